Context: an optimization exercise on an open-source flow, tuned for small area. The choices shown serve that exercise and are no tape-out recipe.
Function was checked by simulation only, so behaviour that the tests miss may differ from the original.
Runs are listed by start time; runs that overlapped did not see each other's results, and the first one shown may already differ from the original design.
Some runs may be left out. An edit can pass the tests and still lose a function that they never use.
Power figures rest on the tool's default switching activity, not on a simulated workload.

===== config.mk =====
export PLATFORM = sky130hd
export DESIGN_NAME = projeto_vinho_top
export DESIGN_NICKNAME = projeto_vinho_top
export VERILOG_FILES = /design/flow/design.v
export SDC_FILE = /design/flow/constraint.sdc
export NUM_CORES = 4
export LEC_CHECK = 0
export CAP_MARGIN = 20
export CORE_MARGIN = 2
export CORE_UTILIZATION = 40
export PLACE_DENSITY = 0.6
export SLEW_MARGIN = 20

===== constraint.sdc =====
create_clock -name core_clock -period 10.0 [get_ports {CLOCK_50}]
set_input_delay 2.0000 -clock core_clock [delete_from_list [all_inputs] [get_ports {CLOCK_50}]]
set_output_delay 2.0000 -clock core_clock [all_outputs]
set_load 0.01 [all_outputs]

===== design.v =====
module fsm_main (
    input wire clk,                       
    input wire reset,                     
    input wire cmd_iniciar,               
    input wire sensor_nivel,              
    input wire alarme_rolha,              
	 input wire aprovado,                 
    input wire reprovado,               
	 output wire esteira,						 
    output wire valvula_ativa,            
    output wire vedacao_ativa,            
    output wire decrementar_rolha,        
    output wire descarte_ativo,           
    output wire garrafa_aprovada,         
	 output wire posicao_cq
);
    localparam IDLE = 4'b0000 ;
	 localparam ESTEIRA = 4'b0001 ;
    localparam ENCHENDO = 4'b0010 ;
    localparam CONCLUIDO = 4'b0011 ;
	 localparam VEDANDO =  4'b0100 ;
	 localparam POSICAO_CQ = 4'b0101 ;
	 localparam DESCARTANDO = 4'b0110 ;
	 localparam APROVADO = 4'b0111 ;
	 reg [25:0] tempo_motor;
	 reg [25:0] tempo_ved;
	 reg [25:0] tempo_descarte;
	 reg [25:0] tempo_aprovado;
	 parameter UM_SEGUNDO = 26'd1000;    
	 reg motor;
    reg [3:0] estado_atual;
    always @(posedge clk or posedge reset) begin
        if (reset) begin
            estado_atual <= IDLE;
				tempo_motor <= 0;
				tempo_ved <= 0;
				motor <= 1'b0;
				tempo_descarte <= 0;
				tempo_aprovado <= 0;
        end else begin
            case (estado_atual)
                IDLE: begin
							tempo_motor <= 0;
							motor <= 1'b0;
                    if (cmd_iniciar) begin
                        estado_atual <= ESTEIRA;
                    end
                end
					 ESTEIRA: begin
							motor <= 1'b1;
							tempo_motor <= tempo_motor + 1;
							tempo_descarte <= 0;
							tempo_ved <= 0;
							tempo_aprovado <= 0;
							if (tempo_motor >= UM_SEGUNDO) begin
								motor <= 1'b0;
								tempo_motor <= 0;
								estado_atual <= ENCHENDO;
							end
                end
                ENCHENDO: begin
                    if (sensor_nivel && !alarme_rolha) begin
                        estado_atual <= VEDANDO;
                    end
						  else if (alarme_rolha) begin
								estado_atual <= IDLE;
							end
                end
					 VEDANDO: begin
						tempo_ved <= tempo_ved+1;
						if (tempo_ved >= UM_SEGUNDO) begin
							tempo_ved <= 0;
							estado_atual <= POSICAO_CQ;
						end
					 end
					 POSICAO_CQ: begin
                    if (reprovado && !aprovado) begin
                        estado_atual <= DESCARTANDO;
                    end
						  if (aprovado && !reprovado) begin
                        estado_atual <= APROVADO;
                    end
					 end
					 DESCARTANDO: begin
							tempo_descarte <= tempo_descarte+1;
							if (tempo_descarte >= UM_SEGUNDO) begin
								tempo_descarte <= 0;
								 estado_atual <= ESTEIRA;
							end
                end
                APROVADO: begin
                    tempo_aprovado <= tempo_aprovado+1;
                    if (tempo_aprovado >= UM_SEGUNDO) begin
								tempo_aprovado <= 0;
                        estado_atual <= ESTEIRA;
                    end
                end
                default: begin
                    estado_atual <= IDLE;
                end
            endcase
        end
    end
    wire state_bit0, state_bit1, state_bit2, state_bit3;
    buf (state_bit0, estado_atual[0]);
    buf (state_bit1, estado_atual[1]);
	 buf (state_bit2, estado_atual[2]);
	 buf (state_bit3, estado_atual[3]);
    wire not_state_bit0, not_state_bit1, not_state_bit2, not_state_bit3;
    not (not_state_bit0, state_bit0);
    not (not_state_bit1, state_bit1);
	 not (not_state_bit2, state_bit2);
	 not (not_state_bit3, state_bit3);
	 buf (esteira, motor);
    and (valvula_ativa, not_state_bit3, not_state_bit2, state_bit1, not_state_bit0);
	 wire estado_ved;
	 and (estado_ved, not_state_bit3, state_bit2, not_state_bit1, not_state_bit0);
	 buf (vedacao_ativa , estado_ved);
	 buf (decrementar_rolha, estado_ved);
	 and (posicao_cq, not_state_bit3, state_bit2, not_state_bit1, state_bit0);
	 and (descarte_ativo, not_state_bit3, state_bit2, state_bit1, not_state_bit0);
	 and (garrafa_aprovada, not_state_bit3, state_bit2, state_bit1, state_bit0);
endmodule
module contador_rolhas (
    input wire clk,                       
    input wire reset,                     
    input wire decrementar,               
    input wire sw_adicionar_manual,       
    output reg dispensador_ativo,         
    output reg alarme_rolha_vazia,        
    output reg [6:0] contador_valor       
);
    parameter MAX_ROLHAS = 7'd99;
    parameter LIMITE_REPOSICAO = 7'd5;    
    parameter QTD_REPOSICAO = 7'd15;      
    localparam IDLE = 2'd0;
    localparam DISPENSANDO = 2'd1;
    localparam AGUARDANDO = 2'd2;
	 reg estoque;
    reg [1:0] estado_dispensador;
    reg [25:0] timer_dispensador;         
    reg adicionar_rolhas_dispensador;     
    parameter TEMPO_DISPENSADOR = 26'd1000;  
    reg decrementar_prev;
    reg sw_adicionar_prev;
    wire pulso_decrementar;
    wire pulso_adicionar;
    assign pulso_decrementar = decrementar && !decrementar_prev;
    assign pulso_adicionar = sw_adicionar_manual && !sw_adicionar_prev;
    always @(posedge clk or posedge reset) begin
        if (reset) begin
            decrementar_prev <= 1'b0;
            sw_adicionar_prev <= 1'b0;
        end else begin
            decrementar_prev <= decrementar;
            sw_adicionar_prev <= sw_adicionar_manual;
        end
    end
    always @(posedge clk or posedge reset) begin
        if (reset) begin
            contador_valor <= 7'd20;   
            alarme_rolha_vazia <= 1'b0;
            estado_dispensador <= IDLE;
            dispensador_ativo <= 1'b0;
            timer_dispensador <= 0;
            adicionar_rolhas_dispensador <= 1'b0;
				estoque <= 1'b1;
        end else begin
            case (estado_dispensador)
                IDLE: begin
                    dispensador_ativo <= 1'b0;
                    timer_dispensador <= 0;
                    adicionar_rolhas_dispensador <= 1'b0;
                    if (contador_valor == LIMITE_REPOSICAO && estoque) begin
                        estado_dispensador <= DISPENSANDO;
                        dispensador_ativo <= 1'b1;
                    end
                end
                DISPENSANDO: begin
                    dispensador_ativo <= 1'b1;
                    timer_dispensador <= timer_dispensador + 1;
                    adicionar_rolhas_dispensador <= 1'b0;
                    if (timer_dispensador >= TEMPO_DISPENSADOR && estoque) begin
                        adicionar_rolhas_dispensador <= 1'b1;   
                        estado_dispensador <= AGUARDANDO;
                        dispensador_ativo <= 1'b0;
                        timer_dispensador <= 0;
								estoque <= 1'b0;
                    end
                end
                AGUARDANDO: begin
                    dispensador_ativo <= 1'b0;
                    adicionar_rolhas_dispensador <= 1'b0;
                    if (contador_valor != LIMITE_REPOSICAO && 
                        contador_valor != (LIMITE_REPOSICAO + QTD_REPOSICAO)) begin
                        estado_dispensador <= IDLE;
                    end
                end
                default: begin
                    estado_dispensador <= IDLE;
                    dispensador_ativo <= 1'b0;
                    adicionar_rolhas_dispensador <= 1'b0;
						  estoque <= 1'b1;
                end
            endcase
            if (adicionar_rolhas_dispensador) begin
                if (contador_valor + QTD_REPOSICAO <= MAX_ROLHAS) begin
                    contador_valor <= contador_valor + QTD_REPOSICAO;
                end else begin
                    contador_valor <= MAX_ROLHAS;
                end
            end else if (pulso_adicionar && contador_valor < MAX_ROLHAS) begin
                contador_valor <= contador_valor + 1;
            end else if (pulso_decrementar && contador_valor > 0) begin
                contador_valor <= contador_valor - 1;
            end
            if (contador_valor == 0) begin
                alarme_rolha_vazia <= 1'b1;
            end else if (contador_valor == 1 && pulso_decrementar) begin
                alarme_rolha_vazia <= 1'b1;
            end else begin
                alarme_rolha_vazia <= 1'b0;
            end
        end
    end
endmodule
module contador_duzias_v2 (
    input wire clk,
    input wire reset,
    input wire incrementar,
    output reg [6:0] contador_valor
);
    parameter MAX_DUZIAS = 7'd10;
    parameter DUZIA = 7'd12;
    reg [3:0] doze;
    reg incrementar_prev;        
    wire pulso_subida;           
    assign pulso_subida = incrementar && !incrementar_prev;
    always @(posedge clk or posedge reset) begin
        if (reset) begin
            contador_valor <= 7'd0;
            doze <= 4'd0;
            incrementar_prev <= 1'b0;
        end else begin
            incrementar_prev <= incrementar;
            if (pulso_subida) begin
                if (doze >= DUZIA - 1) begin  
                    doze <= 0;
                    if (contador_valor >= MAX_DUZIAS)
                        contador_valor <= 0;  
                    else
                        contador_valor <= contador_valor + 1;
                end else begin
                    doze <= doze + 1;
                end
            end
        end
    end
endmodule
module debounce (
    input wire clk,               
    input wire reset,             
    input wire button_in,         
    output reg pulse_out          
);
    parameter COUNTER_WIDTH = 20;
    parameter COUNTER_MAX = 20'd20;  
    reg [COUNTER_WIDTH-1:0] counter;
    reg button_sync_0;           
    reg button_sync_1;           
    reg button_stable;           
    reg button_stable_prev;      
    always @(posedge clk or posedge reset) begin
        if (reset) begin
            button_sync_0 <= 1'b1;   
            button_sync_1 <= 1'b1;
        end else begin
            button_sync_0 <= button_in;
            button_sync_1 <= button_sync_0;
        end
    end
    always @(posedge clk or posedge reset) begin
        if (reset) begin
            counter <= 0;
            button_stable <= 1'b1;   
        end else begin
            if (button_sync_1 != button_stable) begin
                counter <= counter + 1;
                if (counter >= COUNTER_MAX) begin
                    button_stable <= button_sync_1;
                    counter <= 0;
                end
            end else begin
                counter <= 0;
            end
        end
    end
    always @(posedge clk or posedge reset) begin
        if (reset) begin
            button_stable_prev <= 1'b1;
        end else begin
            button_stable_prev <= button_stable;
        end
    end
    always @(posedge clk or posedge reset) begin
        if (reset) begin
            pulse_out <= 1'b0;
        end else begin
            pulse_out <= (button_stable_prev == 1'b1) && (button_stable == 1'b0);
        end
    end
endmodule
module decodificador_display (
    input wire [6:0] valor,         
    output reg [6:0] hex1,          
    output reg [6:0] hex0           
);
    wire [3:0] dezena;
    wire [3:0] unidade;
    assign dezena = valor / 10;
    assign unidade = valor % 10;
    always @(*) begin
        case (unidade)
            4'd0: hex0 = 7'b1000000;  
            4'd1: hex0 = 7'b1111001;  
            4'd2: hex0 = 7'b0100100;  
            4'd3: hex0 = 7'b0110000;  
            4'd4: hex0 = 7'b0011001;  
            4'd5: hex0 = 7'b0010010;  
            4'd6: hex0 = 7'b0000010;  
            4'd7: hex0 = 7'b1111000;  
            4'd8: hex0 = 7'b0000000;  
            4'd9: hex0 = 7'b0010000;  
            default: hex0 = 7'b1111111;  
        endcase
    end
    always @(*) begin
        case (dezena)
            4'd0: hex1 = 7'b1000000;  
            4'd1: hex1 = 7'b1111001;  
            4'd2: hex1 = 7'b0100100;  
            4'd3: hex1 = 7'b0110000;  
            4'd4: hex1 = 7'b0011001;  
            4'd5: hex1 = 7'b0010010;  
            4'd6: hex1 = 7'b0000010;  
            4'd7: hex1 = 7'b1111000;  
            4'd8: hex1 = 7'b0000000;  
            4'd9: hex1 = 7'b0010000;  
            default: hex1 = 7'b1111111;  
        endcase
    end
endmodule
module projeto_vinho_top (
    input wire CLOCK_50,                      
    input wire KEY0,                          
    input wire KEY1,                          
    input wire [7:0] SW,                      
    output wire [9:0] LEDR,                   
    output wire [6:0] HEX0,                   
    output wire [6:0] HEX1,                   
    output wire [6:0] HEX2,                   
    output wire [6:0] HEX3                    
);
    wire sensor_nivel;                        
    wire aprovado_cq;                         
    wire reprovado_cq;                        
    wire sensor_posicao_cq;                    
    wire sw_adicionar_rolha;                  
	 wire iniciar;
    wire clk;
    wire reset;
    wire not_key1;
    wire posicao_cq;
    wire esteira_enchimento;
	 debounce debounce_sensor (
        .clk(clk),
        .reset(reset),
        .button_in(SW[1]),
        .pulse_out(sensor_nivel)
    );
	debounce debounce_apro_cq (
        .clk(clk),
        .reset(reset),
        .button_in(SW[2]),
        .pulse_out(aprovado_cq)
    );
	 debounce debounce_repro_cq (
        .clk(clk),
        .reset(reset),
        .button_in(SW[3]),
        .pulse_out(reprovado_cq)
    );
	 debounce debounce_add_rolha (
        .clk(clk),
        .reset(reset),
        .button_in(SW[7]),
        .pulse_out(sw_adicionar_rolha)
    );
	 not (iniciar, KEY0);
    wire alarme_rolha_vazia;                  
    wire dispensador_ativo;                   
    wire descarte_ativo;                      
    wire vedacao_ativa;                       
    wire valvula_ativa;                       
    wire motor_ativo;                         
    supply0 gnd;   
    wire zero_const;
    buf (zero_const, gnd);
    buf (LEDR[0], alarme_rolha_vazia);
    buf (LEDR[1], zero_const);                
    buf (LEDR[2], zero_const);                
    buf (LEDR[3], zero_const);                
    buf (LEDR[4], posicao_cq);                
    buf (LEDR[5], dispensador_ativo);
    buf (LEDR[6], descarte_ativo);		 
    buf (LEDR[7], vedacao_ativa);
    buf (LEDR[8], valvula_ativa);
    buf (LEDR[9], motor_ativo);
    buf (clk, CLOCK_50);
    not (not_key1, KEY1);                   
    buf (reset, not_key1);
    wire pulso_start;
    wire pulso_reset;
    wire cmd_mover_para_enchimento;
    wire cmd_mover_para_cq;
    wire cmd_mover_para_final;
    wire cmd_encher;
    wire cmd_vedar;
    wire incrementar_garrafa;
    wire enchimento_concluido;
    wire vedacao_concluida;
    wire cq_concluida;
    wire garrafa_aprovada;
    wire decrementar_rolha;
    wire [6:0] contador_rolhas;
    wire [6:0] contador_duzias;
    or (motor_ativo, esteira_enchimento);
    debounce debounce_start (
        .clk(clk),
        .reset(reset),
        .button_in(KEY0),
        .pulse_out(pulso_start)
    );
    fsm_main fsm_main_inst (
		.clk(clk),                       
		.reset(reset),                     
		.cmd_iniciar(iniciar),               
		.sensor_nivel(sensor_nivel),              
		.alarme_rolha(alarme_rolha_vazia),              
		.aprovado(aprovado_cq),                 
		.reprovado(reprovado_cq),               
		.esteira(esteira_enchimento),						 
		.valvula_ativa(valvula_ativa),            
		.vedacao_ativa(vedacao_ativa),            
		.decrementar_rolha(decrementar_rolha),        
		.descarte_ativo(descarte_ativo),           
		.garrafa_aprovada(garrafa_aprovada),         
		.posicao_cq(posicao_cq)
	);
    contador_rolhas contador_rolhas_inst (
        .clk(clk),
        .reset(reset),
        .decrementar(decrementar_rolha),
        .sw_adicionar_manual(sw_adicionar_rolha),
        .dispensador_ativo(dispensador_ativo),
        .alarme_rolha_vazia(alarme_rolha_vazia),
        .contador_valor(contador_rolhas)
    );
	 buf (incrementar_garrafa, garrafa_aprovada);
	 wire reset_duzias;
	 or (reset_duzias, reset, pulso_start);
    contador_duzias_v2 contador_duzias_inst (
        .clk(clk),
        .reset(reset_duzias),
        .incrementar(incrementar_garrafa),
        .contador_valor(contador_duzias)
    );
    decodificador_display dec_rolhas (
        .valor(contador_rolhas),
        .hex1(HEX1),
        .hex0(HEX0)
    );
    decodificador_display dec_duzias (
        .valor(contador_duzias),
        .hex1(HEX3),
        .hex0(HEX2)
    );
endmodule

===== run.sh =====
#!/bin/bash
# synth_recipe.tcl (not shown) runs the flow's synth.tcl, then flattens the netlist and writes it again
# the make line also repeats each setting of config.mk as NAME=value (left out here)
make -C /OpenROAD-flow-scripts/flow DESIGN_CONFIG=/design/flow/config.mk WORK_HOME=/design/flow/orfs CLKGATE_MAP_FILE= SYNTH_SCRIPT=/design/flow/synth_recipe.tcl finish

==> run notes, run 1 <==
setup TNS 0 ns; Worst-Margin Slew 1.08 ns; worst path cell trace or2_1 -> ha_1 -> nand2b_2 -> o2111ai_2 -> a22oi_1 -> or3_4 -> clkinv_2 -> a211oi_2 -> o31ai_4 -> inv_4 -> xnor2_1 -> inv_1 -> ha_1 -> a21oi_1 -> o21ai_0 -> a21boi_0 -> a211oi_2 -> a21o_1 -> clkdlybuf4s50_1; initial antenna violation count 0; CP startpoint kind flip-flop; HPWL after DPL 16.8 mm; Hold Crit Class reg2reg; Leakage 0.00710 µW; R2R Setup Slk 6.98 ns; num rows 68; I/O Pins 49; most common cell after layout, fill and taps aside dfrtp_1; CTS Buf Count 30; CTS Buffer Depth 3; Crit path largest cell delay 0.58 ns; IO Port Bufs 41; final core area utilization 46.2%; total congestion overflow 0; clk latency of the worst-skew pair 0.54 ns; Final nets 1547; chip height 190 µm; cts hold-fix bufs 0; CP Capture Type primary output; Critical path origin contador_duzias_inst.contador_valor[5]$_DFFE_PP0P_; WL per Instance 13.1 µm; Yosys cell types 89; arrival time at the worst endpoint 5.96 ns; Final ANT Viol Nets 0; clock period minus worst slack 7.96 ns; relative slew slack 28.0%; # diodes 0; Layout Cells excl Fill 1962; Pwr Density 217 mW/mm²; Fin. Hold Viols 0; layout cells sized above 1 7.50%; largest cells by area after synthesis dfrtp_1, ha_1, o21ai_0, dfstp_2, nor2_1; final WL 25.8 mm; main flop type after synthesis dfrtp_1; CTS tree done; share of the synthesized area in the top cell type 47.5%; Synthesis Warnings 5; DR pass1 iterations 5; vias in the first global route 9757; via count 10.0k; Reg2Reg Launch Point contador_rolhas_inst.timer_dispensador[12]$_DFFE_PN0P_; Critical R2R Capture contador_rolhas_inst.timer_dispensador[19]$_DFFE_PN0P_; status complete, no violations; combinational power share 29.7%; Worst-path clk slew 0.06 ns; Synth Area per Inst 9.91 µm²; critical path depth 19; Post-synth EDFFs 0; clock power share 33.3%; Critical Path Sink HEX2[3]; chip width 190 µm; WP buf/inv 4; post-CTS sizing 0; Root Buffer clkbuf_16; r2r worst-path depth 7; Tcrit/Tclk final 79.6%; critical path's slowest cell dfrtp_1; most frequent cells in the layout dfrtp_1, nor2_1, o21ai_0; Area growth, synth to finish 14.6%; Inst Count DP 1908; GPL Wtd Cong 0.871; Peak Freq 0.126 GHz; DR vias/cell 5.11; synthesized area 0.0139 mm²; largest net degree at the start of global routing 178; CP max FO 21; Switch Pwr 1060 µW; core box area 0.0344 mm²; Seq/Total Area, Yosys 51.8%; sequential share of power 37.0%; total track usage 14.5%; maxcap violations 0; Mapped Cells 1400; Residual DRC 0; area leader, netlist dfrtp_1; first-pass GRT wire length 45.4 mm; final slew viol count 0; Post-CTS Setup Bufs 0; htree depth 1; clock sinks 286; Initial Util 40.4%; Async SR Flop Fraction 100%; Crit Path Class reg2out; internal power 2390 µW; worst clock skew 0.00998 ns; Top delay family on crit path compound AO/OA/AOI/OAI gates; fill count 3232; #FFs+latches synth 286; final setup violation count 0; peak supply drop 304 µV; RSZ-0062 raised after global routing false; die area 0.0362 mm²; Switching Share 30.7%; Initial DRC Count 646; CP required 8.00 ns
-- metrics by stage --
stage               instance area [µm²]  setup WS [ns]  power, µW  hold WS, ns
floorplan                         14200           4.08       1950        0.345
global placement                  14800           2.74       2310        0.346
detailed placement                14800           2.69       2320        0.347
CTS                               15900           2.08       3490        0.355
global route                      15900           1.59       3650        0.360
finish                            15900           2.04       3450        0.354
-- logic make-up after synthesis --
group	count (synthesis)	share of synthesized area, %
AND/OR/NAND/NOR	558	20.9
buffers and inverters	122	3.88
flip-flops	286	51.8
multiplexers	19	1.53
AO/OA/AOI/OAI	316	14.1
other	1	0.0270
adder cells (fa/ha/maj)	54	4.83
XOR/XNOR	44	2.91
-- flip-flops by register name, indices dropped and copies added (netlist names), 2 cells and up --
| signal | cells |
|---|---|
| debounce_start.counter | 20 |
| contador_rolhas_inst.estado_dispensador | 2 |
| debounce_repro_cq.counter | 20 |
| debounce_add_rolha.counter | 20 |
| contador_duzias_inst.contador_valor | 7 |
| contador_duzias_inst.doze | 4 |
| contador_rolhas_inst.timer_dispensador | 26 |
| fsm_main_inst.tempo_aprovado | 26 |
| fsm_main_inst.tempo_ved | 26 |
| contador_rolhas_inst.contador_valor | 7 |
| fsm_main_inst.tempo_descarte | 26 |
| fsm_main_inst.estado_atual | 3 |
| fsm_main_inst.tempo_motor | 26 |
| debounce_sensor.counter | 20 |
| debounce_apro_cq.counter | 20 |
-- worst min-delay path by stage --
stage,from,endpoint,slack [ns],cells after the start
floorplan,debounce_add_rolha.button_sync_0$_DFF_PN1_,debounce_add_rolha.button_sync_1$_DFF_PN1_,0.35,0
global placement,debounce_add_rolha.button_sync_0$_DFF_PN1_,debounce_add_rolha.button_sync_1$_DFF_PN1_,0.35,0
detailed placement,debounce_repro_cq.button_sync_0$_DFF_PN1_,debounce_repro_cq.button_sync_1$_DFF_PN1_,0.35,0
CTS,debounce_repro_cq.button_sync_0$_DFF_PN1_,debounce_repro_cq.button_sync_1$_DFF_PN1_,0.36,0
global route,debounce_repro_cq.button_sync_0$_DFF_PN1_,debounce_repro_cq.button_sync_1$_DFF_PN1_,0.36,0
finish,debounce_repro_cq.button_sync_0$_DFF_PN1_,debounce_repro_cq.button_sync_1$_DFF_PN1_,0.35,0
-- power groups by stage --
| stage | registers (µW) | logic [µW] | clock network, µW |
|---|---|---|---|
| after floorplan | 1230 | 713 | 0 |
| after global placement | 1290 | 1020 | 0 |
| after detailed placement | 1290 | 1030 | 0 |
| after CTS | 1270 | 1030 | 1180 |
| after global routing | 1280 | 1140 | 1230 |
| final | 1270 | 1020 | 1150 |
-- synthesized netlist by cell type (all sizes together), types with 25 or more instances --
library cell,count
a21oi,65
and2,63
buf,25
clkbuf,43
dfrtp,263
ha,51
inv,51
nand2,114
nand3,52
nor2,124
nor3,27
nor4,39
o21ai,125
xor2,28
-- metal layers --
layer	share of wire, %	GRT usage, %
met4	1.5	3.76
met2	47	24.6
met1	48	19.9
met5	0	0
met3	3.7	1.71
-- layout make-up --
type	instances	area [µm²]	area share [%]
clock buffers	45	908	5.72
repair buffers	44	450	2.83
multi-input cells	1069	6440	40.5
well taps	455	569	3.58
inverters	54	206	1.30
clock inverters	9	135	0.850
flip-flops and latches	286	7190	45.2
==> run 2, diff against run 1 <==
==> design.v (replaced) <==
module fsm_main (
    input  wire clk,
    input  wire reset,
    input  wire cmd_iniciar,
    input  wire sensor_nivel,
    input  wire alarme_rolha,
    input  wire aprovado,
    input  wire reprovado,
    output wire esteira,
    output wire valvula_ativa,
    output wire vedacao_ativa,
    output wire decrementar_rolha,
    output wire descarte_ativo,
    output wire garrafa_aprovada,
    output wire posicao_cq
);
    localparam IDLE        = 3'd0;
    localparam ESTEIRA0    = 3'd1;
    localparam ESTEIRA     = 3'd2;
    localparam ENCHENDO    = 3'd3;
    localparam VEDANDO     = 3'd4;
    localparam POSICAO_CQ  = 3'd5;
    localparam DESCARTANDO = 3'd6;
    localparam APROVADO    = 3'd7;
    reg [2:0] estado;
    reg [9:0] tempo;
    wire fim = (tempo == 10'b0101100100);
    wire temporizado = (estado == ESTEIRA0) | (estado == ESTEIRA) |
                       (estado == VEDANDO) | (estado == DESCARTANDO) |
                       (estado == APROVADO);
    always @(posedge clk or posedge reset) begin
        if (reset) begin
            estado <= IDLE;
            tempo  <= 10'd0;
        end else begin
            if (fim | ~temporizado)
                tempo <= 10'd0;
            else
                tempo <= {tempo[8:0], ~(tempo[9] ^ tempo[6])};
            case (estado)
                IDLE:        if (cmd_iniciar) estado <= ESTEIRA0;
                ESTEIRA0:    estado <= ESTEIRA;
                ESTEIRA:     if (fim) estado <= ENCHENDO;
                ENCHENDO:    if (alarme_rolha) estado <= IDLE;
                             else if (sensor_nivel) estado <= VEDANDO;
                VEDANDO:     if (fim) estado <= POSICAO_CQ;
                POSICAO_CQ:  if (reprovado & ~aprovado) estado <= DESCARTANDO;
                             else if (aprovado & ~reprovado) estado <= APROVADO;
                DESCARTANDO: if (fim) estado <= ESTEIRA0;
                APROVADO:    if (fim) estado <= ESTEIRA0;
            endcase
        end
    end
    assign esteira           = (estado == ESTEIRA);
    assign valvula_ativa     = (estado == ENCHENDO);
    assign vedacao_ativa     = (estado == VEDANDO);
    assign decrementar_rolha = (estado == VEDANDO);
    assign posicao_cq        = (estado == POSICAO_CQ);
    assign descarte_ativo    = (estado == DESCARTANDO);
    assign garrafa_aprovada  = (estado == APROVADO);
endmodule
module contador_rolhas (
    input  wire clk,
    input  wire reset,
    input  wire decrementar,
    input  wire sw_adicionar_manual,    
    output wire dispensador_ativo,
    output reg  alarme_rolha_vazia,
    output reg  [4:0] dezena,
    output reg  [4:0] unidade
);
    reg       decrementar_prev;
    reg [9:0] disp;
    wire pulso_decrementar = decrementar & ~decrementar_prev;
    wire u0  = ~unidade[4] & ~unidade[0];
    wire u1  = ~unidade[1] &  unidade[0];
    wire u5  =  unidade[4] &  unidade[0];
    wire u9  =  unidade[4] & ~unidade[3];
    wire d0  = ~dezena[4]  & ~dezena[0];
    wire d9  =  dezena[4]  & ~dezena[3];
    wire c0  = d0 & u0;
    wire c1  = d0 & u1;
    wire c5  = d0 & u5;
    wire c99 = d9 & u9;
    wire h     = disp[9] & disp[8] & disp[7] & disp[6] & disp[5] & disp[3];
    wire repor = h & disp[0] & ~disp[1];                        
    assign dispensador_ativo = ~(h & (disp[0] | disp[1]));      
    wire disp_en = ~h | ~disp[1] | (disp[0] & c5);
    wire [4:0] dez_inc  = {dezena[3:0], ~dezena[4]};
    wire [4:0] dez_inc2 = {dezena[2:0], ~dezena[4], ~dezena[3]};
    always @(posedge clk or posedge reset) begin
        if (reset) begin
            decrementar_prev   <= 1'b0;
            disp               <= 10'd1023;
            alarme_rolha_vazia <= 1'b0;
            dezena             <= 5'b00011;      
            unidade            <= 5'b00000;
        end else begin
            decrementar_prev <= decrementar;
            if (disp_en)
                disp <= disp + 10'd1;
            if (repor) begin
                unidade <= ~unidade;
                dezena  <= unidade[4] ? dez_inc2 : dez_inc;
            end else if (sw_adicionar_manual & ~c99) begin
                unidade <= {unidade[3:0], ~unidade[4]};
                if (u9) dezena <= dez_inc;
            end else if (pulso_decrementar & ~c0) begin
                unidade <= {~unidade[0], unidade[4:1]};
                if (u0) dezena <= {~dezena[0], dezena[4:1]};
            end
            alarme_rolha_vazia <= c0 | (c1 & pulso_decrementar);
        end
    end
endmodule
module contador_duzias_v2 (
    input  wire clk,
    input  wire reset,
    input  wire incrementar,
    output reg  [4:0] unidade,
    output reg        dezena
);
    reg [3:0] doze;                      
    reg       incrementar_prev;
    wire pulso_subida = incrementar & ~incrementar_prev;
    wire doze_fim     = doze[3] & doze[1] & doze[0];         
    wire unid9        = unidade[4] & ~unidade[3];
    always @(posedge clk or posedge reset) begin
        if (reset) begin
            unidade          <= 5'd0;
            dezena           <= 1'b0;
            doze             <= 4'd0;
            incrementar_prev <= 1'b0;
        end else begin
            incrementar_prev <= incrementar;
            if (pulso_subida) begin
                if (doze_fim) begin
                    doze <= 4'd0;
                    if (dezena) begin
                        dezena <= 1'b0;
                    end else if (unid9) begin
                        dezena  <= 1'b1;
                        unidade <= 5'd0;
                    end else begin
                        unidade <= {unidade[3:0], ~unidade[4]};
                    end
                end else begin
                    doze <= doze + 4'd1;
                end
            end
        end
    end
endmodule
module debounce (
    input  wire clk,
    input  wire reset,
    input  wire button_in,
    output reg  pulse_out
);
    reg       button_sync_0;
    reg       button_sync_1;
    reg       button_stable;
    reg       button_stable_prev;
    reg [4:0] counter;
    wire differ = button_sync_1 ^ button_stable;
    wire fim    = counter[4] & ~counter[3] & ~counter[1] & ~counter[0];
    always @(posedge clk or posedge reset) begin
        if (reset) begin
            button_sync_0      <= 1'b1;
            button_sync_1      <= 1'b1;
            button_stable      <= 1'b1;
            button_stable_prev <= 1'b1;
            counter            <= 5'd0;
            pulse_out          <= 1'b0;
        end else begin
            button_sync_0      <= button_in;
            button_sync_1      <= button_sync_0;
            button_stable_prev <= button_stable;
            pulse_out          <= button_stable_prev & ~button_stable;
            if (differ & fim)
                button_stable <= button_sync_1;
            if (differ & ~fim)
                counter <= {counter[3:0], ~(counter[4] ^ counter[0])};
            else
                counter <= 5'd0;
        end
    end
endmodule
module decodificador_display (
    input  wire [4:0] j,
    output wire [6:0] hex
);
    wire d0 = ~j[4] & ~j[0];
    wire d1 = ~j[1] &  j[0];
    wire d2 = ~j[2] &  j[1];
    wire d3 = ~j[3] &  j[2];
    wire d4 = ~j[4] &  j[3];
    wire d5 =  j[4] &  j[0];
    wire d6 =  j[4] & ~j[0] & j[1];
    wire d7 = ~j[1] &  j[2];
    wire d8 = ~j[2] &  j[3];
    wire d9 = ~j[3] &  j[4];
    assign hex[0] = d1 | d4;
    assign hex[1] = j[4] & j[1];                        
    assign hex[2] = d2;
    assign hex[3] = d1 | d4 | d7;
    assign hex[4] = d1 | d3 | d4 | d5 | d7 | d9;
    assign hex[5] = (j[0] & ~j[3]) | d7;                
    assign hex[6] = ~j[1] & (~j[4] | j[2]);             
endmodule
module projeto_vinho_top (
    input  wire       CLOCK_50,
    input  wire       KEY0,        
    input  wire       KEY1,        
    input  wire [7:0] SW,
    output wire [9:0] LEDR,
    output wire [6:0] HEX0,
    output wire [6:0] HEX1,
    output wire [6:0] HEX2,
    output wire [6:0] HEX3
);
    wire clk   = CLOCK_50;
    wire reset = ~KEY1;
    wire sensor_nivel, aprovado_cq, reprovado_cq, sw_adicionar_rolha, pulso_start;
    debounce debounce_sensor   (.clk(clk), .reset(reset), .button_in(SW[1]), .pulse_out(sensor_nivel));
    debounce debounce_apro_cq  (.clk(clk), .reset(reset), .button_in(SW[2]), .pulse_out(aprovado_cq));
    debounce debounce_repro_cq (.clk(clk), .reset(reset), .button_in(SW[3]), .pulse_out(reprovado_cq));
    debounce debounce_add_rolha(.clk(clk), .reset(reset), .button_in(SW[7]), .pulse_out(sw_adicionar_rolha));
    debounce debounce_start    (.clk(clk), .reset(reset), .button_in(KEY0),  .pulse_out(pulso_start));
    wire alarme_rolha_vazia, dispensador_ativo;
    wire motor_ativo, valvula_ativa, vedacao_ativa, decrementar_rolha;
    wire descarte_ativo, garrafa_aprovada, posicao_cq;
    fsm_main fsm_main_inst (
        .clk(clk),
        .reset(reset),
        .cmd_iniciar(~KEY0),
        .sensor_nivel(sensor_nivel),
        .alarme_rolha(alarme_rolha_vazia),
        .aprovado(aprovado_cq),
        .reprovado(reprovado_cq),
        .esteira(motor_ativo),
        .valvula_ativa(valvula_ativa),
        .vedacao_ativa(vedacao_ativa),
        .decrementar_rolha(decrementar_rolha),
        .descarte_ativo(descarte_ativo),
        .garrafa_aprovada(garrafa_aprovada),
        .posicao_cq(posicao_cq)
    );
    wire [4:0] rolhas_dezena, rolhas_unidade;
    contador_rolhas contador_rolhas_inst (
        .clk(clk),
        .reset(reset),
        .decrementar(decrementar_rolha),
        .sw_adicionar_manual(sw_adicionar_rolha),
        .dispensador_ativo(dispensador_ativo),
        .alarme_rolha_vazia(alarme_rolha_vazia),
        .dezena(rolhas_dezena),
        .unidade(rolhas_unidade)
    );
    wire reset_duzias = reset | pulso_start;
    wire [4:0] duzias_unidade;
    wire       duzias_dezena;
    contador_duzias_v2 contador_duzias_inst (
        .clk(clk),
        .reset(reset_duzias),
        .incrementar(garrafa_aprovada),
        .unidade(duzias_unidade),
        .dezena(duzias_dezena)
    );
    assign LEDR = {motor_ativo, valvula_ativa, vedacao_ativa, descarte_ativo,
                   dispensador_ativo, posicao_cq, 3'b000, alarme_rolha_vazia};
    decodificador_display dec_rolhas_u (.j(rolhas_unidade), .hex(HEX0));
    decodificador_display dec_rolhas_d (.j(rolhas_dezena),  .hex(HEX1));
    decodificador_display dec_duzias_u (.j(duzias_unidade), .hex(HEX2));
    assign HEX3 = duzias_dezena ? 7'b1111001 : 7'b1000000;
endmodule
==> run 2 against run 1 <==
Still clean on timing, DRC and antenna. Clock power decreased by 73%. Sequential share of layout area increased by 2.5 points. Sequential cell count decreased by 190. Largest cell class unchanged. Largest power group unchanged. Highest routed layer unchanged.
==> run notes, run 2 <==
status complete, no violations; main flop type after synthesis dfrtp_1; most common cell after layout, fill and taps aside dfrtp_1; Reg2Reg Launch Point contador_rolhas_inst.disp[3]$_DFFE_PN1P_; die area 0.0121 mm² (-66%); chip height 110 µm (-42%); core box area 0.0109 mm² (-68%); Critical R2R Capture contador_rolhas_inst.dezena[3]$_DFFE_PN0P_; layout cells sized above 1 16.0% (+8.5 points); clock power share 22.1% (-11 points); Post-synth EDFFs 0 (unchanged); Mapped Cells 410 (-71%); largest net degree at the start of global routing 49 (-72%); clock period minus worst slack 4.14 ns (-3.81 ns); CP max FO 23 (+9.5%); DR vias/cell 5.11 (about the same); clk latency of the worst-skew pair 0.33 ns (-0.21 ns); area leader, netlist dfrtp_1; first-pass GRT wire length 13.2 mm (-71%); Peak Freq 0.241 GHz (+92%); worst hold start debounce_sensor.button_sync_0$_DFF_PN1_; final slew viol count 0 (unchanged); WL per Instance 13.3 µm (+1.2%); total track usage 13.7% (-0.85 points); Post-CTS Setup Bufs 0 (unchanged); final setup violation count 0 (unchanged); r2r worst-path depth 5 (-2); CP startpoint kind flip-flop; WHS 0.356 ns (+0.00159 ns); Initial DRC Count 222 (-66%); CP Capture Type primary output; Switch Pwr 477 µW (-55%); # diodes 0 (unchanged); Tcrit/Tclk final 41.4% (-38 points); sequential share of power 45.1% (+8.1 points); Area growth, synth to finish 13.7%; Crit Path Class reg2out; relative slew slack 35.5% (+7.5 points); Worst Hold Endpoint debounce_sensor.button_sync_1$_DFF_PN1_; pre-CTS setup slack 6.20 ns (+3.51 ns); IO Port Bufs 38 (-7.3%); synthesized area 0.00450 mm² (-68%); largest cells by area after synthesis dfrtp_1, dfstp_2, and2_1, buf_4, xnor2_1; num rows 38 (-44%); DR pass1 iterations 4 (-1); maxcap violations 0 (unchanged); DP Area 0.00486 mm² (-67%); Leakage 0.00222 µW (-69%); internal power 911 µW (-62%); cts hold-fix bufs 0 (unchanged); #FFs+latches synth 96 (-66%); share of the synthesized area in the top cell type 35.6% (-12 points); worst clock skew 0.00392 ns (-0.00607 ns); peak supply drop 138 µV (-54%); Async SR Flop Fraction 100% (unchanged); Final ANT Viol Nets 0 (unchanged); Worst-path clk slew 0.07 ns (about the same); top post-synthesis cells by count dfrtp_1, and2_1, dfstp_2, buf_4, nor2_1; Worst-Margin Slew 0.965 ns (-0.114 ns); initial antenna violation count 0 (unchanged); GPL Wtd Cong 0.811 (-6.9%); final core area utilization 46.9% (+0.62 points); most numerous cell in the Yosys netlist dfrtp_1; CTS tree done; combinational power share 32.8% (+3.1 points); setup TNS 0 ns (unchanged); Seq/Total Area, Yosys 54.2% (+2.4 points); biggest regs contador_rolhas_inst.disp (10), fsm_main_inst.tempo (10); final WL 7.61 mm (-70%); Fin. Hold Viols 0 (unchanged); Hold Crit Class reg2reg; Final nets 445 (-71%); Final Instance Area 0.00512 mm² (-68%); hold path cells 0 (unchanged); total congestion overflow 0 (unchanged); Switching Share 34.4% (+3.7 points); Root Buffer clkbuf_16; Residual DRC 0 (unchanged); R2R Setup Slk 7.76 ns (+0.78 ns); Yosys cell types 62 (-30%); RSZ-0062 raised after global routing false; Pwr Density 271 mW/mm² (+25%); post-CTS sizing 0 (unchanged); htree depth 3 (+2); via count 2924 (-71%); vias in the first global route 2854 (-71%); most frequent cells in the layout dfrtp_1, clkdlybuf4s50_1, and2_1; setup ws final 5.86 ns (+3.81 ns); I/O Pins 49 (unchanged); chip width 110 µm (-42%); CP required 8.00 ns (about the same); arrival time at the worst endpoint 2.14 ns (-3.82 ns); clock sinks 96 (-66%); CTS Buffer Depth 2 (-1); Synthesis Warnings 4 (-1); Synth Area per Inst 11.0 µm² (+11%); CTS Buf Count 9 (-70%); HPWL after DPL 5.18 mm (-69%); Initial Util 41.2% (+0.84 points)
==> run 2: cell types whose count changed in the layout (fill, tap and decap cells not counted), sizes merged, moves of 34 or more <==
cell    before  now
conb        78    6
dfrtp      263   64
o21ai      125   17
nand3       52    6
inv         52   18
nor4        39    1
ha          51    7
nand2      114   18
nor2       124   19
clkbuf      45   11
a21oi       65   12
==> run 2: cell families (layout without fill, tap and decap cells) <==
| kind of cell | Yosys count | count (layout) | share of synthesized area, % |
|---|---|---|---|
| compound gates | 71 | 71 | 11.1 |
| simple gates | 146 | 146 | 19.2 |
| fa+ha+maj | 7 | 7 | 1.94 |
| other cells | 2 | 6 | 0.167 |
| mux | 10 | 10 | 2.44 |
| xor+xnor | 23 | 23 | 4.47 |
| buf+inv | 55 | 73 | 6.50 |
| flops | 96 | 96 | 54.2 |
==> run 2: metrics by stage <==
stage / power, µW / instances
2_1_floorplan: 939 / 414
6_report: 1390 / 572
3_3_place_gp: 1070 / 556
5_1_grt: 1490 / 572
3_5_place_dp: 1090 / 556
4_1_cts: 1410 / 572
==> run 2: cell type report <==
cell class | instances | area, µm²
clock buffers | 11 | 233
clock inverters | 5 | 32.5
fillers | 997 | 5810
inverters | 17 | 63.8
multi-input cells | 263 | 1780
flip-flops and latches | 96 | 2440
well taps | 140 | 175
repair buffers | 40 | 393
==> run 2: power by group through the flow <==
stage / combinational (µW) / sequential, µW / clock (µW)
global route: 513 / 644 / 338
finish: 455 / 626 / 306
CTS: 460 / 625 / 321
detailed placement: 458 / 631 / 0
floorplan: 378 / 561 / 0
global placement: 447 / 627 / 0
==> run 2: per-layer routing <==
| metal | GRT usage (%) | routed length (µm) | up-vias |
|---|---|---|---|
| met2 | 21.6 | 3550 | 46 |
| met4 | 3.66 | 59 | 0 |
| li1 | - | - | 1434 |
| met5 | 0 | 0 | - |
| met1 | 18.6 | 3710 | 1439 |
| met3 | 3.82 | 292 | 5 |
==> run 2: worst max path at each step <==
stage / from / endpoint / slack, ns / cells past startpoint
6_report: contador_rolhas_inst.unidade[4]$_DFFE_PN0P_ / HEX0[4] / 5.86 / 4
5_1_grt: contador_rolhas_inst.unidade[4]$_DFFE_PN0P_ / HEX0[4] / 5.70 / 4
4_1_cts: fsm_main_inst.estado[1]$_DFFE_PN0P_ / LEDR[8] / 5.84 / 3
3_5_place_dp: fsm_main_inst.estado[1]$_DFFE_PN0P_ / LEDR[8] / 6.20 / 3
3_3_place_gp: fsm_main_inst.estado[1]$_DFFE_PN0P_ / LEDR[8] / 6.24 / 3
2_1_floorplan: contador_rolhas_inst.unidade[4]$_DFFE_PN0P_ / HEX0[4] / 6.68 / 4
==> run 2: worst max-delay path, stage by stage, from the launching register on <==
cell and delay [ns]:
dfrtp_1 0.82, nor3_1 0.10, a31oi_1 0.18, o32a_1 0.18
clkdlybuf4s50_1 0.53
==> run 3, diff against run 2 <==
--- a/config.mk
+++ b/config.mk
@@ -9,4 +9,7 @@
 export CORE_MARGIN = 2
 export CORE_UTILIZATION = 40
+export CTS_BUF_LIST = sky130_fd_sc_hd__clkbuf_16
+export CTS_CLUSTER_DIAMETER = 200
+export CTS_CLUSTER_SIZE = 40
 export PLACE_DENSITY = 0.6
 export SLEW_MARGIN = 20
==> run 3 against run 2 <==
Critical path type unchanged. Worst hold slack barely moved. Clock skew is essentially flat. Total power barely moved. Via count down 0.14%. Fmax barely moved. Largest power group unchanged. Critical path depth did not move. First-iteration DRC count grew 0.45%. Setup slack about the same. Sequential share of layout area unchanged.
==> run notes, run 3 <==
most frequent cells in the layout dfrtp_1, clkdlybuf4s50_1, and2_1; CP Capture Type primary output; core box area 0.0109 mm² (unchanged); Synth Area in XOR/XNOR 4.47% (unchanged); first-pass GRT wire length 13.2 mm (unchanged); mux cell area share after synthesis 2.44% (unchanged); layout cells sized above 1 16.0% (unchanged); final WL 7.62 mm (+0.20%); die area 0.0121 mm² (unchanged); Final Instance Area 0.00512 mm² (unchanged); DP Area 0.00486 mm² (unchanged); share of the synthesized area in the top cell type 35.6% (unchanged); HPWL after DPL 5.18 mm (unchanged); DR pass1 iterations 4 (unchanged); Pwr Density 271 mW/mm² (about the same); largest family of logic cells by synthesized area simple AND/OR/NAND/NOR gates; Tcrit/Tclk final 41.4% (about the same); num rows 38 (unchanged); largest net degree at the start of global routing 49 (unchanged); Synthesis Warnings 4 (unchanged); chip width 110 µm (unchanged); compound-cell area share of the yosys netlist 11.1% (unchanged); CTS Buffer Depth 2 (unchanged); simple-gate share of the synthesized area 19.2% (unchanged); synthesized area 0.00450 mm² (unchanged); biggest regs contador_rolhas_inst.disp (10), fsm_main_inst.tempo (10); final setup violation count 0 (unchanged); Fin. Hold Viols 0 (unchanged); relative slew slack 35.5% (unchanged); clock sinks 96 (unchanged); R2R Setup Slk 7.76 ns (about the same); Leakage 0.00222 µW (+0.37%); Peak Freq 0.241 GHz (about the same); Post-CTS Setup Bufs 0 (unchanged); top post-synthesis cells by count dfrtp_1, and2_1, dfstp_2, buf_4, nor2_1; Seq/Total Area, Yosys 54.2% (unchanged); status complete, no violations; cts hold-fix bufs 0 (unchanged); Async SR Flop Fraction 100% (unchanged); #FFs+latches synth 96 (unchanged); largest cells by area after synthesis dfrtp_1, dfstp_2, and2_1, buf_4, xnor2_1; Residual DRC 0 (unchanged); Initial Util 41.2% (unchanged); CP max FO 23 (unchanged); Layout Cells excl Fill 572 (unchanged); via count 2920 (-0.14%); most common cell after layout, fill and taps aside dfrtp_1; CTS Buf Count 9 (unchanged); maxcap violations 0 (unchanged); most numerous cell in the Yosys netlist dfrtp_1; IO Port Bufs 38 (unchanged); peak supply drop 139 µV (about the same); arrival time at the worst endpoint 2.14 ns (about the same); Mapped Cells 410 (unchanged); initial antenna violation count 0 (unchanged); Post-Synth Adder-Cell Area 1.94% (unchanged); I/O Pins 49 (unchanged); total track usage 13.7% (unchanged); Post-synth EDFFs 0 (unchanged); htree depth 3 (unchanged); clk latency of the worst-skew pair 0.33 ns (about the same); clock period minus worst slack 4.14 ns (-0.0000500 ns); # diodes 0 (unchanged); RSZ-0062 raised after global routing false; DR vias/cell 5.10 (-0.14%); CP startpoint kind flip-flop; Final nets 445 (unchanged); CP required 8.00 ns (about the same); Yosys cell types 62 (unchanged); final slew viol count 0 (unchanged); post-CTS sizing 0 (unchanged); Final ANT Viol Nets 0 (unchanged); area leader, netlist dfrtp_1; Initial DRC Count 223 (+0.45%); Tot Pwr 1390 µW (about the same); Hold Crit Class reg2reg; Area growth, synth to finish 13.7% (unchanged); main flop type after synthesis dfrtp_1; Root Buffer clkbuf_16; chip height 110 µm (unchanged); CTS tree done; Synth Area per Inst 11.0 µm² (unchanged); Crit Path Class reg2out; setup TNS 0 ns (unchanged); fill count 997 (unchanged); Inst Count DP 556 (unchanged); Worst-path clk slew 0.07 ns (about the same); Worst-Margin Slew 0.965 ns (unchanged); WL per Instance 13.3 µm (+0.20%); vias in the first global route 2854 (unchanged); GPL Wtd Cong 0.811 (unchanged); worst clock skew 0.00383 ns (-0.0000849 ns); total congestion overflow 0 (unchanged)
## run 3: power breakdown
| part | internal, µW | total (µW) | switching [µW] |
|---|---|---|---|
| Combinational | 237 | 455 | 218 |
| Clock | 167 | 305 | 138 |
| Sequential | 505 | 626 | 121 |
## run 3: worst max-delay path, cell delays in order (launching register included)
cell	delay, ns
dfrtp_1	0.82
nor3_1	0.10
a31oi_1	0.18
o32a_1	0.18
clkdlybuf4s50_1	0.53
## run 3: layout make-up
class                   instances  area, µm²  share of cell area (%)
clock buffers                   9        225                    4.40
well taps                     140        175                    3.42
flip-flops and latches         96       2440                    47.7
multi-input cells             263       1780                    34.8
inverters                      17       63.8                    1.25
clock inverters                 7       40.0                   0.781
repair buffers                 40        393                    7.67
## run 3: metal layers
layer	up-vias	GRT usage, %	routed length (µm)
met4	0	3.66	65
met1	1428	18.6	3710
met5	-	0	0
met3	9	3.82	299
li1	1432	-	-
met2	51	21.6	3540
## run 3: path summary, 6_finish.rpt
| check | startpoint | end | cells after the start |
|---|---|---|---|
| setup reg to reg | contador_rolhas_inst.disp[3]$_DFFE_PN1P_ | contador_rolhas_inst.dezena[3]$_DFFE_PN0P_ | 5 |
| hold reg to reg | debounce_sensor.button_sync_0$_DFF_PN1_ | debounce_sensor.button_sync_1$_DFF_PN1_ | 0 |
| setup / recovery | contador_rolhas_inst.unidade[4]$_DFFE_PN0P_ | HEX0[4] | 4 |
| min in group asynchronous | debounce_start.pulse_out$_DFF_PN0_ | contador_duzias_inst.unidade[0]$_DFFE_PP0P_ | 1 |
| hold / removal | debounce_sensor.button_sync_0$_DFF_PN1_ | debounce_sensor.button_sync_1$_DFF_PN1_ | 0 |
| max in group asynchronous | KEY1 | contador_duzias_inst.doze[0]$_DFFE_PP0P_ | 2 |
## run 3: cell families (layout without fill, tap and decap cells)
| kind of cell | Yosys count | in the layout |
|---|---|---|
| other cells | 2 | 6 |
| compound gates | 71 | 71 |
| mux | 10 | 10 |
| fa+ha+maj | 7 | 7 |
| xor+xnor | 23 | 23 |
| flops | 96 | 96 |
| simple gates | 146 | 146 |
| buf+inv | 55 | 73 |
## run 3: metrics by stage
stage	setup WS, ns	util, %	hold slack, ns
final	5.86	46.9	0.356
after global routing	5.70	46.9	0.358
after CTS	5.84	46.9	0.358
after detailed placement	6.20	44.4	0.348
after global placement	6.24	44.4	0.346
after floorplan	6.68	-	0.345
==> run 4, diff against run 3 <==
--- a/config.mk
+++ b/config.mk
@@ -9,7 +9,5 @@
 export CORE_MARGIN = 2
 export CORE_UTILIZATION = 40
-export CTS_BUF_LIST = sky130_fd_sc_hd__clkbuf_16
-export CTS_CLUSTER_DIAMETER = 200
-export CTS_CLUSTER_SIZE = 40
+export CTS_BUF_LIST = sky130_fd_sc_hd__clkbuf_8
 export PLACE_DENSITY = 0.6
 export SLEW_MARGIN = 20
==> run 4 against run 3 <==
Cell count did not move. Worst hold slack improved by 0.0033 ns. Sequential share of layout area rose by 0.96 points. Clock skew rose by 0.0020 ns.
==> run notes, run 4 <==
status complete, no violations; final slew viol count 0 (unchanged); most common cell after layout, fill and taps aside dfrtp_1; initial antenna violation count 0 (unchanged); area of the multi-input gates 0.00178 mm² (unchanged); chip width 110 µm (unchanged); Final ANT Viol Nets 0 (unchanged); Mapped Cells 410 (unchanged); Crit path largest cell delay 0.83 ns (about the same); htree depth 3 (unchanged); Reg area 0.00244 mm² (unchanged); Final Instance Area 0.00502 mm² (-2.0%); relative slew slack 35.6% (+0.074 points); HPWL after DPL 5.18 mm (unchanged); total congestion overflow 0 (unchanged); setup TNS 0 ns (unchanged); first-pass GRT wire length 13.2 mm (+0.11%); peak supply drop 122 µV (-12%); Seq/Total Area, Yosys 54.2% (unchanged); Initial Util 41.2% (unchanged); die area 0.0121 mm² (unchanged); worst hold start debounce_sensor.button_sync_0$_DFF_PN1_; Root Buffer clkbuf_8; worst clock skew 0.00586 ns (+0.00203 ns); post-CTS sizing 0 (unchanged); synthesized area 0.00450 mm² (unchanged); largest net degree at the start of global routing 49 (unchanged); clock sinks 96 (unchanged); chip height 110 µm (unchanged); largest cells by area after synthesis dfrtp_1, dfstp_2, and2_1, buf_4, xnor2_1; Leakage 0.00218 µW (-2.1%); Fin. Hold Viols 0 (unchanged); critical path's slowest cell dfrtp_1; Pwr Density 259 mW/mm² (-4.5%); main flop type after synthesis dfrtp_1; Worst-Margin Slew 0.964 ns (-0.00111 ns); Final nets 445 (unchanged); Tcrit/Tclk final 41.8% (+0.35 points); M3 GR Usage 3.82% (unchanged); biggest regs contador_rolhas_inst.disp (10), fsm_main_inst.tempo (10); total track usage 13.7% (+0.038 points); Residual DRC 0 (unchanged); core box area 0.0109 mm² (unchanged); Critical R2R Capture contador_rolhas_inst.dezena[3]$_DFFE_PN0P_; vias in the first global route 2873 (+0.67%); clock period minus worst slack 4.18 ns (+0.0354 ns); Hold Crit Class reg2reg; DR pass1 iterations 4 (unchanged); met1 GRT Util 18.2% (-0.45 points); CP max FO 23 (unchanged); Most Used Layer, Global Route met2; most frequent cells in the layout dfrtp_1, clkdlybuf4s50_1, and2_1; met2 usage 22.0% (+0.39 points); CTS tree done; cts hold-fix bufs 0 (unchanged); CP startpoint kind flip-flop; most numerous cell in the Yosys netlist dfrtp_1; num rows 38 (unchanged); arrival time at the worst endpoint 2.18 ns (+0.04 ns); RSZ-0062 raised after global routing false; DP Area 0.00486 mm² (unchanged); final setup violation count 0 (unchanged); CP required 8.00 ns (about the same); DR vias/cell 5.11 (about the same); IO Port Bufs 38 (unchanged); CTS Buffer Depth 2 (unchanged); Initial DRC Count 241 (+8.1%); share of the synthesized area in the top cell type 35.6% (unchanged); final WL 7.62 mm (unchanged); clk latency of the worst-skew pair 0.35 ns (+0.02 ns); layout cells sized above 1 16.0% (unchanged); Worst-path clk slew 0.09 ns (+0.02 ns); Async SR Flop Fraction 100% (unchanged); area leader, netlist dfrtp_1; via count 2922 (+0.068%); Crit Path Class reg2out; Post-CTS Setup Bufs 0 (unchanged); CTS Buf Count 9 (unchanged); top post-synthesis cells by count dfrtp_1, and2_1, dfstp_2, buf_4, nor2_1; I/O Pins 49 (unchanged); WL per Instance 13.3 µm (unchanged); Peak Freq 0.239 GHz (-0.85%); worst path cell trace nor3_1 -> a31oi_1 -> o32a_1 -> clkdlybuf4s50_1; hold path cells 0 (unchanged); fill count 1011 (+1.4%); Yosys cell types 62 (unchanged); Reg2Reg Launch Point contador_rolhas_inst.disp[3]$_DFFE_PN1P_; #FFs+latches synth 96 (unchanged); # diodes 0 (unchanged); Worst Hold Endpoint debounce_sensor.button_sync_1$_DFF_PN1_; Post-synth EDFFs 0 (unchanged); Synthesis Warnings 4 (unchanged); CP Capture Type primary output; Synth Area per Inst 11.0 µm² (unchanged); GPL Wtd Cong 0.811 (unchanged); Area growth, synth to finish 11.5%; R2R Setup Slk 7.76 ns (about the same); maxcap violations 0 (unchanged); r2r worst-path depth 5 (unchanged)
==> run 4: cell counts after synthesis <==
No cell type changed its count.
==> run 4: metal layers <==
layer	vias up	wire, µm
met5	-	0
met4	0	71
met3	7	328
met2	56	3610
met1	1432	3610
li1	1427	-
==> run 4: logic make-up after synthesis <==
logic type	after synthesis	share of synthesized area, %
simple gates	146	19.2
flops	96	54.2
compound gates	71	11.1
buf+inv	55	6.50
xor+xnor	23	4.47
mux	10	2.44
fa+ha+maj	7	1.94
other cells	2	0.167
==> run 4: critical path, delay by kind of cell (launching register included) <==
kind / cells / cell delay (ns)
flops: 1 / 0.83
buf+inv: 1 / 0.53
compound gates: 2 / 0.36
simple gates: 1 / 0.10
==> run 4: through the flow <==
step           hold WS (ns)  cells  worst slack, ns  power (µW)  utilization, %
2_1_floorplan         0.345    414             6.68         939               -
3_3_place_gp          0.346    556             6.24        1070            44.4
3_5_place_dp          0.348    556             6.20        1090            44.4
4_1_cts               0.361    572             5.80        1320            45.9
5_1_grt               0.362    572             5.66        1400            45.9
6_report              0.359    572             5.82        1300            45.9
==> run 4: worst max-delay path by stage <==
stage | from | to
after floorplan | contador_rolhas_inst.unidade[4]$_DFFE_PN0P_ | HEX0[4]
after global placement | fsm_main_inst.estado[1]$_DFFE_PN0P_ | LEDR[8]
after detailed placement | fsm_main_inst.estado[1]$_DFFE_PN0P_ | LEDR[8]
after CTS | fsm_main_inst.estado[1]$_DFFE_PN0P_ | LEDR[8]
after global routing | contador_rolhas_inst.unidade[4]$_DFFE_PN0P_ | HEX0[4]
final | contador_rolhas_inst.unidade[4]$_DFFE_PN0P_ | HEX0[4]
==> run 4: final cells by class <==
class / instances / area share [%]
clock inverters: 7 / 0.797
repair buffers: 40 / 7.82
multi-input cells: 263 / 35.5
flip-flops and latches: 96 / 48.6
clock buffers: 9 / 2.47
well taps: 140 / 3.49
inverters: 17 / 1.27
==> run 4: where the power goes <==
| group | switching (µW) | total, µW | internal, µW |
|---|---|---|---|
| logic | 218 | 455 | 237 |
| clock network | 130 | 219 | 88.7 |
| registers | 121 | 625 | 504 |
==> run 5, diff against run 4 <==
--- a/config.mk
+++ b/config.mk
@@ -9,5 +9,5 @@
 export CORE_MARGIN = 2
 export CORE_UTILIZATION = 40
-export CTS_BUF_LIST = sky130_fd_sc_hd__clkbuf_8
+export CTS_BUF_LIST = sky130_fd_sc_hd__clkbuf_4 sky130_fd_sc_hd__clkbuf_8
 export PLACE_DENSITY = 0.6
 export SLEW_MARGIN = 20
==> run 5 against run 4 <==
Largest cell class unchanged. Core utilization grew 0.069 points. Setup slack is essentially flat. Synthesized cell count is the same. Worst hold slack is the same. Area after synthesis is the same. Die area is the same. Global-route usage is the same. Sequential power is essentially flat. Clock power grew 3%. Critical endpoint unchanged. First-iteration DRC count is the same. Final area grew 0.15%.
==> run notes, run 5 <==
WL per Instance 13.3 µm (unchanged); HPWL after DPL 5.18 mm (unchanged); area leader, netlist dfrtp_1; largest cells by area after synthesis dfrtp_1, dfstp_2, and2_1, buf_4, xnor2_1; pre-CTS setup slack 6.20 ns (unchanged); top post-synthesis cells by count dfrtp_1, and2_1, dfstp_2, buf_4, nor2_1; chip height 110 µm (unchanged); RSZ-0062 raised after global routing false; relative slew slack 35.6% (unchanged); met2 WL post-DR 3.61 mm (unchanged); CTS Buffer Depth 2 (unchanged); htree depth 3 (unchanged); Post-synth EDFFs 0 (unchanged); DR pass1 iterations 4 (unchanged); CTS Buf Count 9 (unchanged); peak supply drop 122 µV (about the same); #FFs+latches synth 96 (unchanged); final WL 7.62 mm (unchanged); GPL Wtd Cong 0.811 (unchanged); most common cell after layout, fill and taps aside dfrtp_1; arrival time at the worst endpoint 2.18 ns (about the same); Yosys cell types 62 (unchanged); initial antenna violation count 0 (unchanged); I/O Pins 49 (unchanged); total congestion overflow 0 (unchanged); CP required 8.00 ns (about the same); worst clock skew 0.00587 ns (+0.00000597 ns); Synth Area per Inst 11.0 µm² (unchanged); DP Area 0.00486 mm² (unchanged); share of the synthesized area in the top cell type 35.6% (unchanged); most numerous cell in the Yosys netlist dfrtp_1; DR vias/cell 5.11 (unchanged); Leakage 0.00218 µW (about the same); Fin. Hold Viols 0 (unchanged); uppermost layer routed met4; final setup violation count 0 (unchanged); # diodes 0 (unchanged); met1 WL 3.61 mm (about the same); Async SR Flop Fraction 100% (unchanged); clock period minus worst slack 4.18 ns (-0.000220 ns); Synthesis Warnings 4 (unchanged); CP max FO 23 (unchanged); Routed met3 length 328 µm (unchanged); most frequent cells in the layout dfrtp_1, clkdlybuf4s50_1, and2_1; cts hold-fix bufs 0 (unchanged); internal power 838 µW (+0.90%); setup TNS 0 ns (unchanged); via count 2922 (unchanged); maxcap violations 0 (unchanged); Initial DRC Count 241 (unchanged); Mapped Cells 410 (unchanged); clock power share 17.3% (+0.5 points); CP Capture Type primary output; Final Instance Area 0.00503 mm² (+0.15%); synthesized area 0.00450 mm² (unchanged); main flop type after synthesis dfrtp_1; Final nets 445 (unchanged); first-pass GRT wire length 13.2 mm (unchanged); Peak Freq 0.239 GHz (about the same); chip width 110 µm (unchanged); total track usage 13.7% (unchanged); num rows 38 (unchanged); Post-CTS Setup Bufs 0 (unchanged); biggest regs contador_rolhas_inst.disp (10), fsm_main_inst.tempo (10); layout cells sized above 1 16.4% (+0.46 points); IO Port Bufs 38 (unchanged); largest net degree at the start of global routing 49 (unchanged); Worst-path clk slew 0.09 ns (about the same); setup ws final 5.82 ns (+0.000220 ns); post-CTS sizing 0 (unchanged); vias in the first global route 2873 (unchanged); combinational power share 34.8% (-0.2 points); Tcrit/Tclk final 41.8% (about the same); final core area utilization 46.0% (+0.069 points); clock sinks 96 (unchanged); Crit Path Class reg2out; final slew viol count 0 (unchanged); Worst-Margin Slew 0.964 ns (unchanged); Seq/Total Area, Yosys 54.2% (unchanged); Root Buffer clkbuf_8; CP startpoint kind flip-flop; CTS tree done; sequential share of power 47.9% (-0.3 points); Final ANT Viol Nets 0 (unchanged); Switching Share 35.9% (-0.21 points); Area growth, synth to finish 11.7%; core box area 0.0109 mm² (unchanged); Initial Util 41.2% (unchanged); die area 0.0121 mm² (unchanged); Residual DRC 0 (unchanged); Hold Crit Class reg2reg; status complete, no violations; clk latency of the worst-skew pair 0.35 ns (about the same); Pwr Density 260 mW/mm² (+0.41%); Switch Pwr 468 µW (about the same)
run 5: kinds of logic after synthesis:
family / synth area share [%]
AO/OA/AOI/OAI: 11.1
XOR/XNOR: 4.47
adder cells (fa/ha/maj): 1.94
buffers and inverters: 6.50
flip-flops: 54.2
multiplexers: 2.44
other: 0.167
AND/OR/NAND/NOR: 19.2
run 5: area by class of cell:
type	count	area, µm²
Clock buffer	11	139
Fill cell	1011	5910
Inverter	17	63.8
Sequential cell	96	2440
Timing Repair Buffer	40	393
Clock inverter	5	32.5
Multi-Input combinational cell	263	1780
Tap cell	140	175
run 5: worst paths after layout:
check	start	to	slack [ns]	cells past startpoint
worst max-delay path	contador_rolhas_inst.unidade[4]$_DFFE_PN0P_	HEX0[4]	5.82	4
worst min-delay path	debounce_sensor.button_sync_0$_DFF_PN1_	debounce_sensor.button_sync_1$_DFF_PN1_	0.36	0
max in group asynchronous	KEY1	contador_duzias_inst.dezena$_DFFE_PP0P_	7.08	2
worst min register to register	debounce_sensor.button_sync_0$_DFF_PN1_	debounce_sensor.button_sync_1$_DFF_PN1_	0.36	0
min in group asynchronous	debounce_start.pulse_out$_DFF_PN0_	contador_duzias_inst.unidade[0]$_DFFE_PP0P_	0.52	1
worst max register to register	contador_rolhas_inst.disp[3]$_DFFE_PN1P_	contador_rolhas_inst.dezena[3]$_DFFE_PN0P_	7.76	5
run 5: routing by layer:
metal  GRT usage [%]  vias to the layer above
met5               0                        -
met4            4.20                        0
met3            3.82                        7
met2            22.0                       56
met1            18.2                     1432
li1                -                     1427
run 5: power groups by stage:
stage	clock network, µW	logic (µW)	registers (µW)
after global routing	255	513	643
final	226	455	625
after floorplan	0	378	561
after detailed placement	0	458	631
after CTS	239	460	625
after global placement	0	447	627
run 5: critical path, stage by stage (launching register included):
cell,delay [ns]
dfrtp_1,0.83
nor3_1,0.10
a31oi_1,0.18
o32a_1,0.18
clkdlybuf4s50_1,0.53
run 5: stage by stage:
stage	power [µW]	std cells	hold WS (ns)
6_report	1310	572	0.359
3_5_place_dp	1090	556	0.348
2_1_floorplan	939	414	0.345
3_3_place_gp	1070	556	0.346
5_1_grt	1410	572	0.362
4_1_cts	1320	572	0.361
==> run 6, diff against run 5 <==
--- a/design.v
+++ b/design.v
@@ -24,6 +24,6 @@
     localparam APROVADO    = 3'd7;
     reg [2:0] estado;
-    reg [9:0] tempo;
-    wire fim = (tempo == 10'b0101100100);
+    reg [9:0] r;
+    wire fim = (r == 10'b1001000111);
     wire temporizado = (estado == ESTEIRA0) | (estado == ESTEIRA) |
                        (estado == VEDANDO) | (estado == DESCARTANDO) |
@@ -32,10 +32,10 @@
         if (reset) begin
             estado <= IDLE;
-            tempo  <= 10'd0;
-        end else begin
-            if (fim | ~temporizado)
-                tempo <= 10'd0;
+            r      <= 10'd0;
+        end else begin
+            if (temporizado & ~fim)
+                r <= {~r[8:0], r[9] ^ r[6]};
             else
-                tempo <= {tempo[8:0], ~(tempo[9] ^ tempo[6])};
+                r <= 10'd0;
             case (estado)
                 IDLE:        if (cmd_iniciar) estado <= ESTEIRA0;
@@ -65,5 +65,5 @@
     input  wire decrementar,
     input  wire sw_adicionar_manual,    
-    output wire dispensador_ativo,
+    output reg  dispensador_ativo,
     output reg  alarme_rolha_vazia,
     output reg  [4:0] dezena,
@@ -71,5 +71,6 @@
 );
     reg       decrementar_prev;
-    reg [9:0] disp;
+    reg [9:0] r;
+    reg       gasto;
     wire pulso_decrementar = decrementar & ~decrementar_prev;
     wire u0  = ~unidade[4] & ~unidade[0];
@@ -83,8 +84,6 @@
     wire c5  = d0 & u5;
     wire c99 = d9 & u9;
-    wire h     = disp[9] & disp[8] & disp[7] & disp[6] & disp[5] & disp[3];
-    wire repor = h & disp[0] & ~disp[1];                        
-    assign dispensador_ativo = ~(h & (disp[0] | disp[1]));      
-    wire disp_en = ~h | ~disp[1] | (disp[0] & c5);
+    wire fim   = (r == 10'b1001000111);
+    wire repor = gasto & r[4];
     wire [4:0] dez_inc  = {dezena[3:0], ~dezena[4]};
     wire [4:0] dez_inc2 = {dezena[2:0], ~dezena[4], ~dezena[3]};
@@ -92,5 +91,7 @@
         if (reset) begin
             decrementar_prev   <= 1'b0;
-            disp               <= 10'd1023;
+            r                  <= 10'd0;
+            dispensador_ativo  <= 1'b0;
+            gasto              <= 1'b0;
             alarme_rolha_vazia <= 1'b0;
             dezena             <= 5'b00011;      
@@ -98,6 +99,14 @@
         end else begin
             decrementar_prev <= decrementar;
-            if (disp_en)
-                disp <= disp + 10'd1;
+            if (dispensador_ativo)
+                r <= {~r[8:0], r[9] ^ r[6]};
+            else
+                r <= 10'd0;
+            if (dispensador_ativo & fim) begin
+                dispensador_ativo <= 1'b0;
+                gasto             <= 1'b1;
+            end else if (c5 & ~gasto) begin
+                dispensador_ativo <= 1'b1;
+            end
             if (repor) begin
                 unidade <= ~unidade;
@@ -162,7 +171,7 @@
     reg       button_stable;
     reg       button_stable_prev;
-    reg [4:0] counter;
+    reg [4:0] r;
     wire differ = button_sync_1 ^ button_stable;
-    wire fim    = counter[4] & ~counter[3] & ~counter[1] & ~counter[0];
+    wire fim    = r[2] & r[1] & r[0];
     always @(posedge clk or posedge reset) begin
         if (reset) begin
@@ -171,5 +180,5 @@
             button_stable      <= 1'b1;
             button_stable_prev <= 1'b1;
-            counter            <= 5'd0;
+            r                  <= 5'b00000;
             pulse_out          <= 1'b0;
         end else begin
@@ -181,7 +190,7 @@
                 button_stable <= button_sync_1;
             if (differ & ~fim)
-                counter <= {counter[3:0], ~(counter[4] ^ counter[0])};
+                r <= {~r[3:0], r[4] ^ r[1]};
             else
-                counter <= 5'd0;
+                r <= 5'b00000;
         end
     end
--- a/config.mk
+++ b/config.mk
@@ -9,5 +9,5 @@
 export CORE_MARGIN = 2
 export CORE_UTILIZATION = 40
-export CTS_BUF_LIST = sky130_fd_sc_hd__clkbuf_4 sky130_fd_sc_hd__clkbuf_8
+export CTS_BUF_LIST = sky130_fd_sc_hd__clkbuf_8
 export PLACE_DENSITY = 0.6
 export SLEW_MARGIN = 20
==> run 6 against run 5 <==
Still clean. Count of clock-buffer cells in the layout down 1. Clock skew up 0.0041 ns. Worst hold slack about the same. Total power down 1.9%. Area after synthesis down 3.0%. Final area down 1.2%. Global-route usage down 0.50 points. Synthesized cell count down 3.2%. Clock power up 22%. Combinational power down about 20%. Die area down 2.9%. Largest power group unchanged. Highest routed layer unchanged.
==> run notes, run 6 <==
status complete, no violations; Final nets 436 (-2.0%); total track usage 13.2% (-0.50 points); Final ANT Viol Nets 0 (unchanged); most numerous cell in the Yosys netlist dfrtp_1; HPWL after DPL 4.88 mm (-5.9%); Worst-Margin Slew 0.725 ns (-0.239 ns); Seq/Total Area, Yosys 56.8% (+2.5 points); worst path cell trace clkinv_1 -> nor3_1 -> clkdlybuf4s50_1; main flop type after synthesis dfrtp_1; CTS Buf Count 9 (unchanged); initial antenna violation count 0 (unchanged); post-CTS sizing 0 (unchanged); CP max FO 16 (-30%); largest cells by area after synthesis dfrtp_1, dfstp_2, nor2_1, buf_4, nor2b_1; Initial Util 40.7% (-0.53 points); top post-synthesis cells by count dfrtp_1, nor2_1, dfstp_2, inv_1, nand2_1; chip height 109 µm (-1.5%); share of the synthesized area in the top cell type 43.5% (+8.0 points); Post-synth EDFFs 0 (unchanged); clk latency of the worst-skew pair 0.36 ns (about the same); Synth Area per Inst 11.0 µm² (+0.18%); Hold Crit Class reg2async; DR pass1 iterations 4 (unchanged); Root Buffer clkbuf_8; final WL 7.26 mm (-4.8%); Tcrit/Tclk final 44.1% (+2.3 points); clock sinks 98 (+2.1%); #FFs+latches synth 98 (+2.1%); cts hold-fix bufs 0 (unchanged); biggest regs contador_rolhas_inst.r (10), fsm_main_inst.r (10); Area growth, synth to finish 13.7%; largest net degree at the start of global routing 83 (+69%); vias in the first global route 2653 (-7.7%); Fin. Hold Viols 0 (unchanged); WL per Instance 12.8 µm (-3.6%); chip width 109 µm (-1.5%); I/O Pins 49 (unchanged); layout cells sized above 1 15.1% (-1.4 points); area leader, netlist dfrtp_1; final slew viol count 0 (unchanged); DR vias/cell 5.10 (-0.11%); CP startpoint kind flip-flop; # diodes 0 (unchanged); Leakage 0.00211 µW (-2.8%); WHS 0.360 ns (+0.000374 ns); total congestion overflow 0 (unchanged); relative slew slack 51.7% (+16 points); setup TNS 0 ns (unchanged); Mapped Cells 397 (-3.2%); most frequent cells in the layout dfrtp_1, nor2_1, clkdlybuf4s50_1; Switch Pwr 415 µW (-11%); Post-CTS Setup Bufs 0 (unchanged); Peak Freq 0.227 GHz (-5.3%); arrival time at the worst endpoint 2.41 ns (+0.23 ns); CP Capture Type primary output; core box area 0.0107 mm² (-1.7%); peak supply drop 112 µV (-8.3%); htree depth 3 (unchanged); Yosys cell types 65 (+4.8%); most common cell after layout, fill and taps aside dfrtp_1; Tot Pwr 1280 µW (-1.9%); worst clock skew 0.00998 ns (+0.00411 ns); sequential share of power 49.9% (+2.0 points); Crit path largest cell delay 0.68 ns (-0.15 ns); CP required 8.00 ns (about the same); Pwr Density 258 mW/mm² (-0.68%); Residual DRC 0 (unchanged); clock period minus worst slack 4.41 ns (+0.232 ns); via count 2883 (-1.3%); RSZ-0062 raised after global routing false; final setup violation count 0 (unchanged); first-pass GRT wire length 12.3 mm (-6.7%); Synthesis Warnings 4 (unchanged); combinational power share 28.5% (-6.3 points); Worst-path clk slew 0.09 ns (about the same); Crit Path Class reg2out; CTS Buffer Depth 2 (unchanged); Initial DRC Count 152 (-37%); maxcap violations 0 (unchanged); die area 0.0118 mm² (-2.9%); Top delay family on crit path buffers and inverters; num rows 38 (unchanged); fill count 1016 (+0.49%); internal power 866 µW (+3.3%); clock power share 21.6% (+4.3 points); WP buf/inv 2 (+1); IO Port Bufs 38 (unchanged); CTS tree done; Switching Share 32.4% (-3.4 points); GPL Wtd Cong 0.789 (-2.7%); synthesized area 0.00437 mm² (-3.0%); critical path's slowest cell dfrtp_1; Async SR Flop Fraction 100% (unchanged)
run 6: cells by family (layout without fill, tap and decap cells):
group                    Yosys count  count (layout)  synth area share [%]
AND/OR/NAND/NOR                  137             137                  16.9
flip-flops                        98              98                  56.8
AO/OA/AOI/OAI                     77              77                  12.6
buffers and inverters             54              78                  6.64
multiplexers                      14              14                  3.52
XOR/XNOR                          10              10                  2.00
adder cells (fa/ha/maj)            5               5                  1.43
other                              2               6                 0.172
run 6: per-stage QoR:
stage	setup slack [ns]	instance area, µm²	util (%)	std cells
6_report	5.59	4970	46.2	565
5_1_grt	5.42	4970	46.2	565
4_1_cts	5.53	4960	46.2	565
3_5_place_dp	5.95	4740	44.1	549
3_3_place_gp	5.95	4740	44.1	549
2_1_floorplan	6.66	4380	-	401
run 6: power groups by stage:
stage	sequential, µW	clock (µW)	combinational (µW)
after global placement	642	0	358
final	639	276	365
after detailed placement	644	0	368
after floorplan	597	0	281
after CTS	638	287	370
after global routing	659	302	413
run 6: path summary, 6_finish.rpt:
kind / endpoint / slack (ns) / from / cells past startpoint
worst max-delay path: LEDR[9] / 5.59 / fsm_main_inst.estado[1]$_DFFE_PN0P_ / 3
worst min-delay path: contador_duzias_inst.unidade[3]$_DFFE_PP0P_ / 0.36 / debounce_start.pulse_out$_DFF_PN0_ / 1
worst max register to register: fsm_main_inst.estado[2]$_DFFE_PN0P_ / 7.74 / fsm_main_inst.estado[1]$_DFFE_PN0P_ / 7
worst min register to register: contador_duzias_inst.unidade[3]$_DFFE_PP0P_ / 0.36 / debounce_start.pulse_out$_DFF_PN0_ / 1
max in group asynchronous: contador_rolhas_inst.unidade[1]$_DFFE_PN0P_ / 7.66 / KEY1 / 2
min in group core_clock: debounce_add_rolha.button_sync_1$_DFF_PN1_ / 0.36 / debounce_add_rolha.button_sync_0$_DFF_PN1_ / 0
run 6: routing by layer:
metal	share of wire, %	vias up	GRT usage [%]	routed length, µm
met5	0	-	0	0
met2	46	65	20.1	3350
met4	1.6	0	5.31	117
met3	4.5	12	3.07	323
met1	48	1400	18.4	3470
li1	-	1406	-	-
run 6: final cells by class:
class | instances | area (µm²) | share of cell area [%]
Clock buffer | 10 | 138 | 2.77
Multi-Input combinational cell | 249 | 1620 | 32.5
Inverter | 23 | 86.3 | 1.74
Tap cell | 140 | 175 | 3.53
Clock inverter | 6 | 82.6 | 1.66
Timing Repair Buffer | 39 | 389 | 7.83
Sequential cell | 98 | 2480 | 49.9
run 6: worst register-to-register path, cell delays in order, from the launching register on:
cell and delay, ns:
dfrtp_1 0.68, clkinv_1 0.35, ha_1 0.45, nor3b_1 0.21
a21oi_1 0.07, o32ai_1 0.24, nor2_1 0.06, a21oi_1 0.12
==> run 7, diff against run 6 <==
==> flow/run.sh (new file) <==
#!/bin/bash
# The standard layout, with two changes made right after global placement
# (flow/downsize.tcl): port buffers are sky130_fd_sc_hd__buf_1, and logic
# cells start at their smallest drive strength.
export BUFFER_PORTS_ARGS="-buffer_cell sky130_fd_sc_hd__buf_1"
export POST_GLOBAL_PLACE_TCL="$PWD/flow/downsize.tcl"
bash standard.sh > standard.log 2>&1
==> flow/downsize.tcl (new file) <==
set dmap [dict create \
  sky130_fd_sc_hd__a2111o_2 sky130_fd_sc_hd__a2111o_1 \
  sky130_fd_sc_hd__a2111o_4 sky130_fd_sc_hd__a2111o_1 \
  sky130_fd_sc_hd__a2111oi_1 sky130_fd_sc_hd__a2111oi_0 \
  sky130_fd_sc_hd__a2111oi_2 sky130_fd_sc_hd__a2111oi_0 \
  sky130_fd_sc_hd__a2111oi_4 sky130_fd_sc_hd__a2111oi_0 \
  sky130_fd_sc_hd__a211o_2 sky130_fd_sc_hd__a211o_1 \
  sky130_fd_sc_hd__a211o_4 sky130_fd_sc_hd__a211o_1 \
  sky130_fd_sc_hd__a211oi_2 sky130_fd_sc_hd__a211oi_1 \
  sky130_fd_sc_hd__a211oi_4 sky130_fd_sc_hd__a211oi_1 \
  sky130_fd_sc_hd__a21bo_4 sky130_fd_sc_hd__a21bo_1 \
  sky130_fd_sc_hd__a21boi_2 sky130_fd_sc_hd__a21boi_0 \
  sky130_fd_sc_hd__a21boi_4 sky130_fd_sc_hd__a21boi_0 \
  sky130_fd_sc_hd__a21o_2 sky130_fd_sc_hd__a21o_1 \
  sky130_fd_sc_hd__a21o_4 sky130_fd_sc_hd__a21o_1 \
  sky130_fd_sc_hd__a21oi_2 sky130_fd_sc_hd__a21oi_1 \
  sky130_fd_sc_hd__a21oi_4 sky130_fd_sc_hd__a21oi_1 \
  sky130_fd_sc_hd__a221o_2 sky130_fd_sc_hd__a221o_1 \
  sky130_fd_sc_hd__a221o_4 sky130_fd_sc_hd__a221o_1 \
  sky130_fd_sc_hd__a221oi_2 sky130_fd_sc_hd__a221oi_1 \
  sky130_fd_sc_hd__a221oi_4 sky130_fd_sc_hd__a221oi_1 \
  sky130_fd_sc_hd__a22o_2 sky130_fd_sc_hd__a22o_1 \
  sky130_fd_sc_hd__a22o_4 sky130_fd_sc_hd__a22o_1 \
  sky130_fd_sc_hd__a22oi_2 sky130_fd_sc_hd__a22oi_1 \
  sky130_fd_sc_hd__a22oi_4 sky130_fd_sc_hd__a22oi_1 \
  sky130_fd_sc_hd__a2bb2o_2 sky130_fd_sc_hd__a2bb2o_1 \
  sky130_fd_sc_hd__a2bb2o_4 sky130_fd_sc_hd__a2bb2o_1 \
  sky130_fd_sc_hd__a2bb2oi_2 sky130_fd_sc_hd__a2bb2oi_1 \
  sky130_fd_sc_hd__a2bb2oi_4 sky130_fd_sc_hd__a2bb2oi_1 \
  sky130_fd_sc_hd__a311o_2 sky130_fd_sc_hd__a311o_1 \
  sky130_fd_sc_hd__a311o_4 sky130_fd_sc_hd__a311o_1 \
  sky130_fd_sc_hd__a311oi_2 sky130_fd_sc_hd__a311oi_1 \
  sky130_fd_sc_hd__a311oi_4 sky130_fd_sc_hd__a311oi_1 \
  sky130_fd_sc_hd__a31o_4 sky130_fd_sc_hd__a31o_1 \
  sky130_fd_sc_hd__a31oi_2 sky130_fd_sc_hd__a31oi_1 \
  sky130_fd_sc_hd__a31oi_4 sky130_fd_sc_hd__a31oi_1 \
  sky130_fd_sc_hd__a32o_2 sky130_fd_sc_hd__a32o_1 \
  sky130_fd_sc_hd__a32o_4 sky130_fd_sc_hd__a32o_1 \
  sky130_fd_sc_hd__a32oi_2 sky130_fd_sc_hd__a32oi_1 \
  sky130_fd_sc_hd__a32oi_4 sky130_fd_sc_hd__a32oi_1 \
  sky130_fd_sc_hd__a41o_2 sky130_fd_sc_hd__a41o_1 \
  sky130_fd_sc_hd__a41o_4 sky130_fd_sc_hd__a41o_1 \
  sky130_fd_sc_hd__a41oi_2 sky130_fd_sc_hd__a41oi_1 \
  sky130_fd_sc_hd__a41oi_4 sky130_fd_sc_hd__a41oi_1 \
  sky130_fd_sc_hd__and2_2 sky130_fd_sc_hd__and2_0 \
  sky130_fd_sc_hd__and2_4 sky130_fd_sc_hd__and2_0 \
  sky130_fd_sc_hd__and2b_2 sky130_fd_sc_hd__and2b_1 \
  sky130_fd_sc_hd__and2b_4 sky130_fd_sc_hd__and2b_1 \
  sky130_fd_sc_hd__and3_2 sky130_fd_sc_hd__and3_1 \
  sky130_fd_sc_hd__and3_4 sky130_fd_sc_hd__and3_1 \
  sky130_fd_sc_hd__and3b_2 sky130_fd_sc_hd__and3b_1 \
  sky130_fd_sc_hd__and3b_4 sky130_fd_sc_hd__and3b_1 \
  sky130_fd_sc_hd__and4_2 sky130_fd_sc_hd__and4_1 \
  sky130_fd_sc_hd__and4_4 sky130_fd_sc_hd__and4_1 \
  sky130_fd_sc_hd__and4b_2 sky130_fd_sc_hd__and4b_1 \
  sky130_fd_sc_hd__and4b_4 sky130_fd_sc_hd__and4b_1 \
  sky130_fd_sc_hd__and4bb_4 sky130_fd_sc_hd__and4bb_1 \
  sky130_fd_sc_hd__buf_2 sky130_fd_sc_hd__buf_1 \
  sky130_fd_sc_hd__buf_4 sky130_fd_sc_hd__buf_1 \
  sky130_fd_sc_hd__buf_6 sky130_fd_sc_hd__buf_1 \
  sky130_fd_sc_hd__buf_8 sky130_fd_sc_hd__buf_1 \
  sky130_fd_sc_hd__buf_12 sky130_fd_sc_hd__buf_1 \
  sky130_fd_sc_hd__buf_16 sky130_fd_sc_hd__buf_1 \
  sky130_fd_sc_hd__bufbuf_16 sky130_fd_sc_hd__bufbuf_8 \
  sky130_fd_sc_hd__bufinv_16 sky130_fd_sc_hd__bufinv_8 \
  sky130_fd_sc_hd__fa_2 sky130_fd_sc_hd__fa_1 \
  sky130_fd_sc_hd__fa_4 sky130_fd_sc_hd__fa_1 \
  sky130_fd_sc_hd__ha_2 sky130_fd_sc_hd__ha_1 \
  sky130_fd_sc_hd__ha_4 sky130_fd_sc_hd__ha_1 \
  sky130_fd_sc_hd__inv_4 sky130_fd_sc_hd__inv_1 \
  sky130_fd_sc_hd__inv_6 sky130_fd_sc_hd__inv_1 \
  sky130_fd_sc_hd__inv_8 sky130_fd_sc_hd__inv_1 \
  sky130_fd_sc_hd__inv_12 sky130_fd_sc_hd__inv_1 \
  sky130_fd_sc_hd__inv_16 sky130_fd_sc_hd__inv_1 \
  sky130_fd_sc_hd__maj3_2 sky130_fd_sc_hd__maj3_1 \
  sky130_fd_sc_hd__maj3_4 sky130_fd_sc_hd__maj3_1 \
  sky130_fd_sc_hd__mux2_4 sky130_fd_sc_hd__mux2_1 \
  sky130_fd_sc_hd__mux2_8 sky130_fd_sc_hd__mux2_1 \
  sky130_fd_sc_hd__mux2i_2 sky130_fd_sc_hd__mux2i_1 \
  sky130_fd_sc_hd__mux2i_4 sky130_fd_sc_hd__mux2i_1 \
  sky130_fd_sc_hd__mux4_4 sky130_fd_sc_hd__mux4_2 \
  sky130_fd_sc_hd__mux4_1 sky130_fd_sc_hd__mux4_2 \
  sky130_fd_sc_hd__nand2_2 sky130_fd_sc_hd__nand2_1 \
  sky130_fd_sc_hd__nand2_4 sky130_fd_sc_hd__nand2_1 \
  sky130_fd_sc_hd__nand2_8 sky130_fd_sc_hd__nand2_1 \
  sky130_fd_sc_hd__nand2b_2 sky130_fd_sc_hd__nand2b_1 \
  sky130_fd_sc_hd__nand2b_4 sky130_fd_sc_hd__nand2b_1 \
  sky130_fd_sc_hd__nand3_2 sky130_fd_sc_hd__nand3_1 \
  sky130_fd_sc_hd__nand3_4 sky130_fd_sc_hd__nand3_1 \
  sky130_fd_sc_hd__nand3b_2 sky130_fd_sc_hd__nand3b_1 \
  sky130_fd_sc_hd__nand3b_4 sky130_fd_sc_hd__nand3b_1 \
  sky130_fd_sc_hd__nand4_2 sky130_fd_sc_hd__nand4_1 \
  sky130_fd_sc_hd__nand4_4 sky130_fd_sc_hd__nand4_1 \
  sky130_fd_sc_hd__nand4b_2 sky130_fd_sc_hd__nand4b_1 \
  sky130_fd_sc_hd__nand4b_4 sky130_fd_sc_hd__nand4b_1 \
  sky130_fd_sc_hd__nand4bb_2 sky130_fd_sc_hd__nand4bb_1 \
  sky130_fd_sc_hd__nand4bb_4 sky130_fd_sc_hd__nand4bb_1 \
  sky130_fd_sc_hd__nor2_2 sky130_fd_sc_hd__nor2_1 \
  sky130_fd_sc_hd__nor2_4 sky130_fd_sc_hd__nor2_1 \
  sky130_fd_sc_hd__nor2_8 sky130_fd_sc_hd__nor2_1 \
  sky130_fd_sc_hd__nor2b_2 sky130_fd_sc_hd__nor2b_1 \
  sky130_fd_sc_hd__nor2b_4 sky130_fd_sc_hd__nor2b_1 \
  sky130_fd_sc_hd__nor3_2 sky130_fd_sc_hd__nor3_1 \
  sky130_fd_sc_hd__nor3_4 sky130_fd_sc_hd__nor3_1 \
  sky130_fd_sc_hd__nor3b_2 sky130_fd_sc_hd__nor3b_1 \
  sky130_fd_sc_hd__nor3b_4 sky130_fd_sc_hd__nor3b_1 \
  sky130_fd_sc_hd__nor4_2 sky130_fd_sc_hd__nor4_1 \
  sky130_fd_sc_hd__nor4_4 sky130_fd_sc_hd__nor4_1 \
  sky130_fd_sc_hd__nor4b_2 sky130_fd_sc_hd__nor4b_1 \
  sky130_fd_sc_hd__nor4b_4 sky130_fd_sc_hd__nor4b_1 \
  sky130_fd_sc_hd__nor4bb_2 sky130_fd_sc_hd__nor4bb_1 \
  sky130_fd_sc_hd__nor4bb_4 sky130_fd_sc_hd__nor4bb_1 \
  sky130_fd_sc_hd__o2111a_2 sky130_fd_sc_hd__o2111a_1 \
  sky130_fd_sc_hd__o2111a_4 sky130_fd_sc_hd__o2111a_1 \
  sky130_fd_sc_hd__o2111ai_2 sky130_fd_sc_hd__o2111ai_1 \
  sky130_fd_sc_hd__o2111ai_4 sky130_fd_sc_hd__o2111ai_1 \
  sky130_fd_sc_hd__o211a_4 sky130_fd_sc_hd__o211a_1 \
  sky130_fd_sc_hd__o211ai_2 sky130_fd_sc_hd__o211ai_1 \
  sky130_fd_sc_hd__o211ai_4 sky130_fd_sc_hd__o211ai_1 \
  sky130_fd_sc_hd__o21a_2 sky130_fd_sc_hd__o21a_1 \
  sky130_fd_sc_hd__o21a_4 sky130_fd_sc_hd__o21a_1 \
  sky130_fd_sc_hd__o21ai_2 sky130_fd_sc_hd__o21ai_0 \
  sky130_fd_sc_hd__o21ai_4 sky130_fd_sc_hd__o21ai_0 \
  sky130_fd_sc_hd__o21ba_4 sky130_fd_sc_hd__o21ba_1 \
  sky130_fd_sc_hd__o21bai_2 sky130_fd_sc_hd__o21bai_1 \
  sky130_fd_sc_hd__o21bai_4 sky130_fd_sc_hd__o21bai_1 \
  sky130_fd_sc_hd__o221a_4 sky130_fd_sc_hd__o221a_1 \
  sky130_fd_sc_hd__o221ai_2 sky130_fd_sc_hd__o221ai_1 \
  sky130_fd_sc_hd__o221ai_4 sky130_fd_sc_hd__o221ai_1 \
  sky130_fd_sc_hd__o22a_2 sky130_fd_sc_hd__o22a_1 \
  sky130_fd_sc_hd__o22a_4 sky130_fd_sc_hd__o22a_1 \
  sky130_fd_sc_hd__o22ai_2 sky130_fd_sc_hd__o22ai_1 \
  sky130_fd_sc_hd__o22ai_4 sky130_fd_sc_hd__o22ai_1 \
  sky130_fd_sc_hd__o2bb2a_2 sky130_fd_sc_hd__o2bb2a_1 \
  sky130_fd_sc_hd__o2bb2a_4 sky130_fd_sc_hd__o2bb2a_1 \
  sky130_fd_sc_hd__o2bb2ai_2 sky130_fd_sc_hd__o2bb2ai_1 \
  sky130_fd_sc_hd__o2bb2ai_4 sky130_fd_sc_hd__o2bb2ai_1 \
  sky130_fd_sc_hd__o311a_2 sky130_fd_sc_hd__o311a_1 \
  sky130_fd_sc_hd__o311a_4 sky130_fd_sc_hd__o311a_1 \
  sky130_fd_sc_hd__o311ai_2 sky130_fd_sc_hd__o311ai_0 \
  sky130_fd_sc_hd__o311ai_4 sky130_fd_sc_hd__o311ai_0 \
  sky130_fd_sc_hd__o31a_2 sky130_fd_sc_hd__o31a_1 \
  sky130_fd_sc_hd__o31a_4 sky130_fd_sc_hd__o31a_1 \
  sky130_fd_sc_hd__o31ai_2 sky130_fd_sc_hd__o31ai_1 \
  sky130_fd_sc_hd__o31ai_4 sky130_fd_sc_hd__o31ai_1 \
  sky130_fd_sc_hd__o32a_2 sky130_fd_sc_hd__o32a_1 \
  sky130_fd_sc_hd__o32a_4 sky130_fd_sc_hd__o32a_1 \
  sky130_fd_sc_hd__o32ai_2 sky130_fd_sc_hd__o32ai_1 \
  sky130_fd_sc_hd__o32ai_4 sky130_fd_sc_hd__o32ai_1 \
  sky130_fd_sc_hd__o41a_2 sky130_fd_sc_hd__o41a_1 \
  sky130_fd_sc_hd__o41a_4 sky130_fd_sc_hd__o41a_1 \
  sky130_fd_sc_hd__o41ai_2 sky130_fd_sc_hd__o41ai_1 \
  sky130_fd_sc_hd__o41ai_4 sky130_fd_sc_hd__o41ai_1 \
  sky130_fd_sc_hd__or2_4 sky130_fd_sc_hd__or2_0 \
  sky130_fd_sc_hd__or2b_2 sky130_fd_sc_hd__or2b_1 \
  sky130_fd_sc_hd__or2b_4 sky130_fd_sc_hd__or2b_1 \
  sky130_fd_sc_hd__or3_2 sky130_fd_sc_hd__or3_1 \
  sky130_fd_sc_hd__or3_4 sky130_fd_sc_hd__or3_1 \
  sky130_fd_sc_hd__or3b_4 sky130_fd_sc_hd__or3b_1 \
  sky130_fd_sc_hd__or4_2 sky130_fd_sc_hd__or4_1 \
  sky130_fd_sc_hd__or4_4 sky130_fd_sc_hd__or4_1 \
  sky130_fd_sc_hd__or4b_4 sky130_fd_sc_hd__or4b_1 \
  sky130_fd_sc_hd__or4bb_2 sky130_fd_sc_hd__or4bb_1 \
  sky130_fd_sc_hd__or4bb_4 sky130_fd_sc_hd__or4bb_1 \
  sky130_fd_sc_hd__sdlclkp_2 sky130_fd_sc_hd__sdlclkp_1 \
  sky130_fd_sc_hd__sdlclkp_4 sky130_fd_sc_hd__sdlclkp_1 \
  sky130_fd_sc_hd__xnor2_2 sky130_fd_sc_hd__xnor2_1 \
  sky130_fd_sc_hd__xnor2_4 sky130_fd_sc_hd__xnor2_1 \
  sky130_fd_sc_hd__xnor3_2 sky130_fd_sc_hd__xnor3_1 \
  sky130_fd_sc_hd__xnor3_4 sky130_fd_sc_hd__xnor3_1 \
  sky130_fd_sc_hd__xor2_2 sky130_fd_sc_hd__xor2_1 \
  sky130_fd_sc_hd__xor2_4 sky130_fd_sc_hd__xor2_1 \
  sky130_fd_sc_hd__xor3_2 sky130_fd_sc_hd__xor3_1 \
  sky130_fd_sc_hd__xor3_4 sky130_fd_sc_hd__xor3_1 \
]
# Downsize every logic cell to the smallest cell of the same function, and
# make the port buffers the smallest buffer; repair_design and repair_timing
# later in the flow upsize whatever timing, slew or load then calls for.
set n 0
foreach inst [get_cells *] {
  set ref [get_property $inst ref_name]
  set name [get_full_name $inst]
  if {[dict exists $dmap $ref]} {
    replace_cell $name [dict get $dmap $ref]
    incr n
  } elseif {$ref eq "sky130_fd_sc_hd__clkdlybuf4s50_1" && [regexp {^(input|output)[0-9]+$} $name]} {
    replace_cell $name sky130_fd_sc_hd__buf_1
    incr n
  }
}
puts "downsize: replaced $n cells"
==> standard.sh (new file) <==
#!/bin/bash
# synth_recipe.tcl (not shown) runs the flow's synth.tcl, then flattens the netlist and writes it again
# the make line also repeats each setting of config.mk as NAME=value (left out here)
make -C /OpenROAD-flow-scripts/flow DESIGN_CONFIG=/design/flow/config.mk WORK_HOME=/design/flow/orfs CLKGATE_MAP_FILE= SYNTH_SCRIPT=/design/flow/synth_recipe.tcl "${@:-finish}"
removed: run.sh
==> run 7 against run 6 <==
Still clean on timing, DRC and antenna. Clock skew rose by 0.0037 ns. Wire length decreased by 1.7%. Non-clock buffer count up 1. Global-route usage down 0.073 points. Total power decreased by 7.0%. Sequential power down 0.8%. Worst hold slack worse by 0.0021 ns. Clock power is 11% lower. Sequential share of layout area up 3.4 points. Critical path type unchanged. Critical endpoint unchanged. Largest power group unchanged.
==> run notes, run 7 <==
# diodes 0 (unchanged); Root Buffer clkbuf_8; Post-Synth Adder-Cell Area 1.43% (unchanged); largest net degree at the start of global routing 34 (-59%); CP max FO 16 (unchanged); biggest regs contador_rolhas_inst.r (10), fsm_main_inst.r (10); Final nets 437 (+0.23%); Seq/Total Area, Yosys 56.8% (unchanged); layout cells sized above 1 11.7% (-3.3 points); Initial DRC Count 119 (-22%); Crit Path Class reg2out; Crit path largest cell delay 0.65 ns (-0.03 ns); Tot Pwr 1190 µW (-7.0%); clock sinks 98 (unchanged); maxcap violations 0 (unchanged); Worst-path clk slew 0.09 ns (about the same); Synth Area per Inst 11.0 µm² (unchanged); Post-synth EDFFs 0 (unchanged); HPWL after DPL 4.87 mm (-0.15%); Fin. Hold Viols 0 (unchanged); mux cell area share after synthesis 3.52% (unchanged); met2 usage 20.5% (+0.45 points); htree depth 3 (unchanged); compound-cell area share of the yosys netlist 12.6% (unchanged); clock period minus worst slack 3.94 ns (-0.465 ns); #FFs+latches synth 98 (unchanged); largest cells by area after synthesis dfrtp_1, dfstp_2, nor2_1, buf_4, nor2b_1; relative slew slack 29.9% (-22 points); chip height 109 µm (unchanged); Hold Crit Class reg2reg; final core area utilization 43.3% (-3.0 points); worst path cell trace clkinv_1 -> nor3_1 -> buf_1; worst clock skew 0.0137 ns (+0.00373 ns); Synth Area in XOR/XNOR 2.00% (unchanged); Pwr Density 256 mW/mm² (-0.57%); I/O Pins 49 (unchanged); CTS Buffer Depth 2 (unchanged); final slew viol count 0 (unchanged); initial antenna violation count 0 (unchanged); main flop type after synthesis dfrtp_1; Area growth, synth to finish 6.39%; Peak Freq 0.253 GHz (+12%); Worst-Margin Slew 1.04 ns (+0.316 ns); share of the synthesized area in the top cell type 43.5% (unchanged); first-pass GRT wire length 12.2 mm (-0.73%); total track usage 13.2% (-0.073 points); WHS 0.358 ns (-0.00213 ns); Final ANT Viol Nets 0 (unchanged); CP Capture Type primary output; met1 GRT Util 17.9% (-0.46 points); vias in the first global route 2609 (-1.7%); DR vias/cell 4.99 (-2.1%); Mapped Cells 397 (unchanged); total congestion overflow 0 (unchanged); top post-synthesis cells by count dfrtp_1, nor2_1, dfstp_2, inv_1, nand2_1; cts hold-fix bufs 0 (unchanged); core box area 0.0107 mm² (unchanged); Most Used Layer, Global Route met2; final WL 7.14 mm (-1.7%); most common cell after layout, fill and taps aside dfrtp_1; largest family of logic cells by synthesized area simple AND/OR/NAND/NOR gates; arrival time at the worst endpoint 1.94 ns (-0.47 ns); num rows 38 (unchanged); CTS tree done; post-CTS sizing 0 (unchanged); Leakage 0.00199 µW (-6.0%); area leader, netlist dfrtp_1; RSZ-0062 raised after global routing false; CTS Buf Count 9 (unchanged); Async SR Flop Fraction 100% (unchanged); DR pass1 iterations 4 (unchanged); final setup violation count 0 (unchanged); M3 GR Usage 2.89% (-0.18 points); CP required 8.00 ns (about the same); most numerous cell in the Yosys netlist dfrtp_1; critical path's slowest cell dfrtp_1; synthesized area 0.00437 mm² (unchanged); IO Port Bufs 38 (unchanged); setup TNS 0 ns (unchanged); CP startpoint kind flip-flop; Tcrit/Tclk final 39.4% (-4.7 points); status complete, no violations; WL per Instance 12.6 µm (-1.9%); Initial Util 40.7% (unchanged); Post-CTS Setup Bufs 0 (unchanged); Synthesis Warnings 4 (unchanged); Residual DRC 0 (unchanged); via count 2827 (-1.9%); die area 0.0118 mm² (unchanged); peak supply drop 80.1 µV (-29%); clk latency of the worst-skew pair 0.36 ns (about the same); most frequent cells in the layout dfrtp_1, nor2_1, buf_1; chip width 109 µm (unchanged); simple-gate share of the synthesized area 16.9% (unchanged); Yosys cell types 65 (unchanged)
run 7: routing by layer:
layer	routed length [µm]	part of all wire, %
met2	3250	46
met4	127	1.8
met5	0	0
met3	276	3.9
met1	3480	49
run 7: kinds of logic after synthesis:
logic type,count (synthesis)
AND/OR/NAND/NOR,137
flip-flops,98
AO/OA/AOI/OAI,77
buffers and inverters,54
multiplexers,14
XOR/XNOR,10
adder cells (fa/ha/maj),5
other,2
run 7: final timing paths:
check,startpoint,to,slack (ns),cells after the start
worst max-delay path,fsm_main_inst.estado[1]$_DFFE_PN0P_,LEDR[9],6.06,3
worst min-delay path,debounce_start.button_sync_0$_DFF_PN1_,debounce_start.button_sync_1$_DFF_PN1_,0.36,0
worst max register to register,contador_rolhas_inst.unidade[4]$_DFFE_PN0P_,contador_rolhas_inst.dezena[0]$_DFFE_PN1P_,7.28,5
worst min register to register,debounce_start.button_sync_0$_DFF_PN1_,debounce_start.button_sync_1$_DFF_PN1_,0.36,0
max in group asynchronous,KEY1,debounce_add_rolha.button_stable_prev$_DFF_PN1_,7.20,3
min in group asynchronous,debounce_start.pulse_out$_DFF_PN0_,contador_duzias_inst.doze[3]$_DFFE_PP0P_,0.50,1
run 7: report_power, final:
part           total [µW]  leakage [µW]  switching [µW]  internal (µW)
Sequential            634       0.00117             103            531
Clock                 245      0.000110             126            119
Combinational         313      0.000710             173            139
Total                1190       0.00199             402            790
run 7: layout make-up:
cell class              instances  area, µm²
flip-flops and latches         98       2480
clock buffers                  10        138
repair buffers                 40        171
fillers                      1018       6100
well taps                     140        175
clock inverters                 6       51.3
inverters                      23       86.3
multi-input cells             249       1550
run 7: worst max-delay path: cells and delay by family (launching register included):
family | cells | cell delay, ns
flip-flops | 1 | 0.65
buffers and inverters | 2 | 0.54
AND/OR/NAND/NOR | 1 | 0.40
run 7: through the flow:
stage                     cells  setup WS [ns]  area (µm²)
final                       566           6.06        4650
after global routing        566           5.91        4650
after CTS                   566           6.01        4650
after detailed placement    550           6.42        4460
after global placement      549           6.37        4510
after floorplan             401           6.66        4380
==> run 8, diff against run 7 <==
--- a/flow/run.sh
+++ b/flow/run.sh
@@ -5,3 +5,4 @@
 export BUFFER_PORTS_ARGS="-buffer_cell sky130_fd_sc_hd__buf_1"
 export POST_GLOBAL_PLACE_TCL="$PWD/flow/downsize.tcl"
+export CTS_ARGS="-sink_clustering_enable -repair_clock_nets -buf_list sky130_fd_sc_hd__clkbuf_8 -dont_use_dummy_load -sink_clustering_size 30 -sink_clustering_max_diameter 100"
 bash standard.sh > standard.log 2>&1
==> run 8 against run 7 <==
Register-to-register slack barely moved. Sequential share of layout area grew 0.76 points. Count of clock-buffer cells in the layout down 1. Highest routed layer unchanged. Die area did not move. Clock skew is 0.0031 ns higher. Critical endpoint unchanged. First-iteration DRC count fell by 15%. Still clean on timing, DRC and antenna. Largest power group unchanged.
==> run notes, run 8 <==
status complete, no violations; Initial DRC Count 101 (-15%); peak supply drop 79.3 µV (-1.0%); cts hold-fix bufs 0 (unchanged); largest net degree at the start of global routing 34 (unchanged); Inst Count DP 550 (unchanged); Root Buffer clkbuf_8; first-pass GRT wire length 12.2 mm (-0.34%); clock power share 17.1% (-3.4 points); clock sinks 98 (unchanged); # diodes 0 (unchanged); DP Area 0.00446 mm² (unchanged); Crit path largest cell delay 0.64 ns (about the same); area leader, netlist dfrtp_1; CP max FO 16 (unchanged); synthesized area 0.00437 mm² (unchanged); HPWL after DPL 4.87 mm (unchanged); clk latency of the worst-skew pair 0.35 ns (about the same); Yosys cell types 65 (unchanged); worst hold start debounce_start.button_sync_0$_DFF_PN1_; vias in the first global route 2610 (+0.038%); top post-synthesis cells by count dfrtp_1, nor2_1, dfstp_2, inv_1, nand2_1; arrival time at the worst endpoint 1.93 ns (about the same); WHS 0.356 ns (-0.00151 ns); largest cells by area after synthesis dfrtp_1, dfstp_2, nor2_1, buf_4, nor2b_1; post-CTS sizing 0 (unchanged); Post-CTS Setup Bufs 0 (unchanged); worst path cell trace clkinv_1 -> nor3_1 -> buf_1; CTS Buffer Depth 2 (unchanged); Crit Path Class reg2out; RSZ-0062 raised after global routing false; setup TNS 0 ns (unchanged); combinational power share 27.3% (+1.1 points); Layout Cells excl Fill 559 (-1.2%); main flop type after synthesis dfrtp_1; final setup violation count 0 (unchanged); Seq/Total Area, Yosys 56.8% (unchanged); final core area utilization 42.7% (-0.61 points); Worst-path clk slew 0.08 ns (about the same); htree depth 3 (unchanged); sequential share of power 55.6% (+2.4 points); Switch Pwr 392 µW (-2.4%); clock period minus worst slack 3.93 ns (-0.0140 ns); most numerous cell in the Yosys netlist dfrtp_1; maxcap violations 0 (unchanged); Synthesis Warnings 4 (unchanged); num rows 38 (unchanged); #FFs+latches synth 98 (unchanged); Tcrit/Tclk final 39.3% (-0.14 points); CP Capture Type primary output; I/O Pins 49 (unchanged); final WL 7.11 mm (-0.29%); Residual DRC 0 (unchanged); Leakage 0.00194 µW (-2.3%); Final Instance Area 0.00458 mm² (-1.4%); share of the synthesized area in the top cell type 43.5% (unchanged); Top delay family on crit path flip-flops; Post-synth EDFFs 0 (unchanged); Hold Crit Class reg2reg; die area 0.0118 mm² (unchanged); core box area 0.0107 mm² (unchanged); Final nets 437 (unchanged); Mapped Cells 397 (unchanged); layout cells sized above 1 11.0% (-0.76 points); R2R Setup Slk 7.28 ns (about the same); DR vias/cell 5.06 (+1.2%); WL per Instance 12.7 µm (+0.95%); critical path's slowest cell dfrtp_1; Worst-Margin Slew 1.05 ns (+0.00796 ns); most frequent cells in the layout dfrtp_1, nor2_1, buf_1; Switching Share 34.3% (+0.57 points); total track usage 13.1% (-0.037 points); Critical path origin fsm_main_inst.estado[1]$_DFFE_PN0P_; worst clock skew 0.0168 ns (+0.00307 ns); Async SR Flop Fraction 100% (unchanged); Fin. Hold Viols 0 (unchanged); most common cell after layout, fill and taps aside dfrtp_1; via count 2826 (-0.035%); chip height 109 µm (unchanged); initial antenna violation count 0 (unchanged); Reg2Reg Launch Point contador_rolhas_inst.unidade[4]$_DFFE_PN0P_; Final ANT Viol Nets 0 (unchanged); Synth Area per Inst 11.0 µm² (unchanged); internal power 752 µW (-4.8%); Pwr Density 250 mW/mm² (-2.6%); CTS tree done; WP buf/inv 2 (unchanged); Area growth, synth to finish 4.90%; relative slew slack 29.3% (-0.54 points); IO Port Bufs 38 (unchanged); Peak Freq 0.254 GHz (+0.36%); CTS Buf Count 9 (unchanged); biggest regs contador_rolhas_inst.r (10), fsm_main_inst.r (10); total congestion overflow 0 (unchanged); final slew viol count 0 (unchanged); chip width 109 µm (unchanged); CP required 8.00 ns (about the same); DR pass1 iterations 4 (unchanged); CP startpoint kind flip-flop; Initial Util 40.7% (unchanged)
-- run 8: kinds of logic (layout without fill, tap and decap cells) --
group | after synthesis | in the layout | synth area share (%)
buffers and inverters | 54 | 72 | 6.64
other | 2 | 6 | 0.172
AOI/OAI and AO/OA | 77 | 77 | 12.6
xor gates and xnor gates | 10 | 10 | 2.00
and+or+nand+nor | 137 | 137 | 16.9
DFF | 98 | 98 | 56.8
adders and majority gates | 5 | 5 | 1.43
muxes | 14 | 14 | 3.52
-- run 8: cell type report --
cell class | instances | area (µm²)
timing repair buffer | 40 | 171
tap | 140 | 175
sequential | 98 | 2480
clock buffer | 9 | 124
multi-input combinational | 249 | 1550
inverter | 23 | 86.3
fill | 1023 | 6160
-- run 8: final timing paths --
check,depth (start not counted),end
max in group asynchronous,3,debounce_add_rolha.button_stable_prev$_DFF_PN1_
min,0,debounce_start.button_sync_1$_DFF_PN1_
max,3,LEDR[9]
max reg2reg,5,contador_rolhas_inst.dezena[0]$_DFFE_PN1P_
min in group asynchronous,1,contador_duzias_inst.doze[3]$_DFFE_PP0P_
min reg2reg,0,debounce_start.button_sync_1$_DFF_PN1_
-- run 8: power by group through the flow --
stage / Sequential (µW) / Combinational, µW / Clock [µW]
5_1_grt: 656 / 355 / 223
3_3_place_gp: 642 / 310 / 0
3_5_place_dp: 642 / 314 / 0
2_1_floorplan: 597 / 281 / 0
4_1_cts: 634 / 316 / 208
6_report: 636 / 312 / 196
-- run 8: metal layers --
metal | vias up | track usage, % | share of wire [%]
met4 | 0 | 5.22 | 1.6
li1 | 1393 | - | -
met1 | 1376 | 18.0 | 50
met5 | - | 0 | 0
met3 | 11 | 2.89 | 3.5
met2 | 46 | 20.3 | 45
-- run 8: metrics by stage --
| stage | worst slack, ns | power [µW] |
|---|---|---|
| 2_1_floorplan | 6.66 | 879 |
| 3_3_place_gp | 6.37 | 952 |
| 3_5_place_dp | 6.42 | 956 |
| 4_1_cts | 6.02 | 1160 |
| 5_1_grt | 5.92 | 1230 |
| 6_report | 6.07 | 1140 |
-- run 8: worst reg2reg max path: stages (launching register included) --
cell and delay (ns):
dfrtp_1 0.66, nand2b_1 0.20, o21ai_0 0.86, nand4b_1 0.19, o211ai_1 0.35, mux2_2 0.41
==> run 9, diff against run 8 <==
==> flow/run.sh (replaced) <==
#!/bin/bash
# The standard layout, with two changes made right after global placement
# (flow/downsize.tcl): port buffers are sky130_fd_sc_hd__buf_1, and logic
# cells start at their smallest drive strength.
export BUFFER_PORTS_ARGS="-buffer_cell sky130_fd_sc_hd__buf_1"
export POST_GLOBAL_PLACE_TCL="$PWD/flow/downsize.tcl"
export CTS_ARGS="-sink_clustering_enable -repair_clock_nets -buf_list sky130_fd_sc_hd__clkbuf_8 -dont_use_dummy_load"
bash standard.sh > standard.log 2>&1
==> run 9 against run 8 <==
Still clean on timing, DRC and antenna. Register-to-register slack about the same. Final area is the same. Sequential cell count is the same. Total power unchanged. Count of clock-buffer cells in the layout did not move. Via count is the same. Clock skew unchanged. Combinational power hardly changed. Critical path depth stayed put. Critical path type unchanged. Critical endpoint unchanged. Highest routed layer unchanged.
==> run notes, run 9 <==
Post-synth EDFFs 0 (unchanged); CP max FO 16 (unchanged); share of the synthesized area in the top cell type 43.5% (unchanged); # diodes 0 (unchanged); post-CTS sizing 0 (unchanged); CTS tree done; Seq/Total Area, Yosys 56.8% (unchanged); largest cells by area after synthesis dfrtp_1, dfstp_2, nor2_1, buf_4, nor2b_1; internal power 752 µW (unchanged); HPWL after DPL 4.87 mm (unchanged); status complete, no violations; Initial DRC Count 101 (unchanged); final setup violation count 0 (unchanged); chip width 109 µm (unchanged); area leader, netlist dfrtp_1; CP Capture Type primary output; Synth Area per Inst 11.0 µm² (unchanged); DR pass1 iterations 4 (unchanged); Pwr Density 250 mW/mm² (unchanged); biggest regs contador_rolhas_inst.r (10), fsm_main_inst.r (10); htree depth 3 (unchanged); area of the multi-input gates 0.00155 mm² (unchanged); Yosys cell types 65 (unchanged); total congestion overflow 0 (unchanged); sequential share of power 55.6% (about the same); top post-synthesis cells by count dfrtp_1, nor2_1, dfstp_2, inv_1, nand2_1; main flop type after synthesis dfrtp_1; Switching Share 34.3% (unchanged); first-pass GRT wire length 12.2 mm (unchanged); Hold Crit Class reg2reg; cts hold-fix bufs 0 (unchanged); Final ANT Viol Nets 0 (unchanged); Async SR Flop Fraction 100% (unchanged); Leakage 0.00194 µW (unchanged); die area 0.0118 mm² (unchanged); Post-CTS Setup Bufs 0 (unchanged); WL per Instance 12.7 µm (unchanged); I/O Pins 49 (unchanged); Worst-path clk slew 0.08 ns (about the same); Root Buffer clkbuf_8; via count 2826 (unchanged); CP required 8.00 ns (about the same); Synthesis Warnings 4 (unchanged); clock power share 17.1% (about the same); CTS Buf Count 9 (unchanged); chip height 109 µm (unchanged); Switch Pwr 392 µW (unchanged); synthesized area 0.00437 mm² (unchanged); Tcrit/Tclk final 39.3% (unchanged); final WL 7.11 mm (unchanged); arrival time at the worst endpoint 1.93 ns (about the same); fill count 1023 (unchanged); clock sinks 98 (unchanged); Layout Cells excl Fill 559 (unchanged); Initial Util 40.7% (unchanged); clk latency of the worst-skew pair 0.35 ns (about the same); worst clock skew 0.0168 ns (unchanged); DR vias/cell 5.06 (unchanged); #FFs+latches synth 98 (unchanged); initial antenna violation count 0 (unchanged); RSZ-0062 raised after global routing false; IO Port Bufs 38 (unchanged); Reg area 0.00248 mm² (unchanged); Peak Freq 0.254 GHz (unchanged); combinational power share 27.3% (about the same); final slew viol count 0 (unchanged); Area growth, synth to finish 4.90% (unchanged); most common cell after layout, fill and taps aside dfrtp_1; core box area 0.0107 mm² (unchanged); Mapped Cells 397 (unchanged); setup TNS 0 ns (unchanged); maxcap violations 0 (unchanged); layout cells sized above 1 11.0% (unchanged); CP startpoint kind flip-flop; total track usage 13.1% (unchanged); most numerous cell in the Yosys netlist dfrtp_1; peak supply drop 79.3 µV (unchanged); CTS Buffer Depth 2 (unchanged); vias in the first global route 2610 (unchanged); relative slew slack 29.3% (unchanged); Crit Path Class reg2out; most frequent cells in the layout dfrtp_1, nor2_1, buf_1; Inst Count DP 550 (unchanged); clock period minus worst slack 3.93 ns (unchanged); num rows 38 (unchanged); Residual DRC 0 (unchanged); Fin. Hold Viols 0 (unchanged); Final nets 437 (unchanged); largest net degree at the start of global routing 34 (unchanged); Worst-Margin Slew 1.05 ns (unchanged)
## run 9: final timing paths
path / from / to / slack, ns / depth (start not counted)
max: fsm_main_inst.estado[1]$_DFFE_PN0P_ / LEDR[9] / 6.07 / 3
min in group asynchronous: debounce_start.pulse_out$_DFF_PN0_ / contador_duzias_inst.doze[3]$_DFFE_PP0P_ / 0.50 / 1
min: debounce_start.button_sync_0$_DFF_PN1_ / debounce_start.button_sync_1$_DFF_PN1_ / 0.36 / 0
max in group asynchronous: KEY1 / debounce_add_rolha.button_stable_prev$_DFF_PN1_ / 7.18 / 3
max reg2reg: contador_rolhas_inst.unidade[4]$_DFFE_PN0P_ / contador_rolhas_inst.dezena[0]$_DFFE_PN1P_ / 7.28 / 5
min reg2reg: debounce_start.button_sync_0$_DFF_PN1_ / debounce_start.button_sync_1$_DFF_PN1_ / 0.36 / 0
## run 9: worst max-delay path: stages (launching register included)
cell      delay [ns]
dfrtp_1         0.64
clkinv_1        0.34
nor3_1          0.40
buf_1           0.20
## run 9: power by group through the flow
stage | registers (µW) | clock network (µW) | logic [µW]
after floorplan | 597 | 0 | 281
after CTS | 634 | 208 | 316
final | 636 | 196 | 312
after global routing | 656 | 223 | 355
after global placement | 642 | 0 | 310
after detailed placement | 642 | 0 | 314
## run 9: kinds of logic (layout without fill, tap and decap cells)
group / count (synthesis) / count (layout) / share of synthesized area [%]
xor gates and xnor gates: 10 / 10 / 2.00
DFF: 98 / 98 / 56.8
muxes: 14 / 14 / 3.52
buffers and inverters: 54 / 72 / 6.64
other: 2 / 6 / 0.172
AOI/OAI and AO/OA: 77 / 77 / 12.6
adders and majority gates: 5 / 5 / 1.43
and+or+nand+nor: 137 / 137 / 16.9
## run 9: final cells by class
class                   instances  share of cell area (%)
inverters                      23                    1.88
multi-input cells             249                    33.7
flip-flops and latches         98                    54.1
clock buffers                   9                    2.70
well taps                     140                    3.82
repair buffers                 40                    3.74
## run 9: per-layer routing
metal | global-route usage (%) | vias up | part of all wire, %
li1 | - | 1393 | -
met1 | 18.0 | 1376 | 50
met2 | 20.3 | 46 | 45
met3 | 2.89 | 11 | 3.5
met4 | 5.22 | 0 | 1.6
met5 | 0 | - | 0
## run 9: per-stage QoR
stage	utilization, %	area [µm²]	setup slack [ns]	total power (µW)	hold slack [ns]
floorplan	-	4380	6.66	879	0.345
detailed placement	41.5	4460	6.42	956	0.347
finish	42.7	4580	6.07	1140	0.356
global route	42.7	4580	5.92	1230	0.361
global placement	42.0	4510	6.37	952	0.346
CTS	42.7	4580	6.02	1160	0.358
==> run 10, diff against run 9 <==
--- a/design.v
+++ b/design.v
@@ -169,8 +169,8 @@
     reg       button_sync_0;
     reg       button_sync_1;
-    reg       button_stable;
-    reg       button_stable_prev;
+    reg       button_stable_n;         
+    reg       button_stable_prev_n;    
     reg [4:0] r;
-    wire differ = button_sync_1 ^ button_stable;
+    wire differ = ~(button_sync_1 ^ button_stable_n);
     wire fim    = r[2] & r[1] & r[0];
     always @(posedge clk or posedge reset) begin
@@ -178,6 +178,6 @@
             button_sync_0      <= 1'b1;
             button_sync_1      <= 1'b1;
-            button_stable      <= 1'b1;
-            button_stable_prev <= 1'b1;
+            button_stable_n      <= 1'b0;
+            button_stable_prev_n <= 1'b0;
             r                  <= 5'b00000;
             pulse_out          <= 1'b0;
@@ -185,8 +185,8 @@
             button_sync_0      <= button_in;
             button_sync_1      <= button_sync_0;
-            button_stable_prev <= button_stable;
-            pulse_out          <= button_stable_prev & ~button_stable;
+            button_stable_prev_n <= button_stable_n;
+            pulse_out            <= ~button_stable_prev_n & button_stable_n;
             if (differ & fim)
-                button_stable <= button_sync_1;
+                button_stable_n <= ~button_sync_1;
             if (differ & ~fim)
                 r <= {~r[3:0], r[4] ^ r[1]};
==> flow/run.sh (replaced) <==
#!/bin/bash
# The standard layout (standard.sh, which runs ORFS from the standard
# synthesis to the routed layout), with three changes:
#  - the port buffers that global placement inserts are sky130_fd_sc_hd__buf_1;
#  - right after global placement (flow/downsize.tcl) every logic cell starts
#    at the smallest drive strength of its function; the resizer's
#    repair_design and repair_timing later in the flow upsize whatever slew,
#    load or timing then calls for;
#  - clock tree synthesis uses clkbuf_8 buffers and inserts no dummy loads.
# Each tool's full output goes to standard.log here.
export BUFFER_PORTS_ARGS="-buffer_cell sky130_fd_sc_hd__buf_1"
export POST_GLOBAL_PLACE_TCL="$PWD/flow/downsize.tcl"
export CTS_ARGS="-sink_clustering_enable -repair_clock_nets -buf_list sky130_fd_sc_hd__clkbuf_8 -dont_use_dummy_load"
bash standard.sh > standard.log 2>&1
==> run 10 against run 9 <==
Clock power is essentially flat. Still clean. Clock skew grew 0.018 ns. Fmax grew 2.0%. Final area is essentially flat. Sequential cell count is the same. Setup slack gained 0.076 ns. Sequential share of layout area shrank 0.30 points. Via count grew 1.2%. Global-route usage grew 0.27 points. Critical path depth is the same. Wire length grew 1.1%.
==> run notes, run 10 <==
status complete, no violations; Pwr Density 245 mW/mm² (-1.8%); arrival time at the worst endpoint 1.86 ns (-0.07 ns); initial antenna violation count 0 (unchanged); DR vias/cell 5.10 (+0.81%); Top delay family on crit path flip-flops; peak supply drop 94.6 µV (+19%); Peak Freq 0.259 GHz (+2.0%); Post-CTS Setup Bufs 0 (unchanged); Final ANT Viol Nets 0 (unchanged); main flop type after synthesis dfrtp_1; Reg area 0.00247 mm² (-0.50%); largest net degree at the start of global routing 30 (-12%); maxcap violations 0 (unchanged); cts hold-fix bufs 0 (unchanged); CTS Buf Count 9 (unchanged); Worst-Margin Slew 0.983 ns (-0.0654 ns); Residual DRC 0 (unchanged); IO Port Bufs 38 (unchanged); layout cells sized above 1 7.29% (-3.7 points); post-CTS sizing 0 (unchanged); CP required 8.00 ns (about the same); worst path cell trace clkinv_1 -> nor3_1 -> buf_1; Yosys cell types 61 (-6.2%); most frequent cells in the layout dfrtp_1, nor2_1, buf_1; setup ws final 6.14 ns (+0.0758 ns); final setup violation count 0 (unchanged); DR pass1 iterations 5 (+1); Crit path largest cell delay 0.63 ns (about the same); critical path's slowest cell dfrtp_1; CTS Buffer Depth 2 (unchanged); Leakage 0.00199 µW (+2.3%); Area growth, synth to finish 6.08%; top post-synthesis cells by count dfrtp_1, nor2_1, nand2_1, inv_1, o21ai_0; Post-synth EDFFs 0 (unchanged); core box area 0.0104 mm² (-3.1%); Synthesis Warnings 4 (unchanged); Tcrit/Tclk final 38.6% (-0.76 points); clk latency of the worst-skew pair 0.35 ns (about the same); htree depth 3 (unchanged); num rows 37 (-2.6%); chip height 108 µm (-0.52%); die area 0.0117 mm² (-1.0%); Crit Path Class reg2out; total track usage 13.4% (+0.27 points); CP Capture Type primary output; area of the multi-input gates 0.00153 mm² (-0.97%); total congestion overflow 0 (unchanged); share of the synthesized area in the top cell type 49.8% (+6.3 points); via count 2859 (+1.2%); CP startpoint kind flip-flop; largest cells by area after synthesis dfrtp_1, dfstp_2, nor2_1, buf_4, o21ai_0; Synth Area per Inst 10.8 µm² (-2.0%); WP buf/inv 2 (unchanged); most common cell after layout, fill and taps aside dfrtp_1; clock sinks 98 (unchanged); Async SR Flop Fraction 100% (unchanged); WL per Instance 12.8 µm (+0.71%); Root Buffer clkbuf_8; synthesized area 0.00432 mm² (-1.1%); Worst-path clk slew 0.08 ns (about the same); #FFs+latches synth 98 (unchanged); chip width 108 µm (-0.52%); biggest regs contador_rolhas_inst.r (10), fsm_main_inst.r (10); first-pass GRT wire length 12.6 mm (+3.1%); relative slew slack 33.9% (+4.5 points); hold path cells 0 (unchanged); Hold Crit Class reg2reg; area leader, netlist dfrtp_1; CP max FO 16 (unchanged); # diodes 0 (unchanged); final slew viol count 0 (unchanged); critical path depth 3 (unchanged); worst clock skew 0.0347 ns (+0.0179 ns); Final nets 443 (+1.4%); fill count 983 (-3.9%); Initial DRC Count 137 (+36%); Seq/Total Area, Yosys 57.1% (+0.32 points); vias in the first global route 2697 (+3.3%); Mapped Cells 401 (+1.0%); pre-CTS setup slack 6.50 ns (+0.0855 ns); most numerous cell in the Yosys netlist dfrtp_1; HPWL after DPL 5.10 mm (+4.8%); CTS tree done; RSZ-0062 raised after global routing false; Fin. Hold Viols 0 (unchanged); r2r worst-path depth 5 (unchanged); Initial Util 41.5% (+0.84 points); I/O Pins 49 (unchanged); final WL 7.19 mm (+1.1%); setup TNS 0 ns (unchanged); clock period minus worst slack 3.86 ns (-0.0758 ns)
[run 10: changes by cell type after synthesis, moves of 2 or more]
cell / previous run / this run
clkbuf_1: 6 / 4
dfrtp_1: 76 / 86
dfstp_2: 22 / 12
mux2_2: 7 / 2
nand2_1: 21 / 25
nor2_1: 46 / 49
o21ai_0: 17 / 22
xnor2_1: 7 / 2
xor2_1: 3 / 8
[run 10: logic make-up after synthesis]
group	count (synthesis)	share of synthesized area, %
compound gates	79	12.9
xor+xnor	10	2.03
fa+ha+maj	5	1.45
buf+inv	53	6.66
flops	98	57.1
mux	10	2.40
other cells	2	0.174
simple gates	144	17.3
[run 10: layer usage]
layer	share of wire, %	up-vias	track usage [%]
li1	-	1407	-
met1	50	1383	18.3
met2	45	60	20.8
met3	4.1	9	2.65
met4	1.5	0	5.77
met5	0	-	0
[run 10: layout make-up]
cell class | count | share of cell area, %
tap | 136 | 3.71
timing repair buffer | 41 | 4.50
inverter | 23 | 1.88
sequential | 98 | 53.8
multi-input combinational | 254 | 33.4
clock buffer | 9 | 2.70
[run 10: report_power, final]
part	internal, µW	total [µW]	leakage (µW)	switching [µW]
Clock	80.9	193	0.0000647	112
Combinational	134	311	0.000732	177
Sequential	517	620	0.00119	103
Total	732	1120	0.00199	392
[run 10: final timing paths]
| kind | from | to | slack, ns |
|---|---|---|---|
| setup reg to reg | fsm_main_inst.estado[2]$_DFFE_PN0P_ | contador_rolhas_inst.unidade[3]$_DFFE_PN0P_ | 7.27 |
| hold / removal | debounce_apro_cq.button_sync_0$_DFF_PN1_ | debounce_apro_cq.button_sync_1$_DFF_PN1_ | 0.36 |
| hold reg to reg | debounce_apro_cq.button_sync_0$_DFF_PN1_ | debounce_apro_cq.button_sync_1$_DFF_PN1_ | 0.36 |
| min in group asynchronous | debounce_start.pulse_out$_DFF_PN0_ | contador_duzias_inst.unidade[1]$_DFFE_PP0P_ | 0.50 |
| max in group asynchronous | KEY1 | debounce_sensor.button_sync_0$_DFF_PN1_ | 7.12 |
| setup / recovery | fsm_main_inst.estado[1]$_DFFE_PN0P_ | LEDR[9] | 6.14 |
[run 10: per-stage QoR]
stage,power (µW),instance area (µm²),util [%],hold slack [ns],instances
2_1_floorplan,855,4340,-,0.345,405
3_3_place_gp,928,4460,42.8,0.346,550
3_5_place_dp,940,4460,42.8,0.347,552
4_1_cts,1140,4590,44.0,0.360,561
5_1_grt,1220,4590,44.0,0.366,561
6_report,1120,4590,44.0,0.358,561
==> run 11, diff against run 10 <==
--- a/config.mk
+++ b/config.mk
@@ -6,8 +6,8 @@
 export NUM_CORES = 4
 export LEC_CHECK = 0
-export CAP_MARGIN = 20
+export CAP_MARGIN = 0
 export CORE_MARGIN = 2
 export CORE_UTILIZATION = 40
 export CTS_BUF_LIST = sky130_fd_sc_hd__clkbuf_8
 export PLACE_DENSITY = 0.6
-export SLEW_MARGIN = 20
+export SLEW_MARGIN = 0
==> run 11 against run 10 <==
Still clean on timing, DRC and antenna. Setup slack better by 0.039 ns. Clock skew is 0.0030 ns lower. Sequential cell count unchanged. Sequential power about the same. Global-route usage is 0.089 points lower. Worst hold slack barely moved. Core utilization decreased by 0.34 points. First-iteration DRC count is 20% lower. Via count shrank 0.28%. Sequential share of layout area increased by 0.41 points. Critical path depth unchanged. Critical path type unchanged. Critical endpoint unchanged.
==> run notes, run 11 <==
status complete, no violations; final setup violation count 0 (unchanged); chip width 108 µm (unchanged); WHS 0.358 ns (-0.0000960 ns); main flop type after synthesis dfrtp_1; core box area 0.0104 mm² (unchanged); worst path cell trace clkinv_1 -> nor3_1 -> buf_1; Reg area 0.00247 mm² (unchanged); mux cell area share after synthesis 2.40% (unchanged); htree depth 3 (unchanged); clk latency of the worst-skew pair 0.35 ns (about the same); Root Buffer clkbuf_8; maxcap violations 0 (unchanged); Initial Util 41.5% (unchanged); arrival time at the worst endpoint 1.82 ns (-0.04 ns); HPWL after DPL 5.10 mm (-0.10%); critical path's slowest cell dfrtp_1; layout cells sized above 1 7.08% (-0.22 points); final slew viol count 0 (unchanged); top post-synthesis cells by count dfrtp_1, nor2_1, nand2_1, inv_1, o21ai_0; biggest regs contador_rolhas_inst.r (10), fsm_main_inst.r (10); Peak Freq 0.262 GHz (+1.0%); cts hold-fix bufs 0 (unchanged); Worst-Margin Slew 0.893 ns (-0.0901 ns); most common cell after layout, fill and taps aside dfrtp_1; Synth Area per Inst 10.8 µm² (unchanged); most numerous cell in the Yosys netlist dfrtp_1; final WL 7.15 mm (-0.57%); # diodes 0 (unchanged); CTS Buf Count 9 (unchanged); Worst-path clk slew 0.08 ns (about the same); share of the synthesized area in the top cell type 49.8% (unchanged); die area 0.0117 mm² (unchanged); DR vias/cell 5.09 (-0.10%); post-CTS sizing 0 (unchanged); peak supply drop 85.7 µV (-9.4%); Top delay family on crit path flip-flops; Crit path largest cell delay 0.63 ns (about the same); Residual DRC 0 (unchanged); worst clock skew 0.0316 ns (-0.00303 ns); total track usage 13.3% (-0.089 points); CTS tree done; WP buf/inv 2 (unchanged); chip height 108 µm (unchanged); Mapped Cells 401 (unchanged); RSZ-0062 raised after global routing false; CP required 8.00 ns (about the same); Async SR Flop Fraction 100% (unchanged); Final nets 442 (-0.23%); Area growth, synth to finish 5.27%; Yosys cell types 61 (unchanged); Fin. Hold Viols 0 (unchanged); largest net degree at the start of global routing 37 (+23%); Leakage 0.00197 µW (-0.80%); via count 2851 (-0.28%); first-pass GRT wire length 12.4 mm (-1.4%); fill count 1002 (+1.9%); I/O Pins 49 (unchanged); largest family of logic cells by synthesized area simple AND/OR/NAND/NOR gates; Initial DRC Count 110 (-20%); Post-Synth Adder-Cell Area 1.45% (unchanged); WL per Instance 12.8 µm (-0.39%); initial antenna violation count 0 (unchanged); largest cells by area after synthesis dfrtp_1, dfstp_2, nor2_1, buf_4, o21ai_0; most frequent cells in the layout dfrtp_1, nor2_1, buf_1; Tcrit/Tclk final 38.2% (-0.39 points); clock period minus worst slack 3.82 ns (-0.0394 ns); area of the multi-input gates 0.00153 mm² (unchanged); Pwr Density 246 mW/mm² (+0.45%); num rows 37 (unchanged); Hold Crit Class reg2reg; CTS Buffer Depth 2 (unchanged); setup TNS 0 ns (unchanged); synthesized area 0.00432 mm² (unchanged); Synth Area in XOR/XNOR 2.03% (unchanged); final core area utilization 43.7% (-0.34 points); compound-cell area share of the yosys netlist 12.9% (unchanged); #FFs+latches synth 98 (unchanged); total congestion overflow 0 (unchanged); Post-CTS Setup Bufs 0 (unchanged); vias in the first global route 2700 (+0.11%); CP Capture Type primary output; IO Port Bufs 38 (unchanged); Post-synth EDFFs 0 (unchanged); Synthesis Warnings 4 (unchanged); Crit Path Class reg2out; CP max FO 16 (unchanged); area leader, netlist dfrtp_1; Seq/Total Area, Yosys 57.1% (unchanged); relative slew slack 39.9% (+6.1 points); simple-gate share of the synthesized area 17.3% (unchanged); Final ANT Viol Nets 0 (unchanged); clock sinks 98 (unchanged); DR pass1 iterations 4 (-1); CP startpoint kind flip-flop
-- run 11: cell counts after synthesis --
Identical to the previous run, type by type.
-- run 11: per-stage QoR --
step	area [µm²]	worst slack [ns]	total power [µW]	std cells
2_1_floorplan	4340	6.81	855	405
3_3_place_gp	4460	6.46	928	550
5_1_grt	4550	5.94	1220	560
3_5_place_dp	4430	6.51	940	551
4_1_cts	4550	6.15	1140	560
6_report	4550	6.18	1120	560
-- run 11: cell type report --
type / instances / area share [%]
repair buffers: 40 / 3.77
clock buffers: 9 / 2.72
flip-flops and latches: 98 / 54.2
multi-input cells: 254 / 33.7
well taps: 136 / 3.74
inverters: 23 / 1.90
-- run 11: cell families after synthesis --
kind of cell,after synthesis
muxes,10
DFF,98
AOI/OAI and AO/OA,79
xor gates and xnor gates,10
other,2
and+or+nand+nor,144
buffers and inverters,53
adders and majority gates,5
-- run 11: power by group --
| group | switching (µW) | internal (µW) | total, µW |
|---|---|---|---|
| Combinational | 176 | 133 | 308 |
| Sequential | 102 | 517 | 620 |
| Clock | 112 | 80.9 | 193 |
-- run 11: worst paths after layout --
kind / depth (start not counted) / to / from / slack [ns]
worst max register to register: 5 / contador_rolhas_inst.unidade[3]$_DFFE_PN0P_ / fsm_main_inst.estado[2]$_DFFE_PN0P_ / 7.32
worst min register to register: 0 / debounce_apro_cq.button_sync_1$_DFF_PN1_ / debounce_apro_cq.button_sync_0$_DFF_PN1_ / 0.36
worst max-delay path: 3 / LEDR[9] / fsm_main_inst.estado[1]$_DFFE_PN0P_ / 6.18
max in group asynchronous: 2 / contador_duzias_inst.incrementar_prev$_DFF_PP0_ / KEY1 / 7.17
worst min-delay path: 0 / debounce_apro_cq.button_sync_1$_DFF_PN1_ / debounce_apro_cq.button_sync_0$_DFF_PN1_ / 0.36
min in group asynchronous: 1 / contador_duzias_inst.unidade[2]$_DFFE_PP0P_ / debounce_start.pulse_out$_DFF_PN0_ / 0.50
-- run 11: per-layer routing --
metal	global-route usage (%)	routed length (µm)	vias up
met2	20.3	3210	64
met5	0	0	-
li1	-	-	1403
met1	18.3	3460	1373
met4	4.30	97	0
met3	4.04	378	11
==> run 12, diff against run 11 <==
--- a/flow/run.sh
+++ b/flow/run.sh
@@ -12,3 +12,4 @@
 export POST_GLOBAL_PLACE_TCL="$PWD/flow/downsize.tcl"
 export CTS_ARGS="-sink_clustering_enable -repair_clock_nets -buf_list sky130_fd_sc_hd__clkbuf_8 -dont_use_dummy_load"
+export SKIP_REPAIR_TIE_FANOUT=1
 bash standard.sh > standard.log 2>&1
--- a/config.mk
+++ b/config.mk
@@ -6,8 +6,8 @@
 export NUM_CORES = 4
 export LEC_CHECK = 0
-export CAP_MARGIN = 0
+export CAP_MARGIN = 20
 export CORE_MARGIN = 2
 export CORE_UTILIZATION = 40
 export CTS_BUF_LIST = sky130_fd_sc_hd__clkbuf_8
 export PLACE_DENSITY = 0.6
-export SLEW_MARGIN = 0
+export SLEW_MARGIN = 20
==> run 12 against run 11 <==
Die area unchanged. Sequential cell count unchanged. Critical endpoint unchanged. Largest power group unchanged. Count of clock-buffer cells in the layout unchanged. Still clean. Worst hold slack improved by 0.0013 ns. First-iteration DRC count increased by 48%. Fmax decreased by 1.0%. Final area increased by 0.44%.
==> run notes, run 12 <==
die area 0.0117 mm² (unchanged); Post-CTS Setup Bufs 0 (unchanged); most common cell after layout, fill and taps aside dfrtp_1; largest net degree at the start of global routing 32 (-14%); Post-synth EDFFs 0 (unchanged); total track usage 13.4% (+0.049 points); # diodes 0 (unchanged); largest cells by area after synthesis dfrtp_1, dfstp_2, nor2_1, buf_4, o21ai_0; Tcrit/Tclk final 38.6% (+0.40 points); Synthesis Warnings 4 (unchanged); num rows 37 (unchanged); share of the synthesized area in the top cell type 49.8% (unchanged); Fin. Hold Viols 0 (unchanged); Root Buffer clkbuf_8; clock sinks 98 (unchanged); Initial Util 41.5% (unchanged); arrival time at the worst endpoint 1.86 ns (+0.04 ns); final setup violation count 0 (unchanged); most frequent cells in the layout dfrtp_1, nor2_1, buf_1; Area growth, synth to finish 5.73%; Worst-path clk slew 0.08 ns (about the same); Peak Freq 0.259 GHz (-1.0%); area leader, netlist dfrtp_1; Synth Area per Inst 10.8 µm² (unchanged); initial antenna violation count 0 (unchanged); vias in the first global route 2729 (+1.1%); clock period minus worst slack 3.86 ns (+0.0398 ns); chip height 108 µm (unchanged); Final ANT Viol Nets 0 (unchanged); area of the multi-input gates 0.00152 mm² (-0.98%); Async SR Flop Fraction 100% (unchanged); status complete, no violations; CP Capture Type primary output; #FFs+latches synth 98 (unchanged); CTS Buffer Depth 2 (unchanged); DR pass1 iterations 5 (+1); Crit Path Class reg2out; WL per Instance 12.8 µm (+0.38%); relative slew slack 35.2% (-4.7 points); Seq/Total Area, Yosys 57.1% (unchanged); HPWL after DPL 5.06 mm (-0.76%); Hold Crit Class reg2reg; cts hold-fix bufs 0 (unchanged); Yosys cell types 61 (unchanged); I/O Pins 49 (unchanged); main flop type after synthesis dfrtp_1; Leakage 0.00198 µW (+0.15%); peak supply drop 95.7 µV (+12%); Mapped Cells 401 (unchanged); Worst-Margin Slew 0.970 ns (+0.0765 ns); CTS tree done; final WL 7.14 mm (-0.15%); post-CTS sizing 0 (unchanged); Final nets 439 (-0.68%); Residual DRC 0 (unchanged); chip width 108 µm (unchanged); CP required 8.00 ns (about the same); fill count 982 (-2.0%); Initial DRC Count 163 (+48%); total congestion overflow 0 (unchanged); CTS Buf Count 9 (unchanged); first-pass GRT wire length 12.4 mm (-0.27%); CP startpoint kind flip-flop; layout cells sized above 1 7.36% (+0.29 points); synthesized area 0.00432 mm² (unchanged); DR vias/cell 5.17 (+1.6%); RSZ-0062 raised after global routing false; clk latency of the worst-skew pair 0.35 ns (about the same); biggest regs contador_rolhas_inst.r (10), fsm_main_inst.r (10); maxcap violations 0 (unchanged); core box area 0.0104 mm² (unchanged); final slew viol count 0 (unchanged); via count 2882 (+1.1%); CP max FO 16 (unchanged); most numerous cell in the Yosys netlist dfrtp_1; setup TNS 0 ns (unchanged); Pwr Density 246 mW/mm² (-0.21%); top post-synthesis cells by count dfrtp_1, nor2_1, nand2_1, inv_1, o21ai_0; worst clock skew 0.0269 ns (-0.00472 ns); htree depth 3 (unchanged); IO Port Bufs 38 (unchanged); Reg area 0.00247 mm² (unchanged); WHS 0.360 ns (+0.00128 ns)
run 12: worst paths after layout:
kind | cells after the start | end | slack (ns) | startpoint
max | 3 | LEDR[9] | 6.14 | fsm_main_inst.estado[1]$_DFFE_PN0P_
min | 0 | debounce_repro_cq.button_sync_1$_DFF_PN1_ | 0.36 | debounce_repro_cq.button_sync_0$_DFF_PN1_
max reg2reg | 5 | contador_rolhas_inst.unidade[3]$_DFFE_PN0P_ | 7.31 | fsm_main_inst.estado[2]$_DFFE_PN0P_
min reg2reg | 0 | debounce_repro_cq.button_sync_1$_DFF_PN1_ | 0.36 | debounce_repro_cq.button_sync_0$_DFF_PN1_
max in group asynchronous | 2 | contador_duzias_inst.unidade[0]$_DFFE_PP0P_ | 7.10 | KEY1
min in group asynchronous | 1 | contador_duzias_inst.unidade[1]$_DFFE_PP0P_ | 0.51 | debounce_start.pulse_out$_DFF_PN0_
run 12: area by class of cell:
class / count / area share (%)
sequential: 98 / 54.0
multi-input combinational: 250 / 33.2
timing repair buffer: 41 / 4.52
tap: 136 / 3.72
clock buffer: 9 / 2.71
inverter: 23 / 1.89
run 12: cell families (layout without fill, tap and decap cells):
group	after synthesis	after routing	synth area share, %
AND/OR/NAND/NOR	144	144	17.3
flip-flops	98	98	57.1
AO/OA/AOI/OAI	79	79	12.9
buffers and inverters	53	73	6.66
XOR/XNOR	10	10	2.03
multiplexers	10	10	2.40
adder cells (fa/ha/maj)	5	5	1.45
other	2	2	0.174
run 12: worst max-delay path, cell delays in order (launching register included):
cell,delay [ns]
dfrtp_1,0.64
clkinv_1,0.34
nor3_1,0.32
buf_1,0.20
run 12: per-stage QoR:
stage | worst slack, ns | utilization [%] | cells | area (µm²) | total power, µW
global placement | 6.45 | 42.7 | 546 | 4450 | 930
floorplan | 6.81 | - | 401 | 4320 | 855
global route | 5.97 | 43.9 | 557 | 4570 | 1210
finish | 6.14 | 43.9 | 557 | 4570 | 1120
detailed placement | 6.51 | 42.7 | 548 | 4450 | 939
CTS | 6.11 | 43.9 | 557 | 4570 | 1140
run 12: per-layer routing:
| layer | global-route usage, % | vias to the layer above | wire length (µm) |
|---|---|---|---|
| li1 | - | 1409 | - |
| met5 | 0 | - | 0 |
| met1 | 18.2 | 1397 | 3560 |
| met4 | 7.42 | 0 | 137 |
| met3 | 2.47 | 11 | 267 |
| met2 | 20.3 | 65 | 3170 |
run 12: power by group:
part	leakage [µW]	switching (µW)	internal, µW
registers	0.00119	100	517
clock network	0.0000647	114	80.9
logic	0.000719	176	134
total	0.00198	391	732
==> run 13, diff against run 12 <==
--- a/design.v
+++ b/design.v
@@ -10,5 +10,5 @@
     output wire valvula_ativa,
     output wire vedacao_ativa,
-    output wire decrementar_rolha,
+    output wire decrementar_rolha,      
     output wire descarte_ativo,
     output wire garrafa_aprovada,
@@ -16,17 +16,16 @@
 );
     localparam IDLE        = 3'd0;
-    localparam ESTEIRA0    = 3'd1;
-    localparam ESTEIRA     = 3'd2;
+    localparam ESTEIRA     = 3'd1;
     localparam ENCHENDO    = 3'd3;
-    localparam VEDANDO     = 3'd4;
-    localparam POSICAO_CQ  = 3'd5;
-    localparam DESCARTANDO = 3'd6;
-    localparam APROVADO    = 3'd7;
+    localparam VEDANDO     = 3'd2;
+    localparam POSICAO_CQ  = 3'd7;
+    localparam DESCARTANDO = 3'd4;
+    localparam APROVADO    = 3'd5;
     reg [2:0] estado;
     reg [9:0] r;
-    wire fim = (r == 10'b1001000111);
-    wire temporizado = (estado == ESTEIRA0) | (estado == ESTEIRA) |
-                       (estado == VEDANDO) | (estado == DESCARTANDO) |
-                       (estado == APROVADO);
+    wire fim      = (r == 10'b1001000111);
+    wire primeiro = (r == 10'd0);
+    wire temporizado = (estado == ESTEIRA) | (estado == VEDANDO) |
+                       (estado == DESCARTANDO) | (estado == APROVADO);
     always @(posedge clk or posedge reset) begin
         if (reset) begin
@@ -39,6 +38,5 @@
                 r <= 10'd0;
             case (estado)
-                IDLE:        if (cmd_iniciar) estado <= ESTEIRA0;
-                ESTEIRA0:    estado <= ESTEIRA;
+                IDLE:        if (cmd_iniciar) estado <= ESTEIRA;
                 ESTEIRA:     if (fim) estado <= ENCHENDO;
                 ENCHENDO:    if (alarme_rolha) estado <= IDLE;
@@ -47,13 +45,14 @@
                 POSICAO_CQ:  if (reprovado & ~aprovado) estado <= DESCARTANDO;
                              else if (aprovado & ~reprovado) estado <= APROVADO;
-                DESCARTANDO: if (fim) estado <= ESTEIRA0;
-                APROVADO:    if (fim) estado <= ESTEIRA0;
+                DESCARTANDO: if (fim) estado <= ESTEIRA;
+                APROVADO:    if (fim) estado <= ESTEIRA;
+                default:     estado <= IDLE;
             endcase
         end
     end
-    assign esteira           = (estado == ESTEIRA);
+    assign esteira           = (estado == ESTEIRA) & ~primeiro;
     assign valvula_ativa     = (estado == ENCHENDO);
     assign vedacao_ativa     = (estado == VEDANDO);
-    assign decrementar_rolha = (estado == VEDANDO);
+    assign decrementar_rolha = (estado == VEDANDO) & primeiro;
     assign posicao_cq        = (estado == POSICAO_CQ);
     assign descarte_ativo    = (estado == DESCARTANDO);
@@ -63,5 +62,5 @@
     input  wire clk,
     input  wire reset,
-    input  wire decrementar,
+    input  wire decrementar,            
     input  wire sw_adicionar_manual,    
     output reg  dispensador_ativo,
@@ -70,8 +69,7 @@
     output reg  [4:0] unidade
 );
-    reg       decrementar_prev;
     reg [9:0] r;
     reg       gasto;
-    wire pulso_decrementar = decrementar & ~decrementar_prev;
+    wire pulso_decrementar = decrementar;
     wire u0  = ~unidade[4] & ~unidade[0];
     wire u1  = ~unidade[1] &  unidade[0];
@@ -90,5 +88,4 @@
     always @(posedge clk or posedge reset) begin
         if (reset) begin
-            decrementar_prev   <= 1'b0;
             r                  <= 10'd0;
             dispensador_ativo  <= 1'b0;
@@ -98,5 +95,4 @@
             unidade            <= 5'b00000;
         end else begin
-            decrementar_prev <= decrementar;
             if (dispensador_ativo)
                 r <= {~r[8:0], r[9] ^ r[6]};
--- a/flow/run.sh
+++ b/flow/run.sh
@@ -7,5 +7,6 @@
 #    repair_design and repair_timing later in the flow upsize whatever slew,
 #    load or timing then calls for;
-#  - clock tree synthesis uses clkbuf_8 buffers and inserts no dummy loads.
+#  - clock tree synthesis uses clkbuf_8 buffers and inserts no dummy loads;
+#  - the floorplan does not split the tie cells (SKIP_REPAIR_TIE_FANOUT).
 # Each tool's full output goes to standard.log here.
 export BUFFER_PORTS_ARGS="-buffer_cell sky130_fd_sc_hd__buf_1"
--- a/config.mk
+++ b/config.mk
@@ -6,8 +6,8 @@
 export NUM_CORES = 4
 export LEC_CHECK = 0
-export CAP_MARGIN = 20
+export CAP_MARGIN = 0
 export CORE_MARGIN = 2
 export CORE_UTILIZATION = 40
 export CTS_BUF_LIST = sky130_fd_sc_hd__clkbuf_8
 export PLACE_DENSITY = 0.6
-export SLEW_MARGIN = 20
+export SLEW_MARGIN = 0
==> run 13 against run 12 <==
Final area is 1.6% lower. Non-clock buffer count is 1 lower. Register-to-register slack got worse by 0.24 ns. Highest routed layer unchanged. Global-route usage up 0.36 points. Sequential cell count decreased by 1. Critical path depth increased by 1. Sequential share of layout area up 0.33 points. Count of clock-buffer cells in the layout did not move. Synthesized cell count up 3.5%. Wire length barely moved.
==> run notes, run 13 <==
status complete, no violations; #FFs+latches synth 97 (-1.0%); Reg2Reg Launch Point fsm_main_inst.estado[1]$_DFFE_PN0P_; total congestion overflow 0 (unchanged); CTS tree done; # diodes 0 (unchanged); Worst Hold Endpoint debounce_apro_cq.button_sync_1$_DFF_PN1_; Synth Area per Inst 10.3 µm² (-4.3%); Critical R2R Capture contador_rolhas_inst.dezena[4]$_DFFE_PN0P_; Layout Cells excl Fill 565 (+1.4%); Mapped Cells 415 (+3.5%); Crit Path Class reg2out; Initial DRC Count 137 (-16%); Peak Freq 0.262 GHz (+0.93%); CP startpoint kind flip-flop; synthesized area 0.00428 mm² (-0.93%); total track usage 13.7% (+0.36 points); clock sinks 97 (-1.0%); hold path cells 0 (unchanged); worst path cell trace or4_1 -> nor4_1 -> nor4_1 -> buf_1; maxcap violations 0 (unchanged); HPWL after DPL 4.94 mm (-2.4%); Root Buffer clkbuf_8; most numerous cell in the Yosys netlist dfrtp_1; relative slew slack 25.1% (-10 points); WL per Instance 12.6 µm (-1.4%); Synthesis Warnings 4 (unchanged); r2r worst-path depth 4 (-1); chip height 107 µm (-0.44%); Pwr Density 293 mW/mm² (+19%); Seq/Total Area, Yosys 57.0% (about the same); CTS Buffer Depth 2 (unchanged); I/O Pins 49 (unchanged); worst clock skew 0.0262 ns (-0.000676 ns); Hold Crit Class reg2reg; layout cells sized above 1 7.46% (+0.096 points); final WL 7.14 mm (about the same); Post-synth EDFFs 0 (unchanged); chip width 107 µm (-0.44%); CP required 8.00 ns (about the same); initial antenna violation count 0 (unchanged); share of the synthesized area in the top cell type 49.7% (-0.12 points); worst hold start debounce_apro_cq.button_sync_0$_DFF_PN1_; CP Capture Type primary output; post-CTS sizing 0 (unchanged); via count 2840 (-1.5%); die area 0.0116 mm² (-0.89%); Fin. Hold Viols 0 (unchanged); cts hold-fix bufs 0 (unchanged); CP max FO 4 (-12); largest net degree at the start of global routing 37 (+16%); DP Area 0.00437 mm² (-1.7%); Post-CTS Setup Bufs 0 (unchanged); most common cell after layout, fill and taps aside dfrtp_1; core box area 0.0104 mm² (-0.44%); Worst-Margin Slew 1.11 ns (+0.143 ns); RSZ-0062 raised after global routing false; critical path's slowest cell or4_1; arrival time at the worst endpoint 1.82 ns (-0.04 ns); num rows 37 (unchanged); clk latency of the worst-skew pair 0.35 ns (about the same); first-pass GRT wire length 12.8 mm (+3.2%); Tcrit/Tclk final 38.2% (-0.36 points); biggest regs contador_rolhas_inst.r (10), fsm_main_inst.r (10); CTS Buf Count 9 (unchanged); Crit path largest cell delay 0.59 ns (-0.05 ns); main flop type after synthesis dfrtp_1; Yosys cell types 56 (-8.2%); htree depth 3 (unchanged); most frequent cells in the layout dfrtp_1, nor2_1, buf_1; DR pass1 iterations 5 (unchanged); Final nets 444 (+1.1%); Async SR Flop Fraction 100% (unchanged); Leakage 0.00195 µW (-1.3%); CP most frequent cell nor4_1; Final Instance Area 0.00450 mm² (-1.6%); final slew viol count 0 (unchanged); top post-synthesis cells by count dfrtp_1, nor2_1, nand2_1, o21ai_0, a21oi_1; Initial Util 41.3% (-0.20 points); peak supply drop 142 µV (+49%); setup TNS 0 ns (unchanged); DR vias/cell 5.03 (-2.9%); Residual DRC 0 (unchanged); Area growth, synth to finish 5.00%; Inst Count DP 556 (+1.5%); Worst-path clk slew 0.09 ns (about the same); largest cells by area after synthesis dfrtp_1, dfstp_2, nor2_1, buf_4, nor2b_1; Final ANT Viol Nets 0 (unchanged); IO Port Bufs 38 (unchanged); clock period minus worst slack 3.82 ns (-0.0355 ns); vias in the first global route 2754 (+0.92%); final setup violation count 0 (unchanged); R2R Setup Slk 7.07 ns (-0.24 ns); area leader, netlist dfrtp_1
run 13: worst max-delay path by stage:
stage,start,end,slack (ns)
after floorplan,fsm_main_inst.r[5]$_DFF_PN0_,LEDR[9],6.65
after global placement,fsm_main_inst.r[5]$_DFF_PN0_,LEDR[9],6.51
after detailed placement,fsm_main_inst.r[5]$_DFF_PN0_,LEDR[9],6.52
after CTS,fsm_main_inst.r[5]$_DFF_PN0_,LEDR[9],6.12
after global routing,fsm_main_inst.r[5]$_DFF_PN0_,LEDR[9],6.04
final,fsm_main_inst.r[5]$_DFF_PN0_,LEDR[9],6.18
run 13: cell families after synthesis:
family / after synthesis / synth area share, %
adder cells (fa/ha/maj): 2 / 0.584
buffers and inverters: 55 / 6.98
other: 2 / 0.175
AND/OR/NAND/NOR: 163 / 19.9
AO/OA/AOI/OAI: 81 / 12.0
XOR/XNOR: 9 / 1.84
multiplexers: 6 / 1.49
flip-flops: 97 / 57.0
run 13: stage by stage:
| stage | power, µW | worst slack, ns | hold WS (ns) | utilization (%) |
|---|---|---|---|---|
| after global routing | 1440 | 6.04 | 0.362 | 43.4 |
| after detailed placement | 1140 | 6.52 | 0.347 | 42.2 |
| after CTS | 1340 | 6.12 | 0.351 | 43.4 |
| final | 1320 | 6.18 | 0.346 | 43.4 |
| after floorplan | 1050 | 6.65 | 0.345 | - |
| after global placement | 1130 | 6.51 | 0.347 | 42.3 |
run 13: worst max-delay path, delay by kind of cell (launching register included):
kind | cells | cell delay (ns)
buffers and inverters | 1 | 0.15
flip-flops | 1 | 0.38
AND/OR/NAND/NOR | 3 | 0.96
run 13: layout make-up:
class	instances	area (µm²)
multi-input cells	263	1510
well taps	136	170
clock buffers	9	124
repair buffers	40	179
inverters	20	75.1
flip-flops and latches	97	2440
fillers	1011	5870
run 13: routing by layer:
| layer | up-vias | part of all wire (%) | track usage (%) |
|---|---|---|---|
| li1 | 1418 | - | - |
| met1 | 1379 | 48 | 18.4 |
| met2 | 37 | 49 | 22.2 |
| met3 | 6 | 2.6 | 2.72 |
| met4 | 0 | 1.2 | 4.95 |
| met5 | - | 0 | 0 |
run 13: power by group:
part | internal, µW | switching, µW | leakage, µW
sequential | 545 | 148 | 0.00119
clock | 80.9 | 112 | 0.0000647
combinational | 188 | 245 | 0.000695
total | 814 | 506 | 0.00195
==> run 14, diff against run 13 <==
--- a/design.v
+++ b/design.v
@@ -71,11 +71,12 @@
     reg [9:0] r;
     reg       gasto;
-    wire pulso_decrementar = decrementar;
-    wire u0  = ~unidade[4] & ~unidade[0];
-    wire u1  = ~unidade[1] &  unidade[0];
-    wire u5  =  unidade[4] &  unidade[0];
-    wire u9  =  unidade[4] & ~unidade[3];
-    wire d0  = ~dezena[4]  & ~dezena[0];
-    wire d9  =  dezena[4]  & ~dezena[3];
+    wire [4:0] u = unidade;
+    wire [4:0] d = dezena;
+    wire u0  = ~u[4] & ~u[0];
+    wire u1  = ~u[1] &  u[0];
+    wire u5  =  u[4] &  u[0];
+    wire u9  =  u[4] & ~u[3];
+    wire d0  = ~d[4] & ~d[0];
+    wire d9  =  d[4] & ~d[3];
     wire c0  = d0 & u0;
     wire c1  = d0 & u1;
@@ -84,6 +85,17 @@
     wire fim   = (r == 10'b1001000111);
     wire repor = gasto & r[4];
-    wire [4:0] dez_inc  = {dezena[3:0], ~dezena[4]};
-    wire [4:0] dez_inc2 = {dezena[2:0], ~dezena[4], ~dezena[3]};
+    wire soma = ~repor & sw_adicionar_manual & ~c99;
+    wire sub  = ~repor & ~soma & decrementar & ~c0;
+    wire [4:0] u_mais  = {u[3:0], ~u[4]};
+    wire [4:0] u_menos = {~u[0], u[4:1]};
+    wire [4:0] u_prox  = (soma | sub) ? (soma ? u_mais : u_menos) : (u ^ {5{repor}});
+    wire d_mais1 = (soma & u9) | (repor & ~u[4]);
+    wire d_mais2 = repor & u[4];
+    wire d_menos = sub & u0;
+    wire d_fica  = ~(d_mais1 | d_mais2 | d_menos);
+    wire [4:0] d_prox = ({5{d_fica}}  & d) |
+                        ({5{d_mais1}} & {d[3:0], ~d[4]}) |
+                        ({5{d_mais2}} & {1'b0, d[1], d[0], 2'b11}) |
+                        ({5{d_menos}} & {~d[0], d[4:1]});
     always @(posedge clk or posedge reset) begin
         if (reset) begin
@@ -105,15 +117,7 @@
                 dispensador_ativo <= 1'b1;
             end
-            if (repor) begin
-                unidade <= ~unidade;
-                dezena  <= unidade[4] ? dez_inc2 : dez_inc;
-            end else if (sw_adicionar_manual & ~c99) begin
-                unidade <= {unidade[3:0], ~unidade[4]};
-                if (u9) dezena <= dez_inc;
-            end else if (pulso_decrementar & ~c0) begin
-                unidade <= {~unidade[0], unidade[4:1]};
-                if (u0) dezena <= {~dezena[0], dezena[4:1]};
-            end
-            alarme_rolha_vazia <= c0 | (c1 & pulso_decrementar);
+            unidade <= u_prox;
+            dezena  <= d_prox;
+            alarme_rolha_vazia <= c0 | (c1 & decrementar);
         end
     end
--- a/flow/run.sh
+++ b/flow/run.sh
@@ -1,5 +1,5 @@
 #!/bin/bash
 # The standard layout (standard.sh, which runs ORFS from the standard
-# synthesis to the routed layout), with three changes:
+# synthesis to the routed layout), with four changes:
 #  - the port buffers that global placement inserts are sky130_fd_sc_hd__buf_1;
 #  - right after global placement (flow/downsize.tcl) every logic cell starts
==> run 14 against run 13 <==
First-iteration DRC count fell by 20%. Sequential power fell by 2%. Highest routed layer unchanged. Critical path type unchanged. Combinational power fell by 12%. Final area fell by 2.1%. Largest power group unchanged. Die area fell by 2.0%. Total power fell by 5.1%. Clock power barely moved. Worst hold slack improved by 0.0096 ns.
==> run notes, run 14 <==
Tcrit/Tclk final 45.3% (+7.1 points); WL per Instance 12.6 µm (-0.49%); met1 GRT Util 19.3% (+0.85 points); Pwr Density 285 mW/mm² (-3.0%); largest net degree at the start of global routing 37 (unchanged); arrival time at the worst endpoint 2.53 ns (+0.71 ns); Yosys cell types 60 (+7.1%); total congestion overflow 0 (unchanged); CTS tree done; Seq/Total Area, Yosys 58.2% (+1.2 points); CP startpoint kind flip-flop; biggest regs contador_rolhas_inst.r (10), fsm_main_inst.r (10); DR vias/cell 5.03 (about the same); WHS 0.355 ns (+0.00961 ns); IO Port Bufs 38 (unchanged); clock period minus worst slack 4.53 ns (+0.706 ns); worst clock skew 0.0276 ns (+0.00132 ns); RSZ-0062 raised after global routing false; Initial Util 41.0% (-0.30 points); Fin. Hold Viols 0 (unchanged); most frequent cells in the layout dfrtp_1, nor2_1, buf_1; CTS Buffer Depth 2 (unchanged); vias in the first global route 2535 (-8.0%); Post-synth EDFFs 0 (unchanged); Top delay family on crit path simple AND/OR/NAND/NOR gates; Worst-path clk slew 0.10 ns (about the same); Root Buffer clkbuf_8; area of the multi-input gates 0.00141 mm² (-6.4%); main flop type after synthesis dfrtp_1; clk latency of the worst-skew pair 0.36 ns (about the same); CP max FO 7 (+3); CP required 8.00 ns (about the same); combinational power share 30.4% (-2.4 points); Residual DRC 0 (unchanged); post-CTS sizing 0 (unchanged); Final nets 424 (-4.5%); pre-CTS setup slack 5.85 ns (-0.670 ns); htree depth 3 (unchanged); final WL 6.83 mm (-4.4%); most common cell after layout, fill and taps aside dfrtp_1; first-pass GRT wire length 11.8 mm (-7.1%); Switching Share 36.9% (-1.4 points); Reg area 0.00244 mm² (unchanged); Peak Freq 0.221 GHz (-16%); peak supply drop 96.9 µV (-32%); core box area 0.0102 mm² (-1.3%); DR pass1 iterations 7 (+2); Mapped Cells 393 (-5.3%); Worst-Margin Slew 1.01 ns (-0.105 ns); WP buf/inv 1 (unchanged); via count 2729 (-3.9%); #FFs+latches synth 97 (unchanged); clock sinks 97 (unchanged); setup TNS 0 ns (unchanged); chip height 106 µm (-0.99%); largest cells by area after synthesis dfrtp_1, dfstp_2, buf_4, nor2_1, o21ai_0; die area 0.0113 mm² (-2.0%); Most Used Layer, Global Route met1; Async SR Flop Fraction 100% (unchanged); I/O Pins 49 (unchanged); cts hold-fix bufs 0 (unchanged); M3 GR Usage 2.39% (-0.33 points); HPWL after DPL 4.84 mm (-2.0%); Post-CTS Setup Bufs 0 (unchanged); chip width 106 µm (-0.99%); share of the synthesized area in the top cell type 50.7% (+1.0 points); # diodes 0 (unchanged); Synth Area per Inst 10.7 µm² (+3.4%); Switch Pwr 463 µW (-8.6%); sequential share of power 54.3% (+1.8 points); clock power share 15.4% (+0.8 points); CTS Buf Count 9 (unchanged); critical path's slowest cell nor4_1; Initial DRC Count 110 (-20%); num rows 37 (unchanged); Area growth, synth to finish 4.89% (about the same); final slew viol count 0 (unchanged); CP Capture Type primary output; fill count 1018 (+0.69%); Synthesis Warnings 4 (unchanged); final setup violation count 0 (unchanged); final core area utilization 43.0% (-0.35 points); synthesized area 0.00420 mm² (-2.0%); area leader, netlist dfrtp_1; total track usage 13.1% (-0.64 points); status complete, no violations; Final ANT Viol Nets 0 (unchanged); internal power 790 µW (-2.9%); Crit path largest cell delay 0.84 ns (+0.25 ns); top post-synthesis cells by count dfrtp_1, nor2_1, nand2_1, o21ai_0; Hold Crit Class reg2reg; setup ws final 5.47 ns (-0.706 ns); met2 usage 18.5% (-3.7 points); Final Instance Area 0.00440 mm² (-2.1%); layout cells sized above 1 6.88% (-0.58 points); initial antenna violation count 0 (unchanged); Crit Path Class reg2out; Leakage 0.00196 µW (+0.52%); relative slew slack 32.2% (+7.1 points); DP Area 0.00428 mm² (-2.2%); maxcap violations 0 (unchanged); most numerous cell in the Yosys netlist dfrtp_1; worst path cell trace or4_1 -> nor4_1 -> and2b_1 -> buf_1
==> run 14: cell count changes after synthesis, moves of 3 or more <==
cell and change:
mux2_2 -3, nor3b_1 +3, nor4_1 -5, mux2i_1 -3, nand3_1 +5, a21oi_1 -13, a31oi_1 -4, nor2_1 -10
nor3_1 -5, nand2b_1 -3, nand4_1 +3
==> run 14: worst paths after layout <==
kind / startpoint / end / slack [ns] / depth (start not counted)
max in group asynchronous: KEY1 / contador_duzias_inst.unidade[3]$_DFFE_PP0P_ / 7.12 / 2
max: fsm_main_inst.r[5]$_DFF_PN0_ / LEDR[9] / 5.47 / 4
min in group asynchronous: debounce_start.pulse_out$_DFF_PN0_ / contador_duzias_inst.unidade[1]$_DFFE_PP0P_ / 0.49 / 1
min: debounce_start.button_sync_0$_DFF_PN1_ / debounce_start.button_sync_1$_DFF_PN1_ / 0.36 / 0
max reg2reg: fsm_main_inst.r[5]$_DFF_PN0_ / contador_rolhas_inst.unidade[1]$_DFF_PN0_ / 7.18 / 4
min reg2reg: debounce_start.button_sync_0$_DFF_PN1_ / debounce_start.button_sync_1$_DFF_PN1_ / 0.36 / 0
==> run 14: cell families (layout without fill, tap and decap cells) <==
logic type               count (synthesis)  count (layout)  synth area share [%]
AO/OA/AOI/OAI                           74              74                  12.3
flip-flops                              97              97                  58.2
adder cells (fa/ha/maj)                  4               4                  1.19
AND/OR/NAND/NOR                        151             151                  19.0
buffers and inverters                   57              71                  7.43
other                                    2               2                 0.179
XOR/XNOR                                 8               8                  1.67
==> run 14: cell type report <==
| type | instances | share of cell area, % |
|---|---|---|
| clock buffers | 9 | 2.81 |
| inverters | 22 | 1.88 |
| multi-input cells | 239 | 32.0 |
| flip-flops and latches | 97 | 55.5 |
| well taps | 136 | 3.87 |
| repair buffers | 40 | 3.90 |
==> run 14: layer usage <==
layer,part of all wire (%),vias to the layer above
li1,-,1349
met1,52,1314
met2,42,59
met3,4.9,7
met4,1.1,0
met5,0,-
==> run 14: per-stage QoR <==
| stage | total power (µW) | cells |
|---|---|---|
| floorplan | 987 | 393 |
| global placement | 1060 | 533 |
| detailed placement | 1070 | 534 |
| CTS | 1270 | 543 |
| global route | 1360 | 543 |
| finish | 1250 | 543 |
==> run 14: power groups by stage <==
stage | Combinational, µW | Clock [µW] | Sequential (µW)
after CTS | 387 | 203 | 680
after global routing | 438 | 218 | 705
after detailed placement | 385 | 0 | 687
final | 380 | 193 | 680
after floorplan | 363 | 0 | 624
after global placement | 380 | 0 | 684
==> run 15, diff against run 14 <==
==> flow/run.sh (replaced) <==
#!/bin/bash
# The standard layout (standard.sh: ORFS from synthesis to the routed
# layout), with these changes:
#  - synthesis is synth_recipe.tcl unchanged except that ORFS's synth.tcl maps
#    the logic with flow/abc.script, an area-oriented ABC script, in place of
#    abc_speed.script; registers are mapped before ABC runs, so they are the
#    standard synthesis's, with the same names and cells;
#  - the port buffers that global placement inserts are sky130_fd_sc_hd__buf_1;
#  - right after global placement (flow/downsize.tcl) every logic cell starts
#    at the smallest drive strength of its function; the resizer's
#    repair_design and repair_timing later in the flow upsize whatever slew,
#    load or timing then calls for;
#  - clock tree synthesis uses clkbuf_8 buffers and inserts no dummy loads;
#  - the floorplan does not split the tie cells (SKIP_REPAIR_TIE_FANOUT).
# Each tool's full output goes to standard.log here.
set -euo pipefail
W=$PWD

sed 's|^source \$::env(SCRIPTS_DIR)/synth_preamble.tcl$|&\nset abc_args [lreplace $abc_args 1 1 '"$W"'/flow/abc.script]|' \
  "$FLOW_HOME/scripts/synth.tcl" > "$W/synth_abc.tcl"
grep -q "flow/abc.script" "$W/synth_abc.tcl"
sed 's|\$::env(SCRIPTS_DIR)/synth.tcl|'"$W"'/synth_abc.tcl|' synth_recipe.tcl > "$W/synth_recipe_abc.tcl"
grep -q "synth_abc.tcl" "$W/synth_recipe_abc.tcl"
sed 's|SYNTH_SCRIPT=[^ ]*synth_recipe.tcl|SYNTH_SCRIPT='"$W"'/synth_recipe_abc.tcl|' standard.sh > "$W/standard_abc.sh"
grep -q "synth_recipe_abc.tcl" "$W/standard_abc.sh"

export BUFFER_PORTS_ARGS="-buffer_cell sky130_fd_sc_hd__buf_1"
export POST_GLOBAL_PLACE_TCL="$W/flow/downsize.tcl"
export CTS_ARGS="-sink_clustering_enable -repair_clock_nets -buf_list sky130_fd_sc_hd__clkbuf_8 -dont_use_dummy_load"
export SKIP_REPAIR_TIE_FANOUT=1
bash "$W/standard_abc.sh" > standard.log 2>&1
==> flow/abc.script (new file) <==
&get -n
&st
&syn3
&dch -f
&nf -R 1000
&put
==> run 15 against run 14 <==
Still clean on timing, DRC and antenna. Worst hold slack got worse by 0.015 ns. Critical path depth increased by 1. Combinational power down 29%. Total power down 15%. Count of clock-buffer cells in the layout did not move. First-iteration DRC count decreased by 10%. Sequential cell count unchanged. Critical path type unchanged. Highest routed layer unchanged.
==> run notes, run 15 <==
status complete, no violations; final slew viol count 0 (unchanged); initial antenna violation count 0 (unchanged); final core area utilization 44.0% (+1.0 points); combinational power share 25.4% (-5.0 points); CP max FO 9 (+2); CTS Buffer Depth 2 (unchanged); # diodes 0 (unchanged); CTS tree done; Leakage 0.00183 µW (-6.6%); most numerous cell in the Yosys netlist dfrtp_1; Final ANT Viol Nets 0 (unchanged); internal power 707 µW (-11%); Final nets 413 (-2.6%); Initial Util 40.7% (-0.27 points); largest cells by area after synthesis dfrtp_1, dfstp_2, nor2_1, nand2_1, buf_4; via count 2526 (-7.4%); Tot Pwr 1060 µW (-15%); Area growth, synth to finish 8.13%; vias in the first global route 2453 (-3.2%); I/O Pins 49 (unchanged); CP startpoint kind flip-flop; Synth Area per Inst 10.8 µm² (+0.77%); clock power share 18.1% (+2.7 points); Crit Path Class reg2out; most frequent cells in the layout dfrtp_1, nor2_1, nand2_1; Residual DRC 0 (unchanged); final setup violation count 0 (unchanged); Worst-path clk slew 0.08 ns (-0.02 ns); Hold Crit Class reg2reg; Mapped Cells 365 (-7.1%); Crit path largest cell delay 0.49 ns (-0.35 ns); Root Buffer clkbuf_8; Synthesis Warnings 4 (unchanged); Async SR Flop Fraction 100% (unchanged); chip width 103 µm (-3.1%); post-CTS sizing 0 (unchanged); Switch Pwr 356 µW (-23%); IO Port Bufs 38 (unchanged); cts hold-fix bufs 0 (unchanged); critical path's slowest cell dfrtp_1; worst path cell trace nand2b_1 -> a31oi_1 -> nor2_1 -> a31oi_1 -> buf_1; Yosys cell types 40 (-33%); main flop type after synthesis dfrtp_1; synthesized area 0.00393 mm² (-6.4%); Post-synth EDFFs 0 (unchanged); setup TNS 0 ns (unchanged); Peak Freq 0.276 GHz (+25%); Worst-Margin Slew 0.911 ns (-0.0965 ns); first-pass GRT wire length 11.2 mm (-5.3%); core box area 0.00964 mm² (-5.8%); num rows 36 (-2.7%); HPWL after DPL 4.59 mm (-5.3%); CP required 8.00 ns (about the same); layout cells sized above 1 6.06% (-0.82 points); WL per Instance 12.3 µm (-2.6%); maxcap violations 0 (unchanged); total congestion overflow 0 (unchanged); Inst Count DP 520 (-2.6%); arrival time at the worst endpoint 1.63 ns (-0.90 ns); Initial DRC Count 99 (-10%); clock sinks 97 (unchanged); clk latency of the worst-skew pair 0.35 ns (about the same); Post-CTS Setup Bufs 0 (unchanged); CP most frequent cell a31oi_1; clock period minus worst slack 3.63 ns (-0.898 ns); Switching Share 33.5% (-3.5 points); Tcrit/Tclk final 36.3% (-9.0 points); chip height 103 µm (-3.1%); largest net degree at the start of global routing 38 (+2.7%); htree depth 3 (unchanged); CP Capture Type primary output; sequential share of power 56.5% (+2.2 points); Seq/Total Area, Yosys 62.2% (+4.0 points); die area 0.0106 mm² (-6.2%); DR pass1 iterations 4 (-3); biggest regs contador_rolhas_inst.r (10), fsm_main_inst.r (10); most common cell after layout, fill and taps aside dfrtp_1; total track usage 13.5% (+0.39 points); top post-synthesis cells by count dfrtp_1, nor2_1, nand2_1, o21ai_0, buf_4; CTS Buf Count 9 (unchanged); final WL 6.48 mm (-5.1%); RSZ-0062 raised after global routing false; #FFs+latches synth 97 (unchanged); worst clock skew 0.0246 ns (-0.00292 ns); relative slew slack 39.2% (+6.9 points); area leader, netlist dfrtp_1; Layout Cells excl Fill 529 (-2.6%); Fin. Hold Viols 0 (unchanged); peak supply drop 125 µV (+29%); DR vias/cell 4.78 (-5.0%); Pwr Density 250 mW/mm² (-12%); share of the synthesized area in the top cell type 54.2% (+3.5 points)
run 15: cell count changes in the layout (fill, tap and decap cells not counted), sizes merged, moves of 4 or more:
| cell | delta |
|---|---|
| nand2 | +12 |
| inv | -22 |
| xor2 | -5 |
| xnor2 | +12 |
| nor3b | -6 |
| a211oi | -7 |
| a31oi | +4 |
| nor2 | +10 |
| nor3 | +4 |
| nand3 | -6 |
| clkinv | +12 |
run 15: per-stage QoR:
step	worst slack [ns]	area, µm²	hold WS (ns)
6_report	6.37	4250	0.340
5_1_grt	6.25	4250	0.341
4_1_cts	6.35	4250	0.342
3_5_place_dp	6.62	4120	0.348
3_3_place_gp	6.64	4110	0.346
2_1_floorplan	6.57	3930	0.345
run 15: final timing paths:
check / start / to / slack [ns] / depth (start not counted)
setup / recovery: contador_rolhas_inst.unidade[1]$_DFF_PN0_ / HEX0[4] / 6.37 / 5
hold / removal: debounce_start.button_sync_0$_DFF_PN1_ / debounce_start.button_sync_1$_DFF_PN1_ / 0.34 / 0
setup reg to reg: fsm_main_inst.estado[1]$_DFFE_PN0P_ / contador_rolhas_inst.dezena[4]$_DFF_PN0_ / 7.07 / 6
hold reg to reg: debounce_start.button_sync_0$_DFF_PN1_ / debounce_start.button_sync_1$_DFF_PN1_ / 0.34 / 0
max in group asynchronous: KEY1 / contador_duzias_inst.unidade[4]$_DFFE_PP0P_ / 7.11 / 2
min in group asynchronous: debounce_start.pulse_out$_DFF_PN0_ / contador_duzias_inst.unidade[2]$_DFFE_PP0P_ / 0.51 / 1
run 15: power groups by stage:
stage | clock network (µW) | registers [µW] | logic (µW)
after floorplan | 0 | 582 | 214
after global placement | 0 | 604 | 265
after detailed placement | 0 | 608 | 274
after CTS | 206 | 602 | 274
after global routing | 218 | 619 | 315
final | 193 | 600 | 269
run 15: layout make-up:
| type | count | area, µm² |
|---|---|---|
| Clock buffer | 9 | 124 |
| Inverter | 12 | 45.0 |
| Multi-Input combinational cell | 236 | 1290 |
| Timing Repair Buffer | 42 | 179 |
| Fill cell | 941 | 5390 |
| Tap cell | 133 | 166 |
| Sequential cell | 97 | 2440 |
run 15: logic make-up (layout without fill, tap and decap cells):
kind of cell / count (synthesis) / after routing / synth area share [%]
simple gates: 156 / 156 / 18.4
flops: 97 / 97 / 62.2
compound gates: 59 / 59 / 9.59
buf+inv: 32 / 63 / 4.97
xor+xnor: 15 / 15 / 3.35
fa+ha+maj: 4 / 4 / 1.27
other cells: 2 / 2 / 0.191
run 15: per-layer routing:
| metal | global-route usage (%) | routed length [µm] | vias up |
|---|---|---|---|
| li1 | - | - | 1280 |
| met1 | 17.7 | 3140 | 1197 |
| met2 | 22.2 | 3040 | 41 |
| met3 | 3.05 | 219 | 8 |
| met4 | 4.55 | 84 | 0 |
| met5 | 0 | 0 | - |
run 15: worst max-delay path, delay by kind of cell, from the launching register on:
kind / cells / cell delay [ns]
and+or+nand+nor: 2 / 0.28
DFF: 1 / 0.49
AOI/OAI and AO/OA: 2 / 0.34
buffers and inverters: 1 / 0.17
==> run 16, diff against run 15 <==
--- a/design.v
+++ b/design.v
@@ -127,16 +127,14 @@
     input  wire reset,
     input  wire incrementar,
-    output reg  [4:0] unidade,
-    output reg        dezena
+    output reg  [3:0] contador_valor    
 );
     reg [3:0] doze;                      
     reg       incrementar_prev;
     wire pulso_subida = incrementar & ~incrementar_prev;
-    wire doze_fim     = doze[3] & doze[1] & doze[0];         
-    wire unid9        = unidade[4] & ~unidade[3];
-    always @(posedge clk or posedge reset) begin
-        if (reset) begin
-            unidade          <= 5'd0;
-            dezena           <= 1'b0;
+    wire doze_fim     = doze[3] & doze[1] & doze[0];                  
+    wire valor_fim    = contador_valor[3] & contador_valor[1];        
+    always @(posedge clk or posedge reset) begin
+        if (reset) begin
+            contador_valor   <= 4'd0;
             doze             <= 4'd0;
             incrementar_prev <= 1'b0;
@@ -146,12 +144,5 @@
                 if (doze_fim) begin
                     doze <= 4'd0;
-                    if (dezena) begin
-                        dezena <= 1'b0;
-                    end else if (unid9) begin
-                        dezena  <= 1'b1;
-                        unidade <= 5'd0;
-                    end else begin
-                        unidade <= {unidade[3:0], ~unidade[4]};
-                    end
+                    contador_valor <= valor_fim ? 4'd0 : contador_valor + 4'd1;
                 end else begin
                     doze <= doze + 4'd1;
@@ -268,12 +259,10 @@
     );
     wire reset_duzias = reset | pulso_start;
-    wire [4:0] duzias_unidade;
-    wire       duzias_dezena;
+    wire [3:0] duzias;
     contador_duzias_v2 contador_duzias_inst (
         .clk(clk),
         .reset(reset_duzias),
         .incrementar(garrafa_aprovada),
-        .unidade(duzias_unidade),
-        .dezena(duzias_dezena)
+        .contador_valor(duzias)
     );
     assign LEDR = {motor_ativo, valvula_ativa, vedacao_ativa, descarte_ativo,
@@ -281,5 +270,27 @@
     decodificador_display dec_rolhas_u (.j(rolhas_unidade), .hex(HEX0));
     decodificador_display dec_rolhas_d (.j(rolhas_dezena),  .hex(HEX1));
-    decodificador_display dec_duzias_u (.j(duzias_unidade), .hex(HEX2));
-    assign HEX3 = duzias_dezena ? 7'b1111001 : 7'b1000000;
-endmodule
+    wire duzias_dez = duzias[3] & duzias[1];
+    reg  [6:0] hex2;
+    always @(*) begin
+        case (duzias)
+            4'd0:  hex2 = 7'b1000000;
+            4'd1:  hex2 = 7'b1111001;
+            4'd2:  hex2 = 7'b0100100;
+            4'd3:  hex2 = 7'b0110000;
+            4'd4:  hex2 = 7'b0011001;
+            4'd5:  hex2 = 7'b0010010;
+            4'd6:  hex2 = 7'b0000010;
+            4'd7:  hex2 = 7'b1111000;
+            4'd8:  hex2 = 7'b0000000;
+            4'd9:  hex2 = 7'b0010000;
+            4'd10: hex2 = 7'b1000000;
+            4'd11: hex2 = 7'b0110000;
+            4'd12: hex2 = 7'b0011001;
+            4'd13: hex2 = 7'b0010010;
+            4'd14: hex2 = 7'b0000010;
+            default: hex2 = 7'b1111000;
+        endcase
+    end
+    assign HEX2 = hex2;
+    assign HEX3 = duzias_dez ? 7'b1111001 : 7'b1000000;
+endmodule
==> run 16 against run 15 <==
Combinational power hardly changed. Final area increased by 0.71%. Clock power is essentially flat. Area after synthesis grew 0.67%. Setup slack worse by 0.030 ns. Critical path type unchanged. Non-clock buffer count is 1 lower. Cell count stayed put. Critical path depth is 1 higher. Largest power group unchanged. Via count increased by 2.3%. Still clean. Synthesized cell count unchanged. Global-route usage down 0.26 points.
==> run notes, run 16 <==
compound-cell area share of the yosys netlist 8.90% (-0.70 points); DR vias/cell 4.88 (+2.3%); mux cell area share after synthesis 0.791% (+0.79 points); I/O Pins 49 (unchanged); Mapped Cells 365 (unchanged); clock period minus worst slack 3.66 ns (+0.0302 ns); IO Port Bufs 38 (unchanged); R2R Setup Slk 6.79 ns (-0.28 ns); #FFs+latches synth 95 (-2.1%); CTS Buffer Depth 2 (unchanged); clock sinks 95 (-2.1%); CP startpoint kind flip-flop; Yosys cell types 40 (unchanged); Worst-Margin Slew 0.758 ns (-0.152 ns); Crit Path Class reg2out; final slew viol count 0 (unchanged); Post-synth EDFFs 0 (unchanged); Inst Count DP 520 (unchanged); final WL 6.36 mm (-1.9%); num rows 36 (unchanged); DR pass1 iterations 4 (unchanged); HPWL after DPL 4.40 mm (-4.1%); CTS Buf Count 9 (unchanged); worst hold start debounce_repro_cq.button_sync_0$_DFF_PN1_; Synthesis Warnings 5 (+1); largest net degree at the start of global routing 45 (+18%); synthesized area 0.00395 mm² (+0.67%); worst clock skew 0.0203 ns (-0.00439 ns); clk latency of the worst-skew pair 0.35 ns (about the same); die area 0.0107 mm² (+0.64%); post-CTS sizing 0 (unchanged); Post-CTS Setup Bufs 0 (unchanged); DP Area 0.00415 mm² (+0.73%); Leakage 0.00188 µW (+2.6%); Synth Area per Inst 10.8 µm² (+0.67%); area leader, netlist dfrtp_1; main flop type after synthesis dfrtp_1; CP Capture Type primary output; Async SR Flop Fraction 100% (unchanged); r2r worst-path depth 7 (+1); initial antenna violation count 0 (unchanged); Peak Freq 0.273 GHz (-0.82%); Initial Util 40.8% (+0.082 points); Synth Area in XOR/XNOR 3.55% (+0.20 points); Area growth, synth to finish 8.17% (about the same); largest cells by area after synthesis dfrtp_1, dfstp_2, nor2_1, buf_4, nand2_1; RSZ-0062 raised after global routing false; maxcap violations 0 (unchanged); biggest regs contador_rolhas_inst.r (10), fsm_main_inst.r (10); Worst-path clk slew 0.09 ns (about the same); # diodes 0 (unchanged); first-pass GRT wire length 11.1 mm (-0.62%); chip height 103 µm (+0.32%); via count 2583 (+2.3%); largest family of logic cells by synthesized area simple AND/OR/NAND/NOR gates; Tcrit/Tclk final 36.6% (+0.30 points); Seq/Total Area, Yosys 60.5% (-1.7 points); Final ANT Viol Nets 0 (unchanged); Worst Hold Endpoint debounce_repro_cq.button_sync_1$_DFF_PN1_; Root Buffer clkbuf_8; peak supply drop 117 µV (-6.7%); Layout Cells excl Fill 529 (unchanged); Initial DRC Count 68 (-31%); Post-Synth Adder-Cell Area 3.48% (+2.2 points); most frequent cells in the layout dfrtp_1, nor2_1, nand2_1, buf_1, o21ai_0; chip width 103 µm (+0.32%); Fin. Hold Viols 0 (unchanged); Residual DRC 0 (unchanged); most common cell after layout, fill and taps aside dfrtp_1; WL per Instance 12.0 µm (-1.9%); vias in the first global route 2477 (+0.98%); relative slew slack 49.3% (+10 points); arrival time at the worst endpoint 1.66 ns (+0.03 ns); Reg2Reg Launch Point contador_rolhas_inst.dezena[4]$_DFF_PN0_; Critical R2R Capture contador_rolhas_inst.dezena[4]$_DFF_PN0_; Pwr Density 246 mW/mm² (-1.6%); status complete, no violations; total congestion overflow 0 (unchanged); hold path cells 0 (unchanged); most numerous cell in the Yosys netlist dfrtp_1; htree depth 3 (unchanged); top post-synthesis cells by count dfrtp_1, nor2_1, nand2_1, buf_4, o21ai_0; setup TNS 0 ns (unchanged); simple-gate share of the synthesized area 17.8% (-0.60 points); fill count 946 (+0.53%); final setup violation count 0 (unchanged); Final nets 420 (+1.7%); Final Instance Area 0.00428 mm² (+0.71%); CTS tree done; total track usage 13.2% (-0.26 points); Hold Crit Class reg2reg; share of the synthesized area in the top cell type 52.5% (-1.6 points); layout cells sized above 1 6.06% (unchanged); final core area utilization 44.1% (+0.11 points); cts hold-fix bufs 0 (unchanged); core box area 0.00968 mm² (+0.47%); CP max FO 5 (-4); CP required 8.00 ns (about the same)
-- run 16: changes by cell type after synthesis, sizes merged, moves of 3 or more --
cell and change:
nor2 +3, nand2 -5, o21ai -4, ha +7
-- run 16: metrics by stage --
stage / setup slack [ns] / hold slack, ns / total power, µW
2_1_floorplan: 6.58 / 0.345 / 788
3_3_place_gp: 6.71 / 0.345 / 859
3_5_place_dp: 6.70 / 0.347 / 872
4_1_cts: 6.30 / 0.339 / 1070
5_1_grt: 6.11 / 0.338 / 1150
6_report: 6.34 / 0.334 / 1050
-- run 16: cell families after synthesis --
kind of cell | Yosys count
AND/OR/NAND/NOR | 151
XOR/XNOR | 16
flip-flops | 95
adder cells (fa/ha/maj) | 11
other | 2
AO/OA/AOI/OAI | 56
buffers and inverters | 31
multiplexers | 3
-- run 16: area by class of cell --
class / instances / area [µm²] / area share (%)
Sequential cell: 95 / 2390 / 56.0
Inverter: 12 / 45.0 / 1.05
Timing Repair Buffer: 41 / 175 / 4.10
Multi-Input combinational cell: 239 / 1370 / 32.1
Tap cell: 133 / 166 / 3.89
Clock buffer: 9 / 124 / 2.90
-- run 16: worst max path at each step --
stage,startpoint,end,slack [ns],depth (start not counted)
2_1_floorplan,contador_rolhas_inst.dezena[4]$_DFF_PN0_,contador_rolhas_inst.dezena[4]$_DFF_PN0_,6.58,6
3_3_place_gp,contador_duzias_inst.contador_valor[0]$_DFFE_PP0P_,HEX2[6],6.71,6
3_5_place_dp,contador_duzias_inst.contador_valor[0]$_DFFE_PP0P_,HEX2[6],6.70,6
4_1_cts,contador_duzias_inst.contador_valor[0]$_DFFE_PP0P_,HEX2[6],6.30,6
5_1_grt,contador_duzias_inst.contador_valor[0]$_DFFE_PP0P_,HEX2[6],6.11,6
6_report,contador_duzias_inst.contador_valor[0]$_DFFE_PP0P_,HEX2[6],6.34,6
-- run 16: worst max-delay path: stages, from the launching register on --
cell	delay, ns
dfrtp_1	0.41
clkinv_1	0.18
ha_1	0.27
a21oi_1	0.14
o21ai_0	0.09
o21a_1	0.11
buf_1	0.12
-- run 16: where the power goes --
part           leakage (µW)  total, µW  internal (µW)  switching [µW]
combinational      0.000659        266            114             151
sequential          0.00116        594            504            89.9
clock             0.0000647        193           80.9             112
total               0.00188       1050            699             354
-- run 16: per-layer routing --
layer	global-route usage, %	up-vias	wire length (µm)
met2	21.4	55	2930
met3	3.43	10	269
met1	17.5	1245	3070
met4	3.95	0	92
met5	0	-	0
li1	-	1273	-
==> run 17, diff against run 16 <==
--- a/design.v
+++ b/design.v
@@ -31,10 +31,5 @@
         if (reset) begin
             estado <= IDLE;
-            r      <= 10'd0;
         end else begin
-            if (temporizado & ~fim)
-                r <= {~r[8:0], r[9] ^ r[6]};
-            else
-                r <= 10'd0;
             case (estado)
                 IDLE:        if (cmd_iniciar) estado <= ESTEIRA;
@@ -51,4 +46,9 @@
         end
     end
+    always @(posedge clk)
+        if (temporizado & ~fim)
+            r <= {~r[8:0], r[9] ^ r[6]};
+        else
+            r <= 10'd0;
     assign esteira           = (estado == ESTEIRA) & ~primeiro;
     assign valvula_ativa     = (estado == ENCHENDO);
@@ -100,5 +100,4 @@
     always @(posedge clk or posedge reset) begin
         if (reset) begin
-            r                  <= 10'd0;
             dispensador_ativo  <= 1'b0;
             gasto              <= 1'b0;
@@ -107,8 +106,4 @@
             unidade            <= 5'b00000;
         end else begin
-            if (dispensador_ativo)
-                r <= {~r[8:0], r[9] ^ r[6]};
-            else
-                r <= 10'd0;
             if (dispensador_ativo & fim) begin
                 dispensador_ativo <= 1'b0;
@@ -122,4 +117,9 @@
         end
     end
+    always @(posedge clk)
+        if (dispensador_ativo)
+            r <= {~r[8:0], r[9] ^ r[6]};
+        else
+            r <= 10'd0;
 endmodule
 module contador_duzias_v2 (
@@ -152,5 +152,7 @@
     end
 endmodule
-module debounce (
+module debounce #(
+    parameter PULSO_RESET = 1
+) (
     input  wire clk,
     input  wire reset,
@@ -170,12 +172,8 @@
             button_sync_1      <= 1'b1;
             button_stable_n      <= 1'b0;
-            button_stable_prev_n <= 1'b0;
             r                  <= 5'b00000;
-            pulse_out          <= 1'b0;
         end else begin
             button_sync_0      <= button_in;
             button_sync_1      <= button_sync_0;
-            button_stable_prev_n <= button_stable_n;
-            pulse_out            <= ~button_stable_prev_n & button_stable_n;
             if (differ & fim)
                 button_stable_n <= ~button_sync_1;
@@ -186,4 +184,16 @@
         end
     end
+    always @(posedge clk)
+        button_stable_prev_n <= button_stable_n;
+    generate
+        if (PULSO_RESET) begin : pulso_com_reset
+            always @(posedge clk or posedge reset)
+                if (reset) pulse_out <= 1'b0;
+                else       pulse_out <= ~button_stable_prev_n & button_stable_n;
+        end else begin : pulso_sem_reset
+            always @(posedge clk)
+                pulse_out <= ~button_stable_prev_n & button_stable_n;
+        end
+    endgenerate
 endmodule
 module decodificador_display (
@@ -223,7 +233,7 @@
     wire reset = ~KEY1;
     wire sensor_nivel, aprovado_cq, reprovado_cq, sw_adicionar_rolha, pulso_start;
-    debounce debounce_sensor   (.clk(clk), .reset(reset), .button_in(SW[1]), .pulse_out(sensor_nivel));
-    debounce debounce_apro_cq  (.clk(clk), .reset(reset), .button_in(SW[2]), .pulse_out(aprovado_cq));
-    debounce debounce_repro_cq (.clk(clk), .reset(reset), .button_in(SW[3]), .pulse_out(reprovado_cq));
+    debounce #(.PULSO_RESET(0)) debounce_sensor   (.clk(clk), .reset(reset), .button_in(SW[1]), .pulse_out(sensor_nivel));
+    debounce #(.PULSO_RESET(0)) debounce_apro_cq  (.clk(clk), .reset(reset), .button_in(SW[2]), .pulse_out(aprovado_cq));
+    debounce #(.PULSO_RESET(0)) debounce_repro_cq (.clk(clk), .reset(reset), .button_in(SW[3]), .pulse_out(reprovado_cq));
     debounce debounce_add_rolha(.clk(clk), .reset(reset), .button_in(SW[7]), .pulse_out(sw_adicionar_rolha));
     debounce debounce_start    (.clk(clk), .reset(reset), .button_in(KEY0),  .pulse_out(pulso_start));
==> run 17 against run 16 <==
Worst hold slack gained 0.025 ns. Wire length shrank 4.8%. Combinational power grew 38%. Sequential power grew 11%. Clock power shrank 2%. Sequential cell count is the same. Critical path depth shrank 1. Register-to-register slack gained 0.05 ns. Fmax shrank 0.93%. Critical endpoint is now HEX0[4]. Largest cell class unchanged. Total power grew 15%. Largest power group unchanged. Clock skew shrank 0.0054 ns. Still clean on timing, DRC and antenna.
==> run notes, run 17 <==
status complete, no violations; CP startpoint kind flip-flop; cts hold-fix bufs 0 (unchanged); peak supply drop 142 µV (+22%); Layout Cells excl Fill 529 (unchanged); Yosys cell types 41 (+2.5%); most common cell after layout, fill and taps aside nor2_1; worst path cell trace nand2b_1 -> a31oi_1 -> nor2_1 -> a31oi_1 -> buf_1; CTS Buf Count 9 (unchanged); clock power share 15.6% (-2.8 points); via count 2511 (-2.8%); CP max FO 9 (+4); Seq/Total Area, Yosys 59.1% (-1.5 points); critical path's slowest cell dfrtp_1; WL per Instance 11.4 µm (-4.8%); worst clock skew 0.0149 ns (-0.00537 ns); Initial DRC Count 144 (+110%); Root Buffer clkbuf_8; relative slew slack 48.2% (-1.2 points); core box area 0.00924 mm² (-4.6%); Tcrit/Tclk final 36.9% (+0.35 points); clk latency of the worst-skew pair 0.34 ns (about the same); CP most frequent cell a31oi_1; internal power 776 µW (+11%); final core area utilization 44.7% (+0.58 points); maxcap violations 0 (unchanged); sequential share of power 54.1% (-2.3 points); most frequent cells in the layout nor2_1, dfrtp_1, nand2_1; Post-synth EDFFs 0 (unchanged); die area 0.0103 mm² (-3.4%); synthesized area 0.00381 mm² (-3.5%); Synthesis Warnings 6 (+1); share of the synthesized area in the top cell type 36.1% (-16 points); total congestion overflow 0 (unchanged); WP buf/inv 1 (-1); most numerous cell in the Yosys netlist nor2_1; CTS Buffer Depth 2 (unchanged); htree depth 3 (unchanged); chip width 102 µm (-1.7%); Final nets 424 (+0.95%); Pwr Density 294 mW/mm² (+19%); Mapped Cells 368 (+0.82%); Fin. Hold Viols 0 (unchanged); Initial Util 41.3% (+0.46 points); Tot Pwr 1210 µW (+15%); post-CTS sizing 0 (unchanged); Residual DRC 0 (unchanged); Inst Count DP 520 (unchanged); biggest regs contador_rolhas_inst.r (10), fsm_main_inst.r (10); layout cells sized above 1 6.00% (-0.061 points); CP Capture Type primary output; Top delay family on crit path flip-flops; Crit path largest cell delay 0.50 ns (+0.09 ns); #FFs+latches synth 95 (unchanged); combinational power share 30.3% (+5.1 points); area leader, netlist dfrtp_1; Switching Share 36.1% (+2.5 points); main flop type after synthesis dfrtp_1; num rows 35 (-2.8%); HPWL after DPL 4.37 mm (-0.55%); Post-CTS Setup Bufs 0 (unchanged); CTS tree done; Hold Crit Class reg2reg; Leakage 0.00177 µW (-5.8%); DR vias/cell 4.75 (-2.8%); I/O Pins 49 (unchanged); Peak Freq 0.271 GHz (-0.93%); final setup violation count 0 (unchanged); RSZ-0062 raised after global routing false; DR pass1 iterations 4 (unchanged); Worst-path clk slew 0.08 ns (about the same); first-pass GRT wire length 10.6 mm (-4.8%); Switch Pwr 438 µW (+24%); Async SR Flop Fraction 70.5% (-29 points); final WL 6.05 mm (-4.8%); initial antenna violation count 0 (unchanged); IO Port Bufs 38 (unchanged); Worst-Margin Slew 0.776 ns (+0.0174 ns); vias in the first global route 2325 (-6.1%); CP required 8.00 ns (about the same); arrival time at the worst endpoint 1.69 ns (+0.03 ns); largest net degree at the start of global routing 40 (-11%); clock period minus worst slack 3.69 ns (+0.0345 ns); # diodes 0 (unchanged); setup TNS 0 ns (unchanged); Synth Area per Inst 10.4 µm² (-4.3%); total track usage 13.2% (-0.048 points); chip height 102 µm (-1.7%); Final ANT Viol Nets 0 (unchanged); largest cells by area after synthesis dfrtp_1, dfxtp_1, dfstp_2, nor2_1, nand2_1; Area growth, synth to finish 8.37%; top post-synthesis cells by count nor2_1, dfrtp_1, nand2_1, dfxtp_1, buf_4; final slew viol count 0 (unchanged); clock sinks 95 (unchanged); Crit Path Class reg2out
run 17: final cells by class:
class                      count  area [µm²]
fill                         920        5110
timing repair buffer          42         176
inverter                      14        52.6
multi-input combinational    240        1370
tap                          129         161
clock buffer                   9         124
sequential                    95        2250
run 17: logic make-up after synthesis:
logic type | share of synthesized area [%]
other cells | 0.197
fa+ha+maj | 3.61
mux | 0.558
xor+xnor | 3.67
simple gates | 18.6
compound gates | 9.15
flops | 59.1
buf+inv | 5.12
run 17: final timing paths:
path	start	cells past startpoint	slack, ns	end
worst min register to register	debounce_repro_cq.button_sync_0$_DFF_PN1_	0	0.36	debounce_repro_cq.button_sync_1$_DFF_PN1_
worst max-delay path	contador_rolhas_inst.unidade[1]$_DFF_PN0_	5	6.31	HEX0[4]
worst min-delay path	debounce_repro_cq.button_sync_0$_DFF_PN1_	0	0.36	debounce_repro_cq.button_sync_1$_DFF_PN1_
worst max register to register	contador_rolhas_inst.dezena[4]$_DFF_PN0_	7	6.84	contador_rolhas_inst.dezena[4]$_DFF_PN0_
min in group asynchronous	debounce_start.pulse_out$_DFF_PN0_	1	0.44	contador_duzias_inst.doze[0]$_DFFE_PP0P_
max in group asynchronous	KEY1	4	6.91	contador_duzias_inst.incrementar_prev$_DFF_PP0_
run 17: metal layers:
metal  GRT usage, %  share of wire (%)  up-vias
met5              0                  0        -
met4           3.74                1.1        0
met3           4.69                4.8        7
met2           19.2                 44       46
met1           18.5                 50     1182
li1               -                  -     1276
run 17: per-stage QoR:
stage | hold slack [ns] | worst slack [ns] | instance area, µm²
floorplan | 0.345 | 6.58 | 3810
global placement | 0.347 | 6.56 | 4000
detailed placement | 0.347 | 6.43 | 4010
CTS | 0.360 | 6.28 | 4130
global route | 0.363 | 6.17 | 4130
finish | 0.358 | 6.31 | 4130
run 17: power by group through the flow:
stage / clock network (µW) / logic (µW) / registers (µW)
after CTS: 200 / 376 / 659
after detailed placement: 0 / 374 / 666
final: 189 / 368 / 657
after global routing: 214 / 430 / 682
after floorplan: 0 / 303 / 632
after global placement: 0 / 366 / 661
==> run 18, diff against run 17 <==
==> design.v: back to that of run 14 <==
==> flow/abc.script (replaced) <==
&get -n
&st
&syn3
&put
dch -f
amap
strash
dch -f
amap
==> run 18 against run 17 <==
Die area up 1.3%. First-iteration DRC count down 40%. Sequential power down 8.5%. Clock skew up 0.0083 ns. Worst hold slack worse by 0.00086 ns. Area after synthesis up 1.3%. Via count up 7.0%.
==> run notes, run 18 <==
final WL 6.30 mm (+4.1%); Post-synth EDFFs 0 (unchanged); # diodes 0 (unchanged); DR vias/cell 5.07 (+6.8%); DR pass1 iterations 5 (+1); CP most frequent cell clkinv_1; maxcap violations 0 (unchanged); Crit path largest cell delay 0.87 ns (+0.37 ns); Worst-path clk slew 0.07 ns (about the same); Tot Pwr 1080 µW (-11%); peak supply drop 69.2 µV (-51%); Initial Util 41.4% (+0.15 points); Final ANT Viol Nets 0 (unchanged); chip width 102 µm (+0.63%); Post-CTS Setup Bufs 0 (unchanged); final setup violation count 0 (unchanged); Hold Crit Class reg2reg; Mapped Cells 372 (+1.1%); relative slew slack 31.4% (-17 points); Synth Area per Inst 10.4 µm² (+0.22%); Residual DRC 0 (unchanged); final core area utilization 44.7% (about the same); area leader, netlist dfrtp_1; cts hold-fix bufs 0 (unchanged); post-CTS sizing 0 (unchanged); status complete, no violations; largest cells by area after synthesis dfrtp_1, nor2_1, dfstp_2, clkinv_1, buf_4; CP Capture Type flip-flop; biggest regs contador_rolhas_inst.r (10), fsm_main_inst.r (10); Worst-Margin Slew 1.02 ns (+0.245 ns); clock period minus worst slack 4.03 ns (+0.341 ns); Synthesis Warnings 4 (-2); Inst Count DP 521 (+0.19%); CTS tree done; main flop type after synthesis dfrtp_1; Peak Freq 0.248 GHz (-8.5%); share of the synthesized area in the top cell type 55.1% (+19 points); vias in the first global route 2498 (+7.4%); initial antenna violation count 0 (unchanged); Final nets 418 (-1.4%); Async SR Flop Fraction 100% (+29 points); top post-synthesis cells by count dfrtp_1, nor2_1, clkinv_1, a21oi_1; setup TNS 0 ns (unchanged); Yosys cell types 33 (-20%); pre-CTS setup slack 6.09 ns (-0.343 ns); Layout Cells excl Fill 530 (+0.19%); final slew viol count 0 (unchanged); Tcrit/Tclk final 40.3% (+3.4 points); num rows 35 (unchanged); die area 0.0105 mm² (+1.3%); setup ws final 5.97 ns (-0.341 ns); clk latency of the worst-skew pair 0.35 ns (about the same); Root Buffer clkbuf_8; core box area 0.00933 mm² (+0.95%); Leakage 0.00174 µW (-1.7%); RSZ-0062 raised after global routing false; worst clock skew 0.0232 ns (+0.00831 ns); total congestion overflow 0 (unchanged); CTS Buf Count 9 (unchanged); clock sinks 97 (+2.1%); CP required 10.19 ns (+2.19 ns); CTS Buffer Depth 2 (unchanged); Seq/Total Area, Yosys 63.2% (+4.2 points); R2R Setup Slk 5.97 ns (-0.87 ns); htree depth 3 (unchanged); fill count 901 (-2.1%); HPWL after DPL 4.47 mm (+2.2%); largest net degree at the start of global routing 42 (+5.0%); I/O Pins 49 (unchanged); first-pass GRT wire length 11.2 mm (+5.7%); synthesized area 0.00386 mm² (+1.3%); Fin. Hold Viols 0 (unchanged); Initial DRC Count 86 (-40%); chip height 102 µm (+0.63%); via count 2686 (+7.0%); critical path's slowest cell nor4_1; arrival time at the worst endpoint 4.22 ns (+2.53 ns); WL per Instance 11.9 µm (+3.9%); Pwr Density 259 mW/mm² (-12%); most frequent cells in the layout nor2_1, dfrtp_1, clkinv_1; CP max FO 10 (+1); total track usage 13.6% (+0.47 points); CP startpoint kind flip-flop; #FFs+latches synth 97 (+2.1%); worst path cell trace clkinv_1 -> nor2_1 -> nand2_1 -> nand3_1 -> clkinv_1 -> nor4_1 -> clkinv_1 -> nor3_1 -> clkinv_1 -> nand3_1 -> nor2_1 -> a21oi_1 -> o221ai_1; layout cells sized above 1 5.99% (-0.015 points); Crit Path Class reg2reg; IO Port Bufs 38 (unchanged); Area growth, synth to finish 7.93%
run 18: metal layers:
metal	vias to the layer above	share of wire, %	GRT usage [%]
met5	-	0	0
met4	0	1.0	5.23
met3	8	4.1	3.90
met2	64	46	21.1
met1	1297	49	18.3
li1	1317	-	-
run 18: stage by stage:
step	instance area, µm²	hold slack, ns
2_1_floorplan	3860	0.345
3_3_place_gp	4030	0.346
3_5_place_dp	4050	0.347
4_1_cts	4170	0.360
5_1_grt	4170	0.364
6_report	4170	0.358
run 18: layout make-up:
type	instances	area, µm²	share of cell area, %
clock buffers	9	124	2.97
well taps	129	161	3.87
multi-input cells	213	1110	26.7
flip-flops and latches	97	2440	58.6
repair buffers	40	171	4.11
inverters	42	158	3.78
run 18: worst max-delay path: cells and delay by family, from the launching register on:
family,cells,cell delay (ns)
compound gates,2,0.26
buf+inv,4,1.07
flops,1,0.52
simple gates,7,2.03
run 18: cells by family after synthesis:
| group | synth area share [%] |
|---|---|
| AOI/OAI and AO/OA | 14.1 |
| adders and majority gates | 1.30 |
| buffers and inverters | 7.97 |
| DFF | 63.2 |
| other | 0.194 |
| and+or+nand+nor | 13.2 |
run 18: path summary, 6_finish.rpt:
kind                                                           start                                           to  depth (start not counted)
setup / recovery           contador_rolhas_inst.unidade[4]$_DFF_PN0_     contador_rolhas_inst.dezena[3]$_DFF_PN0_                         13
hold / removal              debounce_apro_cq.button_sync_0$_DFF_PN1_     debounce_apro_cq.button_sync_1$_DFF_PN1_                          0
setup reg to reg           contador_rolhas_inst.unidade[4]$_DFF_PN0_     contador_rolhas_inst.dezena[3]$_DFF_PN0_                         13
hold reg to reg             debounce_apro_cq.button_sync_0$_DFF_PN1_     debounce_apro_cq.button_sync_1$_DFF_PN1_                          0
max in group asynchronous                                       KEY1     contador_duzias_inst.doze[2]$_DFFE_PP0P_                          2
min in group asynchronous         debounce_start.pulse_out$_DFF_PN0_  contador_duzias_inst.unidade[3]$_DFFE_PP0P_                          1
run 18: report_power, final:
group	leakage, µW	internal [µW]	total [µW]	switching, µW
Combinational	0.000526	107	287	180
Clock	0.0000647	80.8	192	111
Sequential	0.00115	518	601	82.2
Total	0.00174	707	1080	373
==> run 19, diff against run 18 <==
--- a/design.v
+++ b/design.v
@@ -31,10 +31,5 @@
         if (reset) begin
             estado <= IDLE;
-            r      <= 10'd0;
-        end else begin
-            if (temporizado & ~fim)
-                r <= {~r[8:0], r[9] ^ r[6]};
-            else
-                r <= 10'd0;
+        end else begin
             case (estado)
                 IDLE:        if (cmd_iniciar) estado <= ESTEIRA;
@@ -51,4 +46,9 @@
         end
     end
+    always @(posedge clk)
+        if (temporizado & ~fim)
+            r <= {~r[8:0], r[9] ^ r[6]};
+        else
+            r <= 10'd0;
     assign esteira           = (estado == ESTEIRA) & ~primeiro;
     assign valvula_ativa     = (estado == ENCHENDO);
@@ -100,5 +100,4 @@
     always @(posedge clk or posedge reset) begin
         if (reset) begin
-            r                  <= 10'd0;
             dispensador_ativo  <= 1'b0;
             gasto              <= 1'b0;
@@ -107,8 +106,4 @@
             unidade            <= 5'b00000;
         end else begin
-            if (dispensador_ativo)
-                r <= {~r[8:0], r[9] ^ r[6]};
-            else
-                r <= 10'd0;
             if (dispensador_ativo & fim) begin
                 dispensador_ativo <= 1'b0;
@@ -122,4 +117,9 @@
         end
     end
+    always @(posedge clk)
+        if (dispensador_ativo)
+            r <= {~r[8:0], r[9] ^ r[6]};
+        else
+            r <= 10'd0;
 endmodule
 module contador_duzias_v2 (
@@ -161,5 +161,7 @@
     end
 endmodule
-module debounce (
+module debounce #(
+    parameter PULSO_RESET = 1
+) (
     input  wire clk,
     input  wire reset,
@@ -179,12 +181,8 @@
             button_sync_1      <= 1'b1;
             button_stable_n      <= 1'b0;
-            button_stable_prev_n <= 1'b0;
             r                  <= 5'b00000;
-            pulse_out          <= 1'b0;
         end else begin
             button_sync_0      <= button_in;
             button_sync_1      <= button_sync_0;
-            button_stable_prev_n <= button_stable_n;
-            pulse_out            <= ~button_stable_prev_n & button_stable_n;
             if (differ & fim)
                 button_stable_n <= ~button_sync_1;
@@ -195,4 +193,16 @@
         end
     end
+    always @(posedge clk)
+        button_stable_prev_n <= button_stable_n;
+    generate
+        if (PULSO_RESET) begin : pulso_com_reset
+            always @(posedge clk or posedge reset)
+                if (reset) pulse_out <= 1'b0;
+                else       pulse_out <= ~button_stable_prev_n & button_stable_n;
+        end else begin : pulso_sem_reset
+            always @(posedge clk)
+                pulse_out <= ~button_stable_prev_n & button_stable_n;
+        end
+    endgenerate
 endmodule
 module decodificador_display (
@@ -232,7 +242,7 @@
     wire reset = ~KEY1;
     wire sensor_nivel, aprovado_cq, reprovado_cq, sw_adicionar_rolha, pulso_start;
-    debounce debounce_sensor   (.clk(clk), .reset(reset), .button_in(SW[1]), .pulse_out(sensor_nivel));
-    debounce debounce_apro_cq  (.clk(clk), .reset(reset), .button_in(SW[2]), .pulse_out(aprovado_cq));
-    debounce debounce_repro_cq (.clk(clk), .reset(reset), .button_in(SW[3]), .pulse_out(reprovado_cq));
+    debounce #(.PULSO_RESET(0)) debounce_sensor   (.clk(clk), .reset(reset), .button_in(SW[1]), .pulse_out(sensor_nivel));
+    debounce #(.PULSO_RESET(0)) debounce_apro_cq  (.clk(clk), .reset(reset), .button_in(SW[2]), .pulse_out(aprovado_cq));
+    debounce #(.PULSO_RESET(0)) debounce_repro_cq (.clk(clk), .reset(reset), .button_in(SW[3]), .pulse_out(reprovado_cq));
     debounce debounce_add_rolha(.clk(clk), .reset(reset), .button_in(SW[7]), .pulse_out(sw_adicionar_rolha));
     debounce debounce_start    (.clk(clk), .reset(reset), .button_in(KEY0),  .pulse_out(pulso_start));
==> run 19 against run 18 <==
Combinational power is 5% lower. Area after synthesis is 3.2% lower. Cell count is 2.1% lower. Highest routed layer unchanged. Fmax is 7.5% higher. Sequential cell count stayed put. Largest cell class unchanged. Still clean.
==> run notes, run 19 <==
I/O Pins 49 (unchanged); Mapped Cells 379 (+1.9%); Leakage 0.00167 µW (-4.3%); most frequent cells in the layout nor2_1, dfrtp_1, clkinv_1; die area 0.0101 mm² (-3.1%); largest cells by area after synthesis dfrtp_1, dfxtp_1, nor2_1, dfstp_2, clkinv_1; maxcap violations 0 (unchanged); CP max FO 9 (-1); HPWL after DPL 4.52 mm (+1.2%); CP required 8.00 ns (-2.19 ns); Initial Util 40.9% (-0.56 points); post-CTS sizing 0 (unchanged); Yosys cell types 34 (+3.0%); htree depth 3 (unchanged); status complete, no violations; Final nets 425 (+1.7%); final setup violation count 0 (unchanged); Residual DRC 0 (unchanged); peak supply drop 137 µV (+98%); Peak Freq 0.267 GHz (+7.5%); relative slew slack 31.6% (+0.23 points); Tcrit/Tclk final 37.5% (-2.8 points); chip height 101 µm (-1.5%); Post-synth EDFFs 0 (unchanged); #FFs+latches synth 97 (unchanged); Root Buffer clkbuf_8; chip width 101 µm (-1.5%); CTS Buf Count 9 (unchanged); biggest regs contador_rolhas_inst.r (10), fsm_main_inst.r (10); final WL 6.33 mm (+0.56%); IO Port Bufs 38 (unchanged); Layout Cells excl Fill 519 (-2.1%); synthesized area 0.00374 mm² (-3.2%); WHS 0.329 ns (-0.0289 ns); fill count 865 (-4.0%); arrival time at the worst endpoint 1.75 ns (-2.47 ns); vias in the first global route 2353 (-5.8%); area of the multi-input gates 0.00112 mm² (+0.79%); Synthesis Warnings 5 (+1); Inst Count DP 510 (-2.1%); Fin. Hold Viols 0 (unchanged); Post-CTS Setup Bufs 0 (unchanged); first-pass GRT wire length 10.7 mm (-4.8%); share of the synthesized area in the top cell type 38.1% (-17 points); CTS tree done; cts hold-fix bufs 0 (unchanged); Worst-path clk slew 0.09 ns (+0.02 ns); clock sinks 97 (unchanged); setup TNS 0 ns (unchanged); final slew viol count 0 (unchanged); DP Area 0.00390 mm² (-3.7%); Seq/Total Area, Yosys 61.6% (-1.7 points); CP startpoint kind flip-flop; Synth Area per Inst 9.87 µm² (-5.0%); core box area 0.00915 mm² (-1.9%); clock period minus worst slack 3.75 ns (-0.281 ns); Async SR Flop Fraction 71.1% (-29 points); Initial DRC Count 130 (+51%); RSZ-0062 raised after global routing false; most numerous cell in the Yosys netlist nor2_1; Pwr Density 263 mW/mm² (+1.5%); Final Instance Area 0.00402 mm² (-3.6%); largest net degree at the start of global routing 41 (-2.4%); Final ANT Viol Nets 0 (unchanged); main flop type after synthesis dfrtp_1; total congestion overflow 0 (unchanged); total track usage 13.2% (-0.45 points); worst clock skew 0.0339 ns (+0.0107 ns); initial antenna violation count 0 (unchanged); CTS Buffer Depth 2 (unchanged); Hold Crit Class reg2reg; Crit Path Class reg2out; CP Capture Type primary output; num rows 35 (unchanged); Area growth, synth to finish 7.53%; layout cells sized above 1 5.88% (-0.10 points); # diodes 0 (unchanged); via count 2657 (-1.1%); DR pass1 iterations 5 (unchanged); Reg area 0.00230 mm² (-5.7%); Worst-Margin Slew 1.01 ns (-0.00697 ns); most common cell after layout, fill and taps aside nor2_1; clk latency of the worst-skew pair 0.35 ns (about the same); WL per Instance 12.2 µm (+2.7%); area leader, netlist dfrtp_1; DR vias/cell 5.12 (+1.0%); top post-synthesis cells by count nor2_1, dfrtp_1, clkinv_1, dfxtp_1, a21oi_1
run 19: worst paths after layout:
path,startpoint,end,slack (ns),cells after the start
max,contador_rolhas_inst.unidade[4]$_DFF_PN0_,HEX0[4],6.25,5
min,debounce_sensor.button_sync_0$_DFF_PN1_,debounce_sensor.button_sync_1$_DFF_PN1_,0.33,0
max reg2reg,contador_rolhas_inst.unidade[4]$_DFF_PN0_,contador_rolhas_inst.dezena[2]$_DFF_PN0_,6.77,13
min reg2reg,debounce_sensor.button_sync_0$_DFF_PN1_,debounce_sensor.button_sync_1$_DFF_PN1_,0.33,0
max in group asynchronous,KEY1,contador_duzias_inst.doze[1]$_DFFE_PP0P_,7.41,2
min in group asynchronous,debounce_start.pulse_out$_DFF_PN0_,contador_duzias_inst.doze[3]$_DFFE_PP0P_,0.50,1
run 19: per-stage QoR:
step / util [%] / power [µW] / setup slack [ns]
after floorplan: - / 796 / 6.82
after global placement: 42.4 / 864 / 6.57
after detailed placement: 42.6 / 875 / 6.60
after CTS: 43.9 / 1070 / 6.23
after global routing: 43.9 / 1140 / 6.08
final: 43.9 / 1060 / 6.25
run 19: kinds of logic after synthesis:
family | Yosys count | synth area share (%)
adder cells (fa/ha/maj) | 4 | 1.34
other | 2 | 0.201
AND/OR/NAND/NOR | 129 | 14.4
buffers and inverters | 64 | 8.43
flip-flops | 97 | 61.6
AO/OA/AOI/OAI | 83 | 14.1
run 19: final cells by class:
type / count / share of cell area [%]
flip-flops and latches: 97 / 57.2
clock buffers: 9 / 3.08
well taps: 111 / 3.45
multi-input cells: 218 / 27.9
inverters: 44 / 4.11
repair buffers: 40 / 4.20
run 19: worst max-delay path, cell delays in order (launching register included):
cell and delay (ns):
dfrtp_1 0.48, clkinv_1 0.14, nor2_1 0.07, a2111oi_0 0.41
o21ai_0 0.16, buf_1 0.16
run 19: metal layers:
metal	part of all wire [%]	global-route usage, %	wire (µm)
met1	51	18.8	3220
met2	43	18.9	2730
met3	4.4	3.33	276
met4	1.7	5.90	105
met5	0	0	0
run 19: where the power goes:
group,total [µW],switching [µW],internal [µW]
clock network,191,110,80.9
registers,594,76.9,517
logic,272,167,104
total,1060,355,702
==> run 20, diff against run 19 <==
--- a/design.v
+++ b/design.v
@@ -15,11 +15,11 @@
     output wire posicao_cq
 );
-    localparam IDLE        = 3'd0;
-    localparam ESTEIRA     = 3'd1;
-    localparam ENCHENDO    = 3'd3;
-    localparam VEDANDO     = 3'd2;
-    localparam POSICAO_CQ  = 3'd7;
+    localparam IDLE        = 3'd1;
+    localparam ESTEIRA     = 3'd3;
+    localparam ENCHENDO    = 3'd7;
+    localparam VEDANDO     = 3'd0;
+    localparam POSICAO_CQ  = 3'd2;
     localparam DESCARTANDO = 3'd4;
-    localparam APROVADO    = 3'd5;
+    localparam APROVADO    = 3'd6;
     reg [2:0] estado;
     reg [9:0] r;
@@ -31,5 +31,10 @@
         if (reset) begin
             estado <= IDLE;
-        end else begin
+            r      <= 10'd0;
+        end else begin
+            if (temporizado & ~fim)
+                r <= {~r[8:0], r[9] ^ r[6]};
+            else
+                r <= 10'd0;
             case (estado)
                 IDLE:        if (cmd_iniciar) estado <= ESTEIRA;
@@ -46,9 +51,4 @@
         end
     end
-    always @(posedge clk)
-        if (temporizado & ~fim)
-            r <= {~r[8:0], r[9] ^ r[6]};
-        else
-            r <= 10'd0;
     assign esteira           = (estado == ESTEIRA) & ~primeiro;
     assign valvula_ativa     = (estado == ENCHENDO);
@@ -100,4 +100,5 @@
     always @(posedge clk or posedge reset) begin
         if (reset) begin
+            r                  <= 10'd0;
             dispensador_ativo  <= 1'b0;
             gasto              <= 1'b0;
@@ -106,4 +107,8 @@
             unidade            <= 5'b00000;
         end else begin
+            if (dispensador_ativo)
+                r <= {~r[8:0], r[9] ^ r[6]};
+            else
+                r <= 10'd0;
             if (dispensador_ativo & fim) begin
                 dispensador_ativo <= 1'b0;
@@ -117,9 +122,4 @@
         end
     end
-    always @(posedge clk)
-        if (dispensador_ativo)
-            r <= {~r[8:0], r[9] ^ r[6]};
-        else
-            r <= 10'd0;
 endmodule
 module contador_duzias_v2 (
@@ -161,7 +161,5 @@
     end
 endmodule
-module debounce #(
-    parameter PULSO_RESET = 1
-) (
+module debounce (
     input  wire clk,
     input  wire reset,
@@ -181,8 +179,12 @@
             button_sync_1      <= 1'b1;
             button_stable_n      <= 1'b0;
+            button_stable_prev_n <= 1'b0;
             r                  <= 5'b00000;
+            pulse_out          <= 1'b0;
         end else begin
             button_sync_0      <= button_in;
             button_sync_1      <= button_sync_0;
+            button_stable_prev_n <= button_stable_n;
+            pulse_out            <= ~button_stable_prev_n & button_stable_n;
             if (differ & fim)
                 button_stable_n <= ~button_sync_1;
@@ -193,16 +195,4 @@
         end
     end
-    always @(posedge clk)
-        button_stable_prev_n <= button_stable_n;
-    generate
-        if (PULSO_RESET) begin : pulso_com_reset
-            always @(posedge clk or posedge reset)
-                if (reset) pulse_out <= 1'b0;
-                else       pulse_out <= ~button_stable_prev_n & button_stable_n;
-        end else begin : pulso_sem_reset
-            always @(posedge clk)
-                pulse_out <= ~button_stable_prev_n & button_stable_n;
-        end
-    endgenerate
 endmodule
 module decodificador_display (
@@ -242,7 +232,7 @@
     wire reset = ~KEY1;
     wire sensor_nivel, aprovado_cq, reprovado_cq, sw_adicionar_rolha, pulso_start;
-    debounce #(.PULSO_RESET(0)) debounce_sensor   (.clk(clk), .reset(reset), .button_in(SW[1]), .pulse_out(sensor_nivel));
-    debounce #(.PULSO_RESET(0)) debounce_apro_cq  (.clk(clk), .reset(reset), .button_in(SW[2]), .pulse_out(aprovado_cq));
-    debounce #(.PULSO_RESET(0)) debounce_repro_cq (.clk(clk), .reset(reset), .button_in(SW[3]), .pulse_out(reprovado_cq));
+    debounce debounce_sensor   (.clk(clk), .reset(reset), .button_in(SW[1]), .pulse_out(sensor_nivel));
+    debounce debounce_apro_cq  (.clk(clk), .reset(reset), .button_in(SW[2]), .pulse_out(aprovado_cq));
+    debounce debounce_repro_cq (.clk(clk), .reset(reset), .button_in(SW[3]), .pulse_out(reprovado_cq));
     debounce debounce_add_rolha(.clk(clk), .reset(reset), .button_in(SW[7]), .pulse_out(sw_adicionar_rolha));
     debounce debounce_start    (.clk(clk), .reset(reset), .button_in(KEY0),  .pulse_out(pulso_start));
==> run 20 against run 19 <==
Still clean on timing, DRC and antenna. Via count is 0.75% lower. Clock power grew 3%. First-iteration DRC count down 23%. Critical path depth up 1. Wire length grew 5.3%. Combinational power up 54%.
==> run notes, run 20 <==
final slew viol count 0 (unchanged); htree depth 3 (unchanged); area leader, netlist dfrtp_1; Final nets 417 (-1.9%); Area growth, synth to finish 7.93%; critical path's slowest cell nor4_1; DR pass1 iterations 4 (-1); Synth Area per Inst 10.4 µm² (+5.6%); DR vias/cell 4.98 (-2.6%); total track usage 14.2% (+1.1 points); # diodes 0 (unchanged); Hold Crit Class reg2reg; Worst-Margin Slew 1.10 ns (+0.0902 ns); r2r worst-path depth 8 (-5); Synthesis Warnings 4 (-1); Yosys cell types 36 (+5.9%); CTS Buffer Depth 2 (unchanged); total congestion overflow 0 (unchanged); Mapped Cells 371 (-2.1%); met2 WL post-DR 2.91 mm (+6.5%); worst clock skew 0.0251 ns (-0.00882 ns); status complete, no violations; peak supply drop 107 µV (-22%); Pwr Density 306 mW/mm² (+16%); Initial DRC Count 100 (-23%); WHS 0.358 ns (+0.0293 ns); Seq/Total Area, Yosys 63.2% (+1.6 points); Crit Path Class reg2out; Peak Freq 0.248 GHz (-7.0%); Tcrit/Tclk final 40.4% (+2.8 points); first-pass GRT wire length 11.6 mm (+8.7%); biggest regs contador_rolhas_inst.r (10), fsm_main_inst.r (10); Residual DRC 0 (unchanged); Final ANT Viol Nets 0 (unchanged); Worst-path clk slew 0.08 ns (about the same); Post-synth EDFFs 0 (unchanged); CP Capture Type primary output; #FFs+latches synth 97 (unchanged); post-CTS sizing 0 (unchanged); met1 WL 3.38 mm (+4.9%); relative slew slack 25.8% (-5.8 points); CP max FO 3 (-6); chip width 102 µm (+1.6%); die area 0.0105 mm² (+3.3%); largest cells by area after synthesis dfrtp_1, dfstp_2, nor2_1, buf_4, clkinv_1; via count 2637 (-0.75%); maxcap violations 0 (unchanged); most frequent cells in the layout nor2_1, dfrtp_1, clkinv_1; setup TNS 0 ns (unchanged); num rows 35 (unchanged); pre-CTS setup slack 6.36 ns (-0.245 ns); worst path cell trace nor2_1 -> nor4b_1 -> nand2_1 -> nor4_1 -> nor3_1 -> buf_1; Tot Pwr 1280 µW (+21%); final WL 6.67 mm (+5.3%); setup ws final 5.96 ns (-0.284 ns); clock period minus worst slack 4.04 ns (+0.284 ns); Async SR Flop Fraction 100% (+29 points); top post-synthesis cells by count dfrtp_1, nor2_1, clkinv_1, a21oi_1, buf_4; core box area 0.00933 mm² (+1.9%); main flop type after synthesis dfrtp_1; CTS Buf Count 9 (unchanged); Root Buffer clkbuf_8; largest net degree at the start of global routing 36 (-12%); Leakage 0.00177 µW (+6.2%); synthesized area 0.00387 mm² (+3.4%); RSZ-0062 raised after global routing false; initial antenna violation count 0 (unchanged); WL per Instance 12.6 µm (+3.3%); I/O Pins 49 (unchanged); uppermost layer routed met4; IO Port Bufs 38 (unchanged); cts hold-fix bufs 0 (unchanged); Initial Util 41.5% (+0.60 points); vias in the first global route 2472 (+5.1%); Post-CTS Setup Bufs 0 (unchanged); CP startpoint kind flip-flop; CTS tree done; hold path cells 0 (unchanged); Routed met3 length 267 µm (-3.3%); layout cells sized above 1 6.25% (+0.37 points); Crit path largest cell delay 0.48 ns (about the same); CP required 8.00 ns (about the same); chip height 102 µm (+1.6%); arrival time at the worst endpoint 2.04 ns (+0.29 ns); Fin. Hold Viols 0 (unchanged); clk latency of the worst-skew pair 0.35 ns (about the same); clock sinks 97 (unchanged); final setup violation count 0 (unchanged); HPWL after DPL 4.70 mm (+4.0%); fill count 909 (+5.1%); share of the synthesized area in the top cell type 54.4% (+16 points)
-- run 20: cell types whose count changed after synthesis, moves of 4 or more --
cell and delta:
o21ai_0 -6, o22ai_1 -4, clkinv_1 -5, dfxtp_1 -28
dfrtp_1 +27
-- run 20: worst max-delay path, delay by kind of cell, from the launching register on --
kind	cells	cell delay, ns
and+or+nand+nor	5	1.17
DFF	1	0.38
buffers and inverters	1	0.15
-- run 20: per-stage QoR --
step | std cells | cell area, µm² | utilization [%]
global route | 529 | 4170 | 44.7
CTS | 529 | 4170 | 44.7
detailed placement | 520 | 4050 | 43.4
finish | 529 | 4170 | 44.7
global placement | 519 | 4030 | 43.2
floorplan | 371 | 3870 | -
-- run 20: kinds of logic after synthesis --
kind of cell             share of synthesized area (%)
AO/OA/AOI/OAI                                     13.4
adder cells (fa/ha/maj)                           1.29
buffers and inverters                             7.67
flip-flops                                        63.2
other                                            0.194
AND/OR/NAND/NOR                                   14.3
-- run 20: final cells by class --
| type | instances | area, µm² | area share, % |
|---|---|---|---|
| flip-flops and latches | 97 | 2440 | 58.5 |
| multi-input cells | 215 | 1130 | 27.0 |
| repair buffers | 40 | 171 | 4.11 |
| well taps | 129 | 161 | 3.87 |
| inverters | 39 | 146 | 3.51 |
| clock buffers | 9 | 124 | 2.97 |
-- run 20: path summary, 6_finish.rpt --
path / from / endpoint / slack, ns
max reg2reg: fsm_main_inst.estado[2]$_DFFE_PN0P_ / contador_duzias_inst.unidade[2]$_DFFE_PP0P_ / 6.94
min reg2reg: debounce_add_rolha.button_sync_0$_DFF_PN1_ / debounce_add_rolha.button_sync_1$_DFF_PN1_ / 0.36
max in group asynchronous: KEY1 / contador_duzias_inst.incrementar_prev$_DFF_PP0_ / 7.10
min: debounce_add_rolha.button_sync_0$_DFF_PN1_ / debounce_add_rolha.button_sync_1$_DFF_PN1_ / 0.36
max: fsm_main_inst.r[7]$_DFF_PN0_ / LEDR[9] / 5.96
min in group asynchronous: debounce_start.pulse_out$_DFF_PN0_ / contador_duzias_inst.unidade[4]$_DFFE_PP0P_ / 0.52
-- run 20: report_power, final --
group / internal (µW) / total (µW) / leakage (µW) / switching (µW)
logic: 154 / 418 / 0.000524 / 264
clock network: 81.0 / 196 / 0.0000647 / 115
registers: 557 / 663 / 0.00118 / 107
-- run 20: routing by layer --
layer / track usage (%) / vias up
met4: 5.54 / 0
met3: 3.49 / 10
met2: 20.7 / 43
met1: 20.6 / 1274
met5: 0 / -
li1: - / 1310
==> run 21, diff against run 20 <==
--- a/design.v
+++ b/design.v
@@ -31,10 +31,5 @@
         if (reset) begin
             estado <= IDLE;
-            r      <= 10'd0;
-        end else begin
-            if (temporizado & ~fim)
-                r <= {~r[8:0], r[9] ^ r[6]};
-            else
-                r <= 10'd0;
+        end else begin
             case (estado)
                 IDLE:        if (cmd_iniciar) estado <= ESTEIRA;
@@ -51,4 +46,9 @@
         end
     end
+    always @(posedge clk)
+        if (temporizado & ~fim)
+            r <= {~r[8:0], r[9] ^ r[6]};
+        else
+            r <= 10'd0;
     assign esteira           = (estado == ESTEIRA) & ~primeiro;
     assign valvula_ativa     = (estado == ENCHENDO);
@@ -100,5 +100,4 @@
     always @(posedge clk or posedge reset) begin
         if (reset) begin
-            r                  <= 10'd0;
             dispensador_ativo  <= 1'b0;
             gasto              <= 1'b0;
@@ -107,8 +106,4 @@
             unidade            <= 5'b00000;
         end else begin
-            if (dispensador_ativo)
-                r <= {~r[8:0], r[9] ^ r[6]};
-            else
-                r <= 10'd0;
             if (dispensador_ativo & fim) begin
                 dispensador_ativo <= 1'b0;
@@ -122,4 +117,9 @@
         end
     end
+    always @(posedge clk)
+        if (dispensador_ativo)
+            r <= {~r[8:0], r[9] ^ r[6]};
+        else
+            r <= 10'd0;
 endmodule
 module contador_duzias_v2 (
@@ -161,5 +161,7 @@
     end
 endmodule
-module debounce (
+module debounce #(
+    parameter PULSO_RESET = 1
+) (
     input  wire clk,
     input  wire reset,
@@ -179,12 +181,8 @@
             button_sync_1      <= 1'b1;
             button_stable_n      <= 1'b0;
-            button_stable_prev_n <= 1'b0;
             r                  <= 5'b00000;
-            pulse_out          <= 1'b0;
         end else begin
             button_sync_0      <= button_in;
             button_sync_1      <= button_sync_0;
-            button_stable_prev_n <= button_stable_n;
-            pulse_out            <= ~button_stable_prev_n & button_stable_n;
             if (differ & fim)
                 button_stable_n <= ~button_sync_1;
@@ -195,4 +193,16 @@
         end
     end
+    always @(posedge clk)
+        button_stable_prev_n <= button_stable_n;
+    generate
+        if (PULSO_RESET) begin : pulso_com_reset
+            always @(posedge clk or posedge reset)
+                if (reset) pulse_out <= 1'b0;
+                else       pulse_out <= ~button_stable_prev_n & button_stable_n;
+        end else begin : pulso_sem_reset
+            always @(posedge clk)
+                pulse_out <= ~button_stable_prev_n & button_stable_n;
+        end
+    endgenerate
 endmodule
 module decodificador_display (
@@ -232,7 +242,7 @@
     wire reset = ~KEY1;
     wire sensor_nivel, aprovado_cq, reprovado_cq, sw_adicionar_rolha, pulso_start;
-    debounce debounce_sensor   (.clk(clk), .reset(reset), .button_in(SW[1]), .pulse_out(sensor_nivel));
-    debounce debounce_apro_cq  (.clk(clk), .reset(reset), .button_in(SW[2]), .pulse_out(aprovado_cq));
-    debounce debounce_repro_cq (.clk(clk), .reset(reset), .button_in(SW[3]), .pulse_out(reprovado_cq));
+    debounce #(.PULSO_RESET(0)) debounce_sensor   (.clk(clk), .reset(reset), .button_in(SW[1]), .pulse_out(sensor_nivel));
+    debounce #(.PULSO_RESET(0)) debounce_apro_cq  (.clk(clk), .reset(reset), .button_in(SW[2]), .pulse_out(aprovado_cq));
+    debounce #(.PULSO_RESET(0)) debounce_repro_cq (.clk(clk), .reset(reset), .button_in(SW[3]), .pulse_out(reprovado_cq));
     debounce debounce_add_rolha(.clk(clk), .reset(reset), .button_in(SW[7]), .pulse_out(sw_adicionar_rolha));
     debounce debounce_start    (.clk(clk), .reset(reset), .button_in(KEY0),  .pulse_out(pulso_start));
==> run 21 against run 20 <==
Clock skew grew 0.0021 ns. Core utilization shrank 0.87 points. Synthesized cell count is the same. Sequential cell count is the same. Worst hold slack gained 0.00073 ns. Sequential power shrank 11%. Count of clock-buffer cells in the layout is the same. Highest routed layer unchanged. Still clean.
==> run notes, run 21 <==
status complete, no violations; most common cell after layout, fill and taps aside nor2_1; CP required 8.00 ns (about the same); core box area 0.00911 mm² (-2.3%); Crit Path Class reg2out; biggest regs contador_rolhas_inst.r (10), fsm_main_inst.r (10); Post-synth EDFFs 0 (unchanged); main flop type after synthesis dfrtp_1; Tcrit/Tclk final 37.4% (-3.0 points); area of the multi-input gates 0.00111 mm² (-1.1%); CP max FO 9 (+6); Leakage 0.00164 µW (-7.5%); peak supply drop 134 µV (+25%); DR pass1 iterations 4 (unchanged); Final nets 417 (unchanged); share of the synthesized area in the top cell type 37.7% (-17 points); DR vias/cell 5.05 (+1.4%); chip height 100 µm (-1.9%); CTS Buffer Depth 2 (unchanged); # diodes 0 (unchanged); total track usage 12.8% (-1.5 points); clock period minus worst slack 3.74 ns (-0.295 ns); most numerous cell in the Yosys netlist nor2_1; WP buf/inv 2 (+1); Reg area 0.00230 mm² (-5.7%); Fin. Hold Viols 0 (unchanged); htree depth 3 (unchanged); layout cells sized above 1 6.25% (unchanged); Final ANT Viol Nets 0 (unchanged); Synthesis Warnings 5 (+1); via count 2582 (-2.1%); Mapped Cells 371 (unchanged); CP Capture Type primary output; largest net degree at the start of global routing 41 (+14%); HPWL after DPL 4.37 mm (-7.1%); cts hold-fix bufs 0 (unchanged); largest cells by area after synthesis dfrtp_1, dfxtp_1, dfstp_2, nor2_1, o22ai_1; clock sinks 97 (unchanged); Seq/Total Area, Yosys 62.0% (-1.2 points); worst clock skew 0.0272 ns (+0.00209 ns); post-CTS sizing 0 (unchanged); Worst-Margin Slew 1.09 ns (-0.0184 ns); vias in the first global route 2267 (-8.3%); final slew viol count 0 (unchanged); top post-synthesis cells by count nor2_1, dfrtp_1, clkinv_1, dfxtp_1, a21oi_1; Pwr Density 264 mW/mm² (-14%); clk latency of the worst-skew pair 0.35 ns (about the same); relative slew slack 26.9% (+1.1 points); arrival time at the worst endpoint 1.74 ns (-0.30 ns); Initial Util 40.8% (-0.68 points); WL per Instance 11.9 µm (-5.5%); Residual DRC 0 (unchanged); RSZ-0062 raised after global routing false; Yosys cell types 36 (unchanged); fill count 882 (-3.0%); Initial DRC Count 113 (+13%); area leader, netlist dfrtp_1; num rows 35 (unchanged); Area growth, synth to finish 7.58%; Root Buffer clkbuf_8; die area 0.0101 mm² (-3.8%); #FFs+latches synth 97 (unchanged); final setup violation count 0 (unchanged); Final Instance Area 0.00400 mm² (-4.3%); initial antenna violation count 0 (unchanged); Post-CTS Setup Bufs 0 (unchanged); CTS Buf Count 9 (unchanged); worst path cell trace clkinv_1 -> nor2_1 -> a2111oi_0 -> o21ai_0 -> buf_1; Hold Crit Class reg2reg; IO Port Bufs 38 (unchanged); Peak Freq 0.267 GHz (+7.9%); chip width 100 µm (-1.9%); CP startpoint kind flip-flop; critical path's slowest cell dfrtp_1; total congestion overflow 0 (unchanged); final WL 6.09 mm (-8.7%); Top delay family on crit path compound AO/OA/AOI/OAI gates; setup TNS 0 ns (unchanged); CTS tree done; synthesized area 0.00371 mm² (-3.9%); most frequent cells in the layout nor2_1, dfrtp_1, clkinv_1; Worst-path clk slew 0.09 ns (about the same); first-pass GRT wire length 10.3 mm (-12%); Crit path largest cell delay 0.49 ns (about the same); maxcap violations 0 (unchanged); Synth Area per Inst 10.0 µm² (-3.9%); I/O Pins 49 (unchanged); DP Area 0.00387 mm² (-4.4%); Async SR Flop Fraction 71.1% (-29 points)
## run 21: cell type report
cell class                      instances  share of cell area, %
Tap cell                              111                   3.48
Timing Repair Buffer                   40                   4.23
Inverter                               39                   3.66
Multi-Input combinational cell        215                   27.9
Sequential cell                        97                   57.6
Clock buffer                            9                   3.10
## run 21: power breakdown
| group | switching, µW | internal, µW |
|---|---|---|
| registers | 76.4 | 517 |
| clock network | 110 | 80.9 |
| logic | 169 | 104 |
| total | 355 | 701 |
## run 21: metal layers
layer  up-vias  share of wire (%)  global-route usage [%]
li1       1308                  -                       -
met2        45                 44                    18.6
met5         -                  0                       0
met1      1227                 51                    18.0
met3         2                4.6                    4.32
met4         0               0.46                    4.00
## run 21: worst paths after layout
| kind | endpoint | cells after the start | startpoint | slack, ns |
|---|---|---|---|---|
| max | HEX0[4] | 5 | contador_rolhas_inst.unidade[4]$_DFF_PN0_ | 6.26 |
| min | debounce_sensor.button_sync_1$_DFF_PN1_ | 0 | debounce_sensor.button_sync_0$_DFF_PN1_ | 0.36 |
| max reg2reg | contador_rolhas_inst.dezena[2]$_DFF_PN0_ | 13 | contador_rolhas_inst.unidade[4]$_DFF_PN0_ | 7.03 |
| min reg2reg | debounce_sensor.button_sync_1$_DFF_PN1_ | 0 | debounce_sensor.button_sync_0$_DFF_PN1_ | 0.36 |
| max in group asynchronous | contador_duzias_inst.incrementar_prev$_DFF_PP0_ | 3 | KEY1 | 7.05 |
| min in group asynchronous | contador_duzias_inst.unidade[0]$_DFFE_PP0P_ | 1 | debounce_start.pulse_out$_DFF_PN0_ | 0.50 |
## run 21: kinds of logic after synthesis
kind of cell             share of synthesized area [%]
other                                            0.202
flip-flops                                        62.0
AND/OR/NAND/NOR                                   14.0
AO/OA/AOI/OAI                                     14.4
adder cells (fa/ha/maj)                           1.35
buffers and inverters                             7.98
## run 21: through the flow
step	instances	setup slack, ns	power, µW	hold slack [ns]	utilization (%)
6_report	511	6.26	1060	0.359	43.9
5_1_grt	511	6.13	1140	0.363	43.9
4_1_cts	511	6.23	1070	0.360	43.9
3_5_place_dp	502	6.55	874	0.347	42.5
3_3_place_gp	501	6.40	863	0.346	42.3
2_1_floorplan	371	6.82	795	0.345	-
==> run 22, diff against run 21 <==
--- a/design.v
+++ b/design.v
@@ -31,5 +31,10 @@
         if (reset) begin
             estado <= IDLE;
-        end else begin
+            r      <= 10'd0;
+        end else begin
+            if (temporizado & ~fim)
+                r <= {~r[8:0], r[9] ^ r[6]};
+            else
+                r <= 10'd0;
             case (estado)
                 IDLE:        if (cmd_iniciar) estado <= ESTEIRA;
@@ -46,9 +51,4 @@
         end
     end
-    always @(posedge clk)
-        if (temporizado & ~fim)
-            r <= {~r[8:0], r[9] ^ r[6]};
-        else
-            r <= 10'd0;
     assign esteira           = (estado == ESTEIRA) & ~primeiro;
     assign valvula_ativa     = (estado == ENCHENDO);
@@ -100,4 +100,5 @@
     always @(posedge clk or posedge reset) begin
         if (reset) begin
+            r                  <= 10'd0;
             dispensador_ativo  <= 1'b0;
             gasto              <= 1'b0;
@@ -106,4 +107,8 @@
             unidade            <= 5'b00000;
         end else begin
+            if (dispensador_ativo)
+                r <= {~r[8:0], r[9] ^ r[6]};
+            else
+                r <= 10'd0;
             if (dispensador_ativo & fim) begin
                 dispensador_ativo <= 1'b0;
@@ -117,9 +122,4 @@
         end
     end
-    always @(posedge clk)
-        if (dispensador_ativo)
-            r <= {~r[8:0], r[9] ^ r[6]};
-        else
-            r <= 10'd0;
 endmodule
 module contador_duzias_v2 (
@@ -127,16 +127,14 @@
     input  wire reset,
     input  wire incrementar,
-    output reg  [4:0] unidade,
-    output reg        dezena
+    output reg  [3:0] contador_valor    
 );
     reg [3:0] doze;                      
     reg       incrementar_prev;
     wire pulso_subida = incrementar & ~incrementar_prev;
-    wire doze_fim     = doze[3] & doze[1] & doze[0];         
-    wire unid9        = unidade[4] & ~unidade[3];
-    always @(posedge clk or posedge reset) begin
-        if (reset) begin
-            unidade          <= 5'd0;
-            dezena           <= 1'b0;
+    wire doze_fim     = doze[3] & doze[1] & doze[0];                  
+    wire valor_fim    = contador_valor[3] & contador_valor[1];        
+    always @(posedge clk or posedge reset) begin
+        if (reset) begin
+            contador_valor   <= 4'd0;
             doze             <= 4'd0;
             incrementar_prev <= 1'b0;
@@ -146,12 +144,5 @@
                 if (doze_fim) begin
                     doze <= 4'd0;
-                    if (dezena) begin
-                        dezena <= 1'b0;
-                    end else if (unid9) begin
-                        dezena  <= 1'b1;
-                        unidade <= 5'd0;
-                    end else begin
-                        unidade <= {unidade[3:0], ~unidade[4]};
-                    end
+                    contador_valor <= valor_fim ? 4'd0 : contador_valor + 4'd1;
                 end else begin
                     doze <= doze + 4'd1;
@@ -161,7 +152,5 @@
     end
 endmodule
-module debounce #(
-    parameter PULSO_RESET = 1
-) (
+module debounce (
     input  wire clk,
     input  wire reset,
@@ -181,8 +170,12 @@
             button_sync_1      <= 1'b1;
             button_stable_n      <= 1'b0;
+            button_stable_prev_n <= 1'b0;
             r                  <= 5'b00000;
+            pulse_out          <= 1'b0;
         end else begin
             button_sync_0      <= button_in;
             button_sync_1      <= button_sync_0;
+            button_stable_prev_n <= button_stable_n;
+            pulse_out            <= ~button_stable_prev_n & button_stable_n;
             if (differ & fim)
                 button_stable_n <= ~button_sync_1;
@@ -193,16 +186,4 @@
         end
     end
-    always @(posedge clk)
-        button_stable_prev_n <= button_stable_n;
-    generate
-        if (PULSO_RESET) begin : pulso_com_reset
-            always @(posedge clk or posedge reset)
-                if (reset) pulse_out <= 1'b0;
-                else       pulse_out <= ~button_stable_prev_n & button_stable_n;
-        end else begin : pulso_sem_reset
-            always @(posedge clk)
-                pulse_out <= ~button_stable_prev_n & button_stable_n;
-        end
-    endgenerate
 endmodule
 module decodificador_display (
@@ -242,7 +223,7 @@
     wire reset = ~KEY1;
     wire sensor_nivel, aprovado_cq, reprovado_cq, sw_adicionar_rolha, pulso_start;
-    debounce #(.PULSO_RESET(0)) debounce_sensor   (.clk(clk), .reset(reset), .button_in(SW[1]), .pulse_out(sensor_nivel));
-    debounce #(.PULSO_RESET(0)) debounce_apro_cq  (.clk(clk), .reset(reset), .button_in(SW[2]), .pulse_out(aprovado_cq));
-    debounce #(.PULSO_RESET(0)) debounce_repro_cq (.clk(clk), .reset(reset), .button_in(SW[3]), .pulse_out(reprovado_cq));
+    debounce debounce_sensor   (.clk(clk), .reset(reset), .button_in(SW[1]), .pulse_out(sensor_nivel));
+    debounce debounce_apro_cq  (.clk(clk), .reset(reset), .button_in(SW[2]), .pulse_out(aprovado_cq));
+    debounce debounce_repro_cq (.clk(clk), .reset(reset), .button_in(SW[3]), .pulse_out(reprovado_cq));
     debounce debounce_add_rolha(.clk(clk), .reset(reset), .button_in(SW[7]), .pulse_out(sw_adicionar_rolha));
     debounce debounce_start    (.clk(clk), .reset(reset), .button_in(KEY0),  .pulse_out(pulso_start));
@@ -278,12 +259,10 @@
     );
     wire reset_duzias = reset | pulso_start;
-    wire [4:0] duzias_unidade;
-    wire       duzias_dezena;
+    wire [3:0] duzias;
     contador_duzias_v2 contador_duzias_inst (
         .clk(clk),
         .reset(reset_duzias),
         .incrementar(garrafa_aprovada),
-        .unidade(duzias_unidade),
-        .dezena(duzias_dezena)
+        .contador_valor(duzias)
     );
     assign LEDR = {motor_ativo, valvula_ativa, vedacao_ativa, descarte_ativo,
@@ -291,5 +270,27 @@
     decodificador_display dec_rolhas_u (.j(rolhas_unidade), .hex(HEX0));
     decodificador_display dec_rolhas_d (.j(rolhas_dezena),  .hex(HEX1));
-    decodificador_display dec_duzias_u (.j(duzias_unidade), .hex(HEX2));
-    assign HEX3 = duzias_dezena ? 7'b1111001 : 7'b1000000;
-endmodule
+    wire duzias_dez = duzias[3] & duzias[1];
+    reg  [6:0] hex2;
+    always @(*) begin
+        case (duzias)
+            4'd0:  hex2 = 7'b1000000;
+            4'd1:  hex2 = 7'b1111001;
+            4'd2:  hex2 = 7'b0100100;
+            4'd3:  hex2 = 7'b0110000;
+            4'd4:  hex2 = 7'b0011001;
+            4'd5:  hex2 = 7'b0010010;
+            4'd6:  hex2 = 7'b0000010;
+            4'd7:  hex2 = 7'b1111000;
+            4'd8:  hex2 = 7'b0000000;
+            4'd9:  hex2 = 7'b0010000;
+            4'd10: hex2 = 7'b1000000;
+            4'd11: hex2 = 7'b0110000;
+            4'd12: hex2 = 7'b0011001;
+            4'd13: hex2 = 7'b0010010;
+            4'd14: hex2 = 7'b0000010;
+            default: hex2 = 7'b1111000;
+        endcase
+    end
+    assign HEX2 = hex2;
+    assign HEX3 = duzias_dez ? 7'b1111001 : 7'b1000000;
+endmodule
==> flow/abc.script (replaced) <==
&get -n
&st
&syn3
&put
dch -f
amap
strash
dch -f
amap
strash
dch -f
amap
strash
dch -f
amap
==> run 22 against run 21 <==
Clock skew barely moved. Sequential cell count fell by 2. Critical path depth rose by 1. Largest cell class unchanged. Critical path type unchanged. Critical endpoint is now LEDR[9]. Sequential share of layout area fell by 0.86 points.
==> run notes, run 22 <==
total congestion overflow 0 (unchanged); setup TNS 0 ns (unchanged); CP max FO 3 (-6); Reg2Reg Launch Point fsm_main_inst.r[7]$_DFF_PN0_; #FFs+latches synth 95 (-2.1%); most numerous cell in the Yosys netlist dfrtp_1; die area 0.0105 mm² (+4.7%); mux cell area share after synthesis 0% (unchanged); Inst Count DP 526 (+4.8%); area leader, netlist dfrtp_1; worst path cell trace nor2_1 -> nor4b_1 -> nand2_1 -> nor4_1 -> nor3_1 -> buf_1; Layout Cells excl Fill 535 (+4.7%); layout cells sized above 1 6.22% (-0.031 points); num rows 36 (+2.9%); share of the synthesized area in the top cell type 52.7% (+15 points); Residual DRC 0 (unchanged); Peak Freq 0.243 GHz (-8.9%); final WL 6.77 mm (+11%); Final ANT Viol Nets 0 (unchanged); met2 WL post-DR 2.98 mm (+12%); hold path cells 0 (unchanged); Worst-Margin Slew 1.07 ns (-0.0131 ns); Tot Pwr 1050 µW (-0.86%); Worst Hold Endpoint debounce_sensor.button_sync_1$_DFF_PN1_; Synth Area per Inst 10.5 µm² (+4.6%); status complete, no violations; initial antenna violation count 0 (unchanged); R2R Setup Slk 7.07 ns (+0.04 ns); simple-gate share of the synthesized area 14.1% (+0.052 points); largest cells by area after synthesis dfrtp_1, dfstp_2, nor2_1, clkinv_1, buf_4; chip height 103 µm (+2.3%); peak supply drop 67.8 µV (-49%); relative slew slack 27.9% (+0.98 points); Crit path largest cell delay 0.51 ns (+0.02 ns); Root Buffer clkbuf_8; synthesized area 0.00390 mm² (+4.9%); Yosys cell types 38 (+5.6%); compound-cell area share of the yosys netlist 13.3% (-1.1 points); most frequent cells in the layout dfrtp_1, nor2_1, clkinv_1; final slew viol count 0 (unchanged); biggest regs contador_rolhas_inst.r (10), fsm_main_inst.r (10); Mapped Cells 372 (+0.27%); largest family of logic cells by synthesized area simple AND/OR/NAND/NOR gates; Synth Area in XOR/XNOR 0% (unchanged); total track usage 13.7% (+0.90 points); Leakage 0.00176 µW (+7.4%); chip width 103 µm (+2.3%); Seq/Total Area, Yosys 61.4% (-0.58 points); Crit Path Class reg2out; RSZ-0062 raised after global routing false; Initial DRC Count 68 (-40%); WP buf/inv 1 (-1); met1 WL 3.42 mm (+9.5%); cts hold-fix bufs 0 (unchanged); Fin. Hold Viols 0 (unchanged); I/O Pins 49 (unchanged); Hold Crit Class reg2reg; vias in the first global route 2458 (+8.4%); IO Port Bufs 38 (unchanged); htree depth 3 (unchanged); post-CTS sizing 0 (unchanged); pre-CTS setup slack 6.26 ns (-0.291 ns); final core area utilization 43.9% (+0.062 points); CTS Buffer Depth 2 (unchanged); Pwr Density 248 mW/mm² (-6.0%); maxcap violations 0 (unchanged); worst clock skew 0.0271 ns (-0.0000229 ns); Post-Synth Adder-Cell Area 3.53% (+2.2 points); DR vias/cell 4.92 (-2.7%); Routed met3 length 266 µm (-6.0%); final setup violation count 0 (unchanged); most common cell after layout, fill and taps aside dfrtp_1; arrival time at the worst endpoint 2.11 ns (+0.37 ns); Area growth, synth to finish 8.19%; largest net degree at the start of global routing 41 (unchanged); main flop type after synthesis dfrtp_1; worst hold start debounce_sensor.button_sync_0$_DFF_PN1_; Async SR Flop Fraction 100% (+29 points); Final nets 426 (+2.2%); clock period minus worst slack 4.11 ns (+0.367 ns); uppermost layer routed met4; WL per Instance 12.7 µm (+6.2%); critical path's slowest cell nor4_1; clk latency of the worst-skew pair 0.35 ns (about the same); Critical R2R Capture contador_rolhas_inst.dezena[4]$_DFF_PN0_; Tcrit/Tclk final 41.1% (+3.7 points); first-pass GRT wire length 11.2 mm (+9.3%); CP startpoint kind flip-flop; Initial Util 40.6% (-0.17 points); core box area 0.00959 mm² (+5.3%); Post-synth EDFFs 0 (unchanged); Synthesis Warnings 5 (unchanged); r2r worst-path depth 10 (-3); CP required 8.00 ns (about the same); CTS Buf Count 9 (unchanged); # diodes 0 (unchanged); via count 2630 (+1.9%); Top delay family on crit path simple AND/OR/NAND/NOR gates; CP Capture Type primary output; Worst-path clk slew 0.08 ns (about the same); clock sinks 95 (-2.1%); top post-synthesis cells by count dfrtp_1, nor2_1, clkinv_1, buf_4, a21oi_1; DR pass1 iterations 4 (unchanged); CTS tree done; setup ws final 5.89 ns (-0.367 ns); Post-CTS Setup Bufs 0 (unchanged); HPWL after DPL 4.81 mm (+10%)
run 22: cell count changes after synthesis, sizes merged, moves of 3 or more:
| cell | previous run | this run |
|---|---|---|
| nor3 | 9 | 6 |
| dfxtp | 28 | 0 |
| a31oi | 1 | 4 |
| a21oi | 26 | 17 |
| ha | 4 | 11 |
| a221oi | 1 | 4 |
| o22ai | 25 | 10 |
| o21ai | 9 | 12 |
| o32ai | 0 | 4 |
| dfrtp | 56 | 82 |
run 22: final cells by class:
class,instances,area (µm²)
repair buffers,40,171
clock buffers,9,124
fillers,962,5380
well taps,133,166
inverters,39,146
multi-input cells,219,1210
flip-flops and latches,95,2390
run 22: worst max-delay path by stage:
stage / slack [ns] / endpoint / depth (start not counted) / startpoint
2_1_floorplan: 6.69 / LEDR[9] / 6 / fsm_main_inst.r[7]$_DFF_PN0_
3_3_place_gp: 6.33 / LEDR[9] / 6 / fsm_main_inst.r[7]$_DFF_PN0_
3_5_place_dp: 6.26 / LEDR[9] / 6 / fsm_main_inst.r[7]$_DFF_PN0_
4_1_cts: 5.87 / LEDR[9] / 6 / fsm_main_inst.r[7]$_DFF_PN0_
5_1_grt: 5.68 / LEDR[9] / 6 / fsm_main_inst.r[7]$_DFF_PN0_
6_report: 5.89 / LEDR[9] / 6 / fsm_main_inst.r[7]$_DFF_PN0_
run 22: per-layer routing:
layer / vias up / track usage (%)
met5: - / 0
li1: 1329 / -
met1: 1240 / 19.0
met3: 11 / 3.46
met4: 0 / 5.44
met2: 50 / 20.7
run 22: through the flow:
| step | hold WS, ns | area, µm² |
|---|---|---|
| after global routing | 0.360 | 4220 |
| after detailed placement | 0.347 | 4090 |
| after floorplan | 0.345 | 3900 |
| after global placement | 0.346 | 4070 |
| after CTS | 0.357 | 4220 |
| final | 0.357 | 4220 |
run 22: logic make-up (layout without fill, tap and decap cells):
kind of cell,Yosys count,count (layout)
AO/OA/AOI/OAI,77,77
adder cells (fa/ha/maj),11,11
buffers and inverters,58,88
flip-flops,95,95
other,2,2
AND/OR/NAND/NOR,129,129
run 22: where the power goes:
part	switching, µW	internal (µW)
combinational	165	100
sequential	81.5	508
clock	111	80.8
total	358	689
==> run 23, diff against run 22 <==
--- a/design.v
+++ b/design.v
@@ -31,10 +31,5 @@
         if (reset) begin
             estado <= IDLE;
-            r      <= 10'd0;
         end else begin
-            if (temporizado & ~fim)
-                r <= {~r[8:0], r[9] ^ r[6]};
-            else
-                r <= 10'd0;
             case (estado)
                 IDLE:        if (cmd_iniciar) estado <= ESTEIRA;
@@ -51,4 +46,9 @@
         end
     end
+    always @(posedge clk)
+        if (temporizado & ~fim)
+            r <= {~r[8:0], r[9] ^ r[6]};
+        else
+            r <= 10'd0;
     assign esteira           = (estado == ESTEIRA) & ~primeiro;
     assign valvula_ativa     = (estado == ENCHENDO);
@@ -100,5 +100,4 @@
     always @(posedge clk or posedge reset) begin
         if (reset) begin
-            r                  <= 10'd0;
             dispensador_ativo  <= 1'b0;
             gasto              <= 1'b0;
@@ -107,8 +106,4 @@
             unidade            <= 5'b00000;
         end else begin
-            if (dispensador_ativo)
-                r <= {~r[8:0], r[9] ^ r[6]};
-            else
-                r <= 10'd0;
             if (dispensador_ativo & fim) begin
                 dispensador_ativo <= 1'b0;
@@ -122,4 +117,9 @@
         end
     end
+    always @(posedge clk)
+        if (dispensador_ativo)
+            r <= {~r[8:0], r[9] ^ r[6]};
+        else
+            r <= 10'd0;
 endmodule
 module contador_duzias_v2 (
@@ -152,5 +152,7 @@
     end
 endmodule
-module debounce (
+module debounce #(
+    parameter PULSO_RESET = 1
+) (
     input  wire clk,
     input  wire reset,
@@ -170,12 +172,8 @@
             button_sync_1      <= 1'b1;
             button_stable_n      <= 1'b0;
-            button_stable_prev_n <= 1'b0;
             r                  <= 5'b00000;
-            pulse_out          <= 1'b0;
         end else begin
             button_sync_0      <= button_in;
             button_sync_1      <= button_sync_0;
-            button_stable_prev_n <= button_stable_n;
-            pulse_out            <= ~button_stable_prev_n & button_stable_n;
             if (differ & fim)
                 button_stable_n <= ~button_sync_1;
@@ -186,4 +184,16 @@
         end
     end
+    always @(posedge clk)
+        button_stable_prev_n <= button_stable_n;
+    generate
+        if (PULSO_RESET) begin : pulso_com_reset
+            always @(posedge clk or posedge reset)
+                if (reset) pulse_out <= 1'b0;
+                else       pulse_out <= ~button_stable_prev_n & button_stable_n;
+        end else begin : pulso_sem_reset
+            always @(posedge clk)
+                pulse_out <= ~button_stable_prev_n & button_stable_n;
+        end
+    endgenerate
 endmodule
 module decodificador_display (
@@ -223,7 +233,7 @@
     wire reset = ~KEY1;
     wire sensor_nivel, aprovado_cq, reprovado_cq, sw_adicionar_rolha, pulso_start;
-    debounce debounce_sensor   (.clk(clk), .reset(reset), .button_in(SW[1]), .pulse_out(sensor_nivel));
-    debounce debounce_apro_cq  (.clk(clk), .reset(reset), .button_in(SW[2]), .pulse_out(aprovado_cq));
-    debounce debounce_repro_cq (.clk(clk), .reset(reset), .button_in(SW[3]), .pulse_out(reprovado_cq));
+    debounce #(.PULSO_RESET(0)) debounce_sensor   (.clk(clk), .reset(reset), .button_in(SW[1]), .pulse_out(sensor_nivel));
+    debounce #(.PULSO_RESET(0)) debounce_apro_cq  (.clk(clk), .reset(reset), .button_in(SW[2]), .pulse_out(aprovado_cq));
+    debounce #(.PULSO_RESET(0)) debounce_repro_cq (.clk(clk), .reset(reset), .button_in(SW[3]), .pulse_out(reprovado_cq));
     debounce debounce_add_rolha(.clk(clk), .reset(reset), .button_in(SW[7]), .pulse_out(sw_adicionar_rolha));
     debounce debounce_start    (.clk(clk), .reset(reset), .button_in(KEY0),  .pulse_out(pulso_start));
==> run 23 against run 22 <==
Critical endpoint unchanged. Highest routed layer unchanged. Register-to-register slack worse by 0.27 ns. Total power is 0.65% higher. Clock skew shrank 0.0032 ns. Global-route usage barely moved. Critical path depth is 2 lower.
==> run notes, run 23 <==
biggest regs contador_rolhas_inst.r (10), fsm_main_inst.r (10); first-pass GRT wire length 11.1 mm (-1.4%); Critical path origin fsm_main_inst.r[0]$_SDFF_PN0_; clock period minus worst slack 3.77 ns (-0.339 ns); combinational power share 26.3% (+1.0 points); Crit Path Class reg2out; area leader, netlist dfrtp_1; RSZ-0062 raised after global routing false; maxcap violations 0 (unchanged); Synthesis Warnings 6 (+1); Final nets 423 (-0.70%); Async SR Flop Fraction 70.5% (-29 points); Area growth, synth to finish 7.96%; Fin. Hold Viols 0 (unchanged); compound-cell area share of the yosys netlist 14.1% (+0.74 points); Inst Count DP 501 (-4.8%); largest net degree at the start of global routing 35 (-15%); Routed met3 length 261 µm (-1.9%); WHS 0.357 ns (-0.000771 ns); r2r worst-path depth 12 (+2); uppermost layer routed met4; post-CTS sizing 0 (unchanged); Seq/Total Area, Yosys 60.5% (-0.98 points); CP Capture Type primary output; cts hold-fix bufs 0 (unchanged); Peak Freq 0.265 GHz (+9.0%); simple-gate share of the synthesized area 13.9% (-0.17 points); critical path's slowest cell nor4_1; clk latency of the worst-skew pair 0.34 ns (about the same); main flop type after synthesis dfrtp_1; Post-CTS Setup Bufs 0 (unchanged); Mapped Cells 367 (-1.3%); CTS tree done; via count 2593 (-1.4%); met2 WL post-DR 2.88 mm (-3.2%); Tot Pwr 1050 µW (+0.65%); Final ANT Viol Nets 0 (unchanged); Initial DRC Count 186 (+170%); CTS Buffer Depth 2 (unchanged); final WL 6.33 mm (-6.6%); Critical R2R Capture contador_rolhas_inst.dezena[2]$_DFF_PN0_; most numerous cell in the Yosys netlist nor2_1; Tcrit/Tclk final 37.7% (-3.4 points); final setup violation count 0 (unchanged); sequential share of power 55.9% (-0.4 points); most frequent cells in the layout nor2_1, dfrtp_1, buf_1; met1 WL 3.07 mm (-10%); status complete, no violations; top post-synthesis cells by count nor2_1, dfrtp_1, clkinv_1, dfxtp_1, buf_4; most common cell after layout, fill and taps aside nor2_1; Leakage 0.00166 µW (-5.4%); DR vias/cell 5.08 (+3.4%); WP buf/inv 1 (unchanged); Post-Synth Adder-Cell Area 3.69% (+0.16 points); Root Buffer clkbuf_8; R2R Setup Slk 6.80 ns (-0.27 ns); chip width 101 µm (-2.1%); CP max FO 3 (unchanged); Synth Area per Inst 10.2 µm² (-3.0%); mux cell area share after synthesis 0% (unchanged); Residual DRC 0 (unchanged); total congestion overflow 0 (unchanged); Worst-path clk slew 0.07 ns (about the same); HPWL after DPL 4.54 mm (-5.6%); Switch Pwr 358 µW (+0.13%); total track usage 13.7% (about the same); layout cells sized above 1 6.27% (+0.047 points); peak supply drop 85.8 µV (+27%); Layout Cells excl Fill 510 (-4.7%); Initial Util 40.7% (+0.11 points); die area 0.0101 mm² (-4.2%); initial antenna violation count 0 (unchanged); clock power share 17.9% (-0.4 points); # diodes 0 (unchanged); worst path cell trace or3_1 -> nor4_1 -> nor3_1 -> buf_1; Hold Crit Class reg2reg; chip height 101 µm (-2.1%); setup TNS 0 ns (unchanged); WL per Instance 12.4 µm (-2.0%); Top delay family on crit path simple AND/OR/NAND/NOR gates; Post-synth EDFFs 0 (unchanged); Synth Area in XOR/XNOR 0% (unchanged); vias in the first global route 2444 (-0.57%); IO Port Bufs 38 (unchanged); share of the synthesized area in the top cell type 36.3% (-16 points); Switching Share 34.0% (-0.18 points); CTS Buf Count 9 (unchanged); Crit path largest cell delay 0.48 ns (-0.03 ns); fill count 889 (-7.6%); relative slew slack 32.2% (+4.3 points); num rows 35 (-2.8%); largest family of logic cells by synthesized area compound AO/OA/AOI/OAI gates; Critical Path Sink LEDR[9]; internal power 696 µW (+0.92%); critical path depth 4 (-2); DR pass1 iterations 4 (unchanged); Worst-Margin Slew 1.01 ns (-0.0643 ns); worst clock skew 0.0240 ns (-0.00317 ns); CP required 8.00 ns (about the same); Pwr Density 262 mW/mm² (+5.4%); synthesized area 0.00373 mm² (-4.3%); I/O Pins 49 (unchanged); final slew viol count 0 (unchanged); core box area 0.00915 mm² (-4.6%); Reg2Reg Launch Point contador_rolhas_inst.unidade[4]$_DFF_PN0_; final core area utilization 44.0% (about the same); Yosys cell types 38 (unchanged); htree depth 3 (unchanged); arrival time at the worst endpoint 1.77 ns (-0.34 ns); clock sinks 95 (unchanged); #FFs+latches synth 95 (unchanged); CP startpoint kind flip-flop; largest cells by area after synthesis dfrtp_1, dfxtp_1, dfstp_2, nor2_1, buf_4
run 23: cell types whose count changed after synthesis, sizes merged, moves of 3 or more:
cell / delta
a221oi: -3
a22oi: +3
a31oi: -3
dfrtp: -28
dfxtp: +28
nand2: -3
nor2: -5
nor3: +5
o22ai: +8
o32ai: -3
run 23: how the worst min path moves through the flow:
stage	slack [ns]	from	to	depth (start not counted)
2_1_floorplan	0.35	debounce_start.pulse_out$_DFF_PN0_	contador_duzias_inst.contador_valor[0]$_DFFE_PP0P_	1
3_3_place_gp	0.35	debounce_add_rolha.button_sync_0$_DFF_PN1_	debounce_add_rolha.button_sync_1$_DFF_PN1_	0
3_5_place_dp	0.35	debounce_apro_cq.button_sync_0$_DFF_PN1_	debounce_apro_cq.button_sync_1$_DFF_PN1_	0
4_1_cts	0.36	debounce_add_rolha.button_sync_0$_DFF_PN1_	debounce_add_rolha.button_sync_1$_DFF_PN1_	0
5_1_grt	0.36	debounce_repro_cq.button_sync_0$_DFF_PN1_	debounce_repro_cq.button_sync_1$_DFF_PN1_	0
6_report	0.36	debounce_add_rolha.button_sync_0$_DFF_PN1_	debounce_add_rolha.button_sync_1$_DFF_PN1_	0
run 23: kinds of logic (layout without fill, tap and decap cells):
family,Yosys count,in the layout
compound gates,80,80
fa+ha+maj,11,11
simple gates,122,122
flops,95,95
buf+inv,57,89
other cells,2,2
run 23: layer usage:
metal	track usage, %	up-vias
met2	20.5	47
li1	-	1313
met3	2.84	9
met5	0	-
met1	19.1	1224
met4	6.32	0
run 23: layout make-up:
| class | count | area [µm²] | share of cell area [%] |
|---|---|---|---|
| Multi-Input combinational cell | 215 | 1190 | 29.5 |
| Clock buffer | 9 | 124 | 3.08 |
| Tap cell | 111 | 139 | 3.45 |
| Inverter | 38 | 143 | 3.54 |
| Sequential cell | 95 | 2250 | 56.0 |
| Timing Repair Buffer | 42 | 176 | 4.38 |
run 23: per-stage QoR:
step | instance area (µm²) | worst slack [ns]
4_1_cts | 4020 | 6.20
5_1_grt | 4020 | 6.10
2_1_floorplan | 3730 | 6.82
6_report | 4020 | 6.23
3_5_place_dp | 3900 | 6.40
3_3_place_gp | 3890 | 6.54
run 23: power by group through the flow:
| stage | Combinational, µW | Clock (µW) | Sequential (µW) |
|---|---|---|---|
| floorplan | 217 | 0 | 575 |
| finish | 277 | 188 | 589 |
| global route | 320 | 214 | 605 |
| CTS | 282 | 199 | 588 |
| global placement | 273 | 0 | 593 |
| detailed placement | 282 | 0 | 595 |
==> run 24, diff against run 23 <==
==> design.v: back to that of run 22 <==
--- a/flow/run.sh
+++ b/flow/run.sh
@@ -4,6 +4,7 @@
 #  - synthesis is synth_recipe.tcl unchanged except that ORFS's synth.tcl maps
 #    the logic with flow/abc.script, an area-oriented ABC script, in place of
-#    abc_speed.script; registers are mapped before ABC runs, so they are the
-#    standard synthesis's, with the same names and cells;
+#    abc_speed.script, and leaves adders to ABC (no extract_fa/ADDER_MAP_FILE
+#    step); registers are mapped before ABC runs, so they are the standard
+#    synthesis's, with the same names and cells;
 #  - the port buffers that global placement inserts are sky130_fd_sc_hd__buf_1;
 #  - right after global placement (flow/downsize.tcl) every logic cell starts
@@ -17,7 +18,8 @@
 W=$PWD
 
-sed 's|^source \$::env(SCRIPTS_DIR)/synth_preamble.tcl$|&\nset abc_args [lreplace $abc_args 1 1 '"$W"'/flow/abc.script]|' \
+sed 's|^source \$::env(SCRIPTS_DIR)/synth_preamble.tcl$|&\nset abc_args [lreplace $abc_args 1 1 '"$W"'/flow/abc.script]\nunset -nocomplain ::env(ADDER_MAP_FILE)|' \
   "$FLOW_HOME/scripts/synth.tcl" > "$W/synth_abc.tcl"
 grep -q "flow/abc.script" "$W/synth_abc.tcl"
+grep -q "unset -nocomplain ::env(ADDER_MAP_FILE)" "$W/synth_abc.tcl"
 sed 's|\$::env(SCRIPTS_DIR)/synth.tcl|'"$W"'/synth_abc.tcl|' synth_recipe.tcl > "$W/synth_recipe_abc.tcl"
 grep -q "synth_abc.tcl" "$W/synth_recipe_abc.tcl"
==> flow/abc.script (replaced) <==
&get -n
&st
&put
strash
dch -f
amap
strash
dch -f
amap
strash
dch -f
amap
strash
dch -f
amap
==> run 24 against run 23 <==
Combinational power down 1%. Critical path type unchanged. Clock power about the same. Sequential cell count unchanged. Clock skew down 0.0047 ns. Via count down 0.85%. Sequential share of layout area up 3.1 points. Largest power group unchanged. Register-to-register slack better by 0.30 ns. Largest cell class unchanged. Non-clock buffer count down 2.
==> run notes, run 24 <==
Fin. Hold Viols 0 (unchanged); vias in the first global route 2398 (-1.9%); most frequent cells in the layout nor2_1, dfrtp_1, clkinv_1; area leader, netlist dfrtp_1; cts hold-fix bufs 0 (unchanged); HPWL after DPL 4.57 mm (+0.60%); biggest regs contador_rolhas_inst.r (10), fsm_main_inst.r (10); share of the synthesized area in the top cell type 54.6% (+18 points); Final Instance Area 0.00405 mm² (+0.68%); clock period minus worst slack 4.31 ns (+0.542 ns); core box area 0.00920 mm² (+0.48%); r2r worst-path depth 9 (-3); clk latency of the worst-skew pair 0.35 ns (about the same); largest net degree at the start of global routing 34 (-2.9%); via count 2571 (-0.85%); relative slew slack 50.6% (+18 points); Seq/Total Area, Yosys 63.7% (+3.2 points); status complete, no violations; CP required 8.00 ns (about the same); final core area utilization 44.1% (+0.090 points); Final nets 410 (-3.1%); area of the multi-input gates 0.00108 mm² (-9.4%); DR pass1 iterations 4 (unchanged); Async SR Flop Fraction 100% (+29 points); Critical R2R Capture contador_rolhas_inst.dezena[4]$_DFF_PN0_; Worst-path clk slew 0.07 ns (about the same); Root Buffer clkbuf_8; arrival time at the worst endpoint 2.31 ns (+0.54 ns); Synthesis Warnings 5 (-1); Mapped Cells 367 (unchanged); total congestion overflow 0 (unchanged); Critical Path Sink LEDR[9]; total track usage 13.5% (-0.20 points); CTS Buffer Depth 2 (unchanged); #FFs+latches synth 95 (unchanged); setup TNS 0 ns (unchanged); CTS tree done; CP Capture Type primary output; Reg area 0.00239 mm² (+6.2%); layout cells sized above 1 6.30% (+0.032 points); Tcrit/Tclk final 43.1% (+5.4 points); DP Area 0.00393 mm² (+0.71%); die area 0.0102 mm² (+0.84%); Area growth, synth to finish 7.75%; most numerous cell in the Yosys netlist nor2_1; maxcap violations 0 (unchanged); Critical path origin fsm_main_inst.r[5]$_DFF_PN0_; Final ANT Viol Nets 0 (unchanged); R2R Setup Slk 7.10 ns (+0.30 ns); fill count 917 (+3.1%); Leakage 0.00169 µW (+1.4%); main flop type after synthesis dfrtp_1; top post-synthesis cells by count nor2_1, dfrtp_1, clkinv_1, buf_4, nand2_1; largest cells by area after synthesis dfrtp_1, nor2_1, dfstp_2, clkinv_1, buf_4; Pwr Density 259 mW/mm² (-1.3%); CP max FO 3 (unchanged); num rows 35 (unchanged); Peak Freq 0.232 GHz (-13%); Residual DRC 0 (unchanged); Crit Path Class reg2out; final slew viol count 0 (unchanged); most common cell after layout, fill and taps aside nor2_1; Worst-Margin Slew 0.740 ns (-0.268 ns); final setup violation count 0 (unchanged); Post-synth EDFFs 0 (unchanged); Post-CTS Setup Bufs 0 (unchanged); final WL 6.21 mm (-1.9%); WHS 0.356 ns (-0.000531 ns); post-CTS sizing 0 (unchanged); RSZ-0062 raised after global routing false; chip width 101 µm (+0.42%); clock sinks 95 (unchanged); Tot Pwr 1050 µW (-0.62%); CTS Buf Count 9 (unchanged); peak supply drop 62.5 µV (-27%); IO Port Bufs 38 (unchanged); Initial Util 40.9% (+0.16 points); synthesized area 0.00376 mm² (+0.87%); Hold Crit Class reg2reg; htree depth 3 (unchanged); Synth Area per Inst 10.2 µm² (+0.87%); Reg2Reg Launch Point fsm_main_inst.r[5]$_DFF_PN0_; CP startpoint kind flip-flop; initial antenna violation count 0 (unchanged); chip height 101 µm (+0.42%); Yosys cell types 30 (-21%); DR vias/cell 5.06 (-0.46%); I/O Pins 49 (unchanged); first-pass GRT wire length 10.9 mm (-1.6%); WL per Instance 12.2 µm (-1.5%); Initial DRC Count 67 (-64%); worst clock skew 0.0193 ns (-0.00472 ns); # diodes 0 (unchanged)
run 24: cell types whose count changed in the layout (fill, tap and decap cells not counted), sizes merged, moves of 3 or more:
| cell | change |
|---|---|
| dfrtp | +28 |
| a21oi | -4 |
| nand3 | +4 |
| nand4 | -3 |
| ha | -11 |
| nand2 | +3 |
| o22ai | -6 |
| nor2 | +18 |
| a211oi | +3 |
| dfxtp | -28 |
run 24: worst max-delay path: stages (launching register included):
cell and delay [ns]:
dfrtp_1 0.38, or4_1 0.55, nor4_1 0.21, nor4b_1 0.55, nor3_1 0.13, buf_1 0.16
run 24: how the worst min path moves through the flow:
stage | to | slack [ns] | cells past startpoint | from
after floorplan | contador_duzias_inst.contador_valor[0]$_DFFE_PP0P_ | 0.35 | 1 | debounce_start.pulse_out$_DFF_PN0_
after detailed placement | debounce_start.button_sync_1$_DFF_PN1_ | 0.35 | 0 | debounce_start.button_sync_0$_DFF_PN1_
final | debounce_apro_cq.button_sync_1$_DFF_PN1_ | 0.36 | 0 | debounce_apro_cq.button_sync_0$_DFF_PN1_
after CTS | debounce_apro_cq.button_sync_1$_DFF_PN1_ | 0.36 | 0 | debounce_apro_cq.button_sync_0$_DFF_PN1_
after global placement | debounce_apro_cq.button_sync_1$_DFF_PN1_ | 0.35 | 0 | debounce_apro_cq.button_sync_0$_DFF_PN1_
after global routing | debounce_apro_cq.button_sync_1$_DFF_PN1_ | 0.36 | 0 | debounce_apro_cq.button_sync_0$_DFF_PN1_
run 24: cell type report:
cell class | count | area share, %
inverter | 39 | 3.61
clock buffer | 9 | 3.06
timing repair buffer | 40 | 4.23
multi-input combinational | 214 | 26.6
sequential | 95 | 59.1
tap | 111 | 3.43
run 24: report_power, final:
part,switching (µW),internal [µW],leakage (µW)
sequential,76.2,510,0.00113
combinational,173,100,0.000495
clock,108,80.8,0.0000647
total,357,690,0.00169
run 24: cells by family after synthesis:
logic type      after synthesis  share of synthesized area (%)
compound gates               67                           12.0
flops                        95                           63.7
buf+inv                      58                           7.69
simple gates                145                           16.4
other cells                   2                          0.200
run 24: metal layers:
layer	global-route usage (%)	part of all wire [%]	vias to the layer above
met5	0	0	-
met4	6.24	1.6	0
met3	2.77	2.9	9
met2	20.3	45	35
met1	18.8	51	1239
li1	-	-	1288
run 24: per-stage QoR:
step | instances | setup slack [ns]
6_report | 508 | 5.69
5_1_grt | 508 | 5.59
4_1_cts | 508 | 5.68
3_5_place_dp | 499 | 6.09
3_3_place_gp | 498 | 6.08
2_1_floorplan | 367 | 6.37
==> run 25, diff against run 24 <==
==> design.v: back to that of run 23 <==
==> run 25 against run 24 <==
Highest routed layer unchanged. Register-to-register slack better by 0.02 ns. Combinational power decreased by 11%. Global-route usage is 0.10 points lower. Via count decreased by 2.2%. Sequential power about the same. Still clean on timing, DRC and antenna. First-iteration DRC count up 58%. Core utilization increased by 0.69 points.
==> run notes, run 25 <==
r2r worst-path depth 9 (unchanged); setup TNS 0 ns (unchanged); main flop type after synthesis dfrtp_1; chip width 99.0 µm (-1.9%); RSZ-0062 raised after global routing false; biggest regs contador_rolhas_inst.r (10), fsm_main_inst.r (10); Worst-Margin Slew 0.805 ns (+0.0657 ns); final WL 6.08 mm (-2.0%); post-CTS sizing 0 (unchanged); peak supply drop 114 µV (+83%); chip height 99.0 µm (-1.9%); Hold Crit Class reg2reg; Final nets 410 (unchanged); total track usage 13.4% (-0.10 points); total congestion overflow 0 (unchanged); critical path's slowest cell dfstp_2; layout cells sized above 1 6.30% (unchanged); Reg2Reg Launch Point contador_rolhas_inst.unidade[4]$_DFF_PN0_; maxcap violations 0 (unchanged); Post-synth EDFFs 0 (unchanged); internal power 678 µW (-1.8%); worst hold start debounce_apro_cq.button_sync_0$_DFF_PN1_; Pwr Density 261 mW/mm² (+0.87%); Area growth, synth to finish 8.00%; Crit Path Class reg2out; status complete, no violations; WHS 0.357 ns (+0.00103 ns); CP required 8.00 ns (about the same); simple-gate share of the synthesized area 16.6% (+0.15 points); largest net degree at the start of global routing 41 (+21%); Tot Pwr 1020 µW (-2.8%); largest cells by area after synthesis dfrtp_1, dfxtp_1, nor2_1, dfstp_2, clkinv_1; Synthesis Warnings 6 (+1); clk latency of the worst-skew pair 0.34 ns (about the same); WL per Instance 12.0 µm (-1.5%); share of the synthesized area in the top cell type 37.4% (-17 points); relative slew slack 46.3% (-4.3 points); arrival time at the worst endpoint 1.75 ns (-0.56 ns); Synth Area in XOR/XNOR 0% (unchanged); mux cell area share after synthesis 0% (unchanged); sequential share of power 57.4% (+1.5 points); Critical R2R Capture contador_rolhas_inst.dezena[2]$_DFF_PN0_; Worst Hold Endpoint debounce_apro_cq.button_sync_1$_DFF_PN1_; CP max FO 5 (+2); clock period minus worst slack 3.75 ns (-0.563 ns); Initial Util 41.4% (+0.55 points); Post-CTS Setup Bufs 0 (unchanged); hold path cells 0 (unchanged); area leader, netlist dfrtp_1; IO Port Bufs 38 (unchanged); Leakage 0.00159 µW (-5.8%); Crit path largest cell delay 0.56 ns (about the same); most numerous cell in the Yosys netlist nor2_1; worst clock skew 0.0126 ns (-0.00670 ns); clock power share 18.7% (+0.7 points); Seq/Total Area, Yosys 62.4% (-1.3 points); final slew viol count 0 (unchanged); CTS Buf Count 9 (unchanged); Final ANT Viol Nets 0 (unchanged); top post-synthesis cells by count nor2_1, dfrtp_1, clkinv_1, dfxtp_1, buf_4; vias in the first global route 2326 (-3.0%); # diodes 0 (unchanged); worst path cell trace clkinv_1 -> o22ai_1 -> o21bai_1 -> a21oi_1 -> o221ai_1 -> buf_1; via count 2514 (-2.2%); Async SR Flop Fraction 70.5% (-29 points); Initial DRC Count 106 (+58%); CTS Buffer Depth 2 (unchanged); most frequent cells in the layout nor2_1, dfrtp_1, clkinv_1; HPWL after DPL 4.45 mm (-2.7%); Peak Freq 0.267 GHz (+15%); R2R Setup Slk 7.12 ns (+0.02 ns); Yosys cell types 32 (+6.7%); compound-cell area share of the yosys netlist 12.7% (+0.63 points); Fin. Hold Viols 0 (unchanged); initial antenna violation count 0 (unchanged); cts hold-fix bufs 0 (unchanged); Switching Share 33.4% (-0.72 points); CTS tree done; synthesized area 0.00361 mm² (-3.9%); first-pass GRT wire length 10.5 mm (-3.0%); Post-Synth Adder-Cell Area 0% (unchanged); Residual DRC 0 (unchanged); combinational power share 23.8% (-2.2 points); CP startpoint kind flip-flop; #FFs+latches synth 95 (unchanged); htree depth 3 (unchanged); Worst-path clk slew 0.07 ns (about the same); clock sinks 95 (unchanged); Mapped Cells 366 (-0.27%); I/O Pins 49 (unchanged); DR vias/cell 4.98 (-1.6%); core box area 0.00872 mm² (-5.2%); most common cell after layout, fill and taps aside nor2_1; Tcrit/Tclk final 37.5% (-5.6 points); DR pass1 iterations 4 (unchanged); final setup violation count 0 (unchanged); num rows 34 (-2.9%); Switch Pwr 340 µW (-4.9%); CP Capture Type primary output; Synth Area per Inst 9.87 µm² (-3.6%); die area 0.00981 mm² (-3.7%); fill count 856 (-6.7%); largest family of logic cells by synthesized area simple AND/OR/NAND/NOR gates; Root Buffer clkbuf_8
==> run 25: cell types whose count changed after synthesis, moves of 3 or more <==
cell | previous run | this run
o221ai_1 | 11 | 7
nor3_1 | 9 | 12
o22ai_1 | 12 | 16
dfrtp_1 | 82 | 54
a21oi_1 | 14 | 10
nand3_1 | 13 | 8
dfxtp_1 | 0 | 28
a221oi_1 | 0 | 3
==> run 25: metal layers <==
metal | track usage [%] | part of all wire (%)
met1 | 18.6 | 50
met2 | 19.7 | 42
met3 | 4.54 | 6.5
met4 | 4.43 | 0.97
met5 | 0 | 0
==> run 25: worst max-delay path by stage <==
| stage | from | end | depth (start not counted) |
|---|---|---|---|
| 4_1_cts | contador_rolhas_inst.dezena[0]$_DFF_PN1_ | HEX1[4] | 6 |
| 3_5_place_dp | KEY1 | contador_duzias_inst.contador_valor[3]$_DFFE_PP0P_ | 4 |
| 3_3_place_gp | KEY1 | contador_duzias_inst.contador_valor[2]$_DFFE_PP0P_ | 3 |
| 5_1_grt | contador_rolhas_inst.dezena[0]$_DFF_PN1_ | HEX1[4] | 6 |
| 2_1_floorplan | contador_rolhas_inst.dezena[0]$_DFF_PN1_ | HEX1[4] | 5 |
| 6_report | contador_rolhas_inst.dezena[0]$_DFF_PN1_ | HEX1[4] | 6 |
==> run 25: critical path, delay by kind of cell (launching register included) <==
kind                   cells  cell delay (ns)
buffers and inverters      2             0.34
flip-flops                 1             0.56
AO/OA/AOI/OAI              4             0.53
==> run 25: final cells by class <==
| cell class | instances | area [µm²] | area share [%] |
|---|---|---|---|
| clock buffer | 9 | 124 | 3.17 |
| inverter | 41 | 154 | 3.94 |
| multi-input combinational | 211 | 1060 | 27.3 |
| sequential | 95 | 2250 | 57.7 |
| tap | 108 | 135 | 3.46 |
| timing repair buffer | 41 | 173 | 4.42 |
==> run 25: kinds of logic (layout without fill, tap and decap cells) <==
| kind of cell | Yosys count | count (layout) |
|---|---|---|
| and+or+nand+nor | 142 | 142 |
| DFF | 95 | 95 |
| AOI/OAI and AO/OA | 67 | 67 |
| buffers and inverters | 60 | 91 |
| other | 2 | 2 |
==> run 25: power groups by stage <==
stage               registers, µW  logic, µW  clock network, µW
finish                        584        243                191
global placement              589        242                  0
global route                  602        279                217
CTS                           584        247                200
floorplan                     570        192                  0
detailed placement            591        247                  0
==> run 25: stage by stage <==
step / utilization [%] / instances / worst slack, ns / area, µm²
global route: 44.7 / 505 / 6.15 / 3900
global placement: 43.2 / 495 / 6.55 / 3760
CTS: 44.7 / 505 / 6.26 / 3900
finish: 44.7 / 505 / 6.25 / 3900
floorplan: - / 366 / 6.69 / 3610
detailed placement: 43.3 / 496 / 6.49 / 3780
==> run 26, diff against run 25 <==
--- a/design.v
+++ b/design.v
@@ -31,5 +31,10 @@
         if (reset) begin
             estado <= IDLE;
+            r      <= 10'd0;
         end else begin
+            if (temporizado & ~fim)
+                r <= {~r[8:0], r[9] ^ r[6]};
+            else
+                r <= 10'd0;
             case (estado)
                 IDLE:        if (cmd_iniciar) estado <= ESTEIRA;
@@ -46,9 +51,4 @@
         end
     end
-    always @(posedge clk)
-        if (temporizado & ~fim)
-            r <= {~r[8:0], r[9] ^ r[6]};
-        else
-            r <= 10'd0;
     assign esteira           = (estado == ESTEIRA) & ~primeiro;
     assign valvula_ativa     = (estado == ENCHENDO);
@@ -100,4 +100,5 @@
     always @(posedge clk or posedge reset) begin
         if (reset) begin
+            r                  <= 10'd0;
             dispensador_ativo  <= 1'b0;
             gasto              <= 1'b0;
@@ -106,4 +107,8 @@
             unidade            <= 5'b00000;
         end else begin
+            if (dispensador_ativo)
+                r <= {~r[8:0], r[9] ^ r[6]};
+            else
+                r <= 10'd0;
             if (dispensador_ativo & fim) begin
                 dispensador_ativo <= 1'b0;
@@ -117,9 +122,4 @@
         end
     end
-    always @(posedge clk)
-        if (dispensador_ativo)
-            r <= {~r[8:0], r[9] ^ r[6]};
-        else
-            r <= 10'd0;
 endmodule
 module contador_duzias_v2 (
@@ -152,7 +152,5 @@
     end
 endmodule
-module debounce #(
-    parameter PULSO_RESET = 1
-) (
+module debounce (
     input  wire clk,
     input  wire reset,
@@ -163,37 +161,28 @@
     reg       button_sync_1;
     reg       button_stable_n;         
-    reg       button_stable_prev_n;    
     reg [4:0] r;
     wire differ = ~(button_sync_1 ^ button_stable_n);
     wire fim    = r[2] & r[1] & r[0];
+    wire queda  = r[4] & ~r[3] & ~r[1];        
+    wire cai    = differ & fim & ~button_stable_n;
     always @(posedge clk or posedge reset) begin
         if (reset) begin
-            button_sync_0      <= 1'b1;
-            button_sync_1      <= 1'b1;
-            button_stable_n      <= 1'b0;
-            r                  <= 5'b00000;
+            button_sync_0   <= 1'b1;
+            button_sync_1   <= 1'b1;
+            button_stable_n <= 1'b0;
+            r               <= 5'b00000;
+            pulse_out       <= 1'b0;
         end else begin
-            button_sync_0      <= button_in;
-            button_sync_1      <= button_sync_0;
+            button_sync_0 <= button_in;
+            button_sync_1 <= button_sync_0;
+            pulse_out     <= queda;
             if (differ & fim)
                 button_stable_n <= ~button_sync_1;
             if (differ & ~fim)
-                r <= {~r[3:0], r[4] ^ r[1]};
+                r <= {~r[3:0], (r[4] ^ r[1]) & ~queda};
             else
-                r <= 5'b00000;
+                r <= {cai, 4'b0000};
         end
     end
-    always @(posedge clk)
-        button_stable_prev_n <= button_stable_n;
-    generate
-        if (PULSO_RESET) begin : pulso_com_reset
-            always @(posedge clk or posedge reset)
-                if (reset) pulse_out <= 1'b0;
-                else       pulse_out <= ~button_stable_prev_n & button_stable_n;
-        end else begin : pulso_sem_reset
-            always @(posedge clk)
-                pulse_out <= ~button_stable_prev_n & button_stable_n;
-        end
-    endgenerate
 endmodule
 module decodificador_display (
@@ -233,7 +222,7 @@
     wire reset = ~KEY1;
     wire sensor_nivel, aprovado_cq, reprovado_cq, sw_adicionar_rolha, pulso_start;
-    debounce #(.PULSO_RESET(0)) debounce_sensor   (.clk(clk), .reset(reset), .button_in(SW[1]), .pulse_out(sensor_nivel));
-    debounce #(.PULSO_RESET(0)) debounce_apro_cq  (.clk(clk), .reset(reset), .button_in(SW[2]), .pulse_out(aprovado_cq));
-    debounce #(.PULSO_RESET(0)) debounce_repro_cq (.clk(clk), .reset(reset), .button_in(SW[3]), .pulse_out(reprovado_cq));
+    debounce debounce_sensor   (.clk(clk), .reset(reset), .button_in(SW[1]), .pulse_out(sensor_nivel));
+    debounce debounce_apro_cq  (.clk(clk), .reset(reset), .button_in(SW[2]), .pulse_out(aprovado_cq));
+    debounce debounce_repro_cq (.clk(clk), .reset(reset), .button_in(SW[3]), .pulse_out(reprovado_cq));
     debounce debounce_add_rolha(.clk(clk), .reset(reset), .button_in(SW[7]), .pulse_out(sw_adicionar_rolha));
     debounce debounce_start    (.clk(clk), .reset(reset), .button_in(KEY0),  .pulse_out(pulso_start));
==> run 26 against run 25 <==
Critical path depth shrank 2. Non-clock buffer count shrank 1. Total power grew 0.51%. Final area grew 1.8%. Core utilization shrank 0.93 points. Global-route usage grew 0.64 points. Sequential power shrank 4.6%. Cell count shrank 0.59%. Worst hold slack lost 0.0016 ns. Setup slack lost 0.26 ns. Area after synthesis grew 1.9%. Still clean. Clock skew grew 0.0029 ns. Critical endpoint is now LEDR[9].
==> run notes, run 26 <==
Peak Freq 0.249 GHz (-6.6%); die area 0.00999 mm² (+1.8%); status complete, no violations; Worst-path clk slew 0.07 ns (about the same); core box area 0.00906 mm² (+3.9%); most common cell after layout, fill and taps aside dfrtp_1; Post-CTS Setup Bufs 0 (unchanged); biggest regs contador_rolhas_inst.r (10), fsm_main_inst.r (10); #FFs+latches synth 90 (-5.3%); num rows 35 (+2.9%); DR pass1 iterations 4 (unchanged); initial antenna violation count 0 (unchanged); Mapped Cells 361 (-1.4%); most frequent cells in the layout dfrtp_1, nor2_1, clkinv_1; CP Capture Type primary output; CTS Buf Count 9 (unchanged); worst clock skew 0.0154 ns (+0.00287 ns); largest net degree at the start of global routing 37 (-9.8%); final setup violation count 0 (unchanged); CP startpoint kind flip-flop; Residual DRC 0 (unchanged); RSZ-0062 raised after global routing false; total congestion overflow 0 (unchanged); # diodes 0 (unchanged); Final nets 404 (-1.5%); largest cells by area after synthesis dfrtp_1, dfstp_2, nor2_1, clkinv_1, buf_4; R2R Setup Slk 7.28 ns (+0.16 ns); final WL 6.36 mm (+4.5%); Seq/Total Area, Yosys 61.6% (-0.74 points); Tot Pwr 1020 µW (+0.51%); clock period minus worst slack 4.01 ns (+0.265 ns); chip height 99.9 µm (+0.89%); DR vias/cell 5.21 (+4.7%); htree depth 3 (unchanged); Tcrit/Tclk final 40.1% (+2.6 points); I/O Pins 49 (unchanged); CTS tree done; post-CTS sizing 0 (unchanged); CP required 8.00 ns (about the same); via count 2617 (+4.1%); most numerous cell in the Yosys netlist dfrtp_1; Root Buffer clkbuf_8; Yosys cell types 37 (+16%); clock sinks 90 (-5.3%); maxcap violations 0 (unchanged); Synth Area per Inst 10.2 µm² (+3.3%); IO Port Bufs 38 (unchanged); Fin. Hold Viols 0 (unchanged); Area growth, synth to finish 7.92% (about the same); clk latency of the worst-skew pair 0.35 ns (about the same); total track usage 14.0% (+0.64 points); Final ANT Viol Nets 0 (unchanged); relative slew slack 49.4% (+3.1 points); HPWL after DPL 4.61 mm (+3.8%); top post-synthesis cells by count dfrtp_1, nor2_1, clkinv_1, nand2_1, buf_4; main flop type after synthesis dfrtp_1; WL per Instance 12.7 µm (+5.2%); setup TNS 0 ns (unchanged); arrival time at the worst endpoint 2.01 ns (+0.26 ns); Pwr Density 257 mW/mm² (-1.3%); chip width 99.9 µm (+0.89%); Initial DRC Count 101 (-4.7%); Crit Path Class reg2out; peak supply drop 85.2 µV (-25%); cts hold-fix bufs 0 (unchanged); first-pass GRT wire length 11.2 mm (+6.0%); layout cells sized above 1 6.39% (+0.097 points); Post-synth EDFFs 0 (unchanged); Hold Crit Class reg2reg; CTS Buffer Depth 2 (unchanged); Initial Util 40.6% (-0.83 points); CP max FO 3 (-2); final slew viol count 0 (unchanged); Synthesis Warnings 5 (-1); vias in the first global route 2561 (+10%); synthesized area 0.00368 mm² (+1.9%); Leakage 0.00162 µW (+1.8%); Worst-Margin Slew 0.757 ns (-0.0485 ns); Async SR Flop Fraction 100% (+29 points); area leader, netlist dfrtp_1; share of the synthesized area in the top cell type 52.3% (+15 points)
## run 26: layout make-up
type | instances | area, µm²
clock buffers | 9 | 124
fillers | 867 | 5090
inverters | 45 | 169
multi-input cells | 207 | 1100
flip-flops and latches | 90 | 2270
well taps | 111 | 139
repair buffers | 40 | 171
## run 26: logic make-up after synthesis
| logic type | share of synthesized area, % |
|---|---|
| AND/OR/NAND/NOR | 15.9 |
| flip-flops | 61.6 |
| AO/OA/AOI/OAI | 13.8 |
| buffers and inverters | 8.46 |
| other | 0.204 |
## run 26: critical path, stage by stage, from the launching register on
cell	delay, ns
dfrtp_1	0.38
or4_1	0.55
nor4bb_1	0.50
nor3_1	0.10
buf_1	0.15
## run 26: routing by layer
metal  up-vias  GRT usage (%)  wire [µm]
li1       1298              -          -
met1      1234           18.6       3120
met2        74           21.5       2760
met3        11           3.06        330
met4         0           7.69        145
met5         -              0          0
## run 26: path summary, 6_finish.rpt
check / start / endpoint / cells past startpoint
max: fsm_main_inst.r[5]$_DFF_PN0_ / LEDR[9] / 4
min: debounce_apro_cq.button_sync_0$_DFF_PN1_ / debounce_apro_cq.button_sync_1$_DFF_PN1_ / 0
max reg2reg: contador_rolhas_inst.unidade[4]$_DFF_PN0_ / contador_rolhas_inst.dezena[4]$_DFF_PN0_ / 10
min reg2reg: debounce_apro_cq.button_sync_0$_DFF_PN1_ / debounce_apro_cq.button_sync_1$_DFF_PN1_ / 0
max in group asynchronous: KEY1 / contador_duzias_inst.incrementar_prev$_DFF_PP0_ / 2
min in group asynchronous: debounce_start.pulse_out$_DFF_PN0_ / contador_duzias_inst.contador_valor[0]$_DFFE_PP0P_ / 1
## run 26: where the power goes
group          internal, µW  leakage, µW  switching (µW)
clock network          80.7    0.0000647             106
logic                   106     0.000471             173
registers               475      0.00108            81.8
## run 26: metrics by stage
stage | cells | utilization, % | hold WS [ns] | worst slack (ns) | cell area (µm²)
finish | 502 | 43.8 | 0.355 | 5.99 | 3970
global placement | 492 | 42.3 | 0.345 | 6.33 | 3830
CTS | 502 | 43.8 | 0.358 | 5.96 | 3970
floorplan | 361 | - | 0.345 | 6.51 | 3680
global route | 502 | 43.8 | 0.363 | 5.84 | 3970
detailed placement | 493 | 42.5 | 0.347 | 6.33 | 3850
==> run 27, diff against run 26 <==
--- a/design.v
+++ b/design.v
@@ -31,10 +31,5 @@
         if (reset) begin
             estado <= IDLE;
-            r      <= 10'd0;
         end else begin
-            if (temporizado & ~fim)
-                r <= {~r[8:0], r[9] ^ r[6]};
-            else
-                r <= 10'd0;
             case (estado)
                 IDLE:        if (cmd_iniciar) estado <= ESTEIRA;
@@ -51,4 +46,9 @@
         end
     end
+    always @(posedge clk)
+        if (temporizado & ~fim)
+            r <= {~r[8:0], r[9] ^ r[6]};
+        else
+            r <= 10'd0;
     assign esteira           = (estado == ESTEIRA) & ~primeiro;
     assign valvula_ativa     = (estado == ENCHENDO);
@@ -100,5 +100,4 @@
     always @(posedge clk or posedge reset) begin
         if (reset) begin
-            r                  <= 10'd0;
             dispensador_ativo  <= 1'b0;
             gasto              <= 1'b0;
@@ -107,8 +106,4 @@
             unidade            <= 5'b00000;
         end else begin
-            if (dispensador_ativo)
-                r <= {~r[8:0], r[9] ^ r[6]};
-            else
-                r <= 10'd0;
             if (dispensador_ativo & fim) begin
                 dispensador_ativo <= 1'b0;
@@ -122,4 +117,9 @@
         end
     end
+    always @(posedge clk)
+        if (dispensador_ativo)
+            r <= {~r[8:0], r[9] ^ r[6]};
+        else
+            r <= 10'd0;
 endmodule
 module contador_duzias_v2 (
@@ -152,5 +152,7 @@
     end
 endmodule
-module debounce (
+module debounce #(
+    parameter PULSO_RESET = 1
+) (
     input  wire clk,
     input  wire reset,
@@ -172,9 +174,7 @@
             button_stable_n <= 1'b0;
             r               <= 5'b00000;
-            pulse_out       <= 1'b0;
         end else begin
             button_sync_0 <= button_in;
             button_sync_1 <= button_sync_0;
-            pulse_out     <= queda;
             if (differ & fim)
                 button_stable_n <= ~button_sync_1;
@@ -185,4 +185,14 @@
         end
     end
+    generate
+        if (PULSO_RESET) begin : pulso_com_reset
+            always @(posedge clk or posedge reset)
+                if (reset) pulse_out <= 1'b0;
+                else       pulse_out <= queda;
+        end else begin : pulso_sem_reset
+            always @(posedge clk)
+                pulse_out <= queda;
+        end
+    endgenerate
 endmodule
 module decodificador_display (
@@ -222,7 +232,7 @@
     wire reset = ~KEY1;
     wire sensor_nivel, aprovado_cq, reprovado_cq, sw_adicionar_rolha, pulso_start;
-    debounce debounce_sensor   (.clk(clk), .reset(reset), .button_in(SW[1]), .pulse_out(sensor_nivel));
-    debounce debounce_apro_cq  (.clk(clk), .reset(reset), .button_in(SW[2]), .pulse_out(aprovado_cq));
-    debounce debounce_repro_cq (.clk(clk), .reset(reset), .button_in(SW[3]), .pulse_out(reprovado_cq));
+    debounce #(.PULSO_RESET(0)) debounce_sensor   (.clk(clk), .reset(reset), .button_in(SW[1]), .pulse_out(sensor_nivel));
+    debounce #(.PULSO_RESET(0)) debounce_apro_cq  (.clk(clk), .reset(reset), .button_in(SW[2]), .pulse_out(aprovado_cq));
+    debounce #(.PULSO_RESET(0)) debounce_repro_cq (.clk(clk), .reset(reset), .button_in(SW[3]), .pulse_out(reprovado_cq));
     debounce debounce_add_rolha(.clk(clk), .reset(reset), .button_in(SW[7]), .pulse_out(sw_adicionar_rolha));
     debounce debounce_start    (.clk(clk), .reset(reset), .button_in(KEY0),  .pulse_out(pulso_start));
==> run 27 against run 26 <==
Register-to-register slack improved by 0.14 ns. Highest routed layer unchanged. Critical endpoint is now HEX1[4]. Critical path type unchanged. Fmax increased by 8.7%. Sequential power about the same. Cell count is 0.60% lower.
==> run notes, run 27 <==
status complete, no violations; #FFs+latches synth 90 (unchanged); Pwr Density 263 mW/mm² (+2.0%); initial antenna violation count 0 (unchanged); Synth Area per Inst 9.88 µm² (-3.1%); top post-synthesis cells by count nor2_1, dfrtp_1, clkinv_1, dfxtp_1, buf_4; CTS tree done; maxcap violations 0 (unchanged); relative slew slack 50.0% (+0.57 points); chip width 98.5 µm (-1.5%); CTS Buf Count 9 (unchanged); htree depth 3 (unchanged); r2r worst-path depth 10 (unchanged); setup TNS 0 ns (unchanged); most frequent cells in the layout nor2_1, dfrtp_1, clkinv_1; clock period minus worst slack 3.69 ns (-0.320 ns); arrival time at the worst endpoint 1.69 ns (-0.32 ns); Mapped Cells 361 (unchanged); clk latency of the worst-skew pair 0.35 ns (about the same); biggest regs contador_rolhas_inst.r (10), fsm_main_inst.r (10); most common cell after layout, fill and taps aside nor2_1; most numerous cell in the Yosys netlist nor2_1; Yosys cell types 38 (+2.7%); via count 2581 (-1.4%); largest net degree at the start of global routing 33 (-11%); Hold Crit Class reg2reg; final WL 6.22 mm (-2.2%); Fin. Hold Viols 0 (unchanged); CP max FO 5 (+2); CP required 8.00 ns (about the same); CP Capture Type primary output; num rows 34 (-2.9%); Worst-Margin Slew 0.748 ns (-0.00854 ns); Post-synth EDFFs 0 (unchanged); RSZ-0062 raised after global routing false; Leakage 0.00156 µW (-3.7%); Tcrit/Tclk final 36.9% (-3.2 points); total track usage 13.5% (-0.55 points); DR vias/cell 5.17 (-0.78%); Final nets 404 (unchanged); Area growth, synth to finish 7.99% (about the same); final slew viol count 0 (unchanged); die area 0.00969 mm² (-2.9%); Worst-path clk slew 0.07 ns (about the same); worst clock skew 0.0217 ns (+0.00623 ns); CTS Buffer Depth 2 (unchanged); chip height 98.5 µm (-1.5%); synthesized area 0.00357 mm² (-3.1%); Residual DRC 0 (unchanged); first-pass GRT wire length 10.7 mm (-3.9%); area leader, netlist dfrtp_1; cts hold-fix bufs 0 (unchanged); layout cells sized above 1 6.39% (unchanged); DR pass1 iterations 4 (unchanged); largest cells by area after synthesis dfrtp_1, dfxtp_1, dfstp_2, nor2_1, clkinv_1; Initial DRC Count 134 (+33%); Initial Util 41.1% (+0.51 points); Root Buffer clkbuf_8; I/O Pins 49 (unchanged); core box area 0.00868 mm² (-4.3%); IO Port Bufs 38 (unchanged); Final ANT Viol Nets 0 (unchanged); hold path cells 0 (unchanged); peak supply drop 177 µV (+110%); HPWL after DPL 4.64 mm (+0.59%); WHS 0.358 ns (+0.00201 ns); Synthesis Warnings 6 (+1); Crit Path Class reg2out; Peak Freq 0.271 GHz (+8.7%); final setup violation count 0 (unchanged); Post-CTS Setup Bufs 0 (unchanged); WL per Instance 12.5 µm (-1.6%); total congestion overflow 0 (unchanged); share of the synthesized area in the top cell type 37.9% (-14 points); # diodes 0 (unchanged); Async SR Flop Fraction 74.4% (-26 points); Seq/Total Area, Yosys 60.3% (-1.3 points); post-CTS sizing 0 (unchanged); main flop type after synthesis dfrtp_1; vias in the first global route 2443 (-4.6%); clock sinks 90 (unchanged); CP startpoint kind flip-flop
[run 27: cell types whose count changed in the layout (fill, tap and decap cells not counted), moves of 2 or more]
cell	change
o21ai_0	-3
dfxtp_1	+23
dfrtp_1	-23
nor4_1	+3
and3_1	+2
nand2_1	-4
[run 27: stage by stage]
step                power [µW]  instances  setup slack [ns]  instance area (µm²)  utilization (%)
global placement           829        489              6.67                 3710             42.8
global route              1090        499              6.16                 3850             44.4
floorplan                  755        361              6.65                 3570                -
CTS                       1030        499              6.29                 3850             44.4
finish                    1010        499              6.31                 3850             44.4
detailed placement         838        490              6.66                 3730             43.0
[run 27: path summary, 6_finish.rpt]
path                                                                start                                                  to  slack, ns
worst max-delay path             contador_rolhas_inst.dezena[0]$_DFF_PN1_                                             HEX1[4]       6.31
worst min-delay path              debounce_sensor.button_sync_0$_DFF_PN1_             debounce_sensor.button_sync_1$_DFF_PN1_       0.36
worst max register to register  contador_rolhas_inst.unidade[4]$_DFF_PN0_            contador_rolhas_inst.dezena[4]$_DFF_PN0_       7.42
worst min register to register    debounce_sensor.button_sync_0$_DFF_PN1_             debounce_sensor.button_sync_1$_DFF_PN1_       0.36
max in group asynchronous                                            KEY1            contador_rolhas_inst.dezena[0]$_DFF_PN1_       7.47
min in group asynchronous              debounce_start.pulse_out$_DFF_PN0_  contador_duzias_inst.contador_valor[0]$_DFFE_PP0P_       0.45
[run 27: cell type report]
class                   instances  area, µm²
multi-input cells             207       1100
fillers                       872       4820
flip-flops and latches         90       2150
clock buffers                   9        124
inverters                      45        169
well taps                     108        135
repair buffers                 40        169
[run 27: worst max-delay path, stage by stage (launching register included)]
cell	delay [ns]
dfstp_2	0.57
clkinv_1	0.15
o22ai_1	0.18
o21bai_1	0.16
a211oi_1	0.07
o21ai_0	0.08
buf_1	0.17
[run 27: cell families (layout without fill, tap and decap cells)]
logic type      after synthesis  after routing  synth area share (%)
compound gates               72             72                  14.1
other cells                   2              2                 0.210
simple gates                133            133                  16.7
buf+inv                      64             94                  8.73
flops                        90             90                  60.3
[run 27: power breakdown]
part	total (µW)	leakage (µW)	internal, µW	switching [µW]
Sequential	558	0.00101	475	83.1
Combinational	271	0.000487	105	165
Clock	183	0.0000647	80.7	103
Total	1010	0.00156	661	351
[run 27: per-layer routing]
layer	part of all wire (%)	wire [µm]	vias up	track usage (%)
met5	0	0	-	0
li1	-	-	1296	-
met4	1.5	91	0	5.58
met3	3.7	231	9	2.55
met2	46	2860	48	21.2
met1	49	3040	1228	18.4
==> run 28, diff against run 27 <==
==> design.v: back to that of run 26 <==
--- a/flow/run.sh
+++ b/flow/run.sh
@@ -12,5 +12,5 @@
 #    repair_design and repair_timing later in the flow upsize whatever slew,
 #    load or timing then calls for;
-#  - clock tree synthesis uses clkbuf_8 buffers and inserts no dummy loads;
+#  - clock tree synthesis uses buf_6 buffers and inserts no dummy loads;
 #  - the floorplan does not split the tie cells (SKIP_REPAIR_TIE_FANOUT).
 # Each tool's full output goes to standard.log here.
@@ -29,5 +29,5 @@
 export BUFFER_PORTS_ARGS="-buffer_cell sky130_fd_sc_hd__buf_1"
 export POST_GLOBAL_PLACE_TCL="$W/flow/downsize.tcl"
-export CTS_ARGS="-sink_clustering_enable -repair_clock_nets -buf_list sky130_fd_sc_hd__clkbuf_8 -dont_use_dummy_load"
+export CTS_ARGS="-sink_clustering_enable -repair_clock_nets -buf_list sky130_fd_sc_hd__buf_6 -dont_use_dummy_load"
 export SKIP_REPAIR_TIE_FANOUT=1
 bash "$W/standard_abc.sh" > standard.log 2>&1
==> run 28 against run 27 <==
Still clean. Count of clock-buffer cells in the layout unchanged. Setup slack got worse by 0.32 ns. Critical path type unchanged. Sequential cell count unchanged. Cell count increased by 0.60%.
==> run notes, run 28 <==
WL per Instance 12.7 µm (+2.0%); worst clock skew 0.0167 ns (-0.00492 ns); largest family of logic cells by synthesized area simple AND/OR/NAND/NOR gates; Post-CTS Setup Bufs 0 (unchanged); WHS 0.356 ns (-0.00140 ns); met1 WL 3.15 mm (+3.7%); final setup violation count 0 (unchanged); main flop type after synthesis dfrtp_1; DR pass1 iterations 5 (+1); peak supply drop 85.2 µV (-52%); synthesized area 0.00368 mm² (+3.2%); Top delay family on crit path simple AND/OR/NAND/NOR gates; Final ANT Viol Nets 0 (unchanged); CP Capture Type primary output; Synthesis Warnings 5 (-1); Post-Synth Adder-Cell Area 0% (unchanged); layout cells sized above 1 6.39% (unchanged); most frequent cells in the layout dfrtp_1, nor2_1, clkinv_1; total congestion overflow 0 (unchanged); DR vias/cell 5.19 (+0.40%); I/O Pins 49 (unchanged); Tot Pwr 1010 µW (about the same); hold path cells 0 (unchanged); Root Buffer buf_6; mux cell area share after synthesis 0% (unchanged); largest cells by area after synthesis dfrtp_1, dfstp_2, nor2_1, clkinv_1, buf_4; Crit path largest cell delay 0.57 ns (about the same); Residual DRC 0 (unchanged); Crit Path Class reg2out; clock period minus worst slack 4.01 ns (+0.320 ns); RSZ-0062 raised after global routing false; Worst Hold Endpoint debounce_apro_cq.button_sync_1$_DFF_PN1_; post-CTS sizing 0 (unchanged); Layout Cells excl Fill 502 (+0.60%); die area 0.00999 mm² (+3.0%); Inst Count DP 493 (+0.61%); initial antenna violation count 0 (unchanged); HPWL after DPL 4.61 mm (-0.58%); biggest regs contador_rolhas_inst.r (10), fsm_main_inst.r (10); maxcap violations 0 (unchanged); CP max FO 3 (-2); pre-CTS setup slack 6.33 ns (-0.324 ns); simple-gate share of the synthesized area 15.9% (-0.78 points); most common cell after layout, fill and taps aside dfrtp_1; Routed met3 length 324 µm (+40%); WP buf/inv 1 (-1); most numerous cell in the Yosys netlist dfrtp_1; Async SR Flop Fraction 100% (+26 points); #FFs+latches synth 90 (unchanged); core box area 0.00906 mm² (+4.5%); Pwr Density 256 mW/mm² (-2.4%); uppermost layer routed met4; arrival time at the worst endpoint 2.01 ns (+0.32 ns); total track usage 14.0% (+0.55 points); clock sinks 90 (unchanged); CTS tree done; via count 2607 (+1.0%); R2R Setup Slk 7.28 ns (-0.14 ns); largest net degree at the start of global routing 37 (+12%); Synth Area per Inst 10.2 µm² (+3.2%); Yosys cell types 37 (-2.6%); CTS Buf Count 9 (unchanged); # diodes 0 (unchanged); share of the synthesized area in the top cell type 52.3% (+14 points); Seq/Total Area, Yosys 61.6% (+1.3 points); final slew viol count 0 (unchanged); critical path's slowest cell or4_1; Initial Util 40.6% (-0.51 points); Fin. Hold Viols 0 (unchanged); htree depth 3 (unchanged); relative slew slack 49.4% (-0.57 points); Worst-path clk slew 0.07 ns (about the same); clk latency of the worst-skew pair 0.32 ns (-0.03 ns); Initial DRC Count 93 (-31%); first-pass GRT wire length 11.2 mm (+4.2%); CP required 8.00 ns (about the same); r2r worst-path depth 10 (unchanged); Hold Crit Class reg2reg; worst path cell trace or4_1 -> nor4bb_1 -> nor3_1 -> buf_1; Tcrit/Tclk final 40.1% (+3.2 points); chip height 99.9 µm (+1.5%); Final nets 404 (unchanged); CP startpoint kind flip-flop; setup TNS 0 ns (unchanged); setup ws final 5.99 ns (-0.320 ns); Post-synth EDFFs 0 (unchanged); Peak Freq 0.249 GHz (-8.0%); Area growth, synth to finish 7.31%; Mapped Cells 361 (unchanged); vias in the first global route 2568 (+5.1%); worst hold start debounce_apro_cq.button_sync_0$_DFF_PN1_; chip width 99.9 µm (+1.5%); Synth Area in XOR/XNOR 0% (unchanged); top post-synthesis cells by count dfrtp_1, nor2_1, clkinv_1, nand2_1, buf_4; IO Port Bufs 38 (unchanged); num rows 35 (+2.9%); Critical R2R Capture contador_rolhas_inst.dezena[4]$_DFF_PN0_; Leakage 0.00161 µW (+3.2%); CTS Buffer Depth 2 (unchanged); status complete, no violations; area leader, netlist dfrtp_1; Reg2Reg Launch Point contador_rolhas_inst.unidade[4]$_DFF_PN0_; compound-cell area share of the yosys netlist 13.8% (-0.23 points); cts hold-fix bufs 0 (unchanged); final WL 6.38 mm (+2.6%); Worst-Margin Slew 0.757 ns (+0.00860 ns); met2 WL post-DR 2.81 mm (-1.9%)
-- run 28: cell count changes after synthesis, sizes merged, moves of 2 or more --
cell	change
and3	-2
dfrtp	+23
dfxtp	-23
nand2	+4
nor4	-3
o21ai	+3
-- run 28: cells by family after synthesis --
group                  Yosys count
other                            2
AND/OR/NAND/NOR                132
AO/OA/AOI/OAI                   73
flip-flops                      90
buffers and inverters           64
-- run 28: through the flow --
stage          cell area (µm²)  util [%]
4_1_cts                   3950      43.6
5_1_grt                   3950      43.6
6_report                  3950      43.6
3_5_place_dp              3850      42.5
2_1_floorplan             3680         -
3_3_place_gp              3830      42.3
-- run 28: final cells by class --
class                      instances  area [µm²]
sequential                        90        2270
clock buffer                       9         101
inverter                          45         169
tap                              111         139
fill                             869        5110
multi-input combinational        207        1100
timing repair buffer              40         171
-- run 28: how the worst max path moves through the flow --
stage,from,slack (ns),endpoint,cells past startpoint
after floorplan,fsm_main_inst.r[5]$_DFF_PN0_,6.51,LEDR[9],4
after global placement,fsm_main_inst.r[5]$_DFF_PN0_,6.33,LEDR[9],4
after detailed placement,fsm_main_inst.r[5]$_DFF_PN0_,6.33,LEDR[9],4
after CTS,fsm_main_inst.r[5]$_DFF_PN0_,5.97,LEDR[9],4
after global routing,fsm_main_inst.r[5]$_DFF_PN0_,5.85,LEDR[9],4
final,fsm_main_inst.r[5]$_DFF_PN0_,5.99,LEDR[9],4
-- run 28: power breakdown --
group	switching [µW]	internal (µW)	total (µW)
sequential	81.9	476	558
clock	107	69.4	176
combinational	173	106	279
-- run 28: layer usage --
| layer | up-vias | track usage, % |
|---|---|---|
| li1 | 1296 | - |
| met1 | 1231 | 18.5 |
| met2 | 72 | 21.6 |
| met3 | 8 | 3.27 |
| met4 | 0 | 7.38 |
| met5 | - | 0 |
==> run 29, diff against run 28 <==
==> design.v: back to that of run 27 <==
==> run 29 against run 28 <==
Cell count is 0.60% lower. Final area down 3.0%. Critical path depth up 2. Clock skew increased by 0.0065 ns. Synthesized cell count did not move. Die area decreased by 2.9%. First-iteration DRC count is 49% higher. Fmax increased by 9.9%. Largest power group unchanged. Via count decreased by 0.69%. Setup slack gained 0.36 ns. Combinational power is 3% lower. Non-clock buffer count unchanged.
==> run notes, run 29 <==
Crit Path Class reg2out; maxcap violations 0 (unchanged); Area growth, synth to finish 7.36% (about the same); synthesized area 0.00357 mm² (-3.1%); core box area 0.00868 mm² (-4.3%); IO Port Bufs 38 (unchanged); clock power share 17.4% (about the same); Leakage 0.00155 µW (-3.8%); relative slew slack 50.0% (+0.57 points); biggest regs contador_rolhas_inst.r (10), fsm_main_inst.r (10); CP max FO 5 (+2); Seq/Total Area, Yosys 60.3% (-1.3 points); DR vias/cell 5.19 (about the same); worst path cell trace clkinv_1 -> o22ai_1 -> o21bai_1 -> a211oi_1 -> o21ai_0 -> buf_1; CTS Buffer Depth 2 (unchanged); initial antenna violation count 0 (unchanged); main flop type after synthesis dfrtp_1; total congestion overflow 0 (unchanged); Switch Pwr 353 µW (-2.4%); via count 2589 (-0.69%); Hold Crit Class reg2reg; most numerous cell in the Yosys netlist nor2_1; WL per Instance 12.5 µm (-1.8%); CP startpoint kind flip-flop; area leader, netlist dfrtp_1; final slew viol count 0 (unchanged); cts hold-fix bufs 0 (unchanged); Synthesis Warnings 6 (+1); vias in the first global route 2437 (-5.1%); Worst-path clk slew 0.08 ns (about the same); chip height 98.5 µm (-1.5%); Final Instance Area 0.00383 mm² (-3.0%); most common cell after layout, fill and taps aside nor2_1; CTS tree done; combinational power share 26.9% (-0.6 points); Fin. Hold Viols 0 (unchanged); htree depth 3 (unchanged); RSZ-0062 raised after global routing false; share of the synthesized area in the top cell type 37.9% (-14 points); status complete, no violations; Pwr Density 262 mW/mm² (+2.2%); final WL 6.23 mm (-2.4%); # diodes 0 (unchanged); fill count 877 (+0.92%); Initial Util 41.1% (+0.51 points); DR pass1 iterations 4 (-1); post-CTS sizing 0 (unchanged); R2R Setup Slk 7.43 ns (+0.15 ns); clock sinks 90 (unchanged); sequential share of power 55.7% (+0.6 points); peak supply drop 176 µV (+110%); most frequent cells in the layout nor2_1, dfrtp_1, clkinv_1; die area 0.00969 mm² (-2.9%); I/O Pins 49 (unchanged); clock period minus worst slack 3.65 ns (-0.360 ns); clk latency of the worst-skew pair 0.31 ns (about the same); Final nets 404 (unchanged); top post-synthesis cells by count nor2_1, dfrtp_1, clkinv_1, dfxtp_1, buf_4; Root Buffer buf_6; Worst-Margin Slew 0.748 ns (-0.00860 ns); internal power 651 µW (about the same); total track usage 13.5% (-0.54 points); Async SR Flop Fraction 74.4% (-26 points); layout cells sized above 1 6.39% (unchanged); CP required 8.00 ns (about the same); Switching Share 35.2% (-0.53 points); first-pass GRT wire length 10.8 mm (-3.8%); Tcrit/Tclk final 36.5% (-3.6 points); Residual DRC 0 (unchanged); DP Area 0.00373 mm² (-3.1%); final setup violation count 0 (unchanged); Initial DRC Count 139 (+49%); Post-synth EDFFs 0 (unchanged); Yosys cell types 38 (+2.7%); largest net degree at the start of global routing 33 (-11%); arrival time at the worst endpoint 1.65 ns (-0.36 ns); Synth Area per Inst 9.88 µm² (-3.1%); Crit path largest cell delay 0.57 ns (about the same); setup TNS 0 ns (unchanged); #FFs+latches synth 90 (unchanged); num rows 34 (-2.9%); chip width 98.5 µm (-1.5%); worst clock skew 0.0233 ns (+0.00655 ns); critical path's slowest cell dfstp_2; Peak Freq 0.274 GHz (+9.9%); HPWL after DPL 4.64 mm (+0.59%); Post-CTS Setup Bufs 0 (unchanged); Final ANT Viol Nets 0 (unchanged); CP Capture Type primary output; largest cells by area after synthesis dfrtp_1, dfxtp_1, dfstp_2, nor2_1, clkinv_1; Mapped Cells 361 (unchanged); CTS Buf Count 9 (unchanged)
## run 29: area by class of cell
type                       count  area, µm²  share of cell area (%)
sequential                    90       2150                    56.2
multi-input combinational    207       1100                    28.8
timing repair buffer          40        169                    4.41
inverter                      45        169                    4.41
tap                          108        135                    3.53
clock buffer                   9        101                    2.65
## run 29: metal layers
metal,global-route usage (%),share of wire (%),up-vias
met1,18.4,49,1229
li1,-,-,1298
met5,0,0,-
met3,2.34,4.1,9
met4,5.90,1.6,0
met2,21.3,46,53
## run 29: cells by family (layout without fill, tap and decap cells)
kind of cell / after synthesis / in the layout / share of synthesized area, %
and+or+nand+nor: 133 / 133 / 16.7
DFF: 90 / 90 / 60.3
AOI/OAI and AO/OA: 72 / 72 / 14.1
buffers and inverters: 64 / 94 / 8.73
other: 2 / 2 / 0.210
## run 29: power groups by stage
| stage | clock network, µW | registers [µW] | logic, µW |
|---|---|---|---|
| 6_report | 175 | 559 | 270 |
| 5_1_grt | 201 | 576 | 308 |
| 4_1_cts | 184 | 559 | 274 |
| 3_5_place_dp | 0 | 565 | 274 |
| 3_3_place_gp | 0 | 563 | 265 |
| 2_1_floorplan | 0 | 542 | 213 |
## run 29: final timing paths
path                                                                      end  depth (start not counted)                                      start
setup / recovery                                                      HEX1[4]                          6   contador_rolhas_inst.dezena[0]$_DFF_PN1_
hold / removal                        debounce_sensor.button_sync_1$_DFF_PN1_                          0    debounce_sensor.button_sync_0$_DFF_PN1_
setup reg to reg                     contador_rolhas_inst.dezena[4]$_DFF_PN0_                         10  contador_rolhas_inst.unidade[4]$_DFF_PN0_
hold reg to reg                       debounce_sensor.button_sync_1$_DFF_PN1_                          0    debounce_sensor.button_sync_0$_DFF_PN1_
max in group asynchronous            contador_rolhas_inst.dezena[0]$_DFF_PN1_                          3                                       KEY1
min in group asynchronous  contador_duzias_inst.contador_valor[0]$_DFFE_PP0P_                          1         debounce_start.pulse_out$_DFF_PN0_
## run 29: through the flow
stage                     setup slack, ns  hold WS [ns]  utilization (%)  total power (µW)  cells
final                                6.35         0.358             44.1              1000    499
after global placement               6.67         0.345             42.8               829    489
after CTS                            6.33         0.360             44.1              1020    499
after floorplan                      6.65         0.345                -               755    361
after detailed placement             6.66         0.347             43.0               838    490
after global routing                 6.19         0.363             44.1              1080    499
## run 29: worst max-delay path, delay by kind of cell, from the launching register on
kind	cells	cell delay, ns
compound gates	4	0.49
buf+inv	2	0.32
flops	1	0.57
==> run 30, diff against run 29 <==
==> design.v: back to that of run 26 <==
--- a/config.mk
+++ b/config.mk
@@ -8,6 +8,6 @@
 export CAP_MARGIN = 0
 export CORE_MARGIN = 2
-export CORE_UTILIZATION = 40
+export CORE_UTILIZATION = 70
 export CTS_BUF_LIST = sky130_fd_sc_hd__clkbuf_8
-export PLACE_DENSITY = 0.6
+export PLACE_DENSITY = 0.85
 export SLEW_MARGIN = 0
==> run 30 against run 29 <==
Die area shrank 40%. Final area grew 1.8%. Cell count shrank 7.6%. First-iteration DRC count grew 64%. Synthesized cell count is the same. Worst hold slack lost 0.0089 ns. Highest routed layer unchanged. Core utilization grew 33 points. Sequential cell count is the same. Sequential power is essentially flat. Wire length grew 1.1%. Clock power shrank 2%. Total power grew 1.1%. Still clean.
==> run notes, run 30 <==
Synth Area per Inst 10.2 µm² (+3.2%); pre-CTS setup slack 6.25 ns (-0.405 ns); synthesized area 0.00368 mm² (+3.2%); Final ANT Viol Nets 0 (unchanged); Async SR Flop Fraction 100% (+26 points); final setup violation count 0 (unchanged); Top delay family on crit path simple AND/OR/NAND/NOR gates; Reg area 0.00227 mm² (+5.3%); HPWL after DPL 4.61 mm (-0.73%); clock sinks 90 (unchanged); maxcap violations 0 (unchanged); Final nets 404 (unchanged); RSZ-0062 raised after global routing false; Area growth, synth to finish 5.91%; biggest regs contador_rolhas_inst.r (10), fsm_main_inst.r (10); CTS tree done; most common cell after layout, fill and taps aside dfrtp_1; total congestion overflow 0 (unchanged); critical path's slowest cell nor4bb_1; post-CTS sizing 0 (unchanged); Tcrit/Tclk final 40.2% (+3.7 points); r2r worst-path depth 6 (-4); most numerous cell in the Yosys netlist dfrtp_1; largest net degree at the start of global routing 37 (+12%); first-pass GRT wire length 11.2 mm (+3.9%); die area 0.00585 mm² (-40%); htree depth 3 (unchanged); layout cells sized above 1 6.39% (unchanged); worst hold start debounce_sensor.button_sync_0$_DFF_PN1_; Residual DRC 0 (unchanged); CP startpoint kind flip-flop; WL per Instance 13.7 µm (+9.4%); clock power share 16.9% (-0.5 points); Worst-Margin Slew 0.757 ns (+0.00836 ns); core box area 0.00507 mm² (-42%); Reg2Reg Launch Point fsm_main_inst.r[5]$_DFF_PN0_; Synthesis Warnings 5 (-1); Root Buffer buf_6; Initial Util 72.5% (+31 points); num rows 26 (-24%); hold path cells 0 (unchanged); R2R Setup Slk 7.24 ns (-0.19 ns); Post-CTS Setup Bufs 0 (unchanged); setup ws final 5.98 ns (-0.370 ns); combinational power share 27.7% (+0.8 points); Initial DRC Count 228 (+64%); Leakage 0.00161 µW (+3.9%); CP required 8.00 ns (about the same); final WL 6.30 mm (+1.1%); Seq/Total Area, Yosys 61.6% (+1.3 points); DR vias/cell 5.82 (+12%); sequential share of power 55.4% (-0.3 points); I/O Pins 49 (unchanged); CTS Buffer Depth 2 (unchanged); clk latency of the worst-skew pair 0.30 ns (about the same); peak supply drop 184 µV (+4.8%); DR pass1 iterations 4 (unchanged); CTS Buf Count 9 (unchanged); Post-synth EDFFs 0 (unchanged); arrival time at the worst endpoint 2.02 ns (+0.37 ns); # diodes 0 (unchanged); worst path cell trace or4_1 -> nor4bb_1 -> nor3_1 -> buf_1; largest cells by area after synthesis dfrtp_1, dfstp_2, nor2_1, clkinv_1, buf_4; Crit path largest cell delay 0.57 ns (about the same); final slew viol count 0 (unchanged); CP max FO 3 (-2); initial antenna violation count 0 (unchanged); Peak Freq 0.249 GHz (-9.2%); area leader, netlist dfrtp_1; Crit Path Class reg2out; worst clock skew 0.0247 ns (+0.00145 ns); IO Port Bufs 38 (unchanged); fill count 343 (-61%); total track usage 24.1% (+11 points); CP Capture Type primary output; top post-synthesis cells by count dfrtp_1, nor2_1, clkinv_1, nand2_1, buf_4; area of the multi-input gates 0.00110 mm² (-0.23%); vias in the first global route 2493 (+2.3%); #FFs+latches synth 90 (unchanged); share of the synthesized area in the top cell type 52.3% (+14 points); setup TNS 0 ns (unchanged); cts hold-fix bufs 0 (unchanged); most frequent cells in the layout dfrtp_1, nor2_1, clkinv_1; Hold Crit Class reg2reg; Worst-path clk slew 0.08 ns (about the same); internal power 651 µW (about the same); Switch Pwr 364 µW (+3.1%); Pwr Density 260 mW/mm² (-0.63%); status complete, no violations; Mapped Cells 361 (unchanged); chip height 76.5 µm (-22%); relative slew slack 49.5% (-0.56 points); Yosys cell types 37 (-2.6%); final core area utilization 76.8% (+33 points); Worst Hold Endpoint debounce_sensor.button_sync_1$_DFF_PN1_; main flop type after synthesis dfrtp_1; Fin. Hold Viols 0 (unchanged); Critical R2R Capture contador_rolhas_inst.dezena[4]$_DFF_PN0_; chip width 76.5 µm (-22%); WP buf/inv 1 (-1); clock period minus worst slack 4.02 ns (+0.370 ns); Switching Share 35.8% (+0.67 points); via count 2682 (+3.6%)
-- run 30: changes by cell type in the layout (fill, tap and decap cells not counted), sizes merged, moves of 2 or more --
cell	before	now
dfrtp	54	77
and3	2	0
dfxtp	23	0
nor4	6	3
nand2	18	22
o21ai	15	18
-- run 30: worst reg2reg max path, stage by stage (launching register included) --
cell      delay [ns]
dfrtp_1         0.37
or4_1           0.55
nor4bb_1        0.57
nand3_1         0.34
nor2_1          0.41
or3_1           0.24
o221ai_1        0.15
-- run 30: power groups by stage --
stage | Clock [µW] | Sequential (µW) | Combinational (µW)
global route | 193 | 577 | 319
detailed placement | 0 | 566 | 280
floorplan | 0 | 542 | 214
global placement | 0 | 559 | 266
CTS | 178 | 560 | 281
finish | 171 | 562 | 281
-- run 30: how the worst max path moves through the flow --
| stage | from | end | cells after the start |
|---|---|---|---|
| floorplan | fsm_main_inst.r[5]$_DFF_PN0_ | LEDR[9] | 4 |
| global placement | fsm_main_inst.r[5]$_DFF_PN0_ | LEDR[9] | 4 |
| detailed placement | fsm_main_inst.r[5]$_DFF_PN0_ | LEDR[9] | 4 |
| CTS | fsm_main_inst.r[5]$_DFF_PN0_ | LEDR[9] | 4 |
| global route | fsm_main_inst.r[5]$_DFF_PN0_ | LEDR[9] | 4 |
| finish | fsm_main_inst.r[5]$_DFF_PN0_ | LEDR[9] | 4 |
-- run 30: cells by family (layout without fill, tap and decap cells) --
family	count (synthesis)	count (layout)	share of synthesized area, %
other	2	2	0.204
buffers and inverters	64	94	8.46
AOI/OAI and AO/OA	73	73	13.8
DFF	90	90	61.6
and+or+nand+nor	132	132	15.9
-- run 30: final cells by class --
cell class                 count  area share, %
clock buffer                   9           2.60
inverter                      45           4.33
multi-input combinational    207           28.2
sequential                    90           58.2
tap                           70           2.25
timing repair buffer          40           4.40
-- run 30: per-stage QoR --
step	area [µm²]	instances	hold slack (ns)	total power, µW
after detailed placement	3800	452	0.347	846
after CTS	3900	461	0.348	1020
after global routing	3900	461	0.351	1090
after global placement	3780	451	0.346	825
after floorplan	3680	361	0.345	756
final	3900	461	0.349	1010
-- run 30: routing by layer --
metal,vias to the layer above,share of wire [%],global-route usage [%]
met5,-,0,0
met4,0,1.8,9.64
met3,12,5.7,6.40
met2,99,46,35.3
met1,1276,47,34.9
li1,1295,-,-
==> run 31, diff against run 30 <==
--- a/flow/run.sh
+++ b/flow/run.sh
@@ -29,5 +29,5 @@
 export BUFFER_PORTS_ARGS="-buffer_cell sky130_fd_sc_hd__buf_1"
 export POST_GLOBAL_PLACE_TCL="$W/flow/downsize.tcl"
-export CTS_ARGS="-sink_clustering_enable -repair_clock_nets -buf_list sky130_fd_sc_hd__buf_6 -dont_use_dummy_load"
+export CTS_ARGS="-sink_clustering_enable -repair_clock_nets -buf_list sky130_fd_sc_hd__buf_4 -dont_use_dummy_load"
 export SKIP_REPAIR_TIE_FANOUT=1
 bash "$W/standard_abc.sh" > standard.log 2>&1
==> run 31 against run 30 <==
Synthesized cell count stayed put. First-iteration DRC count is 13% lower. Final area is 0.87% lower. Non-clock buffer count stayed put. Via count is 0.34% lower. Largest power group unchanged. Cell count stayed put. Count of clock-buffer cells in the layout stayed put. Die area stayed put. Sequential cell count stayed put. Register-to-register slack worse by 0.02 ns. Critical endpoint unchanged. Critical path depth stayed put.
==> run notes, run 31 <==
most common cell after layout, fill and taps aside dfrtp_1; clock power share 14.6% (-2.3 points); Worst Hold Endpoint debounce_start.button_sync_1$_DFF_PN1_; maxcap violations 0 (unchanged); worst hold start debounce_start.button_sync_0$_DFF_PN1_; internal power 627 µW (-3.8%); num rows 26 (unchanged); CP required 8.00 ns (about the same); clk latency of the worst-skew pair 0.36 ns (+0.06 ns); Pwr Density 255 mW/mm² (-2.0%); relative slew slack 49.7% (+0.20 points); Hold Crit Class reg2reg; setup TNS 0 ns (unchanged); initial antenna violation count 0 (unchanged); I/O Pins 49 (unchanged); DR pass1 iterations 5 (+1); Final nets 404 (unchanged); CP max FO 3 (unchanged); Critical R2R Capture contador_rolhas_inst.dezena[4]$_DFF_PN0_; clock sinks 90 (unchanged); chip height 76.5 µm (unchanged); pre-CTS setup slack 6.25 ns (unchanged); #FFs+latches synth 90 (unchanged); sequential share of power 56.9% (+1.5 points); vias in the first global route 2483 (-0.40%); CP startpoint kind flip-flop; Peak Freq 0.244 GHz (-1.7%); Area growth, synth to finish 5.00%; setup ws final 5.91 ns (-0.0702 ns); total track usage 24.2% (+0.099 points); first-pass GRT wire length 11.2 mm (-0.18%); Leakage 0.00160 µW (-0.70%); arrival time at the worst endpoint 2.09 ns (+0.07 ns); largest cells by area after synthesis dfrtp_1, dfstp_2, nor2_1, clkinv_1, buf_4; final setup violation count 0 (unchanged); final slew viol count 0 (unchanged); DR vias/cell 5.80 (-0.34%); HPWL after DPL 4.61 mm (unchanged); Crit Path Class reg2out; Switch Pwr 359 µW (-1.2%); WL per Instance 13.7 µm (+0.44%); peak supply drop 179 µV (-2.9%); cts hold-fix bufs 0 (unchanged); share of the synthesized area in the top cell type 52.3% (unchanged); Reg2Reg Launch Point fsm_main_inst.r[5]$_DFF_PN0_; RSZ-0062 raised after global routing false; status complete, no violations; final WL 6.32 mm (+0.44%); top post-synthesis cells by count dfrtp_1, nor2_1, clkinv_1, nand2_1, buf_4; area leader, netlist dfrtp_1; Root Buffer buf_4; R2R Setup Slk 7.22 ns (-0.02 ns); CP Capture Type primary output; Synth Area per Inst 10.2 µm² (unchanged); Post-synth EDFFs 0 (unchanged); worst clock skew 0.0365 ns (+0.0117 ns); most frequent cells in the layout dfrtp_1, nor2_1, clkinv_1; total congestion overflow 0 (unchanged); core box area 0.00507 mm² (unchanged); fill count 345 (+0.58%); synthesized area 0.00368 mm² (unchanged); # diodes 0 (unchanged); Seq/Total Area, Yosys 61.6% (unchanged); Final ANT Viol Nets 0 (unchanged); Mapped Cells 361 (unchanged); post-CTS sizing 0 (unchanged); Fin. Hold Viols 0 (unchanged); Initial DRC Count 199 (-13%); CTS Buffer Depth 2 (unchanged); Residual DRC 0 (unchanged); die area 0.00585 mm² (unchanged); Tcrit/Tclk final 40.9% (+0.70 points); r2r worst-path depth 6 (unchanged); IO Port Bufs 38 (unchanged); via count 2673 (-0.34%); Initial Util 72.5% (unchanged); most numerous cell in the Yosys netlist dfrtp_1; hold path cells 0 (unchanged); Worst-Margin Slew 0.754 ns (-0.00293 ns); CTS tree done; largest net degree at the start of global routing 37 (unchanged); main flop type after synthesis dfrtp_1; layout cells sized above 1 6.39% (unchanged); clock period minus worst slack 4.09 ns (+0.0702 ns); Async SR Flop Fraction 100% (unchanged); Worst-path clk slew 0.11 ns (+0.03 ns); Yosys cell types 37 (unchanged); Post-CTS Setup Bufs 0 (unchanged); Synthesis Warnings 5 (unchanged); combinational power share 28.5% (+0.8 points); biggest regs contador_rolhas_inst.r (10), fsm_main_inst.r (10); chip width 76.5 µm (unchanged); CTS Buf Count 9 (unchanged); Switching Share 36.5% (+0.60 points); htree depth 3 (unchanged)
[run 31: cell counts after synthesis]
Identical to the previous run, type by type.
[run 31: through the flow]
stage / total power, µW / hold WS, ns / area [µm²] / utilization (%) / cells
after floorplan: 756 / 0.345 / 3680 / - / 361
after global placement: 825 / 0.346 / 3780 / 74.5 / 451
after detailed placement: 846 / 0.347 / 3800 / 74.8 / 452
after CTS: 990 / 0.347 / 3860 / 76.2 / 461
after global routing: 1060 / 0.349 / 3860 / 76.2 / 461
final: 986 / 0.352 / 3860 / 76.2 / 461
[run 31: final cells by class]
type | count | area, µm² | area share [%]
clock buffer | 9 | 67.6 | 1.75
sequential | 90 | 2270 | 58.7
tap | 70 | 87.6 | 2.27
timing repair buffer | 40 | 171 | 4.44
multi-input combinational | 207 | 1100 | 28.5
inverter | 45 | 169 | 4.37
[run 31: worst max-delay path: stages (launching register included)]
cell	delay (ns)
dfrtp_1	0.38
or4_1	0.55
nor4bb_1	0.59
nor3_1	0.10
buf_1	0.15
[run 31: kinds of logic after synthesis]
group | after synthesis | synth area share, %
AND/OR/NAND/NOR | 132 | 15.9
other | 2 | 0.204
AO/OA/AOI/OAI | 73 | 13.8
flip-flops | 90 | 61.6
buffers and inverters | 64 | 8.46
[run 31: worst max-delay path by stage]
| stage | slack (ns) | endpoint | from |
|---|---|---|---|
| 2_1_floorplan | 6.51 | LEDR[9] | fsm_main_inst.r[5]$_DFF_PN0_ |
| 3_3_place_gp | 6.31 | LEDR[9] | fsm_main_inst.r[5]$_DFF_PN0_ |
| 3_5_place_dp | 6.25 | LEDR[9] | fsm_main_inst.r[5]$_DFF_PN0_ |
| 4_1_cts | 5.89 | LEDR[9] | fsm_main_inst.r[5]$_DFF_PN0_ |
| 5_1_grt | 5.77 | LEDR[9] | fsm_main_inst.r[5]$_DFF_PN0_ |
| 6_report | 5.91 | LEDR[9] | fsm_main_inst.r[5]$_DFF_PN0_ |
[run 31: per-layer routing]
| metal | vias up | global-route usage, % | wire length, µm |
|---|---|---|---|
| li1 | 1295 | - | - |
| met3 | 16 | 6.87 | 302 |
| met5 | - | 0 | 0 |
| met4 | 0 | 9.45 | 123 |
| met1 | 1276 | 35.0 | 2990 |
| met2 | 86 | 35.3 | 2910 |
[run 31: power groups by stage]
stage | clock network (µW) | logic, µW | registers, µW
after global placement | 0 | 266 | 559
after floorplan | 0 | 214 | 542
final | 144 | 281 | 561
after detailed placement | 0 | 280 | 566
after global routing | 165 | 319 | 576
after CTS | 150 | 281 | 559
==> run 32, diff against run 31 <==
--- a/config.mk
+++ b/config.mk
@@ -8,6 +8,6 @@
 export CAP_MARGIN = 0
 export CORE_MARGIN = 2
-export CORE_UTILIZATION = 70
+export CORE_UTILIZATION = 85
 export CTS_BUF_LIST = sky130_fd_sc_hd__clkbuf_8
-export PLACE_DENSITY = 0.85
+export PLACE_DENSITY = 0.95
 export SLEW_MARGIN = 0
==> run 32 against run 31 <==
Clock power about the same. Global-route usage rose by 11 points. Via count increased by 8.9%. Critical path depth did not move. Non-clock buffer count rose by 1. Clock skew is 0.0086 ns lower. Wire length rose by 22%. Area after synthesis unchanged. Core utilization grew 18 points. Sequential cell count unchanged. Largest power group unchanged.
==> run notes, run 32 <==
maxcap violations 0 (unchanged); CTS Buffer Depth 2 (unchanged); Synthesis Warnings 5 (unchanged); WL per Instance 17.4 µm (+27%); final WL 7.69 mm (+22%); most frequent cells in the layout dfrtp_1, nor2_1, clkinv_1; #FFs+latches synth 90 (unchanged); final setup violation count 0 (unchanged); Critical path origin fsm_main_inst.r[5]$_DFF_PN0_; Peak Freq 0.239 GHz (-2.2%); worst clock skew 0.0278 ns (-0.00861 ns); chip height 69.8 µm (-8.8%); clock sinks 90 (unchanged); clock power share 14.5% (about the same); Switching Share 38.0% (+1.5 points); Post-Synth Adder-Cell Area 0% (unchanged); cts hold-fix bufs 0 (unchanged); IO Port Bufs 38 (unchanged); Hold Crit Class reg2reg; initial antenna violation count 0 (unchanged); Critical R2R Capture contador_rolhas_inst.dezena[4]$_DFF_PN0_; total congestion overflow 0 (unchanged); Residual DRC 0 (unchanged); Worst-path clk slew 0.11 ns (about the same); I/O Pins 49 (unchanged); r2r worst-path depth 10 (+4); peak supply drop 219 µV (+22%); share of the synthesized area in the top cell type 52.3% (unchanged); largest family of logic cells by synthesized area simple AND/OR/NAND/NOR gates; Final nets 405 (+0.25%); CTS Buf Count 9 (unchanged); synthesized area 0.00368 mm² (unchanged); R2R Setup Slk 7.05 ns (-0.17 ns); fill count 120 (-65%); Tcrit/Tclk final 41.8% (+0.92 points); Pwr Density 262 mW/mm² (+2.6%); Final Instance Area 0.00387 mm² (about the same); status complete, no violations; Worst-Margin Slew 0.810 ns (+0.0564 ns); Post-CTS Setup Bufs 0 (unchanged); first-pass GRT wire length 13.2 mm (+18%); layout cells sized above 1 6.63% (+0.24 points); Mapped Cells 361 (unchanged); Routed met3 length 641 µm (+110%); relative slew slack 45.9% (-3.8 points); CP max FO 3 (unchanged); DP Area 0.00380 mm² (about the same); combinational power share 29.6% (+1.1 points); Switch Pwr 385 µW (+7.0%); most numerous cell in the Yosys netlist dfrtp_1; met1 WL 3.02 mm (+1.1%); DR vias/cell 6.59 (+14%); biggest regs contador_rolhas_inst.r (10), fsm_main_inst.r (10); largest net degree at the start of global routing 34 (-8.1%); HPWL after DPL 5.44 mm (+18%); CP required 8.00 ns (about the same); compound-cell area share of the yosys netlist 13.8% (unchanged); Final ANT Viol Nets 0 (unchanged); Initial Util 90.1% (+18 points); final core area utilization 94.6% (+18 points); uppermost layer routed met4; final slew viol count 0 (unchanged); core box area 0.00409 mm² (-19%); CP startpoint kind flip-flop; die area 0.00487 mm² (-17%); clk latency of the worst-skew pair 0.37 ns (about the same); clock period minus worst slack 4.18 ns (+0.0924 ns); Crit Path Class reg2out; Yosys cell types 37 (unchanged); top post-synthesis cells by count dfrtp_1, nor2_1, clkinv_1, nand2_1, buf_4; Post-synth EDFFs 0 (unchanged); Seq/Total Area, Yosys 61.6% (unchanged); met2 WL post-DR 3.74 mm (+28%); num rows 23 (-12%); area leader, netlist dfrtp_1; RSZ-0062 raised after global routing false; chip width 69.8 µm (-8.8%); post-CTS sizing 0 (unchanged); Initial DRC Count 391 (+96%); Reg area 0.00227 mm² (unchanged); DR pass1 iterations 6 (+1); largest cells by area after synthesis dfrtp_1, dfstp_2, nor2_1, clkinv_1, buf_4; Leakage 0.00161 µW (+0.79%); Fin. Hold Viols 0 (unchanged); vias in the first global route 2857 (+15%); sequential share of power 55.9% (-1.0 points); mux cell area share after synthesis 0% (unchanged); Area growth, synth to finish 5.06% (about the same); area of the multi-input gates 0.00110 mm² (unchanged); Synth Area per Inst 10.2 µm² (unchanged); Critical Path Sink LEDR[9]; most common cell after layout, fill and taps aside dfrtp_1; via count 2912 (+8.9%); setup TNS 0 ns (unchanged); total track usage 35.4% (+11 points); Synth Area in XOR/XNOR 0% (unchanged); main flop type after synthesis dfrtp_1; Reg2Reg Launch Point contador_rolhas_inst.unidade[4]$_DFF_PN0_; Root Buffer buf_4; # diodes 0 (unchanged); simple-gate share of the synthesized area 15.9% (unchanged); arrival time at the worst endpoint 2.18 ns (+0.09 ns); Async SR Flop Fraction 100% (unchanged); CP Capture Type primary output; CTS tree done; internal power 628 µW (+0.21%); htree depth 3 (unchanged)
## run 32: final cells by class
type                       count  area share (%)
sequential                    90            58.7
clock buffer                   9            1.75
inverter                      45            4.37
multi-input combinational    207            28.5
timing repair buffer          41            5.14
tap                           50            1.62
## run 32: worst min-delay path by stage
| stage | from | to | slack [ns] | cells past startpoint |
|---|---|---|---|---|
| 2_1_floorplan | debounce_start.pulse_out$_DFF_PN0_ | contador_duzias_inst.contador_valor[0]$_DFFE_PP0P_ | 0.35 | 1 |
| 3_3_place_gp | debounce_repro_cq.button_sync_0$_DFF_PN1_ | debounce_repro_cq.button_sync_1$_DFF_PN1_ | 0.35 | 0 |
| 3_5_place_dp | debounce_start.button_sync_0$_DFF_PN1_ | debounce_start.button_sync_1$_DFF_PN1_ | 0.35 | 0 |
| 4_1_cts | debounce_start.button_sync_0$_DFF_PN1_ | debounce_start.button_sync_1$_DFF_PN1_ | 0.36 | 0 |
| 5_1_grt | debounce_start.button_sync_0$_DFF_PN1_ | debounce_start.button_sync_1$_DFF_PN1_ | 0.37 | 0 |
| 6_report | debounce_start.button_sync_0$_DFF_PN1_ | debounce_start.button_sync_1$_DFF_PN1_ | 0.36 | 0 |
## run 32: metal layers
layer	GRT usage [%]	up-vias
li1	-	1294
met1	46.9	1381
met2	55.9	198
met3	8.43	39
met4	17.5	0
met5	0	-
## run 32: kinds of logic after synthesis
logic type      after synthesis
simple gates                132
flops                        90
compound gates               73
buf+inv                      64
other cells                   2
## run 32: stage by stage
step | setup slack (ns) | hold WS [ns] | total power (µW) | cells
2_1_floorplan | 6.51 | 0.345 | 756 | 361
3_5_place_dp | 6.27 | 0.347 | 856 | 433
3_3_place_gp | 6.34 | 0.346 | 822 | 431
4_1_cts | 5.85 | 0.363 | 1000 | 442
5_1_grt | 5.73 | 0.367 | 1070 | 442
6_report | 5.82 | 0.363 | 1010 | 442
## run 32: power by group through the flow
stage	registers (µW)	clock network [µW]	logic (µW)
5_1_grt	579	162	331
6_report	566	147	299
2_1_floorplan	542	0	214
4_1_cts	562	147	295
3_3_place_gp	558	0	264
3_5_place_dp	568	0	288
## run 32: critical path, cell delays in order, from the launching register on
cell	delay [ns]
dfrtp_1	0.39
or4_1	0.58
nor4bb_1	0.57
nor3_1	0.12
buf_1	0.16
==> run 33, diff against run 32 <==
--- a/flow/run.sh
+++ b/flow/run.sh
@@ -12,5 +12,5 @@
 #    repair_design and repair_timing later in the flow upsize whatever slew,
 #    load or timing then calls for;
-#  - clock tree synthesis uses buf_6 buffers and inserts no dummy loads;
+#  - clock tree synthesis uses buf_4 buffers and inserts no dummy loads;
 #  - the floorplan does not split the tie cells (SKIP_REPAIR_TIE_FANOUT).
 # Each tool's full output goes to standard.log here.
--- a/config.mk
+++ b/config.mk
@@ -8,6 +8,6 @@
 export CAP_MARGIN = 0
 export CORE_MARGIN = 2
-export CORE_UTILIZATION = 85
+export CORE_UTILIZATION = 70
 export CTS_BUF_LIST = sky130_fd_sc_hd__clkbuf_8
-export PLACE_DENSITY = 0.95
+export PLACE_DENSITY = 0.85
 export SLEW_MARGIN = 0
==> run 33 against run 32 <==
Clock skew grew 0.0086 ns. Via count fell by 8.2%. Fmax up 2.3%. Total power decreased by 2.6%. Sequential share of layout area about the same. Non-clock buffer count is 1 lower. Cell count up 4.3%. Final area is essentially flat.
==> run notes, run 33 <==
status complete, no violations; area leader, netlist dfrtp_1; synthesized area 0.00368 mm² (unchanged); Residual DRC 0 (unchanged); biggest regs contador_rolhas_inst.r (10), fsm_main_inst.r (10); cts hold-fix bufs 0 (unchanged); # diodes 0 (unchanged); CP startpoint kind flip-flop; fill count 345 (+190%); setup ws final 5.91 ns (+0.0924 ns); chip height 76.5 µm (+9.6%); HPWL after DPL 4.61 mm (-15%); clk latency of the worst-skew pair 0.36 ns (about the same); final setup violation count 0 (unchanged); via count 2673 (-8.2%); htree depth 3 (unchanged); most frequent cells in the layout dfrtp_1, nor2_1, clkinv_1; arrival time at the worst endpoint 2.09 ns (-0.09 ns); main flop type after synthesis dfrtp_1; Crit Path Class reg2out; post-CTS sizing 0 (unchanged); RSZ-0062 raised after global routing false; largest net degree at the start of global routing 37 (+8.8%); num rows 26 (+13%); R2R Setup Slk 7.22 ns (+0.17 ns); Peak Freq 0.244 GHz (+2.3%); vias in the first global route 2483 (-13%); #FFs+latches synth 90 (unchanged); CP Capture Type primary output; CP required 8.00 ns (about the same); Initial Util 72.5% (-18 points); initial antenna violation count 0 (unchanged); Post-synth EDFFs 0 (unchanged); total congestion overflow 0 (unchanged); Seq/Total Area, Yosys 61.6% (unchanged); worst clock skew 0.0365 ns (+0.00861 ns); share of the synthesized area in the top cell type 52.3% (unchanged); final WL 6.32 mm (-18%); CTS Buffer Depth 2 (unchanged); Post-CTS Setup Bufs 0 (unchanged); CP max FO 3 (unchanged); met2 WL post-DR 2.91 mm (-22%); IO Port Bufs 38 (unchanged); Root Buffer buf_4; Final ANT Viol Nets 0 (unchanged); Yosys cell types 37 (unchanged); maxcap violations 0 (unchanged); uppermost layer routed met4; most common cell after layout, fill and taps aside dfrtp_1; Leakage 0.00160 µW (-0.79%); I/O Pins 49 (unchanged); die area 0.00585 mm² (+20%); Pwr Density 255 mW/mm² (-2.6%); worst hold start debounce_start.button_sync_0$_DFF_PN1_; Async SR Flop Fraction 100% (unchanged); chip width 76.5 µm (+9.6%); Tcrit/Tclk final 40.9% (-0.92 points); Critical Path Sink LEDR[9]; setup TNS 0 ns (unchanged); first-pass GRT wire length 11.2 mm (-15%); Hold Crit Class reg2reg; met1 WL 2.99 mm (-1.1%); Final nets 404 (-0.25%); total track usage 24.2% (-11 points); Area growth, synth to finish 5.00% (about the same); Mapped Cells 361 (unchanged); Initial DRC Count 199 (-49%); relative slew slack 49.7% (+3.8 points); Synthesis Warnings 5 (unchanged); clock sinks 90 (unchanged); clock period minus worst slack 4.09 ns (-0.0924 ns); CTS tree done; final slew viol count 0 (unchanged); DR vias/cell 5.80 (-12%); DR pass1 iterations 5 (-1); Routed met3 length 302 µm (-53%); most numerous cell in the Yosys netlist dfrtp_1; Critical R2R Capture contador_rolhas_inst.dezena[4]$_DFF_PN0_; core box area 0.00507 mm² (+24%); top post-synthesis cells by count dfrtp_1, nor2_1, clkinv_1, nand2_1, buf_4; Synth Area per Inst 10.2 µm² (unchanged); pre-CTS setup slack 6.25 ns (-0.0195 ns); Critical path origin fsm_main_inst.r[5]$_DFF_PN0_; peak supply drop 179 µV (-18%); Reg2Reg Launch Point fsm_main_inst.r[5]$_DFF_PN0_; Worst-path clk slew 0.11 ns (about the same); largest cells by area after synthesis dfrtp_1, dfstp_2, nor2_1, clkinv_1, buf_4; Fin. Hold Viols 0 (unchanged); CTS Buf Count 9 (unchanged); r2r worst-path depth 6 (-4); Worst-Margin Slew 0.754 ns (-0.0564 ns); layout cells sized above 1 6.39% (-0.24 points); WL per Instance 13.7 µm (-21%)
[run 33: cell count changes in the layout (fill, tap and decap cells not counted)]
cell / delta
buf_16: -1
[run 33: where the power goes]
part / internal (µW) / leakage, µW / total [µW] / switching [µW]
Clock: 46.1 / 0.0000432 / 144 / 98.3
Combinational: 106 / 0.000471 / 281 / 175
Sequential: 475 / 0.00108 / 561 / 86.0
[run 33: area by class of cell]
type	instances	area, µm²	area share (%)
sequential	90	2270	58.7
multi-input combinational	207	1100	28.5
timing repair buffer	40	171	4.44
inverter	45	169	4.37
tap	70	87.6	2.27
clock buffer	9	67.6	1.75
[run 33: through the flow]
stage	total power, µW	std cells	util, %	hold WS, ns	area (µm²)
3_5_place_dp	846	452	74.8	0.347	3800
5_1_grt	1060	461	76.2	0.349	3860
4_1_cts	990	461	76.2	0.347	3860
3_3_place_gp	825	451	74.5	0.346	3780
6_report	986	461	76.2	0.352	3860
2_1_floorplan	756	361	-	0.345	3680
[run 33: critical path, stage by stage (launching register included)]
cell	delay (ns)
dfrtp_1	0.38
or4_1	0.55
nor4bb_1	0.59
nor3_1	0.10
buf_1	0.15
[run 33: logic make-up after synthesis]
kind of cell    share of synthesized area [%]
flops                                    61.6
other cells                             0.204
buf+inv                                  8.46
simple gates                             15.9
compound gates                           13.8
[run 33: how the worst min path moves through the flow]
stage	slack [ns]	to	depth (start not counted)
2_1_floorplan	0.35	contador_duzias_inst.contador_valor[0]$_DFFE_PP0P_	1
3_3_place_gp	0.35	debounce_sensor.button_sync_1$_DFF_PN1_	0
3_5_place_dp	0.35	debounce_repro_cq.button_sync_1$_DFF_PN1_	0
4_1_cts	0.35	debounce_sensor.button_sync_1$_DFF_PN1_	0
5_1_grt	0.35	debounce_apro_cq.button_sync_1$_DFF_PN1_	0
6_report	0.35	debounce_start.button_sync_1$_DFF_PN1_	0
[run 33: routing by layer]
| layer | vias up | global-route usage (%) |
|---|---|---|
| li1 | 1295 | - |
| met1 | 1276 | 35.0 |
| met2 | 86 | 35.3 |
| met3 | 16 | 6.87 |
| met4 | 0 | 9.45 |
| met5 | - | 0 |
==> run 34, diff against run 33 <==
==> design.v: back to that of run 27 <==
==> run 34 against run 33 <==
Still clean. Die area fell by 2.9%. Wire length fell by 3.4%. Critical path type unchanged. Synthesized cell count did not move. Largest power group unchanged. Critical endpoint unchanged.
==> run notes, run 34 <==
Layout Cells excl Fill 458 (-0.65%); Final ANT Viol Nets 0 (unchanged); WL per Instance 13.3 µm (-2.7%); # diodes 0 (unchanged); most common cell after layout, fill and taps aside nor2_1; critical path depth 5 (+1); main flop type after synthesis dfrtp_1; fill count 348 (+0.87%); Critical path origin fsm_main_inst.estado[1]$_DFFE_PN0P_; clock period minus worst slack 3.75 ns (-0.338 ns); CTS Buffer Depth 2 (unchanged); HPWL after DPL 4.60 mm (-0.12%); largest cells by area after synthesis dfrtp_1, dfxtp_1, dfstp_2, nor2_1, clkinv_1; htree depth 3 (unchanged); area leader, netlist dfrtp_1; Initial Util 74.1% (+1.5 points); Crit path largest cell delay 0.39 ns (-0.20 ns); most frequent cells in the layout nor2_1, dfrtp_1, clkinv_1; clock sinks 90 (unchanged); CP most frequent cell clkinv_1; Worst-path clk slew 0.10 ns (about the same); Tcrit/Tclk final 37.5% (-3.4 points); R2R Setup Slk 7.34 ns (+0.12 ns); synthesized area 0.00357 mm² (-3.1%); Final Instance Area 0.00375 mm² (-3.1%); CP max FO 6 (+3); final WL 6.11 mm (-3.4%); WP buf/inv 3 (+2); Async SR Flop Fraction 74.4% (-26 points); CP startpoint kind flip-flop; Post-synth EDFFs 0 (unchanged); Crit Path Class reg2out; first-pass GRT wire length 9.92 mm (-11%); Critical R2R Capture contador_rolhas_inst.dezena[4]$_DFF_PN0_; vias in the first global route 2385 (-3.9%); Area growth, synth to finish 4.98% (about the same); CP required 8.00 ns (about the same); maxcap violations 0 (unchanged); total congestion overflow 0 (unchanged); chip height 75.4 µm (-1.5%); post-CTS sizing 0 (unchanged); Hold Crit Class reg2reg; status complete, no violations; Critical Path Sink LEDR[9]; DR vias/cell 5.68 (-2.0%); cts hold-fix bufs 0 (unchanged); core box area 0.00482 mm² (-5.1%); final slew viol count 0 (unchanged); Post-CTS Setup Bufs 0 (unchanged); Worst-Margin Slew 0.799 ns (+0.0455 ns); Leakage 0.00154 µW (-3.8%); Pwr Density 261 mW/mm² (+2.3%); num rows 25 (-3.8%); worst path cell trace clkinv_1 -> nor2_1 -> clkinv_1 -> nor3_1 -> buf_1; setup TNS 0 ns (unchanged); CP Capture Type primary output; Initial DRC Count 127 (-36%); Synth Area per Inst 9.88 µm² (-3.1%); Fin. Hold Viols 0 (unchanged); final setup violation count 0 (unchanged); via count 2602 (-2.7%); top post-synthesis cells by count nor2_1, dfrtp_1, clkinv_1, dfxtp_1, buf_4; Synthesis Warnings 6 (+1); Peak Freq 0.266 GHz (+9.0%); biggest regs contador_rolhas_inst.r (10), fsm_main_inst.r (10); relative slew slack 46.6% (-3.0 points); die area 0.00569 mm² (-2.9%); peak supply drop 207 µV (+16%); layout cells sized above 1 6.39% (unchanged); Root Buffer buf_4; CTS Buf Count 9 (unchanged); share of the synthesized area in the top cell type 37.9% (-14 points); r2r worst-path depth 10 (+4); clk latency of the worst-skew pair 0.35 ns (about the same); critical path's slowest cell dfrtp_1; CTS tree done; worst clock skew 0.0323 ns (-0.00418 ns); Seq/Total Area, Yosys 60.3% (-1.3 points); Reg2Reg Launch Point contador_rolhas_inst.unidade[4]$_DFF_PN0_; IO Port Bufs 38 (unchanged); RSZ-0062 raised after global routing false; Inst Count DP 449 (-0.66%); chip width 75.4 µm (-1.5%); DP Area 0.00368 mm² (-3.1%); arrival time at the worst endpoint 1.75 ns (-0.34 ns); most numerous cell in the Yosys netlist nor2_1; I/O Pins 49 (unchanged); DR pass1 iterations 4 (-1); Final nets 404 (unchanged); #FFs+latches synth 90 (unchanged); Residual DRC 0 (unchanged); largest net degree at the start of global routing 34 (-8.1%); initial antenna violation count 0 (unchanged); Top delay family on crit path buffers and inverters; Yosys cell types 38 (+2.7%); Mapped Cells 361 (unchanged); total track usage 23.4% (-0.81 points)
[run 34: changes by cell type in the layout (fill, tap and decap cells not counted), sizes merged, moves of 2 or more]
cell,previous run,this run
dfxtp,0,23
nand2,22,18
o21ai,18,15
dfrtp,77,54
nor4,3,6
and3,0,2
[run 34: area by class of cell]
| class | count | area [µm²] | share of cell area [%] |
|---|---|---|---|
| inverter | 45 | 169 | 4.51 |
| timing repair buffer | 40 | 169 | 4.51 |
| multi-input combinational | 207 | 1100 | 29.5 |
| sequential | 90 | 2150 | 57.5 |
| clock buffer | 9 | 67.6 | 1.80 |
| tap | 67 | 83.8 | 2.24 |
[run 34: per-stage QoR]
stage / total power [µW] / util (%) / hold WS, ns / setup slack, ns
3_3_place_gp: 822 / 76.0 / 0.346 / 6.66
2_1_floorplan: 755 / - / 0.345 / 6.65
4_1_cts: 984 / 77.8 / 0.364 / 6.27
6_report: 978 / 77.8 / 0.363 / 6.25
5_1_grt: 1050 / 77.8 / 0.366 / 6.13
3_5_place_dp: 840 / 76.4 / 0.348 / 6.64
[run 34: worst reg2reg max path, cell delays in order (launching register included)]
cell      delay (ns)
dfrtp_1         0.43
clkinv_1        0.21
nor2_1          0.23
nand2_1         0.07
nand3_1         0.20
clkinv_1        0.21
nor3_1          0.21
nand3_1         0.24
nor2_1          0.37
or3_1           0.24
o221ai_1        0.12
[run 34: worst min-delay path by stage]
stage                                                   from                                                 end  depth (start not counted)
floorplan                 debounce_start.pulse_out$_DFF_PN0_  contador_duzias_inst.contador_valor[0]$_DFFE_PP0P_                          1
global placement    debounce_apro_cq.button_sync_0$_DFF_PN1_            debounce_apro_cq.button_sync_1$_DFF_PN1_                          0
detailed placement  debounce_apro_cq.button_sync_0$_DFF_PN1_            debounce_apro_cq.button_sync_1$_DFF_PN1_                          0
CTS                   debounce_start.button_sync_0$_DFF_PN1_              debounce_start.button_sync_1$_DFF_PN1_                          0
global route          debounce_start.button_sync_0$_DFF_PN1_              debounce_start.button_sync_1$_DFF_PN1_                          0
finish                debounce_start.button_sync_0$_DFF_PN1_              debounce_start.button_sync_1$_DFF_PN1_                          0
[run 34: kinds of logic after synthesis]
kind of cell / count (synthesis) / synth area share (%)
simple gates: 133 / 16.7
flops: 90 / 60.3
compound gates: 72 / 14.1
buf+inv: 64 / 8.73
other cells: 2 / 0.210
[run 34: power breakdown]
group          leakage (µW)  switching [µW]  internal (µW)  total (µW)
Sequential          0.00101            84.1            475         559
Combinational      0.000487             169            105         274
Clock             0.0000432            98.9           46.1         145
Total               0.00154             351            626         978
[run 34: per-layer routing]
layer  part of all wire (%)  up-vias  routed length, µm  track usage, %
li1                       -     1296                  -               -
met1                     44     1230               2710            28.9
met2                     49       63               3020            38.9
met3                    4.1       13                249            4.89
met4                    2.1        0                130            12.3
met5                      0        -                  0               0
==> run 35, diff against run 34 <==
==> design.v: back to that of run 26 <==
--- a/config.mk
+++ b/config.mk
@@ -8,5 +8,5 @@
 export CAP_MARGIN = 0
 export CORE_MARGIN = 2
-export CORE_UTILIZATION = 70
+export CORE_UTILIZATION = 78
 export CTS_BUF_LIST = sky130_fd_sc_hd__clkbuf_8
 export PLACE_DENSITY = 0.85
==> run 35 against run 34 <==
Still clean. Sequential cell count did not move. Area after synthesis increased by 3.2%. First-iteration DRC count grew 66%. Register-to-register slack worse by 0.02 ns. Core utilization increased by 9.3 points. Critical path type unchanged. Critical endpoint unchanged. Largest cell class unchanged.
==> run notes, run 35 <==
Mapped Cells 361 (unchanged); most numerous cell in the Yosys netlist dfrtp_1; main flop type after synthesis dfrtp_1; maxcap violations 0 (unchanged); clock period minus worst slack 4.04 ns (+0.285 ns); clock sinks 90 (unchanged); CTS Buf Count 9 (unchanged); Pwr Density 261 mW/mm² (about the same); Residual DRC 0 (unchanged); I/O Pins 49 (unchanged); #FFs+latches synth 90 (unchanged); share of the synthesized area in the top cell type 52.3% (+14 points); Root Buffer buf_4; IO Port Bufs 38 (unchanged); arrival time at the worst endpoint 2.04 ns (+0.29 ns); r2r worst-path depth 10 (unchanged); Initial Util 82.8% (+8.7 points); Critical R2R Capture contador_rolhas_inst.dezena[4]$_DFF_PN0_; Reg2Reg Launch Point contador_rolhas_inst.unidade[4]$_DFF_PN0_; Async SR Flop Fraction 100% (+26 points); WL per Instance 16.7 µm (+25%); peak supply drop 229 µV (+11%); Crit Path Class reg2out; CP required 8.00 ns (about the same); total congestion overflow 0 (unchanged); Post-CTS Setup Bufs 0 (unchanged); R2R Setup Slk 7.32 ns (-0.02 ns); CP startpoint kind flip-flop; vias in the first global route 2672 (+12%); final setup violation count 0 (unchanged); Peak Freq 0.248 GHz (-7.1%); Worst-Margin Slew 0.743 ns (-0.0566 ns); htree depth 3 (unchanged); initial antenna violation count 0 (unchanged); final WL 7.41 mm (+21%); DR pass1 iterations 5 (+1); cts hold-fix bufs 0 (unchanged); CTS Buffer Depth 2 (unchanged); CP max FO 3 (-3); CP Capture Type primary output; num rows 24 (-4.0%); die area 0.00528 mm² (-7.0%); most common cell after layout, fill and taps aside dfrtp_1; Tcrit/Tclk final 40.4% (+2.9 points); Initial DRC Count 211 (+66%); CTS tree done; DR vias/cell 6.34 (+12%); largest net degree at the start of global routing 34 (unchanged); synthesized area 0.00368 mm² (+3.2%); clk latency of the worst-skew pair 0.36 ns (about the same); Tot Pwr 1010 µW (+3.3%); Leakage 0.00161 µW (+4.8%); top post-synthesis cells by count dfrtp_1, nor2_1, clkinv_1, nand2_1, buf_4; Synth Area per Inst 10.2 µm² (+3.2%); worst clock skew 0.0202 ns (-0.0121 ns); HPWL after DPL 5.26 mm (+14%); Critical path origin fsm_main_inst.r[5]$_DFF_PN0_; Worst-path clk slew 0.11 ns (about the same); core box area 0.00444 mm² (-7.7%); Hold Crit Class reg2reg; first-pass GRT wire length 12.2 mm (+23%); total track usage 31.3% (+8.0 points); biggest regs contador_rolhas_inst.r (10), fsm_main_inst.r (10); most frequent cells in the layout dfrtp_1, nor2_1, clkinv_1; post-CTS sizing 0 (unchanged); hold path cells 0 (unchanged); chip height 72.7 µm (-3.6%); # diodes 0 (unchanged); RSZ-0062 raised after global routing false; Yosys cell types 37 (-2.6%); Area growth, synth to finish 5.13%; setup TNS 0 ns (unchanged); Fin. Hold Viols 0 (unchanged); Final ANT Viol Nets 0 (unchanged); Seq/Total Area, Yosys 61.6% (+1.3 points); final slew viol count 0 (unchanged); layout cells sized above 1 6.63% (+0.24 points); largest cells by area after synthesis dfrtp_1, dfstp_2, nor2_1, clkinv_1, buf_4; area leader, netlist dfrtp_1; Synthesis Warnings 5 (-1); Final nets 405 (+0.25%); Critical Path Sink LEDR[9]; chip width 72.7 µm (-3.6%); relative slew slack 50.4% (+3.8 points); via count 2814 (+8.1%); status complete, no violations; Post-synth EDFFs 0 (unchanged)
run 35: cell count changes after synthesis, sizes merged, moves of 2 or more:
cell | before | now
o21ai | 15 | 18
dfrtp | 54 | 77
nor4 | 6 | 3
and3 | 2 | 0
nand2 | 18 | 22
dfxtp | 23 | 0
run 35: area by class of cell:
cell class | count | area, µm²
multi-input combinational | 207 | 1100
timing repair buffer | 41 | 199
fill | 227 | 574
clock buffer | 9 | 67.6
inverter | 45 | 169
tap | 52 | 65.1
sequential | 90 | 2270
run 35: through the flow:
stage               utilization [%]  cell area, µm²  hold WS (ns)  setup WS (ns)  instances
floorplan                         -            3680         0.345           6.51        361
global placement               84.5            3760         0.346           6.34        433
detailed placement             85.6            3800         0.349           6.33        435
CTS                            87.1            3870         0.360           5.94        444
global route                   87.1            3870         0.365           5.86        444
finish                         87.1            3870         0.358           5.96        444
run 35: how the worst min path moves through the flow:
stage / slack (ns) / start / end
after floorplan: 0.35 / debounce_start.pulse_out$_DFF_PN0_ / contador_duzias_inst.contador_valor[0]$_DFFE_PP0P_
after global placement: 0.35 / debounce_add_rolha.button_sync_0$_DFF_PN1_ / debounce_add_rolha.button_sync_1$_DFF_PN1_
after detailed placement: 0.35 / debounce_add_rolha.button_sync_0$_DFF_PN1_ / debounce_add_rolha.button_sync_1$_DFF_PN1_
after CTS: 0.36 / debounce_start.button_sync_0$_DFF_PN1_ / debounce_start.button_sync_1$_DFF_PN1_
after global routing: 0.37 / debounce_start.button_sync_0$_DFF_PN1_ / debounce_start.button_sync_1$_DFF_PN1_
final: 0.36 / debounce_start.button_sync_0$_DFF_PN1_ / debounce_start.button_sync_1$_DFF_PN1_
run 35: layer usage:
| metal | vias up | wire length [µm] | GRT usage (%) | share of wire, % |
|---|---|---|---|---|
| met2 | 116 | 3760 | 52.0 | 51 |
| li1 | 1301 | - | - | - |
| met1 | 1375 | 3130 | 40.3 | 42 |
| met4 | 0 | 176 | 14.2 | 2.4 |
| met3 | 22 | 350 | 6.49 | 4.7 |
| met5 | - | 0 | 0 | 0 |
run 35: worst max-delay path: stages (launching register included):
cell,delay (ns)
dfrtp_1,0.39
or4_1,0.56
nor4bb_1,0.49
nor3_1,0.10
buf_1,0.15
run 35: kinds of logic (layout without fill, tap and decap cells):
logic type      after synthesis  count (layout)  share of synthesized area (%)
buf+inv                      64              95                           8.46
compound gates               73              73                           13.8
simple gates                132             132                           15.9
other cells                   2               2                          0.204
flops                        90              90                           61.6
run 35: where the power goes:
part | leakage (µW) | internal [µW] | switching (µW)
Sequential | 0.00108 | 475 | 97.7
Combinational | 0.000483 | 107 | 183
Clock | 0.0000432 | 46.1 | 101

==> afterwards: timing with drivers on the ports <==
The results above use ideal ports. As a check the final layouts listed here were re-extracted and re-timed, cells and wires unchanged. Step 1: set_driving_cell puts a clkbuf_16 on CLOCK_50 and a buf_2 on each other input, an assumption about the parent block. Step 2 adds t to the input delays and takes it off the output delays; t is the mean of the earliest and latest rising clock arrival at the registers after step 1. Input paths then give back, and output paths get back, about the clock's delay inside the block. Slacks: ideal ports / drivers / drivers and shift; pairs: ideal ports / drivers.
run | shift t [ns] | slack for setup (ns) | worst setup path after step 2 | worst slew at a driven data input, ns
run 1 | 0.589 | 2.044 / 1.993 / 2.581 | register to output | 0.05
run 2 | 0.361 | 5.857 / 5.820 / 6.182 | register to output | 0.03
run 3 | 0.360 | 5.857 / 5.821 / 6.181 | register to output | 0.03
run 4 | 0.382 | 5.822 / 5.790 / 6.172 | register to output | 0.03
run 5 | 0.382 | 5.822 / 5.790 / 6.172 | register to output | 0.03
run 6 | 0.384 | 5.590 / 5.559 / 5.942 | register to output | 0.03
run 7 | 0.379 | 6.055 / 6.025 / 6.404 | register to output | 0.03
run 8 | 0.371 | 6.069 / 6.039 / 6.410 | register to output | 0.03
run 9 | 0.371 | 6.069 / 6.039 / 6.410 | register to output | 0.03
run 10 | 0.367 | 6.145 / 6.114 / 6.481 | register to output | 0.04
run 11 | 0.368 | 6.184 / 6.153 / 6.521 | register to output | 0.04
run 12 | 0.373 | 6.145 / 6.112 / 6.485 | register to output | 0.03
run 13 | 0.365 | 6.180 / 6.149 / 6.514 | register to output | 0.03
run 14 | 0.374 | 5.474 / 5.444 / 5.818 | register to output | 0.03
run 15 | 0.369 | 6.373 / 6.340 / 6.709 | register to output | 0.05
run 16 | 0.364 | 6.342 / 6.314 / 6.678 | register to output | 0.03
run 17 | 0.365 | 6.308 / 6.277 / 6.555 | input, reset recovery | 0.03
run 18 | 0.372 | 5.967 / 5.967 / 5.967 | register to register | 0.03
run 19 | 0.366 | 6.248 / 6.217 / 6.583 | register to output | 0.03
run 20 | 0.366 | 5.964 / 5.933 / 6.300 | register to output | 0.04
run 21 | 0.365 | 6.259 / 6.230 / 6.595 | register to output | 0.03
run 22 | 0.374 | 5.892 / 5.859 / 6.233 | register to output | 0.03
run 23 | 0.360 | 6.232 / 6.199 / 6.540 | input, reset recovery | 0.03
run 24 | 0.370 | 5.690 / 5.659 / 6.029 | register to output | 0.03
run 25 | 0.366 | 6.253 / 6.223 / 6.589 | input, reset recovery | 0.03
run 26 | 0.371 | 5.988 / 5.956 / 6.328 | register to output | 0.03
run 27 | 0.360 | 6.308 / 6.279 / 6.639 | register to output | 0.03
run 28 | 0.336 | 5.988 / 5.957 / 6.293 | register to output | 0.03
run 29 | 0.327 | 6.347 / 6.317 / 6.643 | register to output | 0.03
run 30 | 0.318 | 5.978 / 5.949 / 6.266 | register to output | 0.03
run 31 | 0.364 | 5.907 / 5.882 / 6.247 | register to output | 0.03
run 32 | 0.386 | 5.815 / 5.787 / 6.173 | register to output | 0.05
run 33 | 0.364 | 5.907 / 5.882 / 6.247 | register to output | 0.03
run 34 | 0.365 | 6.245 / 6.219 / 6.584 | register to output | 0.03
run 35 | 0.377 | 5.960 / 5.932 / 6.309 | register to output | 0.04
After both steps setup and hold are still met in every run listed. The worst setup slack also covers recovery checks on asynchronous resets.
